This design comes from an exercise in tuning for small area and a short achievable clock period on the open sky130 flow, not from production work.
At most, simulation tests tie the RTL to the original design; equivalence was not proved.
Order is by start time. A run may have started before the one above it ended, and the first run may already hold edits.
Some runs may be left out. An edit can pass the tests and still lose a function that they never use.
Function not checked in runs 2 to 7, 13, 15, 19 to 25, 32, 35, 36, 38, 39 and 41: the RTL went through the layout flow alone.
Power is estimated from default activity; no workload was simulated.

===== flow/run.sh =====
#!/bin/bash
# synth_recipe.tcl (not shown) runs the flow's synth.tcl, then flattens the netlist and writes it again
# the make line also repeats each setting of config.mk as NAME=value (left out here)
make -C /OpenROAD-flow-scripts/flow DESIGN_CONFIG=/design/flow/config.mk WORK_HOME=/design/flow/orfs CLKGATE_MAP_FILE= SYNTH_SCRIPT=/design/flow/synth_recipe.tcl finish

===== flow/config.mk =====
export PLATFORM = sky130hd
export DESIGN_NAME = Matrix_Multiplication
export DESIGN_NICKNAME = Matrix_Multiplication
export VERILOG_FILES = /design/flow/design.v
export SDC_FILE = /design/flow/constraint.sdc
export NUM_CORES = 4
export LEC_CHECK = 0
export CAP_MARGIN = 20
export CORE_MARGIN = 2
export CORE_UTILIZATION = 40
export SLEW_MARGIN = 20

===== flow/constraint.sdc =====
create_clock -name core_clock -period 6.5 [get_ports {clk}]
set_input_delay 1.3000 -clock core_clock [delete_from_list [all_inputs] [get_ports {clk}]]
set_output_delay 1.3000 -clock core_clock [all_outputs]
set_load 0.01 [all_outputs]

===== flow/design.v =====
module Systolic_array (
    input clk, reset,
    input [7:0] in_a, in_b,
    output reg [7:0] out_a, out_b,
    output reg [16:0] out_c
);
    always @(posedge clk or posedge reset) 
		begin
			if (reset) begin
				out_a <= 8'b0;
				out_b <= 8'b0;
				out_c <= 17'b0;
        end
			else 
				begin
					out_c <= out_c + (in_a * in_b);
					out_a <= in_a;
					out_b <= in_b;
				end
			end
endmodule
module Matrix_Multiplication (
  input clk, reset,
  input [7:0] a1, a2, a3, a4, b1, b2, b3, b4,
  output [16:0] c1, c2, c3, c4, c5, c6, c7, c8, c9, c10, c11, c12, c13, c14, c15, c16
);
  wire [7:0] 
  p12, p15, p23, p26, 
  p34, p37, p48, p56, 
  p59, p610, p67, p78, 
  p711, p812, p913, p910, 
  p1014, p1011, p1115, p1112, 
  p1216, p1314, p1415, p1516;
  Systolic_array B1(
    .clk(clk),
    .reset(reset),
    .in_a(a1),
    .in_b(b1),
    .out_a(p15),
    .out_b(p12),
    .out_c(c1)
  );
  Systolic_array B2(
    .clk(clk),
    .reset(reset),
    .in_a(a2),
    .in_b(p12),
    .out_a(p26),
    .out_b(p23),
    .out_c(c2)
  );
  Systolic_array B3(
    .clk(clk),
    .reset(reset),
    .in_a(a3),
    .in_b(p23),
    .out_a(p37),
    .out_b(p34),
    .out_c(c3)
  );
  Systolic_array B4(
    .clk(clk),
    .reset(reset),
    .in_a(a4),
    .in_b(p34),
    .out_a(p48),
    .out_b(),
    .out_c(c4)
  );
  Systolic_array B5(
    .clk(clk),
    .reset(reset),
    .in_a(p15),
    .in_b(b2),
    .out_a(p59),
    .out_b(p56),
    .out_c(c5)
  );
  Systolic_array B6(
    .clk(clk),
    .reset(reset),
    .in_a(p26),
    .in_b(p56),
    .out_a(p610),
    .out_b(p67),
    .out_c(c6)
  );
  Systolic_array B7(
    .clk(clk),
    .reset(reset),
    .in_a(p37),
    .in_b(p67),
    .out_a(p711),
    .out_b(p78),
    .out_c(c7)
  );
  Systolic_array B8(
    .clk(clk),
    .reset(reset),
    .in_a(p48),
    .in_b(p78),
    .out_a(p812),
    .out_b(),
    .out_c(c8)
  );
  Systolic_array B9(
    .clk(clk),
    .reset(reset),
    .in_a(p59),
    .in_b(b3),
    .out_a(p913),
    .out_b(p910),
    .out_c(c9)
  );
  Systolic_array B10(
    .clk(clk),
    .reset(reset),
    .in_a(p610),
    .in_b(p910),
    .out_a(p1014),
    .out_b(p1011),
    .out_c(c10)
  );
  Systolic_array B11(
    .clk(clk),
    .reset(reset),
    .in_a(p711),
    .in_b(p1011),
    .out_a(p1115),
    .out_b(p1112),
    .out_c(c11)
  );
  Systolic_array B12(
    .clk(clk),
    .reset(reset),
    .in_a(p812),
    .in_b(p1112),
    .out_a(p1216),
    .out_b(),
    .out_c(c12)
  );
  Systolic_array B13(
    .clk(clk),
    .reset(reset),
    .in_a(p913),
    .in_b(b4),
    .out_a(),
    .out_b(p1314),
    .out_c(c13)
  );
  Systolic_array B14(
    .clk(clk),
    .reset(reset),
    .in_a(p1014),
    .in_b(p1314),
    .out_a(),
    .out_b(p1415),
    .out_c(c14)
  );
  Systolic_array B15(
    .clk(clk),
    .reset(reset),
    .in_a(p1115),
    .in_b(p1415),
    .out_a(),
    .out_b(p1516),
    .out_c(c15)
  );
  Systolic_array B16(
    .clk(clk),
    .reset(reset),
    .in_a(p1216),
    .in_b(p1516),
    .out_a(),
    .out_b(),
    .out_c(c16)
  );
endmodule

==> reports/qor.csv, run 1 <==
stage;metric;value;unit
cells_and_area;layout-drive-gt1-share;0.0726;
clock_network;insertion_delay;670;ps
die;die_x;379;um
routing;drtIter0Drc;1840;
run_status;outcome;timing/DRC/antenna clean;
timing;relSlewSlack;0.408;
yosys;synth_top_family_by_area;adder cells;
critical_path;r2r-end;B16.out_c[16];
critical_path;crit_slowest_cell;clkdlybuf4s50_1;
critical_path;r2r-start;B15.out_b[2];
timing;hold_violations;0;
yosys;synth_seq_cells;464;
yosys;yosysTopAreaCellShare;0.211;
yosys;synth_xor_area_frac;0.0616;
die;rows;137;
yosys;yosys.area_share.simple;0.157;
routing;ant_nets;0;
hold_path;holdCritPathClass;flop to flop;
global_routing;grt_pass1_wl;227;mm
placement;dpl_worst_slack;-478;ps
critical_path;worstPathCellList;clkdlybuf4s50_1, and2_1, fa_1, fa_1, inv_1, fa_1, fa_1, inv_1, ha_1, inv_1, o21bai_1, a2111oi_2, buf_4, or2_2, xnor2_1, ha_1, and2_1, a22o_1, a211oi_1, o31ai_1, a21oi_1, xnor2_1;
yosys;netlist_area;56100;um2
clock_network;cts.sinks;464;
timing;post-route-min-period;6260;ps
global_routing;antenna_found_initial;20;
critical_path;cp.arrival;6840;ps
placement;dp_hpwl;113;mm
critical_path;ff2ff_path_depth;22;
routing;drc;0;
global_routing;grt.total_usage;0.196;
critical_path;cpMostUsedCell;fa_1;
global_routing;grt_pass1_vias;44217;
critical_path;worst-path-max-fanout;5;
timing;setup_viol;0;
global_routing;grt_max_degree;135;
clock_network;cts_max_level;3;
clock_network;cts_root_buffer;clkbuf_16;
yosys;synth-edff-count;0;
timing;slew_viol_final;0;
critical_path;cp.depth;22;
die;initial_core_util;0.403;
clock_network;cts_buffer_depth;3;
cells_and_area;area_growth_syn_to_layout;18.3;%
yosys;ys_seq_area_frac;0.207;
placement;io_buffers;337;
routing;wirelength;137;mm
die;die_h;379;um
timing;skew;30.5;ps
cells_and_area;fin_nets;7977;
global_routing;overflow;0;
job;maxCapViolCount;0;
placement;place_congestion;0.895;
yosys;yosysWarnings;1;
routing;vias;41644;
die;io_pins;338;
critical_path;cp_top_family;adder cells;
yosys;ys.flop_type;dfrtp_1;
routing;viasPerCell;4.95;
timing;tightestPinTransition;888;ps
yosys;synthArstFlopShare;1.00;
critical_path;endpoint_kind;flop;
yosys;synth_top_area_cell;fa_1;
timing;setup_ws;239;ps
routing;drt_pass1_iterations;7;
yosys;synthMuxAreaShare;0.00107;
timing;post-route-period-util;0.963;
critical_path;critPathBufInv;5;
critical_path;setup.worst_path.start;b3[3];
critical_path;critical_path_class;primary input to flop;
yosys;synth_area_leaders;fa_1 21%, dfrtp_1 21%, ha_1 19%, and2_1 9.7%, inv_1 6.3%;
clock_network;cts_hold_repair.buffers;0;
yosys;syn_inst;5788;
critical_path;endpoint;B9.out_c[15];
clock_network;cts_tree;built;
yosys;synth_adder_area_share;0.400;
die;fp.coreArea;139000;um2
yosys;ys_types;75;
clock_network;cts_buffers;68;
clock_network;clk_pin_slew_worst_paths;60;ps
timing;fmax;0.160;GHz
yosys;synth.avg_cell_area;9.70;um2
critical_path;cp-start-kind;primary input;
critical_path;critPathRequiredTime;7080;ps
clock_network;cts_setup_buffers;0;
critical_path;r2r_setup_slack;660;ps
critical_path;slowest_delay;560;ps
yosys;synth_compound_area_frac;0.109;
die;die_area;143000;um2
routing;wl_per_cell;16.3;um
[what timing repair did]
action | 4_1_cts | 5_1_grt
hold endpoints to repair | 0 | 0
endpoints found under the setup margin | 0 | 6
resized for setup | 0 | 8
[registers in the layout (all words and copies together), names as in the netlist, 17 cells and up]
| register | flops |
|---|---|
| B3.out_c | 17 |
| B7.out_c | 17 |
| B9.out_c | 17 |
| B10.out_c | 17 |
| B12.out_c | 17 |
| B4.out_c | 17 |
| B15.out_c | 17 |
| B14.out_c | 17 |
| B6.out_c | 17 |
| B8.out_c | 17 |
| B2.out_c | 17 |
| B11.out_c | 17 |
| B5.out_c | 17 |
| B16.out_c | 17 |
| B1.out_c | 17 |
| B13.out_c | 17 |
[per-layer routing]
| metal | part of all wire | track usage |
|---|---|---|
| met1 | 0.43 | 0.242 |
| met2 | 0.48 | 0.338 |
| met3 | 0.051 | 0.0433 |
| met4 | 0.035 | 0.0671 |
| met5 | 0.0013 | 0 |
[stage by stage]
| step | utilization | setup TNS (ps) | area (um2) | hold slack, ps | instances |
|---|---|---|---|---|---|
| global placement | 0.460 | -5320 | 64100 | 459 | 8277 |
| detailed placement | 0.460 | -6480 | 64100 | 456 | 8277 |
| floorplan | - | -501560 | 56100 | 432 | 5788 |
| finish | 0.477 | 0 | 66400 | 467 | 8405 |
| CTS | 0.476 | 0 | 66400 | 467 | 8401 |
| global route | 0.477 | -4.89 | 66400 | 487 | 8403 |
[cell type report]
type                            instances  area [um2]
Clock buffer                           87        1880
Timing Repair Buffer                  636        5670
Clock inverter                         37         452
Antenna cell                            4        10.0
Sequential cell                       464       11600
Inverter                              949        3570
Multi-Input combinational cell       4352       40900
Tap cell                             1876        2350
Fill cell                           13210       72900
[synth_stat cells (11+ instances only)]
library cell	n
a2111o_1	11
a2111oi_0	13
a211oi_1	18
a21o_1	149
a21oi_1	309
a21oi_2	18
a31oi_1	32
and2_1	869
and3_1	19
clkbuf_1	19
dfrtp_1	464
fa_1	592
ha_1	848
inv_1	949
nand2_1	274
nand2b_1	27
nand3_1	35
nand4_1	35
nor2_1	154
nor2b_1	25
nor3_1	51
nor4_1	16
o211ai_1	15
o21a_1	47
o21ai_0	117
o21bai_1	86
o31ai_1	24
or2_2	18
or3_1	19
or4_1	13
xnor2_1	291
xor2_1	104
[worst min-delay path by stage]
stage,cells after the start,from,endpoint
global placement,1,B1.out_c[16],B1.out_c[16]
global route,1,B1.out_c[16],B1.out_c[16]
floorplan,0,B13.out_b[0],B14.out_b[0]
finish,1,B12.out_c[16],B12.out_c[16]
detailed placement,1,B3.out_c[16],B3.out_c[16]
CTS,1,B3.out_c[16],B3.out_c[16]
[kinds of logic after synthesis]
kind of cell / after synthesis
and+or+nand+nor: 1583
adders and majority gates: 1440
buffers and inverters: 972
AOI/OAI and AO/OA: 928
DFF: 464
xor gates and xnor gates: 395
muxes: 6
[cells in the final DEF, fill, tap and decap left out, types with 47 or more instances in the layout]
master	n
buf_4	295
clkdlybuf4s50_1	335
nand2_1	274
a21oi_1	308
nor3_1	51
o21a_1	47
xor2_1	104
o21bai_1	86
ha_1	848
xnor2_1	291
nor2_1	154
fa_1	592
clkbuf_16	70
and2_1	869
dfrtp_1	464
a21o_1	149
inv_1	948
o21ai_0	117
Power of run 1 is not shown: the default activity estimate is doubtful for this run.
==> run 2, diff against run 1 <==
==> flow/design.v (replaced) <==
module Systolic_array (
    input clk, reset,
    input [7:0] in_a, in_b,
    output reg [16:0] out_c
);
  wire pp1;
  assign pp1 = in_a[0] & in_b[0];
  wire pp2;
  assign pp2 = in_a[0] & in_b[1];
  wire pp3;
  assign pp3 = in_a[0] & in_b[2];
  wire pp4;
  assign pp4 = in_a[0] & in_b[3];
  wire pp5;
  assign pp5 = in_a[0] & in_b[4];
  wire pp6;
  assign pp6 = in_a[0] & in_b[5];
  wire pp7;
  assign pp7 = in_a[0] & in_b[6];
  wire pp8;
  assign pp8 = in_a[0] & in_b[7];
  wire pp9;
  assign pp9 = in_a[1] & in_b[0];
  wire pp10;
  assign pp10 = in_a[1] & in_b[1];
  wire pp11;
  assign pp11 = in_a[1] & in_b[2];
  wire pp12;
  assign pp12 = in_a[1] & in_b[3];
  wire pp13;
  assign pp13 = in_a[1] & in_b[4];
  wire pp14;
  assign pp14 = in_a[1] & in_b[5];
  wire pp15;
  assign pp15 = in_a[1] & in_b[6];
  wire pp16;
  assign pp16 = in_a[1] & in_b[7];
  wire pp17;
  assign pp17 = in_a[2] & in_b[0];
  wire pp18;
  assign pp18 = in_a[2] & in_b[1];
  wire pp19;
  assign pp19 = in_a[2] & in_b[2];
  wire pp20;
  assign pp20 = in_a[2] & in_b[3];
  wire pp21;
  assign pp21 = in_a[2] & in_b[4];
  wire pp22;
  assign pp22 = in_a[2] & in_b[5];
  wire pp23;
  assign pp23 = in_a[2] & in_b[6];
  wire pp24;
  assign pp24 = in_a[2] & in_b[7];
  wire pp25;
  assign pp25 = in_a[3] & in_b[0];
  wire pp26;
  assign pp26 = in_a[3] & in_b[1];
  wire pp27;
  assign pp27 = in_a[3] & in_b[2];
  wire pp28;
  assign pp28 = in_a[3] & in_b[3];
  wire pp29;
  assign pp29 = in_a[3] & in_b[4];
  wire pp30;
  assign pp30 = in_a[3] & in_b[5];
  wire pp31;
  assign pp31 = in_a[3] & in_b[6];
  wire pp32;
  assign pp32 = in_a[3] & in_b[7];
  wire pp33;
  assign pp33 = in_a[4] & in_b[0];
  wire pp34;
  assign pp34 = in_a[4] & in_b[1];
  wire pp35;
  assign pp35 = in_a[4] & in_b[2];
  wire pp36;
  assign pp36 = in_a[4] & in_b[3];
  wire pp37;
  assign pp37 = in_a[4] & in_b[4];
  wire pp38;
  assign pp38 = in_a[4] & in_b[5];
  wire pp39;
  assign pp39 = in_a[4] & in_b[6];
  wire pp40;
  assign pp40 = in_a[4] & in_b[7];
  wire pp41;
  assign pp41 = in_a[5] & in_b[0];
  wire pp42;
  assign pp42 = in_a[5] & in_b[1];
  wire pp43;
  assign pp43 = in_a[5] & in_b[2];
  wire pp44;
  assign pp44 = in_a[5] & in_b[3];
  wire pp45;
  assign pp45 = in_a[5] & in_b[4];
  wire pp46;
  assign pp46 = in_a[5] & in_b[5];
  wire pp47;
  assign pp47 = in_a[5] & in_b[6];
  wire pp48;
  assign pp48 = in_a[5] & in_b[7];
  wire pp49;
  assign pp49 = in_a[6] & in_b[0];
  wire pp50;
  assign pp50 = in_a[6] & in_b[1];
  wire pp51;
  assign pp51 = in_a[6] & in_b[2];
  wire pp52;
  assign pp52 = in_a[6] & in_b[3];
  wire pp53;
  assign pp53 = in_a[6] & in_b[4];
  wire pp54;
  assign pp54 = in_a[6] & in_b[5];
  wire pp55;
  assign pp55 = in_a[6] & in_b[6];
  wire pp56;
  assign pp56 = in_a[6] & in_b[7];
  wire pp57;
  assign pp57 = in_a[7] & in_b[0];
  wire pp58;
  assign pp58 = in_a[7] & in_b[1];
  wire pp59;
  assign pp59 = in_a[7] & in_b[2];
  wire pp60;
  assign pp60 = in_a[7] & in_b[3];
  wire pp61;
  assign pp61 = in_a[7] & in_b[4];
  wire pp62;
  assign pp62 = in_a[7] & in_b[5];
  wire pp63;
  assign pp63 = in_a[7] & in_b[6];
  wire pp64;
  assign pp64 = in_a[7] & in_b[7];
  wire s65;
  wire k66;
  mm_ha u66 (.a(out_c[5]), .b(pp6), .s(s65), .co(k66));
  wire s67;
  wire k68;
  mm_fa u68 (.a(out_c[6]), .b(pp7), .c(pp14), .s(s67), .co(k68));
  wire s69;
  wire k70;
  mm_ha u70 (.a(pp21), .b(pp28), .s(s69), .co(k70));
  wire s71;
  wire k72;
  mm_fa u72 (.a(out_c[7]), .b(pp8), .c(pp15), .s(s71), .co(k72));
  wire s73;
  wire k74;
  mm_fa u74 (.a(pp22), .b(pp29), .c(pp36), .s(s73), .co(k74));
  wire s75;
  wire k76;
  mm_ha u76 (.a(pp43), .b(pp50), .s(s75), .co(k76));
  wire s77;
  wire k78;
  mm_fa u78 (.a(out_c[8]), .b(pp16), .c(pp23), .s(s77), .co(k78));
  wire s79;
  wire k80;
  mm_fa u80 (.a(pp30), .b(pp37), .c(pp44), .s(s79), .co(k80));
  wire s81;
  wire k82;
  mm_ha u82 (.a(pp51), .b(pp58), .s(s81), .co(k82));
  wire s83;
  wire k84;
  mm_fa u84 (.a(out_c[9]), .b(pp24), .c(pp31), .s(s83), .co(k84));
  wire s85;
  wire k86;
  mm_fa u86 (.a(pp38), .b(pp45), .c(pp52), .s(s85), .co(k86));
  wire s87;
  wire k88;
  mm_fa u88 (.a(out_c[10]), .b(pp32), .c(pp39), .s(s87), .co(k88));
  wire s89;
  wire k90;
  mm_ha u90 (.a(out_c[3]), .b(pp4), .s(s89), .co(k90));
  wire s91;
  wire k92;
  mm_fa u92 (.a(out_c[4]), .b(pp5), .c(pp12), .s(s91), .co(k92));
  wire s93;
  wire k94;
  mm_ha u94 (.a(pp19), .b(pp26), .s(s93), .co(k94));
  wire s95;
  wire k96;
  mm_fa u96 (.a(pp13), .b(pp20), .c(pp27), .s(s95), .co(k96));
  wire s97;
  wire k98;
  mm_fa u98 (.a(pp34), .b(pp41), .c(s65), .s(s97), .co(k98));
  wire s99;
  wire k100;
  mm_fa u100 (.a(pp35), .b(pp42), .c(pp49), .s(s99), .co(k100));
  wire s101;
  wire k102;
  mm_fa u102 (.a(k66), .b(s69), .c(s67), .s(s101), .co(k102));
  wire s103;
  wire k104;
  mm_fa u104 (.a(pp57), .b(k70), .c(s75), .s(s103), .co(k104));
  wire s105;
  wire k106;
  mm_fa u106 (.a(k68), .b(s71), .c(s73), .s(s105), .co(k106));
  wire s107;
  wire k108;
  mm_fa u108 (.a(k76), .b(s81), .c(k72), .s(s107), .co(k108));
  wire s109;
  wire k110;
  mm_fa u110 (.a(k74), .b(s77), .c(s79), .s(s109), .co(k110));
  wire s111;
  wire k112;
  mm_fa u112 (.a(pp59), .b(k82), .c(k78), .s(s111), .co(k112));
  wire s113;
  wire k114;
  mm_fa u114 (.a(k80), .b(s83), .c(s85), .s(s113), .co(k114));
  wire s115;
  wire k116;
  mm_fa u116 (.a(pp46), .b(pp53), .c(pp60), .s(s115), .co(k116));
  wire s117;
  wire k118;
  mm_fa u118 (.a(k84), .b(k86), .c(s87), .s(s117), .co(k118));
  wire s119;
  wire k120;
  mm_fa u120 (.a(out_c[11]), .b(pp40), .c(pp47), .s(s119), .co(k120));
  wire s121;
  wire k122;
  mm_fa u122 (.a(pp54), .b(pp61), .c(k88), .s(s121), .co(k122));
  wire s123;
  wire k124;
  mm_fa u124 (.a(out_c[12]), .b(pp48), .c(pp55), .s(s123), .co(k124));
  wire s125;
  wire k126;
  mm_ha u126 (.a(out_c[2]), .b(pp3), .s(s125), .co(k126));
  wire s127;
  wire k128;
  mm_fa u128 (.a(pp11), .b(pp18), .c(pp25), .s(s127), .co(k128));
  wire s129;
  wire k130;
  mm_fa u130 (.a(pp33), .b(k90), .c(s93), .s(s129), .co(k130));
  wire s131;
  wire k132;
  mm_fa u132 (.a(k94), .b(k92), .c(s95), .s(s131), .co(k132));
  wire s133;
  wire k134;
  mm_fa u134 (.a(k96), .b(s99), .c(k98), .s(s133), .co(k134));
  wire s135;
  wire k136;
  mm_fa u136 (.a(k100), .b(s103), .c(k102), .s(s135), .co(k136));
  wire s137;
  wire k138;
  mm_fa u138 (.a(k104), .b(k106), .c(s107), .s(s137), .co(k138));
  wire s139;
  wire k140;
  mm_fa u140 (.a(k108), .b(k110), .c(s111), .s(s139), .co(k140));
  wire s141;
  wire k142;
  mm_fa u142 (.a(s115), .b(k112), .c(k114), .s(s141), .co(k142));
  wire s143;
  wire k144;
  mm_fa u144 (.a(k116), .b(s119), .c(k118), .s(s143), .co(k144));
  wire s145;
  wire k146;
  mm_fa u146 (.a(pp62), .b(k120), .c(s123), .s(s145), .co(k146));
  wire s147;
  wire k148;
  mm_fa u148 (.a(out_c[13]), .b(pp56), .c(pp63), .s(s147), .co(k148));
  wire s149;
  wire k150;
  mm_ha u150 (.a(out_c[1]), .b(pp2), .s(s149), .co(k150));
  wire s151;
  wire k152;
  mm_fa u152 (.a(pp10), .b(pp17), .c(s125), .s(s151), .co(k152));
  wire s153;
  wire k154;
  mm_fa u154 (.a(k126), .b(s89), .c(s127), .s(s153), .co(k154));
  wire s155;
  wire k156;
  mm_fa u156 (.a(k128), .b(s91), .c(s129), .s(s155), .co(k156));
  wire s157;
  wire k158;
  mm_fa u158 (.a(k130), .b(s97), .c(s131), .s(s157), .co(k158));
  wire s159;
  wire k160;
  mm_fa u160 (.a(k132), .b(s101), .c(s133), .s(s159), .co(k160));
  wire s161;
  wire k162;
  mm_fa u162 (.a(s105), .b(k134), .c(s135), .s(s161), .co(k162));
  wire s163;
  wire k164;
  mm_fa u164 (.a(s109), .b(k136), .c(s137), .s(s163), .co(k164));
  wire s165;
  wire k166;
  mm_fa u166 (.a(s113), .b(k138), .c(s139), .s(s165), .co(k166));
  wire s167;
  wire k168;
  mm_fa u168 (.a(s117), .b(k140), .c(s141), .s(s167), .co(k168));
  wire s169;
  wire k170;
  mm_fa u170 (.a(s121), .b(k142), .c(s143), .s(s169), .co(k170));
  wire s171;
  wire k172;
  mm_fa u172 (.a(k122), .b(s145), .c(k144), .s(s171), .co(k172));
  wire s173;
  wire k174;
  mm_fa u174 (.a(k124), .b(s147), .c(k146), .s(s173), .co(k174));
  wire s175;
  wire k176;
  mm_fa u176 (.a(out_c[14]), .b(pp64), .c(k148), .s(s175), .co(k176));
  wire [16:0] x = {out_c[16], out_c[15], s175, s173, s171, s169, s167, s165, s163, s161, s159, s157, s155, s153, s151, pp9, out_c[0]};
  wire [16:0] y = {1'b0, k176, k174, k172, k170, k168, k166, k164, k162, k160, k158, k156, k154, k152, k150, s149, pp1};
  wire [16:0] sum = x + y;
  always @(posedge clk or posedge reset) begin
    if (reset) begin
      out_c <= 17'b0;
    end else begin
      out_c <= sum;
    end
  end
endmodule
module mm_fa (input a, b, c, output s, co);
  assign s = a ^ b ^ c;
  assign co = (a & b) | (c & (a ^ b));
endmodule
module mm_ha (input a, b, output s, co);
  assign s = a ^ b;
  assign co = a & b;
endmodule
module Matrix_Multiplication (
  input clk, reset,
  input [7:0] a1, a2, a3, a4, b1, b2, b3, b4,
  output [16:0] c1, c2, c3, c4, c5, c6, c7, c8, c9, c10, c11, c12, c13, c14, c15, c16
);
  reg [7:0] ad1_0, ad1_1, ad1_2, ad1_3, ad2_0, ad2_1, ad2_2, ad2_3, ad3_0, ad3_1, ad3_2, ad3_3;
  reg [7:0] bd1_0, bd1_1, bd1_2, bd1_3, bd2_0, bd2_1, bd2_2, bd2_3, bd3_0, bd3_1, bd3_2, bd3_3;
  wire [7:0] ad0_0 = a1, ad0_1 = a2, ad0_2 = a3, ad0_3 = a4;
  wire [7:0] bd0_0 = b1, bd0_1 = b2, bd0_2 = b3, bd0_3 = b4;
  always @(posedge clk or posedge reset) begin
    if (reset) begin
      ad1_0 <= 8'b0;
      ad1_1 <= 8'b0;
      ad1_2 <= 8'b0;
      ad1_3 <= 8'b0;
      ad2_0 <= 8'b0;
      ad2_1 <= 8'b0;
      ad2_2 <= 8'b0;
      ad2_3 <= 8'b0;
      ad3_0 <= 8'b0;
      ad3_1 <= 8'b0;
      ad3_2 <= 8'b0;
      ad3_3 <= 8'b0;
      bd1_0 <= 8'b0;
      bd1_1 <= 8'b0;
      bd1_2 <= 8'b0;
      bd1_3 <= 8'b0;
      bd2_0 <= 8'b0;
      bd2_1 <= 8'b0;
      bd2_2 <= 8'b0;
      bd2_3 <= 8'b0;
      bd3_0 <= 8'b0;
      bd3_1 <= 8'b0;
      bd3_2 <= 8'b0;
      bd3_3 <= 8'b0;
    end else begin
      ad1_0 <= ad0_0;
      ad1_1 <= ad0_1;
      ad1_2 <= ad0_2;
      ad1_3 <= ad0_3;
      ad2_0 <= ad1_0;
      ad2_1 <= ad1_1;
      ad2_2 <= ad1_2;
      ad2_3 <= ad1_3;
      ad3_0 <= ad2_0;
      ad3_1 <= ad2_1;
      ad3_2 <= ad2_2;
      ad3_3 <= ad2_3;
      bd1_0 <= bd0_0;
      bd1_1 <= bd0_1;
      bd1_2 <= bd0_2;
      bd1_3 <= bd0_3;
      bd2_0 <= bd1_0;
      bd2_1 <= bd1_1;
      bd2_2 <= bd1_2;
      bd2_3 <= bd1_3;
      bd3_0 <= bd2_0;
      bd3_1 <= bd2_1;
      bd3_2 <= bd2_2;
      bd3_3 <= bd2_3;
    end
  end
  Systolic_array B1 (.clk(clk), .reset(reset), .in_a(ad0_0), .in_b(bd0_0), .out_c(c1));
  Systolic_array B2 (.clk(clk), .reset(reset), .in_a(ad0_1), .in_b(bd1_0), .out_c(c2));
  Systolic_array B3 (.clk(clk), .reset(reset), .in_a(ad0_2), .in_b(bd2_0), .out_c(c3));
  Systolic_array B4 (.clk(clk), .reset(reset), .in_a(ad0_3), .in_b(bd3_0), .out_c(c4));
  Systolic_array B5 (.clk(clk), .reset(reset), .in_a(ad1_0), .in_b(bd0_1), .out_c(c5));
  Systolic_array B6 (.clk(clk), .reset(reset), .in_a(ad1_1), .in_b(bd1_1), .out_c(c6));
  Systolic_array B7 (.clk(clk), .reset(reset), .in_a(ad1_2), .in_b(bd2_1), .out_c(c7));
  Systolic_array B8 (.clk(clk), .reset(reset), .in_a(ad1_3), .in_b(bd3_1), .out_c(c8));
  Systolic_array B9 (.clk(clk), .reset(reset), .in_a(ad2_0), .in_b(bd0_2), .out_c(c9));
  Systolic_array B10 (.clk(clk), .reset(reset), .in_a(ad2_1), .in_b(bd1_2), .out_c(c10));
  Systolic_array B11 (.clk(clk), .reset(reset), .in_a(ad2_2), .in_b(bd2_2), .out_c(c11));
  Systolic_array B12 (.clk(clk), .reset(reset), .in_a(ad2_3), .in_b(bd3_2), .out_c(c12));
  Systolic_array B13 (.clk(clk), .reset(reset), .in_a(ad3_0), .in_b(bd0_3), .out_c(c13));
  Systolic_array B14 (.clk(clk), .reset(reset), .in_a(ad3_1), .in_b(bd1_3), .out_c(c14));
  Systolic_array B15 (.clk(clk), .reset(reset), .in_a(ad3_2), .in_b(bd2_3), .out_c(c15));
  Systolic_array B16 (.clk(clk), .reset(reset), .in_a(ad3_3), .in_b(bd3_3), .out_c(c16));
endmodule
--- a/flow/config.mk
+++ b/flow/config.mk
@@ -10,2 +10,4 @@
 export CORE_UTILIZATION = 40
 export SLEW_MARGIN = 20
+export SYNTH_HIERARCHICAL = 1
+export SYNTH_MINIMUM_KEEP_SIZE = 0
==> reports/qor.csv, run 2 <==
stage;metric;value;unit;change
clock_network;cts_tree;built;;
die;die_x;347;um;-8.4%
critical_path;cp-start-kind;primary input;;
die;die_area;120000;um2;-16%
yosys;synth_seq_cells;464;;unchanged
cells_and_area;final_cell_mix;1040 x and2_1, 784 x fa_1, 464 x dfrtp_1;;
critical_path;critPathRequiredTime;7030;ps;-50 ps
yosys;synth-edff-count;0;;unchanged
yosys;synth.avg_cell_area;12.3;um2;+27%
clock_network;cts_setup_buffers;0;;unchanged
global_routing;grt_use_met1;0.274;;+0.0318
placement;io_buffers;337;;unchanged
critical_path;cp.arrival;5400;ps;-1440 ps
critical_path;r2r-end;B6.out_c[14];;
global_routing;grt_use_met3;0.0417;;-0.00158
critical_path;r2r_setup_slack;2410;ps;+1750 ps
clock_network;cts.sinks;464;;unchanged
critical_path;r2r-start;bd1_1[4];;
global_routing;met2_usage;0.345;;+0.00705
yosys;syn_inst;3809;;-34%
timing;setup_viol;0;;unchanged
timing;rsz0062_at_grt;no;;
timing;slew_viol_final;0;;unchanged
routing;drt_pass1_iterations;5;;-2
die;fp.coreArea;116000;um2;-17%
cells_and_area;final_common_cell;and2_1;;
hold_path;hp-start;B14.out_c[16];;
yosys;post-synth-top-count-cell;and2_1;;
clock_network;cts_buffer_depth;3;;unchanged
timing;post-route-period-util;0.749;;-0.214
clock_network;post_cts_resized;0;;unchanged
global_routing;busiest_layer;met2;;
timing;fin_tns_setup;0;ps;unchanged
yosys;synthArstFlopShare;1.00;;unchanged
hold_path;holdCritPathClass;flop to flop;;
routing;drc;0;;unchanged
job;maxCapViolCount;0;;unchanged
global_routing;antenna_found_initial;1;;-95%
critical_path;endpoint_kind;flop;;
yosys;ys.flop_type;dfrtp_1;;
global_routing;overflow;0;;unchanged
yosys;netlist_area;47000;um2;-16%
yosys;ys_types;31;;-59%
global_routing;grt.total_usage;0.207;;+0.0108
routing;wirelength;118;mm;-13%
timing;skew;24.4;ps;-6.07 ps
global_routing;grt_max_degree;110;;-19%
clock_network;insertion_delay;630;ps;-40 ps
cells_and_area;layout-drive-gt1-share;0.0714;;-0.00120
yosys;yosysWarnings;8;;+7
clock_network;clk_pin_slew_worst_paths;50;ps;about the same
die;die_h;347;um;-8.4%
critical_path;worst-path-max-fanout;9;;+4
yosys;yosysTopAreaCellShare;0.334;;+0.123
yosys;ys_seq_area_frac;0.247;;+0.0404
placement;place_congestion;0.877;;-2.0%
yosys;yosys-top-cells-count;1040 x and2_1, 784 x fa_1, 464 x dfrtp_1, 384 x ha_1;;
routing;ant_nets;0;;unchanged
clock_network;cts_hold_repair.buffers;0;;unchanged
timing;hold_violations;0;;unchanged
hold_path;min_path_cells;1;;unchanged
routing;viasPerCell;5.16;;+4.2%
die;initial_core_util;0.404;;+0.000776
yosys;synth_top_area_cell;fa_1;;
clock_network;cts_max_level;3;;unchanged
run_status;outcome;timing/DRC/antenna clean;;
routing;wl_per_cell;20.4;um;+26%
critical_path;ff2ff_path_depth;12;;-45%
clock_network;cts_buffers;66;;-2.9%
cells_and_area;area_growth_syn_to_layout;16.2;%;
timing;fmax;0.205;GHz;+29%
hold_path;hold_end;B14.out_c[16];;
routing;drtIter0Drc;1186;;-36%
routing;vias;29928;;-28%
placement;dp_hpwl;94.9;mm;-16%
yosys;synth_area_leaders;fa_1 33%, dfrtp_1 25%, and2_1 14%, ha_1 10%, xnor2_1 3.3%;;
die;rows;125;;-8.8%
timing;relSlewSlack;0.476;;+0.0686
critical_path;critical_path_class;primary input to flop;;
timing;tightestPinTransition;785;ps;-104 ps
cells_and_area;fin_nets;5453;;-32%
timing;post-route-min-period;4870;ps;-1390 ps
global_routing;grt_pass1_vias;34246;;-23%
die;io_pins;338;;unchanged
global_routing;grt_pass1_wl;195;mm;-14%
clock_network;cts_root_buffer;clkbuf_16;;
[run 2: cell types whose count changed in the layout (fill, tap and decap cells not counted), sizes merged, moves of 115 or more]
cell	previous run	this run
a21oi	327	192
and2	869	1040
buf	299	6
fa	592	784
ha	848	384
inv	957	33
nand2	274	48
xnor2	291	176
[run 2: final cells by class]
type	instances	area (um2)
fillers	10617	61800
multi-input cells	3312	35200
flip-flops and latches	464	11600
repair buffers	342	3430
clock buffers	94	1970
well taps	1524	1910
clock inverters	24	313
inverters	33	128
diodes	2	5.00
[run 2: Yosys stat by module (local to each module, per instance)]
module	cells inside	area [um2]
mm_fa	1	20.0
Systolic_array	170	1570
mm_ha	1	12.5
Matrix_Multiplication	193	4810
[run 2: per-stage QoR]
stage	utilization	setup slack, ps	hold WS [ps]	cells	cell area [um2]
finish	0.469	1630	471	5795	54600
detailed placement	0.449	1030	464	5674	52300
global placement	0.449	1050	462	5674	52300
floorplan	-	1960	431	3809	47000
global route	0.469	1390	490	5794	54600
CTS	0.469	1690	478	5792	54600
[run 2: worst max-delay path by stage]
stage / slack, ps / cells past startpoint / start / end
2_1_floorplan: 1960 / 12 / b1[7] / B1.out_c[14]
3_3_place_gp: 1050 / 12 / a2[1] / B2.out_c[13]
3_5_place_dp: 1030 / 12 / a2[1] / B2.out_c[15]
4_1_cts: 1690 / 12 / a2[1] / B2.out_c[15]
5_1_grt: 1390 / 12 / a2[1] / B2.out_c[15]
6_report: 1630 / 13 / a1[1] / B1.out_c[14]
[run 2: metal layers]
| metal | part of all wire | wire (um) |
|---|---|---|
| met2 | 0.49 | 57500 |
| met3 | 0.048 | 5740 |
| met1 | 0.44 | 51900 |
| met5 | 0 | 0 |
| met4 | 0.027 | 3200 |
[run 2: cells by family after synthesis]
logic type                 count (synthesis)  synth area share
AOI/OAI and AO/OA                        624             0.104
xor gates and xnor gates                 240            0.0448
adders and majority gates               1168             0.436
buffers and inverters                     33           0.00264
DFF                                      464             0.247
and+or+nand+nor                         1280             0.165
[run 2: critical path, cell delays in order]
cell and delay [ps]:
clkdlybuf4s50_1 700, and2_1 230, fa_1 460, fa_1 430, fa_1 550, fa_1 430, ha_1 360, a21oi_1 190
nor2b_1 60, o21ai_1 200, o21ai_4 110, o41ai_2 240, xnor2_1 150
Power of run 2 is not shown: the default activity estimate is doubtful for this run.
==> run 3, diff against run 2 <==
--- a/flow/design.v
+++ b/flow/design.v
@@ -242,8 +242,8 @@
   wire s137;
   wire k138;
-  mm_fa u138 (.a(k104), .b(k106), .c(s107), .s(s137), .co(k138));
+  mm_fa u138 (.a(k104), .b(s107), .c(k106), .s(s137), .co(k138));
   wire s139;
   wire k140;
-  mm_fa u140 (.a(k108), .b(k110), .c(s111), .s(s139), .co(k140));
+  mm_fa u140 (.a(k108), .b(s111), .c(k110), .s(s139), .co(k140));
   wire s141;
   wire k142;
@@ -251,5 +251,5 @@
   wire s143;
   wire k144;
-  mm_fa u144 (.a(k116), .b(s119), .c(k118), .s(s143), .co(k144));
+  mm_fa u144 (.a(k116), .b(s119), .c(s121), .s(s143), .co(k144));
   wire s145;
   wire k146;
@@ -290,5 +290,5 @@
   wire s169;
   wire k170;
-  mm_fa u170 (.a(s121), .b(k142), .c(s143), .s(s169), .co(k170));
+  mm_fa u170 (.a(k118), .b(k142), .c(s143), .s(s169), .co(k170));
   wire s171;
   wire k172;
@@ -300,13 +300,355 @@
   wire k176;
   mm_fa u176 (.a(out_c[14]), .b(pp64), .c(k148), .s(s175), .co(k176));
-  wire [16:0] x = {out_c[16], out_c[15], s175, s173, s171, s169, s167, s165, s163, s161, s159, s157, s155, s153, s151, pp9, out_c[0]};
-  wire [16:0] y = {1'b0, k176, k174, k172, k170, k168, k166, k164, k162, k160, k158, k156, k154, k152, k150, s149, pp1};
-  wire [16:0] sum = x + y;
+  wire s177;
+  wire k178;
+  mm_ha u178 (.a(out_c[0]), .b(pp1), .s(s177), .co(k178));
+  wire s179;
+  wire k180;
+  mm_fa u180 (.a(pp9), .b(k178), .c(s149), .s(s179), .co(k180));
+  wire s181;
+  wire k182;
+  mm_fa u182 (.a(k150), .b(k180), .c(s151), .s(s181), .co(k182));
+  wire [13:0] cx = {out_c[16], out_c[15], s175, s173, s171, s169, s167, s165, s163, s161, s159, s157, s155, s153};
+  wire [13:0] cy = {1'b0, k176, k174, k172, k170, k168, k166, k164, k162, k160, k158, k156, k154, k152};
+  wire [13:0] cs = cx + cy + k182;
+  wire [16:0] sum = {cs[13], cs[12], cs[11], cs[10], cs[9], cs[8], cs[7], cs[6], cs[5], cs[4], cs[3], cs[2], cs[1], cs[0], s181, s179, s177};
   always @(posedge clk or posedge reset) begin
-    if (reset) begin
+    if (reset)
       out_c <= 17'b0;
-    end else begin
+    else
+      out_c <= sum;
+  end
+endmodule
+module Systolic_array_int (
+    input clk, reset,
+    input [7:0] in_a, in_b,
+    output reg [16:0] out_c
+);
+  wire pp1;
+  assign pp1 = in_a[0] & in_b[0];
+  wire pp2;
+  assign pp2 = in_a[0] & in_b[1];
+  wire pp3;
+  assign pp3 = in_a[0] & in_b[2];
+  wire pp4;
+  assign pp4 = in_a[0] & in_b[3];
+  wire pp5;
+  assign pp5 = in_a[0] & in_b[4];
+  wire pp6;
+  assign pp6 = in_a[0] & in_b[5];
+  wire pp7;
+  assign pp7 = in_a[0] & in_b[6];
+  wire pp8;
+  assign pp8 = in_a[0] & in_b[7];
+  wire pp9;
+  assign pp9 = in_a[1] & in_b[0];
+  wire pp10;
+  assign pp10 = in_a[1] & in_b[1];
+  wire pp11;
+  assign pp11 = in_a[1] & in_b[2];
+  wire pp12;
+  assign pp12 = in_a[1] & in_b[3];
+  wire pp13;
+  assign pp13 = in_a[1] & in_b[4];
+  wire pp14;
+  assign pp14 = in_a[1] & in_b[5];
+  wire pp15;
+  assign pp15 = in_a[1] & in_b[6];
+  wire pp16;
+  assign pp16 = in_a[1] & in_b[7];
+  wire pp17;
+  assign pp17 = in_a[2] & in_b[0];
+  wire pp18;
+  assign pp18 = in_a[2] & in_b[1];
+  wire pp19;
+  assign pp19 = in_a[2] & in_b[2];
+  wire pp20;
+  assign pp20 = in_a[2] & in_b[3];
+  wire pp21;
+  assign pp21 = in_a[2] & in_b[4];
+  wire pp22;
+  assign pp22 = in_a[2] & in_b[5];
+  wire pp23;
+  assign pp23 = in_a[2] & in_b[6];
+  wire pp24;
+  assign pp24 = in_a[2] & in_b[7];
+  wire pp25;
+  assign pp25 = in_a[3] & in_b[0];
+  wire pp26;
+  assign pp26 = in_a[3] & in_b[1];
+  wire pp27;
+  assign pp27 = in_a[3] & in_b[2];
+  wire pp28;
+  assign pp28 = in_a[3] & in_b[3];
+  wire pp29;
+  assign pp29 = in_a[3] & in_b[4];
+  wire pp30;
+  assign pp30 = in_a[3] & in_b[5];
+  wire pp31;
+  assign pp31 = in_a[3] & in_b[6];
+  wire pp32;
+  assign pp32 = in_a[3] & in_b[7];
+  wire pp33;
+  assign pp33 = in_a[4] & in_b[0];
+  wire pp34;
+  assign pp34 = in_a[4] & in_b[1];
+  wire pp35;
+  assign pp35 = in_a[4] & in_b[2];
+  wire pp36;
+  assign pp36 = in_a[4] & in_b[3];
+  wire pp37;
+  assign pp37 = in_a[4] & in_b[4];
+  wire pp38;
+  assign pp38 = in_a[4] & in_b[5];
+  wire pp39;
+  assign pp39 = in_a[4] & in_b[6];
+  wire pp40;
+  assign pp40 = in_a[4] & in_b[7];
+  wire pp41;
+  assign pp41 = in_a[5] & in_b[0];
+  wire pp42;
+  assign pp42 = in_a[5] & in_b[1];
+  wire pp43;
+  assign pp43 = in_a[5] & in_b[2];
+  wire pp44;
+  assign pp44 = in_a[5] & in_b[3];
+  wire pp45;
+  assign pp45 = in_a[5] & in_b[4];
+  wire pp46;
+  assign pp46 = in_a[5] & in_b[5];
+  wire pp47;
+  assign pp47 = in_a[5] & in_b[6];
+  wire pp48;
+  assign pp48 = in_a[5] & in_b[7];
+  wire pp49;
+  assign pp49 = in_a[6] & in_b[0];
+  wire pp50;
+  assign pp50 = in_a[6] & in_b[1];
+  wire pp51;
+  assign pp51 = in_a[6] & in_b[2];
+  wire pp52;
+  assign pp52 = in_a[6] & in_b[3];
+  wire pp53;
+  assign pp53 = in_a[6] & in_b[4];
+  wire pp54;
+  assign pp54 = in_a[6] & in_b[5];
+  wire pp55;
+  assign pp55 = in_a[6] & in_b[6];
+  wire pp56;
+  assign pp56 = in_a[6] & in_b[7];
+  wire pp57;
+  assign pp57 = in_a[7] & in_b[0];
+  wire pp58;
+  assign pp58 = in_a[7] & in_b[1];
+  wire pp59;
+  assign pp59 = in_a[7] & in_b[2];
+  wire pp60;
+  assign pp60 = in_a[7] & in_b[3];
+  wire pp61;
+  assign pp61 = in_a[7] & in_b[4];
+  wire pp62;
+  assign pp62 = in_a[7] & in_b[5];
+  wire pp63;
+  assign pp63 = in_a[7] & in_b[6];
+  wire pp64;
+  assign pp64 = in_a[7] & in_b[7];
+  wire s65;
+  wire k66;
+  mm_ha u66 (.a(out_c[5]), .b(pp6), .s(s65), .co(k66));
+  wire s67;
+  wire k68;
+  mm_fa u68 (.a(out_c[6]), .b(pp7), .c(pp14), .s(s67), .co(k68));
+  wire s69;
+  wire k70;
+  mm_ha u70 (.a(pp21), .b(pp28), .s(s69), .co(k70));
+  wire s71;
+  wire k72;
+  mm_fa u72 (.a(out_c[7]), .b(pp8), .c(pp15), .s(s71), .co(k72));
+  wire s73;
+  wire k74;
+  mm_fa u74 (.a(pp22), .b(pp29), .c(pp36), .s(s73), .co(k74));
+  wire s75;
+  wire k76;
+  mm_ha u76 (.a(pp43), .b(pp50), .s(s75), .co(k76));
+  wire s77;
+  wire k78;
+  mm_fa u78 (.a(out_c[8]), .b(pp16), .c(pp23), .s(s77), .co(k78));
+  wire s79;
+  wire k80;
+  mm_fa u80 (.a(pp30), .b(pp37), .c(pp44), .s(s79), .co(k80));
+  wire s81;
+  wire k82;
+  mm_ha u82 (.a(pp51), .b(pp58), .s(s81), .co(k82));
+  wire s83;
+  wire k84;
+  mm_fa u84 (.a(out_c[9]), .b(pp24), .c(pp31), .s(s83), .co(k84));
+  wire s85;
+  wire k86;
+  mm_fa u86 (.a(pp38), .b(pp45), .c(pp52), .s(s85), .co(k86));
+  wire s87;
+  wire k88;
+  mm_fa u88 (.a(out_c[10]), .b(pp32), .c(pp39), .s(s87), .co(k88));
+  wire s89;
+  wire k90;
+  mm_ha u90 (.a(out_c[3]), .b(pp4), .s(s89), .co(k90));
+  wire s91;
+  wire k92;
+  mm_fa u92 (.a(out_c[4]), .b(pp5), .c(pp12), .s(s91), .co(k92));
+  wire s93;
+  wire k94;
+  mm_ha u94 (.a(pp19), .b(pp26), .s(s93), .co(k94));
+  wire s95;
+  wire k96;
+  mm_fa u96 (.a(pp13), .b(pp20), .c(pp27), .s(s95), .co(k96));
+  wire s97;
+  wire k98;
+  mm_fa u98 (.a(pp34), .b(pp41), .c(s65), .s(s97), .co(k98));
+  wire s99;
+  wire k100;
+  mm_fa u100 (.a(pp35), .b(pp42), .c(pp49), .s(s99), .co(k100));
+  wire s101;
+  wire k102;
+  mm_fa u102 (.a(k66), .b(s69), .c(s67), .s(s101), .co(k102));
+  wire s103;
+  wire k104;
+  mm_fa u104 (.a(pp57), .b(k70), .c(s75), .s(s103), .co(k104));
+  wire s105;
+  wire k106;
+  mm_fa u106 (.a(k68), .b(s71), .c(s73), .s(s105), .co(k106));
+  wire s107;
+  wire k108;
+  mm_fa u108 (.a(k76), .b(s81), .c(k72), .s(s107), .co(k108));
+  wire s109;
+  wire k110;
+  mm_fa u110 (.a(k74), .b(s77), .c(s79), .s(s109), .co(k110));
+  wire s111;
+  wire k112;
+  mm_fa u112 (.a(pp59), .b(k82), .c(k78), .s(s111), .co(k112));
+  wire s113;
+  wire k114;
+  mm_fa u114 (.a(k80), .b(s83), .c(s85), .s(s113), .co(k114));
+  wire s115;
+  wire k116;
+  mm_fa u116 (.a(pp46), .b(pp53), .c(pp60), .s(s115), .co(k116));
+  wire s117;
+  wire k118;
+  mm_fa u118 (.a(k84), .b(k86), .c(s87), .s(s117), .co(k118));
+  wire s119;
+  wire k120;
+  mm_fa u120 (.a(out_c[11]), .b(pp40), .c(pp47), .s(s119), .co(k120));
+  wire s121;
+  wire k122;
+  mm_fa u122 (.a(pp54), .b(pp61), .c(k88), .s(s121), .co(k122));
+  wire s123;
+  wire k124;
+  mm_fa u124 (.a(out_c[12]), .b(pp48), .c(pp55), .s(s123), .co(k124));
+  wire s125;
+  wire k126;
+  mm_ha u126 (.a(out_c[2]), .b(pp3), .s(s125), .co(k126));
+  wire s127;
+  wire k128;
+  mm_fa u128 (.a(pp11), .b(pp18), .c(pp25), .s(s127), .co(k128));
+  wire s129;
+  wire k130;
+  mm_fa u130 (.a(pp33), .b(k90), .c(s93), .s(s129), .co(k130));
+  wire s131;
+  wire k132;
+  mm_fa u132 (.a(k94), .b(k92), .c(s95), .s(s131), .co(k132));
+  wire s133;
+  wire k134;
+  mm_fa u134 (.a(k96), .b(s99), .c(k98), .s(s133), .co(k134));
+  wire s135;
+  wire k136;
+  mm_fa u136 (.a(k100), .b(s103), .c(k102), .s(s135), .co(k136));
+  wire s137;
+  wire k138;
+  mm_fa u138 (.a(k104), .b(s107), .c(k106), .s(s137), .co(k138));
+  wire s139;
+  wire k140;
+  mm_fa u140 (.a(k108), .b(s111), .c(k110), .s(s139), .co(k140));
+  wire s141;
+  wire k142;
+  mm_fa u142 (.a(s115), .b(k112), .c(k114), .s(s141), .co(k142));
+  wire s143;
+  wire k144;
+  mm_fa u144 (.a(k116), .b(s119), .c(s121), .s(s143), .co(k144));
+  wire s145;
+  wire k146;
+  mm_fa u146 (.a(pp62), .b(k120), .c(s123), .s(s145), .co(k146));
+  wire s147;
+  wire k148;
+  mm_fa u148 (.a(out_c[13]), .b(pp56), .c(pp63), .s(s147), .co(k148));
+  wire s149;
+  wire k150;
+  mm_ha u150 (.a(out_c[1]), .b(pp2), .s(s149), .co(k150));
+  wire s151;
+  wire k152;
+  mm_fa u152 (.a(pp10), .b(pp17), .c(s125), .s(s151), .co(k152));
+  wire s153;
+  wire k154;
+  mm_fa u154 (.a(k126), .b(s89), .c(s127), .s(s153), .co(k154));
+  wire s155;
+  wire k156;
+  mm_fa u156 (.a(k128), .b(s91), .c(s129), .s(s155), .co(k156));
+  wire s157;
+  wire k158;
+  mm_fa u158 (.a(k130), .b(s97), .c(s131), .s(s157), .co(k158));
+  wire s159;
+  wire k160;
+  mm_fa u160 (.a(k132), .b(s101), .c(s133), .s(s159), .co(k160));
+  wire s161;
+  wire k162;
+  mm_fa u162 (.a(s105), .b(k134), .c(s135), .s(s161), .co(k162));
+  wire s163;
+  wire k164;
+  mm_fa u164 (.a(s109), .b(k136), .c(s137), .s(s163), .co(k164));
+  wire s165;
+  wire k166;
+  mm_fa u166 (.a(s113), .b(k138), .c(s139), .s(s165), .co(k166));
+  wire s167;
+  wire k168;
+  mm_fa u168 (.a(s117), .b(k140), .c(s141), .s(s167), .co(k168));
+  wire s169;
+  wire k170;
+  mm_fa u170 (.a(k118), .b(k142), .c(s143), .s(s169), .co(k170));
+  wire s171;
+  wire k172;
+  mm_fa u172 (.a(k122), .b(s145), .c(k144), .s(s171), .co(k172));
+  wire s173;
+  wire k174;
+  mm_fa u174 (.a(k124), .b(s147), .c(k146), .s(s173), .co(k174));
+  wire s175;
+  wire k176;
+  mm_fa u176 (.a(out_c[14]), .b(pp64), .c(k148), .s(s175), .co(k176));
+  wire s177;
+  wire k178;
+  mm_ha u178 (.a(out_c[0]), .b(pp1), .s(s177), .co(k178));
+  wire s179;
+  wire k180;
+  mm_fa u180 (.a(pp9), .b(k178), .c(s149), .s(s179), .co(k180));
+  wire s181;
+  wire k182;
+  mm_fa u182 (.a(k150), .b(k180), .c(s151), .s(s181), .co(k182));
+  wire s183;
+  wire k184;
+  mm_fa u184 (.a(k152), .b(s153), .c(k182), .s(s183), .co(k184));
+  wire s185;
+  wire k186;
+  mm_fa u186 (.a(k154), .b(s155), .c(k184), .s(s185), .co(k186));
+  wire s187;
+  wire k188;
+  mm_fa u188 (.a(k156), .b(s157), .c(k186), .s(s187), .co(k188));
+  wire s189;
+  wire k190;
+  mm_fa u190 (.a(k158), .b(s159), .c(k188), .s(s189), .co(k190));
+  wire [9:0] cx = {out_c[16], out_c[15], s175, s173, s171, s169, s167, s165, s163, s161};
+  wire [9:0] cy = {1'b0, k176, k174, k172, k170, k168, k166, k164, k162, k160};
+  wire [9:0] cs = cx + cy + k190;
+  wire [16:0] sum = {cs[9], cs[8], cs[7], cs[6], cs[5], cs[4], cs[3], cs[2], cs[1], cs[0], s189, s187, s185, s183, s181, s179, s177};
+  always @(posedge clk or posedge reset) begin
+    if (reset)
+      out_c <= 17'b0;
+    else
       out_c <= sum;
-    end
   end
 endmodule
@@ -386,14 +728,14 @@
   Systolic_array B4 (.clk(clk), .reset(reset), .in_a(ad0_3), .in_b(bd3_0), .out_c(c4));
   Systolic_array B5 (.clk(clk), .reset(reset), .in_a(ad1_0), .in_b(bd0_1), .out_c(c5));
-  Systolic_array B6 (.clk(clk), .reset(reset), .in_a(ad1_1), .in_b(bd1_1), .out_c(c6));
-  Systolic_array B7 (.clk(clk), .reset(reset), .in_a(ad1_2), .in_b(bd2_1), .out_c(c7));
-  Systolic_array B8 (.clk(clk), .reset(reset), .in_a(ad1_3), .in_b(bd3_1), .out_c(c8));
+  Systolic_array_int B6 (.clk(clk), .reset(reset), .in_a(ad1_1), .in_b(bd1_1), .out_c(c6));
+  Systolic_array_int B7 (.clk(clk), .reset(reset), .in_a(ad1_2), .in_b(bd2_1), .out_c(c7));
+  Systolic_array_int B8 (.clk(clk), .reset(reset), .in_a(ad1_3), .in_b(bd3_1), .out_c(c8));
   Systolic_array B9 (.clk(clk), .reset(reset), .in_a(ad2_0), .in_b(bd0_2), .out_c(c9));
-  Systolic_array B10 (.clk(clk), .reset(reset), .in_a(ad2_1), .in_b(bd1_2), .out_c(c10));
-  Systolic_array B11 (.clk(clk), .reset(reset), .in_a(ad2_2), .in_b(bd2_2), .out_c(c11));
-  Systolic_array B12 (.clk(clk), .reset(reset), .in_a(ad2_3), .in_b(bd3_2), .out_c(c12));
+  Systolic_array_int B10 (.clk(clk), .reset(reset), .in_a(ad2_1), .in_b(bd1_2), .out_c(c10));
+  Systolic_array_int B11 (.clk(clk), .reset(reset), .in_a(ad2_2), .in_b(bd2_2), .out_c(c11));
+  Systolic_array_int B12 (.clk(clk), .reset(reset), .in_a(ad2_3), .in_b(bd3_2), .out_c(c12));
   Systolic_array B13 (.clk(clk), .reset(reset), .in_a(ad3_0), .in_b(bd0_3), .out_c(c13));
-  Systolic_array B14 (.clk(clk), .reset(reset), .in_a(ad3_1), .in_b(bd1_3), .out_c(c14));
-  Systolic_array B15 (.clk(clk), .reset(reset), .in_a(ad3_2), .in_b(bd2_3), .out_c(c15));
-  Systolic_array B16 (.clk(clk), .reset(reset), .in_a(ad3_3), .in_b(bd3_3), .out_c(c16));
+  Systolic_array_int B14 (.clk(clk), .reset(reset), .in_a(ad3_1), .in_b(bd1_3), .out_c(c14));
+  Systolic_array_int B15 (.clk(clk), .reset(reset), .in_a(ad3_2), .in_b(bd2_3), .out_c(c15));
+  Systolic_array_int B16 (.clk(clk), .reset(reset), .in_a(ad3_3), .in_b(bd3_3), .out_c(c16));
 endmodule
==> reports/qor.csv, run 3 <==
stage;metric;value;unit;change
run_status;outcome;timing/DRC/antenna clean;;
yosys;yosys-top-cells-count;1024 x and2_1, 868 x fa_1, 464 x dfrtp_1, 300 x ha_1, 112 x xnor2_1;;
yosys;synthArstFlopShare;1.00;;unchanged
yosys;netlist_area;44300;um2;-5.7%
yosys;yosys.area_share.simple;0.180;;+0.0157
clock_network;clk_pin_slew_worst_paths;60;ps;about the same
cells_and_area;final_cell_mix;1024 x and2_1, 868 x fa_1, 464 x dfrtp_1;;
yosys;ys_types;35;;+13%
cells_and_area;final_common_cell;and2_1;;
timing;post-route-min-period;5070;ps;+203 ps
clock_network;cts_tree;built;;
yosys;synthMuxAreaShare;0.00158;;+0.00158
yosys;synth_top_area_cell;fa_1;;
yosys;synth_top_family_by_area;adder cells;;
routing;drtIter0Drc;1345;;+13%
critical_path;critical_path_class;primary input to flop;;
timing;post-route-period-util;0.780;;+0.0313
yosys;yosysTopAreaCellShare;0.393;;+0.0583
cells_and_area;layout-drive-gt1-share;0.0361;;-0.0353
timing;setup_viol;0;;unchanged
die;initial_core_util;0.402;;-0.00195
clock_network;cts_buffers;60;;-9.1%
timing;slew_viol_final;0;;unchanged
critical_path;crit_slowest_cell;clkdlybuf4s50_1;;
yosys;ys_seq_area_frac;0.262;;+0.0151
routing;wl_per_cell;20.6;um;+0.73%
yosys;synth_xor_area_frac;0.0295;;-0.0153
critical_path;endpoint_kind;flop;;
die;rows;122;;-2.4%
job;maxCapViolCount;0;;unchanged
clock_network;cts.sinks;464;;unchanged
timing;fmax;0.197;GHz;-4.0%
critical_path;cp.arrival;5610;ps;+210 ps
global_routing;overflow;0;;unchanged
placement;io_buffers;337;;unchanged
timing;fin_tns_setup;0;ps;unchanged
clock_network;cts_max_level;2;;-1
yosys;synth_compound_area_frac;0.0408;;-0.0636
critical_path;worstPathCellList;clkdlybuf4s50_1, and2_1, fa_1, fa_1, fa_1, fa_1, ha_1, nand2_1, or3b_1, a311oi_2, o221ai_1, xnor2_1;;
die;io_pins;338;;unchanged
clock_network;cts_setup_buffers;0;;unchanged
timing;skew;18.3;ps;-6.08 ps
cells_and_area;fill_cells;10042;;-5.4%
die;die_h;337;um;-2.9%
die;die_x;337;um;-2.9%
clock_network;post_cts_resized;0;;unchanged
clock_network;cts_buffer_depth;3;;unchanged
global_routing;grt_pass1_vias;31248;;-8.8%
yosys;ys.flop_type;dfrtp_1;;
hold_path;holdCritPathClass;flop to flop;;
routing;vias;27438;;-8.3%
cells_and_area;fin_nets;5118;;-6.1%
yosys;synth_seq_cells;464;;unchanged
cells_and_area;area_growth_syn_to_layout;16.4;%;about the same
timing;rsz0062_at_grt;no;;
global_routing;grt_pass1_wl;181;mm;-7.2%
clock_network;cts_hold_repair.buffers;0;;unchanged
yosys;post-synth-top-count-cell;and2_1;;
critical_path;cpMostUsedCell;fa_1;;
clock_network;insertion_delay;660;ps;+30 ps
yosys;syn_inst;3487;;-8.5%
clock_network;cts_root_buffer;clkbuf_16;;
yosys;synth.avg_cell_area;12.7;um2;+3.0%
routing;drc;0;;unchanged
timing;tightestPinTransition;853;ps;+68.4 ps
yosys;synth_area_leaders;fa_1 39%, dfrtp_1 26%, and2_1 14%, ha_1 8.5%, xnor2_1 2.2%;;
die;fp.coreArea;110000;um2;-5.3%
placement;place_congestion;0.863;;-1.6%
global_routing;antenna_found_initial;1;;unchanged
critical_path;worst-path-max-fanout;9;;unchanged
timing;relSlewSlack;0.431;;-0.0450
yosys;yosysWarnings;9;;+1
global_routing;grt_max_degree;145;;+32%
placement;dp_hpwl;88.7;mm;-6.6%
global_routing;grt.total_usage;0.207;;+0.000392
routing;ant_nets;0;;unchanged
routing;wirelength;111;mm;-5.8%
timing;hold_violations;0;;unchanged
cells_and_area;final_util;0.467;;-0.00184
yosys;synth-edff-count;0;;unchanged
routing;viasPerCell;5.06;;-1.9%
yosys;synth_adder_area_share;0.477;;+0.0408
critical_path;slowest_delay;740;ps;+40 ps
die;die_area;113000;um2;-5.7%
critical_path;cp-start-kind;primary input;;
critical_path;critPathRequiredTime;7040;ps;about the same
routing;drt_pass1_iterations;5;;unchanged
[run 3: Yosys stat by module (local to each module, per instance)]
module	flip-flops and latches	times used
Systolic_array_int	17	9
Systolic_array	17	7
mm_ha	0	144
mm_fa	0	836
Matrix_Multiplication	192	1
[run 3: routing by layer]
| layer | global-route usage | vias to the layer above | share of wire |
|---|---|---|---|
| met1 | 0.275 | 14682 | 0.43 |
| met3 | 0.0418 | 123 | 0.050 |
| li1 | - | 12163 | - |
| met5 | 0 | - | 0 |
| met2 | 0.347 | 470 | 0.49 |
| met4 | 0.0551 | 0 | 0.027 |
[run 3: metrics by stage]
step / worst slack [ps] / std cells / hold slack [ps] / instance area, um2
after floorplan: 1770 / 3487 / 431 / 44300
after global placement: 789 / 5310 / 461 / 49500
after detailed placement: 778 / 5310 / 465 / 49500
after CTS: 1480 / 5417 / 474 / 51500
after global routing: 1160 / 5417 / 493 / 51500
final: 1430 / 5418 / 471 / 51500
[run 3: critical path, delay by kind of cell]
| family | cells | cell delay [ps] |
|---|---|---|
| adder cells (fa/ha/maj) | 5 | 2130 |
| buffers and inverters | 1 | 740 |
| AND/OR/NAND/NOR | 3 | 680 |
| AO/OA/AOI/OAI | 2 | 620 |
| XOR/XNOR | 1 | 150 |
[run 3: logic make-up after synthesis]
family	Yosys count
xor gates and xnor gates	149
buffers and inverters	96
and+or+nand+nor	1332
adders and majority gates	1168
AOI/OAI and AO/OA	271
muxes	7
DFF	464
[run 3: layout make-up]
class | instances | area [um2] | area share
Antenna cell | 1 | 2.50 | 0.0000486
Clock buffer | 76 | 1640 | 0.0319
Clock inverter | 31 | 347 | 0.00673
Inverter | 89 | 338 | 0.00656
Multi-Input combinational cell | 2927 | 32300 | 0.627
Sequential cell | 464 | 11600 | 0.225
Tap cell | 1488 | 1860 | 0.0361
Timing Repair Buffer | 342 | 3420 | 0.0664
[run 3: path summary, 6_finish.rpt]
path / startpoint / end / slack, ps / cells after the start
min reg2reg: B9.out_c[16] / B9.out_c[16] / 470 / 1
max reg2reg: bd1_1[2] / B6.out_c[15] / 1690 / 16
max in group asynchronous: reset / ad1_2[2] / 4490 / 4
min in group asynchronous: reset / B12.out_c[8] / 1160 / 3
min: B9.out_c[16] / B9.out_c[16] / 470 / 1
max: b3[5] / B9.out_c[16] / 1430 / 12
Power of run 3 is not shown: the default activity estimate is doubtful for this run.
==> run 4, diff against run 3 <==
--- a/flow/config.mk
+++ b/flow/config.mk
@@ -9,4 +9,5 @@
 export CORE_MARGIN = 2
 export CORE_UTILIZATION = 40
+export SETUP_SLACK_MARGIN = 2.0
 export SLEW_MARGIN = 20
 export SYNTH_HIERARCHICAL = 1
==> reports/qor.csv, run 4 <==
stage;metric;value;unit;change
run_status;outcome;timing/DRC/antenna clean;;
yosys;yosysTopAreaCellShare;0.393;;unchanged
clock_network;cts_root_buffer;clkbuf_16;;
critical_path;worst-path-max-fanout;7;;-2
yosys;syn_inst;3487;;unchanged
critical_path;cpMostUsedCell;fa_2;;
yosys;yosys-top-cells-count;1024 x and2_1, 868 x fa_1, 464 x dfrtp_1, 300 x ha_1, 112 x xnor2_1;;
clock_network;cts_max_level;2;;unchanged
die;die_area;113000;um2;unchanged
global_routing;grt.total_usage;0.210;;+0.00235
yosys;synth-edff-count;0;;unchanged
die;io_pins;338;;unchanged
critical_path;critical_path_class;flop to flop;;
die;die_h;337;um;unchanged
clock_network;cts_buffer_depth;3;;unchanged
critical_path;critPathRequiredTime;7070;ps;+30 ps
routing;vias;27648;;+0.77%
clock_network;clk_pin_slew_worst_paths;60;ps;about the same
global_routing;grt_pass1_vias;31549;;+0.96%
timing;post-route-min-period;4480;ps;-595 ps
yosys;post-synth-top-count-cell;and2_1;;
cells_and_area;layout-drive-gt1-share;0.130;;+0.0937
global_routing;grt_pass1_wl;183;mm;+0.91%
routing;wirelength;114;mm;+1.9%
yosys;ys_types;35;;unchanged
timing;setup_viol;0;;unchanged
timing;skew;32.8;ps;+14.4 ps
timing;fin_tns_setup;0;ps;unchanged
placement;dp.cells;5309;;-0.019%
cells_and_area;final_common_cell;and2_1;;
yosys;synth.avg_cell_area;12.7;um2;unchanged
clock_network;insertion_delay;660;ps;about the same
placement;dp_hpwl;89.6;mm;+0.96%
yosys;yosysWarnings;9;;unchanged
yosys;synth_top_area_cell;fa_1;;
clock_network;cts_tree;built;;
routing;ant_nets;0;;unchanged
cells_and_area;multiInputGateArea;33300;um2;+3.3%
yosys;netlist_area;44300;um2;unchanged
cells_and_area;fin_nets;5166;;+0.94%
die;fp.coreArea;110000;um2;unchanged
global_routing;antenna_found_initial;1;;unchanged
clock_network;cts_hold_repair.buffers;0;;unchanged
yosys;synth_area_leaders;fa_1 39%, dfrtp_1 26%, and2_1 14%, ha_1 8.5%, xnor2_1 2.2%;;
critical_path;cp-start-kind;flop;;
global_routing;overflow;0;;unchanged
placement;io_buffers;337;;unchanged
cells_and_area;fill_cells;9949;;-0.93%
placement;place_congestion;0.837;;-3.1%
yosys;synth_seq_cells;464;;unchanged
timing;hold_violations;0;;unchanged
yosys;ys.flop_type;dfrtp_1;;
timing;rsz0062_at_grt;yes;;
die;die_x;337;um;unchanged
cells_and_area;area.sequential;11700;um2;+0.54%
timing;slew_viol_final;0;;unchanged
critical_path;crit_slowest_cell;fa_1;;
cells_and_area;final_cell_mix;1004 x and2_1, 787 x fa_1, 414 x dfrtp_1;;
die;rows;122;;unchanged
critical_path;endpoint_kind;flop;;
timing;post-route-period-util;0.689;;-0.0916
global_routing;grt_max_degree;144;;-0.69%
critical_path;worstPathCellList;and2_4, ha_4, fa_1, fa_2, fa_2, fa_2, fa_2, fa_2, inv_2, fa_2, nor2b_1, o2111ai_1, nand3_2, o221ai_1, xnor2_1;;
critical_path;cp.arrival;5050;ps;-560 ps
timing;fmax;0.223;GHz;+13%
die;initial_core_util;0.402;;unchanged
cells_and_area;n_antenna_cell;0;;-1
routing;drt_pass1_iterations;5;;unchanged
clock_network;cts_buffers;60;;unchanged
timing;tightestPinTransition;904;ps;+50.8 ps
cells_and_area;area_growth_syn_to_layout;19.5;%;
hold_path;holdCritPathClass;flop to flop;;
job;maxCapViolCount;0;;unchanged
routing;drc;0;;unchanged
routing;viasPerCell;5.06;;-0.17%
routing;wl_per_cell;20.8;um;+0.96%
yosys;ys_seq_area_frac;0.262;;unchanged
clock_network;cts.sinks;464;;unchanged
timing;relSlewSlack;0.397;;-0.0339
routing;drtIter0Drc;1154;;-14%
yosys;synthArstFlopShare;1.00;;unchanged
critical_path;slowest_delay;500;ps;-240 ps
cells_and_area;layoutNonFillerInstCount;5469;;+0.94%
-- run 4: stage by stage --
stage,setup WS (ps),cell area (um2),hold WS (ps),util
2_1_floorplan,1910,44700,431,-
3_3_place_gp,1020,50000,461,0.453
3_5_place_dp,929,50000,462,0.453
4_1_cts,1880,52500,474,0.477
5_1_grt,1870,52900,483,0.480
6_report,2020,52900,467,0.480
-- run 4: final timing paths --
| kind | startpoint | endpoint | slack [ps] | depth (start not counted) |
|---|---|---|---|---|
| worst max-delay path | bd3_3[2] | B16.out_c[16] | 2020 | 15 |
| min in group asynchronous | reset | B11.out_c[2] | 1160 | 3 |
| worst min-delay path | B15.out_c[16] | B15.out_c[16] | 470 | 1 |
| max in group asynchronous | reset | ad1_2[3] | 4410 | 4 |
| worst max register to register | bd3_3[2] | B16.out_c[16] | 2020 | 15 |
| worst min register to register | B15.out_c[16] | B15.out_c[16] | 470 | 1 |
-- run 4: cells by family after synthesis --
kind of cell	share of synthesized area
AND/OR/NAND/NOR	0.180
multiplexers	0.00158
adder cells (fa/ha/maj)	0.477
AO/OA/AOI/OAI	0.0408
flip-flops	0.262
XOR/XNOR	0.0295
buffers and inverters	0.00834
-- run 4: critical path: cells and delay by family, from the launching register on --
kind | cells | cell delay (ps)
DFF | 1 | 450
AOI/OAI and AO/OA | 2 | 470
buffers and inverters | 1 | 60
adders and majority gates | 8 | 2840
xor gates and xnor gates | 1 | 140
and+or+nand+nor | 3 | 420
-- run 4: repair_timing --
item | in CTS | in global routing
endpoints found under the setup margin | 102 | 71
pin swaps | 28 | 103
buffers inserted | 33 | 16
resized for setup | 192 | 205
-- run 4: layout make-up --
cell class              count  area share
clock buffers              75      0.0316
clock inverters            36     0.00899
inverters                  89     0.00639
multi-input cells        2927       0.630
flip-flops and latches    464       0.221
well taps                1488      0.0352
repair buffers            390      0.0668
-- run 4: per-module statistics from Yosys, one instance, submodules excluded --
| module | cells inside | flip-flops and latches |
|---|---|---|
| mm_ha | 1 | 0 |
| Systolic_array | 157 | 17 |
| Matrix_Multiplication | 193 | 192 |
| mm_fa | 1 | 0 |
| Systolic_array_int | 135 | 17 |
-- run 4: routing by layer --
metal | wire, um | GRT usage | up-vias
met2 | 54700 | 0.343 | 520
li1 | - | - | 12250
met1 | 49500 | 0.282 | 14716
met5 | 0 | 0 | -
met3 | 5820 | 0.0427 | 162
met4 | 3500 | 0.0649 | 0
Power of run 4 is not shown: the default activity estimate is doubtful for this run.
==> run 5, diff against run 4 <==
--- a/flow/config.mk
+++ b/flow/config.mk
@@ -9,5 +9,5 @@
 export CORE_MARGIN = 2
 export CORE_UTILIZATION = 40
-export SETUP_SLACK_MARGIN = 2.0
+export SETUP_SLACK_MARGIN = 2.5
 export SLEW_MARGIN = 20
 export SYNTH_HIERARCHICAL = 1
==> reports/qor.csv, run 5 <==
stage;metric;value;unit;change
run_status;outcome;timing/DRC/antenna clean;;
clock_network;cts_max_level;3;;+1
yosys;synth.avg_cell_area;12.7;um2;unchanged
hold_path;hp-start;B16.out_c[16];;
yosys;synth_seq_cells;464;;unchanged
die;io_pins;338;;unchanged
yosys;netlist_area;44300;um2;unchanged
routing;viasPerCell;5.08;;+0.49%
critical_path;r2r_setup_slack;2140;ps;+110 ps
yosys;yosysWarnings;9;;unchanged
yosys;syn_inst;3487;;unchanged
global_routing;grt_max_degree;68;;-53%
critical_path;cp.arrival;4890;ps;-160 ps
timing;fmax;0.229;GHz;+2.6%
hold_path;hold_end;B16.out_c[16];;
routing;wl_per_cell;21.0;um;+1.3%
global_routing;grt_pass1_vias;32818;;+4.0%
clock_network;clk_pin_slew_worst_paths;50;ps;about the same
timing;relSlewSlack;0.374;;-0.0239
clock_network;cts.sinks;464;;unchanged
yosys;ys.flop_type;dfrtp_1;;
cells_and_area;fin_nets;5295;;+2.5%
global_routing;antenna_found_initial;1;;unchanged
critical_path;critPathRequiredTime;7020;ps;-50 ps
global_routing;grt_pass1_wl;189;mm;+3.6%
die;die_x;337;um;unchanged
die;fp.coreArea;110000;um2;unchanged
critical_path;cp-start-kind;flop;;
critical_path;worst-path-max-fanout;4;;-3
cells_and_area;final_common_cell;and2_1;;
timing;tightestPinTransition;940;ps;+35.8 ps
routing;drtIter0Drc;1030;;-11%
critical_path;r2r-start;bd1_2[2];;
timing;hold_violations;0;;unchanged
critical_path;cpMostUsedCell;fa_2;;
critical_path;ff2ff_path_depth;16;;+1
yosys;synth_top_area_cell;fa_1;;
routing;wirelength;118;mm;+3.7%
timing;rsz0062_at_grt;yes;;
clock_network;cts_buffers;67;;+12%
timing;skew;30.2;ps;-2.58 ps
placement;dp.cells;5310;;+0.019%
cells_and_area;n_antenna_cell;0;;unchanged
routing;ant_nets;0;;unchanged
routing;drc;0;;unchanged
cells_and_area;layoutNonFillerInstCount;5600;;+2.4%
timing;post-route-period-util;0.671;;-0.0173
placement;io_buffers;337;;unchanged
yosys;yosysTopAreaCellShare;0.393;;unchanged
cells_and_area;final_cell_mix;944 x and2_1, 738 x fa_1, 401 x dfrtp_1;;
die;die_h;337;um;unchanged
hold_path;min_path_cells;1;;unchanged
critical_path;critical_path_class;flop to flop;;
critical_path;slowest_delay;470;ps;-30 ps
die;initial_core_util;0.402;;unchanged
cells_and_area;area_growth_syn_to_layout;26.9;%;
clock_network;cts_root_buffer;clkbuf_16;;
yosys;ys_seq_area_frac;0.262;;unchanged
placement;place_congestion;0.866;;+3.5%
placement;dp_hpwl;89.9;mm;+0.40%
yosys;synth_area_leaders;fa_1 39%, dfrtp_1 26%, and2_1 14%, ha_1 8.5%, xnor2_1 2.2%;;
yosys;synthArstFlopShare;1.00;;unchanged
hold_path;holdCritPathClass;flop to flop;;
clock_network;cts_buffer_depth;3;;unchanged
timing;setup_viol;0;;unchanged
clock_network;insertion_delay;630;ps;-30 ps
yosys;ys_types;35;;unchanged
yosys;post-synth-top-count-cell;and2_1;;
critical_path;r2r-end;B10.out_c[15];;
die;rows;122;;unchanged
timing;slew_viol_final;0;;unchanged
timing;fin_tns_setup;0;ps;unchanged
yosys;synth-edff-count;0;;unchanged
critical_path;endpoint_kind;flop;;
yosys;yosys-top-cells-count;1024 x and2_1, 868 x fa_1, 464 x dfrtp_1, 300 x ha_1, 112 x xnor2_1;;
critical_path;worstPathCellList;and2_4, ha_4, fa_1, fa_2, fa_2, fa_2, fa_2, fa_2, inv_2, fa_2, fa_2, nand2b_4, a21oi_4, a21o_1, a21oi_2, xnor2_1;;
global_routing;grt.total_usage;0.218;;+0.00775
clock_network;cts_hold_repair.buffers;0;;unchanged
global_routing;overflow;0;;unchanged
critical_path;crit_slowest_cell;dfrtp_2;;
routing;vias;28449;;+2.9%
clock_network;cts_tree;built;;
timing;post-route-min-period;4360;ps;-113 ps
routing;drt_pass1_iterations;4;;-1
job;maxCapViolCount;0;;unchanged
cells_and_area;layout-drive-gt1-share;0.230;;+0.100
die;die_area;113000;um2;unchanged
==> run 5: cell counts after synthesis <==
Identical to the previous run, type by type.
==> run 5: repair_timing <==
action | in CTS | in global routing
resized for setup | 721 | 249
gates cloned | 2 | 1
hold endpoints to repair | 0 | 0
setup endpoints to repair | 143 | 124
pin swaps | 201 | 220
setup buffers | 125 | 42
==> run 5: critical path: cells and delay by family (launching register included) <==
kind            cells  cell delay, ps
simple gates        2             330
xor+xnor            1             130
flops               1             470
compound gates      3             400
fa+ha+maj           9            2880
buf+inv             1              60
==> run 5: per-module statistics from Yosys (local to each module, per instance) <==
module                 flops+latches  cell area (um2)  cells
Systolic_array_int                17             1220    135
mm_fa                              0             20.0      1
Systolic_array                    17             1420    157
Matrix_Multiplication            192             4810    193
mm_ha                              0             12.5      1
==> run 5: routing by layer <==
layer	vias up	track usage	wire [um]
li1	12503	-	-
met1	15227	0.289	50300
met2	544	0.359	58000
met3	175	0.0461	5790
met4	0	0.0650	3690
met5	-	0	0
==> run 5: cell type report <==
| class | count | area [um2] |
|---|---|---|
| Inverter | 89 | 338 |
| Clock buffer | 91 | 1960 |
| Clock inverter | 29 | 380 |
| Multi-Input combinational cell | 2927 | 34900 |
| Sequential cell | 464 | 11700 |
| Tap cell | 1488 | 1860 |
| Fill cell | 9638 | 54000 |
| Timing Repair Buffer | 512 | 5030 |
==> run 5: cell families after synthesis <==
logic type,share of synthesized area
DFF,0.262
xor gates and xnor gates,0.0295
buffers and inverters,0.00834
and+or+nand+nor,0.180
adders and majority gates,0.477
muxes,0.00158
AOI/OAI and AO/OA,0.0408
==> run 5: how the worst max path moves through the flow <==
stage | slack [ps] | cells after the start | end | from
after detailed placement | 930 | 12 | B9.out_c[16] | b3[5]
after CTS | 2090 | 16 | B8.out_c[15] | bd3_1[2]
final | 2140 | 16 | B10.out_c[15] | bd1_2[2]
after floorplan | 1910 | 11 | B1.out_c[16] | b1[6]
after global placement | 950 | 12 | B9.out_c[16] | b3[5]
after global routing | 1980 | 16 | B10.out_c[15] | bd1_2[2]
==> run 5: through the flow <==
stage	utilization	area, um2	hold slack (ps)	worst slack [ps]
after floorplan	-	45000	431	1910
after global placement	0.456	50300	461	955
after detailed placement	0.456	50300	465	930
after CTS	0.498	54900	468	2090
after global routing	0.510	56200	483	1980
final	0.510	56200	467	2140
Power of run 5 is not shown: the default activity estimate is doubtful for this run.
==> run 6, diff against run 5 <==
--- a/flow/config.mk
+++ b/flow/config.mk
@@ -9,5 +9,5 @@
 export CORE_MARGIN = 2
 export CORE_UTILIZATION = 40
-export SETUP_SLACK_MARGIN = 2.5
+export SETUP_SLACK_MARGIN = 3.0
 export SLEW_MARGIN = 20
 export SYNTH_HIERARCHICAL = 1
==> reports/qor.csv, run 6 <==
stage;metric;value;unit;change
timing;slew_viol_final;0;;unchanged
routing;drtIter0Drc;1111;;+7.9%
yosys;yosys-top-cells-count;1024 x and2_1, 868 x fa_1, 464 x dfrtp_1, 300 x ha_1, 112 x xnor2_1;;
routing;vias;28454;;+0.018%
critical_path;endpoint_kind;flop;;
placement;io_buffers;337;;unchanged
yosys;netlist_area;44300;um2;unchanged
critical_path;worst-path-max-fanout;8;;+4
timing;relSlewSlack;0.453;;+0.0795
routing;drc;0;;unchanged
die;io_pins;338;;unchanged
clock_network;cts_root_buffer;clkbuf_16;;
timing;setup_viol;0;;unchanged
critical_path;critical_path_class;flop to flop;;
global_routing;grt_use_met3;0.0423;;-0.00380
yosys;syn_inst;3487;;unchanged
run_status;outcome;timing/DRC/antenna clean;;
global_routing;grt.total_usage;0.216;;-0.00162
routing;ant_nets;0;;unchanged
die;rows;122;;unchanged
critical_path;setup.worst_path.start;bd3_1[1];;
yosys;ys_types;35;;unchanged
placement;place_area;50500;um2;+0.43%
global_routing;overflow;0;;unchanged
timing;post-route-min-period;4350;ps;-11.8 ps
cells_and_area;finalInstanceArea;56500;um2;+0.52%
yosys;synth_seq_cells;464;;unchanged
critical_path;cp.arrival;4890;ps;about the same
cells_and_area;layout-drive-gt1-share;0.243;;+0.0127
critical_path;r2r_setup_slack;2150;ps;about the same
global_routing;grt_pass1_vias;32497;;-0.98%
global_routing;grt_use_met1;0.291;;+0.00203
routing;wl_per_cell;20.9;um;-0.37%
die;die_x;337;um;unchanged
cells_and_area;multiInputGateArea;35200;um2;+0.75%
placement;dp.cells;5310;;unchanged
die;die_area;113000;um2;unchanged
critical_path;endpoint;B8.out_c[15];;
cells_and_area;final_common_cell;and2_1;;
timing;fin_tns_setup;0;ps;unchanged
clock_network;clk_pin_slew_worst_paths;60;ps;about the same
yosys;ys.flop_type;dfrtp_1;;
yosys;yosysTopAreaCellShare;0.393;;unchanged
cells_and_area;fill_cells;9624;;-0.15%
timing;hold_ws;459;ps;-7.73 ps
clock_network;cts_tree;built;;
cells_and_area;layoutNonFillerInstCount;5603;;+0.054%
yosys;synth_area_leaders;fa_1 39%, dfrtp_1 26%, and2_1 14%, ha_1 8.5%, xnor2_1 2.2%;;
cells_and_area;n_antenna_cell;0;;unchanged
timing;post-route-period-util;0.670;;-0.00181
routing;viasPerCell;5.08;;about the same
yosys;yosysWarnings;9;;unchanged
die;fp.coreArea;110000;um2;unchanged
critical_path;r2r-end;B8.out_c[15];;
yosys;synth.avg_cell_area;12.7;um2;unchanged
clock_network;cts_hold_repair.buffers;0;;unchanged
global_routing;busiest_layer;met2;;
job;maxCapViolCount;0;;unchanged
timing;skew;22.9;ps;-7.31 ps
critical_path;ff2ff_path_depth;15;;-1
timing;hold_violations;0;;unchanged
cells_and_area;area.sequential;11700;um2;about the same
die;initial_core_util;0.402;;unchanged
clock_network;insertion_delay;620;ps;about the same
yosys;synth_top_area_cell;fa_1;;
placement;dp_hpwl;89.3;mm;-0.65%
timing;fmax;0.230;GHz;+0.27%
yosys;synth-edff-count;0;;unchanged
critical_path;critPathRequiredTime;7030;ps;about the same
global_routing;met2_usage;0.354;;-0.00574
routing;wirelength;117;mm;-0.32%
timing;rsz0062_at_grt;yes;;
clock_network;cts_buffer_depth;3;;unchanged
routing;drt_pass1_iterations;5;;+1
critical_path;cp-start-kind;flop;;
cells_and_area;area_growth_syn_to_layout;27.5;%;
yosys;synthArstFlopShare;1.00;;unchanged
yosys;post-synth-top-count-cell;and2_1;;
timing;tightestPinTransition;819;ps;-120 ps
cells_and_area;final_cell_mix;946 x and2_1, 733 x fa_1, 397 x dfrtp_1;;
global_routing;grt_pass1_wl;188;mm;-0.80%
global_routing;grt_max_degree;121;;+78%
hold_path;holdCritPathClass;flop to flop;;
critical_path;r2r-start;bd3_1[1];;
global_routing;antenna_found_initial;1;;unchanged
placement;place_congestion;0.846;;-2.3%
clock_network;cts_max_level;3;;unchanged
yosys;ys_seq_area_frac;0.262;;unchanged
cells_and_area;fin_nets;5301;;+0.11%
clock_network;cts.sinks;464;;unchanged
hold_path;hp-start;B16.out_c[16];;
clock_network;cts_buffers;66;;-1.5%
die;die_h;337;um;unchanged
## run 6: critical path, cell delays in order (launching register included)
cell      delay [ps]
dfrtp_2          480
and2_4           190
fa_2             580
fa_1             430
fa_2             390
fa_2             350
fa_2             350
fa_2             350
inv_2             60
fa_2             230
fa_2             230
nand2b_4         130
a21oi_2           70
a21o_1           170
a21oi_2          130
xnor2_1          120
## run 6: area by class of cell
type / count / area share
repair buffers: 519 / 0.0903
flip-flops and latches: 464 / 0.207
well taps: 1488 / 0.0330
clock inverters: 29 / 0.00711
inverters: 89 / 0.00598
multi-input cells: 2927 / 0.623
clock buffers: 87 / 0.0338
## run 6: routing by layer
layer | up-vias | routed length [um]
met5 | - | 0
met4 | 0 | 3420
met3 | 162 | 5990
met2 | 533 | 56900
met1 | 15229 | 51000
li1 | 12530 | -
## run 6: how the worst min path moves through the flow
stage	slack, ps	cells past startpoint	end
3_5_place_dp	460	1	B16.out_c[16]
5_1_grt	480	1	B12.out_c[16]
2_1_floorplan	430	0	bd2_1[0]
3_3_place_gp	450	1	B15.out_c[16]
4_1_cts	470	1	B15.out_c[16]
6_report	460	1	B16.out_c[16]
## run 6: stage by stage
step	setup WS, ps	utilization
after floorplan	1910	-
after global placement	865	0.458
after detailed placement	804	0.458
after CTS	2120	0.500
after global routing	1990	0.512
final	2150	0.512
## run 6: kinds of logic after synthesis
group | synth area share
compound gates | 0.0408
buf+inv | 0.00834
flops | 0.262
simple gates | 0.180
fa+ha+maj | 0.477
mux | 0.00158
xor+xnor | 0.0295
## run 6: timing repair
item / 4_1_cts / 5_1_grt
setup endpoints to repair: 186 / 161
resized for setup: 759 / 224
hold endpoints to repair: 0 / 0
cloned: 1 / 1
buffers inserted: 136 / 39
pin swaps: 192 / 211
## run 6: modules after synthesis (local to each module, per instance)
module                 copies in the design  cells  area, um2
Systolic_array_int                        9    135       1220
Systolic_array                            7    157       1420
mm_fa                                   836      1       20.0
Matrix_Multiplication                     1    193       4810
mm_ha                                   144      1       12.5
Power of run 6 is left out: the tool's default activity adds up to more than one toggle a clock period on the data nets, which glitch-free logic cannot reach.
==> run 7, diff against run 6 <==
--- a/flow/design.v
+++ b/flow/design.v
@@ -311,6 +311,210 @@
   wire [13:0] cx = {out_c[16], out_c[15], s175, s173, s171, s169, s167, s165, s163, s161, s159, s157, s155, s153};
   wire [13:0] cy = {1'b0, k176, k174, k172, k170, k168, k166, k164, k162, k160, k158, k156, k154, k152};
-  wire [13:0] cs = cx + cy + k182;
-  wire [16:0] sum = {cs[13], cs[12], cs[11], cs[10], cs[9], cs[8], cs[7], cs[6], cs[5], cs[4], cs[3], cs[2], cs[1], cs[0], s181, s179, s177};
+  wire s183;
+  wire k184;
+  mm_ha u184 (.a(s153), .b(k152), .s(s183), .co(k184));
+  wire s185;
+  wire k186;
+  mm_ha u186 (.a(s155), .b(k154), .s(s185), .co(k186));
+  wire s187;
+  wire k188;
+  mm_ha u188 (.a(s157), .b(k156), .s(s187), .co(k188));
+  wire s189;
+  wire k190;
+  mm_ha u190 (.a(s159), .b(k158), .s(s189), .co(k190));
+  wire s191;
+  wire k192;
+  mm_ha u192 (.a(s161), .b(k160), .s(s191), .co(k192));
+  wire s193;
+  wire k194;
+  mm_ha u194 (.a(s163), .b(k162), .s(s193), .co(k194));
+  wire s195;
+  wire k196;
+  mm_ha u196 (.a(s165), .b(k164), .s(s195), .co(k196));
+  wire s197;
+  wire k198;
+  mm_ha u198 (.a(s167), .b(k166), .s(s197), .co(k198));
+  wire s199;
+  wire k200;
+  mm_ha u200 (.a(s169), .b(k168), .s(s199), .co(k200));
+  wire s201;
+  wire k202;
+  mm_ha u202 (.a(s171), .b(k170), .s(s201), .co(k202));
+  wire s203;
+  wire k204;
+  mm_ha u204 (.a(s173), .b(k172), .s(s203), .co(k204));
+  wire s205;
+  wire k206;
+  mm_ha u206 (.a(s175), .b(k174), .s(s205), .co(k206));
+  wire s207;
+  wire k208;
+  mm_ha u208 (.a(out_c[15]), .b(k176), .s(s207), .co(k208));
+  wire g209;
+  assign g209 = k184 | (s183 & k182);
+  wire g210;
+  assign g210 = k186 | (s185 & g209);
+  wire p211;
+  assign p211 = s185 & s183;
+  wire g212;
+  assign g212 = k188 | (s187 & k186);
+  wire p213;
+  assign p213 = s187 & s185;
+  wire g214;
+  assign g214 = k190 | (s189 & k188);
+  wire p215;
+  assign p215 = s189 & s187;
+  wire g216;
+  assign g216 = k192 | (s191 & k190);
+  wire p217;
+  assign p217 = s191 & s189;
+  wire g218;
+  assign g218 = k194 | (s193 & k192);
+  wire p219;
+  assign p219 = s193 & s191;
+  wire g220;
+  assign g220 = k196 | (s195 & k194);
+  wire p221;
+  assign p221 = s195 & s193;
+  wire g222;
+  assign g222 = k198 | (s197 & k196);
+  wire p223;
+  assign p223 = s197 & s195;
+  wire g224;
+  assign g224 = k200 | (s199 & k198);
+  wire p225;
+  assign p225 = s199 & s197;
+  wire g226;
+  assign g226 = k202 | (s201 & k200);
+  wire p227;
+  assign p227 = s201 & s199;
+  wire g228;
+  assign g228 = k204 | (s203 & k202);
+  wire p229;
+  assign p229 = s203 & s201;
+  wire g230;
+  assign g230 = k206 | (s205 & k204);
+  wire p231;
+  assign p231 = s205 & s203;
+  wire g232;
+  assign g232 = k208 | (s207 & k206);
+  wire p233;
+  assign p233 = s207 & s205;
+  wire g234;
+  assign g234 = 1'b0 | (out_c[16] & k208);
+  wire p235;
+  assign p235 = out_c[16] & s207;
+  wire g236;
+  assign g236 = g212 | (p213 & g209);
+  wire p237;
+  assign p237 = p213 & s183;
+  wire g238;
+  assign g238 = g214 | (p215 & g210);
+  wire p239;
+  assign p239 = p215 & p211;
+  wire g240;
+  assign g240 = g216 | (p217 & g212);
+  wire p241;
+  assign p241 = p217 & p213;
+  wire g242;
+  assign g242 = g218 | (p219 & g214);
+  wire p243;
+  assign p243 = p219 & p215;
+  wire g244;
+  assign g244 = g220 | (p221 & g216);
+  wire p245;
+  assign p245 = p221 & p217;
+  wire g246;
+  assign g246 = g222 | (p223 & g218);
+  wire p247;
+  assign p247 = p223 & p219;
+  wire g248;
+  assign g248 = g224 | (p225 & g220);
+  wire p249;
+  assign p249 = p225 & p221;
+  wire g250;
+  assign g250 = g226 | (p227 & g222);
+  wire p251;
+  assign p251 = p227 & p223;
+  wire g252;
+  assign g252 = g228 | (p229 & g224);
+  wire p253;
+  assign p253 = p229 & p225;
+  wire g254;
+  assign g254 = g230 | (p231 & g226);
+  wire p255;
+  assign p255 = p231 & p227;
+  wire g256;
+  assign g256 = g232 | (p233 & g228);
+  wire p257;
+  assign p257 = p233 & p229;
+  wire g258;
+  assign g258 = g234 | (p235 & g230);
+  wire p259;
+  assign p259 = p235 & p231;
+  wire g260;
+  assign g260 = g240 | (p241 & g209);
+  wire p261;
+  assign p261 = p241 & s183;
+  wire g262;
+  assign g262 = g242 | (p243 & g210);
+  wire p263;
+  assign p263 = p243 & p211;
+  wire g264;
+  assign g264 = g244 | (p245 & g236);
+  wire p265;
+  assign p265 = p245 & p237;
+  wire g266;
+  assign g266 = g246 | (p247 & g238);
+  wire p267;
+  assign p267 = p247 & p239;
+  wire g268;
+  assign g268 = g248 | (p249 & g240);
+  wire p269;
+  assign p269 = p249 & p241;
+  wire g270;
+  assign g270 = g250 | (p251 & g242);
+  wire p271;
+  assign p271 = p251 & p243;
+  wire g272;
+  assign g272 = g252 | (p253 & g244);
+  wire p273;
+  assign p273 = p253 & p245;
+  wire g274;
+  assign g274 = g254 | (p255 & g246);
+  wire p275;
+  assign p275 = p255 & p247;
+  wire g276;
+  assign g276 = g256 | (p257 & g248);
+  wire p277;
+  assign p277 = p257 & p249;
+  wire g278;
+  assign g278 = g258 | (p259 & g250);
+  wire p279;
+  assign p279 = p259 & p251;
+  wire g280;
+  assign g280 = g268 | (p269 & g209);
+  wire p281;
+  assign p281 = p269 & s183;
+  wire g282;
+  assign g282 = g270 | (p271 & g210);
+  wire p283;
+  assign p283 = p271 & p211;
+  wire g284;
+  assign g284 = g272 | (p273 & g236);
+  wire p285;
+  assign p285 = p273 & p237;
+  wire g286;
+  assign g286 = g274 | (p275 & g238);
+  wire p287;
+  assign p287 = p275 & p239;
+  wire g288;
+  assign g288 = g276 | (p277 & g260);
+  wire p289;
+  assign p289 = p277 & p261;
+  wire g290;
+  assign g290 = g278 | (p279 & g262);
+  wire p291;
+  assign p291 = p279 & p263;
+  wire [16:0] sum = {(out_c[16] ^ g288), (s207 ^ g286), (s205 ^ g284), (s203 ^ g282), (s201 ^ g280), (s199 ^ g266), (s197 ^ g264), (s195 ^ g262), (s193 ^ g260), (s191 ^ g238), (s189 ^ g236), (s187 ^ g210), (s185 ^ g209), (s183 ^ k182), s181, s179, s177};
   always @(posedge clk or posedge reset) begin
     if (reset)
@@ -630,20 +834,148 @@
   wire k182;
   mm_fa u182 (.a(k150), .b(k180), .c(s151), .s(s181), .co(k182));
+  wire [13:0] cx = {out_c[16], out_c[15], s175, s173, s171, s169, s167, s165, s163, s161, s159, s157, s155, s153};
+  wire [13:0] cy = {1'b0, k176, k174, k172, k170, k168, k166, k164, k162, k160, k158, k156, k154, k152};
   wire s183;
   wire k184;
-  mm_fa u184 (.a(k152), .b(s153), .c(k182), .s(s183), .co(k184));
+  mm_ha u184 (.a(s153), .b(k152), .s(s183), .co(k184));
   wire s185;
   wire k186;
-  mm_fa u186 (.a(k154), .b(s155), .c(k184), .s(s185), .co(k186));
+  mm_ha u186 (.a(s155), .b(k154), .s(s185), .co(k186));
   wire s187;
   wire k188;
-  mm_fa u188 (.a(k156), .b(s157), .c(k186), .s(s187), .co(k188));
+  mm_ha u188 (.a(s157), .b(k156), .s(s187), .co(k188));
   wire s189;
   wire k190;
-  mm_fa u190 (.a(k158), .b(s159), .c(k188), .s(s189), .co(k190));
-  wire [9:0] cx = {out_c[16], out_c[15], s175, s173, s171, s169, s167, s165, s163, s161};
-  wire [9:0] cy = {1'b0, k176, k174, k172, k170, k168, k166, k164, k162, k160};
-  wire [9:0] cs = cx + cy + k190;
-  wire [16:0] sum = {cs[9], cs[8], cs[7], cs[6], cs[5], cs[4], cs[3], cs[2], cs[1], cs[0], s189, s187, s185, s183, s181, s179, s177};
+  mm_ha u190 (.a(s159), .b(k158), .s(s189), .co(k190));
+  wire s191;
+  wire k192;
+  mm_ha u192 (.a(s161), .b(k160), .s(s191), .co(k192));
+  wire s193;
+  wire k194;
+  mm_ha u194 (.a(s163), .b(k162), .s(s193), .co(k194));
+  wire s195;
+  wire k196;
+  mm_ha u196 (.a(s165), .b(k164), .s(s195), .co(k196));
+  wire s197;
+  wire k198;
+  mm_ha u198 (.a(s167), .b(k166), .s(s197), .co(k198));
+  wire s199;
+  wire k200;
+  mm_ha u200 (.a(s169), .b(k168), .s(s199), .co(k200));
+  wire s201;
+  wire k202;
+  mm_ha u202 (.a(s171), .b(k170), .s(s201), .co(k202));
+  wire s203;
+  wire k204;
+  mm_ha u204 (.a(s173), .b(k172), .s(s203), .co(k204));
+  wire s205;
+  wire k206;
+  mm_ha u206 (.a(s175), .b(k174), .s(s205), .co(k206));
+  wire s207;
+  wire k208;
+  mm_ha u208 (.a(out_c[15]), .b(k176), .s(s207), .co(k208));
+  wire g209;
+  assign g209 = k184 | (s183 & k182);
+  wire g210;
+  assign g210 = k186 | (s185 & g209);
+  wire p211;
+  assign p211 = s185 & s183;
+  wire g212;
+  assign g212 = k190 | (s189 & k188);
+  wire p213;
+  assign p213 = s189 & s187;
+  wire g214;
+  assign g214 = k194 | (s193 & k192);
+  wire p215;
+  assign p215 = s193 & s191;
+  wire g216;
+  assign g216 = k198 | (s197 & k196);
+  wire p217;
+  assign p217 = s197 & s195;
+  wire g218;
+  assign g218 = k202 | (s201 & k200);
+  wire p219;
+  assign p219 = s201 & s199;
+  wire g220;
+  assign g220 = k206 | (s205 & k204);
+  wire p221;
+  assign p221 = s205 & s203;
+  wire g222;
+  assign g222 = 1'b0 | (out_c[16] & k208);
+  wire p223;
+  assign p223 = out_c[16] & s207;
+  wire g224;
+  assign g224 = k188 | (s187 & g210);
+  wire p225;
+  assign p225 = s187 & p211;
+  wire g226;
+  assign g226 = g212 | (p213 & g210);
+  wire p227;
+  assign p227 = p213 & p211;
+  wire g228;
+  assign g228 = k196 | (s195 & g214);
+  wire p229;
+  assign p229 = s195 & p215;
+  wire g230;
+  assign g230 = g216 | (p217 & g214);
+  wire p231;
+  assign p231 = p217 & p215;
+  wire g232;
+  assign g232 = k204 | (s203 & g218);
+  wire p233;
+  assign p233 = s203 & p219;
+  wire g234;
+  assign g234 = g220 | (p221 & g218);
+  wire p235;
+  assign p235 = p221 & p219;
+  wire g236;
+  assign g236 = k192 | (s191 & g226);
+  wire p237;
+  assign p237 = s191 & p227;
+  wire g238;
+  assign g238 = g214 | (p215 & g226);
+  wire p239;
+  assign p239 = p215 & p227;
+  wire g240;
+  assign g240 = g228 | (p229 & g226);
+  wire p241;
+  assign p241 = p229 & p227;
+  wire g242;
+  assign g242 = g230 | (p231 & g226);
+  wire p243;
+  assign p243 = p231 & p227;
+  wire g244;
+  assign g244 = k208 | (s207 & g234);
+  wire p245;
+  assign p245 = s207 & p235;
+  wire g246;
+  assign g246 = g222 | (p223 & g234);
+  wire p247;
+  assign p247 = p223 & p235;
+  wire g248;
+  assign g248 = k200 | (s199 & g242);
+  wire p249;
+  assign p249 = s199 & p243;
+  wire g250;
+  assign g250 = g218 | (p219 & g242);
+  wire p251;
+  assign p251 = p219 & p243;
+  wire g252;
+  assign g252 = g232 | (p233 & g242);
+  wire p253;
+  assign p253 = p233 & p243;
+  wire g254;
+  assign g254 = g234 | (p235 & g242);
+  wire p255;
+  assign p255 = p235 & p243;
+  wire g256;
+  assign g256 = g244 | (p245 & g242);
+  wire p257;
+  assign p257 = p245 & p243;
+  wire g258;
+  assign g258 = g246 | (p247 & g242);
+  wire p259;
+  assign p259 = p247 & p243;
+  wire [16:0] sum = {(out_c[16] ^ g256), (s207 ^ g254), (s205 ^ g252), (s203 ^ g250), (s201 ^ g248), (s199 ^ g242), (s197 ^ g240), (s195 ^ g238), (s193 ^ g236), (s191 ^ g226), (s189 ^ g224), (s187 ^ g210), (s185 ^ g209), (s183 ^ k182), s181, s179, s177};
   always @(posedge clk or posedge reset) begin
     if (reset)
@@ -672,28 +1004,28 @@
   always @(posedge clk or posedge reset) begin
     if (reset) begin
-      ad1_0 <= 8'b0;
-      ad1_1 <= 8'b0;
-      ad1_2 <= 8'b0;
-      ad1_3 <= 8'b0;
-      ad2_0 <= 8'b0;
-      ad2_1 <= 8'b0;
-      ad2_2 <= 8'b0;
-      ad2_3 <= 8'b0;
-      ad3_0 <= 8'b0;
-      ad3_1 <= 8'b0;
-      ad3_2 <= 8'b0;
-      ad3_3 <= 8'b0;
-      bd1_0 <= 8'b0;
-      bd1_1 <= 8'b0;
-      bd1_2 <= 8'b0;
-      bd1_3 <= 8'b0;
-      bd2_0 <= 8'b0;
-      bd2_1 <= 8'b0;
-      bd2_2 <= 8'b0;
-      bd2_3 <= 8'b0;
-      bd3_0 <= 8'b0;
-      bd3_1 <= 8'b0;
-      bd3_2 <= 8'b0;
-      bd3_3 <= 8'b0;
+      ad1_0 <= 8'b00000000;
+      ad1_1 <= 8'b00000000;
+      ad1_2 <= 8'b00000000;
+      ad1_3 <= 8'b00000000;
+      ad2_0 <= 8'b00000000;
+      ad2_1 <= 8'b00000000;
+      ad2_2 <= 8'b00000000;
+      ad2_3 <= 8'b00000000;
+      ad3_0 <= 8'b00000000;
+      ad3_1 <= 8'b00000000;
+      ad3_2 <= 8'b00000000;
+      ad3_3 <= 8'b00000000;
+      bd1_0 <= 8'b00000000;
+      bd1_1 <= 8'b00000000;
+      bd1_2 <= 8'b00000000;
+      bd1_3 <= 8'b00000000;
+      bd2_0 <= 8'b00000000;
+      bd2_1 <= 8'b00000000;
+      bd2_2 <= 8'b00000000;
+      bd2_3 <= 8'b00000000;
+      bd3_0 <= 8'b00000000;
+      bd3_1 <= 8'b00000000;
+      bd3_2 <= 8'b00000000;
+      bd3_3 <= 8'b00000000;
     end else begin
       ad1_0 <= ad0_0;
==> flow/flow/run.sh (new file) <==
#!/bin/bash
set -uo pipefail
export BUFFER_PORTS_ARGS="-buffer_cell sky130_fd_sc_hd__buf_1"
bash standard.sh > flow_standard.log 2>&1
==> flow/standard.sh (new file) <==
#!/bin/bash
# synth_recipe.tcl (not shown) runs the flow's synth.tcl, then flattens the netlist and writes it again
# the make line also repeats each setting of config.mk as NAME=value (left out here)
make -C /OpenROAD-flow-scripts/flow DESIGN_CONFIG=/design/flow/config.mk WORK_HOME=/design/flow/orfs CLKGATE_MAP_FILE= SYNTH_SCRIPT=/design/flow/synth_recipe.tcl "${@:-finish}"
--- a/flow/config.mk
+++ b/flow/config.mk
@@ -9,5 +9,5 @@
 export CORE_MARGIN = 2
 export CORE_UTILIZATION = 40
-export SETUP_SLACK_MARGIN = 3.0
+export SETUP_SLACK_MARGIN = 2.0
 export SLEW_MARGIN = 20
 export SYNTH_HIERARCHICAL = 1
removed: flow/run.sh
==> reports/qor.csv, run 7 <==
stage;metric;value;unit;change
run_status;outcome;timing/DRC/antenna clean;;
critical_path;endpoint_kind;flop;;
cells_and_area;area_growth_syn_to_layout;12.6;%;
timing;skew;32.5;ps;+9.60 ps
critical_path;critPathBufInv;1;;unchanged
global_routing;grt_pass1_vias;32387;;-0.34%
clock_network;cts_tree;built;;
critical_path;critical_path_class;primary input to flop;;
die;die_h;340;um;+0.98%
clock_network;cts_hold_repair.buffers;0;;unchanged
timing;hold_ws;465;ps;+5.86 ps
clock_network;cts_root_buffer;clkbuf_16;;
yosys;yosysTopAreaCellShare;0.355;;-0.0378
die;initial_core_util;0.402;;+0.000748
yosys;synthArstFlopShare;1.00;;unchanged
global_routing;grt_pass1_wl;190;mm;+0.89%
placement;place_congestion;0.870;;+2.8%
clock_network;cts.sinks;464;;unchanged
die;fp.coreArea;112000;um2;+1.8%
die;die_area;116000;um2;+2.0%
yosys;synth_seq_cells;464;;unchanged
timing;tightestPinTransition;814;ps;-5.77 ps
timing;rsz0062_at_grt;yes;;
critical_path;r2r_setup_slack;2160;ps;about the same
yosys;ys_seq_area_frac;0.257;;-0.00511
yosys;post-synth-top-count-cell;and2_1;;
placement;place_area;48200;um2;-4.4%
clock_network;clk_pin_slew_worst_paths;60;ps;about the same
cells_and_area;multiInputGateArea;33300;um2;-5.4%
yosys;synth-edff-count;0;;unchanged
yosys;ys.flop_type;dfrtp_1;;
routing;drtIter0Drc;1261;;+14%
critical_path;cpMostUsedCell;fa_1;;
critical_path;cp-start-kind;primary input;;
timing;post-route-min-period;4370;ps;+13.0 ps
yosys;ys_types;43;;+23%
die;rows;123;;+0.82%
cells_and_area;fill_cells;10376;;+7.8%
yosys;syn_inst;3641;;+4.4%
clock_network;cts_max_level;3;;unchanged
job;maxCapViolCount;0;;unchanged
yosys;yosysWarnings;9;;unchanged
cells_and_area;final_common_cell;and2_1;;
yosys;synth_top_area_cell;fa_1;;
cells_and_area;final_cell_mix;1024 x and2_1, 800 x fa_1, 432 x dfrtp_1;;
critical_path;slowest_delay;470;ps;-110 ps
routing;drc;0;;unchanged
hold_path;holdCritPathClass;flop to flop;;
yosys;synth_area_leaders;fa_1 35%, dfrtp_1 26%, and2_1 14%, ha_1 11%, xnor2_1 1.8%;;
timing;slew_viol_final;0;;unchanged
global_routing;antenna_found_initial;12;;+11
clock_network;insertion_delay;640;ps;+20 ps
critical_path;cp.arrival;4870;ps;-20 ps
timing;post-route-period-util;0.672;;+0.00200
global_routing;overflow;0;;unchanged
timing;setup_ws;2130;ps;-13.0 ps
global_routing;grt.total_usage;0.212;;-0.00424
routing;ant_nets;0;;unchanged
critical_path;critPathRequiredTime;7000;ps;-30 ps
timing;relSlewSlack;0.457;;+0.00385
die;die_x;340;um;+0.98%
critical_path;worst-path-max-fanout;9;;+1
yosys;yosys-top-cells-count;1024 x and2_1, 800 x fa_1, 464 x dfrtp_1, 411 x ha_1, 92 x a21oi_1;;
placement;dpl_worst_slack;1390;ps;+584 ps
clock_network;cts_buffer_depth;3;;unchanged
critical_path;cp_top_family;adder cells;;
critical_path;worstPathCellList;buf_1, and2_1, fa_1, fa_1, fa_1, fa_1, ha_1, a21oi_1, o21ai_0, a31oi_1, o31ai_1, xor2_1;;
die;io_pins;338;;unchanged
routing;wirelength;117;mm;about the same
timing;setup_viol;0;;unchanged
placement;dp_hpwl;94.5;mm;+5.8%
cells_and_area;layout-drive-gt1-share;0.0736;;-0.169
timing;fin_tns_setup;0;ps;unchanged
routing;vias;28768;;+1.1%
yosys;netlist_area;45200;um2;+2.0%
routing;viasPerCell;5.14;;+1.3%
routing;wl_per_cell;21.0;um;+0.15%
timing;hold_violations;0;;unchanged
clock_network;cts_buffers;66;;unchanged
timing;fmax;0.229;GHz;-0.30%
yosys;synth.avg_cell_area;12.4;um2;-2.3%
cells_and_area;area.sequential;11700;um2;-0.37%
routing;drt_pass1_iterations;5;;unchanged
cells_and_area;fin_nets;5317;;+0.30%
critical_path;crit_slowest_cell;fa_1;;
global_routing;grt_max_degree;98;;-19%
cells_and_area;finalInstanceArea;50800;um2;-9.9%
cells_and_area;n_antenna_cell;0;;unchanged
placement;io_buffers;337;;unchanged
-- run 7: changes by cell type after synthesis, sizes merged, moves of 20 or more --
cell,change
a31oi,+28
fa,-68
xnor2,-21
nand3,-31
inv,-36
nor2b,-23
nor2,+20
or4,+22
o21ai,+36
ha,+111
-- run 7: area by class of cell --
class	instances	share of cell area
clock buffers	91	0.0381
clock inverters	29	0.00930
inverters	53	0.00399
multi-input cells	3103	0.654
flip-flops and latches	464	0.229
well taps	1500	0.0369
repair buffers	352	0.0285
-- run 7: cell families (layout without fill, tap and decap cells) --
group | count (synthesis) | count (layout) | synth area share
DFF | 464 | 464 | 0.257
and+or+nand+nor | 1394 | 1394 | 0.187
buffers and inverters | 74 | 525 | 0.00673
adders and majority gates | 1211 | 1211 | 0.469
xor gates and xnor gates | 140 | 140 | 0.0272
AOI/OAI and AO/OA | 358 | 358 | 0.0535
-- run 7: modules after synthesis (local to each module, per instance) --
module,flops+latches,times used,cells
Matrix_Multiplication,192,1,193
Systolic_array,17,7,148
Systolic_array_int,17,9,140
mm_fa,0,800,1
mm_ha,0,352,1
-- run 7: per-stage QoR --
step	std cells	utilization
after floorplan	3641	-
after global placement	5461	0.430
after detailed placement	5461	0.430
after CTS	5581	0.451
after global routing	5592	0.453
final	5592	0.453
-- run 7: layer usage --
| metal | vias up | GRT usage | part of all wire |
|---|---|---|---|
| met2 | 528 | 0.361 | 0.50 |
| met3 | 162 | 0.0466 | 0.054 |
| met1 | 15128 | 0.276 | 0.42 |
| met5 | - | 0 | 0.0011 |
| li1 | 12930 | - | - |
| met4 | 20 | 0.0475 | 0.022 |
-- run 7: worst paths after layout --
check	start	to	cells after the start
max	a2[0]	B2.out_c[14]	12
max reg2reg	ad2_2[1]	B11.out_c[12]	14
min	B7.out_c[16]	B7.out_c[16]	1
max in group asynchronous	reset	bd2_3[7]	4
min reg2reg	B7.out_c[16]	B7.out_c[16]	1
min in group asynchronous	reset	B12.out_c[2]	3
-- run 7: what timing repair did --
action,4_1_cts,5_1_grt
buffers inserted,0,11
endpoints found under the setup margin,0,51
gates resized for setup,0,82
Power of run 7 is not shown: the default activity estimate is doubtful for this run.
==> run 8, diff against run 7 <==
--- a/flow/design.v
+++ b/flow/design.v
@@ -834,12 +834,12 @@
   wire k182;
   mm_fa u182 (.a(k150), .b(k180), .c(s151), .s(s181), .co(k182));
-  wire [13:0] cx = {out_c[16], out_c[15], s175, s173, s171, s169, s167, s165, s163, s161, s159, s157, s155, s153};
-  wire [13:0] cy = {1'b0, k176, k174, k172, k170, k168, k166, k164, k162, k160, k158, k156, k154, k152};
   wire s183;
   wire k184;
-  mm_ha u184 (.a(s153), .b(k152), .s(s183), .co(k184));
+  mm_fa u184 (.a(k152), .b(s153), .c(k182), .s(s183), .co(k184));
   wire s185;
   wire k186;
-  mm_ha u186 (.a(s155), .b(k154), .s(s185), .co(k186));
+  mm_fa u186 (.a(k154), .b(s155), .c(k184), .s(s185), .co(k186));
+  wire [11:0] cx = {out_c[16], out_c[15], s175, s173, s171, s169, s167, s165, s163, s161, s159, s157};
+  wire [11:0] cy = {1'b0, k176, k174, k172, k170, k168, k166, k164, k162, k160, k158, k156};
   wire s187;
   wire k188;
@@ -876,106 +876,86 @@
   mm_ha u208 (.a(out_c[15]), .b(k176), .s(s207), .co(k208));
   wire g209;
-  assign g209 = k184 | (s183 & k182);
+  assign g209 = k188 | (s187 & k186);
   wire g210;
-  assign g210 = k186 | (s185 & g209);
+  assign g210 = k190 | (s189 & g209);
   wire p211;
-  assign p211 = s185 & s183;
+  assign p211 = s189 & s187;
   wire g212;
-  assign g212 = k190 | (s189 & k188);
+  assign g212 = k194 | (s193 & k192);
   wire p213;
-  assign p213 = s189 & s187;
+  assign p213 = s193 & s191;
   wire g214;
-  assign g214 = k194 | (s193 & k192);
+  assign g214 = k198 | (s197 & k196);
   wire p215;
-  assign p215 = s193 & s191;
+  assign p215 = s197 & s195;
   wire g216;
-  assign g216 = k198 | (s197 & k196);
+  assign g216 = k202 | (s201 & k200);
   wire p217;
-  assign p217 = s197 & s195;
+  assign p217 = s201 & s199;
   wire g218;
-  assign g218 = k202 | (s201 & k200);
+  assign g218 = k206 | (s205 & k204);
   wire p219;
-  assign p219 = s201 & s199;
+  assign p219 = s205 & s203;
   wire g220;
-  assign g220 = k206 | (s205 & k204);
+  assign g220 = 1'b0 | (out_c[16] & k208);
   wire p221;
-  assign p221 = s205 & s203;
+  assign p221 = out_c[16] & s207;
   wire g222;
-  assign g222 = 1'b0 | (out_c[16] & k208);
+  assign g222 = k192 | (s191 & g210);
   wire p223;
-  assign p223 = out_c[16] & s207;
+  assign p223 = s191 & p211;
   wire g224;
-  assign g224 = k188 | (s187 & g210);
+  assign g224 = g212 | (p213 & g210);
   wire p225;
-  assign p225 = s187 & p211;
+  assign p225 = p213 & p211;
   wire g226;
-  assign g226 = g212 | (p213 & g210);
+  assign g226 = k200 | (s199 & g214);
   wire p227;
-  assign p227 = p213 & p211;
+  assign p227 = s199 & p215;
   wire g228;
-  assign g228 = k196 | (s195 & g214);
+  assign g228 = g216 | (p217 & g214);
   wire p229;
-  assign p229 = s195 & p215;
+  assign p229 = p217 & p215;
   wire g230;
-  assign g230 = g216 | (p217 & g214);
+  assign g230 = k208 | (s207 & g218);
   wire p231;
-  assign p231 = p217 & p215;
+  assign p231 = s207 & p219;
   wire g232;
-  assign g232 = k204 | (s203 & g218);
+  assign g232 = g220 | (p221 & g218);
   wire p233;
-  assign p233 = s203 & p219;
+  assign p233 = p221 & p219;
   wire g234;
-  assign g234 = g220 | (p221 & g218);
+  assign g234 = k196 | (s195 & g224);
   wire p235;
-  assign p235 = p221 & p219;
+  assign p235 = s195 & p225;
   wire g236;
-  assign g236 = k192 | (s191 & g226);
+  assign g236 = g214 | (p215 & g224);
   wire p237;
-  assign p237 = s191 & p227;
+  assign p237 = p215 & p225;
   wire g238;
-  assign g238 = g214 | (p215 & g226);
+  assign g238 = g226 | (p227 & g224);
   wire p239;
-  assign p239 = p215 & p227;
+  assign p239 = p227 & p225;
   wire g240;
-  assign g240 = g228 | (p229 & g226);
+  assign g240 = g228 | (p229 & g224);
   wire p241;
-  assign p241 = p229 & p227;
+  assign p241 = p229 & p225;
   wire g242;
-  assign g242 = g230 | (p231 & g226);
+  assign g242 = k204 | (s203 & g240);
   wire p243;
-  assign p243 = p231 & p227;
+  assign p243 = s203 & p241;
   wire g244;
-  assign g244 = k208 | (s207 & g234);
+  assign g244 = g218 | (p219 & g240);
   wire p245;
-  assign p245 = s207 & p235;
+  assign p245 = p219 & p241;
   wire g246;
-  assign g246 = g222 | (p223 & g234);
+  assign g246 = g230 | (p231 & g240);
   wire p247;
-  assign p247 = p223 & p235;
+  assign p247 = p231 & p241;
   wire g248;
-  assign g248 = k200 | (s199 & g242);
+  assign g248 = g232 | (p233 & g240);
   wire p249;
-  assign p249 = s199 & p243;
-  wire g250;
-  assign g250 = g218 | (p219 & g242);
-  wire p251;
-  assign p251 = p219 & p243;
-  wire g252;
-  assign g252 = g232 | (p233 & g242);
-  wire p253;
-  assign p253 = p233 & p243;
-  wire g254;
-  assign g254 = g234 | (p235 & g242);
-  wire p255;
-  assign p255 = p235 & p243;
-  wire g256;
-  assign g256 = g244 | (p245 & g242);
-  wire p257;
-  assign p257 = p245 & p243;
-  wire g258;
-  assign g258 = g246 | (p247 & g242);
-  wire p259;
-  assign p259 = p247 & p243;
-  wire [16:0] sum = {(out_c[16] ^ g256), (s207 ^ g254), (s205 ^ g252), (s203 ^ g250), (s201 ^ g248), (s199 ^ g242), (s197 ^ g240), (s195 ^ g238), (s193 ^ g236), (s191 ^ g226), (s189 ^ g224), (s187 ^ g210), (s185 ^ g209), (s183 ^ k182), s181, s179, s177};
+  assign p249 = p233 & p241;
+  wire [16:0] sum = {(out_c[16] ^ g246), (s207 ^ g244), (s205 ^ g242), (s203 ^ g240), (s201 ^ g238), (s199 ^ g236), (s197 ^ g234), (s195 ^ g224), (s193 ^ g222), (s191 ^ g210), (s189 ^ g209), (s187 ^ k186), s185, s183, s181, s179, s177};
   always @(posedge clk or posedge reset) begin
     if (reset)
--- a/flow/config.mk
+++ b/flow/config.mk
@@ -6,4 +6,5 @@
 export NUM_CORES = 4
 export LEC_CHECK = 0
+export ABC_CLOCK_PERIOD_IN_PS = 3000
 export CAP_MARGIN = 20
 export CORE_MARGIN = 2
==> reports/qor.csv, run 8 <==
stage;metric;value;unit;change
critical_path;cp-start-kind;flop;;
placement;place_congestion;0.858;;-1.4%
cells_and_area;layoutNonFillerInstCount;5348;;-4.4%
critical_path;cp.arrival;4930;ps;+60 ps
global_routing;antenna_found_initial;4;;-8
yosys;ys_types;35;;-19%
timing;slew_viol_final;0;;unchanged
yosys;yosysTopAreaCellShare;0.372;;+0.0171
global_routing;grt.total_usage;0.210;;-0.00127
routing;vias;27489;;-4.4%
timing;rsz0062_at_grt;yes;;
clock_network;cts.sinks;464;;unchanged
job;maxCapViolCount;0;;unchanged
timing;tightestPinTransition;1080;ps;+266 ps
die;fp.coreArea;109000;um2;-2.8%
critical_path;critPathRequiredTime;7070;ps;+70 ps
yosys;synth-edff-count;0;;unchanged
cells_and_area;area_growth_syn_to_layout;13.1;%;
cells_and_area;final_common_cell;and2_1;;
yosys;ys_seq_area_frac;0.264;;+0.00644
routing;wl_per_cell;21.1;um;+0.69%
global_routing;grt_pass1_wl;183;mm;-3.6%
timing;post-route-period-util;0.671;;-0.00102
hold_path;holdCritPathClass;flop to flop;;
timing;relSlewSlack;0.280;;-0.177
clock_network;clk_pin_slew_worst_paths;60;ps;about the same
yosys;ys.flop_type;dfrtp_1;;
routing;drtIter0Drc;1189;;-5.7%
routing;drt_pass1_iterations;5;;unchanged
cells_and_area;n_antenna_cell;0;;unchanged
cells_and_area;final_cell_mix;1020 x and2_1, 793 x fa_1, 408 x dfrtp_1;;
routing;ant_nets;0;;unchanged
global_routing;overflow;0;;unchanged
yosys;synth_top_area_cell;fa_1;;
routing;viasPerCell;5.14;;about the same
global_routing;grt_max_degree;143;;+46%
timing;hold_violations;0;;unchanged
timing;setup_ws;2140;ps;+6.60 ps
clock_network;cts_root_buffer;clkbuf_16;;
yosys;synthArstFlopShare;1.00;;unchanged
die;die_area;113000;um2;-2.4%
routing;wirelength;113;mm;-3.7%
yosys;yosys-top-cells-count;1024 x and2_1, 818 x fa_1, 464 x dfrtp_1, 393 x ha_1, 105 x nand2_1;;
clock_network;insertion_delay;660;ps;+20 ps
placement;dpl_worst_slack;1370;ps;-17.6 ps
timing;skew;14.1;ps;-18.4 ps
routing;drc;0;;unchanged
timing;setup_viol;0;;unchanged
yosys;synth.avg_cell_area;12.8;um2;+2.9%
yosys;synth_seq_cells;464;;unchanged
yosys;synth_area_leaders;fa_1 37%, dfrtp_1 26%, and2_1 15%, ha_1 11%, xnor2_1 1.6%;;
die;initial_core_util;0.404;;+0.00164
placement;dp.cells;5185;;-5.1%
die;io_pins;338;;unchanged
timing;fmax;0.229;GHz;+0.15%
cells_and_area;fin_nets;5163;;-2.9%
yosys;yosysWarnings;9;;unchanged
timing;fin_tns_setup;0;ps;unchanged
yosys;syn_inst;3452;;-5.2%
clock_network;cts_buffer_depth;3;;unchanged
die;die_x;336;um;-1.2%
placement;io_buffers;337;;unchanged
cells_and_area;layout-drive-gt1-share;0.0923;;+0.0187
placement;dp_hpwl;89.7;mm;-5.1%
die;rows;121;;-1.6%
global_routing;grt_pass1_vias;31518;;-2.7%
die;die_h;336;um;-1.2%
yosys;netlist_area;44000;um2;-2.4%
critical_path;endpoint_kind;flop;;
clock_network;cts_buffers;61;;-7.6%
critical_path;worst-path-max-fanout;4;;-5
critical_path;r2r_setup_slack;2140;ps;-20 ps
clock_network;cts_tree;built;;
run_status;outcome;timing/DRC/antenna clean;;
timing;post-route-min-period;4360;ps;-6.60 ps
clock_network;cts_max_level;2;;-1
critical_path;critical_path_class;flop to flop;;
clock_network;cts_hold_repair.buffers;0;;unchanged
yosys;post-synth-top-count-cell;and2_1;;
[run 8: area by class of cell]
type / count / area [um2]
timing repair buffer: 392 / 1760
tap: 1414 / 1770
fill: 10089 / 59200
sequential: 464 / 11700
clock buffer: 90 / 1810
inverter: 17 / 67.6
clock inverter: 21 / 263
multi-input combinational: 2950 / 32500
[run 8: worst paths after layout]
kind | end | from | cells past startpoint
worst min register to register | bd3_3[1] | bd2_3[1] | 0
max in group asynchronous | bd2_2[0] | reset | 4
min in group asynchronous | B1.out_c[11] | reset | 3
worst min-delay path | bd3_3[1] | bd2_3[1] | 0
worst max-delay path | B10.out_c[14] | bd1_2[2] | 17
worst max register to register | B10.out_c[14] | bd1_2[2] | 17
[run 8: critical path, cell delays in order (launching register included)]
cell,delay [ps]
dfrtp_2,460
buf_6,150
and2_4,130
fa_1,470
fa_1,560
fa_1,430
ha_1,290
ha_1,180
or2_2,280
ha_2,180
o211ai_1,170
nand2_1,140
a41o_1,270
nand2_1,70
nand2_1,60
ha_2,190
nor2_2,110
xnor2_1,130
[run 8: timing repair]
item | in CTS | in global routing
resized for setup | 35 | 125
setup buffers | 26 | 26
pin swaps | 11 | 45
setup endpoints to repair | 31 | 62
[run 8: per-stage QoR]
step | util | hold slack [ps] | cell area, um2
detailed placement | 0.431 | 460 | 47000
CTS | 0.453 | 456 | 49300
floorplan | - | 431 | 44100
global route | 0.457 | 453 | 49800
global placement | 0.431 | 456 | 47000
finish | 0.457 | 444 | 49800
[run 8: logic make-up (layout without fill, tap and decap cells)]
kind of cell | after synthesis | after routing | share of synthesized area
AOI/OAI and AO/OA | 286 | 286 | 0.0464
DFF | 464 | 464 | 0.264
and+or+nand+nor | 1322 | 1322 | 0.177
xor gates and xnor gates | 131 | 131 | 0.0260
buffers and inverters | 38 | 520 | 0.00383
adders and majority gates | 1211 | 1211 | 0.483
[run 8: Yosys stat by module (local to each module, per instance)]
module	cells inside	flip-flops and latches	copies in the design	area (um2)
Matrix_Multiplication	193	192	1	4810
Systolic_array_int	119	17	9	1090
mm_fa	1	0	818	20.0
Systolic_array	148	17	7	1270
mm_ha	1	0	334	12.5
[run 8: per-layer routing]
layer,up-vias,GRT usage,routed length (um)
li1,12278,-,-
met1,14528,0.269,46800
met2,515,0.359,56700
met3,168,0.0422,5690
met4,0,0.0671,3790
met5,-,0,0
Power of run 8 is not shown: the default activity estimate is doubtful for this run.
==> run 9, diff against run 8 <==
--- a/flow/config.mk
+++ b/flow/config.mk
@@ -6,9 +6,8 @@
 export NUM_CORES = 4
 export LEC_CHECK = 0
-export ABC_CLOCK_PERIOD_IN_PS = 3000
 export CAP_MARGIN = 20
 export CORE_MARGIN = 2
 export CORE_UTILIZATION = 40
-export SETUP_SLACK_MARGIN = 2.0
+export SETUP_SLACK_MARGIN = 2.4
 export SLEW_MARGIN = 20
 export SYNTH_HIERARCHICAL = 1
==> reports/qor.csv, run 9 <==
stage;metric;value;unit;change
critical_path;critPathRequiredTime;7100;ps;+30 ps
clock_network;cts_max_level;2;;unchanged
die;initial_core_util;0.404;;unchanged
cells_and_area;layout-drive-gt1-share;0.180;;+0.0874
hold_path;holdCritPathClass;flop to flop;;
run_status;outcome;timing/DRC/antenna clean;;
critical_path;setup.worst_path.start;ad1_2[1];;
die;rows;121;;unchanged
critical_path;endpoint_kind;flop;;
cells_and_area;area_growth_syn_to_layout;18.1;%;
placement;dpl_worst_slack;1490;ps;+123 ps
global_routing;grt_pass1_wl;188;mm;+2.8%
clock_network;cts.sinks;464;;unchanged
yosys;synth-edff-count;0;;unchanged
global_routing;grt_pass1_vias;32004;;+1.5%
yosys;synth_top_family_by_area;adder cells;;
critical_path;ff2ff_path_depth;15;;-2
die;die_h;336;um;unchanged
critical_path;cp-start-kind;flop;;
job;maxCapViolCount;0;;unchanged
clock_network;cts_buffers;60;;-1.6%
yosys;yosys.area_share.simple;0.177;;unchanged
yosys;yosysTopAreaCellShare;0.372;;unchanged
critical_path;critical_path_class;flop to flop;;
yosys;yosys-top-cells-count;1024 x and2_1, 818 x fa_1, 464 x dfrtp_1, 393 x ha_1, 105 x nand2_1;;
timing;post-route-min-period;4250;ps;-107 ps
yosys;yosysWarnings;9;;unchanged
placement;io_buffers;337;;unchanged
critical_path;endpoint;B7.out_c[16];;
yosys;synth_seq_cells;464;;unchanged
routing;wirelength;118;mm;+4.1%
clock_network;cts_hold_repair.buffers;0;;unchanged
die;fp.coreArea;109000;um2;unchanged
critical_path;worst-path-max-fanout;6;;+2
yosys;syn_inst;3452;;unchanged
timing;relSlewSlack;0.447;;+0.167
yosys;post-synth-top-count-cell;and2_1;;
global_routing;overflow;0;;unchanged
yosys;synthMuxAreaShare;0;;unchanged
yosys;synth_area_leaders;fa_1 37%, dfrtp_1 26%, and2_1 15%, ha_1 11%, xnor2_1 1.6%;;
routing;drtIter0Drc;1202;;+1.1%
timing;hold_violations;0;;unchanged
timing;slew_viol_final;0;;unchanged
placement;place_congestion;0.869;;+1.3%
clock_network;clk_pin_slew_worst_paths;60;ps;about the same
cells_and_area;final_common_cell;and2_1;;
critical_path;r2r-end;B7.out_c[16];;
critical_path;r2r_setup_slack;2250;ps;+110 ps
global_routing;antenna_found_initial;0;;-4
critical_path;crit_slowest_cell;fa_1;;
routing;drt_pass1_iterations;5;;unchanged
routing;viasPerCell;5.19;;+1.0%
timing;fmax;0.235;GHz;+2.5%
yosys;ys.flop_type;dfrtp_1;;
yosys;synthArstFlopShare;1.00;;unchanged
die;io_pins;338;;unchanged
clock_network;cts_buffer_depth;3;;unchanged
clock_network;cts_root_buffer;clkbuf_16;;
global_routing;grt_max_degree;122;;-15%
timing;setup_viol;0;;unchanged
timing;rsz0062_at_grt;yes;;
die;die_x;336;um;unchanged
timing;tightestPinTransition;828;ps;-252 ps
timing;post-route-period-util;0.654;;-0.0164
cells_and_area;finalInstanceArea;52000;um2;+4.4%
die;die_area;113000;um2;unchanged
cells_and_area;final_util;0.477;;+0.0203
yosys;synth_compound_area_frac;0.0464;;unchanged
routing;wl_per_cell;21.8;um;+3.2%
critical_path;worstPathCellList;buf_6, and2_4, fa_1, fa_1, fa_2, fa_2, ha_4, or2_4, ha_4, o211ai_1, nand2_1, a41o_1, buf_6, a221oi_4, xnor2_1;;
placement;dp_hpwl;91.4;mm;+1.8%
yosys;synth.avg_cell_area;12.8;um2;unchanged
timing;skew;49.4;ps;+35.3 ps
critical_path;r2r-start;ad1_2[1];;
clock_network;insertion_delay;700;ps;+40 ps
critical_path;slowest_delay;530;ps;-30 ps
yosys;ys_types;35;;unchanged
yosys;synth_xor_area_frac;0.0260;;unchanged
yosys;synth_top_area_cell;fa_1;;
routing;drc;0;;unchanged
cells_and_area;fin_nets;5206;;+0.83%
cells_and_area;final_cell_mix;991 x and2_1, 751 x fa_1, 395 x dfrtp_1;;
yosys;ys_seq_area_frac;0.264;;unchanged
routing;ant_nets;0;;unchanged
routing;vias;28009;;+1.9%
critical_path;cp.arrival;4850;ps;-80 ps
clock_network;cts_tree;built;;
timing;fin_tns_setup;0;ps;unchanged
yosys;synth_adder_area_share;0.483;;unchanged
placement;place_area;47700;um2;+1.5%
yosys;netlist_area;44000;um2;unchanged
cells_and_area;fill_cells;9784;;-3.0%
global_routing;grt.total_usage;0.217;;+0.00673
timing;setup_ws;2250;ps;+107 ps
run 9: changes by cell type in the layout (fill, tap and decap cells not counted), moves of 22 or more:
cell | before | now
ha_1 | 382 | 287
buf_2 | 2 | 35
clkbuf_2 | 47 | 25
buf_4 | 49 | 71
and2_1 | 1020 | 991
ha_2 | 6 | 28
a21oi_2 | 0 | 35
a21oi_1 | 83 | 41
and2_4 | 4 | 33
fa_1 | 793 | 751
ha_4 | 5 | 78
fa_2 | 25 | 67
run 9: per-stage QoR:
step | std cells | hold WS [ps]
2_1_floorplan | 3452 | 431
3_3_place_gp | 5186 | 459
4_1_cts | 5364 | 460
5_1_grt | 5393 | 478
6_report | 5395 | 454
3_5_place_dp | 5186 | 463
run 9: critical path, delay by kind of cell (launching register included):
kind,cells,cell delay [ps]
fa+ha+maj,6,2120
compound gates,3,670
flops,1,470
simple gates,3,460
buf+inv,2,300
xor+xnor,1,140
run 9: worst min-delay path by stage:
stage / start / slack, ps / cells past startpoint / to
global placement: B13.out_c[16] / 460 / 1 / B13.out_c[16]
CTS: bd2_3[2] / 460 / 0 / bd3_3[2]
finish: bd2_3[2] / 450 / 0 / bd3_3[2]
global route: ad2_3[0] / 480 / 0 / ad3_3[0]
detailed placement: B13.out_c[16] / 460 / 1 / B13.out_c[16]
floorplan: bd1_0[2] / 430 / 0 / bd2_0[2]
run 9: area by class of cell:
class	instances	area, um2	area share
sequential	464	11700	0.225
timing repair buffer	436	2200	0.0423
clock inverter	37	404	0.00777
tap	1414	1770	0.0340
antenna	2	5.00	0.0000962
multi-input combinational	2950	34300	0.658
clock buffer	75	1640	0.0315
inverter	17	67.6	0.00130
run 9: cell families (layout without fill, tap and decap cells):
logic type | after synthesis | in the layout
AND/OR/NAND/NOR | 1322 | 1322
adder cells (fa/ha/maj) | 1211 | 1211
flip-flops | 464 | 464
AO/OA/AOI/OAI | 286 | 286
XOR/XNOR | 131 | 131
buffers and inverters | 38 | 565
other | 0 | 2
run 9: layer usage:
metal,up-vias,GRT usage,wire [um]
li1,12346,-,-
met1,14927,0.285,49500
met2,566,0.369,58600
met3,170,0.0383,5930
met4,0,0.0626,3590
met5,-,0,0
run 9: modules after synthesis (local to each module, per instance):
module / copies in the design / area (um2) / flip-flops and latches
mm_fa: 818 / 20.0 / 0
mm_ha: 334 / 12.5 / 0
Systolic_array_int: 9 / 1090 / 17
Systolic_array: 7 / 1270 / 17
Matrix_Multiplication: 1 / 4810 / 192
run 9: repair_timing:
item	in CTS	in global routing
setup endpoints to repair	102	108
pin swaps	131	140
gates resized for setup	221	213
hold endpoints to repair	0	0
setup buffers	66	28
Power of run 9 is not shown: the default activity estimate is doubtful for this run.
==> run 10, diff against run 9 <==
--- a/flow/config.mk
+++ b/flow/config.mk
@@ -8,6 +8,6 @@
 export CAP_MARGIN = 20
 export CORE_MARGIN = 2
-export CORE_UTILIZATION = 40
-export SETUP_SLACK_MARGIN = 2.4
+export CORE_UTILIZATION = 60
+export SETUP_SLACK_MARGIN = 2.0
 export SLEW_MARGIN = 20
 export SYNTH_HIERARCHICAL = 1
==> reports/qor.csv, run 10 <==
stage;metric;value;unit;change
run_status;outcome;timing/DRC/antenna clean;;
global_routing;antenna_found_initial;2;;+2
yosys;yosys-top-cells-count;1024 x and2_1, 818 x fa_1, 464 x dfrtp_1, 393 x ha_1, 105 x nand2_1;;
timing;fin_tns_setup;0;ps;unchanged
timing;hold_violations;0;;unchanged
yosys;synth_area_leaders;fa_1 37%, dfrtp_1 26%, and2_1 15%, ha_1 11%, xnor2_1 1.6%;;
global_routing;grt_pass1_wl;180;mm;-4.0%
clock_network;clk_pin_slew_worst_paths;60;ps;about the same
timing;rsz0062_at_grt;no;;
die;die_x;275;um;-18%
clock_network;cts_tree;built;;
die;io_pins;338;;unchanged
routing;wl_per_cell;22.6;um;+3.6%
critical_path;cp-start-kind;flop;;
yosys;synth_top_area_cell;fa_1;;
global_routing;grt_max_degree;193;;+58%
cells_and_area;final_util;0.677;;+0.199
routing;ant_nets;0;;unchanged
yosys;ys.flop_type;dfrtp_1;;
global_routing;grt.total_usage;0.310;;+0.0927
clock_network;cts_max_level;2;;unchanged
global_routing;overflow;0;;unchanged
die;die_area;75600;um2;-33%
yosys;syn_inst;3452;;unchanged
timing;skew;23.0;ps;-26.5 ps
critical_path;cp.arrival;4960;ps;+110 ps
timing;post-route-min-period;4420;ps;+163 ps
cells_and_area;fin_nets;5175;;-0.60%
hold_path;holdCritPathClass;flop to flop;;
routing;drtIter0Drc;1543;;+28%
routing;viasPerCell;5.73;;+10%
cells_and_area;final_cell_mix;1022 x and2_1, 791 x fa_1, 407 x dfrtp_1;;
cells_and_area;final_common_cell;and2_1;;
yosys;yosysTopAreaCellShare;0.372;;unchanged
clock_network;cts_buffers;58;;-3.3%
yosys;netlist_area;44000;um2;unchanged
routing;wirelength;111;mm;-5.9%
timing;slew_viol_final;0;;unchanged
critical_path;worst-path-max-fanout;7;;+1
job;maxCapViolCount;0;;unchanged
routing;vias;28097;;+0.31%
cells_and_area;area_growth_syn_to_layout;11.9;%;
placement;dp_hpwl;87.6;mm;-4.1%
timing;tightestPinTransition;768;ps;-60.3 ps
die;rows;99;;-18%
clock_network;cts_buffer_depth;3;;unchanged
yosys;synthArstFlopShare;1.00;;unchanged
clock_network;cts.sinks;464;;unchanged
yosys;yosysWarnings;9;;unchanged
clock_network;insertion_delay;630;ps;-70 ps
yosys;ys_types;35;;unchanged
critical_path;critical_path_class;flop to flop;;
timing;setup_viol;0;;unchanged
yosys;post-synth-top-count-cell;and2_1;;
placement;place_congestion;0.929;;+6.9%
yosys;ys_seq_area_frac;0.264;;unchanged
cells_and_area;layout-drive-gt1-share;0.0970;;-0.0827
timing;fmax;0.226;GHz;-3.7%
yosys;synth_seq_cells;464;;unchanged
timing;post-route-period-util;0.679;;+0.0250
die;die_h;275;um;-18%
clock_network;cts_root_buffer;clkbuf_16;;
die;initial_core_util;0.605;;+0.201
yosys;synth.avg_cell_area;12.8;um2;unchanged
routing;drc;0;;unchanged
placement;io_buffers;337;;unchanged
yosys;synth-edff-count;0;;unchanged
routing;drt_pass1_iterations;5;;unchanged
global_routing;grt_pass1_vias;32428;;+1.3%
die;fp.coreArea;72800;um2;-33%
critical_path;critPathRequiredTime;7040;ps;-60 ps
critical_path;endpoint_kind;flop;;
timing;relSlewSlack;0.488;;+0.0402
## run 10: kinds of logic (layout without fill, tap and decap cells)
family,Yosys count,after routing,synth area share
buffers and inverters,38,526,0.00383
adder cells (fa/ha/maj),1211,1211,0.483
other,0,2,0
AND/OR/NAND/NOR,1322,1322,0.177
XOR/XNOR,131,131,0.0260
flip-flops,464,464,0.264
AO/OA/AOI/OAI,286,286,0.0464
## run 10: layout make-up
cell class | instances | area, um2
sequential | 464 | 11700
antenna | 2 | 5.00
fill | 5413 | 23500
inverter | 17 | 67.6
clock inverter | 26 | 337
multi-input combinational | 2950 | 32500
timing repair buffer | 407 | 1890
tap | 959 | 1200
clock buffer | 76 | 1640
## run 10: worst paths after layout
check                         start             to  cells after the start  slack (ps)
max                        ad3_2[0]  B15.out_c[14]                     17        2080
min reg2reg                ad2_3[0]       ad3_3[0]                      0         430
min                        ad2_3[0]       ad3_3[0]                      0         430
max in group asynchronous     reset       bd1_1[4]                      5        4250
max reg2reg                ad3_2[0]  B15.out_c[14]                     17        2080
min in group asynchronous     reset    B5.out_c[5]                      3        1130
## run 10: per-layer routing
layer,GRT usage,part of all wire,vias up
li1,-,-,12251
met1,0.394,0.39,14970
met2,0.541,0.52,685
met3,0.0523,0.052,191
met4,0.107,0.040,0
met5,0,0,-
## run 10: through the flow
| step | setup WS (ps) | hold slack [ps] | instance area (um2) | std cells |
|---|---|---|---|---|
| global placement | 1420 | 458 | 46400 | 4729 |
| detailed placement | 1350 | 462 | 46400 | 4729 |
| finish | 2080 | 434 | 49300 | 4901 |
| global route | 1950 | 452 | 49300 | 4901 |
| CTS | 1980 | 434 | 48800 | 4868 |
| floorplan | 2010 | 431 | 44100 | 3452 |
## run 10: timing repair
| action | in CTS | in global routing |
|---|---|---|
| gates resized for setup | 36 | 134 |
| setup endpoints to repair | 29 | 73 |
| setup buffers | 37 | 30 |
| hold buffers | 0 | 0 |
| pin swaps | 15 | 46 |
## run 10: Yosys stat by module (local to each module, per instance)
| module | flops+latches | cells |
|---|---|---|
| Systolic_array_int | 17 | 119 |
| Systolic_array | 17 | 148 |
| mm_fa | 0 | 1 |
| Matrix_Multiplication | 192 | 193 |
| mm_ha | 0 | 1 |
## run 10: worst max-delay path: stages, from the launching register on
cell      delay, ps
dfrtp_2         440
and2_1          160
ha_1            300
fa_1            470
fa_2            380
fa_2            370
fa_1            390
ha_1            220
or2_2           280
ha_1            200
o211ai_1        170
nand2_1         120
a41o_1          230
nand2_1          80
nand2_1          60
ha_1            210
nor2_2          130
xnor2_1         140
Power of run 10 is not shown: the default activity estimate is doubtful for this run.
==> run 11, diff against run 10 <==
--- a/flow/config.mk
+++ b/flow/config.mk
@@ -8,5 +8,5 @@
 export CAP_MARGIN = 20
 export CORE_MARGIN = 2
-export CORE_UTILIZATION = 60
+export CORE_UTILIZATION = 40
 export SETUP_SLACK_MARGIN = 2.0
 export SLEW_MARGIN = 20
==> reports/qor.csv, run 11 <==
stage;metric;value;unit;change
routing;ant_nets;0;;unchanged
hold_path;holdCritPathClass;flop to flop;;
clock_network;cts_buffers;61;;+5.2%
yosys;synth_area_leaders;fa_1 37%, dfrtp_1 26%, and2_1 15%, ha_1 11%, xnor2_1 1.6%;;
yosys;yosysWarnings;9;;unchanged
cells_and_area;final_cell_mix;1020 x and2_1, 793 x fa_1, 408 x dfrtp_1;;
yosys;netlist_area;44000;um2;unchanged
timing;fmax;0.229;GHz;+1.3%
cells_and_area;n_antenna_cell;0;;-2
global_routing;grt_pass1_wl;183;mm;+1.3%
clock_network;clk_pin_slew_worst_paths;60;ps;about the same
timing;post-route-min-period;4360;ps;-56.2 ps
critical_path;endpoint_kind;flop;;
clock_network;cts.sinks;464;;unchanged
routing;drt_pass1_iterations;5;;unchanged
clock_network;cts_max_level;2;;unchanged
yosys;ys_seq_area_frac;0.264;;unchanged
routing;viasPerCell;5.14;;-10%
yosys;syn_inst;3452;;unchanged
global_routing;grt.total_usage;0.210;;-0.0995
yosys;synth_seq_cells;464;;unchanged
timing;rsz0062_at_grt;yes;;
job;maxCapViolCount;0;;unchanged
yosys;synth_top_area_cell;fa_1;;
timing;relSlewSlack;0.280;;-0.207
yosys;yosys-top-cells-count;1024 x and2_1, 818 x fa_1, 464 x dfrtp_1, 393 x ha_1, 105 x nand2_1;;
global_routing;antenna_found_initial;4;;+2
timing;setup_viol;0;;unchanged
yosys;synth-edff-count;0;;unchanged
cells_and_area;multiInputGateArea;32500;um2;about the same
clock_network;cts_buffer_depth;3;;unchanged
cells_and_area;fin_nets;5163;;-0.23%
cells_and_area;fill_cells;10089;;+86%
clock_network;cts_root_buffer;clkbuf_16;;
timing;skew;14.1;ps;-8.86 ps
yosys;synthArstFlopShare;1.00;;unchanged
clock_network;cts_hold_repair.buffers;0;;unchanged
global_routing;grt_pass1_vias;31518;;-2.8%
routing;vias;27489;;-2.2%
global_routing;overflow;0;;unchanged
timing;slew_viol_final;0;;unchanged
routing;drtIter0Drc;1189;;-23%
die;rows;121;;+22%
clock_network;cts_tree;built;;
timing;tightestPinTransition;1080;ps;+312 ps
yosys;yosysTopAreaCellShare;0.372;;unchanged
routing;wl_per_cell;21.1;um;-6.4%
placement;io_buffers;337;;unchanged
critical_path;worst-path-max-fanout;4;;-3
yosys;ys.flop_type;dfrtp_1;;
die;io_pins;338;;unchanged
critical_path;critPathRequiredTime;7070;ps;+30 ps
routing;wirelength;113;mm;+2.1%
die;die_area;113000;um2;+49%
timing;post-route-period-util;0.671;;-0.00864
routing;drc;0;;unchanged
die;fp.coreArea;109000;um2;+50%
die;initial_core_util;0.404;;-0.201
yosys;synth.avg_cell_area;12.8;um2;unchanged
yosys;ys_types;35;;unchanged
cells_and_area;final_common_cell;and2_1;;
global_routing;grt_max_degree;143;;-26%
die;die_x;336;um;+22%
critical_path;cp-start-kind;flop;;
timing;hold_violations;0;;unchanged
critical_path;cp.arrival;4930;ps;-30 ps
cells_and_area;layout-drive-gt1-share;0.0923;;-0.00468
die;die_h;336;um;+22%
clock_network;insertion_delay;660;ps;+30 ps
cells_and_area;area.sequential;11700;um2;about the same
critical_path;critical_path_class;flop to flop;;
run_status;outcome;timing/DRC/antenna clean;;
yosys;post-synth-top-count-cell;and2_1;;
placement;place_congestion;0.858;;-7.7%
timing;fin_tns_setup;0;ps;unchanged
placement;dp_hpwl;89.7;mm;+2.5%
cells_and_area;area_growth_syn_to_layout;13.1;%;
[run 11: cell counts after synthesis]
Identical to the previous run, type by type.
[run 11: Yosys stat by module, one instance, submodules excluded]
module / area (um2) / cells / times used / flip-flops and latches
Systolic_array_int: 1090 / 119 / 9 / 17
Matrix_Multiplication: 4810 / 193 / 1 / 192
Systolic_array: 1270 / 148 / 7 / 17
mm_fa: 20.0 / 1 / 818 / 0
mm_ha: 12.5 / 1 / 334 / 0
[run 11: final cells by class]
class / instances / area share
multi-input cells: 2950 / 0.652
flip-flops and latches: 464 / 0.234
clock buffers: 90 / 0.0363
well taps: 1414 / 0.0355
repair buffers: 392 / 0.0352
clock inverters: 21 / 0.00527
inverters: 17 / 0.00136
[run 11: cell families after synthesis]
logic type	Yosys count	share of synthesized area
flip-flops	464	0.264
AND/OR/NAND/NOR	1322	0.177
buffers and inverters	38	0.00383
adder cells (fa/ha/maj)	1211	0.483
AO/OA/AOI/OAI	286	0.0464
XOR/XNOR	131	0.0260
[run 11: per-stage QoR]
step	cell area (um2)	util	setup WS, ps	std cells	hold WS, ps
after CTS	49300	0.453	1960	5322	456
after global routing	49800	0.457	1920	5348	453
after floorplan	44100	-	2010	3452	431
final	49800	0.457	2140	5348	444
after detailed placement	47000	0.431	1370	5185	460
after global placement	47000	0.431	1410	5185	456
[run 11: critical path: stages (launching register included)]
cell and delay [ps]:
dfrtp_2 460, buf_6 150, and2_4 130, fa_1 470
fa_1 560, fa_1 430, ha_1 290, ha_1 180
or2_2 280, ha_2 180, o211ai_1 170, nand2_1 140
a41o_1 270, nand2_1 70, nand2_1 60, ha_2 190
nor2_2 110, xnor2_1 130
[run 11: timing repair]
action,4_1_cts,5_1_grt
pin swaps,11,45
setup endpoints to repair,31,62
buffers inserted,26,26
gates cloned,0,0
resized for setup,35,125
[run 11: per-layer routing]
layer	part of all wire	wire length (um)	vias to the layer above	track usage
met5	0	0	-	0
met4	0.034	3790	0	0.0671
met3	0.050	5690	168	0.0422
met2	0.50	56700	515	0.359
met1	0.41	46800	14528	0.269
li1	-	-	12278	-
[run 11: worst paths after layout]
path,start,to,slack (ps),cells after the start
setup reg to reg,bd1_2[2],B10.out_c[14],2140,17
min in group asynchronous,reset,B1.out_c[11],1110,3
setup / recovery,bd1_2[2],B10.out_c[14],2140,17
max in group asynchronous,reset,bd2_2[0],4320,4
hold reg to reg,bd2_3[1],bd3_3[1],440,0
hold / removal,bd2_3[1],bd3_3[1],440,0
Power of run 11 is not shown: the default activity estimate is doubtful for this run.
--- run 12: outline of the changes from run 11 ---
flow/design.v: 1053 -> 1053 lines; modules unchanged: 2
  Systolic_array: edited, 525 -> 525 lines, not shown
  Systolic_array_int: edited, 441 -> 441 lines, shown in part
  Matrix_Multiplication: edited, 79 -> 79 lines, not shown
==> module Systolic_array_int, changes in run 12, first 51 of 201 lines <==
@@ -1,135 +1,135 @@
 module Systolic_array_int (
     input clk, reset,
-    input [7:0] in_a, in_b,
+    input [7:0] in_na, in_nb,
     output reg [16:0] out_c
 );
   wire pp1;
-  assign pp1 = in_a[0] & in_b[0];
+  assign pp1 = ~(in_na[0] | in_nb[0]);
   wire pp2;
-  assign pp2 = in_a[0] & in_b[1];
+  assign pp2 = ~(in_na[0] | in_nb[1]);
   wire pp3;
-  assign pp3 = in_a[0] & in_b[2];
+  assign pp3 = ~(in_na[0] | in_nb[2]);
   wire pp4;
-  assign pp4 = in_a[0] & in_b[3];
+  assign pp4 = ~(in_na[0] | in_nb[3]);
   wire pp5;
-  assign pp5 = in_a[0] & in_b[4];
+  assign pp5 = ~(in_na[0] | in_nb[4]);
   wire pp6;
-  assign pp6 = in_a[0] & in_b[5];
+  assign pp6 = ~(in_na[0] | in_nb[5]);
   wire pp7;
-  assign pp7 = in_a[0] & in_b[6];
+  assign pp7 = ~(in_na[0] | in_nb[6]);
   wire pp8;
-  assign pp8 = in_a[0] & in_b[7];
+  assign pp8 = ~(in_na[0] | in_nb[7]);
   wire pp9;
-  assign pp9 = in_a[1] & in_b[0];
+  assign pp9 = ~(in_na[1] | in_nb[0]);
   wire pp10;
-  assign pp10 = in_a[1] & in_b[1];
+  assign pp10 = ~(in_na[1] | in_nb[1]);
   wire pp11;
-  assign pp11 = in_a[1] & in_b[2];
+  assign pp11 = ~(in_na[1] | in_nb[2]);
   wire pp12;
-  assign pp12 = in_a[1] & in_b[3];
+  assign pp12 = ~(in_na[1] | in_nb[3]);
   wire pp13;
-  assign pp13 = in_a[1] & in_b[4];
+  assign pp13 = ~(in_na[1] | in_nb[4]);
   wire pp14;
-  assign pp14 = in_a[1] & in_b[5];
+  assign pp14 = ~(in_na[1] | in_nb[5]);
   wire pp15;
-  assign pp15 = in_a[1] & in_b[6];
==> reports/qor.csv, run 12 <==
stage;metric;value;unit;change
run_status;outcome;timing/DRC/antenna clean;;
global_routing;overflow;0;;unchanged
critical_path;worst-path-max-fanout;4;;unchanged
critical_path;cp.depth;17;;unchanged
yosys;ys.flop_type;dfrtp_1;;
global_routing;grt_pass1_vias;31490;;-0.089%
routing;viasPerCell;5.23;;+1.7%
critical_path;endpoint_kind;flop;;
clock_network;cts_tree;built;;
cells_and_area;n_antenna_cell;0;;unchanged
timing;hold_violations;0;;unchanged
yosys;synth.avg_cell_area;11.4;um2;-11%
clock_network;cts_max_level;2;;unchanged
hold_path;holdCritPathClass;flop to flop;;
timing;setup_viol;0;;unchanged
critical_path;cp.arrival;5020;ps;+90 ps
clock_network;clk_pin_slew_worst_paths;70;ps;about the same
critical_path;endpoint;B11.out_c[14];;
yosys;synth_seq_cells;464;;unchanged
critical_path;r2r-end;B11.out_c[14];;
critical_path;critPathRequiredTime;7080;ps;about the same
yosys;post-synth-top-count-cell;nor2_1;;
job;maxCapViolCount;0;;unchanged
critical_path;r2r-start;bd2_2[2];;
yosys;syn_inst;3772;;+9.3%
routing;drt_pass1_iterations;6;;+1
routing;vias;28608;;+4.1%
timing;fmax;0.225;GHz;-1.9%
placement;dp_hpwl;94.1;mm;+4.9%
die;die_x;332;um;-1.3%
placement;place_congestion;0.888;;+3.4%
critical_path;setup.worst_path.start;bd2_2[2];;
routing;drc;0;;unchanged
yosys;ys_types;36;;+2.9%
critical_path;r2r_setup_slack;2060;ps;-80 ps
routing;wirelength;118;mm;+4.5%
yosys;synth_top_area_cell;fa_1;;
yosys;yosysTopAreaCellShare;0.381;;+0.00971
cells_and_area;layoutNonFillerInstCount;5474;;+2.4%
timing;tightestPinTransition;867;ps;-213 ps
die;die_h;332;um;-1.3%
timing;rsz0062_at_grt;yes;;
critical_path;ff2ff_path_depth;17;;unchanged
cells_and_area;fin_nets;5295;;+2.6%
timing;slew_viol_final;0;;unchanged
critical_path;cp_top_family;adder cells;;
critical_path;slowest_delay;630;ps;+70 ps
yosys;yosys-top-cells-count;1099 x nor2_1, 818 x fa_1, 393 x ha_1, 272 x dfrtp_1, 256 x clkbuf_1;;
timing;post-route-period-util;0.683;;+0.0127
yosys;ys_seq_area_frac;0.276;;+0.0125
yosys;yosysWarnings;9;;unchanged
cells_and_area;area_growth_syn_to_layout;13.3;%;
global_routing;antenna_found_initial;8;;+4
placement;io_buffers;337;;unchanged
yosys;synth-edff-count;0;;unchanged
global_routing;grt_pass1_wl;187;mm;+2.4%
timing;post-route-min-period;4440;ps;+82.6 ps
die;fp.coreArea;107000;um2;-2.1%
critical_path;worstPathCellList;nor2_1, ha_1, fa_1, fa_2, fa_2, fa_2, ha_2, or2_4, ha_4, o211ai_1, nand2_1, a41o_1, nand2_1, nand2_1, ha_2, nor2_2, xnor2_1;;
yosys;synth_area_leaders;fa_1 38%, dfrtp_1 16%, dfstp_2 12%, ha_1 11%, nor2_1 9.6%;;
die;rows;120;;-0.83%
clock_network;cts.sinks;464;;unchanged
yosys;synthArstFlopShare;1.00;;unchanged
cells_and_area;final_common_cell;nor2_1;;
cells_and_area;final_cell_mix;1083 x nor2_1, 782 x fa_1, 367 x ha_1;;
die;io_pins;338;;unchanged
clock_network;insertion_delay;680;ps;+20 ps
global_routing;grt_max_degree;71;;-50%
yosys;netlist_area;42900;um2;-2.5%
timing;fin_tns_setup;0;ps;unchanged
critical_path;crit_slowest_cell;dfstp_2;;
critical_path;cp-start-kind;flop;;
routing;wl_per_cell;21.6;um;+2.1%
routing;drtIter0Drc;1537;;+29%
placement;dp.cells;5239;;+1.0%
die;initial_core_util;0.402;;-0.00198
critical_path;critical_path_class;flop to flop;;
timing;skew;28.0;ps;+13.9 ps
clock_network;cts_buffer_depth;3;;unchanged
timing;relSlewSlack;0.422;;+0.142
die;die_area;110000;um2;-2.5%
routing;ant_nets;0;;unchanged
global_routing;grt.total_usage;0.222;;+0.0120
clock_network;cts_root_buffer;clkbuf_16;;
critical_path;critPathBufInv;0;;-1
cells_and_area;layout-drive-gt1-share;0.142;;+0.0497
clock_network;cts_buffers;61;;unchanged
cells_and_area;final_util;0.456;;-0.00144
==> run 12: changes by cell type after synthesis, sizes merged <==
cell,change
dfstp,+192
inv,+64
dfrtp,-192
and2,-1024
nor2,+1024
clkbuf,+256
==> run 12: cell type report <==
type | instances | area, um2
repair buffers | 460 | 2270
clock buffers | 76 | 1730
clock inverters | 40 | 513
well taps | 1403 | 1760
inverters | 81 | 312
fillers | 9822 | 58100
multi-input cells | 2950 | 30200
flip-flops and latches | 464 | 11900
==> run 12: metrics by stage <==
step	setup WS, ps	hold slack [ps]	area, um2
floorplan	2000	353	43400
finish	2060	400	48600
detailed placement	1420	433	45200
global route	1910	419	48600
CTS	2000	441	47800
global placement	1470	435	45200
==> run 12: cell families after synthesis <==
group,after synthesis,synth area share
AND/OR/NAND/NOR,1322,0.122
adder cells (fa/ha/maj),1211,0.496
flip-flops,464,0.276
buffers and inverters,358,0.0319
AO/OA/AOI/OAI,286,0.0476
XOR/XNOR,131,0.0267
==> run 12: what timing repair did <==
item / 4_1_cts / 5_1_grt
pin swaps: 14 / 60
resized for setup: 7 / 77
setup endpoints to repair: 29 / 44
buffers inserted: 55 / 64
hold buffers: 0 / 0
==> run 12: modules after synthesis (local to each module, per instance) <==
module                 cells  flip-flops and latches  area (um2)
Matrix_Multiplication    257                     192        5290
Systolic_array           164                      17        1170
Systolic_array_int       135                      17         987
mm_fa                      1                       0        20.0
mm_ha                      1                       0        12.5
==> run 12: per-layer routing <==
layer  GRT usage  wire [um]
met1       0.285      48100
met2       0.358      55800
met3      0.0566       8500
met4      0.0956       5590
met5           0         74
==> run 12: worst min-delay path by stage <==
stage	start	to	slack (ps)	depth (start not counted)
3_3_place_gp	ad1_0[6]	ad2_0[6]	430	0
3_5_place_dp	ad1_0[5]	ad2_0[5]	430	0
5_1_grt	ad1_1[1]	ad2_1[1]	420	0
6_report	ad1_1[1]	ad2_1[1]	400	0
4_1_cts	bd1_1[4]	bd2_1[4]	440	0
2_1_floorplan	ad1_0[0]	ad2_0[0]	350	0
==> run 12: worst reg2reg max path, cell delays in order (launching register included) <==
cell and delay (ps):
dfstp_2 630, nor2_1 70, ha_1 310, fa_1 500, fa_2 420, fa_2 390, fa_2 370, ha_2 170
or2_4 230, ha_4 160, o211ai_1 160, nand2_1 140, a41o_1 280, nand2_1 80, nand2_1 60, ha_2 180
nor2_2 90, xnor2_1 130
Power of run 12 is not shown: the default activity estimate is doubtful for this run.
## Run 13: large edit since run 12, in outline
flow/design.v: 1053 -> 1001 lines; modules unchanged: 2
  Systolic_array: edited, 525 -> 473 lines, shown in part
  Systolic_array_int: edited, 441 -> 441 lines, not shown
  Matrix_Multiplication: edited, 79 -> 79 lines, not shown
==> module Systolic_array, changes in run 13, first 51 of 441 lines <==
@@ -1,135 +1,135 @@
 module Systolic_array (
     input clk, reset,
-    input [7:0] in_na, in_nb,
+    input [7:0] in_a, in_b,
     output reg [16:0] out_c
 );
   wire pp1;
-  assign pp1 = ~(in_na[0] | in_nb[0]);
+  assign pp1 = in_a[0] & in_b[0];
   wire pp2;
-  assign pp2 = ~(in_na[0] | in_nb[1]);
+  assign pp2 = in_a[0] & in_b[1];
   wire pp3;
-  assign pp3 = ~(in_na[0] | in_nb[2]);
+  assign pp3 = in_a[0] & in_b[2];
   wire pp4;
-  assign pp4 = ~(in_na[0] | in_nb[3]);
+  assign pp4 = in_a[0] & in_b[3];
   wire pp5;
-  assign pp5 = ~(in_na[0] | in_nb[4]);
+  assign pp5 = in_a[0] & in_b[4];
   wire pp6;
-  assign pp6 = ~(in_na[0] | in_nb[5]);
+  assign pp6 = in_a[0] & in_b[5];
   wire pp7;
-  assign pp7 = ~(in_na[0] | in_nb[6]);
+  assign pp7 = in_a[0] & in_b[6];
   wire pp8;
-  assign pp8 = ~(in_na[0] | in_nb[7]);
+  assign pp8 = in_a[0] & in_b[7];
   wire pp9;
-  assign pp9 = ~(in_na[1] | in_nb[0]);
+  assign pp9 = in_a[1] & in_b[0];
   wire pp10;
-  assign pp10 = ~(in_na[1] | in_nb[1]);
+  assign pp10 = in_a[1] & in_b[1];
   wire pp11;
-  assign pp11 = ~(in_na[1] | in_nb[2]);
+  assign pp11 = in_a[1] & in_b[2];
   wire pp12;
-  assign pp12 = ~(in_na[1] | in_nb[3]);
+  assign pp12 = in_a[1] & in_b[3];
   wire pp13;
-  assign pp13 = ~(in_na[1] | in_nb[4]);
+  assign pp13 = in_a[1] & in_b[4];
   wire pp14;
-  assign pp14 = ~(in_na[1] | in_nb[5]);
+  assign pp14 = in_a[1] & in_b[5];
   wire pp15;
-  assign pp15 = ~(in_na[1] | in_nb[6]);
==> reports/qor.csv, run 13 <==
stage;metric;value;unit;change
run_status;outcome;timing/DRC/antenna clean;;
cells_and_area;final_util;0.463;;+0.00695
critical_path;worst-path-max-fanout;9;;+5
global_routing;grt_max_degree;129;;+82%
critical_path;critical_path_class;primary input to flop;;
placement;dp_hpwl;89.7;mm;-4.7%
timing;skew;23.7;ps;-4.30 ps
routing;viasPerCell;5.11;;-2.2%
yosys;synth_top_area_cell;fa_1;;
timing;tightestPinTransition;839;ps;-28.0 ps
yosys;ys_seq_area_frac;0.265;;-0.0114
yosys;synth-edff-count;0;;unchanged
timing;setup_viol;0;;unchanged
yosys;synth_seq_cells;464;;unchanged
critical_path;critPathRequiredTime;7050;ps;-30 ps
clock_network;cts_hold_repair.buffers;0;;unchanged
cells_and_area;layoutNonFillerInstCount;5347;;-2.3%
cells_and_area;fin_nets;5185;;-2.1%
placement;dp.cells;5180;;-1.1%
clock_network;cts_buffers;60;;-1.6%
timing;hold_ws;471;ps;+71.8 ps
routing;wirelength;113;mm;-4.2%
global_routing;grt_pass1_vias;31685;;+0.62%
yosys;ys_types;33;;-8.3%
timing;fmax;0.228;GHz;+1.4%
global_routing;grt.total_usage;0.212;;-0.0101
die;die_area;112000;um2;+2.2%
cells_and_area;final_common_cell;and2_1;;
routing;ant_nets;0;;unchanged
timing;rsz0062_at_grt;no;;
cells_and_area;area_growth_syn_to_layout;14.8;%;
yosys;syn_inst;3424;;-9.2%
routing;vias;27339;;-4.4%
global_routing;antenna_found_initial;0;;-8
yosys;synth.avg_cell_area;12.8;um2;+13%
hold_path;min_path_cells;1;;+1
critical_path;endpoint_kind;flop;;
timing;fin_tns_setup;0;ps;unchanged
die;fp.coreArea;109000;um2;+2.0%
placement;io_buffers;337;;unchanged
global_routing;grt_pass1_wl;184;mm;-1.9%
yosys;post-synth-top-count-cell;and2_1;;
yosys;netlist_area;43900;um2;+2.2%
clock_network;cts_root_buffer;clkbuf_16;;
die;io_pins;338;;unchanged
cells_and_area;layout-drive-gt1-share;0.122;;-0.0199
timing;slew_viol_final;0;;unchanged
job;maxCapViolCount;0;;unchanged
die;die_h;335;um;+1.1%
clock_network;cts_tree;built;;
timing;post-route-min-period;4380;ps;-59.5 ps
die;initial_core_util;0.403;;+0.000929
routing;wl_per_cell;21.2;um;-1.9%
clock_network;cts_max_level;2;;unchanged
clock_network;cts.sinks;464;;unchanged
cells_and_area;final_cell_mix;1003 x and2_1, 770 x fa_1, 413 x dfrtp_1;;
clock_network;insertion_delay;680;ps;about the same
timing;post-route-period-util;0.674;;-0.00916
critical_path;cp-start-kind;primary input;;
yosys;yosysTopAreaCellShare;0.370;;-0.0114
die;rows;121;;+0.83%
timing;relSlewSlack;0.441;;+0.0187
yosys;yosys-top-cells-count;1024 x and2_1, 811 x fa_1, 464 x dfrtp_1, 421 x ha_1, 110 x nor2_1;;
die;die_x;335;um;+1.1%
yosys;yosysWarnings;9;;unchanged
hold_path;holdCritPathClass;flop to flop;;
critical_path;ff2ff_path_depth;15;;-2
routing;drt_pass1_iterations;5;;-1
routing;drc;0;;unchanged
placement;place_congestion;0.854;;-3.8%
yosys;ys.flop_type;dfrtp_1;;
clock_network;clk_pin_slew_worst_paths;60;ps;about the same
yosys;synth_area_leaders;fa_1 37%, dfrtp_1 26%, and2_1 15%, ha_1 12%, xnor2_1 1.9%;;
routing;drtIter0Drc;1094;;-29%
clock_network;cts_buffer_depth;3;;unchanged
yosys;synthArstFlopShare;1.00;;unchanged
critical_path;cp.arrival;4940;ps;-80 ps
timing;hold_violations;0;;unchanged
global_routing;overflow;0;;unchanged
## run 13: changes by cell type after synthesis, moves of 21 or more
cell and delta:
and2_1 +1024, nor2_1 -989, clkbuf_1 -256, dfrtp_1 +192, dfstp_2 -192, inv_1 -36, xor2_1 -35, ha_1 +28
a21o_1 -21, a21oi_1 -21, nand2_1 -21
## run 13: cell families (layout without fill, tap and decap cells)
group                    Yosys count  count (layout)  synth area share
buffers and inverters             45             553           0.00385
other                              0               1                 0
XOR/XNOR                         110             110            0.0220
AND/OR/NAND/NOR                 1336            1336             0.178
adder cells (fa/ha/maj)         1232            1232             0.490
AO/OA/AOI/OAI                    237             237            0.0410
flip-flops                       464             464             0.265
## run 13: critical path, cell delays in order
cell and delay, ps:
clkbuf_2 200, and2_4 200, fa_1 500, fa_2 380, fa_1 500, fa_1 510
ha_4 320, nand3_2 80, a21oi_2 270, or2_1 190, o21ai_1 80, nand2b_1 80
ha_2 170, nor2_2 40, xnor2_1 110
## run 13: worst paths after layout
kind                       slack (ps)            end           from
setup / recovery                 2120   B5.out_c[11]          b2[3]
hold / removal                    470  B11.out_c[16]  B11.out_c[16]
setup reg to reg                 2150   B6.out_c[16]       bd1_1[2]
hold reg to reg                   470  B11.out_c[16]  B11.out_c[16]
max in group asynchronous        4510       ad1_1[0]          reset
min in group asynchronous        1130    B2.out_c[0]          reset
## run 13: final cells by class
type | instances | area [um2]
clock inverter | 23 | 353
fill | 9824 | 58500
timing repair buffer | 401 | 1830
sequential | 464 | 11700
multi-input combinational | 2915 | 32800
antenna | 1 | 2.50
tap | 1414 | 1770
inverter | 45 | 173
clock buffer | 84 | 1740
## run 13: per-layer routing
metal | vias to the layer above | wire [um] | track usage
li1 | 12156 | - | -
met1 | 14476 | 48400 | 0.279
met2 | 550 | 55900 | 0.360
met3 | 157 | 5590 | 0.0372
met4 | 0 | 3220 | 0.0610
met5 | - | 0 | 0
## run 13: metrics by stage
stage / area [um2] / setup slack [ps]
floorplan: 44300 / 1940
global placement: 47400 / 1260
detailed placement: 47400 / 1210
CTS: 49800 / 1990
global route: 50400 / 1940
finish: 50400 / 2120
## run 13: modules after synthesis (local to each module, per instance)
| module | cells inside | times used | area, um2 | flip-flops and latches |
|---|---|---|---|---|
| Matrix_Multiplication | 193 | 1 | 4810 | 192 |
| Systolic_array | 144 | 7 | 1250 | 17 |
| Systolic_array_int | 119 | 9 | 1090 | 17 |
| mm_fa | 1 | 811 | 20.0 | 0 |
| mm_ha | 1 | 341 | 12.5 | 0 |
## run 13: timing repair
item,4_1_cts,5_1_grt
pin swaps,11,45
resized for setup,33,133
setup buffers,28,31
endpoints found under the setup margin,36,75
Power of run 13 is not shown: the default activity estimate is doubtful for this run.
==> run 14, diff against run 13 <==
==> flow/design.v: back to that of run 8 <==
==> flow/flow/run.sh (replaced) <==
#!/bin/bash
set -uo pipefail
export BUFFER_PORTS_ARGS="-buffer_cell sky130_fd_sc_hd__buf_1"
export CTS_ARGS="-sink_clustering_enable -repair_clock_nets -sink_clustering_size 24 -sink_clustering_max_diameter 150"
bash standard.sh > flow_standard.log 2>&1
==> reports/qor.csv, run 14 <==
stage;metric;value;unit;change
run_status;outcome;timing/DRC/antenna clean;;
timing;hold_violations;0;;unchanged
routing;drc;0;;unchanged
clock_network;cts_buffer_depth;3;;unchanged
timing;tightestPinTransition;1080;ps;+242 ps
routing;viasPerCell;5.14;;+0.52%
yosys;netlist_area;44000;um2;+0.40%
clock_network;insertion_delay;640;ps;-40 ps
clock_network;clk_pin_slew_worst_paths;110;ps;+50 ps
timing;rsz0062_at_grt;yes;;
clock_network;cts_buffers;24;;-60%
yosys;synth_seq_cells;464;;unchanged
die;die_area;113000;um2;+0.39%
die;rows;121;;unchanged
routing;vias;27085;;-0.93%
critical_path;slowest_delay;510;ps;about the same
placement;dpl_worst_slack;1370;ps;+155 ps
routing;wirelength;112;mm;-1.3%
yosys;synth_area_leaders;fa_1 37%, dfrtp_1 26%, and2_1 15%, ha_1 11%, xnor2_1 1.6%;;
clock_network;cts.sinks;464;;unchanged
yosys;synth_top_family_by_area;adder cells;;
routing;wl_per_cell;21.2;um;+0.14%
global_routing;grt_pass1_vias;30999;;-2.2%
timing;relSlewSlack;0.280;;-0.161
critical_path;critPathBufInv;1;;unchanged
cells_and_area;final_cell_mix;1018 x and2_1, 792 x fa_1, 411 x dfrtp_1;;
timing;post-route-period-util;0.673;;-0.00124
timing;skew;38.6;ps;+14.9 ps
placement;place_congestion;0.858;;+0.52%
critical_path;crit_slowest_cell;fa_1;;
global_routing;overflow;0;;unchanged
yosys;ys_seq_area_frac;0.264;;-0.00105
yosys;synth_adder_area_share;0.483;;-0.00672
global_routing;grt.total_usage;0.207;;-0.00517
global_routing;grt_use_met3;0.0352;;-0.00201
yosys;syn_inst;3452;;+0.82%
global_routing;busiest_layer;met2;;
global_routing;grt_pass1_wl;181;mm;-1.5%
cells_and_area;fin_nets;5128;;-1.1%
timing;fin_tns_setup;0;ps;unchanged
routing;drt_pass1_iterations;5;;unchanged
yosys;synth_compound_area_frac;0.0464;;+0.00540
timing;setup_ws;2130;ps;+8.03 ps
yosys;yosysWarnings;9;;unchanged
cells_and_area;final_common_cell;and2_1;;
job;maxCapViolCount;0;;unchanged
die;die_x;336;um;+0.20%
yosys;synthMuxAreaShare;0;;unchanged
timing;fmax;0.229;GHz;+0.18%
die;fp.coreArea;109000;um2;+0.14%
timing;slew_viol_final;0;;unchanged
timing;post-route-min-period;4370;ps;-8.03 ps
yosys;post-synth-top-count-cell;and2_1;;
placement;io_buffers;337;;unchanged
yosys;synth-edff-count;0;;unchanged
global_routing;grt_max_degree;143;;+11%
critical_path;worstPathCellList;buf_4, and2_1, fa_1, fa_1, fa_1, ha_1, ha_1, or2_2, ha_2, o211ai_1, nand2_1, a41o_1, nand2_1, nand2_1, ha_1, nor2_1, xnor2_1;;
cells_and_area;area_growth_syn_to_layout;10.2;%;
yosys;yosysTopAreaCellShare;0.372;;+0.00171
critical_path;endpoint_kind;flop;;
clock_network;cts_max_level;1;;-1
yosys;synthArstFlopShare;1.00;;unchanged
critical_path;critical_path_class;flop to flop;;
global_routing;antenna_found_initial;4;;+4
critical_path;cp.arrival;4940;ps;about the same
placement;dp_hpwl;89.7;mm;about the same
critical_path;cp-start-kind;flop;;
timing;setup_viol;0;;unchanged
routing;drtIter0Drc;1254;;+15%
yosys;synth_xor_area_frac;0.0260;;+0.00409
yosys;ys.flop_type;dfrtp_1;;
yosys;yosys-top-cells-count;1024 x and2_1, 818 x fa_1, 464 x dfrtp_1, 393 x ha_1, 105 x nand2_1;;
hold_path;holdCritPathClass;flop to flop;;
yosys;ys_types;35;;+6.1%
critical_path;worst-path-max-fanout;6;;-3
global_routing;grt_use_met1;0.269;;-0.0108
die;die_h;336;um;+0.20%
clock_network;cts_root_buffer;clkbuf_16;;
die;initial_core_util;0.404;;+0.00105
clock_network;cts_tree;built;;
routing;ant_nets;0;;unchanged
critical_path;critPathRequiredTime;7060;ps;about the same
cells_and_area;layout-drive-gt1-share;0.0791;;-0.0430
yosys;synth.avg_cell_area;12.8;um2;-0.42%
die;io_pins;338;;unchanged
yosys;yosys.area_share.simple;0.177;;-0.00170
global_routing;met2_usage;0.362;;+0.00198
yosys;synth_top_area_cell;fa_1;;
critical_path;cp_top_family;adder cells;;
[run 14: changes by cell type in the layout (fill, tap and decap cells not counted), sizes merged, moves of 26 or more]
cell / delta
clkbuf: -55
nor2: -35
xor2: +35
ha: -28
nand2: +28
inv: -26
[run 14: cell families (layout without fill, tap and decap cells)]
| kind of cell | count (synthesis) | count (layout) |
|---|---|---|
| compound gates | 286 | 286 |
| xor+xnor | 131 | 131 |
| fa+ha+maj | 1211 | 1211 |
| buf+inv | 38 | 441 |
| flops | 464 | 464 |
| other cells | 0 | 1 |
| simple gates | 1322 | 1322 |
[run 14: final timing paths]
path | slack, ps | depth (start not counted) | endpoint | start
setup / recovery | 2130 | 17 | B7.out_c[14] | bd2_1[2]
setup reg to reg | 2130 | 17 | B7.out_c[14] | bd2_1[2]
hold / removal | 460 | 0 | bd3_3[1] | bd2_3[1]
min in group asynchronous | 1120 | 3 | B1.out_c[12] | reset
hold reg to reg | 460 | 0 | bd3_3[1] | bd2_3[1]
max in group asynchronous | 4290 | 4 | bd2_2[0] | reset
[run 14: worst register-to-register path: stages (launching register included)]
cell and delay [ps]:
dfrtp_2 470, buf_4 180, and2_1 140, fa_1 460
fa_1 510, fa_1 430, ha_1 310, ha_1 170
or2_2 270, ha_2 180, o211ai_1 170, nand2_1 150
a41o_1 260, nand2_1 90, nand2_1 50, ha_1 200
nor2_1 120, xnor2_1 140
[run 14: final cells by class]
type / count / area [um2]
clock inverters: 5 / 71.3
multi-input cells: 2950 / 32500
inverters: 17 / 67.6
fillers: 10146 / 60500
flip-flops and latches: 464 / 11700
clock buffers: 25 / 626
diodes: 1 / 2.50
repair buffers: 394 / 1780
well taps: 1414 / 1770
[run 14: through the flow]
step	hold WS (ps)	instance area [um2]	utilization	instances
3_3_place_gp	456	47000	0.431	5185
3_5_place_dp	460	47000	0.431	5185
2_1_floorplan	431	44100	-	3452
5_1_grt	464	48500	0.445	5270
4_1_cts	465	47900	0.440	5239
6_report	458	48500	0.445	5270
[run 14: modules after synthesis, one instance, submodules excluded]
module	area, um2	cells	flops+latches	copies in the design
Systolic_array	1270	148	17	7
mm_ha	12.5	1	0	334
mm_fa	20.0	1	0	818
Matrix_Multiplication	4810	193	192	1
Systolic_array_int	1090	119	17	9
[run 14: what timing repair did]
item	in CTS	in global routing
gates resized for setup	36	133
hold buffers	0	0
setup buffers	24	30
pin swaps	10	52
setup endpoints to repair	31	72
[run 14: per-layer routing]
layer	vias to the layer above	wire length, um
met2	445	57100
li1	12136	-
met5	-	0
met3	111	4950
met1	14393	46700
met4	0	2900
Power of run 14 is not shown: the default activity estimate is doubtful for this run.
==> run 15, diff against run 14 <==
--- a/flow/design.v
+++ b/flow/design.v
@@ -842,120 +842,6 @@
   wire [11:0] cx = {out_c[16], out_c[15], s175, s173, s171, s169, s167, s165, s163, s161, s159, s157};
   wire [11:0] cy = {1'b0, k176, k174, k172, k170, k168, k166, k164, k162, k160, k158, k156};
-  wire s187;
-  wire k188;
-  mm_ha u188 (.a(s157), .b(k156), .s(s187), .co(k188));
-  wire s189;
-  wire k190;
-  mm_ha u190 (.a(s159), .b(k158), .s(s189), .co(k190));
-  wire s191;
-  wire k192;
-  mm_ha u192 (.a(s161), .b(k160), .s(s191), .co(k192));
-  wire s193;
-  wire k194;
-  mm_ha u194 (.a(s163), .b(k162), .s(s193), .co(k194));
-  wire s195;
-  wire k196;
-  mm_ha u196 (.a(s165), .b(k164), .s(s195), .co(k196));
-  wire s197;
-  wire k198;
-  mm_ha u198 (.a(s167), .b(k166), .s(s197), .co(k198));
-  wire s199;
-  wire k200;
-  mm_ha u200 (.a(s169), .b(k168), .s(s199), .co(k200));
-  wire s201;
-  wire k202;
-  mm_ha u202 (.a(s171), .b(k170), .s(s201), .co(k202));
-  wire s203;
-  wire k204;
-  mm_ha u204 (.a(s173), .b(k172), .s(s203), .co(k204));
-  wire s205;
-  wire k206;
-  mm_ha u206 (.a(s175), .b(k174), .s(s205), .co(k206));
-  wire s207;
-  wire k208;
-  mm_ha u208 (.a(out_c[15]), .b(k176), .s(s207), .co(k208));
-  wire g209;
-  assign g209 = k188 | (s187 & k186);
-  wire g210;
-  assign g210 = k190 | (s189 & g209);
-  wire p211;
-  assign p211 = s189 & s187;
-  wire g212;
-  assign g212 = k194 | (s193 & k192);
-  wire p213;
-  assign p213 = s193 & s191;
-  wire g214;
-  assign g214 = k198 | (s197 & k196);
-  wire p215;
-  assign p215 = s197 & s195;
-  wire g216;
-  assign g216 = k202 | (s201 & k200);
-  wire p217;
-  assign p217 = s201 & s199;
-  wire g218;
-  assign g218 = k206 | (s205 & k204);
-  wire p219;
-  assign p219 = s205 & s203;
-  wire g220;
-  assign g220 = 1'b0 | (out_c[16] & k208);
-  wire p221;
-  assign p221 = out_c[16] & s207;
-  wire g222;
-  assign g222 = k192 | (s191 & g210);
-  wire p223;
-  assign p223 = s191 & p211;
-  wire g224;
-  assign g224 = g212 | (p213 & g210);
-  wire p225;
-  assign p225 = p213 & p211;
-  wire g226;
-  assign g226 = k200 | (s199 & g214);
-  wire p227;
-  assign p227 = s199 & p215;
-  wire g228;
-  assign g228 = g216 | (p217 & g214);
-  wire p229;
-  assign p229 = p217 & p215;
-  wire g230;
-  assign g230 = k208 | (s207 & g218);
-  wire p231;
-  assign p231 = s207 & p219;
-  wire g232;
-  assign g232 = g220 | (p221 & g218);
-  wire p233;
-  assign p233 = p221 & p219;
-  wire g234;
-  assign g234 = k196 | (s195 & g224);
-  wire p235;
-  assign p235 = s195 & p225;
-  wire g236;
-  assign g236 = g214 | (p215 & g224);
-  wire p237;
-  assign p237 = p215 & p225;
-  wire g238;
-  assign g238 = g226 | (p227 & g224);
-  wire p239;
-  assign p239 = p227 & p225;
-  wire g240;
-  assign g240 = g228 | (p229 & g224);
-  wire p241;
-  assign p241 = p229 & p225;
-  wire g242;
-  assign g242 = k204 | (s203 & g240);
-  wire p243;
-  assign p243 = s203 & p241;
-  wire g244;
-  assign g244 = g218 | (p219 & g240);
-  wire p245;
-  assign p245 = p219 & p241;
-  wire g246;
-  assign g246 = g230 | (p231 & g240);
-  wire p247;
-  assign p247 = p231 & p241;
-  wire g248;
-  assign g248 = g232 | (p233 & g240);
-  wire p249;
-  assign p249 = p233 & p241;
-  wire [16:0] sum = {(out_c[16] ^ g246), (s207 ^ g244), (s205 ^ g242), (s203 ^ g240), (s201 ^ g238), (s199 ^ g236), (s197 ^ g234), (s195 ^ g224), (s193 ^ g222), (s191 ^ g210), (s189 ^ g209), (s187 ^ k186), s185, s183, s181, s179, s177};
+  wire [11:0] cs = cx + cy + k186;
+  wire [16:0] sum = {cs[11], cs[10], cs[9], cs[8], cs[7], cs[6], cs[5], cs[4], cs[3], cs[2], cs[1], cs[0], s185, s183, s181, s179, s177};
   always @(posedge clk or posedge reset) begin
     if (reset)
==> flow/flow/run.sh (replaced) <==
#!/bin/bash
set -uo pipefail
export BUFFER_PORTS_ARGS="-buffer_cell sky130_fd_sc_hd__buf_1"
bash standard.sh > flow_standard.log 2>&1
==> reports/qor.csv, run 15 <==
stage;metric;value;unit;change
hold_path;hp-start;B3.out_c[16];;
critical_path;r2r-start;bd2_3[2];;
job;maxCapViolCount;0;;unchanged
timing;slew_viol_final;0;;unchanged
yosys;ys_seq_area_frac;0.257;;-0.00657
clock_network;cts_hold_repair.buffers;0;;unchanged
global_routing;busiest_layer;met2;;
clock_network;cts_buffer_depth;3;;unchanged
placement;place_congestion;0.868;;+1.1%
routing;drc;0;;unchanged
critical_path;worstPathCellList;clkbuf_2, and2_1, fa_1, fa_1, fa_1, fa_1, ha_1, a21oi_1, o21ai_0, a31oi_1, o31ai_1, xor2_1;;
timing;fin_tns_setup;0;ps;unchanged
cells_and_area;n_antenna_cell;0;;-1
routing;viasPerCell;5.16;;+0.43%
critical_path;ff2ff_path_depth;14;;-3
yosys;netlist_area;45200;um2;+2.6%
yosys;synth_top_area_cell;fa_1;;
routing;wirelength;115;mm;+2.7%
yosys;ys.flop_type;dfrtp_1;;
timing;fmax;0.227;GHz;-0.69%
timing;skew;23.4;ps;-15.2 ps
timing;rsz0062_at_grt;no;;
routing;drt_pass1_iterations;5;;unchanged
yosys;synth.avg_cell_area;12.7;um2;-0.55%
critical_path;endpoint_kind;flop;;
hold_path;holdCritPathClass;flop to flop;;
critical_path;critical_path_class;primary input to flop;;
critical_path;crit_slowest_cell;fa_1;;
die;rows;123;;+1.7%
cells_and_area;area_growth_syn_to_layout;12.7;%;
timing;post-route-period-util;0.678;;+0.00465
global_routing;met2_usage;0.344;;-0.0184
routing;ant_nets;0;;unchanged
die;initial_core_util;0.403;;-0.00144
cells_and_area;layout-drive-gt1-share;0.0845;;+0.00538
yosys;yosys-top-cells-count;1033 x and2_1, 836 x fa_1, 464 x dfrtp_1, 339 x ha_1, 110 x a21oi_1;;
cells_and_area;final_common_cell;and2_1;;
yosys;synth_area_leaders;fa_1 37%, dfrtp_1 26%, and2_1 14%, ha_1 9.4%, xnor2_1 1.8%;;
critical_path;worst-path-max-fanout;9;;+3
global_routing;overflow;0;;unchanged
timing;setup_viol;0;;unchanged
die;fp.coreArea;112000;um2;+2.9%
yosys;yosysWarnings;9;;unchanged
critical_path;critPathRequiredTime;7000;ps;-60 ps
critical_path;r2r_setup_slack;2140;ps;about the same
global_routing;grt_pass1_vias;32472;;+4.8%
timing;hold_violations;0;;unchanged
hold_path;min_path_cells;1;;+1
critical_path;cp-start-kind;primary input;;
yosys;ys_types;42;;+20%
clock_network;cts_tree;built;;
global_routing;grt_pass1_wl;187;mm;+3.4%
cells_and_area;final_cell_mix;1033 x and2_1, 808 x fa_1, 425 x dfrtp_1;;
cells_and_area;fill_cells;10323;;+1.7%
global_routing;antenna_found_initial;0;;-4
die;die_h;340;um;+1.3%
cells_and_area;fin_nets;5212;;+1.6%
yosys;yosysTopAreaCellShare;0.370;;-0.00129
yosys;synthArstFlopShare;1.00;;unchanged
clock_network;clk_pin_slew_worst_paths;60;ps;-50 ps
critical_path;r2r-end;B15.out_c[13];;
timing;relSlewSlack;0.351;;+0.0717
hold_path;hold_end;B3.out_c[16];;
yosys;synth-edff-count;0;;unchanged
clock_network;insertion_delay;640;ps;about the same
run_status;outcome;timing/DRC/antenna clean;;
clock_network;cts.sinks;464;;unchanged
placement;io_buffers;337;;unchanged
routing;wl_per_cell;20.8;um;-2.0%
placement;dp_hpwl;91.4;mm;+1.8%
clock_network;cts_buffers;66;;+180%
yosys;syn_inst;3560;;+3.1%
critical_path;slowest_delay;510;ps;about the same
clock_network;cts_max_level;3;;+2
global_routing;grt_use_met3;0.0487;;+0.0135
routing;vias;28513;;+5.3%
die;io_pins;338;;unchanged
global_routing;grt_use_met1;0.271;;+0.00234
die;die_area;116000;um2;+2.5%
yosys;post-synth-top-count-cell;and2_1;;
timing;tightestPinTransition;973;ps;-108 ps
yosys;synth_seq_cells;464;;unchanged
die;die_x;340;um;+1.3%
critical_path;cpMostUsedCell;fa_1;;
global_routing;grt.total_usage;0.207;;about the same
global_routing;grt_max_degree;108;;-24%
clock_network;cts_root_buffer;clkbuf_16;;
critical_path;cp.arrival;4910;ps;-30 ps
routing;drtIter0Drc;1287;;+2.6%
timing;post-route-min-period;4400;ps;+30.2 ps
run 15: final cells by class:
type / instances / area, um2 / share of cell area
multi-input cells: 3022 / 33300 / 0.655
flip-flops and latches: 464 / 11700 / 0.229
clock buffers: 87 / 1880 / 0.0370
well taps: 1500 / 1880 / 0.0369
repair buffers: 364 / 1520 / 0.0299
clock inverters: 34 / 442 / 0.00867
inverters: 53 / 203 / 0.00398
run 15: routing by layer:
metal  wire (um)  up-vias  part of all wire
met5           0        -                 0
li1            -    12623                 -
met4        3300        0             0.029
met1       48600    15199              0.42
met2       56000      526              0.49
met3        6750      165             0.059
run 15: cell families after synthesis:
group                      synth area share
DFF                                   0.257
and+or+nand+nor                       0.175
AOI/OAI and AO/OA                    0.0659
xor gates and xnor gates             0.0306
buffers and inverters               0.00673
adders and majority gates             0.464
run 15: metrics by stage:
stage / worst slack (ps) / instance area (um2) / cells / utilization / hold WS, ps
finish: 2100 / 50900 / 5524 / 0.454 / 471
CTS: 1990 / 50600 / 5500 / 0.451 / 471
global route: 2010 / 50900 / 5524 / 0.454 / 475
detailed placement: 1350 / 48300 / 5379 / 0.430 / 457
global placement: 1410 / 48300 / 5379 / 0.430 / 457
floorplan: 2010 / 45200 / 3560 / - / 431
run 15: repair_timing:
action / 4_1_cts / 5_1_grt
pin swaps: 0 / 5
setup endpoints to repair: 11 / 57
resized for setup: 12 / 104
buffers inserted: 0 / 24
run 15: per-module statistics from Yosys (local to each module, per instance):
module / times used / flip-flops and latches / area, um2
Matrix_Multiplication: 1 / 192 / 4810
Systolic_array: 7 / 17 / 1270
Systolic_array_int: 9 / 17 / 1350
mm_fa: 818 / 0 / 20.0
mm_ha: 235 / 0 / 12.5
run 15: how the worst max path moves through the flow:
stage | startpoint | end | cells past startpoint
CTS | bd1_2[1] | B10.out_c[13] | 14
floorplan | a1[1] | B1.out_c[14] | 11
global route | a4[7] | B4.out_c[16] | 12
finish | a1[2] | B1.out_c[14] | 12
detailed placement | b3[6] | B9.out_c[16] | 12
global placement | b3[6] | B9.out_c[16] | 12
run 15: critical path, delay by kind of cell:
| family | cells | cell delay [ps] |
|---|---|---|
| AND/OR/NAND/NOR | 1 | 200 |
| adder cells (fa/ha/maj) | 5 | 2230 |
| XOR/XNOR | 1 | 150 |
| buffers and inverters | 1 | 150 |
| AO/OA/AOI/OAI | 4 | 870 |
Power of run 15 is not shown: the default activity estimate is doubtful for this run.
==> run 16, diff against run 15 <==
==> flow/design.v: back to that of run 8 <==
--- a/flow/config.mk
+++ b/flow/config.mk
@@ -9,4 +9,5 @@
 export CORE_MARGIN = 2
 export CORE_UTILIZATION = 40
+export PLACE_DENSITY = 0.75
 export SETUP_SLACK_MARGIN = 2.0
 export SLEW_MARGIN = 20
==> reports/qor.csv, run 16 <==
stage;metric;value;unit;change
critical_path;ff2ff_path_depth;17;;+3
routing;drc;0;;unchanged
yosys;syn_inst;3452;;-3.0%
die;die_h;336;um;-1.2%
cells_and_area;fin_nets;5159;;-1.0%
placement;dp_hpwl;88.0;mm;-3.7%
yosys;yosysTopAreaCellShare;0.372;;+0.00129
critical_path;r2r-end;B7.out_c[14];;
yosys;synth_compound_area_frac;0.0464;;-0.0195
yosys;netlist_area;44000;um2;-2.5%
job;maxCapViolCount;0;;unchanged
critical_path;worst-path-max-fanout;9;;unchanged
yosys;synth-edff-count;0;;unchanged
hold_path;hp-start;B8.out_c[16];;
critical_path;crit_slowest_cell;fa_1;;
yosys;yosysWarnings;9;;unchanged
clock_network;cts.sinks;464;;unchanged
yosys;synth.avg_cell_area;12.8;um2;+0.56%
critical_path;worstPathCellList;buf_1, and2_1, fa_1, fa_1, fa_1, fa_1, ha_1, a21oi_1, o21ai_0, a31oi_1, o31ai_1, xor2_1;;
timing;post-route-min-period;4430;ps;+23.5 ps
die;rows;121;;-1.6%
clock_network;insertion_delay;680;ps;+40 ps
die;die_x;336;um;-1.2%
global_routing;antenna_found_initial;5;;+5
clock_network;cts_buffers;61;;-7.6%
cells_and_area;layout-drive-gt1-share;0.0859;;+0.00145
critical_path;critPathRequiredTime;7050;ps;+50 ps
critical_path;r2r_setup_slack;2140;ps;about the same
timing;slew_viol_final;0;;unchanged
critical_path;r2r-start;ad1_2[0];;
cells_and_area;area_growth_syn_to_layout;13.0;%;
critical_path;endpoint_kind;flop;;
yosys;ys.flop_type;dfrtp_1;;
die;initial_core_util;0.404;;+0.00144
hold_path;holdCritPathClass;flop to flop;;
critical_path;cp_top_family;adder cells;;
yosys;post-synth-top-count-cell;and2_1;;
timing;skew;43.5;ps;+20.0 ps
cells_and_area;n_antenna_cell;0;;unchanged
critical_path;cp-start-kind;primary input;;
timing;post-route-period-util;0.681;;+0.00362
cells_and_area;final_common_cell;and2_1;;
timing;hold_violations;0;;unchanged
yosys;yosys.area_share.simple;0.177;;+0.00141
routing;drt_pass1_iterations;6;;+1
critical_path;cpMostUsedCell;fa_1;;
critical_path;slowest_delay;510;ps;about the same
yosys;ys_seq_area_frac;0.264;;+0.00657
routing;vias;28030;;-1.7%
clock_network;cts_max_level;2;;-1
critical_path;critPathBufInv;1;;unchanged
clock_network;cts_root_buffer;clkbuf_16;;
placement;io_buffers;337;;unchanged
yosys;synth_xor_area_frac;0.0260;;-0.00459
yosys;synthArstFlopShare;1.00;;unchanged
critical_path;critical_path_class;primary input to flop;;
global_routing;overflow;0;;unchanged
die;io_pins;338;;unchanged
timing;setup_viol;0;;unchanged
clock_network;cts_tree;built;;
die;die_area;113000;um2;-2.5%
timing;fin_tns_setup;0;ps;unchanged
yosys;synth_top_area_cell;fa_1;;
routing;viasPerCell;5.24;;+1.6%
clock_network;cts_buffer_depth;3;;unchanged
routing;wirelength;111;mm;-2.9%
global_routing;grt_pass1_vias;31869;;-1.9%
yosys;synth_area_leaders;fa_1 37%, dfrtp_1 26%, and2_1 15%, ha_1 11%, xnor2_1 1.6%;;
global_routing;grt.total_usage;0.204;;-0.00326
yosys;synth_top_family_by_area;adder cells;;
routing;drtIter0Drc;1439;;+12%
hold_path;hold_end;B8.out_c[16];;
timing;tightestPinTransition;917;ps;-56.2 ps
yosys;synthMuxAreaShare;0;;unchanged
yosys;yosys-top-cells-count;1024 x and2_1, 818 x fa_1, 464 x dfrtp_1, 393 x ha_1, 105 x nand2_1;;
run_status;outcome;timing/DRC/antenna clean;;
global_routing;grt_max_degree;116;;+7.4%
timing;relSlewSlack;0.389;;+0.0374
die;fp.coreArea;109000;um2;-2.8%
global_routing;grt_pass1_wl;180;mm;-4.0%
timing;fmax;0.226;GHz;-0.53%
critical_path;cp.arrival;4980;ps;+70 ps
timing;rsz0062_at_grt;yes;;
routing;wl_per_cell;20.8;um;+0.34%
cells_and_area;final_cell_mix;1024 x and2_1, 793 x fa_1, 415 x dfrtp_1;;
placement;place_congestion;0.918;;+5.8%
clock_network;clk_pin_slew_worst_paths;60;ps;about the same
yosys;synth_adder_area_share;0.483;;+0.0190
hold_path;min_path_cells;1;;unchanged
yosys;synth_seq_cells;464;;unchanged
routing;ant_nets;0;;unchanged
yosys;ys_types;35;;-17%
[run 16: cell types whose count changed in the layout (fill, tap and decap cells not counted), moves of 21 or more]
cell | before | now
ha_1 | 339 | 387
buf_4 | 20 | 42
o21a_1 | 27 | 0
inv_1 | 52 | 16
nand2_1 | 51 | 104
a21oi_1 | 107 | 83
a21oi_2 | 21 | 0
[run 16: layout make-up]
class	instances	area [um2]
clock buffers	76	1680
repair buffers	388	1720
flip-flops and latches	464	11700
multi-input cells	2950	32400
inverters	17	67.6
well taps	1414	1770
clock inverters	38	484
fillers	9767	59200
[run 16: repair_timing]
item,4_1_cts,5_1_grt
gates cloned,0,0
endpoints found under the setup margin,24,64
resized for setup,24,98
setup buffers,20,28
pin swaps,9,33
hold endpoints to repair,0,0
hold buffers,0,0
[run 16: worst max-delay path by stage]
| stage | start | endpoint | depth (start not counted) |
|---|---|---|---|
| 6_report | a3[2] | B3.out_c[14] | 12 |
| 5_1_grt | ad3_1[0] | B14.out_c[14] | 17 |
| 4_1_cts | bd2_1[2] | B7.out_c[14] | 17 |
| 3_5_place_dp | b2[4] | B5.out_c[14] | 12 |
| 3_3_place_gp | b2[7] | B5.out_c[14] | 12 |
| 2_1_floorplan | a1[1] | B1.out_c[14] | 11 |
[run 16: kinds of logic after synthesis]
logic type / count (synthesis)
and+or+nand+nor: 1322
adders and majority gates: 1211
DFF: 464
AOI/OAI and AO/OA: 286
xor gates and xnor gates: 131
buffers and inverters: 38
[run 16: through the flow]
step	instances	utilization	hold WS, ps	setup slack [ps]	cell area (um2)
finish	5347	0.457	469	2070	49800
detailed placement	5185	0.431	459	1350	47000
CTS	5319	0.453	473	1980	49400
global route	5347	0.457	487	1960	49800
floorplan	3452	-	431	2010	44100
global placement	5185	0.431	456	1410	47000
[run 16: per-module statistics from Yosys, one instance, submodules excluded]
module,times used,cells,flip-flops and latches,cell area (um2)
mm_fa,818,1,0,20.0
Matrix_Multiplication,1,193,192,4810
Systolic_array_int,9,119,17,1090
Systolic_array,7,148,17,1270
mm_ha,334,1,0,12.5
[run 16: metal layers]
metal  vias up  routed length [um]  global-route usage
met2       763               55200               0.344
li1      12233                   -                   -
met3       188                8810              0.0588
met5         -                  39                   0
met1     14840               44400               0.256
met4         6                2970              0.0548
Power of run 16 is not shown: the default activity estimate is doubtful for this run.
==> run 17, diff against run 16 <==
--- a/flow/config.mk
+++ b/flow/config.mk
@@ -9,6 +9,5 @@
 export CORE_MARGIN = 2
 export CORE_UTILIZATION = 40
-export PLACE_DENSITY = 0.75
-export SETUP_SLACK_MARGIN = 2.0
+export SETUP_SLACK_MARGIN = 1.8
 export SLEW_MARGIN = 20
 export SYNTH_HIERARCHICAL = 1
==> reports/qor.csv, run 17 <==
stage;metric;value;unit;change
clock_network;cts.sinks;464;;unchanged
job;maxCapViolCount;0;;unchanged
hold_path;hold_end;bd3_3[2];;
clock_network;cts_buffers;61;;unchanged
yosys;synth.avg_cell_area;12.8;um2;unchanged
yosys;yosys.area_share.simple;0.177;;unchanged
global_routing;grt_pass1_wl;182;mm;+1.3%
cells_and_area;area_growth_syn_to_layout;12.2;%;
routing;wl_met2;56.3;mm;+2.0%
hold_path;holdCritPathClass;flop to flop;;
timing;skew;13.6;ps;-29.9 ps
timing;tightestPinTransition;1080;ps;+160 ps
timing;setup_ws;1960;ps;-113 ps
die;die_area;113000;um2;unchanged
timing;hold_violations;0;;unchanged
yosys;yosys-top-cells-count;1024 x and2_1, 818 x fa_1, 464 x dfrtp_1, 393 x ha_1, 105 x nand2_1;;
routing;wirelength;112;mm;+0.89%
cells_and_area;n_antenna_cell;0;;unchanged
cells_and_area;final_cell_mix;1023 x and2_1, 815 x fa_1, 427 x dfrtp_1;;
placement;dpl_worst_slack;1370;ps;+24.8 ps
yosys;ys_seq_area_frac;0.264;;unchanged
hold_path;min_path_cells;0;;-1
yosys;synthMuxAreaShare;0;;unchanged
critical_path;r2r_setup_slack;1960;ps;-180 ps
cells_and_area;final_common_cell;and2_1;;
yosys;yosysTopAreaCellShare;0.372;;unchanged
yosys;synth_seq_cells;464;;unchanged
yosys;ys.flop_type;dfrtp_1;;
run_status;outcome;timing/DRC/antenna clean;;
timing;fin_tns_setup;0;ps;unchanged
yosys;synth_compound_area_frac;0.0464;;unchanged
yosys;synth_area_leaders;fa_1 37%, dfrtp_1 26%, and2_1 15%, ha_1 11%, xnor2_1 1.6%;;
timing;fmax;0.220;GHz;-2.5%
critical_path;cp.arrival;5120;ps;+140 ps
timing;rsz0062_at_grt;no;;
timing;relSlewSlack;0.282;;-0.107
critical_path;r2r-start;bd3_1[1];;
critical_path;ff2ff_path_depth;17;;unchanged
clock_network;cts_max_level;2;;unchanged
routing;drtIter0Drc;1173;;-18%
global_routing;antenna_found_initial;5;;unchanged
routing;ant_nets;0;;unchanged
clock_network;clk_pin_slew_worst_paths;60;ps;about the same
die;fp.coreArea;109000;um2;unchanged
yosys;post-synth-top-count-cell;and2_1;;
routing;highest_layer;met4;;
placement;dp_hpwl;89.7;mm;+2.0%
critical_path;critical_path_class;flop to flop;;
hold_path;hp-start;bd2_3[2];;
yosys;ys_types;35;;unchanged
critical_path;endpoint_kind;flop;;
yosys;synth_top_family_by_area;adder cells;;
yosys;yosysWarnings;9;;unchanged
clock_network;cts_hold_repair.buffers;0;;unchanged
yosys;netlist_area;44000;um2;unchanged
routing;drc;0;;unchanged
clock_network;cts_tree;built;;
critical_path;cp-start-kind;flop;;
cells_and_area;layout-drive-gt1-share;0.0598;;-0.0261
die;die_h;336;um;unchanged
critical_path;worst-path-max-fanout;8;;-1
routing;viasPerCell;5.13;;-2.1%
timing;slew_viol_final;0;;unchanged
critical_path;critPathRequiredTime;7080;ps;+30 ps
clock_network;cts_root_buffer;clkbuf_16;;
placement;io_buffers;337;;unchanged
yosys;syn_inst;3452;;unchanged
routing;dr_wl_met3;5.53;mm;-37%
cells_and_area;fin_nets;5140;;-0.37%
clock_network;cts_buffer_depth;3;;unchanged
yosys;synth_top_area_cell;fa_1;;
routing;wl_per_cell;21.1;um;+1.3%
die;die_x;336;um;unchanged
global_routing;overflow;0;;unchanged
yosys;synth-edff-count;0;;unchanged
die;initial_core_util;0.404;;unchanged
timing;post-route-min-period;4540;ps;+113 ps
routing;drt_pass1_iterations;5;;-1
global_routing;grt_max_degree;143;;+23%
critical_path;r2r-end;B8.out_c[14];;
yosys;synth_xor_area_frac;0.0260;;unchanged
placement;place_congestion;0.858;;-6.5%
die;io_pins;338;;unchanged
timing;post-route-period-util;0.699;;+0.0174
global_routing;grt.total_usage;0.209;;+0.00482
global_routing;grt_pass1_vias;31449;;-1.3%
timing;setup_viol;0;;unchanged
routing;vias;27337;;-2.5%
yosys;synthArstFlopShare;1.00;;unchanged
routing;wl_met1;46.9;mm;+5.6%
yosys;synth_adder_area_share;0.483;;unchanged
clock_network;insertion_delay;660;ps;-20 ps
die;rows;121;;unchanged
==> run 17: worst max-delay path, stage by stage (launching register included) <==
cell and delay (ps):
dfrtp_1 480, and2_1 210, ha_1 290, fa_1 410, fa_1 420, fa_1 390
fa_1 380, ha_1 200, or2_2 280, ha_1 200, o211ai_1 180, nand2_1 140
a41o_1 270, nand2_1 90, nand2_1 50, ha_1 210, nor2_2 130, xnor2_1 130
==> run 17: how the worst max path moves through the flow <==
stage / cells after the start / to / from / slack, ps
after floorplan: 11 / B1.out_c[14] / a1[1] / 2010
after global placement: 12 / B5.out_c[16] / b2[3] / 1410
after detailed placement: 12 / B5.out_c[16] / b2[3] / 1370
after CTS: 16 / B7.out_c[14] / ad1_2[1] / 1790
after global routing: 17 / B8.out_c[14] / ad1_3[0] / 1770
final: 17 / B8.out_c[14] / bd3_1[1] / 1960
==> run 17: cell type report <==
cell class / count / area, um2
flip-flops and latches: 464 / 11700
inverters: 17 / 67.6
multi-input cells: 2950 / 32300
clock buffers: 90 / 1810
repair buffers: 369 / 1510
well taps: 1414 / 1770
clock inverters: 21 / 263
fillers: 10105 / 59600
==> run 17: Yosys stat by module, one instance, submodules excluded <==
module	times used	cell area (um2)
Systolic_array_int	9	1090
mm_ha	334	12.5
Matrix_Multiplication	1	4810
Systolic_array	7	1270
mm_fa	818	20.0
==> run 17: stage by stage <==
step / cells / instance area [um2] / utilization / hold WS [ps]
after floorplan: 3452 / 44100 / - / 431
after global placement: 5185 / 47000 / 0.431 / 456
after detailed placement: 5185 / 47000 / 0.431 / 460
after CTS: 5296 / 49100 / 0.450 / 468
after global routing: 5325 / 49400 / 0.453 / 466
final: 5325 / 49400 / 0.453 / 453
==> run 17: per-layer routing <==
metal  global-route usage  vias to the layer above
met4               0.0648                        0
met5                    0                        -
met2                0.357                      480
li1                     -                    12227
met3               0.0424                      162
met1                0.267                    14468
==> run 17: what timing repair did <==
item / 4_1_cts / 5_1_grt
setup buffers: 0 / 29
hold endpoints to repair: 0 / 0
resized for setup: 13 / 38
setup endpoints to repair: 7 / 19
pin swaps: 0 / 14
==> run 17: cells by family (layout without fill, tap and decap cells) <==
family,count (synthesis),in the layout
DFF,464,464
adders and majority gates,1211,1211
and+or+nand+nor,1322,1322
buffers and inverters,38,497
xor gates and xnor gates,131,131
AOI/OAI and AO/OA,286,286
Power of run 17 is not shown: the default activity estimate is doubtful for this run.
==> run 18, diff against run 17 <==
--- a/flow/config.mk
+++ b/flow/config.mk
@@ -9,5 +9,5 @@
 export CORE_MARGIN = 2
 export CORE_UTILIZATION = 40
-export SETUP_SLACK_MARGIN = 1.8
+export SETUP_SLACK_MARGIN = 2.2
 export SLEW_MARGIN = 20
 export SYNTH_HIERARCHICAL = 1
==> reports/qor.csv, run 18 <==
stage;metric;value;unit;change
critical_path;critPathRequiredTime;7070;ps;about the same
global_routing;grt_pass1_vias;31828;;+1.2%
timing;rsz0062_at_grt;yes;;
yosys;yosysTopAreaCellShare;0.372;;unchanged
timing;slew_viol_final;0;;unchanged
yosys;ys_types;35;;unchanged
routing;vias;27691;;+1.3%
cells_and_area;fin_nets;5192;;+1.0%
placement;place_congestion;0.871;;+1.5%
clock_network;cts_buffer_depth;3;;unchanged
critical_path;endpoint_kind;flop;;
timing;post-route-min-period;4260;ps;-281 ps
clock_network;clk_pin_slew_worst_paths;60;ps;about the same
cells_and_area;layout-drive-gt1-share;0.138;;+0.0784
critical_path;r2r-end;B11.out_c[14];;
hold_path;min_path_cells;1;;+1
critical_path;crit_slowest_cell;dfrtp_2;;
yosys;post-synth-top-count-cell;and2_1;;
clock_network;cts_tree;built;;
routing;drc;0;;unchanged
clock_network;cts.sinks;464;;unchanged
cells_and_area;n_antenna_cell;0;;unchanged
placement;io_buffers;337;;unchanged
yosys;netlist_area;44000;um2;unchanged
placement;dpl_worst_slack;1470;ps;+99.0 ps
cells_and_area;area_growth_syn_to_layout;15.5;%;
hold_path;hp-start;B7.out_c[16];;
timing;post-route-period-util;0.655;;-0.0432
hold_path;holdCritPathClass;flop to flop;;
routing;viasPerCell;5.15;;+0.28%
critical_path;worstPathCellList;and2_4, ha_4, fa_1, fa_2, fa_2, fa_2, ha_2, or2_4, ha_4, o211ai_1, nand2_1, a41o_1, nand2_1, nand2_1, ha_1, nor2_2, xnor2_1;;
die;io_pins;338;;unchanged
global_routing;grt.total_usage;0.212;;+0.00278
yosys;yosysWarnings;9;;unchanged
global_routing;grt_pass1_wl;184;mm;+1.4%
clock_network;cts_root_buffer;clkbuf_16;;
timing;fmax;0.235;GHz;+6.6%
timing;fin_tns_setup;0;ps;unchanged
timing;skew;29.3;ps;+15.7 ps
global_routing;antenna_found_initial;2;;-3
yosys;ys.flop_type;dfrtp_1;;
routing;wl_per_cell;21.2;um;+0.41%
timing;hold_violations;0;;unchanged
timing;setup_ws;2240;ps;+281 ps
timing;relSlewSlack;0.489;;+0.207
die;fp.coreArea;109000;um2;unchanged
yosys;synth-edff-count;0;;unchanged
yosys;synth_top_area_cell;fa_1;;
timing;setup_viol;0;;unchanged
yosys;synth_seq_cells;464;;unchanged
critical_path;slowest_delay;460;ps;-20 ps
critical_path;r2r-start;bd2_2[2];;
die;initial_core_util;0.404;;unchanged
global_routing;overflow;0;;unchanged
routing;ant_nets;0;;unchanged
yosys;syn_inst;3452;;unchanged
die;die_x;336;um;unchanged
critical_path;ff2ff_path_depth;17;;unchanged
yosys;yosys-top-cells-count;1024 x and2_1, 818 x fa_1, 464 x dfrtp_1, 393 x ha_1, 105 x nand2_1;;
critical_path;cp-start-kind;flop;;
routing;wirelength;114;mm;+1.4%
job;maxCapViolCount;0;;unchanged
yosys;synth.avg_cell_area;12.8;um2;unchanged
run_status;outcome;timing/DRC/antenna clean;;
hold_path;hold_end;B7.out_c[16];;
yosys;ys_seq_area_frac;0.264;;unchanged
clock_network;insertion_delay;670;ps;about the same
cells_and_area;final_common_cell;and2_1;;
critical_path;worst-path-max-fanout;3;;-5
global_routing;grt_max_degree;50;;-65%
timing;tightestPinTransition;765;ps;-312 ps
routing;drt_pass1_iterations;5;;unchanged
die;die_area;113000;um2;unchanged
clock_network;cts_max_level;2;;unchanged
cells_and_area;final_util;0.467;;+0.0135
die;rows;121;;unchanged
placement;dp_hpwl;89.9;mm;+0.12%
yosys;synthArstFlopShare;1.00;;unchanged
routing;drtIter0Drc;1253;;+6.8%
critical_path;r2r_setup_slack;2240;ps;+280 ps
cells_and_area;final_cell_mix;1002 x and2_1, 760 x fa_1, 398 x dfrtp_1;;
clock_network;cts_buffers;60;;-1.6%
yosys;synth_area_leaders;fa_1 37%, dfrtp_1 26%, and2_1 15%, ha_1 11%, xnor2_1 1.6%;;
critical_path;critical_path_class;flop to flop;;
die;die_h;336;um;unchanged
critical_path;cp.arrival;4830;ps;-290 ps
[run 18: changes by cell type in the layout (fill, tap and decap cells not counted), moves of 23 or more]
cell,change
a21oi_1,-28
a21oi_2,+28
buf_1,-50
buf_4,+44
clkbuf_2,+48
dfrtp_1,-29
dfrtp_2,+29
fa_1,-55
fa_2,+55
ha_1,-56
ha_2,+23
ha_4,+33
[run 18: layout make-up]
| class | instances | area [um2] |
|---|---|---|
| fill | 9962 | 58100 |
| sequential | 464 | 11700 |
| multi-input combinational | 2950 | 33200 |
| clock buffer | 78 | 1700 |
| tap | 1414 | 1770 |
| timing repair buffer | 422 | 2000 |
| clock inverter | 34 | 394 |
| inverter | 17 | 67.6 |
[run 18: worst max-delay path, delay by kind of cell (launching register included)]
family / cells / cell delay, ps
AO/OA/AOI/OAI: 2 / 410
XOR/XNOR: 1 / 130
adder cells (fa/ha/maj): 8 / 2390
flip-flops: 1 / 460
AND/OR/NAND/NOR: 6 / 780
[run 18: logic make-up (layout without fill, tap and decap cells)]
kind of cell,Yosys count,after routing,synth area share
DFF,464,464,0.264
buffers and inverters,38,551,0.00383
and+or+nand+nor,1322,1322,0.177
xor gates and xnor gates,131,131,0.0260
adders and majority gates,1211,1211,0.483
AOI/OAI and AO/OA,286,286,0.0464
[run 18: repair_timing]
action | in CTS | in global routing
pin swaps | 50 | 110
setup buffers | 56 | 24
setup endpoints to repair | 50 | 88
hold buffers | 0 | 0
gates resized for setup | 101 | 162
[run 18: per-module statistics from Yosys, one instance, submodules excluded]
module | flip-flops and latches | cells
Matrix_Multiplication | 192 | 193
Systolic_array | 17 | 148
Systolic_array_int | 17 | 119
mm_fa | 0 | 1
mm_ha | 0 | 1
[run 18: stage by stage]
| stage | instance area (um2) | hold WS (ps) | instances |
|---|---|---|---|
| final | 50900 | 468 | 5379 |
| after global routing | 50900 | 476 | 5379 |
| after CTS | 50200 | 469 | 5355 |
| after detailed placement | 47400 | 458 | 5187 |
| after global placement | 47400 | 454 | 5187 |
| after floorplan | 44500 | 431 | 3452 |
[run 18: worst max-delay path by stage]
| stage | startpoint | end | slack, ps | cells past startpoint |
|---|---|---|---|---|
| floorplan | a1[4] | B1.out_c[14] | 2140 | 12 |
| global placement | a4[4] | B4.out_c[13] | 1510 | 12 |
| detailed placement | a4[0] | B4.out_c[13] | 1470 | 12 |
| CTS | bd2_2[2] | B11.out_c[14] | 2190 | 17 |
| global route | ad1_2[0] | B7.out_c[14] | 2060 | 17 |
| finish | bd2_2[2] | B11.out_c[14] | 2240 | 17 |
[run 18: layer usage]
metal,vias to the layer above,part of all wire,routed length [um],global-route usage
li1,12313,-,-,-
met1,14730,0.42,48200,0.280
met2,503,0.49,56000,0.351
met3,145,0.056,6360,0.0447
met4,0,0.029,3300,0.0613
met5,-,0,0,0
Power of run 18 is not shown: the default activity estimate is doubtful for this run.
==> run 19: too many edits to list; what changed since run 18 <==
flow/design.v: 1053 -> 1023 lines; modules unchanged: 3
  Systolic_array: edited, 525 -> 496 lines, not shown
  Systolic_array_int: edited, 441 -> 440 lines, not shown
==> flow/flow/run.sh (replaced) <==
#!/bin/bash
set -uo pipefail
export BUFFER_PORTS_ARGS="-buffer_cell sky130_fd_sc_hd__buf_1"
export CTS_ARGS="-sink_clustering_enable -repair_clock_nets -sink_clustering_size 24 -sink_clustering_max_diameter 150"
bash standard.sh > flow_standard.log 2>&1
--- a/flow/config.mk
+++ b/flow/config.mk
@@ -9,5 +9,5 @@
 export CORE_MARGIN = 2
 export CORE_UTILIZATION = 40
-export SETUP_SLACK_MARGIN = 2.2
+export SETUP_SLACK_MARGIN = 2.0
 export SLEW_MARGIN = 20
 export SYNTH_HIERARCHICAL = 1
==> reports/qor.csv, run 19 <==
stage;metric;value;unit;change
die;fp.coreArea;112000;um2;+2.9%
global_routing;grt_pass1_wl;179;mm;-2.7%
yosys;yosysTopAreaCellShare;0.363;;-0.00859
global_routing;grt_pass1_vias;30602;;-3.9%
clock_network;clk_pin_slew_worst_paths;100;ps;+40 ps
placement;dp_hpwl;91.0;mm;+1.3%
cells_and_area;layoutNonFillerInstCount;5366;;-0.24%
critical_path;cp.arrival;4900;ps;+70 ps
cells_and_area;fin_nets;5198;;+0.12%
global_routing;overflow;0;;unchanged
routing;vias;27025;;-2.4%
critical_path;crit_slowest_cell;fa_1;;
routing;drc;0;;unchanged
yosys;yosysWarnings;9;;unchanged
timing;skew;19.0;ps;-10.3 ps
clock_network;cts_hold_repair.buffers;0;;unchanged
cells_and_area;finalInstanceArea;48900;um2;-3.8%
die;io_pins;338;;unchanged
clock_network;cts_max_level;1;;-1
yosys;synth_seq_cells;471;;+1.5%
critical_path;cp_top_family;adder cells;;
yosys;ys_seq_area_frac;0.261;;-0.00221
clock_network;cts_root_buffer;clkbuf_16;;
yosys;synthArstFlopShare;1.00;;unchanged
clock_network;cts_buffer_depth;3;;unchanged
clock_network;insertion_delay;620;ps;-50 ps
placement;dp.cells;5278;;+1.8%
cells_and_area;layout-drive-gt1-share;0.0660;;-0.0722
critical_path;slowest_delay;520;ps;+60 ps
yosys;synth_area_leaders;fa_1 36%, dfrtp_1 26%, and2_1 14%, ha_1 12%, xnor2_1 2.3%;;
run_status;outcome;timing/DRC/antenna clean;;
placement;io_buffers;337;;unchanged
die;initial_core_util;0.402;;-0.00219
global_routing;antenna_found_initial;14;;+12
die;die_h;340;um;+1.2%
die;die_area;115000;um2;+2.3%
placement;place_congestion;0.872;;+0.13%
clock_network;cts_buffers;23;;-62%
cells_and_area;area_growth_syn_to_layout;8.54;%;
critical_path;cpMostUsedCell;fa_1;;
timing;relSlewSlack;0.467;;-0.0223
critical_path;cp-start-kind;flop;;
cells_and_area;final_common_cell;and2_1;;
yosys;ys_types;32;;-8.6%
yosys;post-synth-top-count-cell;and2_1;;
critical_path;worst-path-max-fanout;8;;+5
die;rows;123;;+1.7%
clock_network;cts.sinks;471;;+1.5%
yosys;syn_inst;3522;;+2.0%
yosys;synth-edff-count;0;;unchanged
critical_path;endpoint_kind;flop;;
critical_path;critPathBufInv;0;;unchanged
cells_and_area;final_cell_mix;1026 x and2_1, 794 x fa_1, 441 x ha_1;;
die;die_x;340;um;+1.2%
routing;drtIter0Drc;1024;;-18%
timing;fmax;0.229;GHz;-2.5%
routing;drt_pass1_iterations;5;;unchanged
routing;viasPerCell;5.04;;-2.2%
timing;post-route-min-period;4370;ps;+110 ps
placement;place_area;47600;um2;+0.48%
timing;rsz0062_at_grt;yes;;
global_routing;grt.total_usage;0.200;;-0.0118
yosys;synth.avg_cell_area;12.8;um2;+0.33%
routing;ant_nets;0;;unchanged
yosys;yosys-top-cells-count;1031 x and2_1, 818 x fa_1, 471 x dfrtp_1, 449 x ha_1, 117 x xnor2_1;;
timing;slew_viol_final;0;;unchanged
global_routing;grt_max_degree;128;;+160%
timing;post-route-period-util;0.672;;+0.0169
hold_path;min_path_cells;1;;unchanged
timing;tightestPinTransition;799;ps;+33.4 ps
timing;fin_tns_setup;0;ps;unchanged
critical_path;ff2ff_path_depth;16;;-1
yosys;synth_top_area_cell;fa_1;;
timing;hold_violations;0;;unchanged
timing;setup_viol;0;;unchanged
clock_network;cts_tree;built;;
yosys;netlist_area;45100;um2;+2.4%
hold_path;holdCritPathClass;flop to flop;;
job;maxCapViolCount;0;;unchanged
routing;wirelength;112;mm;-2.0%
critical_path;cp.depth;16;;-1
critical_path;critPathRequiredTime;7030;ps;-40 ps
yosys;ys.flop_type;dfrtp_1;;
critical_path;worstPathCellList;and2_1, fa_1, fa_1, fa_1, fa_1, ha_1, or2_2, ha_1, o211ai_1, nand2_1, a41o_4, nand2_1, nand2_1, ha_1, nor2_1, xnor2_1;;
critical_path;critical_path_class;flop to flop;;
routing;wl_per_cell;20.8;um;-1.7%
-- run 19: cell types whose count changed in the layout (fill, tap and decap cells not counted), sizes merged, moves of 9 or more --
| cell | delta |
|---|---|
| clkbuf | -102 |
| ha | +56 |
| xnor2 | +35 |
| xor2 | -35 |
| buf | +27 |
| nand2 | -21 |
| a31oi | -14 |
| and3 | -14 |
| o31ai | -14 |
| clkinv | -11 |
| clkinvlp | -9 |
-- run 19: cell families (layout without fill, tap and decap cells) --
family / after synthesis / count (layout) / share of synthesized area
buffers and inverters: 108 / 451 / 0.0160
other: 0 / 1 / 0
XOR/XNOR: 131 / 131 / 0.0254
adder cells (fa/ha/maj): 1267 / 1267 / 0.488
AO/OA/AOI/OAI: 244 / 244 / 0.0391
flip-flops: 471 / 471 / 0.261
AND/OR/NAND/NOR: 1294 / 1294 / 0.169
multiplexers: 7 / 7 / 0.00155
-- run 19: layout make-up --
type                    instances  area (um2)
clock inverters                 2        13.8
flip-flops and latches        471       11900
inverters                      24        93.8
multi-input cells            2943       32800
well taps                    1500        1880
repair buffers                402        1770
fillers                     10470       63300
diodes                          1        2.50
clock buffers                  23         576
-- run 19: per-module statistics from Yosys, one instance, submodules excluded --
module / area (um2) / cells
mm_fa: 20.0 / 1
Systolic_array: 1360 / 153
mm_ha: 12.5 / 1
Systolic_array_int: 1090 / 119
Matrix_Multiplication: 4810 / 193
-- run 19: timing repair --
| item | CTS | global route |
|---|---|---|
| setup buffers | 26 | 36 |
| resized for setup | 32 | 74 |
| endpoints found under the setup margin | 21 | 31 |
| pin swaps | 10 | 41 |
-- run 19: layer usage --
layer	up-vias	routed length, um	GRT usage
li1	12109	-	-
met1	14354	47900	0.264
met2	424	54800	0.337
met3	116	6040	0.0431
met4	22	2780	0.0457
met5	-	141	0
-- run 19: per-stage QoR --
step           hold WS (ps)   util  setup slack, ps
5_1_grt                 490  0.436             1950
2_1_floorplan           431      -             2220
3_5_place_dp            462  0.425             1660
4_1_cts                 482  0.432             2010
3_3_place_gp            460  0.425             1680
6_report                476  0.436             2130
-- run 19: path summary, 6_finish.rpt --
check                                end          start  slack, ps
setup / recovery           B15.out_c[14]       ad3_2[2]       2130
hold / removal             B16.out_c[16]  B16.out_c[16]        480
setup reg to reg           B15.out_c[14]       ad3_2[2]       2130
hold reg to reg            B16.out_c[16]  B16.out_c[16]        480
max in group asynchronous       ad2_3[3]          reset       3910
min in group asynchronous   B12.out_c[7]          reset       1200
-- run 19: worst reg2reg max path, delay by kind of cell (launching register included) --
kind	cells	cell delay, ps
xor gates and xnor gates	1	140
adders and majority gates	7	2340
AOI/OAI and AO/OA	2	450
and+or+nand+nor	6	870
DFF	1	490
Power of run 19 is not shown: the default activity estimate is doubtful for this run.
==> run 20: too many edits to list; what changed since run 19 <==
flow/design.v: 1023 -> 1023 lines; modules unchanged: 2
  Systolic_array: edited, 496 -> 496 lines, shown in part
  Systolic_array_int: edited, 440 -> 440 lines, not shown
  Matrix_Multiplication: edited, 79 -> 79 lines, not shown
==> module Systolic_array, changes in run 20, first 52 of 203 lines <==
@@ -1,5 +1,5 @@
 module Systolic_array (
     input clk, reset,
-    input [7:0] in_a, in_b,
+    input [7:0] in_na, in_nb,
     output [16:0] out_c
 );
@@ -8,131 +8,131 @@
   assign out_c = acc + {kc, 12'b0};
   wire pp1;
-  assign pp1 = in_a[0] & in_b[0];
+  assign pp1 = ~(in_na[0] | in_nb[0]);
   wire pp2;
-  assign pp2 = in_a[0] & in_b[1];
+  assign pp2 = ~(in_na[0] | in_nb[1]);
   wire pp3;
-  assign pp3 = in_a[0] & in_b[2];
+  assign pp3 = ~(in_na[0] | in_nb[2]);
   wire pp4;
-  assign pp4 = in_a[0] & in_b[3];
+  assign pp4 = ~(in_na[0] | in_nb[3]);
   wire pp5;
-  assign pp5 = in_a[0] & in_b[4];
+  assign pp5 = ~(in_na[0] | in_nb[4]);
   wire pp6;
-  assign pp6 = in_a[0] & in_b[5];
+  assign pp6 = ~(in_na[0] | in_nb[5]);
   wire pp7;
-  assign pp7 = in_a[0] & in_b[6];
+  assign pp7 = ~(in_na[0] | in_nb[6]);
   wire pp8;
-  assign pp8 = in_a[0] & in_b[7];
+  assign pp8 = ~(in_na[0] | in_nb[7]);
   wire pp9;
-  assign pp9 = in_a[1] & in_b[0];
+  assign pp9 = ~(in_na[1] | in_nb[0]);
   wire pp10;
-  assign pp10 = in_a[1] & in_b[1];
+  assign pp10 = ~(in_na[1] | in_nb[1]);
   wire pp11;
-  assign pp11 = in_a[1] & in_b[2];
+  assign pp11 = ~(in_na[1] | in_nb[2]);
   wire pp12;
-  assign pp12 = in_a[1] & in_b[3];
+  assign pp12 = ~(in_na[1] | in_nb[3]);
   wire pp13;
-  assign pp13 = in_a[1] & in_b[4];
+  assign pp13 = ~(in_na[1] | in_nb[4]);
   wire pp14;
-  assign pp14 = in_a[1] & in_b[5];
+  assign pp14 = ~(in_na[1] | in_nb[5]);
   wire pp15;
==> reports/qor.csv, run 20 <==
stage;metric;value;unit;change
run_status;outcome;timing/DRC/antenna clean;;
cells_and_area;fin_nets;5328;;+2.5%
critical_path;critical_path_class;flop to flop;;
placement;dpl_worst_slack;1630;ps;-24.6 ps
yosys;post-synth-top-count-cell;nor2_1;;
die;io_pins;338;;unchanged
routing;drc;0;;unchanged
global_routing;grt_pass1_wl;183;mm;+2.1%
global_routing;antenna_found_initial;10;;-4
yosys;synth_top_area_cell;fa_1;;
timing;setup_ws;2030;ps;-98.6 ps
clock_network;insertion_delay;630;ps;about the same
timing;setup_viol;0;;unchanged
critical_path;cp.depth;17;;+1
critical_path;slowest_delay;630;ps;+110 ps
cells_and_area;finalInstanceArea;47500;um2;-2.8%
placement;io_buffers;337;;unchanged
timing;relSlewSlack;0.421;;-0.0460
yosys;yosys-top-cells-count;1106 x nor2_1, 818 x fa_1, 449 x ha_1, 279 x dfrtp_1, 256 x clkbuf_1;;
hold_path;holdCritPathClass;flop to flop;;
cells_and_area;layout-drive-gt1-share;0.119;;+0.0527
job;maxCapViolCount;0;;unchanged
global_routing;overflow;0;;unchanged
timing;fmax;0.224;GHz;-2.2%
routing;vias;28155;;+4.2%
routing;drt_pass1_iterations;5;;unchanged
clock_network;cts_tree;built;;
timing;post-route-period-util;0.688;;+0.0152
die;die_x;336;um;-1.2%
yosys;synthArstFlopShare;1.00;;unchanged
critical_path;cp_top_family;adder cells;;
yosys;syn_inst;3842;;+9.1%
clock_network;cts_buffer_depth;3;;unchanged
routing;viasPerCell;5.19;;+3.0%
clock_network;cts_root_buffer;clkbuf_16;;
clock_network;cts_buffers;23;;unchanged
global_routing;grt_max_degree;155;;+21%
critical_path;cp.arrival;5000;ps;+100 ps
yosys;yosysWarnings;9;;unchanged
die;initial_core_util;0.403;;+0.00147
placement;dp_hpwl;92.9;mm;+2.1%
die;die_area;113000;um2;-2.5%
critical_path;endpoint_kind;flop;;
routing;wirelength;115;mm;+3.3%
yosys;yosysTopAreaCellShare;0.372;;+0.00926
cells_and_area;final_common_cell;nor2_1;;
critical_path;ff2ff_path_depth;17;;+1
critical_path;critPathRequiredTime;7030;ps;about the same
routing;ant_nets;0;;unchanged
yosys;synth.avg_cell_area;11.4;um2;-11%
hold_path;min_path_cells;0;;-1
timing;skew;36.1;ps;+17.1 ps
yosys;synth_area_leaders;fa_1 37%, dfrtp_1 16%, ha_1 13%, dfstp_2 11%, nor2_1 9.4%;;
timing;tightestPinTransition;869;ps;+69.9 ps
die;die_h;336;um;-1.2%
timing;fin_tns_setup;0;ps;unchanged
cells_and_area;final_cell_mix;1094 x nor2_1, 794 x fa_1, 428 x ha_1;;
yosys;synth-edff-count;0;;unchanged
die;rows;121;;-1.6%
yosys;ys.flop_type;dfrtp_1;;
yosys;ys_seq_area_frac;0.274;;+0.0121
die;fp.coreArea;109000;um2;-2.8%
critical_path;worst-path-max-fanout;3;;-5
clock_network;cts.sinks;471;;unchanged
timing;slew_viol_final;0;;unchanged
critical_path;worstPathCellList;nor2_1, ha_1, fa_1, fa_2, fa_2, fa_2, ha_2, or2_4, ha_4, o211ai_1, nand2_1, a41o_1, nand2_1, nand2_1, ha_2, nor2_2, xnor2_1;;
yosys;synth_seq_cells;471;;unchanged
critical_path;cp-start-kind;flop;;
critical_path;critPathBufInv;0;;unchanged
global_routing;grt_pass1_vias;30974;;+1.2%
yosys;netlist_area;44000;um2;-2.5%
clock_network;clk_pin_slew_worst_paths;110;ps;about the same
critical_path;crit_slowest_cell;dfstp_2;;
timing;hold_violations;0;;unchanged
timing;post-route-min-period;4470;ps;+98.6 ps
placement;place_area;45400;um2;-4.6%
routing;drtIter0Drc;1417;;+38%
yosys;ys_types;34;;+6.3%
cells_and_area;area_growth_syn_to_layout;8.14;%;
cells_and_area;final_util;0.436;;about the same
clock_network;cts_max_level;1;;unchanged
routing;wl_per_cell;21.3;um;+2.2%
global_routing;grt.total_usage;0.211;;+0.0115
placement;place_congestion;0.868;;-0.47%
timing;rsz0062_at_grt;yes;;
-- run 20: worst register-to-register path: stages, from the launching register on --
cell      delay, ps
dfstp_2         630
nor2_1           80
ha_1            330
fa_1            530
fa_2            420
fa_2            390
fa_2            390
ha_2            170
or2_4           230
ha_4            150
o211ai_1        150
nand2_1         130
a41o_1          260
nand2_1          70
nand2_1          50
ha_2            170
nor2_2           90
xnor2_1         130
-- run 20: final cells by class --
type / count / area [um2]
Fill cell: 10258 / 61500
Inverter: 88 / 334
Timing Repair Buffer: 468 / 2390
Sequential cell: 471 / 12000
Multi-Input combinational cell: 2943 / 30400
Antenna cell: 1 / 2.50
Tap cell: 1414 / 1770
Clock inverter: 2 / 15.0
Clock buffer: 40 / 649
-- run 20: per-stage QoR --
step                hold slack, ps  std cells
detailed placement             426       5255
global placement               425       5255
finish                         412       5427
global route                   420       5426
CTS                            433       5362
floorplan                      353       3842
-- run 20: timing repair --
| item | in CTS | in global routing |
|---|---|---|
| resized for setup | 1 | 99 |
| hold buffers | 0 | 0 |
| buffers inserted | 65 | 63 |
| endpoints found under the setup margin | 27 | 40 |
| pin swaps | 10 | 105 |
-- run 20: cell families after synthesis --
kind of cell               after synthesis  share of synthesized area
muxes                                    7                    0.00159
adders and majority gates             1267                      0.500
DFF                                    471                      0.274
and+or+nand+nor                       1294                      0.115
AOI/OAI and AO/OA                      244                     0.0401
buffers and inverters                  428                     0.0437
xor gates and xnor gates               131                     0.0261
-- run 20: routing by layer --
| layer | track usage | share of wire |
|---|---|---|
| met5 | 0 | 0.00089 |
| met2 | 0.357 | 0.49 |
| met3 | 0.0508 | 0.075 |
| met1 | 0.278 | 0.41 |
| met4 | 0.0427 | 0.023 |
-- run 20: modules after synthesis, one instance, submodules excluded --
module | copies in the design | cells inside | flops+latches
Matrix_Multiplication | 1 | 257 | 192
Systolic_array | 7 | 169 | 18
Systolic_array_int | 9 | 135 | 17
mm_fa | 818 | 1 | 0
mm_ha | 369 | 1 | 0
-- run 20: path summary, 6_finish.rpt --
kind / slack, ps / to / from
min reg2reg: 410 / bd3_3[4] / bd2_3[4]
max in group asynchronous: 4430 / ad3_3[1] / reset
max: 2030 / B8.out_c[14] / ad1_3[0]
min in group asynchronous: 1000 / ad2_3[7] / reset
max reg2reg: 2030 / B8.out_c[14] / ad1_3[0]
min: 410 / bd3_3[4] / bd2_3[4]
Power of run 20 is not shown: the default activity estimate is doubtful for this run.
==> run 21: too many edits to list; what changed since run 20 <==
flow/design.v: 1023 -> 1031 lines; modules unchanged: 2
  Systolic_array: edited, 496 -> 496 lines, not shown
  Systolic_array_int: edited, 440 -> 448 lines, not shown
  Matrix_Multiplication: edited, 79 -> 79 lines, not shown
--- a/flow/config.mk
+++ b/flow/config.mk
@@ -9,5 +9,5 @@
 export CORE_MARGIN = 2
 export CORE_UTILIZATION = 40
-export SETUP_SLACK_MARGIN = 2.0
+export SETUP_SLACK_MARGIN = 2.3
 export SLEW_MARGIN = 20
 export SYNTH_HIERARCHICAL = 1
==> reports/qor.csv, run 21 <==
stage;metric;value;unit;change
yosys;netlist_area;45500;um2;+3.5%
yosys;yosys-top-cells-count;1031 x and2_1, 809 x fa_1, 471 x dfrtp_1, 458 x ha_1, 117 x xnor2_1;;
global_routing;antenna_found_initial;1;;-9
placement;dp_hpwl;89.9;mm;-3.2%
die;io_pins;338;;unchanged
routing;vias;27882;;-0.97%
critical_path;cp.arrival;4770;ps;-230 ps
cells_and_area;layout-drive-gt1-share;0.144;;+0.0250
hold_path;holdCritPathClass;flop to flop;;
die;rows;123;;+1.7%
die;initial_core_util;0.404;;+0.000486
run_status;outcome;timing/DRC/antenna clean;;
routing;wl_per_cell;20.8;um;-2.3%
clock_network;cts_hold_repair.buffers;0;;unchanged
job;maxCapViolCount;0;;unchanged
clock_network;cts_max_level;1;;unchanged
routing;ant_nets;0;;unchanged
timing;tightestPinTransition;867;ps;-1.40 ps
yosys;yosysWarnings;9;;unchanged
yosys;synthArstFlopShare;1.00;;unchanged
clock_network;clk_pin_slew_worst_paths;110;ps;about the same
critical_path;cp_top_family;adder cells;;
timing;post-route-period-util;0.649;;-0.0383
global_routing;grt_max_degree;112;;-28%
routing;drc;0;;unchanged
critical_path;worstPathCellList;clkbuf_4, and2_1, fa_1, fa_1, fa_1, fa_1, ha_4, a21o_1, a31o_4, a21oi_4, o21bai_1, ha_2, nor2_4, xnor2_2;;
critical_path;cpMostUsedCell;fa_1;;
critical_path;ff2ff_path_depth;14;;-3
routing;wirelength;115;mm;about the same
cells_and_area;final_common_cell;and2_1;;
hold_path;min_path_cells;1;;+1
timing;post-route-min-period;4220;ps;-249 ps
yosys;ys.flop_type;dfrtp_1;;
global_routing;overflow;0;;unchanged
global_routing;grt_pass1_vias;31773;;+2.6%
yosys;synth_seq_cells;471;;unchanged
timing;skew;18.1;ps;-18.0 ps
yosys;ys_types;34;;unchanged
routing;drt_pass1_iterations;5;;unchanged
placement;place_congestion;0.864;;-0.40%
placement;dpl_worst_slack;1740;ps;+106 ps
critical_path;cp-start-kind;flop;;
clock_network;cts_tree;built;;
yosys;synth_top_area_cell;fa_1;;
clock_network;cts.sinks;471;;unchanged
die;fp.coreArea;113000;um2;+3.3%
timing;hold_violations;0;;unchanged
timing;slew_viol_final;0;;unchanged
yosys;post-synth-top-count-cell;and2_1;;
timing;fmax;0.237;GHz;+5.9%
yosys;syn_inst;3594;;-6.5%
timing;setup_ws;2280;ps;+249 ps
cells_and_area;final_util;0.457;;+0.0212
routing;viasPerCell;5.02;;-3.2%
cells_and_area;area_growth_syn_to_layout;13.3;%;
clock_network;cts_buffers;24;;+4.3%
die;die_h;341;um;+1.7%
critical_path;critical_path_class;flop to flop;;
die;die_x;341;um;+1.7%
critical_path;critPathBufInv;1;;+1
clock_network;insertion_delay;630;ps;about the same
yosys;ys_seq_area_frac;0.259;;-0.0145
cells_and_area;n_antenna_cell;0;;-1
critical_path;slowest_delay;580;ps;-50 ps
cells_and_area;fin_nets;5379;;+0.96%
critical_path;worst-path-max-fanout;6;;+3
cells_and_area;final_cell_mix;1001 x and2_1, 770 x fa_1, 381 x ha_1;;
critical_path;crit_slowest_cell;fa_1;;
yosys;synth.avg_cell_area;12.7;um2;+11%
clock_network;cts_buffer_depth;3;;unchanged
critical_path;endpoint_kind;flop;;
critical_path;cp.depth;14;;-3
timing;relSlewSlack;0.421;;about the same
timing;setup_viol;0;;unchanged
placement;io_buffers;337;;unchanged
global_routing;grt_pass1_wl;185;mm;+0.91%
global_routing;grt.total_usage;0.204;;-0.00743
yosys;synth_area_leaders;fa_1 36%, dfrtp_1 26%, and2_1 14%, ha_1 13%, xnor2_1 2.3%;;
yosys;yosysTopAreaCellShare;0.356;;-0.0165
critical_path;r2r_setup_slack;2280;ps;+250 ps
timing;fin_tns_setup;0;ps;unchanged
yosys;synth-edff-count;0;;unchanged
timing;rsz0062_at_grt;yes;;
clock_network;cts_root_buffer;clkbuf_16;;
die;die_area;116000;um2;+3.4%
routing;drtIter0Drc;1058;;-25%
critical_path;critPathRequiredTime;7050;ps;+20 ps
==> run 21: cell count changes in the layout (fill, tap and decap cells not counted), sizes merged, moves of 18 or more <==
| cell | delta |
|---|---|
| nor2 | -1033 |
| dfstp | -192 |
| and2 | +1024 |
| nand2 | -36 |
| nor3b | +18 |
| a21oi | +18 |
| inv | -38 |
| dfrtp | +192 |
| xor2 | +18 |
| buf | +20 |
==> run 21: per-layer routing <==
metal | vias to the layer above | routed length (um) | GRT usage
met1 | 14848 | 49800 | 0.275
met2 | 384 | 58200 | 0.350
met4 | 0 | 2220 | 0.0375
met3 | 89 | 5180 | 0.0335
li1 | 12561 | - | -
met5 | - | 0 | 0
==> run 21: cell families (layout without fill, tap and decap cells) <==
logic type | Yosys count | after routing | synth area share
simple gates | 1294 | 1294 | 0.170
buf+inv | 135 | 593 | 0.0181
flops | 471 | 471 | 0.259
mux | 7 | 7 | 0.00154
fa+ha+maj | 1267 | 1267 | 0.482
xor+xnor | 149 | 149 | 0.0287
compound gates | 271 | 271 | 0.0410
==> run 21: final timing paths <==
path	from	endpoint
worst max register to register	bd1_3[3]	B14.out_c[13]
worst min-delay path	B11.out_c[16]	B11.out_c[16]
worst max-delay path	bd1_3[3]	B14.out_c[13]
min in group asynchronous	reset	B10.out_c[4]
worst min register to register	B11.out_c[16]	B11.out_c[16]
max in group asynchronous	reset	bd3_2[6]
==> run 21: cell type report <==
| cell class | instances | area (um2) |
|---|---|---|
| clock buffers | 27 | 643 |
| clock inverters | 5 | 88.8 |
| fillers | 10414 | 61100 |
| inverters | 51 | 195 |
| multi-input cells | 2988 | 34200 |
| flip-flops and latches | 471 | 11900 |
| well taps | 1500 | 1880 |
| repair buffers | 510 | 2660 |
==> run 21: through the flow <==
| step | hold slack, ps | area, um2 | instances |
|---|---|---|---|
| 2_1_floorplan | 431 | 45700 | 3594 |
| 3_3_place_gp | 457 | 48200 | 5351 |
| 3_5_place_dp | 458 | 48200 | 5351 |
| 4_1_cts | 475 | 50200 | 5503 |
| 5_1_grt | 491 | 51500 | 5552 |
| 6_report | 472 | 51500 | 5552 |
==> run 21: what timing repair did <==
action | in CTS | in global routing
hold endpoints to repair | 0 | 0
buffers inserted | 120 | 49
cloned | 0 | 0
pin swaps | 64 | 162
gates resized for setup | 118 | 206
endpoints found under the setup margin | 19 | 48
==> run 21: modules after synthesis, one instance, submodules excluded <==
| module | flops+latches | cell area (um2) |
|---|---|---|
| Matrix_Multiplication | 192 | 4810 |
| Systolic_array_int | 17 | 1140 |
| mm_fa | 0 | 20.0 |
| mm_ha | 0 | 12.5 |
| Systolic_array | 18 | 1360 |
Power of run 21 is not shown: the default activity estimate is doubtful for this run.
==> run 22, diff against run 21 <==
==> flow/design.v: back to that of run 19 <==
==> reports/qor.csv, run 22 <==
stage;metric;value;unit;change
global_routing;busiest_layer;met2;;
timing;setup_viol;0;;unchanged
yosys;synth-edff-count;0;;unchanged
routing;wirelength;112;mm;-3.3%
die;die_h;340;um;-0.44%
routing;viasPerCell;5.07;;+0.88%
clock_network;cts.sinks;471;;unchanged
run_status;outcome;timing/DRC/antenna clean;;
routing;drc;0;;unchanged
die;initial_core_util;0.402;;-0.00195
critical_path;r2r-end;B8.out_c[14];;
critical_path;setup.worst_path.start;bd3_1[2];;
timing;skew;53.5;ps;+35.4 ps
critical_path;critical_path_class;flop to flop;;
yosys;ys_types;32;;-5.9%
yosys;synthArstFlopShare;1.00;;unchanged
timing;tightestPinTransition;1010;ps;+144 ps
yosys;yosysWarnings;9;;unchanged
timing;fin_tns_setup;0;ps;unchanged
global_routing;met2_usage;0.339;;-0.0119
timing;fmax;0.235;GHz;-0.62%
placement;dpl_worst_slack;1720;ps;-21.0 ps
critical_path;endpoint;B8.out_c[14];;
timing;post-route-period-util;0.653;;+0.00408
critical_path;ff2ff_path_depth;18;;+4
die;rows;123;;unchanged
clock_network;cts_hold_repair.buffers;0;;unchanged
global_routing;grt_pass1_vias;31394;;-1.2%
clock_network;cts_tree;built;;
yosys;synth_seq_cells;471;;unchanged
yosys;syn_inst;3522;;-2.0%
die;io_pins;338;;unchanged
placement;place_congestion;0.865;;+0.10%
job;maxCapViolCount;0;;unchanged
critical_path;r2r_setup_slack;2250;ps;-30 ps
placement;place_area;47800;um2;-0.87%
global_routing;grt_max_degree;169;;+51%
clock_network;cts_buffer_depth;3;;unchanged
cells_and_area;final_util;0.448;;-0.00987
yosys;synth_area_leaders;fa_1 36%, dfrtp_1 26%, and2_1 14%, ha_1 12%, xnor2_1 2.3%;;
yosys;ys.flop_type;dfrtp_1;;
die;fp.coreArea;112000;um2;-0.41%
clock_network;clk_pin_slew_worst_paths;120;ps;about the same
yosys;ys_seq_area_frac;0.261;;+0.00233
yosys;yosys-top-cells-count;1031 x and2_1, 818 x fa_1, 471 x dfrtp_1, 449 x ha_1, 117 x xnor2_1;;
clock_network;cts_root_buffer;clkbuf_16;;
cells_and_area;layout-drive-gt1-share;0.110;;-0.0332
critical_path;endpoint_kind;flop;;
clock_network;insertion_delay;650;ps;+20 ps
placement;dp_hpwl;88.2;mm;-1.9%
critical_path;worst-path-max-fanout;5;;-1
critical_path;r2r-start;bd3_1[2];;
yosys;synth_top_area_cell;fa_1;;
routing;ant_nets;0;;unchanged
clock_network;cts_max_level;1;;unchanged
cells_and_area;fin_nets;5223;;-2.9%
die;die_x;340;um;-0.44%
cells_and_area;final_cell_mix;1007 x and2_1, 767 x fa_1, 401 x dfrtp_1;;
yosys;post-synth-top-count-cell;and2_1;;
placement;io_buffers;337;;unchanged
cells_and_area;finalInstanceArea;50200;um2;-2.6%
routing;vias;27328;;-2.0%
critical_path;cp-start-kind;flop;;
global_routing;overflow;0;;unchanged
cells_and_area;area_growth_syn_to_layout;11.4;%;
timing;hold_violations;0;;unchanged
yosys;synth.avg_cell_area;12.8;um2;+1.1%
die;die_area;115000;um2;-0.88%
cells_and_area;n_antenna_cell;0;;unchanged
global_routing;grt_use_met1;0.267;;-0.00727
cells_and_area;final_common_cell;and2_1;;
yosys;netlist_area;45100;um2;-0.89%
timing;slew_viol_final;0;;unchanged
timing;relSlewSlack;0.326;;-0.0950
global_routing;grt_pass1_wl;181;mm;-1.9%
timing;post-route-min-period;4250;ps;+26.5 ps
routing;drt_pass1_iterations;4;;-1
cells_and_area;fill_cells;10299;;-1.1%
global_routing;grt.total_usage;0.201;;-0.00335
routing;wl_per_cell;20.7;um;-0.46%
yosys;yosysTopAreaCellShare;0.363;;+0.00720
global_routing;antenna_found_initial;1;;unchanged
timing;setup_ws;2250;ps;-26.5 ps
critical_path;critPathRequiredTime;7040;ps;about the same
hold_path;holdCritPathClass;flop to flop;;
timing;rsz0062_at_grt;yes;;
global_routing;grt_use_met3;0.0369;;+0.00335
critical_path;cp.arrival;4780;ps;about the same
clock_network;cts_buffers;24;;unchanged
routing;drtIter0Drc;1189;;+12%
-- run 22: area by class of cell --
cell class | count | area (um2) | area share
inverters | 24 | 93.8 | 0.00187
clock buffers | 26 | 629 | 0.0125
clock inverters | 4 | 43.8 | 0.000872
flip-flops and latches | 471 | 11900 | 0.236
multi-input cells | 2943 | 33600 | 0.670
well taps | 1500 | 1880 | 0.0374
repair buffers | 426 | 2060 | 0.0410
-- run 22: routing by layer --
layer  routed length (um)  vias up  part of all wire
li1                     -    12178                 -
met1                48200    14603              0.43
met2                54900      439              0.49
met3                 5410      108             0.049
met4                 3110        0             0.028
met5                    0        -                 0
-- run 22: critical path, cell delays in order, from the launching register on --
cell and delay, ps:
dfrtp_2 440, buf_6 130, and2_4 130, ha_4 230, fa_1 470, fa_2 360, fa_2 370, fa_2 370
ha_4 160, or2_4 250, ha_4 160, o211ai_1 140, nand2_1 120, a41o_1 260, nand2_1 100, nand2_2 70
ha_4 160, nor2_2 90, xnor2_1 120
-- run 22: cells by family after synthesis --
family                     after synthesis  share of synthesized area
and+or+nand+nor                       1294                      0.169
adders and majority gates             1267                      0.488
DFF                                    471                      0.261
AOI/OAI and AO/OA                      244                     0.0391
xor gates and xnor gates               131                     0.0254
buffers and inverters                  108                     0.0160
muxes                                    7                    0.00155
-- run 22: Yosys stat by module (local to each module, per instance) --
module,cells,cell area [um2],times used,flip-flops and latches
Matrix_Multiplication,193,4810,1,192
Systolic_array,153,1360,7,18
Systolic_array_int,119,1090,9,17
mm_fa,1,20.0,818,0
mm_ha,1,12.5,369,0
-- run 22: per-stage QoR --
step	hold WS, ps	instances
floorplan	431	3522
global route	481	5394
detailed placement	462	5277
global placement	462	5277
finish	464	5394
CTS	469	5361
-- run 22: what timing repair did --
action	CTS	global route
setup buffers	54	33
endpoints found under the hold margin	0	0
resized for setup	156	132
endpoints found under the setup margin	62	65
pin swaps	122	124
-- run 22: how the worst min path moves through the flow --
stage	startpoint	end	depth (start not counted)
2_1_floorplan	bd1_0[0]	bd2_0[0]	0
3_3_place_gp	B15.out_c[16]	B15.out_c[16]	1
3_5_place_dp	B7.out_c[16]	B7.out_c[16]	1
4_1_cts	B10.out_c[16]	B10.out_c[16]	1
5_1_grt	ad2_3[0]	ad3_3[0]	0
6_report	ad2_3[0]	ad3_3[0]	0
Power of run 22 is not shown: the default activity estimate is doubtful for this run.
==> run 23, diff against run 22 <==
==> flow/design.v: back to that of run 21 <==
--- a/flow/config.mk
+++ b/flow/config.mk
@@ -9,5 +9,5 @@
 export CORE_MARGIN = 2
 export CORE_UTILIZATION = 40
-export SETUP_SLACK_MARGIN = 2.3
+export SETUP_SLACK_MARGIN = 2.5
 export SLEW_MARGIN = 20
 export SYNTH_HIERARCHICAL = 1
==> reports/qor.csv, run 23 <==
stage;metric;value;unit;change
run_status;outcome;timing/DRC/antenna clean;;
clock_network;clk_pin_slew_worst_paths;110;ps;about the same
yosys;syn_inst;3594;;+2.0%
placement;dp_hpwl;93.4;mm;+5.9%
timing;post-route-min-period;4160;ps;-86.9 ps
routing;drt_pass1_iterations;5;;+1
job;maxCapViolCount;0;;unchanged
die;initial_core_util;0.404;;+0.00195
routing;ant_nets;0;;unchanged
cells_and_area;fill_cells;10141;;-1.5%
cells_and_area;fin_nets;5434;;+4.0%
clock_network;cts.sinks;471;;unchanged
timing;post-route-period-util;0.640;;-0.0134
timing;fmax;0.240;GHz;+2.1%
yosys;synth.avg_cell_area;12.7;um2;-1.1%
placement;dpl_worst_slack;1800;ps;+82.0 ps
global_routing;antenna_found_initial;7;;+6
yosys;synth-edff-count;0;;unchanged
yosys;netlist_area;45500;um2;+0.90%
cells_and_area;area_growth_syn_to_layout;18.2;%;
hold_path;holdCritPathClass;flop to flop;;
die;die_x;341;um;+0.44%
yosys;post-synth-top-count-cell;and2_1;;
yosys;ys_types;34;;+6.3%
routing;vias;28350;;+3.7%
yosys;yosysTopAreaCellShare;0.356;;-0.00720
timing;hold_violations;0;;unchanged
critical_path;endpoint_kind;flop;;
die;die_area;116000;um2;+0.89%
global_routing;grt.total_usage;0.211;;+0.0105
global_routing;grt_pass1_vias;32260;;+2.8%
global_routing;grt_use_met3;0.0320;;-0.00485
routing;drc;0;;unchanged
yosys;ys.flop_type;dfrtp_1;;
critical_path;worst-path-max-fanout;5;;unchanged
critical_path;cp.arrival;4710;ps;-70 ps
timing;fin_tns_setup;0;ps;unchanged
critical_path;crit_slowest_cell;fa_1;;
global_routing;met2_usage;0.365;;+0.0262
yosys;ys_seq_area_frac;0.259;;-0.00233
timing;rsz0062_at_grt;yes;;
routing;drtIter0Drc;1239;;+4.2%
cells_and_area;layout-drive-gt1-share;0.242;;+0.132
yosys;yosys-top-cells-count;1031 x and2_1, 809 x fa_1, 471 x dfrtp_1, 458 x ha_1, 117 x xnor2_1;;
global_routing;grt_max_degree;100;;-41%
clock_network;cts_hold_repair.buffers;0;;unchanged
placement;place_area;48900;um2;+2.3%
clock_network;cts_max_level;1;;unchanged
cells_and_area;final_cell_mix;943 x and2_1, 684 x fa_1, 356 x dfrtp_1;;
placement;place_congestion;0.847;;-2.1%
timing;setup_viol;0;;unchanged
die;io_pins;338;;unchanged
critical_path;cp-start-kind;flop;;
clock_network;cts_root_buffer;clkbuf_16;;
global_routing;grt_pass1_wl;190;mm;+4.8%
timing;relSlewSlack;0.450;;+0.124
clock_network;cts_buffer_depth;3;;unchanged
timing;slew_viol_final;0;;unchanged
critical_path;critPathRequiredTime;7060;ps;+20 ps
critical_path;worstPathCellList;and2_4, ha_4, fa_1, fa_1, ha_1, ha_2, or2_4, ha_4, o211ai_1, nand2_1, a31o_4, a21oi_2, o21bai_1, ha_2, nor2_2, xnor2_1;;
clock_network;insertion_delay;620;ps;-30 ps
clock_network;cts_buffers;24;;unchanged
die;rows;123;;unchanged
die;die_h;341;um;+0.44%
die;fp.coreArea;113000;um2;+0.41%
critical_path;critical_path_class;flop to flop;;
yosys;yosysWarnings;9;;unchanged
placement;io_buffers;337;;unchanged
yosys;synth_top_area_cell;fa_1;;
routing;wirelength;120;mm;+7.4%
global_routing;busiest_layer;met2;;
yosys;synth_area_leaders;fa_1 36%, dfrtp_1 26%, and2_1 14%, ha_1 13%, xnor2_1 2.3%;;
timing;setup_ws;2340;ps;+86.9 ps
clock_network;cts_tree;built;;
routing;viasPerCell;5.05;;-0.31%
global_routing;overflow;0;;unchanged
yosys;synthArstFlopShare;1.00;;unchanged
cells_and_area;finalInstanceArea;53800;um2;+7.1%
yosys;synth_seq_cells;471;;unchanged
critical_path;slowest_delay;500;ps;+30 ps
timing;tightestPinTransition;823;ps;-187 ps
global_routing;grt_use_met1;0.280;;+0.0123
cells_and_area;final_common_cell;and2_1;;
timing;skew;22.2;ps;-31.4 ps
routing;wl_per_cell;21.4;um;+3.3%
## run 23: final cells by class
class / count / area (um2) / area share
diodes: 5 / 12.5 / 0.000233
clock inverters: 5 / 65.1 / 0.00121
multi-input cells: 2988 / 35700 / 0.664
repair buffers: 565 / 3320 / 0.0617
well taps: 1500 / 1880 / 0.0349
flip-flops and latches: 471 / 11900 / 0.222
inverters: 51 / 195 / 0.00363
clock buffers: 28 / 647 / 0.0120
## run 23: worst max-delay path: cells and delay by family (launching register included)
family          cells  cell delay [ps]
flops               1              470
compound gates      4              810
fa+ha+maj           7             1980
simple gates        4              700
xor+xnor            1              110
## run 23: Yosys stat by module (local to each module, per instance)
module / cells / copies in the design / cell area [um2]
mm_fa: 1 / 809 / 20.0
Matrix_Multiplication: 193 / 1 / 4810
mm_ha: 1 / 378 / 12.5
Systolic_array_int: 127 / 9 / 1140
Systolic_array: 153 / 7 / 1360
## run 23: worst paths after layout
check / slack (ps) / endpoint / depth (start not counted) / from
setup / recovery: 2340 / B10.out_c[13] / 16 / ad2_1[2]
hold / removal: 470 / B8.out_c[16] / 1 / B8.out_c[16]
setup reg to reg: 2340 / B10.out_c[13] / 16 / ad2_1[2]
hold reg to reg: 470 / B8.out_c[16] / 1 / B8.out_c[16]
max in group asynchronous: 4230 / bd1_3[7] / 4 / reset
min in group asynchronous: 1120 / bd1_0[6] / 3 / reset
## run 23: metal layers
layer,share of wire,vias up
met5,0.00033,-
met4,0.026,6
met3,0.042,111
met2,0.51,427
met1,0.43,15131
li1,-,12675
## run 23: logic make-up (layout without fill, tap and decap cells)
group,after synthesis,in the layout,synth area share
mux,7,7,0.00154
fa+ha+maj,1267,1267,0.482
simple gates,1294,1294,0.170
buf+inv,135,649,0.0181
compound gates,271,271,0.0410
flops,471,471,0.259
other cells,0,5,0
xor+xnor,149,149,0.0287
## run 23: metrics by stage
step | std cells | util | hold WS (ps)
floorplan | 3594 | - | 431
CTS | 5551 | 0.462 | 476
global placement | 5350 | 0.434 | 454
detailed placement | 5351 | 0.434 | 458
global route | 5611 | 0.477 | 486
finish | 5613 | 0.477 | 466
## run 23: repair_timing
| item | 4_1_cts | 5_1_grt |
|---|---|---|
| setup endpoints to repair | 45 | 94 |
| setup buffers | 167 | 57 |
| pin swaps | 188 | 198 |
| resized for setup | 290 | 306 |
Power of run 23 is not shown: the default activity estimate is doubtful for this run.
## Run 24: large edit since run 23, in outline
flow/design.v: 1031 -> 1051 lines; modules unchanged: 2
  Systolic_array: edited, 496 -> 524 lines, shown in part
  Systolic_array_int: edited, 448 -> 440 lines, not shown
  Matrix_Multiplication: edited, 79 -> 79 lines, not shown
==> module Systolic_array, changes in run 24, first 45 of 635 lines <==
@@ -1,138 +1,136 @@
 module Systolic_array (
     input clk, reset,
-    input [7:0] in_a, in_b,
-    output [16:0] out_c
+    input [7:0] in_na, in_nb,
+    output reg [16:0] out_c
 );
-  reg [16:0] acc;
-  reg kc;
-  assign out_c = acc + {kc, 12'b0};
+  wire [16:0] acc = out_c;
   wire pp1;
-  assign pp1 = in_a[0] & in_b[0];
+  assign pp1 = ~(in_na[0] | in_nb[0]);
   wire pp2;
-  assign pp2 = in_a[0] & in_b[1];
+  assign pp2 = ~(in_na[0] | in_nb[1]);
   wire pp3;
-  assign pp3 = in_a[0] & in_b[2];
+  assign pp3 = ~(in_na[0] | in_nb[2]);
   wire pp4;
-  assign pp4 = in_a[0] & in_b[3];
+  assign pp4 = ~(in_na[0] | in_nb[3]);
   wire pp5;
-  assign pp5 = in_a[0] & in_b[4];
+  assign pp5 = ~(in_na[0] | in_nb[4]);
   wire pp6;
-  assign pp6 = in_a[0] & in_b[5];
+  assign pp6 = ~(in_na[0] | in_nb[5]);
   wire pp7;
-  assign pp7 = in_a[0] & in_b[6];
+  assign pp7 = ~(in_na[0] | in_nb[6]);
   wire pp8;
-  assign pp8 = in_a[0] & in_b[7];
+  assign pp8 = ~(in_na[0] | in_nb[7]);
   wire pp9;
-  assign pp9 = in_a[1] & in_b[0];
+  assign pp9 = ~(in_na[1] | in_nb[0]);
   wire pp10;
-  assign pp10 = in_a[1] & in_b[1];
+  assign pp10 = ~(in_na[1] | in_nb[1]);
   wire pp11;
-  assign pp11 = in_a[1] & in_b[2];
+  assign pp11 = ~(in_na[1] | in_nb[2]);
--- a/flow/config.mk
+++ b/flow/config.mk
@@ -9,5 +9,5 @@
 export CORE_MARGIN = 2
 export CORE_UTILIZATION = 40
-export SETUP_SLACK_MARGIN = 2.5
+export SETUP_SLACK_MARGIN = 2.2
 export SLEW_MARGIN = 20
 export SYNTH_HIERARCHICAL = 1
==> reports/qor.csv, run 24 <==
stage;metric;value;unit;change
run_status;outcome;timing/DRC/antenna clean;;
critical_path;endpoint_kind;flop;;
timing;post-route-period-util;0.662;;+0.0223
die;die_area;110000;um2;-5.6%
cells_and_area;final_util;0.458;;-0.0190
yosys;yosys-top-cells-count;1099 x nor2_1, 818 x fa_1, 393 x ha_1, 272 x dfrtp_1, 256 x clkbuf_1;;
routing;drtIter0Drc;1322;;+6.7%
clock_network;cts_tree;built;;
timing;slew_viol_final;0;;unchanged
clock_network;cts_buffers;24;;unchanged
clock_network;cts_max_level;1;;unchanged
hold_path;holdCritPathClass;flop to flop;;
cells_and_area;layout-drive-gt1-share;0.206;;-0.0364
global_routing;met2_usage;0.362;;-0.00263
die;die_x;332;um;-2.8%
die;io_pins;338;;unchanged
die;fp.coreArea;107000;um2;-5.2%
global_routing;antenna_found_initial;6;;-1
yosys;ys_types;36;;+5.9%
timing;hold_violations;0;;unchanged
routing;vias;28393;;+0.15%
routing;viasPerCell;5.19;;+2.8%
clock_network;cts_root_buffer;clkbuf_16;;
yosys;netlist_area;42900;um2;-5.6%
global_routing;grt_use_met1;0.278;;-0.00196
yosys;synth-edff-count;0;;unchanged
critical_path;cp-start-kind;flop;;
global_routing;grt.total_usage;0.215;;+0.00423
cells_and_area;final_cell_mix;1006 x nor2_1, 732 x fa_1, 334 x ha_1;;
yosys;synthArstFlopShare;1.00;;unchanged
yosys;yosysTopAreaCellShare;0.381;;+0.0255
timing;relSlewSlack;0.411;;-0.0390
routing;wirelength;116;mm;-3.5%
timing;post-route-min-period;4300;ps;+145 ps
die;die_h;332;um;-2.8%
clock_network;cts_buffer_depth;3;;unchanged
critical_path;critPathRequiredTime;7040;ps;-20 ps
yosys;synth_seq_cells;464;;-1.5%
placement;io_buffers;337;;unchanged
timing;tightestPinTransition;883;ps;+59.4 ps
cells_and_area;finalInstanceArea;48900;um2;-9.0%
job;maxCapViolCount;0;;unchanged
critical_path;cp.arrival;4840;ps;+130 ps
global_routing;grt_pass1_wl;184;mm;-3.0%
die;rows;120;;-2.4%
global_routing;grt_use_met3;0.0465;;+0.0145
cells_and_area;n_antenna_cell;0;;-5
yosys;synth_top_area_cell;fa_1;;
routing;drt_pass1_iterations;5;;unchanged
global_routing;busiest_layer;met2;;
routing;drc;0;;unchanged
cells_and_area;fin_nets;5326;;-2.0%
yosys;ys.flop_type;dfrtp_1;;
timing;setup_viol;0;;unchanged
yosys;synth_area_leaders;fa_1 38%, dfrtp_1 16%, dfstp_2 12%, ha_1 11%, nor2_1 9.6%;;
routing;ant_nets;0;;unchanged
yosys;synth.avg_cell_area;11.4;um2;-10%
clock_network;insertion_delay;620;ps;about the same
timing;fmax;0.232;GHz;-3.4%
timing;skew;25.8;ps;+3.66 ps
placement;place_congestion;0.872;;+3.0%
yosys;ys_seq_area_frac;0.276;;+0.0170
global_routing;grt_max_degree;162;;+62%
routing;wl_per_cell;21.2;um;-0.92%
die;initial_core_util;0.402;;-0.00174
clock_network;cts_hold_repair.buffers;0;;unchanged
placement;dp_hpwl;91.7;mm;-1.8%
clock_network;clk_pin_slew_worst_paths;100;ps;about the same
cells_and_area;fill_cells;9766;;-3.7%
yosys;post-synth-top-count-cell;nor2_1;;
global_routing;overflow;0;;unchanged
critical_path;worst-path-max-fanout;3;;-2
yosys;yosysWarnings;9;;unchanged
cells_and_area;area_growth_syn_to_layout;14.0;%;
clock_network;cts.sinks;464;;-1.5%
placement;place_area;45800;um2;-6.3%
critical_path;critical_path_class;flop to flop;;
yosys;syn_inst;3772;;+5.0%
global_routing;grt_pass1_vias;31661;;-1.9%
cells_and_area;final_common_cell;nor2_1;;
timing;rsz0062_at_grt;yes;;
cells_and_area;layoutNonFillerInstCount;5469;;-2.6%
timing;fin_tns_setup;0;ps;unchanged
placement;dp.cells;5238;;-2.1%
## run 24: cell count changes in the layout (fill, tap and decap cells not counted), moves of 56 or more
cell and change:
ha_4 -70, dfrtp_1 -84, and2_4 -88, dfrtp_2 -115, nor2_2 +56, and2_1 -943, nor2_1 +952, dfstp_2 +188
## run 24: area by class of cell
class / count / area [um2] / area share
Sequential cell: 464 / 11900 / 0.243
Timing Repair Buffer: 526 / 2850 / 0.0583
Tap cell: 1403 / 1760 / 0.0359
Inverter: 81 / 502 / 0.0103
Clock inverter: 3 / 41.3 / 0.000844
Multi-Input combinational cell: 2950 / 31200 / 0.638
Timing Repair inverter: 2 / 10.0 / 0.000205
Clock buffer: 40 / 703 / 0.0144
## run 24: logic make-up after synthesis
| group | after synthesis | share of synthesized area |
|---|---|---|
| compound gates | 286 | 0.0476 |
| xor+xnor | 131 | 0.0267 |
| fa+ha+maj | 1211 | 0.496 |
| buf+inv | 358 | 0.0319 |
| flops | 464 | 0.276 |
| simple gates | 1322 | 0.122 |
## run 24: Yosys stat by module (local to each module, per instance)
module,cells,area (um2)
mm_fa,1,20.0
Systolic_array,164,1170
Systolic_array_int,135,987
Matrix_Multiplication,257,5290
mm_ha,1,12.5
## run 24: repair_timing
action / 4_1_cts / 5_1_grt
gates resized for setup: 92 / 153
setup buffers: 107 / 79
cloned: 0 / 2
endpoints found under the setup margin: 53 / 85
pin swaps: 88 / 127
## run 24: worst max-delay path, cell delays in order, from the launching register on
cell and delay, ps:
dfstp_2 580, buf_6 110, buf_6 90, nor2_2 40
fa_1 580, fa_1 450, fa_1 470, ha_1 280
ha_2 160, or2_4 230, ha_4 160, o211ai_1 200
nand2_2 110, a41o_1 240, nand2_1 90, nand2_2 60
ha_4 160, nor2_2 90, xnor2_1 110
## run 24: final timing paths
check / start / end / slack, ps / cells after the start
min in group asynchronous: reset / B16.out_c[6] / 1130 / 3
min: bd2_3[4] / bd3_3[4] / 390 / 0
min reg2reg: bd2_3[4] / bd3_3[4] / 390 / 0
max in group asynchronous: reset / ad1_0[3] / 4150 / 4
max: bd3_2[2] / B12.out_c[14] / 2200 / 18
max reg2reg: bd3_2[2] / B12.out_c[14] / 2200 / 18
## run 24: layer usage
metal  vias to the layer above  share of wire
met5                         -        0.00055
met4                        10          0.038
met3                       158          0.061
met2                       694           0.49
met1                     14996           0.41
li1                      12535              -
## run 24: through the flow
stage          hold WS (ps)  setup slack (ps)
2_1_floorplan           353              2060
3_3_place_gp            425              1460
3_5_place_dp            426              1470
4_1_cts                 397              2090
5_1_grt                 408              2040
6_report                393              2200
Power of run 24 is not shown: the default activity estimate is doubtful for this run.
==> run 25, diff against run 24 <==
==> flow/design.v: back to that of run 20 <==
--- a/flow/config.mk
+++ b/flow/config.mk
@@ -9,5 +9,5 @@
 export CORE_MARGIN = 2
 export CORE_UTILIZATION = 40
-export SETUP_SLACK_MARGIN = 2.2
+export SETUP_SLACK_MARGIN = 2.3
 export SLEW_MARGIN = 20
 export SYNTH_HIERARCHICAL = 1
==> reports/qor.csv, run 25 <==
stage;metric;value;unit;change
critical_path;ff2ff_path_depth;17;;-1
clock_network;cts.sinks;471;;+1.5%
critical_path;cp-start-kind;flop;;
yosys;yosysWarnings;9;;unchanged
cells_and_area;area_growth_syn_to_layout;12.9;%;
timing;rsz0062_at_grt;yes;;
critical_path;cp.arrival;4890;ps;+50 ps
global_routing;grt.total_usage;0.215;;-0.000405
routing;viasPerCell;5.14;;-0.92%
yosys;post-synth-top-count-cell;nor2_1;;
clock_network;cts_hold_repair.buffers;0;;unchanged
yosys;synth-edff-count;0;;unchanged
clock_network;cts_max_level;1;;unchanged
die;initial_core_util;0.403;;+0.00125
cells_and_area;layout-drive-gt1-share;0.205;;-0.000693
yosys;synth_seq_cells;471;;+1.5%
timing;slew_viol_final;0;;unchanged
hold_path;hp-start;bd2_3[1];;
routing;wirelength;116;mm;+0.60%
yosys;synth_area_leaders;fa_1 37%, dfrtp_1 16%, ha_1 13%, dfstp_2 11%, nor2_1 9.4%;;
hold_path;min_path_cells;0;;unchanged
routing;vias;28018;;-1.3%
critical_path;setup.worst_path.start;ad1_2[3];;
critical_path;critPathRequiredTime;7040;ps;about the same
timing;post-route-min-period;4350;ps;+47.0 ps
timing;post-route-period-util;0.669;;+0.00723
critical_path;worst-path-max-fanout;4;;+1
placement;place_congestion;0.861;;-1.2%
timing;skew;21.9;ps;-3.97 ps
global_routing;overflow;0;;unchanged
routing;drc;0;;unchanged
cells_and_area;fin_nets;5346;;+0.38%
clock_network;cts_buffer_depth;3;;unchanged
clock_network;cts_buffers;24;;unchanged
critical_path;r2r-end;B7.out_c[14];;
timing;relSlewSlack;0.456;;+0.0447
timing;hold_violations;0;;unchanged
timing;tightestPinTransition;815;ps;-68.0 ps
routing;ant_nets;0;;unchanged
global_routing;grt_pass1_wl;186;mm;+0.81%
yosys;ys_seq_area_frac;0.274;;-0.00256
yosys;synth.avg_cell_area;11.4;um2;+0.56%
clock_network;clk_pin_slew_worst_paths;110;ps;about the same
die;fp.coreArea;109000;um2;+2.1%
die;die_h;336;um;+1.2%
critical_path;r2r_setup_slack;2150;ps;-50 ps
yosys;synth_top_area_cell;fa_1;;
timing;setup_viol;0;;unchanged
hold_path;hold_end;bd3_3[1];;
routing;drtIter0Drc;1443;;+9.2%
critical_path;r2r-start;ad1_2[3];;
die;die_x;336;um;+1.2%
placement;dp_hpwl;92.7;mm;+1.1%
run_status;outcome;timing/DRC/antenna clean;;
die;io_pins;338;;unchanged
clock_network;cts_tree;built;;
die;die_area;113000;um2;+2.4%
timing;fin_tns_setup;0;ps;unchanged
yosys;yosys-top-cells-count;1106 x nor2_1, 818 x fa_1, 449 x ha_1, 279 x dfrtp_1, 256 x clkbuf_1;;
routing;wl_per_cell;21.4;um;+1.0%
cells_and_area;fill_cells;10060;;+3.0%
timing;fmax;0.230;GHz;-1.1%
critical_path;critical_path_class;flop to flop;;
hold_path;holdCritPathClass;flop to flop;;
placement;io_buffers;337;;unchanged
yosys;syn_inst;3842;;+1.9%
yosys;ys_types;34;;-5.6%
cells_and_area;final_cell_mix;984 x nor2_1, 716 x fa_1, 383 x ha_1;;
job;maxCapViolCount;0;;unchanged
yosys;synthArstFlopShare;1.00;;unchanged
cells_and_area;final_common_cell;nor2_1;;
yosys;yosysTopAreaCellShare;0.372;;-0.00904
critical_path;endpoint_kind;flop;;
routing;drt_pass1_iterations;5;;unchanged
global_routing;grt_max_degree;130;;-20%
clock_network;insertion_delay;620;ps;about the same
yosys;ys.flop_type;dfrtp_1;;
yosys;netlist_area;44000;um2;+2.4%
clock_network;cts_root_buffer;clkbuf_16;;
global_routing;antenna_found_initial;3;;-3
global_routing;grt_pass1_vias;31632;;-0.092%
die;rows;121;;+0.83%
-- run 25: changes by cell type after synthesis, sizes merged, moves of 21 or more --
cell and delta:
buf +70, xor2 -35, ha +56, nand2 -21, xnor2 +35
-- run 25: critical path, cell delays in order (launching register included) --
cell and delay [ps]:
dfstp_4 660, buf_6 130, nor2_4 30, fa_1 570, fa_1 450, fa_1 480
ha_1 290, ha_2 180, or2_4 230, ha_4 160, o211ai_1 180, nand2_1 130
a41o_4 270, nand2_2 80, nand2_2 70, ha_4 170, nor2_4 90, xnor2_2 110
-- run 25: Yosys stat by module (local to each module, per instance) --
module	copies in the design	cells inside	flops+latches
mm_ha	369	1	0
Systolic_array_int	9	135	17
Matrix_Multiplication	1	257	192
mm_fa	818	1	0
Systolic_array	7	169	18
-- run 25: worst max path at each step --
stage	end	depth (start not counted)
floorplan	B1.kc	12
global placement	B9.acc[11]	12
detailed placement	B1.acc[16]	13
CTS	B10.out_c[14]	17
global route	B6.out_c[14]	18
finish	B7.out_c[14]	17
-- run 25: layout make-up --
class | count | area (um2) | area share
Timing Repair Buffer | 485 | 2530 | 0.0510
Antenna cell | 2 | 5.00 | 0.000101
Tap cell | 1414 | 1770 | 0.0356
Sequential cell | 471 | 12100 | 0.243
Inverter | 88 | 529 | 0.0107
Clock inverter | 4 | 42.5 | 0.000857
Multi-Input combinational cell | 2943 | 32000 | 0.645
Clock buffer | 40 | 692 | 0.0139
-- run 25: through the flow --
step	hold slack (ps)	utilization	instance area [um2]	worst slack (ps)	instances
6_report	407	0.456	49700	2150	5447
5_1_grt	409	0.455	49700	2000	5445
3_3_place_gp	434	0.429	46800	1750	5256
3_5_place_dp	436	0.429	46800	1760	5256
2_1_floorplan	353	-	46100	2250	3842
4_1_cts	412	0.448	48800	2100	5402
-- run 25: cells by family after synthesis --
family                   after synthesis  synth area share
AND/OR/NAND/NOR                     1294             0.115
flip-flops                           471             0.274
buffers and inverters                428            0.0437
XOR/XNOR                             131            0.0261
multiplexers                           7           0.00159
adder cells (fa/ha/maj)             1267             0.500
AO/OA/AOI/OAI                        244            0.0401
-- run 25: metal layers --
layer,up-vias,global-route usage,share of wire
li1,12419,-,-
met1,14810,0.277,0.41
met2,659,0.363,0.49
met3,126,0.0480,0.064
met4,4,0.0631,0.031
met5,-,0,0.00023
-- run 25: repair_timing --
item	in CTS	in global routing
gates resized for setup	113	116
pin swaps	140	108
setup buffers	102	43
endpoints found under the setup margin	53	70
Power of run 25 is not shown: the default activity estimate is doubtful for this run.
==> run 26, diff against run 25 <==
==> flow/design.v: back to that of run 12 <==
--- a/flow/config.mk
+++ b/flow/config.mk
@@ -9,5 +9,5 @@
 export CORE_MARGIN = 2
 export CORE_UTILIZATION = 40
-export SETUP_SLACK_MARGIN = 2.3
+export SETUP_SLACK_MARGIN = 2.0
 export SLEW_MARGIN = 20
 export SYNTH_HIERARCHICAL = 1
==> reports/qor.csv, run 26 <==
stage;metric;value;unit;change
run_status;outcome;timing/DRC/antenna clean;;
yosys;post-synth-top-count-cell;nor2_1;;
timing;fmax;0.222;GHz;-3.2%
timing;post-route-period-util;0.692;;+0.0223
yosys;ys_seq_area_frac;0.276;;+0.00256
yosys;synth_top_family_by_area;adder cells;;
yosys;synth_xor_area_frac;0.0267;;+0.000634
global_routing;grt_use_met3;0.0443;;-0.00373
global_routing;overflow;0;;unchanged
cells_and_area;fill_cells;9949;;-1.1%
cells_and_area;fin_nets;5256;;-1.7%
timing;fin_tns_setup;0;ps;unchanged
critical_path;r2r-start;bd2_2[2];;
clock_network;cts_tree;built;;
yosys;synth.avg_cell_area;11.4;um2;-0.56%
placement;io_buffers;337;;unchanged
global_routing;met2_usage;0.362;;-0.000880
placement;place_congestion;0.888;;+3.0%
routing;vias;28352;;+1.2%
yosys;synth_adder_area_share;0.496;;-0.00418
routing;ant_nets;0;;unchanged
clock_network;cts_hold_repair.buffers;0;;unchanged
yosys;synthArstFlopShare;1.00;;unchanged
critical_path;setup.worst_path.start;bd2_2[2];;
timing;skew;22.5;ps;+0.641 ps
critical_path;slowest_delay;660;ps;about the same
routing;drc;0;;unchanged
clock_network;cts_buffer_depth;3;;unchanged
critical_path;crit_slowest_cell;dfstp_2;;
routing;wl_per_cell;21.6;um;+1.2%
die;rows;120;;-0.83%
critical_path;worst-path-max-fanout;4;;unchanged
cells_and_area;final_common_cell;nor2_1;;
critical_path;cp-start-kind;flop;;
die;die_x;332;um;-1.2%
routing;viasPerCell;5.25;;+2.0%
clock_network;cts_root_buffer;clkbuf_16;;
routing;drtIter0Drc;1576;;+9.2%
yosys;synth-edff-count;0;;unchanged
critical_path;critPathBufInv;0;;-1
clock_network;cts_max_level;1;;unchanged
global_routing;grt_pass1_wl;186;mm;about the same
yosys;ys.flop_type;dfrtp_1;;
routing;drt_pass1_iterations;5;;unchanged
yosys;ys_types;36;;+5.9%
critical_path;worstPathCellList;nor2_1, ha_1, fa_1, fa_2, fa_2, fa_2, ha_2, or2_4, ha_4, o211ai_1, nand2_1, a41o_1, nand2_1, nand2_1, ha_2, nor2_2, xnor2_1;;
hold_path;holdCritPathClass;flop to flop;;
yosys;yosys-top-cells-count;1099 x nor2_1, 818 x fa_1, 393 x ha_1, 272 x dfrtp_1, 256 x clkbuf_1;;
cells_and_area;area_growth_syn_to_layout;9.75;%;
hold_path;hp-start;ad1_1[1];;
global_routing;grt_use_met1;0.289;;+0.0121
yosys;yosys.area_share.simple;0.122;;+0.00687
clock_network;cts_buffers;23;;-4.2%
placement;dp_hpwl;94.1;mm;+1.6%
die;io_pins;338;;unchanged
cells_and_area;final_cell_mix;1083 x nor2_1, 782 x fa_1, 364 x ha_1;;
timing;hold_violations;0;;unchanged
yosys;netlist_area;42900;um2;-2.4%
yosys;yosysWarnings;9;;unchanged
timing;tightestPinTransition;868;ps;+53.0 ps
global_routing;grt_pass1_vias;31052;;-1.8%
job;maxCapViolCount;0;;unchanged
critical_path;critPathRequiredTime;7030;ps;about the same
global_routing;grt_max_degree;71;;-45%
critical_path;cp.arrival;5020;ps;+130 ps
timing;setup_viol;0;;unchanged
critical_path;cp_top_family;adder cells;;
timing;slew_viol_final;0;;unchanged
yosys;syn_inst;3772;;-1.8%
timing;rsz0062_at_grt;yes;;
yosys;synth_area_leaders;fa_1 38%, dfrtp_1 16%, dfstp_2 12%, ha_1 11%, nor2_1 9.6%;;
clock_network;insertion_delay;610;ps;about the same
clock_network;cts.sinks;464;;-1.5%
timing;post-route-min-period;4500;ps;+145 ps
global_routing;busiest_layer;met2;;
critical_path;endpoint_kind;flop;;
yosys;synth_compound_area_frac;0.0476;;+0.00750
die;die_area;110000;um2;-2.3%
cells_and_area;layout-drive-gt1-share;0.124;;-0.0808
timing;relSlewSlack;0.421;;-0.0348
die;initial_core_util;0.402;;-0.00125
die;fp.coreArea;107000;um2;-2.1%
yosys;synth_top_area_cell;fa_1;;
global_routing;grt.total_usage;0.219;;+0.00402
yosys;synth_seq_cells;464;;-1.5%
global_routing;antenna_found_initial;10;;+7
clock_network;clk_pin_slew_worst_paths;110;ps;about the same
routing;wirelength;117;mm;+0.39%
yosys;yosysTopAreaCellShare;0.381;;+0.00904
yosys;synthMuxAreaShare;0;;-0.00159
critical_path;critical_path_class;flop to flop;;
die;die_h;332;um;-1.2%
[run 26: cell types whose count changed after synthesis, sizes merged, moves of 21 or more]
cell	delta
buf	-70
xor2	+35
ha	-56
nand2	+21
xnor2	-35
[run 26: Yosys stat by module (local to each module, per instance)]
module | area, um2 | flip-flops and latches | cells inside
Matrix_Multiplication | 5290 | 192 | 257
Systolic_array | 1170 | 17 | 164
Systolic_array_int | 987 | 17 | 135
mm_fa | 20.0 | 0 | 1
mm_ha | 12.5 | 0 | 1
[run 26: kinds of logic (layout without fill, tap and decap cells)]
logic type                 after synthesis  in the layout
AOI/OAI and AO/OA                      286            286
xor gates and xnor gates               131            131
adders and majority gates             1211           1211
buffers and inverters                  358            581
DFF                                    464            464
other                                    0              4
and+or+nand+nor                       1322           1322
[run 26: final cells by class]
cell class / count / area, um2 / share of cell area
multi-input combinational: 2950 / 30200 / 0.641
sequential: 464 / 11900 / 0.252
timing repair buffer: 459 / 2290 / 0.0486
tap: 1403 / 1760 / 0.0373
clock buffer: 39 / 656 / 0.0139
inverter: 81 / 312 / 0.00661
clock inverter: 2 / 15.0 / 0.000319
antenna: 4 / 10.0 / 0.000212
[run 26: timing repair]
item | CTS | global route
endpoints found under the setup margin | 32 | 52
gates resized for setup | 6 | 87
buffers inserted | 56 | 62
pin swaps | 14 | 82
[run 26: path summary, 6_finish.rpt]
check / endpoint / cells after the start / slack, ps
max in group asynchronous: bd2_2[6] / 4 / 4300
worst min-delay path: ad2_1[1] / 0 / 400
worst max-delay path: B11.out_c[14] / 17 / 2000
worst min register to register: ad2_1[1] / 0 / 400
min in group asynchronous: B4.out_c[6] / 3 / 1140
worst max register to register: B11.out_c[14] / 17 / 2000
[run 26: per-layer routing]
metal	wire (um)	up-vias
met5	69	-
met4	4140	10
met3	8100	157
met2	56800	775
met1	47800	15004
li1	-	12406
[run 26: through the flow]
stage / hold WS [ps] / utilization / setup WS, ps / instance area (um2) / std cells
after floorplan: 353 / - / 2000 / 43400 / 3772
after detailed placement: 433 / 0.423 / 1420 / 45200 / 5239
after global routing: 418 / 0.441 / 1870 / 47100 / 5400
final: 400 / 0.441 / 2000 / 47100 / 5402
after CTS: 443 / 0.434 / 2000 / 46300 / 5336
after global placement: 435 / 0.423 / 1470 / 45200 / 5239
Power of run 26 is not shown: the default activity estimate is doubtful for this run.
--- run 27: outline of the changes from run 26 ---
flow/design.v: 1053 -> 1060 lines; modules unchanged: 2
  Systolic_array: edited, 525 -> 513 lines, not shown
  Systolic_array_int: edited, 441 -> 457 lines, not shown
  mm_inv: new, 3 lines
  Matrix_Multiplication: edited, 79 -> 79 lines, not shown
==> module mm_inv as of run 27 <==
module mm_inv (input a, output y);
  assign y = ~a;
endmodule
==> reports/qor.csv, run 27 <==
stage;metric;value;unit;change
routing;drc;0;;unchanged
timing;post-route-min-period;4340;ps;-152 ps
critical_path;r2r_setup_slack;2160;ps;+150 ps
job;maxCapViolCount;0;;unchanged
clock_network;cts_buffers;24;;+4.3%
die;fp.coreArea;111000;um2;+3.5%
critical_path;cp_top_family;adder cells;;
critical_path;ff2ff_path_depth;18;;+1
yosys;syn_inst;4034;;+6.9%
clock_network;cts_tree;built;;
yosys;yosys-top-cells-count;1106 x nor2_1, 818 x fa_1, 471 x dfrtp_1, 449 x ha_1, 280 x inv_1;;
routing;wirelength;115;mm;-1.8%
critical_path;cpMostUsedCell;ha_1;;
timing;setup_ws;2160;ps;+152 ps
timing;rsz0062_at_grt;yes;;
cells_and_area;final_common_cell;nor2_1;;
critical_path;worstPathCellList;inv_4, nor2_1, ha_1, fa_1, fa_2, fa_1, fa_1, ha_1, or2_2, ha_1, o211ai_1, nand2_1, a41o_1, nand2_1, nand2_1, ha_1, nor2_2, xnor2_1;;
die;die_h;337;um;+1.7%
timing;post-route-period-util;0.668;;-0.0233
clock_network;cts.sinks;471;;+1.5%
cells_and_area;area.sequential;11800;um2;-0.41%
global_routing;grt_max_degree;120;;+69%
placement;place_congestion;0.892;;+0.55%
placement;place_area;46000;um2;+1.9%
routing;vias;28342;;-0.035%
global_routing;antenna_found_initial;17;;+7
timing;tightestPinTransition;843;ps;-24.7 ps
timing;setup_viol;0;;unchanged
global_routing;grt.total_usage;0.209;;-0.0104
timing;slew_viol_final;0;;unchanged
die;rows;122;;+1.7%
routing;wl_per_cell;20.4;um;-5.7%
routing;drtIter0Drc;1925;;+22%
yosys;ys_types;33;;-8.3%
yosys;synth_area_leaders;fa_1 37%, dfrtp_1 27%, ha_1 13%, nor2_1 9.3%, inv_1 2.4%;;
yosys;yosysWarnings;9;;unchanged
critical_path;worst-path-max-fanout;6;;+2
critical_path;endpoint;B12.out_c[14];;
yosys;ys_seq_area_frac;0.265;;-0.0109
cells_and_area;fill_cells;10564;;+6.2%
placement;dpl_worst_slack;1480;ps;+58.3 ps
cells_and_area;area_growth_syn_to_layout;7.09;%;
routing;ant_nets;0;;unchanged
critical_path;cp-start-kind;flop;;
global_routing;grt_pass1_wl;181;mm;-2.5%
hold_path;holdCritPathClass;flop to flop;;
yosys;netlist_area;44400;um2;+3.5%
clock_network;cts_hold_repair.buffers;0;;unchanged
die;initial_core_util;0.402;;about the same
yosys;synth.avg_cell_area;11.0;um2;-3.2%
cells_and_area;fin_nets;5460;;+3.9%
clock_network;cts_buffer_depth;3;;unchanged
yosys;synth_seq_cells;471;;+1.5%
die;die_area;114000;um2;+3.5%
critical_path;crit_slowest_cell;fa_1;;
yosys;synth-edff-count;0;;unchanged
yosys;synthArstFlopShare;1.00;;unchanged
critical_path;setup.worst_path.start;ad2_3[0];;
yosys;yosysTopAreaCellShare;0.368;;-0.0131
clock_network;insertion_delay;640;ps;+30 ps
cells_and_area;final_cell_mix;1088 x nor2_1, 797 x fa_1, 452 x dfrtp_1;;
critical_path;critical_path_class;flop to flop;;
yosys;post-synth-top-count-cell;nor2_1;;
yosys;synth_top_area_cell;fa_1;;
timing;fmax;0.230;GHz;+3.5%
timing;skew;44.6;ps;+22.1 ps
cells_and_area;multiInputGateArea;30300;um2;+0.12%
clock_network;cts_root_buffer;clkbuf_16;;
timing;fin_tns_setup;0;ps;unchanged
critical_path;cp.arrival;4920;ps;-100 ps
placement;io_buffers;337;;unchanged
critical_path;r2r-end;B12.out_c[14];;
timing;hold_violations;0;;unchanged
timing;hold_ws;394;ps;-5.40 ps
routing;drt_pass1_iterations;7;;+2
critical_path;cp.depth;18;;+1
cells_and_area;finalInstanceArea;47600;um2;+1.0%
critical_path;endpoint_kind;flop;;
die;io_pins;338;;unchanged
run_status;outcome;timing/DRC/antenna clean;;
critical_path;r2r-start;ad2_3[0];;
routing;viasPerCell;5.04;;-4.0%
die;die_x;337;um;+1.7%
critical_path;critPathBufInv;1;;+1
clock_network;cts_max_level;1;;unchanged
cells_and_area;layout-drive-gt1-share;0.0764;;-0.0480
critical_path;slowest_delay;470;ps;-190 ps
global_routing;grt_pass1_vias;30694;;-1.2%
critical_path;critPathRequiredTime;7070;ps;+40 ps
clock_network;clk_pin_slew_worst_paths;100;ps;about the same
placement;dp_hpwl;96.7;mm;+2.7%
global_routing;overflow;0;;unchanged
timing;relSlewSlack;0.437;;+0.0159
yosys;ys.flop_type;dfrtp_1;;
run 27: cell types whose count changed after synthesis, sizes merged, moves of 21 or more:
cell / change
xnor2: +35
xor2: -35
ha: +56
dfrtp: +199
nand2: -21
inv: +199
buf: +70
dfstp: -192
run 27: kinds of logic after synthesis:
logic type,Yosys count,share of synthesized area
AO/OA/AOI/OAI,244,0.0397
XOR/XNOR,131,0.0258
adder cells (fa/ha/maj),1267,0.495
buffers and inverters,620,0.0595
flip-flops,471,0.265
multiplexers,7,0.00158
AND/OR/NAND/NOR,1294,0.113
run 27: final cells by class:
cell class | instances | share of cell area
multi-input cells | 2943 | 0.636
flip-flops and latches | 471 | 0.248
well taps | 1488 | 0.0391
repair buffers | 407 | 0.0382
inverters | 280 | 0.0244
clock buffers | 28 | 0.0134
clock inverters | 5 | 0.00116
diodes | 2 | 0.000105
run 27: per-module statistics from Yosys (local to each module, per instance):
module | copies in the design | cells
Systolic_array_int | 9 | 135
Systolic_array | 7 | 169
mm_ha | 369 | 1
mm_fa | 818 | 1
Matrix_Multiplication | 1 | 193
mm_inv | 256 | 1
run 27: worst min path at each step:
| stage | slack [ps] | cells after the start | start | end |
|---|---|---|---|---|
| 6_report | 390 | 0 | bd1_0[1] | bd2_0[1] |
| 5_1_grt | 410 | 0 | bd1_0[6] | bd2_0[6] |
| 4_1_cts | 400 | 0 | bd2_1[6] | bd3_1[6] |
| 3_5_place_dp | 370 | 0 | ad2_3[1] | ad3_3[1] |
| 3_3_place_gp | 360 | 0 | ad1_0[3] | ad2_0[3] |
| 2_1_floorplan | 350 | 0 | ad1_0[0] | ad2_0[0] |
run 27: worst register-to-register path, cell delays in order (launching register included):
cell	delay [ps]
dfrtp_1	430
inv_4	110
nor2_1	60
ha_1	290
fa_1	470
fa_2	360
fa_1	390
fa_1	390
ha_1	200
or2_2	270
ha_1	190
o211ai_1	180
nand2_1	140
a41o_1	230
nand2_1	70
nand2_1	70
ha_1	200
nor2_2	120
xnor2_1	120
run 27: through the flow:
stage	utilization	cells
6_report	0.431	5624
5_1_grt	0.431	5622
4_1_cts	0.424	5566
3_5_place_dp	0.416	5522
3_3_place_gp	0.416	5522
2_1_floorplan	-	4034
run 27: what timing repair did:
action / in CTS / in global routing
endpoints found under the hold margin: 0 / 0
buffers inserted: 11 / 56
setup endpoints to repair: 31 / 36
pin swaps: 9 / 46
resized for setup: 65 / 133
run 27: metal layers:
metal | global-route usage | vias up | share of wire | routed length [um]
met2 | 0.336 | 774 | 0.47 | 54300
met5 | 0 | - | 0.0012 | 136
li1 | - | 12626 | - | -
met4 | 0.0567 | 22 | 0.033 | 3830
met1 | 0.280 | 14765 | 0.42 | 47800
met3 | 0.0539 | 155 | 0.077 | 8820
Power of run 27 is not shown: the default activity estimate is doubtful for this run.
==> run 28, diff against run 27 <==
--- a/flow/config.mk
+++ b/flow/config.mk
@@ -9,5 +9,5 @@
 export CORE_MARGIN = 2
 export CORE_UTILIZATION = 40
-export SETUP_SLACK_MARGIN = 2.0
+export SETUP_SLACK_MARGIN = 2.3
 export SLEW_MARGIN = 20
 export SYNTH_HIERARCHICAL = 1
==> reports/qor.csv, run 28 <==
stage;metric;value;unit;change
global_routing;grt.total_usage;0.214;;+0.00582
routing;vias;28594;;+0.89%
critical_path;critPathBufInv;2;;+1
die;io_pins;338;;unchanged
timing;setup_viol;0;;unchanged
global_routing;grt_pass1_wl;186;mm;+2.7%
cells_and_area;finalInstanceArea;50100;um2;+5.2%
clock_network;insertion_delay;640;ps;about the same
routing;ant_nets;0;;unchanged
critical_path;cp_top_family;adder cells;;
routing;drt_pass1_iterations;5;;-2
cells_and_area;final_util;0.453;;+0.0224
global_routing;grt_pass1_vias;31834;;+3.7%
timing;slew_viol_final;0;;unchanged
routing;drtIter0Drc;1251;;-35%
timing;post-route-min-period;4170;ps;-179 ps
critical_path;slowest_delay;520;ps;+50 ps
yosys;synth_area_leaders;fa_1 37%, dfrtp_1 27%, ha_1 13%, nor2_1 9.3%, inv_1 2.4%;;
critical_path;cp.arrival;4730;ps;-190 ps
clock_network;cts_root_buffer;clkbuf_16;;
yosys;post-synth-top-count-cell;nor2_1;;
job;maxCapViolCount;0;;unchanged
global_routing;antenna_found_initial;6;;-11
yosys;ys.flop_type;dfrtp_1;;
hold_path;holdCritPathClass;flop to flop;;
yosys;netlist_area;44400;um2;unchanged
die;fp.coreArea;111000;um2;unchanged
yosys;synth_seq_cells;471;;unchanged
yosys;ys_seq_area_frac;0.265;;unchanged
cells_and_area;final_cell_mix;959 x nor2_1, 712 x fa_1, 446 x dfrtp_1;;
yosys;synth.avg_cell_area;11.0;um2;unchanged
die;initial_core_util;0.402;;unchanged
critical_path;endpoint_kind;flop;;
cells_and_area;fin_nets;5524;;+1.2%
routing;wl_per_cell;20.8;um;+1.9%
timing;fin_tns_setup;0;ps;unchanged
yosys;yosys-top-cells-count;1106 x nor2_1, 818 x fa_1, 471 x dfrtp_1, 449 x ha_1, 280 x inv_1;;
clock_network;cts_max_level;1;;unchanged
die;rows;122;;unchanged
timing;rsz0062_at_grt;yes;;
critical_path;cp-start-kind;flop;;
global_routing;overflow;0;;unchanged
timing;tightestPinTransition;859;ps;+15.8 ps
clock_network;cts_buffers;25;;+4.2%
global_routing;grt_max_degree;121;;+0.83%
yosys;syn_inst;4034;;unchanged
critical_path;crit_slowest_cell;fa_1;;
placement;place_congestion;0.888;;-0.53%
critical_path;critical_path_class;flop to flop;;
routing;drc;0;;unchanged
timing;skew;22.2;ps;-22.4 ps
yosys;synthArstFlopShare;1.00;;unchanged
critical_path;worst-path-max-fanout;7;;+1
die;die_area;114000;um2;unchanged
placement;dp_hpwl;98.2;mm;+1.6%
run_status;outcome;timing/DRC/antenna clean;;
critical_path;worstPathCellList;clkinvlp_4, buf_4, nor2_1, ha_1, fa_1, fa_1, fa_1, ha_1, ha_4, o211ai_1, nand2_2, a41o_1, nand2_1, nand2_1, ha_4, nor2_2, xnor2_1;;
cells_and_area;area_growth_syn_to_layout;12.7;%;
timing;hold_violations;0;;unchanged
yosys;synth-edff-count;0;;unchanged
yosys;ys_types;33;;unchanged
critical_path;critPathRequiredTime;7060;ps;about the same
cells_and_area;final_common_cell;nor2_1;;
clock_network;cts_buffer_depth;3;;unchanged
clock_network;cts.sinks;471;;unchanged
clock_network;clk_pin_slew_worst_paths;100;ps;about the same
yosys;yosysTopAreaCellShare;0.368;;unchanged
routing;wirelength;118;mm;+3.1%
cells_and_area;fill_cells;10385;;-1.7%
die;die_x;337;um;unchanged
critical_path;cpMostUsedCell;fa_1;;
clock_network;cts_tree;built;;
die;die_h;337;um;unchanged
timing;fmax;0.240;GHz;+4.3%
placement;place_area;47200;um2;+2.6%
timing;relSlewSlack;0.427;;-0.00991
yosys;yosysWarnings;9;;unchanged
yosys;synth_top_area_cell;fa_1;;
placement;io_buffers;337;;unchanged
cells_and_area;layout-drive-gt1-share;0.176;;+0.0999
routing;viasPerCell;5.03;;-0.23%
timing;post-route-period-util;0.641;;-0.0275
[run 28: final timing paths]
path                           from  cells past startpoint  slack, ps            to
max in group asynchronous     reset                      4       4190      ad1_1[1]
hold / removal             ad2_1[4]                      0        380      ad3_1[4]
hold reg to reg            ad2_1[4]                      0        380      ad3_1[4]
min in group asynchronous     reset                      3       1070      ad1_3[0]
setup / recovery           bd3_1[5]                     17       2330  B8.out_c[14]
setup reg to reg           bd3_1[5]                     17       2330  B8.out_c[14]
[run 28: worst register-to-register path, stage by stage (launching register included)]
cell	delay (ps)
dfrtp_1	440
clkinvlp_4	230
buf_4	190
nor2_1	80
ha_1	240
fa_1	380
fa_1	520
fa_1	420
ha_1	340
ha_4	170
o211ai_1	190
nand2_2	120
a41o_1	240
nand2_1	80
nand2_1	90
ha_4	170
nor2_2	110
xnor2_1	120
[run 28: logic make-up (layout without fill, tap and decap cells)]
family,count (synthesis),in the layout,synth area share
simple gates,1294,1294,0.113
mux,7,7,0.00158
flops,471,471,0.265
xor+xnor,131,131,0.0258
fa+ha+maj,1267,1267,0.495
buf+inv,620,782,0.0595
compound gates,244,244,0.0397
other cells,0,3,0
[run 28: per-module statistics from Yosys, one instance, submodules excluded]
module	area, um2	cells inside	times used
Matrix_Multiplication	4810	193	1
Systolic_array	1260	169	7
Systolic_array_int	987	135	9
mm_fa	20.0	1	818
mm_ha	12.5	1	369
mm_inv	3.75	1	256
[run 28: repair_timing]
item / CTS / global route
setup endpoints to repair: 68 / 66
gates cloned: 0 / 0
pin swaps: 114 / 124
hold buffers: 0 / 0
resized for setup: 224 / 168
buffers inserted: 86 / 44
[run 28: layout make-up]
type	instances	area (um2)	share of cell area
clock inverter	6	76.3	0.00152
tap	1488	1860	0.0372
sequential	471	11800	0.236
clock buffer	26	639	0.0128
multi-input combinational	2943	32000	0.639
timing repair buffer	470	2380	0.0476
antenna	3	7.51	0.000150
inverter	280	1280	0.0256
[run 28: stage by stage]
| stage | instances | setup slack (ps) | hold slack, ps |
|---|---|---|---|
| 4_1_cts | 5640 | 2190 | 382 |
| 3_3_place_gp | 5522 | 1570 | 360 |
| 5_1_grt | 5686 | 2150 | 392 |
| 3_5_place_dp | 5522 | 1560 | 360 |
| 6_report | 5687 | 2330 | 380 |
| 2_1_floorplan | 4034 | 2260 | 354 |
[run 28: per-layer routing]
layer	vias up	wire length (um)	global-route usage
li1	12789	-	-
met5	-	15	0
met4	2	3850	0.0663
met2	645	59000	0.364
met3	142	7580	0.0466
met1	15016	47900	0.274
Power of run 28 is not shown: the default activity estimate is doubtful for this run.
==> run 29, diff against run 28 <==
==> flow/design.v: back to that of run 12 <==
==> flow/flow/run.sh (replaced) <==
#!/bin/bash
set -uo pipefail
export BUFFER_PORTS_ARGS="-buffer_cell sky130_fd_sc_hd__buf_1"
export CTS_ARGS="-sink_clustering_enable -repair_clock_nets -sink_clustering_size 24 -sink_clustering_max_diameter 150"
export RECOVER_POWER=100
bash standard.sh > flow_standard.log 2>&1
--- a/flow/config.mk
+++ b/flow/config.mk
@@ -9,5 +9,5 @@
 export CORE_MARGIN = 2
 export CORE_UTILIZATION = 40
-export SETUP_SLACK_MARGIN = 2.3
+export SETUP_SLACK_MARGIN = 2.0
 export SLEW_MARGIN = 20
 export SYNTH_HIERARCHICAL = 1
==> reports/qor.csv, run 29 <==
stage;metric;value;unit;change
timing;hold_violations;0;;unchanged
yosys;synth.avg_cell_area;11.4;um2;+3.3%
yosys;ys_seq_area_frac;0.276;;+0.0109
die;die_area;110000;um2;-3.4%
cells_and_area;final_common_cell;nor2_1;;
timing;setup_viol;0;;unchanged
clock_network;clk_pin_slew_worst_paths;110;ps;about the same
critical_path;critical_path_class;flop to flop;;
global_routing;grt_max_degree;71;;-41%
routing;wl_per_cell;21.7;um;+4.1%
cells_and_area;fill_cells;10030;;-3.4%
placement;dpl_worst_slack;1420;ps;-140 ps
die;rows;120;;-1.6%
yosys;yosysTopAreaCellShare;0.381;;+0.0131
routing;vias;28317;;-0.97%
routing;drt_pass1_iterations;5;;unchanged
yosys;syn_inst;3772;;-6.5%
timing;slew_viol_final;199;;+199
yosys;post-synth-top-count-cell;nor2_1;;
yosys;synth_area_leaders;fa_1 38%, dfrtp_1 16%, dfstp_2 12%, ha_1 11%, nor2_1 9.6%;;
routing;ant_nets;0;;unchanged
yosys;ys.flop_type;dfrtp_1;;
timing;fin_tns_setup;0;ps;unchanged
timing;relSlewSlack;-0.713;;-1.14
cells_and_area;layout-drive-gt1-share;0.0706;;-0.106
die;die_h;332;um;-1.7%
job;maxCapViolCount;4;;+4
die;die_x;332;um;-1.7%
timing;fmax;0.203;GHz;-16%
critical_path;cp-start-kind;flop;;
die;io_pins;338;;unchanged
clock_network;cts_root_buffer;clkbuf_16;;
run_status;outcome;complete, but fails checks;;
routing;drc;0;;unchanged
run_status;so.violations;capacitance limit, slew limit;;
timing;tightestPinTransition;2570;ps;+1710 ps
yosys;netlist_area;42900;um2;-3.4%
critical_path;endpoint_kind;flop;;
placement;place_congestion;0.888;;about the same
hold_path;holdCritPathClass;flop to flop;;
critical_path;critPathRequiredTime;6990;ps;-70 ps
yosys;ys_types;36;;+9.1%
global_routing;grt_pass1_vias;31052;;-2.5%
placement;io_buffers;337;;unchanged
die;fp.coreArea;107000;um2;-3.4%
routing;viasPerCell;5.24;;+4.3%
clock_network;cts_buffer_depth;3;;unchanged
cells_and_area;final_cell_mix;1088 x nor2_1, 804 x fa_1, 378 x ha_1;;
clock_network;insertion_delay;610;ps;-30 ps
yosys;synth-edff-count;0;;unchanged
yosys;synth_seq_cells;464;;-1.5%
critical_path;cp.arrival;5420;ps;+690 ps
clock_network;cts.sinks;464;;-1.5%
global_routing;overflow;0;;unchanged
timing;skew;21.2;ps;-0.953 ps
global_routing;grt_pass1_wl;186;mm;-0.18%
global_routing;antenna_found_initial;10;;+4
die;initial_core_util;0.402;;about the same
cells_and_area;area_growth_syn_to_layout;8.54;%;
clock_network;cts_buffers;23;;-8.0%
yosys;yosys-top-cells-count;1099 x nor2_1, 818 x fa_1, 393 x ha_1, 272 x dfrtp_1, 256 x clkbuf_1;;
cells_and_area;fin_nets;5256;;-4.9%
critical_path;worst-path-max-fanout;4;;-3
global_routing;grt.total_usage;0.219;;+0.00457
yosys;synthArstFlopShare;1.00;;unchanged
timing;post-route-period-util;0.759;;+0.118
placement;dp_hpwl;94.1;mm;-4.2%
yosys;synth_top_area_cell;fa_1;;
clock_network;cts_max_level;1;;unchanged
routing;wirelength;117;mm;-1.2%
timing;rsz0062_at_grt;yes;;
timing;setup_ws;1570;ps;-766 ps
routing;drtIter0Drc;1619;;+29%
timing;post-route-min-period;4930;ps;+766 ps
yosys;yosysWarnings;9;;unchanged
clock_network;cts_tree;built;;
## run 29: changes by cell type after synthesis, sizes merged, moves of 14 or more
cell / previous run / this run
a31oi: 14 / 28
and3: 0 / 14
buf: 84 / 14
dfrtp: 471 / 272
dfstp: 0 / 192
ha: 449 / 393
inv: 280 / 81
nand2: 91 / 112
o31ai: 0 / 14
xnor2: 117 / 82
xor2: 14 / 49
## run 29: logic make-up (layout without fill, tap and decap cells)
family                     count (synthesis)  in the layout  synth area share
and+or+nand+nor                         1322           1322             0.122
adders and majority gates               1211           1211             0.496
DFF                                      464            464             0.276
buffers and inverters                    358            581            0.0319
AOI/OAI and AO/OA                        286            286            0.0476
xor gates and xnor gates                 131            131            0.0267
other                                      0              3                 0
## run 29: metal layers
| metal | share of wire | up-vias | track usage |
|---|---|---|---|
| met2 | 0.49 | 741 | 0.362 |
| met4 | 0.036 | 10 | 0.0732 |
| li1 | - | 12396 | - |
| met3 | 0.067 | 164 | 0.0443 |
| met5 | 0.00047 | - | 0 |
| met1 | 0.41 | 15006 | 0.289 |
## run 29: worst max-delay path, stage by stage (launching register included)
cell	delay (ps)
dfstp_1	730
nor2_1	80
ha_1	320
fa_1	510
fa_1	470
fa_1	460
fa_1	420
ha_1	190
or2_2	270
ha_1	200
o211ai_1	170
nand2_1	140
a41o_1	260
clkbuf_1	150
a221oi_1	320
xnor2_1	120
## run 29: path summary, 6_finish.rpt
check	cells after the start	start	slack [ps]	end
min reg2reg	0	ad1_1[1]	450	ad2_1[1]
min	0	ad1_1[1]	450	ad2_1[1]
max reg2reg	15	bd2_2[2]	1570	B11.out_c[16]
max in group asynchronous	4	reset	2010	bd3_2[5]
max	15	bd2_2[2]	1570	B11.out_c[16]
min in group asynchronous	3	reset	2210	B4.out_c[1]
## run 29: what timing repair did
action / CTS / global route
pin swaps: 14 / 82
endpoints found under the setup margin: 32 / 52
hold buffers: 0 / 0
resized for setup: 6 / 87
setup buffers: 56 / 62
cloned: 0 / 0
## run 29: Yosys stat by module (local to each module, per instance)
module	cells	area, um2
Systolic_array_int	135	987
Systolic_array	164	1170
mm_fa	1	20.0
mm_ha	1	12.5
Matrix_Multiplication	257	5290
## run 29: through the flow
step | cell area, um2 | std cells | util | hold WS (ps)
3_3_place_gp | 45200 | 5239 | 0.423 | 435
3_5_place_dp | 45200 | 5239 | 0.423 | 433
4_1_cts | 46300 | 5336 | 0.434 | 443
5_1_grt | 46600 | 5400 | 0.436 | 476
2_1_floorplan | 43400 | 3772 | - | 353
6_report | 46600 | 5401 | 0.436 | 446
## run 29: layout make-up
type,instances,area [um2],share of cell area
Multi-Input combinational cell,2950,29800,0.639
Sequential cell,464,11900,0.254
Timing Repair Buffer,459,2240,0.0480
Tap cell,1403,1760,0.0377
Clock buffer,39,656,0.0141
Inverter,81,307,0.00658
Clock inverter,2,15.0,0.000322
Antenna cell,3,7.51,0.000161
Power of run 29 is not shown: the default activity estimate is doubtful for this run.
==> run 30, diff against run 29 <==
==> flow/design.v: back to that of run 27 <==
==> flow/flow/run.sh (replaced) <==
#!/bin/bash
set -uo pipefail
export BUFFER_PORTS_ARGS="-buffer_cell sky130_fd_sc_hd__buf_1"
export CTS_ARGS="-sink_clustering_enable -repair_clock_nets -sink_clustering_size 24 -sink_clustering_max_diameter 150"
bash standard.sh > flow_standard.log 2>&1
--- a/flow/config.mk
+++ b/flow/config.mk
@@ -9,5 +9,5 @@
 export CORE_MARGIN = 2
 export CORE_UTILIZATION = 40
-export SETUP_SLACK_MARGIN = 2.0
+export SETUP_SLACK_MARGIN = 2.15
 export SLEW_MARGIN = 20
 export SYNTH_HIERARCHICAL = 1
==> reports/qor.csv, run 30 <==
stage;metric;value;unit;change
critical_path;worstPathCellList;inv_4, buf_6, nor2_4, fa_1, fa_1, fa_1, ha_1, ha_1, or2_2, ha_2, o211ai_1, nand2_1, a41o_1, nand2_1, nand2_1, ha_1, nor2_2, xnor2_2;;
critical_path;worst-path-max-fanout;3;;-1
hold_path;hp-start;bd1_2[7];;
yosys;ys_types;33;;-8.3%
yosys;post-synth-top-count-cell;nor2_1;;
timing;post-route-min-period;4280;ps;-651 ps
global_routing;grt_pass1_vias;31082;;+0.097%
placement;io_buffers;337;;unchanged
yosys;yosys.area_share.simple;0.113;;-0.00811
die;initial_core_util;0.402;;about the same
global_routing;antenna_found_initial;7;;-3
clock_network;clk_pin_slew_worst_paths;110;ps;about the same
critical_path;critPathBufInv;2;;+1
yosys;synth-edff-count;0;;unchanged
critical_path;cp.arrival;4810;ps;-610 ps
yosys;synthMuxAreaShare;0.00158;;+0.00158
cells_and_area;final_common_cell;nor2_1;;
die;io_pins;338;;unchanged
clock_network;cts_hold_repair.buffers;0;;unchanged
critical_path;slowest_delay;550;ps;-180 ps
yosys;synth_compound_area_frac;0.0397;;-0.00794
placement;place_congestion;0.897;;+1.0%
global_routing;grt_max_degree;111;;+56%
routing;ant_nets;0;;unchanged
clock_network;cts_root_buffer;clkbuf_16;;
critical_path;endpoint_kind;flop;;
die;fp.coreArea;111000;um2;+3.5%
yosys;synth_top_family_by_area;adder cells;;
timing;relSlewSlack;0.347;;+1.06
placement;place_area;46200;um2;+2.2%
cells_and_area;area_growth_syn_to_layout;8.89;%;
critical_path;crit_slowest_cell;fa_1;;
yosys;synth_area_leaders;fa_1 37%, dfrtp_1 27%, ha_1 13%, nor2_1 9.3%, inv_1 2.4%;;
critical_path;cp-start-kind;flop;;
timing;slew_viol_final;0;;-100%
die;die_x;337;um;+1.7%
yosys;yosys-top-cells-count;1106 x nor2_1, 818 x fa_1, 471 x dfrtp_1, 449 x ha_1, 280 x inv_1;;
critical_path;r2r-start;bd1_1[2];;
yosys;synth_adder_area_share;0.495;;-0.00123
timing;rsz0062_at_grt;yes;;
critical_path;cp_top_family;adder cells;;
placement;dp_hpwl;95.6;mm;+1.6%
cells_and_area;fill_cells;10533;;+5.0%
routing;drt_pass1_iterations;5;;unchanged
cells_and_area;fin_nets;5493;;+4.5%
clock_network;cts_buffers;24;;+4.3%
routing;wirelength;115;mm;-2.1%
job;maxCapViolCount;0;;-4
global_routing;grt_pass1_wl;182;mm;-2.2%
routing;viasPerCell;5.00;;-4.7%
clock_network;cts.sinks;471;;+1.5%
yosys;synth_top_area_cell;fa_1;;
clock_network;insertion_delay;630;ps;+20 ps
yosys;yosysWarnings;9;;unchanged
cells_and_area;final_cell_mix;1077 x nor2_1, 787 x fa_1, 451 x dfrtp_1;;
placement;dp.cells;5522;;+5.4%
cells_and_area;layout-drive-gt1-share;0.0982;;+0.0276
global_routing;overflow;0;;unchanged
critical_path;critical_path_class;flop to flop;;
timing;setup_viol;0;;unchanged
yosys;ys_seq_area_frac;0.265;;-0.0109
routing;vias;28270;;-0.17%
cells_and_area;layoutNonFillerInstCount;5655;;+4.7%
run_status;outcome;timing/DRC/antenna clean;;
yosys;synth_seq_cells;471;;+1.5%
critical_path;critPathRequiredTime;7030;ps;+40 ps
routing;drc;0;;unchanged
critical_path;setup.worst_path.start;bd1_1[2];;
die;rows;122;;+1.7%
die;die_area;114000;um2;+3.5%
routing;wl_per_cell;20.3;um;-6.5%
hold_path;holdCritPathClass;flop to flop;;
timing;hold_violations;0;;unchanged
yosys;synth_xor_area_frac;0.0258;;-0.000916
cells_and_area;finalInstanceArea;48400;um2;+3.9%
yosys;yosysTopAreaCellShare;0.368;;-0.0131
routing;drtIter0Drc;1416;;-13%
die;die_h;337;um;+1.7%
global_routing;grt.total_usage;0.208;;-0.0111
timing;skew;28.7;ps;+7.50 ps
yosys;syn_inst;4034;;+6.9%
yosys;ys.flop_type;dfrtp_1;;
timing;fmax;0.234;GHz;+15%
clock_network;cts_buffer_depth;3;;unchanged
timing;tightestPinTransition;980;ps;-1590 ps
yosys;netlist_area;44400;um2;+3.5%
timing;hold_ws;377;ps;-68.5 ps
clock_network;cts_tree;built;;
yosys;synthArstFlopShare;1.00;;unchanged
timing;post-route-period-util;0.659;;-0.100
clock_network;cts_max_level;1;;unchanged
yosys;synth.avg_cell_area;11.0;um2;-3.2%
timing;fin_tns_setup;0;ps;unchanged
-- run 30: metrics by stage --
step | util | worst slack, ps
after floorplan | - | 2150
after global placement | 0.418 | 1430
after detailed placement | 0.418 | 1420
after CTS | 0.428 | 2130
after global routing | 0.438 | 2030
final | 0.438 | 2220
-- run 30: worst paths after layout --
kind | endpoint | slack (ps) | depth (start not counted)
max | B6.out_c[14] | 2220 | 18
min reg2reg | bd2_2[7] | 380 | 0
min | bd2_2[7] | 380 | 0
max in group asynchronous | bd1_1[3] | 4430 | 3
max reg2reg | B6.out_c[14] | 2220 | 18
min in group asynchronous | bd2_0[0] | 680 | 2
-- run 30: Yosys stat by module (local to each module, per instance) --
module / copies in the design / flip-flops and latches
mm_inv: 256 / 0
Matrix_Multiplication: 1 / 192
mm_fa: 818 / 0
mm_ha: 369 / 0
Systolic_array: 7 / 18
Systolic_array_int: 9 / 17
-- run 30: routing by layer --
metal	global-route usage	share of wire	vias up
li1	-	-	12708
met1	0.279	0.42	14716
met5	0	0.00061	-
met3	0.0449	0.069	155
met4	0.0674	0.036	12
met2	0.337	0.48	679
-- run 30: logic make-up (layout without fill, tap and decap cells) --
kind of cell	Yosys count	after routing
AND/OR/NAND/NOR	1294	1294
adder cells (fa/ha/maj)	1267	1267
buffers and inverters	620	750
flip-flops	471	471
AO/OA/AOI/OAI	244	244
XOR/XNOR	131	131
multiplexers	7	7
other	0	3
-- run 30: worst reg2reg max path, cell delays in order (launching register included) --
cell and delay [ps]:
dfrtp_2 460, inv_4 90, buf_6 120, nor2_4 40, fa_1 490, fa_1 560, fa_1 440, ha_1 290
ha_1 170, or2_2 270, ha_2 180, o211ai_1 160, nand2_1 100, a41o_1 230, nand2_1 80, nand2_1 60
ha_1 200, nor2_2 140, xnor2_2 130
-- run 30: cell type report --
type	count	area, um2	share of cell area
Antenna cell	3	7.51	0.000155
Clock buffer	26	629	0.0130
Clock inverter	4	88.8	0.00184
Inverter	280	1210	0.0250
Multi-Input combinational cell	2943	30700	0.634
Sequential cell	471	11800	0.244
Tap cell	1488	1860	0.0385
Timing Repair Buffer	440	2110	0.0435
-- run 30: timing repair --
| item | 4_1_cts | 5_1_grt |
|---|---|---|
| endpoints found under the setup margin | 46 | 53 |
| setup buffers | 44 | 56 |
| pin swaps | 15 | 108 |
| resized for setup | 117 | 180 |
Power of run 30 is not shown: the default activity estimate is doubtful for this run.
--- run 31: outline of the changes from run 30 ---
flow/design.v: 1060 -> 1088 lines; modules unchanged: 5
  Systolic_array: edited, 513 -> 541 lines, shown in part
==> module Systolic_array, changes in run 31, first 39 of 441 lines <==
@@ -2,9 +2,7 @@
     input clk, reset,
     input [7:0] in_a, in_b,
-    output [16:0] out_c
+    output reg [16:0] out_c
 );
-  reg [16:0] acc;
-  reg [0:0] kc;
-  assign out_c = acc + {kc[0], 12'b0};
+  wire [16:0] acc = out_c;
   wire [7:0] na, nb;   
   mm_inv ua0 (.a(in_a[0]), .y(na[0]));
@@ -241,273 +239,303 @@
   wire s123;
   wire k124;
-  mm_fa u124 (.a(acc[12]), .b(kc[0]), .c(pp48), .s(s123), .co(k124));
+  mm_fa u124 (.a(acc[12]), .b(pp48), .c(pp55), .s(s123), .co(k124));
   wire s125;
   wire k126;
-  mm_ha u126 (.a(pp55), .b(pp62), .s(s125), .co(k126));
+  mm_ha u126 (.a(acc[2]), .b(pp3), .s(s125), .co(k126));
   wire s127;
   wire k128;
-  mm_ha u128 (.a(acc[13]), .b(pp56), .s(s127), .co(k128));
+  mm_fa u128 (.a(pp11), .b(pp18), .c(pp25), .s(s127), .co(k128));
   wire s129;
   wire k130;
-  mm_ha u130 (.a(acc[2]), .b(pp3), .s(s129), .co(k130));
+  mm_fa u130 (.a(pp33), .b(k90), .c(s93), .s(s129), .co(k130));
   wire s131;
   wire k132;
-  mm_fa u132 (.a(pp11), .b(pp18), .c(pp25), .s(s131), .co(k132));
+  mm_fa u132 (.a(k94), .b(k92), .c(s95), .s(s131), .co(k132));
   wire s133;
   wire k134;
-  mm_fa u134 (.a(pp33), .b(k90), .c(s93), .s(s133), .co(k134));
+  mm_fa u134 (.a(k96), .b(s99), .c(k98), .s(s133), .co(k134));
   wire s135;
   wire k136;
--- a/flow/config.mk
+++ b/flow/config.mk
@@ -9,5 +9,5 @@
 export CORE_MARGIN = 2
 export CORE_UTILIZATION = 40
-export SETUP_SLACK_MARGIN = 2.15
+export SETUP_SLACK_MARGIN = 2.0
 export SLEW_MARGIN = 20
 export SYNTH_HIERARCHICAL = 1
==> reports/qor.csv, run 31 <==
stage;metric;value;unit;change
run_status;outcome;timing/DRC/antenna clean;;
routing;ant_nets;0;;unchanged
critical_path;cp_top_family;adder cells;;
hold_path;holdCritPathClass;flop to flop;;
yosys;netlist_area;43400;um2;-2.3%
global_routing;grt_pass1_wl;182;mm;about the same
timing;post-route-min-period;4380;ps;+94.0 ps
placement;place_area;45600;um2;-1.2%
routing;vias;28312;;+0.15%
cells_and_area;area_growth_syn_to_layout;8.42;%;
yosys;synth_top_area_cell;fa_1;;
clock_network;cts_buffers;23;;-4.2%
global_routing;met2_usage;0.339;;+0.00247
yosys;ys.flop_type;dfrtp_1;;
global_routing;grt_use_met1;0.282;;+0.00285
die;die_h;333;um;-1.2%
cells_and_area;final_cell_mix;1080 x nor2_1, 798 x fa_1, 451 x dfrtp_1;;
critical_path;cp-start-kind;primary input;;
global_routing;grt.total_usage;0.212;;+0.00418
global_routing;grt_max_degree;149;;+34%
timing;fmax;0.229;GHz;-2.1%
routing;wl_per_cell;20.6;um;+1.7%
die;io_pins;338;;unchanged
routing;drt_pass1_iterations;5;;unchanged
yosys;synth.avg_cell_area;11.0;um2;-0.62%
critical_path;r2r-end;B14.out_c[14];;
timing;setup_viol;0;;unchanged
yosys;yosysWarnings;9;;unchanged
timing;fin_tns_setup;0;ps;unchanged
routing;drc;0;;unchanged
yosys;post-synth-top-count-cell;nor2_1;;
yosys;synth_seq_cells;464;;-1.5%
die;rows;120;;-1.6%
global_routing;antenna_found_initial;11;;+4
cells_and_area;final_common_cell;nor2_1;;
global_routing;overflow;0;;unchanged
timing;hold_violations;0;;unchanged
cells_and_area;finalInstanceArea;47100;um2;-2.8%
yosys;yosys-top-cells-count;1099 x nor2_1, 818 x fa_1, 464 x dfrtp_1, 393 x ha_1, 273 x inv_1;;
critical_path;r2r_setup_slack;2130;ps;-90 ps
critical_path;worstPathCellList;buf_1, inv_2, nor2_1, fa_1, fa_1, fa_1, fa_1, ha_1, nand3_1, a21oi_1, o21ai_1, and3_1, nor3_1;;
die;die_x;333;um;-1.2%
clock_network;clk_pin_slew_worst_paths;110;ps;about the same
die;die_area;111000;um2;-2.3%
critical_path;ff2ff_path_depth;18;;unchanged
clock_network;cts_tree;built;;
yosys;synth_area_leaders;fa_1 38%, dfrtp_1 27%, ha_1 11%, nor2_1 9.5%, inv_1 2.4%;;
critical_path;slowest_delay;510;ps;-40 ps
routing;drtIter0Drc;1528;;+7.9%
global_routing;grt_use_met3;0.0583;;+0.0133
yosys;synth-edff-count;0;;unchanged
yosys;synthArstFlopShare;1.00;;unchanged
critical_path;crit_slowest_cell;fa_1;;
timing;relSlewSlack;0.338;;-0.00847
critical_path;cpMostUsedCell;fa_1;;
routing;viasPerCell;5.12;;+2.4%
critical_path;critPathRequiredTime;7040;ps;about the same
clock_network;cts_buffer_depth;3;;unchanged
critical_path;critical_path_class;primary input to flop;;
yosys;ys_types;35;;+6.1%
timing;post-route-period-util;0.673;;+0.0145
clock_network;insertion_delay;630;ps;about the same
cells_and_area;fin_nets;5396;;-1.8%
cells_and_area;layout-drive-gt1-share;0.0835;;-0.0147
clock_network;cts.sinks;464;;-1.5%
yosys;yosysTopAreaCellShare;0.377;;+0.00885
cells_and_area;fill_cells;10130;;-3.8%
critical_path;r2r-start;bd1_3[1];;
global_routing;grt_pass1_vias;31131;;+0.16%
global_routing;busiest_layer;met2;;
die;initial_core_util;0.404;;+0.00214
placement;dp_hpwl;94.8;mm;-0.87%
critical_path;critPathBufInv;2;;unchanged
timing;rsz0062_at_grt;yes;;
clock_network;cts_root_buffer;clkbuf_16;;
cells_and_area;final_util;0.438;;+0.000445
job;maxCapViolCount;0;;unchanged
placement;io_buffers;337;;unchanged
placement;place_congestion;0.903;;+0.69%
yosys;syn_inst;3964;;-1.7%
timing;skew;30.4;ps;+1.63 ps
timing;tightestPinTransition;993;ps;+12.7 ps
yosys;ys_seq_area_frac;0.267;;+0.00233
clock_network;cts_max_level;1;;unchanged
timing;slew_viol_final;0;;unchanged
critical_path;cp.arrival;4920;ps;+110 ps
routing;wirelength;114;mm;-0.56%
hold_path;hp-start;ad1_1[6];;
hold_path;hold_end;ad2_1[6];;
hold_path;min_path_cells;0;;unchanged
die;fp.coreArea;107000;um2;-2.9%
critical_path;worst-path-max-fanout;8;;+5
critical_path;endpoint_kind;flop;;
[run 31: changes by cell type in the layout (fill, tap and decap cells not counted), sizes merged, moves of 21 or more]
cell / change
xnor2: -35
nand2: +21
ha: -56
buf: -44
xor2: +35
[run 31: per-module statistics from Yosys, one instance, submodules excluded]
module	cells inside	cell area (um2)	times used	flip-flops and latches
Matrix_Multiplication	193	4810	1	192
Systolic_array	164	1170	7	17
Systolic_array_int	135	987	9	17
mm_fa	1	20.0	818	0
mm_ha	1	12.5	334	0
mm_inv	1	3.75	256	0
[run 31: routing by layer]
metal  vias to the layer above  part of all wire
met5                         -           0.00052
met4                        10             0.035
met3                       148             0.077
met2                       767              0.47
met1                     14726              0.42
li1                      12661                 -
[run 31: repair_timing]
item | CTS | global route
gates cloned | 0 | 0
pin swaps | 8 | 37
setup endpoints to repair | 38 | 55
hold buffers | 0 | 0
gates resized for setup | 79 | 135
buffers inserted | 9 | 58
[run 31: final cells by class]
cell class | count | area (um2) | share of cell area
clock inverters | 3 | 21.3 | 0.000452
flip-flops and latches | 464 | 11600 | 0.247
repair buffers | 407 | 1820 | 0.0387
diodes | 5 | 12.5 | 0.000266
inverters | 273 | 1160 | 0.0246
well taps | 1403 | 1760 | 0.0373
clock buffers | 24 | 579 | 0.0123
multi-input cells | 2950 | 30100 | 0.639
[run 31: logic make-up (layout without fill, tap and decap cells)]
family / after synthesis / after routing / share of synthesized area
and+or+nand+nor: 1322 / 1322 / 0.120
AOI/OAI and AO/OA: 286 / 286 / 0.0471
buffers and inverters: 550 / 707 / 0.0482
xor gates and xnor gates: 131 / 131 / 0.0264
adders and majority gates: 1211 / 1211 / 0.491
other: 0 / 5 / 0
DFF: 464 / 464 / 0.267
[run 31: worst reg2reg max path: cells and delay by family (launching register included)]
| family | cells | cell delay (ps) |
|---|---|---|
| adder cells (fa/ha/maj) | 8 | 2490 |
| AO/OA/AOI/OAI | 2 | 380 |
| buffers and inverters | 1 | 140 |
| AND/OR/NAND/NOR | 6 | 670 |
| XOR/XNOR | 1 | 140 |
| flip-flops | 1 | 470 |
[run 31: worst max path at each step]
stage	depth (start not counted)	slack, ps	to	startpoint
after CTS	18	1950	B10.out_c[14]	ad2_1[0]
after global routing	17	1950	B10.out_c[14]	bd1_2[3]
after floorplan	14	2000	B1.out_c[14]	b1[7]
after global placement	13	1260	B3.out_c[11]	a3[0]
final	13	2120	B13.out_c[13]	b4[7]
after detailed placement	13	1260	B3.out_c[13]	a3[0]
[run 31: stage by stage]
step | setup WS [ps] | hold WS, ps | std cells
finish | 2120 | 384 | 5529
global route | 1950 | 390 | 5528
CTS | 1950 | 385 | 5466
detailed placement | 1260 | 362 | 5430
global placement | 1260 | 360 | 5430
floorplan | 2000 | 354 | 3964
Power of run 31 is not shown: the default activity estimate is doubtful for this run.
--- run 32: outline of the changes from run 31 ---
flow/design.v: 1088 -> 1059 lines; modules unchanged: 5
  Systolic_array: edited, 541 -> 512 lines, shown in part
==> module Systolic_array, changes in run 32, first 47 of 510 lines <==
@@ -2,7 +2,9 @@
     input clk, reset,
     input [7:0] in_a, in_b,
-    output reg [16:0] out_c
+    output [16:0] out_c
 );
-  wire [16:0] acc = out_c;
+  reg [16:0] acc;
+  reg [0:0] kc;
+  assign out_c = acc + {kc[0], 11'b0};
   wire [7:0] na, nb;   
   mm_inv ua0 (.a(in_a[0]), .y(na[0]));
@@ -188,354 +190,323 @@
   wire s89;
   wire k90;
-  mm_ha u90 (.a(acc[3]), .b(pp4), .s(s89), .co(k90));
+  mm_ha u90 (.a(acc[11]), .b(kc[0]), .s(s89), .co(k90));
   wire s91;
   wire k92;
-  mm_fa u92 (.a(acc[4]), .b(pp5), .c(pp12), .s(s91), .co(k92));
+  mm_ha u92 (.a(acc[3]), .b(pp4), .s(s91), .co(k92));
   wire s93;
   wire k94;
-  mm_ha u94 (.a(pp19), .b(pp26), .s(s93), .co(k94));
+  mm_fa u94 (.a(acc[4]), .b(pp5), .c(pp12), .s(s93), .co(k94));
   wire s95;
   wire k96;
-  mm_fa u96 (.a(pp13), .b(pp20), .c(pp27), .s(s95), .co(k96));
+  mm_ha u96 (.a(pp19), .b(pp26), .s(s95), .co(k96));
   wire s97;
   wire k98;
-  mm_fa u98 (.a(pp34), .b(pp41), .c(s65), .s(s97), .co(k98));
+  mm_fa u98 (.a(pp13), .b(pp20), .c(pp27), .s(s97), .co(k98));
   wire s99;
   wire k100;
-  mm_fa u100 (.a(pp35), .b(pp42), .c(pp49), .s(s99), .co(k100));
+  mm_fa u100 (.a(pp34), .b(pp41), .c(s65), .s(s99), .co(k100));
   wire s101;
   wire k102;
-  mm_fa u102 (.a(k66), .b(s69), .c(s67), .s(s101), .co(k102));
+  mm_fa u102 (.a(pp35), .b(pp42), .c(pp49), .s(s101), .co(k102));
   wire s103;
   wire k104;
-  mm_fa u104 (.a(pp57), .b(k70), .c(s75), .s(s103), .co(k104));
+  mm_fa u104 (.a(k66), .b(s69), .c(s67), .s(s103), .co(k104));
   wire s105;
   wire k106;
==> reports/qor.csv, run 32 <==
stage;metric;value;unit;change
die;io_pins;338;;unchanged
timing;hold_violations;0;;unchanged
timing;slew_viol_final;0;;unchanged
critical_path;cp-start-kind;flop;;
placement;io_buffers;337;;unchanged
clock_network;clk_pin_slew_worst_paths;100;ps;about the same
critical_path;ff2ff_path_depth;17;;-1
timing;setup_viol;0;;unchanged
die;die_area;114000;um2;+2.5%
routing;drc;0;;unchanged
critical_path;cpMostUsedCell;ha_1;;
die;initial_core_util;0.403;;-0.00159
timing;tightestPinTransition;911;ps;-82.2 ps
routing;viasPerCell;5.02;;-1.9%
critical_path;worst-path-max-fanout;8;;unchanged
clock_network;cts_max_level;1;;unchanged
routing;vias;28423;;+0.39%
global_routing;grt_use_met1;0.286;;+0.00409
critical_path;r2r-start;bd2_3[3];;
timing;fmax;0.230;GHz;+0.43%
critical_path;endpoint_kind;flop;;
yosys;ys.flop_type;dfrtp_1;;
cells_and_area;final_common_cell;nor2_1;;
placement;place_congestion;0.899;;-0.42%
hold_path;holdCritPathClass;flop to flop;;
yosys;syn_inst;4055;;+2.3%
yosys;synth_area_leaders;fa_1 37%, dfrtp_1 26%, ha_1 13%, nor2_1 9.4%, xnor2_1 2.4%;;
die;die_x;338;um;+1.2%
clock_network;insertion_delay;640;ps;about the same
cells_and_area;fin_nets;5502;;+2.0%
cells_and_area;final_cell_mix;1094 x nor2_1, 794 x fa_1, 447 x dfrtp_1;;
yosys;post-synth-top-count-cell;nor2_1;;
timing;rsz0062_at_grt;yes;;
critical_path;r2r-end;B15.out_c[14];;
yosys;yosysTopAreaCellShare;0.368;;-0.00935
cells_and_area;fill_cells;10628;;+4.9%
critical_path;r2r_setup_slack;2140;ps;about the same
yosys;yosysWarnings;9;;unchanged
cells_and_area;area.sequential;11800;um2;+1.6%
die;rows;122;;+1.7%
run_status;outcome;timing/DRC/antenna clean;;
routing;wl_per_cell;20.3;um;-1.5%
hold_path;min_path_cells;0;;unchanged
yosys;synth_seq_cells;471;;+1.5%
global_routing;antenna_found_initial;9;;-2
critical_path;critical_path_class;flop to flop;;
routing;drtIter0Drc;1514;;-0.92%
hold_path;hp-start;ad1_0[7];;
global_routing;grt_use_met3;0.0482;;-0.0101
job;maxCapViolCount;0;;unchanged
die;fp.coreArea;111000;um2;+2.9%
cells_and_area;layout-drive-gt1-share;0.0785;;-0.00496
global_routing;grt.total_usage;0.208;;-0.00407
hold_path;hold_end;ad2_0[7];;
routing;wirelength;115;mm;+0.79%
yosys;netlist_area;44500;um2;+2.5%
global_routing;grt_pass1_wl;182;mm;unchanged
clock_network;cts_root_buffer;clkbuf_16;;
timing;post-route-min-period;4360;ps;-18.6 ps
cells_and_area;area_growth_syn_to_layout;7.47;%;
clock_network;cts_tree;built;;
yosys;ys_types;31;;-11%
timing;skew;30.7;ps;+0.355 ps
cells_and_area;multiInputGateArea;30400;um2;+1.1%
critical_path;slowest_delay;510;ps;about the same
critical_path;cp.arrival;4910;ps;about the same
yosys;yosys-top-cells-count;1113 x nor2_1, 818 x fa_1, 471 x dfrtp_1, 456 x ha_1, 287 x inv_1;;
routing;ant_nets;0;;unchanged
clock_network;cts.sinks;471;;+1.5%
yosys;synth_top_area_cell;fa_1;;
global_routing;met2_usage;0.334;;-0.00526
timing;post-route-period-util;0.670;;-0.00286
placement;dp_hpwl;96.1;mm;+1.4%
global_routing;overflow;0;;unchanged
critical_path;critPathRequiredTime;7060;ps;+20 ps
global_routing;busiest_layer;met2;;
die;die_h;338;um;+1.2%
timing;relSlewSlack;0.393;;+0.0548
critical_path;worstPathCellList;inv_1, nor2_1, fa_1, fa_1, fa_1, ha_1, ha_1, or2_2, ha_1, o211ai_1, nand2_1, a41o_4, nand2_1, nand2_1, ha_1, nor2_1, xnor2_1;;
yosys;synthArstFlopShare;1.00;;unchanged
yosys;ys_seq_area_frac;0.265;;-0.00270
yosys;synth-edff-count;0;;unchanged
clock_network;cts_buffers;24;;+4.3%
yosys;synth.avg_cell_area;11.0;um2;+0.24%
global_routing;grt_max_degree;113;;-24%
clock_network;cts_buffer_depth;3;;unchanged
global_routing;grt_pass1_vias;31174;;+0.14%
critical_path;crit_slowest_cell;fa_1;;
routing;drt_pass1_iterations;5;;unchanged
timing;fin_tns_setup;0;ps;unchanged
==> run 32: metrics by stage <==
stage	area, um2	util	hold WS [ps]	std cells	setup slack [ps]
floorplan	44500	-	354	4055	2090
global placement	46100	0.417	358	5550	1370
detailed placement	46100	0.417	361	5550	1350
CTS	47000	0.425	371	5594	1940
global route	47800	0.433	382	5653	1970
finish	47800	0.433	365	5657	2140
==> run 32: how the worst max path moves through the flow <==
stage                     to  slack (ps)     start
4_1_cts         B7.out_c[14]        1940  bd2_1[2]
6_report       B15.out_c[14]        2140  bd2_3[3]
2_1_floorplan          B1.kc        2090     b1[7]
3_3_place_gp           B9.kc        1370     b3[2]
3_5_place_dp           B9.kc        1350     b3[2]
5_1_grt         B8.out_c[14]        1970  bd3_1[3]
==> run 32: worst max-delay path: cells and delay by family (launching register included) <==
family,cells,cell delay (ps)
AO/OA/AOI/OAI,2,430
XOR/XNOR,1,120
adder cells (fa/ha/maj),7,2250
buffers and inverters,1,250
flip-flops,1,450
AND/OR/NAND/NOR,6,780
==> run 32: area by class of cell <==
type,instances,share of cell area
multi-input cells,2964,0.636
clock buffers,25,0.0131
repair buffers,414,0.0389
inverters,287,0.0251
well taps,1488,0.0389
diodes,4,0.000209
clock inverters,4,0.000968
flip-flops and latches,471,0.247
==> run 32: Yosys stat by module, one instance, submodules excluded <==
module,cells inside,flip-flops and latches,area [um2],times used
Systolic_array,171,18,1250,7
mm_ha,1,0,12.5,376
mm_fa,1,0,20.0,818
mm_inv,1,0,3.75,256
Matrix_Multiplication,193,192,4810,1
Systolic_array_int,135,17,987,9
==> run 32: cell families (layout without fill, tap and decap cells) <==
logic type | after synthesis | in the layout | synth area share
compound gates | 223 | 223 | 0.0359
xor+xnor | 138 | 138 | 0.0272
fa+ha+maj | 1274 | 1274 | 0.496
buf+inv | 620 | 730 | 0.0588
flops | 471 | 471 | 0.265
mux | 7 | 7 | 0.00157
other cells | 0 | 4 | 0
simple gates | 1322 | 1322 | 0.116
==> run 32: routing by layer <==
metal / share of wire / up-vias
li1: - / 12700
met1: 0.43 / 14846
met2: 0.47 / 733
met3: 0.073 / 132
met4: 0.028 / 12
met5: 0.00066 / -
==> run 32: timing repair <==
item,4_1_cts,5_1_grt
resized for setup,77,140
hold buffers,0,0
setup endpoints to repair,37,38
pin swaps,9,65
setup buffers,15,59
Power of run 32 is not shown: the default activity estimate is doubtful for this run.
==> run 33, diff against run 32 <==
==> flow/design.v: back to that of run 31 <==
==> flow/flow/run.sh (replaced) <==
#!/bin/bash
set -uo pipefail
export BUFFER_PORTS_ARGS="-buffer_cell sky130_fd_sc_hd__buf_1"
export CTS_ARGS="-sink_clustering_enable -repair_clock_nets -sink_clustering_size 24 -sink_clustering_max_diameter 150"
export REMOVE_ABC_BUFFERS=1
bash standard.sh > flow_standard.log 2>&1
==> reports/qor.csv, run 33 <==
stage;metric;value;unit;change
timing;post-route-min-period;4410;ps;+49.8 ps
critical_path;ff2ff_path_depth;17;;unchanged
die;initial_core_util;0.404;;+0.00159
die;die_h;333;um;-1.2%
yosys;ys_seq_area_frac;0.267;;+0.00270
clock_network;cts_buffer_depth;3;;unchanged
timing;hold_violations;0;;unchanged
timing;setup_ws;2090;ps;-49.9 ps
cells_and_area;n_antenna_cell;0;;-4
critical_path;critPathRequiredTime;7010;ps;-50 ps
hold_path;min_path_cells;0;;unchanged
yosys;ys.flop_type;dfrtp_1;;
hold_path;hold_end;ad3_1[6];;
yosys;synth_top_area_cell;fa_1;;
placement;io_buffers;337;;unchanged
critical_path;cp.arrival;4910;ps;about the same
timing;skew;20.4;ps;-10.3 ps
clock_network;clk_pin_slew_worst_paths;110;ps;about the same
run_status;outcome;timing/DRC/antenna clean;;
timing;fmax;0.227;GHz;-1.1%
cells_and_area;layout-drive-gt1-share;0.0870;;+0.00845
critical_path;r2r-end;B7.out_c[14];;
cells_and_area;final_cell_mix;1079 x nor2_1, 797 x fa_1, 443 x dfrtp_1;;
clock_network;cts_hold_repair.buffers;0;;unchanged
timing;fin_tns_setup;0;ps;unchanged
hold_path;holdCritPathClass;flop to flop;;
routing;ant_nets;0;;unchanged
critical_path;critical_path_class;primary input to flop;;
job;maxCapViolCount;0;;unchanged
routing;vias;28596;;+0.61%
critical_path;endpoint_kind;flop;;
global_routing;grt_pass1_vias;31144;;-0.096%
hold_path;hp-start;ad2_1[6];;
placement;place_congestion;0.918;;+2.1%
critical_path;cp-start-kind;primary input;;
timing;setup_viol;0;;unchanged
global_routing;grt_max_degree;109;;-3.5%
clock_network;cts_root_buffer;clkbuf_16;;
yosys;synth.avg_cell_area;11.0;um2;-0.24%
cells_and_area;final_util;0.439;;+0.00637
routing;wirelength;115;mm;about the same
yosys;ys_types;35;;+13%
global_routing;grt_pass1_wl;184;mm;+1.1%
die;io_pins;338;;unchanged
yosys;post-synth-top-count-cell;nor2_1;;
cells_and_area;area_growth_syn_to_layout;8.62;%;
die;fp.coreArea;107000;um2;-2.9%
timing;rsz0062_at_grt;no;;
yosys;yosys-top-cells-count;1099 x nor2_1, 818 x fa_1, 464 x dfrtp_1, 393 x ha_1, 273 x inv_1;;
clock_network;cts.sinks;464;;-1.5%
yosys;netlist_area;43400;um2;-2.5%
clock_network;cts_buffers;24;;unchanged
yosys;syn_inst;3964;;-2.2%
global_routing;grt.total_usage;0.213;;+0.00451
critical_path;r2r_setup_slack;2130;ps;about the same
routing;viasPerCell;5.16;;+2.7%
yosys;synth_seq_cells;464;;-1.5%
die;rows;120;;-1.6%
placement;dpl_worst_slack;1290;ps;-55.8 ps
routing;wl_per_cell;20.7;um;+2.0%
yosys;yosysTopAreaCellShare;0.377;;+0.00935
cells_and_area;final_common_cell;nor2_1;;
routing;drt_pass1_iterations;5;;unchanged
cells_and_area;area.sequential;11600;um2;-1.5%
yosys;synth-edff-count;0;;unchanged
global_routing;antenna_found_initial;1;;-8
critical_path;r2r-start;ad1_2[0];;
timing;tightestPinTransition;848;ps;-62.8 ps
timing;relSlewSlack;0.435;;+0.0419
placement;dp_hpwl;95.2;mm;-0.89%
timing;post-route-period-util;0.678;;+0.00767
yosys;synthArstFlopShare;1.00;;unchanged
global_routing;overflow;0;;unchanged
die;die_area;111000;um2;-2.4%
clock_network;cts_tree;built;;
yosys;yosysWarnings;9;;unchanged
cells_and_area;fin_nets;5410;;-1.7%
cells_and_area;fill_cells;10125;;-4.7%
routing;drtIter0Drc;1955;;+29%
yosys;synth_area_leaders;fa_1 38%, dfrtp_1 27%, ha_1 11%, nor2_1 9.5%, inv_1 2.4%;;
die;die_x;333;um;-1.2%
clock_network;insertion_delay;630;ps;about the same
cells_and_area;multiInputGateArea;30000;um2;-1.4%
critical_path;worst-path-max-fanout;8;;unchanged
routing;drc;0;;unchanged
clock_network;cts_max_level;1;;unchanged
timing;slew_viol_final;0;;unchanged
run 33: changes by cell type after synthesis, sizes merged, moves of 14 or more:
cell   change
o31ai     +14
buf       -63
nor2      -14
a21o      +21
ha        -63
xnor2     -42
a31oi     +21
xor2      +35
inv       -14
run 33: stage by stage:
stage | cells | hold slack [ps] | cell area [um2]
global route | 5543 | 391 | 47100
global placement | 5430 | 358 | 45400
detailed placement | 5430 | 359 | 45400
finish | 5543 | 375 | 47100
CTS | 5499 | 379 | 46500
floorplan | 3687 | 354 | 42300
run 33: worst max-delay path: stages:
cell,delay [ps]
buf_1,200
inv_1,220
nor2_1,170
ha_1,260
fa_1,430
fa_1,580
fa_1,420
ha_1,390
a21oi_1,260
o21ai_0,200
a31oi_1,220
o31ai_1,120
xor2_1,150
run 33: cell families after synthesis:
family          after synthesis  synth area share
simple gates               1322             0.120
compound gates              286            0.0471
buf+inv                     550            0.0482
xor+xnor                    131            0.0264
fa+ha+maj                  1211             0.491
flops                       464             0.267
run 33: cell type report:
cell class                 instances  area share
inverter                         273      0.0245
clock inverter                     6     0.00154
clock buffer                      27      0.0134
sequential                       464       0.247
timing repair buffer             420      0.0405
multi-input combinational       2950       0.636
tap                             1403      0.0372
run 33: per-layer routing:
layer  routed length, um  track usage  up-vias
li1                    -            -    12670
met1               50500        0.296    14998
met2               54500        0.345      789
met3                7070       0.0415      137
met4                2640       0.0463        2
met5                  11            0        -
run 33: worst max path at each step:
stage               endpoint  slack (ps)     start
2_1_floorplan       ad1_0[0]         -30     reset
3_3_place_gp   B13.out_c[14]        1370     b4[1]
3_5_place_dp   B13.out_c[16]        1290     b4[1]
4_1_cts         B6.out_c[14]        1970  ad1_1[0]
5_1_grt        B14.out_c[16]        1970  ad3_1[0]
6_report        B9.out_c[16]        2090     b3[1]
run 33: Yosys stat by module, one instance, submodules excluded:
module                 cell area [um2]  cells inside  times used
Matrix_Multiplication             4810           193           1
mm_ha                             12.5             1         334
Systolic_array                    1170           164           7
Systolic_array_int                 987           135           9
mm_inv                            3.75             1         256
mm_fa                             20.0             1         818
run 33: what timing repair did:
item                                   in CTS  in global routing
gates cloned                                0                  0
pin swaps                                  12                 51
setup buffers                              36                 44
setup endpoints to repair                  33                 80
endpoints found under the hold margin       0                  0
gates resized for setup                    73                160
Power of run 33 is not shown: the default activity estimate is doubtful for this run.
==> run 34, diff against run 33 <==
==> flow/flow/run.sh (replaced) <==
#!/bin/bash
set -uo pipefail
export BUFFER_PORTS_ARGS="-buffer_cell sky130_fd_sc_hd__buf_1"
export CTS_ARGS="-sink_clustering_enable -repair_clock_nets -sink_clustering_size 24 -sink_clustering_max_diameter 150"
bash standard.sh > flow_standard.log 2>&1
--- a/flow/config.mk
+++ b/flow/config.mk
@@ -9,4 +9,5 @@
 export CORE_MARGIN = 2
 export CORE_UTILIZATION = 40
+export GPL_ROUTABILITY_DRIVEN = 0
 export SETUP_SLACK_MARGIN = 2.0
 export SLEW_MARGIN = 20
==> reports/qor.csv, run 34 <==
stage;metric;value;unit;change
routing;viasPerCell;5.12;;-0.70%
routing;drtIter0Drc;1529;;-22%
die;io_pins;338;;unchanged
die;die_area;111000;um2;unchanged
placement;io_buffers;337;;unchanged
yosys;ys.flop_type;dfrtp_1;;
routing;drt_pass1_iterations;5;;unchanged
placement;dp_hpwl;95.7;mm;+0.47%
critical_path;endpoint;B2.out_c[16];;
yosys;syn_inst;3964;;unchanged
yosys;synthArstFlopShare;1.00;;unchanged
die;die_h;333;um;unchanged
clock_network;cts_buffer_depth;3;;unchanged
yosys;synth_seq_cells;464;;unchanged
global_routing;antenna_found_initial;9;;+8
critical_path;endpoint_kind;flop;;
clock_network;clk_pin_slew_worst_paths;100;ps;about the same
timing;relSlewSlack;0.395;;-0.0400
critical_path;cp-start-kind;primary input;;
yosys;synth.avg_cell_area;11.0;um2;unchanged
die;initial_core_util;0.404;;unchanged
clock_network;cts_tree;built;;
yosys;ys_seq_area_frac;0.267;;unchanged
timing;fin_tns_setup;0;ps;unchanged
routing;drc;0;;unchanged
global_routing;overflow;0;;unchanged
critical_path;setup.worst_path.start;a2[3];;
yosys;yosysTopAreaCellShare;0.377;;unchanged
routing;wirelength;115;mm;about the same
routing;wl_per_cell;20.8;um;+0.24%
routing;ant_nets;0;;unchanged
yosys;yosys-top-cells-count;1099 x nor2_1, 818 x fa_1, 464 x dfrtp_1, 393 x ha_1, 273 x inv_1;;
clock_network;cts_max_level;1;;unchanged
timing;post-route-period-util;0.671;;-0.00688
timing;setup_viol;0;;unchanged
critical_path;cp_top_family;adder cells;;
global_routing;grt_pass1_wl;183;mm;-0.31%
global_routing;grt_max_degree;151;;+39%
die;rows;120;;unchanged
timing;post-route-min-period;4360;ps;-44.7 ps
critical_path;critPathBufInv;2;;unchanged
critical_path;ff2ff_path_depth;18;;+1
critical_path;critical_path_class;primary input to flop;;
yosys;synth_area_leaders;fa_1 38%, dfrtp_1 27%, ha_1 11%, nor2_1 9.5%, inv_1 2.4%;;
critical_path;slowest_delay;540;ps;-40 ps
critical_path;worstPathCellList;clkbuf_2, inv_1, nor2_1, fa_1, fa_1, fa_1, fa_1, ha_1, a21oi_1, o21ai_1, a31oi_1, o31ai_1, xor2_1;;
job;maxCapViolCount;0;;unchanged
critical_path;r2r-start;bd3_3[2];;
cells_and_area;area_growth_syn_to_layout;8.58;%;about the same
critical_path;cp.arrival;4860;ps;-50 ps
critical_path;cp.depth;13;;unchanged
clock_network;cts_root_buffer;clkbuf_16;;
cells_and_area;final_common_cell;nor2_1;;
critical_path;r2r_setup_slack;2140;ps;about the same
yosys;netlist_area;43400;um2;unchanged
yosys;synth-edff-count;0;;unchanged
yosys;post-synth-top-count-cell;nor2_1;;
cells_and_area;final_cell_mix;1074 x nor2_1, 798 x fa_1, 451 x dfrtp_1;;
timing;slew_viol_final;0;;unchanged
yosys;synth_top_area_cell;fa_1;;
hold_path;holdCritPathClass;flop to flop;;
timing;rsz0062_at_grt;yes;;
critical_path;r2r-end;B16.out_c[14];;
timing;skew;22.2;ps;+1.82 ps
timing;fmax;0.229;GHz;+1.0%
critical_path;cpMostUsedCell;fa_1;;
clock_network;cts_buffers;23;;-4.2%
critical_path;critPathRequiredTime;7000;ps;about the same
die;die_x;333;um;unchanged
yosys;ys_types;35;;unchanged
timing;hold_violations;0;;unchanged
run_status;outcome;timing/DRC/antenna clean;;
critical_path;crit_slowest_cell;fa_1;;
global_routing;grt_pass1_vias;31090;;-0.17%
global_routing;grt.total_usage;0.214;;+0.00136
timing;tightestPinTransition;908;ps;+60.0 ps
clock_network;cts.sinks;464;;unchanged
routing;vias;28329;;-0.93%
critical_path;worst-path-max-fanout;9;;+1
cells_and_area;fin_nets;5397;;-0.24%
clock_network;insertion_delay;640;ps;about the same
yosys;yosysWarnings;9;;unchanged
die;fp.coreArea;107000;um2;unchanged
cells_and_area;layout-drive-gt1-share;0.0849;;-0.00207
-- run 34: cell counts after synthesis --
Identical to the previous run, type by type.
-- run 34: cell type report --
class | count | area (um2)
Antenna cell | 4 | 10.0
Clock inverter | 3 | 25.0
Timing Repair Buffer | 408 | 1830
Tap cell | 1403 | 1760
Clock buffer | 25 | 603
Sequential cell | 464 | 11600
Multi-Input combinational cell | 2950 | 30100
Fill cell | 10137 | 60200
Inverter | 273 | 1180
-- run 34: how the worst min path moves through the flow --
stage | startpoint | end | slack (ps) | cells past startpoint
finish | bd1_2[7] | bd2_2[7] | 380 | 0
global route | ad2_2[6] | ad3_2[6] | 390 | 0
CTS | bd1_2[7] | bd2_2[7] | 380 | 0
detailed placement | bd1_2[7] | bd2_2[7] | 360 | 0
global placement | bd2_3[1] | bd3_3[1] | 360 | 0
floorplan | ad1_0[0] | ad2_0[0] | 350 | 0
-- run 34: per-layer routing --
metal  GRT usage  wire (um)  vias to the layer above
met1       0.285      47800                    14776
met5           0         65                        -
met3      0.0518       8440                      137
met4      0.0654       3710                       10
met2       0.346      54800                      727
li1            -          -                    12679
-- run 34: cell families after synthesis --
kind of cell / after synthesis / share of synthesized area
DFF: 464 / 0.267
AOI/OAI and AO/OA: 286 / 0.0471
buffers and inverters: 550 / 0.0482
xor gates and xnor gates: 131 / 0.0264
and+or+nand+nor: 1322 / 0.120
adders and majority gates: 1211 / 0.491
-- run 34: Yosys stat by module, one instance, submodules excluded --
module	flip-flops and latches	copies in the design	cell area [um2]
Matrix_Multiplication	192	1	4810
Systolic_array	17	7	1170
mm_ha	0	334	12.5
Systolic_array_int	17	9	987
mm_fa	0	818	20.0
mm_inv	0	256	3.75
-- run 34: what timing repair did --
| action | in CTS | in global routing |
|---|---|---|
| buffers inserted | 14 | 54 |
| gates resized for setup | 75 | 150 |
| setup endpoints to repair | 36 | 55 |
| hold endpoints to repair | 0 | 0 |
| pin swaps | 7 | 40 |
| hold buffers | 0 | 0 |
| cloned | 0 | 0 |
-- run 34: metrics by stage --
step	instances	instance area, um2	hold WS (ps)	utilization	setup slack (ps)
2_1_floorplan	3964	43800	354	-	2000
3_5_place_dp	5430	45600	360	0.425	1240
5_1_grt	5528	47100	394	0.439	1950
4_1_cts	5472	46400	383	0.432	1970
6_report	5530	47100	382	0.439	2140
3_3_place_gp	5430	45600	360	0.425	1270
Power of run 34 is not shown: the default activity estimate is doubtful for this run.
==> run 35, diff against run 34 <==
--- a/flow/design.v
+++ b/flow/design.v
@@ -5,149 +5,132 @@
 );
   wire [16:0] acc = out_c;
-  wire [7:0] na, nb;   
-  mm_inv ua0 (.a(in_a[0]), .y(na[0]));
-  mm_inv ub0 (.a(in_b[0]), .y(nb[0]));
-  mm_inv ua1 (.a(in_a[1]), .y(na[1]));
-  mm_inv ub1 (.a(in_b[1]), .y(nb[1]));
-  mm_inv ua2 (.a(in_a[2]), .y(na[2]));
-  mm_inv ub2 (.a(in_b[2]), .y(nb[2]));
-  mm_inv ua3 (.a(in_a[3]), .y(na[3]));
-  mm_inv ub3 (.a(in_b[3]), .y(nb[3]));
-  mm_inv ua4 (.a(in_a[4]), .y(na[4]));
-  mm_inv ub4 (.a(in_b[4]), .y(nb[4]));
-  mm_inv ua5 (.a(in_a[5]), .y(na[5]));
-  mm_inv ub5 (.a(in_b[5]), .y(nb[5]));
-  mm_inv ua6 (.a(in_a[6]), .y(na[6]));
-  mm_inv ub6 (.a(in_b[6]), .y(nb[6]));
-  mm_inv ua7 (.a(in_a[7]), .y(na[7]));
-  mm_inv ub7 (.a(in_b[7]), .y(nb[7]));
   wire pp1;
-  assign pp1 = ~(na[0] | nb[0]);
+  assign pp1 = in_a[0] & in_b[0];
   wire pp2;
-  assign pp2 = ~(na[0] | nb[1]);
+  assign pp2 = in_a[0] & in_b[1];
   wire pp3;
-  assign pp3 = ~(na[0] | nb[2]);
+  assign pp3 = in_a[0] & in_b[2];
   wire pp4;
-  assign pp4 = ~(na[0] | nb[3]);
+  assign pp4 = in_a[0] & in_b[3];
   wire pp5;
-  assign pp5 = ~(na[0] | nb[4]);
+  assign pp5 = in_a[0] & in_b[4];
   wire pp6;
-  assign pp6 = ~(na[0] | nb[5]);
+  assign pp6 = in_a[0] & in_b[5];
   wire pp7;
-  assign pp7 = ~(na[0] | nb[6]);
+  assign pp7 = in_a[0] & in_b[6];
   wire pp8;
-  assign pp8 = ~(na[0] | nb[7]);
+  assign pp8 = in_a[0] & in_b[7];
   wire pp9;
-  assign pp9 = ~(na[1] | nb[0]);
+  assign pp9 = in_a[1] & in_b[0];
   wire pp10;
-  assign pp10 = ~(na[1] | nb[1]);
+  assign pp10 = in_a[1] & in_b[1];
   wire pp11;
-  assign pp11 = ~(na[1] | nb[2]);
+  assign pp11 = in_a[1] & in_b[2];
   wire pp12;
-  assign pp12 = ~(na[1] | nb[3]);
+  assign pp12 = in_a[1] & in_b[3];
   wire pp13;
-  assign pp13 = ~(na[1] | nb[4]);
+  assign pp13 = in_a[1] & in_b[4];
   wire pp14;
-  assign pp14 = ~(na[1] | nb[5]);
+  assign pp14 = in_a[1] & in_b[5];
   wire pp15;
-  assign pp15 = ~(na[1] | nb[6]);
+  assign pp15 = in_a[1] & in_b[6];
   wire pp16;
-  assign pp16 = ~(na[1] | nb[7]);
+  assign pp16 = in_a[1] & in_b[7];
   wire pp17;
-  assign pp17 = ~(na[2] | nb[0]);
+  assign pp17 = in_a[2] & in_b[0];
   wire pp18;
-  assign pp18 = ~(na[2] | nb[1]);
+  assign pp18 = in_a[2] & in_b[1];
   wire pp19;
-  assign pp19 = ~(na[2] | nb[2]);
+  assign pp19 = in_a[2] & in_b[2];
   wire pp20;
-  assign pp20 = ~(na[2] | nb[3]);
+  assign pp20 = in_a[2] & in_b[3];
   wire pp21;
-  assign pp21 = ~(na[2] | nb[4]);
+  assign pp21 = in_a[2] & in_b[4];
   wire pp22;
-  assign pp22 = ~(na[2] | nb[5]);
+  assign pp22 = in_a[2] & in_b[5];
   wire pp23;
-  assign pp23 = ~(na[2] | nb[6]);
+  assign pp23 = in_a[2] & in_b[6];
   wire pp24;
-  assign pp24 = ~(na[2] | nb[7]);
+  assign pp24 = in_a[2] & in_b[7];
   wire pp25;
-  assign pp25 = ~(na[3] | nb[0]);
+  assign pp25 = in_a[3] & in_b[0];
   wire pp26;
-  assign pp26 = ~(na[3] | nb[1]);
+  assign pp26 = in_a[3] & in_b[1];
   wire pp27;
-  assign pp27 = ~(na[3] | nb[2]);
+  assign pp27 = in_a[3] & in_b[2];
   wire pp28;
-  assign pp28 = ~(na[3] | nb[3]);
+  assign pp28 = in_a[3] & in_b[3];
   wire pp29;
-  assign pp29 = ~(na[3] | nb[4]);
+  assign pp29 = in_a[3] & in_b[4];
   wire pp30;
-  assign pp30 = ~(na[3] | nb[5]);
+  assign pp30 = in_a[3] & in_b[5];
   wire pp31;
-  assign pp31 = ~(na[3] | nb[6]);
+  assign pp31 = in_a[3] & in_b[6];
   wire pp32;
-  assign pp32 = ~(na[3] | nb[7]);
+  assign pp32 = in_a[3] & in_b[7];
   wire pp33;
-  assign pp33 = ~(na[4] | nb[0]);
+  assign pp33 = in_a[4] & in_b[0];
   wire pp34;
-  assign pp34 = ~(na[4] | nb[1]);
+  assign pp34 = in_a[4] & in_b[1];
   wire pp35;
-  assign pp35 = ~(na[4] | nb[2]);
+  assign pp35 = in_a[4] & in_b[2];
   wire pp36;
-  assign pp36 = ~(na[4] | nb[3]);
+  assign pp36 = in_a[4] & in_b[3];
   wire pp37;
-  assign pp37 = ~(na[4] | nb[4]);
+  assign pp37 = in_a[4] & in_b[4];
   wire pp38;
-  assign pp38 = ~(na[4] | nb[5]);
+  assign pp38 = in_a[4] & in_b[5];
   wire pp39;
-  assign pp39 = ~(na[4] | nb[6]);
+  assign pp39 = in_a[4] & in_b[6];
   wire pp40;
-  assign pp40 = ~(na[4] | nb[7]);
+  assign pp40 = in_a[4] & in_b[7];
   wire pp41;
-  assign pp41 = ~(na[5] | nb[0]);
+  assign pp41 = in_a[5] & in_b[0];
   wire pp42;
-  assign pp42 = ~(na[5] | nb[1]);
+  assign pp42 = in_a[5] & in_b[1];
   wire pp43;
-  assign pp43 = ~(na[5] | nb[2]);
+  assign pp43 = in_a[5] & in_b[2];
   wire pp44;
-  assign pp44 = ~(na[5] | nb[3]);
+  assign pp44 = in_a[5] & in_b[3];
   wire pp45;
-  assign pp45 = ~(na[5] | nb[4]);
+  assign pp45 = in_a[5] & in_b[4];
   wire pp46;
-  assign pp46 = ~(na[5] | nb[5]);
+  assign pp46 = in_a[5] & in_b[5];
   wire pp47;
-  assign pp47 = ~(na[5] | nb[6]);
+  assign pp47 = in_a[5] & in_b[6];
   wire pp48;
-  assign pp48 = ~(na[5] | nb[7]);
+  assign pp48 = in_a[5] & in_b[7];
   wire pp49;
-  assign pp49 = ~(na[6] | nb[0]);
+  assign pp49 = in_a[6] & in_b[0];
   wire pp50;
-  assign pp50 = ~(na[6] | nb[1]);
+  assign pp50 = in_a[6] & in_b[1];
   wire pp51;
-  assign pp51 = ~(na[6] | nb[2]);
+  assign pp51 = in_a[6] & in_b[2];
   wire pp52;
-  assign pp52 = ~(na[6] | nb[3]);
+  assign pp52 = in_a[6] & in_b[3];
   wire pp53;
-  assign pp53 = ~(na[6] | nb[4]);
+  assign pp53 = in_a[6] & in_b[4];
   wire pp54;
-  assign pp54 = ~(na[6] | nb[5]);
+  assign pp54 = in_a[6] & in_b[5];
   wire pp55;
-  assign pp55 = ~(na[6] | nb[6]);
+  assign pp55 = in_a[6] & in_b[6];
   wire pp56;
-  assign pp56 = ~(na[6] | nb[7]);
+  assign pp56 = in_a[6] & in_b[7];
   wire pp57;
-  assign pp57 = ~(na[7] | nb[0]);
+  assign pp57 = in_a[7] & in_b[0];
   wire pp58;
-  assign pp58 = ~(na[7] | nb[1]);
+  assign pp58 = in_a[7] & in_b[1];
   wire pp59;
-  assign pp59 = ~(na[7] | nb[2]);
+  assign pp59 = in_a[7] & in_b[2];
   wire pp60;
-  assign pp60 = ~(na[7] | nb[3]);
+  assign pp60 = in_a[7] & in_b[3];
   wire pp61;
-  assign pp61 = ~(na[7] | nb[4]);
+  assign pp61 = in_a[7] & in_b[4];
   wire pp62;
-  assign pp62 = ~(na[7] | nb[5]);
+  assign pp62 = in_a[7] & in_b[5];
   wire pp63;
-  assign pp63 = ~(na[7] | nb[6]);
+  assign pp63 = in_a[7] & in_b[6];
   wire pp64;
-  assign pp64 = ~(na[7] | nb[7]);
+  assign pp64 = in_a[7] & in_b[7];
   wire s65;
   wire k66;
--- a/flow/config.mk
+++ b/flow/config.mk
@@ -9,5 +9,4 @@
 export CORE_MARGIN = 2
 export CORE_UTILIZATION = 40
-export GPL_ROUTABILITY_DRIVEN = 0
 export SETUP_SLACK_MARGIN = 2.0
 export SLEW_MARGIN = 20
==> reports/qor.csv, run 35 <==
stage;metric;value;unit;change
cells_and_area;fin_nets;5285;;-2.1%
clock_network;cts_root_buffer;clkbuf_16;;
critical_path;cp.arrival;4950;ps;+90 ps
routing;vias;27895;;-1.5%
global_routing;antenna_found_initial;4;;-5
timing;relSlewSlack;0.431;;+0.0366
routing;drtIter0Drc;1553;;+1.6%
routing;viasPerCell;5.14;;+0.26%
routing;wl_per_cell;20.4;um;-1.7%
critical_path;worstPathCellList;inv_2, nor2_1, fa_1, fa_1, fa_2, fa_1, ha_1, or2_2, ha_1, o211ai_1, nand2_1, a41o_4, nand2_1, nand2_1, ha_1, nor2_2, xnor2_1;;
critical_path;ff2ff_path_depth;17;;-1
cells_and_area;area.sequential;11600;um2;about the same
yosys;yosysWarnings;9;;unchanged
clock_network;clk_pin_slew_worst_paths;120;ps;+20 ps
placement;dp_hpwl;91.6;mm;-4.3%
clock_network;cts_buffer_depth;3;;unchanged
timing;hold_ws;370;ps;-11.4 ps
timing;skew;32.1;ps;+9.91 ps
clock_network;insertion_delay;610;ps;-30 ps
routing;wirelength;111;mm;-3.5%
yosys;synth.avg_cell_area;11.7;um2;+6.7%
critical_path;worst-path-max-fanout;8;;-1
timing;post-route-min-period;4410;ps;+48.9 ps
clock_network;cts_max_level;1;;unchanged
placement;place_congestion;0.875;;
die;rows;121;;+0.83%
critical_path;critical_path_class;flop to flop;;
die;die_x;334;um;+0.32%
placement;place_area;46100;um2;+1.1%
cells_and_area;final_cell_mix;799 x fa_1, 628 x nor2_1, 448 x and2_1;;
yosys;ys_seq_area_frac;0.266;;-0.00172
yosys;ys.flop_type;dfrtp_1;;
yosys;ys_types;36;;+2.9%
yosys;yosysTopAreaCellShare;0.375;;-0.00242
placement;io_buffers;337;;unchanged
critical_path;endpoint;B10.out_c[14];;
die;initial_core_util;0.402;;-0.00188
routing;drt_pass1_iterations;5;;unchanged
cells_and_area;multiInputGateArea;31100;um2;+3.3%
critical_path;slowest_delay;560;ps;+20 ps
yosys;synthArstFlopShare;1.00;;unchanged
clock_network;cts_buffers;23;;unchanged
critical_path;r2r_setup_slack;2090;ps;-50 ps
timing;rsz0062_at_grt;yes;;
hold_path;holdCritPathClass;flop to flop;;
critical_path;r2r-start;ad2_1[1];;
run_status;outcome;timing/DRC/antenna clean;;
die;io_pins;338;;unchanged
global_routing;grt.total_usage;0.203;;-0.0106
clock_network;cts.sinks;464;;unchanged
critical_path;setup.worst_path.start;ad2_1[1];;
timing;slew_viol_final;0;;unchanged
global_routing;grt_max_degree;121;;-20%
clock_network;cts_hold_repair.buffers;0;;unchanged
yosys;yosys-top-cells-count;818 x fa_1, 651 x nor2_1, 464 x dfrtp_1, 448 x and2_1, 393 x ha_1;;
critical_path;cp_top_family;adder cells;;
clock_network;cts_tree;built;;
die;fp.coreArea;109000;um2;+1.1%
yosys;synth_area_leaders;fa_1 37%, dfrtp_1 27%, ha_1 11%, and2_1 6.4%, nor2_1 5.6%;;
critical_path;cp.depth;17;;+4
timing;fmax;0.227;GHz;-1.1%
timing;setup_viol;0;;unchanged
cells_and_area;fill_cells;10147;;+0.099%
global_routing;grt_pass1_vias;30630;;-1.5%
timing;hold_violations;0;;unchanged
cells_and_area;layoutNonFillerInstCount;5431;;-1.8%
routing;drc;0;;unchanged
critical_path;endpoint_kind;flop;;
critical_path;critPathRequiredTime;7040;ps;+40 ps
die;die_area;112000;um2;+0.64%
yosys;synth_seq_cells;464;;unchanged
placement;dp.cells;5329;;-1.9%
critical_path;cp-start-kind;flop;;
yosys;syn_inst;3740;;-5.7%
die;die_h;334;um;+0.32%
critical_path;critPathBufInv;1;;-1
critical_path;r2r-end;B10.out_c[14];;
cells_and_area;layout-drive-gt1-share;0.0883;;+0.00337
critical_path;crit_slowest_cell;fa_1;;
global_routing;overflow;0;;unchanged
cells_and_area;final_common_cell;fa_1;;
cells_and_area;area_growth_syn_to_layout;9.30;%;
job;maxCapViolCount;0;;unchanged
cells_and_area;finalInstanceArea;47700;um2;+1.3%
timing;fin_tns_setup;0;ps;unchanged
routing;ant_nets;0;;unchanged
yosys;synth-edff-count;0;;unchanged
yosys;synth_top_area_cell;fa_1;;
global_routing;grt_pass1_wl;177;mm;-3.4%
yosys;post-synth-top-count-cell;fa_1;;
timing;tightestPinTransition;851;ps;-56.8 ps
yosys;netlist_area;43700;um2;+0.65%
timing;post-route-period-util;0.679;;+0.00753
## run 35: cell types whose count changed after synthesis
cell / before / now
and2_1: 0 / 448
clkbuf_1: 256 / 144
nor2_1: 1099 / 651
inv_1: 273 / 161
## run 35: metal layers
metal	up-vias	track usage	wire length [um]	part of all wire
met5	-	0	16	0.00014
met4	2	0.0517	2860	0.026
met3	102	0.0281	5570	0.050
met2	638	0.339	54000	0.49
met1	14710	0.280	48300	0.44
li1	12443	-	-	-
## run 35: how the worst min path moves through the flow
stage | start | endpoint | slack [ps] | depth (start not counted)
finish | ad2_3[5] | ad3_3[5] | 370 | 0
global route | ad2_3[3] | ad3_3[3] | 390 | 0
CTS | ad2_3[5] | ad3_3[5] | 370 | 0
detailed placement | ad1_1[1] | ad2_1[1] | 360 | 0
global placement | ad2_3[0] | ad3_3[0] | 360 | 0
floorplan | ad1_1[0] | ad2_1[0] | 350 | 0
## run 35: what timing repair did
action,4_1_cts,5_1_grt
gates resized for setup,66,182
setup endpoints to repair,33,75
setup buffers,18,50
pin swaps,8,39
gates cloned,0,0
## run 35: modules after synthesis (local to each module, per instance)
module                 cells inside  copies in the design  area [um2]  flip-flops and latches
Matrix_Multiplication           193                     1        4810                     192
Systolic_array                  148                     7        1270                      17
Systolic_array_int              135                     9         987                      17
mm_fa                             1                   818        20.0                       0
mm_ha                             1                   334        12.5                       0
mm_inv                            1                   144        3.75                       0
## run 35: final cells by class
type / count / share of cell area
Antenna cell: 6 / 0.000314
Clock buffer: 26 / 0.0125
Clock inverter: 2 / 0.000812
Inverter: 161 / 0.0154
Multi-Input combinational cell: 2950 / 0.651
Sequential cell: 464 / 0.244
Tap cell: 1414 / 0.0371
Timing Repair Buffer: 408 / 0.0394
## run 35: worst reg2reg max path, delay by kind of cell, from the launching register on
family / cells / cell delay (ps)
compound gates: 2 / 470
fa+ha+maj: 7 / 2350
simple gates: 6 / 760
buf+inv: 1 / 170
flops: 1 / 490
xor+xnor: 1 / 130
## run 35: cells by family (layout without fill, tap and decap cells)
group | Yosys count | count (layout) | synth area share
compound gates | 286 | 286 | 0.0468
other cells | 0 | 6 | 0
xor+xnor | 131 | 131 | 0.0263
flops | 464 | 464 | 0.266
simple gates | 1322 | 1322 | 0.145
fa+ha+maj | 1211 | 1211 | 0.487
buf+inv | 326 | 597 | 0.0286
## run 35: through the flow
stage / setup slack, ps / util
3_3_place_gp: 1240 / 0.425
4_1_cts: 1890 / 0.433
6_report: 2090 / 0.440
2_1_floorplan: 2010 / -
5_1_grt: 1910 / 0.440
3_5_place_dp: 1180 / 0.425
Power of run 35 is not shown: the default activity estimate is doubtful for this run.
## Run 36: large edit since run 35, in outline
flow/design.v: 1071 -> 1043 lines; modules unchanged: 5
  Systolic_array: edited, 524 -> 496 lines, shown in part
==> module Systolic_array, changes in run 36, first 40 of 441 lines <==
@@ -2,7 +2,9 @@
     input clk, reset,
     input [7:0] in_a, in_b,
-    output reg [16:0] out_c
+    output [16:0] out_c
 );
-  wire [16:0] acc = out_c;
+  reg [16:0] acc;
+  reg [0:0] kc;
+  assign out_c = acc + {kc[0], 12'b0};
   wire pp1;
   assign pp1 = in_a[0] & in_b[0];
@@ -222,303 +224,273 @@
   wire s123;
   wire k124;
-  mm_fa u124 (.a(acc[12]), .b(pp48), .c(pp55), .s(s123), .co(k124));
+  mm_fa u124 (.a(acc[12]), .b(kc[0]), .c(pp48), .s(s123), .co(k124));
   wire s125;
   wire k126;
-  mm_ha u126 (.a(acc[2]), .b(pp3), .s(s125), .co(k126));
+  mm_ha u126 (.a(pp55), .b(pp62), .s(s125), .co(k126));
   wire s127;
   wire k128;
-  mm_fa u128 (.a(pp11), .b(pp18), .c(pp25), .s(s127), .co(k128));
+  mm_ha u128 (.a(acc[13]), .b(pp56), .s(s127), .co(k128));
   wire s129;
   wire k130;
-  mm_fa u130 (.a(pp33), .b(k90), .c(s93), .s(s129), .co(k130));
+  mm_ha u130 (.a(acc[2]), .b(pp3), .s(s129), .co(k130));
   wire s131;
   wire k132;
-  mm_fa u132 (.a(k94), .b(k92), .c(s95), .s(s131), .co(k132));
+  mm_fa u132 (.a(pp11), .b(pp18), .c(pp25), .s(s131), .co(k132));
   wire s133;
   wire k134;
-  mm_fa u134 (.a(k96), .b(s99), .c(k98), .s(s133), .co(k134));
+  mm_fa u134 (.a(pp33), .b(k90), .c(s93), .s(s133), .co(k134));
   wire s135;
   wire k136;
-  mm_fa u136 (.a(k100), .b(s103), .c(k102), .s(s135), .co(k136));
--- a/flow/config.mk
+++ b/flow/config.mk
@@ -9,5 +9,5 @@
 export CORE_MARGIN = 2
 export CORE_UTILIZATION = 40
-export SETUP_SLACK_MARGIN = 2.0
+export SETUP_SLACK_MARGIN = 2.2
 export SLEW_MARGIN = 20
 export SYNTH_HIERARCHICAL = 1
==> reports/qor.csv, run 36 <==
stage;metric;value;unit;change
hold_path;hp-start;ad1_3[5];;
yosys;ys_seq_area_frac;0.264;;-0.00228
critical_path;critical_path_class;flop to flop;;
critical_path;worst-path-max-fanout;5;;-3
clock_network;cts_max_level;1;;unchanged
die;die_x;338;um;+1.2%
timing;hold_violations;0;;unchanged
critical_path;cp_top_family;adder cells;;
routing;vias;27998;;+0.37%
global_routing;grt_max_degree;85;;-30%
hold_path;hold_end;ad2_3[5];;
timing;skew;44.3;ps;+12.2 ps
clock_network;cts_tree;built;;
critical_path;ff2ff_path_depth;18;;+1
critical_path;r2r_setup_slack;2220;ps;+130 ps
cells_and_area;fill_cells;10400;;+2.5%
placement;dp_hpwl;93.3;mm;+1.9%
critical_path;endpoint_kind;flop;;
routing;drc;0;;unchanged
cells_and_area;finalInstanceArea;49200;um2;+3.1%
yosys;ys_types;33;;-8.3%
critical_path;cp-start-kind;flop;;
yosys;yosysTopAreaCellShare;0.366;;-0.00873
placement;io_buffers;337;;unchanged
clock_network;cts.sinks;471;;+1.5%
cells_and_area;area_growth_syn_to_layout;10.0;%;
cells_and_area;final_cell_mix;786 x fa_1, 623 x nor2_1, 455 x and2_1;;
yosys;synth.avg_cell_area;11.7;um2;+0.50%
cells_and_area;final_common_cell;fa_1;;
clock_network;cts_buffer_depth;3;;unchanged
run_status;outcome;timing/DRC/antenna clean;;
global_routing;grt_pass1_vias;31223;;+1.9%
routing;drtIter0Drc;1431;;-7.9%
clock_network;cts_buffers;24;;+4.3%
global_routing;grt_pass1_wl;183;mm;+3.2%
timing;post-route-period-util;0.658;;-0.0206
cells_and_area;n_antenna_cell;0;;-6
routing;ant_nets;0;;unchanged
yosys;ys.flop_type;dfrtp_1;;
die;initial_core_util;0.404;;+0.00116
yosys;post-synth-top-count-cell;fa_1;;
global_routing;antenna_found_initial;6;;+2
yosys;yosysWarnings;9;;unchanged
clock_network;insertion_delay;630;ps;+20 ps
clock_network;cts_root_buffer;clkbuf_16;;
timing;fin_tns_setup;0;ps;unchanged
timing;rsz0062_at_grt;yes;;
timing;tightestPinTransition;787;ps;-64.4 ps
clock_network;clk_pin_slew_worst_paths;110;ps;about the same
timing;post-route-min-period;4280;ps;-134 ps
timing;relSlewSlack;0.475;;+0.0436
die;die_h;338;um;+1.2%
routing;wl_per_cell;20.5;um;+0.68%
die;die_area;115000;um2;+2.4%
cells_and_area;layout-drive-gt1-share;0.114;;+0.0254
yosys;netlist_area;44700;um2;+2.4%
global_routing;overflow;0;;unchanged
yosys;yosys-top-cells-count;818 x fa_1, 658 x nor2_1, 471 x dfrtp_1, 455 x and2_1, 449 x ha_1;;
timing;setup_ws;2220;ps;+134 ps
critical_path;r2r-end;B8.out_c[14];;
critical_path;critPathBufInv;2;;+1
placement;place_congestion;0.863;;-1.3%
die;io_pins;338;;unchanged
yosys;synth_top_area_cell;fa_1;;
cells_and_area;fin_nets;5396;;+2.1%
global_routing;grt.total_usage;0.205;;+0.00190
critical_path;slowest_delay;490;ps;-70 ps
yosys;synth-edff-count;0;;unchanged
yosys;synth_area_leaders;fa_1 37%, dfrtp_1 26%, ha_1 13%, and2_1 6.4%, nor2_1 5.5%;;
placement;dpl_worst_slack;1530;ps;+351 ps
critical_path;cp.arrival;4830;ps;-120 ps
yosys;syn_inst;3810;;+1.9%
critical_path;r2r-start;ad1_3[3];;
routing;viasPerCell;5.04;;-1.8%
clock_network;cts_hold_repair.buffers;0;;unchanged
die;fp.coreArea;111000;um2;+2.1%
hold_path;holdCritPathClass;flop to flop;;
yosys;synth_seq_cells;471;;+1.5%
critical_path;crit_slowest_cell;fa_1;;
routing;drt_pass1_iterations;5;;unchanged
critical_path;worstPathCellList;clkinvlp_4, buf_6, nor2_4, fa_1, fa_1, fa_2, fa_2, ha_4, or2_4, ha_4, o211ai_1, nand2_1, a41o_4, nand2_2, nand2_1, ha_2, nor2_2, xnor2_1;;
timing;fmax;0.234;GHz;+3.1%
placement;place_area;46700;um2;+1.4%
hold_path;min_path_cells;0;;unchanged
critical_path;critPathRequiredTime;7050;ps;about the same
timing;setup_viol;0;;unchanged
die;rows;122;;+0.83%
routing;wirelength;114;mm;+2.9%
timing;slew_viol_final;0;;unchanged
yosys;synthArstFlopShare;1.00;;unchanged
job;maxCapViolCount;0;;unchanged
==> run 36: layout make-up <==
type / instances / area, um2 / share of cell area
clock buffer: 25 / 626 / 0.0127
clock inverter: 3 / 38.8 / 0.000788
inverter: 168 / 785 / 0.0159
multi-input combinational: 2943 / 31800 / 0.647
sequential: 471 / 11800 / 0.240
tap: 1488 / 1860 / 0.0378
timing repair buffer: 455 / 2250 / 0.0457
==> run 36: how the worst max path moves through the flow <==
stage              from            end  slack [ps]  cells past startpoint
2_1_floorplan  bd3_2[2]  B12.out_c[14]        2200                     19
3_5_place_dp      a3[0]          B3.kc        1530                     10
5_1_grt        bd1_3[2]  B14.out_c[14]        2040                     19
6_report       ad1_3[3]   B8.out_c[14]        2220                     18
3_3_place_gp      b2[3]          B5.kc        1520                     11
4_1_cts        bd1_2[2]  B10.out_c[14]        2170                     18
==> run 36: cell families (layout without fill, tap and decap cells) <==
| logic type | Yosys count | in the layout | synth area share |
|---|---|---|---|
| flip-flops | 471 | 471 | 0.264 |
| multiplexers | 7 | 7 | 0.00157 |
| AO/OA/AOI/OAI | 244 | 244 | 0.0394 |
| buffers and inverters | 396 | 651 | 0.0403 |
| AND/OR/NAND/NOR | 1294 | 1294 | 0.138 |
| adder cells (fa/ha/maj) | 1267 | 1267 | 0.492 |
| XOR/XNOR | 131 | 131 | 0.0257 |
==> run 36: repair_timing <==
action,in CTS,in global routing
setup buffers,69,44
pin swaps,41,127
resized for setup,162,185
setup endpoints to repair,53,70
==> run 36: stage by stage <==
stage / hold slack (ps) / util / std cells
2_1_floorplan: 354 / - / 3810
3_5_place_dp: 362 / 0.422 / 5412
4_1_cts: 389 / 0.435 / 5509
6_report: 383 / 0.444 / 5553
5_1_grt: 397 / 0.444 / 5553
3_3_place_gp: 362 / 0.422 / 5412
==> run 36: per-layer routing <==
metal	wire, um	global-route usage	vias to the layer above
met5	39	0	-
met4	3230	0.0506	6
met3	6460	0.0434	134
met2	55700	0.340	607
met1	48600	0.275	14752
li1	-	-	12499
==> run 36: modules after synthesis, one instance, submodules excluded <==
module | cell area (um2) | flops+latches
mm_fa | 20.0 | 0
Systolic_array | 1360 | 18
Matrix_Multiplication | 4810 | 192
mm_ha | 12.5 | 0
Systolic_array_int | 987 | 17
mm_inv | 3.75 | 0
Power of run 36 is not shown: the default activity estimate is doubtful for this run.
==> run 37, diff against run 36 <==
==> flow/design.v: back to that of run 31 <==
--- a/flow/config.mk
+++ b/flow/config.mk
@@ -9,5 +9,5 @@
 export CORE_MARGIN = 2
 export CORE_UTILIZATION = 40
-export SETUP_SLACK_MARGIN = 2.2
+export SETUP_SLACK_MARGIN = 1.9
 export SLEW_MARGIN = 20
 export SYNTH_HIERARCHICAL = 1
==> reports/qor.csv, run 37 <==
stage;metric;value;unit;change
yosys;yosys-top-cells-count;1099 x nor2_1, 818 x fa_1, 464 x dfrtp_1, 393 x ha_1, 273 x inv_1;;
yosys;synthArstFlopShare;1.00;;unchanged
cells_and_area;final_cell_mix;1090 x nor2_1, 807 x fa_1, 451 x dfrtp_1;;
routing;wl_per_cell;21.3;um;+3.9%
yosys;netlist_area;43400;um2;-3.0%
yosys;synth_area_leaders;fa_1 38%, dfrtp_1 27%, ha_1 11%, nor2_1 9.5%, inv_1 2.4%;;
clock_network;cts_buffer_depth;3;;unchanged
placement;dp_hpwl;98.4;mm;+5.5%
timing;relSlewSlack;0.413;;-0.0619
routing;viasPerCell;5.15;;+2.2%
critical_path;endpoint_kind;flop;;
yosys;synth.avg_cell_area;11.0;um2;-6.7%
yosys;synth_top_area_cell;fa_1;;
clock_network;cts_buffers;24;;unchanged
clock_network;clk_pin_slew_worst_paths;110;ps;about the same
routing;wirelength;118;mm;+3.2%
die;die_x;333;um;-1.5%
global_routing;grt_pass1_wl;187;mm;+2.4%
yosys;ys.flop_type;dfrtp_1;;
critical_path;cpMostUsedCell;fa_1;;
cells_and_area;final_common_cell;nor2_1;;
placement;place_congestion;0.896;;+3.8%
timing;rsz0062_at_grt;yes;;
yosys;yosysTopAreaCellShare;0.377;;+0.0112
die;io_pins;338;;unchanged
timing;slew_viol_final;0;;unchanged
routing;drt_pass1_iterations;5;;unchanged
clock_network;insertion_delay;650;ps;+20 ps
yosys;synth_seq_cells;464;;-1.5%
cells_and_area;area_growth_syn_to_layout;8.01;%;
critical_path;cp_top_family;adder cells;;
routing;drc;0;;unchanged
clock_network;cts_max_level;1;;unchanged
placement;place_area;45500;um2;-2.7%
cells_and_area;layout-drive-gt1-share;0.0674;;-0.0462
die;rows;120;;-1.6%
cells_and_area;finalInstanceArea;46900;um2;-4.7%
routing;vias;28422;;+1.5%
routing;ant_nets;0;;unchanged
run_status;outcome;timing/DRC/antenna clean;;
timing;post-route-min-period;4450;ps;+176 ps
critical_path;critPathBufInv;2;;unchanged
timing;post-route-period-util;0.685;;+0.0270
global_routing;overflow;0;;unchanged
cells_and_area;fin_nets;5381;;-0.28%
timing;hold_violations;0;;unchanged
hold_path;holdCritPathClass;flop to flop;;
critical_path;crit_slowest_cell;fa_1;;
routing;drtIter0Drc;1743;;+22%
yosys;post-synth-top-count-cell;nor2_1;;
yosys;syn_inst;3964;;+4.0%
critical_path;worst-path-max-fanout;8;;+3
clock_network;cts_tree;built;;
global_routing;grt.total_usage;0.219;;+0.0136
timing;tightestPinTransition;879;ps;+92.7 ps
timing;skew;25.4;ps;-18.9 ps
die;initial_core_util;0.404;;+0.000721
die;die_area;111000;um2;-2.9%
timing;fmax;0.225;GHz;-3.9%
global_routing;grt_max_degree;110;;+29%
clock_network;cts.sinks;464;;-1.5%
yosys;ys_seq_area_frac;0.267;;+0.00399
global_routing;grt_pass1_vias;31235;;+0.038%
die;fp.coreArea;107000;um2;-3.1%
yosys;yosysWarnings;9;;unchanged
global_routing;antenna_found_initial;6;;unchanged
critical_path;cp-start-kind;primary input;;
timing;fin_tns_setup;0;ps;unchanged
critical_path;slowest_delay;530;ps;+40 ps
critical_path;critical_path_class;primary input to flop;;
die;die_h;333;um;-1.5%
critical_path;critPathRequiredTime;7040;ps;about the same
cells_and_area;final_util;0.437;;-0.00726
yosys;synth-edff-count;0;;unchanged
clock_network;cts_root_buffer;clkbuf_16;;
job;maxCapViolCount;0;;unchanged
yosys;ys_types;35;;+6.1%
placement;io_buffers;337;;unchanged
timing;setup_viol;0;;unchanged
critical_path;cp.arrival;5000;ps;+170 ps
critical_path;worstPathCellList;buf_1, inv_2, nor2_1, fa_1, fa_1, fa_1, fa_1, ha_1, nand3_1, a21oi_1, o21ai_1, and3_1, nor3_1;;
[run 37: worst paths after layout]
path                       depth (start not counted)     start  slack, ps             to
min in group asynchronous                          3     reset       1020       bd3_0[0]
max in group asynchronous                          4     reset       4520       bd2_2[1]
setup / recovery                                  13     a2[1]       2050   B2.out_c[13]
hold / removal                                     0  bd1_2[4]        380       bd2_2[4]
hold reg to reg                                    0  bd1_2[4]        380       bd2_2[4]
setup reg to reg                                  18  ad3_2[0]       2060  B15.out_c[14]
[run 37: final cells by class]
| type | instances | area, um2 |
|---|---|---|
| diodes | 6 | 15.0 |
| fillers | 10180 | 60500 |
| clock inverters | 6 | 65.1 |
| inverters | 273 | 1140 |
| clock buffers | 25 | 614 |
| flip-flops and latches | 464 | 11600 |
| repair buffers | 391 | 1730 |
| well taps | 1403 | 1760 |
| multi-input cells | 2950 | 29900 |
[run 37: timing repair]
action	CTS	global route
resized for setup	38	120
endpoints found under the hold margin	0	0
buffers inserted	1	49
pin swaps	1	22
endpoints found under the setup margin	12	53
hold buffers	0	0
[run 37: per-stage QoR]
| stage | setup slack (ps) | instances | hold WS (ps) |
|---|---|---|---|
| after global placement | 1250 | 5430 | 359 |
| final | 2050 | 5518 | 380 |
| after floorplan | 1920 | 3964 | 354 |
| after global routing | 1820 | 5512 | 392 |
| after detailed placement | 1260 | 5430 | 359 |
| after CTS | 1890 | 5462 | 378 |
[run 37: modules after synthesis, one instance, submodules excluded]
| module | cells | copies in the design | area [um2] | flip-flops and latches |
|---|---|---|---|---|
| Matrix_Multiplication | 193 | 1 | 4810 | 192 |
| mm_inv | 1 | 256 | 3.75 | 0 |
| Systolic_array_int | 135 | 9 | 987 | 17 |
| Systolic_array | 164 | 7 | 1170 | 17 |
| mm_fa | 1 | 818 | 20.0 | 0 |
| mm_ha | 1 | 334 | 12.5 | 0 |
[run 37: routing by layer]
metal,up-vias,GRT usage,part of all wire
li1,12650,-,-
met2,865,0.349,0.47
met5,-,0,0.00021
met4,4,0.0530,0.026
met3,133,0.0597,0.085
met1,14770,0.297,0.42
[run 37: cell families (layout without fill, tap and decap cells)]
kind of cell             Yosys count  in the layout  share of synthesized area
other                              0              6                          0
XOR/XNOR                         131            131                     0.0264
flip-flops                       464            464                      0.267
buffers and inverters            550            695                     0.0482
adder cells (fa/ha/maj)         1211           1211                      0.491
AO/OA/AOI/OAI                    286            286                     0.0471
AND/OR/NAND/NOR                 1322           1322                      0.120
[run 37: worst register-to-register path, cell delays in order, from the launching register on]
cell,delay [ps]
dfrtp_1,410
inv_4,110
nor2_1,60
ha_1,280
fa_1,460
fa_2,360
fa_1,380
fa_1,380
ha_1,200
or2_2,280
ha_1,200
o211ai_1,210
nand2_1,160
a41o_4,340
nand2_1,70
nand2_1,60
ha_1,190
nor2_2,110
xnor2_1,110
Power of run 37 is not shown: the default activity estimate is doubtful for this run.
==> run 38: too many edits to list; what changed since run 37 <==
flow/design.v: 1088 -> 2645 lines; modules unchanged: 3
  Systolic_array_00: new, 541 lines, not shown
  Systolic_array_ma: new, 549 lines, shown in part
  Systolic_array_mb: new, 549 lines, not shown
  Systolic_array_int_ma: new, 465 lines, not shown
  Systolic_array_int_mb: new, 465 lines, not shown
  mm_nand: new, 3 lines
  Matrix_Multiplication: edited, 79 -> 62 lines, not shown
  removed: Systolic_array, Systolic_array_int
==> module Systolic_array_ma as of run 38, first 30 of 549 lines <==
module Systolic_array_ma (
    input clk, reset,
    input [7:0] in_a, in_b,
    input valid_in,   
    output reg [16:0] out_c
);
  wire [16:0] acc = out_c;
  reg valid;
  always @(posedge clk or posedge reset) begin
    if (reset)
      valid <= 1'b0;
    else
      valid <= valid_in;
  end
  wire [7:0] na, nb;   
  mm_nand ua0 (.a(in_a[0]), .b(valid), .y(na[0]));
  mm_inv ub0 (.a(in_b[0]), .y(nb[0]));
  mm_nand ua1 (.a(in_a[1]), .b(valid), .y(na[1]));
  mm_inv ub1 (.a(in_b[1]), .y(nb[1]));
  mm_nand ua2 (.a(in_a[2]), .b(valid), .y(na[2]));
  mm_inv ub2 (.a(in_b[2]), .y(nb[2]));
  mm_nand ua3 (.a(in_a[3]), .b(valid), .y(na[3]));
  mm_inv ub3 (.a(in_b[3]), .y(nb[3]));
  mm_nand ua4 (.a(in_a[4]), .b(valid), .y(na[4]));
  mm_inv ub4 (.a(in_b[4]), .y(nb[4]));
  mm_nand ua5 (.a(in_a[5]), .b(valid), .y(na[5]));
  mm_inv ub5 (.a(in_b[5]), .y(nb[5]));
  mm_nand ua6 (.a(in_a[6]), .b(valid), .y(na[6]));
  mm_inv ub6 (.a(in_b[6]), .y(nb[6]));
  mm_nand ua7 (.a(in_a[7]), .b(valid), .y(na[7]));
==> module mm_nand as of run 38 <==
module mm_nand (input a, b, output y);
  assign y = ~(a & b);
endmodule
--- a/flow/config.mk
+++ b/flow/config.mk
@@ -9,5 +9,5 @@
 export CORE_MARGIN = 2
 export CORE_UTILIZATION = 40
-export SETUP_SLACK_MARGIN = 1.9
+export SETUP_SLACK_MARGIN = 2.0
 export SLEW_MARGIN = 20
 export SYNTH_HIERARCHICAL = 1
==> reports/qor.csv, run 38 <==
stage;metric;value;unit;change
clock_network;cts_max_level;1;;unchanged
global_routing;grt_max_degree;26;;-76%
yosys;synth_adder_area_share;0.497;;+0.00608
global_routing;grt_pass1_wl;185;mm;-1.1%
clock_network;cts_buffer_depth;3;;unchanged
cells_and_area;fill_cells;10080;;-0.98%
routing;viasPerCell;5.17;;+0.29%
critical_path;setup.worst_path.start;B6.valid;;
yosys;synth_xor_area_frac;0.0268;;+0.000328
timing;relSlewSlack;0.308;;-0.105
yosys;synth_top_family_by_area;adder cells;;
critical_path;slowest_delay;500;ps;-30 ps
timing;slew_viol_final;0;;unchanged
timing;setup_viol;0;;unchanged
job;maxCapViolCount;0;;unchanged
cells_and_area;final_cell_mix;1054 x nor2_1, 784 x fa_1, 363 x ha_1;;
yosys;synth_top_area_cell;fa_1;;
cells_and_area;final_common_cell;nor2_1;;
timing;skew;35.1;ps;+9.61 ps
critical_path;critPathRequiredTime;7030;ps;about the same
clock_network;cts_root_buffer;clkbuf_16;;
clock_network;cts_hold_repair.buffers;0;;unchanged
yosys;synth_area_leaders;fa_1 38%, dfrtp_1 17%, ha_1 11%, nor2_1 9.6%, dfxtp_1 9.0%;;
yosys;ys_types;37;;+5.7%
routing;drt_pass1_iterations;8;;+3
clock_network;cts_tree;built;;
timing;tightestPinTransition;1040;ps;+158 ps
cells_and_area;fin_nets;5428;;+0.87%
die;die_area;110000;um2;-1.2%
yosys;synth_compound_area_frac;0.0477;;+0.000584
global_routing;grt.total_usage;0.218;;-0.00113
power_and_ir_drop;p_per_area;488;nW/um2;
critical_path;crit_slowest_cell;dfrtp_2;;
routing;vias;28800;;+1.3%
yosys;yosys.area_share.simple;0.132;;+0.0120
timing;post-route-period-util;0.671;;-0.0139
die;die_x;331;um;-0.61%
yosys;netlist_area;42900;um2;-1.2%
timing;rsz0062_at_grt;yes;;
clock_network;insertion_delay;630;ps;-20 ps
placement;dp_hpwl;98.2;mm;-0.20%
yosys;yosys-top-cells-count;1099 x nor2_1, 818 x fa_1, 393 x ha_1, 289 x dfrtp_1, 256 x clkbuf_1;;
global_routing;grt_pass1_vias;31434;;+0.64%
critical_path;ff2ff_path_depth;18;;unchanged
critical_path;worstPathCellList;nand2_4, nor2_2, ha_1, fa_1, fa_2, fa_2, fa_2, ha_1, or2_2, ha_1, o211ai_1, nand2_1, a41o_4, nand2_1, nand2_1, ha_1, nor2_2, xnor2_1;;
yosys;ys.flop_type;dfrtp_1;;
yosys;synthArstFlopShare;0.601;;-0.399
run_status;outcome;timing/DRC/antenna clean;;
routing;wl_per_cell;20.9;um;-1.8%
routing;wirelength;117;mm;-0.82%
cells_and_area;layoutNonFillerInstCount;5575;;+1.0%
yosys;synth_seq_cells;481;;+3.7%
cells_and_area;layout-drive-gt1-share;0.0971;;+0.0297
critical_path;cp-start-kind;flop;;
yosys;synth-edff-count;0;;unchanged
clock_network;cts.sinks;481;;+3.7%
timing;fin_tns_setup;0;ps;unchanged
placement;dp.cells;5448;;+0.33%
timing;post-route-min-period;4360;ps;-90.4 ps
critical_path;cpMostUsedCell;ha_1;;
yosys;yosysTopAreaCellShare;0.382;;+0.00468
critical_path;worst-path-max-fanout;5;;-3
clock_network;cts_buffers;24;;unchanged
cells_and_area;area_growth_syn_to_layout;10.3;%;
die;initial_core_util;0.402;;-0.00271
global_routing;overflow;0;;unchanged
power_and_ir_drop;leakage;22.7;nW;
global_routing;antenna_found_initial;23;;+17
die;fp.coreArea;107000;um2;-0.56%
yosys;synthMuxAreaShare;0;;unchanged
yosys;post-synth-top-count-cell;nor2_1;;
yosys;yosysWarnings;12;;+3
critical_path;r2r-start;B6.valid;;
yosys;synth.avg_cell_area;10.8;um2;-1.7%
die;rows;120;;unchanged
timing;hold_violations;0;;unchanged
routing;drc;0;;unchanged
yosys;ys_seq_area_frac;0.258;;-0.00917
timing;fmax;0.229;GHz;+2.1%
die;io_pins;338;;unchanged
routing;ant_nets;0;;unchanged
routing;drtIter0Drc;1641;;-5.9%
critical_path;endpoint;B6.out_c[14];;
critical_path;endpoint_kind;flop;;
critical_path;r2r_setup_slack;2140;ps;+80 ps
critical_path;critical_path_class;flop to flop;;
power_and_ir_drop;worst_ir_drop_vdd;0.000524;V;
placement;place_congestion;0.882;;-1.6%
die;die_h;331;um;-0.61%
critical_path;r2r-end;B6.out_c[14];;
clock_network;clk_pin_slew_worst_paths;110;ps;about the same
placement;io_buffers;337;;unchanged
yosys;syn_inst;3982;;+0.45%
hold_path;holdCritPathClass;flop to flop;;
critical_path;cp.arrival;4890;ps;-110 ps
-- run 38: changes by cell type in the layout (fill, tap and decap cells not counted), moves of 35 or more --
cell | before | now
nand2_1 | 101 | 168
inv_1 | 196 | 121
dfxtp_1 | 0 | 173
nor2_1 | 1090 | 1054
dfrtp_1 | 451 | 280
nand2_4 | 0 | 35
-- run 38: cell families after synthesis --
group	after synthesis
simple gates	1442
compound gates	286
xor+xnor	131
other cells	1
buf+inv	430
fa+ha+maj	1211
flops	481
-- run 38: final cells by class --
class | count | area, um2 | area share
multi-input cells | 3074 | 31100 | 0.658
flip-flops and latches | 481 | 11100 | 0.235
repair buffers | 417 | 1930 | 0.0408
well taps | 1403 | 1760 | 0.0371
clock buffers | 41 | 686 | 0.0145
inverters | 153 | 616 | 0.0130
clock inverters | 3 | 31.3 | 0.000661
diodes | 3 | 7.51 | 0.000159
-- run 38: per-layer routing --
layer / wire length, um / vias up / global-route usage
li1: - / 12886 / -
met1: 49400 / 14932 / 0.293
met2: 55300 / 809 / 0.356
met3: 7910 / 151 / 0.0448
met4: 4040 / 22 / 0.0655
met5: 121 / - / 0
-- run 38: how the worst min path moves through the flow --
stage	cells after the start	from	slack, ps	end
6_report	0	bd2_2[6]	340	bd3_2[6]
5_1_grt	0	bd2_2[6]	350	bd3_2[6]
4_1_cts	0	bd1_1[1]	340	bd2_1[1]
3_5_place_dp	0	bd2_3[7]	340	bd3_3[7]
3_3_place_gp	0	bd2_2[1]	340	bd3_2[1]
2_1_floorplan	0	ad1_2[0]	330	ad2_2[0]
-- run 38: timing repair --
action	CTS	global route
setup buffers	24	56
pin swaps	14	84
hold endpoints to repair	0	0
cloned	0	0
setup endpoints to repair	42	52
gates resized for setup	92	196
-- run 38: modules after synthesis, one instance, submodules excluded --
module / copies in the design / cell area (um2)
Systolic_array_00: 1 / 1170
Systolic_array_int_mb: 3 / 1010
mm_ha: 334 / 12.5
mm_nand: 120 / 3.75
mm_inv: 136 / 3.75
Systolic_array_int_ma: 6 / 1010
mm_fa: 818 / 20.0
Systolic_array_mb: 3 / 1200
Matrix_Multiplication: 1 / 3900
Systolic_array_ma: 3 / 1200
-- run 38: worst max-delay path: cells and delay by family (launching register included) --
kind                     cells  cell delay, ps
adder cells (fa/ha/maj)      8            2380
AND/OR/NAND/NOR              7             810
flip-flops                   1             500
AO/OA/AOI/OAI                2             460
XOR/XNOR                     1             130
-- run 38: power by group --
part           leakage (nW)  internal (mW)  switching, mW
clock                 0.343          0.737           1.10
sequential             4.99           4.21           1.07
combinational          17.4           7.13           8.85
total                  22.7           12.1           11.0
-- run 38: stage by stage --
| stage | hold WS, ps | area, um2 | util | setup slack, ps | power, mW |
|---|---|---|---|---|---|
| 2_1_floorplan | 331 | 43200 | - | 2000 | 16.8 |
| 3_3_place_gp | 336 | 45100 | 0.422 | 1490 | 20.5 |
| 4_1_cts | 340 | 46200 | 0.433 | 1960 | 22.9 |
| 5_1_grt | 352 | 47300 | 0.443 | 1950 | 25.7 |
| 3_5_place_dp | 339 | 45100 | 0.422 | 1450 | 20.8 |
| 6_report | 342 | 47300 | 0.443 | 2140 | 23.1 |
==> run 39, diff against run 38 <==
--- a/flow/design.v
+++ b/flow/design.v
@@ -543,15 +543,8 @@
     input clk, reset,
     input [7:0] in_a, in_b,
-    input valid_in,   
+    input valid,   
     output reg [16:0] out_c
 );
   wire [16:0] acc = out_c;
-  reg valid;
-  always @(posedge clk or posedge reset) begin
-    if (reset)
-      valid <= 1'b0;
-    else
-      valid <= valid_in;
-  end
   wire [7:0] na, nb;   
   mm_nand ua0 (.a(in_a[0]), .b(valid), .y(na[0]));
@@ -1092,15 +1085,8 @@
     input clk, reset,
     input [7:0] in_a, in_b,
-    input valid_in,   
+    input valid,   
     output reg [16:0] out_c
 );
   wire [16:0] acc = out_c;
-  reg valid;
-  always @(posedge clk or posedge reset) begin
-    if (reset)
-      valid <= 1'b0;
-    else
-      valid <= valid_in;
-  end
   wire [7:0] na, nb;   
   mm_inv ua0 (.a(in_a[0]), .y(na[0]));
@@ -1641,15 +1627,8 @@
     input clk, reset,
     input [7:0] in_a, in_b,
-    input valid_in,   
+    input valid,   
     output reg [16:0] out_c
 );
   wire [16:0] acc = out_c;
-  reg valid;
-  always @(posedge clk or posedge reset) begin
-    if (reset)
-      valid <= 1'b0;
-    else
-      valid <= valid_in;
-  end
   wire [7:0] na, nb;   
   mm_nand ua0 (.a(in_a[0]), .b(valid), .y(na[0]));
@@ -2106,15 +2085,8 @@
     input clk, reset,
     input [7:0] in_a, in_b,
-    input valid_in,   
+    input valid,   
     output reg [16:0] out_c
 );
   wire [16:0] acc = out_c;
-  reg valid;
-  always @(posedge clk or posedge reset) begin
-    if (reset)
-      valid <= 1'b0;
-    else
-      valid <= valid_in;
-  end
   wire [7:0] na, nb;   
   mm_inv ua0 (.a(in_a[0]), .y(na[0]));
@@ -2592,11 +2564,30 @@
   wire [7:0] bd0_0 = b1, bd0_1 = b2, bd0_2 = b3, bd0_3 = b4;
   reg v1, v2;
+  reg v1_0, v1_1, v2_0, v2_1, v2_2, v3_0, v3_1, v3_2, v3_3;
   always @(posedge clk or posedge reset) begin
     if (reset) begin
       v1 <= 1'b0;
       v2 <= 1'b0;
+      v1_0 <= 1'b0;
+      v1_1 <= 1'b0;
+      v2_0 <= 1'b0;
+      v2_1 <= 1'b0;
+      v2_2 <= 1'b0;
+      v3_0 <= 1'b0;
+      v3_1 <= 1'b0;
+      v3_2 <= 1'b0;
+      v3_3 <= 1'b0;
     end else begin
       v1 <= 1'b1;
       v2 <= v1;
+      v1_0 <= 1'b1;
+      v1_1 <= 1'b1;
+      v2_0 <= v1;
+      v2_1 <= v1;
+      v2_2 <= v1;
+      v3_0 <= v2;
+      v3_1 <= v2;
+      v3_2 <= v2;
+      v3_3 <= v2;
     end
   end
@@ -2628,18 +2619,18 @@
   end
   Systolic_array_00 B1 (.clk(clk), .reset(reset), .in_a(ad0_0), .in_b(bd0_0), .out_c(c1));
-  Systolic_array_mb B2 (.clk(clk), .reset(reset), .valid_in(1'b1), .in_a(ad0_1), .in_b(bd1_0), .out_c(c2));
-  Systolic_array_mb B3 (.clk(clk), .reset(reset), .valid_in(v1), .in_a(ad0_2), .in_b(bd2_0), .out_c(c3));
-  Systolic_array_mb B4 (.clk(clk), .reset(reset), .valid_in(v2), .in_a(ad0_3), .in_b(bd3_0), .out_c(c4));
-  Systolic_array_ma B5 (.clk(clk), .reset(reset), .valid_in(1'b1), .in_a(ad1_0), .in_b(bd0_1), .out_c(c5));
-  Systolic_array_int_ma B6 (.clk(clk), .reset(reset), .valid_in(1'b1), .in_a(ad1_1), .in_b(bd1_1), .out_c(c6));
-  Systolic_array_int_mb B7 (.clk(clk), .reset(reset), .valid_in(v1), .in_a(ad1_2), .in_b(bd2_1), .out_c(c7));
-  Systolic_array_int_mb B8 (.clk(clk), .reset(reset), .valid_in(v2), .in_a(ad1_3), .in_b(bd3_1), .out_c(c8));
-  Systolic_array_ma B9 (.clk(clk), .reset(reset), .valid_in(v1), .in_a(ad2_0), .in_b(bd0_2), .out_c(c9));
-  Systolic_array_int_ma B10 (.clk(clk), .reset(reset), .valid_in(v1), .in_a(ad2_1), .in_b(bd1_2), .out_c(c10));
-  Systolic_array_int_ma B11 (.clk(clk), .reset(reset), .valid_in(v1), .in_a(ad2_2), .in_b(bd2_2), .out_c(c11));
-  Systolic_array_int_mb B12 (.clk(clk), .reset(reset), .valid_in(v2), .in_a(ad2_3), .in_b(bd3_2), .out_c(c12));
-  Systolic_array_ma B13 (.clk(clk), .reset(reset), .valid_in(v2), .in_a(ad3_0), .in_b(bd0_3), .out_c(c13));
-  Systolic_array_int_ma B14 (.clk(clk), .reset(reset), .valid_in(v2), .in_a(ad3_1), .in_b(bd1_3), .out_c(c14));
-  Systolic_array_int_ma B15 (.clk(clk), .reset(reset), .valid_in(v2), .in_a(ad3_2), .in_b(bd2_3), .out_c(c15));
-  Systolic_array_int_ma B16 (.clk(clk), .reset(reset), .valid_in(v2), .in_a(ad3_3), .in_b(bd3_3), .out_c(c16));
+  Systolic_array_mb B2 (.clk(clk), .reset(reset), .valid(v1_0), .in_a(ad0_1), .in_b(bd1_0), .out_c(c2));
+  Systolic_array_mb B3 (.clk(clk), .reset(reset), .valid(v2_0), .in_a(ad0_2), .in_b(bd2_0), .out_c(c3));
+  Systolic_array_mb B4 (.clk(clk), .reset(reset), .valid(v3_0), .in_a(ad0_3), .in_b(bd3_0), .out_c(c4));
+  Systolic_array_ma B5 (.clk(clk), .reset(reset), .valid(v1_0), .in_a(ad1_0), .in_b(bd0_1), .out_c(c5));
+  Systolic_array_int_ma B6 (.clk(clk), .reset(reset), .valid(v1_1), .in_a(ad1_1), .in_b(bd1_1), .out_c(c6));
+  Systolic_array_int_mb B7 (.clk(clk), .reset(reset), .valid(v2_0), .in_a(ad1_2), .in_b(bd2_1), .out_c(c7));
+  Systolic_array_int_mb B8 (.clk(clk), .reset(reset), .valid(v3_0), .in_a(ad1_3), .in_b(bd3_1), .out_c(c8));
+  Systolic_array_ma B9 (.clk(clk), .reset(reset), .valid(v2_1), .in_a(ad2_0), .in_b(bd0_2), .out_c(c9));
+  Systolic_array_int_ma B10 (.clk(clk), .reset(reset), .valid(v2_1), .in_a(ad2_1), .in_b(bd1_2), .out_c(c10));
+  Systolic_array_int_ma B11 (.clk(clk), .reset(reset), .valid(v2_2), .in_a(ad2_2), .in_b(bd2_2), .out_c(c11));
+  Systolic_array_int_mb B12 (.clk(clk), .reset(reset), .valid(v3_1), .in_a(ad2_3), .in_b(bd3_2), .out_c(c12));
+  Systolic_array_ma B13 (.clk(clk), .reset(reset), .valid(v3_1), .in_a(ad3_0), .in_b(bd0_3), .out_c(c13));
+  Systolic_array_int_ma B14 (.clk(clk), .reset(reset), .valid(v3_2), .in_a(ad3_1), .in_b(bd1_3), .out_c(c14));
+  Systolic_array_int_ma B15 (.clk(clk), .reset(reset), .valid(v3_2), .in_a(ad3_2), .in_b(bd2_3), .out_c(c15));
+  Systolic_array_int_ma B16 (.clk(clk), .reset(reset), .valid(v3_3), .in_a(ad3_3), .in_b(bd3_3), .out_c(c16));
 endmodule
==> reports/qor.csv, run 39 <==
stage;metric;value;unit;change
run_status;outcome;timing/DRC/antenna clean;;
clock_network;cts_root_buffer;clkbuf_16;;
die;initial_core_util;0.403;;+0.00177
timing;rsz0062_at_grt;yes;;
yosys;synth_seq_cells;467;;-2.9%
global_routing;grt_pass1_wl;189;mm;+2.3%
clock_network;cts_hold_repair.buffers;0;;unchanged
yosys;post-synth-top-count-cell;nor2_1;;
die;io_pins;338;;unchanged
global_routing;grt_max_degree;26;;unchanged
timing;skew;21.4;ps;-13.7 ps
routing;viasPerCell;5.21;;+0.81%
cells_and_area;area_growth_syn_to_layout;16.4;%;
job;maxCapViolCount;0;;unchanged
yosys;synth-edff-count;0;;unchanged
yosys;syn_inst;3968;;-0.35%
yosys;yosysTopAreaCellShare;0.385;;+0.00315
power_and_ir_drop;leakage;23.2;nW;+2.2%
global_routing;overflow;0;;unchanged
routing;drt_pass1_iterations;26;;+18
die;die_area;109000;um2;-0.81%
yosys;ys_types;37;;unchanged
timing;slew_viol_final;0;;unchanged
critical_path;endpoint_kind;flop;;
clock_network;clk_pin_slew_worst_paths;110;ps;about the same
clock_network;cts_tree;built;;
yosys;netlist_area;42500;um2;-0.82%
placement;place_congestion;0.903;;+2.4%
cells_and_area;fin_nets;5461;;+0.61%
clock_network;insertion_delay;630;ps;about the same
die;die_h;330;um;-0.40%
placement;io_buffers;337;;unchanged
routing;drc;0;;unchanged
yosys;yosysWarnings;12;;unchanged
placement;dp_hpwl;97.6;mm;-0.60%
critical_path;cp.arrival;5120;ps;+230 ps
clock_network;cts_max_level;1;;unchanged
routing;wirelength;122;mm;+4.6%
timing;tightestPinTransition;769;ps;-268 ps
yosys;ys.flop_type;dfrtp_1;;
power_and_ir_drop;p_per_area;501;nW/um2;+2.6%
yosys;synth.avg_cell_area;10.7;um2;-0.47%
power_and_ir_drop;worst_ir_drop_vdd;0.000442;V;-16%
critical_path;cp-start-kind;flop;;
clock_network;cts_buffers;24;;unchanged
yosys;ys_seq_area_frac;0.252;;-0.00611
timing;relSlewSlack;0.487;;+0.178
routing;wl_per_cell;21.8;um;+4.2%
routing;drtIter0Drc;1794;;+9.3%
die;rows;119;;-0.83%
timing;fmax;0.219;GHz;-4.4%
die;die_x;330;um;-0.40%
global_routing;grt.total_usage;0.228;;+0.0101
yosys;synth_area_leaders;fa_1 39%, dfrtp_1 16%, ha_1 12%, nor2_1 9.7%, dfxtp_1 9.0%;;
power_and_ir_drop;p_total;24.8;mW;+7.4%
yosys;yosys-top-cells-count;1099 x nor2_1, 818 x fa_1, 393 x ha_1, 275 x dfrtp_1, 256 x clkbuf_1;;
yosys;synthArstFlopShare;0.589;;-0.0120
routing;ant_nets;0;;unchanged
global_routing;antenna_found_initial;17;;-26%
critical_path;critical_path_class;flop to flop;;
timing;post-route-period-util;0.702;;+0.0309
cells_and_area;final_cell_mix;1010 x nor2_1, 771 x fa_1, 330 x buf_1;;
clock_network;cts.sinks;467;;-2.9%
timing;hold_violations;0;;unchanged
die;fp.coreArea;105000;um2;-1.3%
global_routing;grt_pass1_vias;31525;;+0.29%
timing;post-route-min-period;4560;ps;+201 ps
cells_and_area;layout-drive-gt1-share;0.145;;+0.0483
clock_network;cts_buffer_depth;3;;unchanged
critical_path;critPathRequiredTime;7060;ps;+30 ps
routing;vias;29132;;+1.2%
timing;fin_tns_setup;0;ps;unchanged
cells_and_area;final_common_cell;nor2_1;;
yosys;synth_top_area_cell;fa_1;;
hold_path;holdCritPathClass;flop to flop;;
critical_path;worst-path-max-fanout;6;;+1
timing;setup_viol;0;;unchanged
[run 39: changes by cell type after synthesis]
cell,before,now
dfrtp_1,289,275
[run 39: cell families (layout without fill, tap and decap cells)]
family / after synthesis / after routing / share of synthesized area
flops: 467 / 467 / 0.252
compound gates: 286 / 286 / 0.0481
buf+inv: 430 / 664 / 0.0386
fa+ha+maj: 1211 / 1211 / 0.501
simple gates: 1442 / 1442 / 0.133
other cells: 1 / 2 / 0.0000882
xor+xnor: 131 / 131 / 0.0270
[run 39: worst max-delay path, cell delays in order, from the launching register on]
cell	delay [ps]
dfrtp_4	520
buf_12	140
buf_16	160
buf_8	140
nand2_8	60
buf_4	150
nor2_1	50
ha_1	300
fa_1	500
fa_1	450
fa_2	380
ha_4	160
or2_4	250
ha_4	160
o211ai_1	170
nand2_1	110
a41o_1	240
nand2_1	90
nand2_2	70
ha_4	160
nor2_2	80
xnor2_1	120
[run 39: cell type report]
| type | count | area [um2] |
|---|---|---|
| Clock buffer | 41 | 727 |
| Tap cell | 1391 | 1740 |
| Inverter | 153 | 574 |
| Timing Repair Buffer | 467 | 2760 |
| Antenna cell | 1 | 2.50 |
| Clock inverter | 3 | 35.0 |
| Sequential cell | 467 | 10700 |
| Fill cell | 9705 | 55900 |
| Multi-Input combinational cell | 3071 | 32900 |
[run 39: timing repair]
item | 4_1_cts | 5_1_grt
pin swaps | 121 | 140
gates cloned | 5 | 2
endpoints found under the hold margin | 0 | 0
setup buffers | 68 | 52
gates resized for setup | 312 | 298
setup endpoints to repair | 109 | 103
[run 39: final timing paths]
path | start | endpoint | slack, ps | depth (start not counted)
max in group asynchronous | reset | B8.out_c[12] | 4710 | 3
hold reg to reg | bd1_1[5] | bd2_1[5] | 340 | 0
min in group asynchronous | reset | v2_0 | 1010 | 3
setup reg to reg | v2_0 | B7.out_c[14] | 1940 | 21
setup / recovery | v2_0 | B7.out_c[14] | 1940 | 21
hold / removal | bd1_1[5] | bd2_1[5] | 340 | 0
[run 39: per-stage QoR]
step	util	instance area (um2)	worst slack [ps]	hold slack (ps)	instances
2_1_floorplan	-	42900	1960	331	3968
4_1_cts	0.451	47600	1930	338	5539
3_5_place_dp	0.424	44700	1270	337	5422
3_3_place_gp	0.424	44700	1270	337	5422
5_1_grt	0.469	49500	1790	345	5594
6_report	0.469	49500	1940	338	5594
[run 39: metal layers]
| metal | up-vias | part of all wire | GRT usage |
|---|---|---|---|
| met3 | 160 | 0.064 | 0.0459 |
| met4 | 20 | 0.032 | 0.0616 |
| met2 | 810 | 0.49 | 0.381 |
| met5 | - | 0.00099 | 0 |
| li1 | 12958 | - | - |
| met1 | 15184 | 0.41 | 0.302 |
[run 39: modules after synthesis (local to each module, per instance)]
module	copies in the design	area [um2]
mm_ha	334	12.5
Systolic_array_int_ma	6	987
Matrix_Multiplication	1	3930
Systolic_array_ma	3	1170
mm_nand	120	3.75
Systolic_array_00	1	1170
mm_inv	136	3.75
Systolic_array_mb	3	1170
Systolic_array_int_mb	3	987
mm_fa	818	20.0
[run 39: report_power, final]
group / internal, mW / switching (mW)
clock: 0.783 / 1.12
combinational: 8.17 / 9.50
sequential: 4.12 / 1.10
total: 13.1 / 11.7
==> run 40, diff against run 39 <==
==> flow/design.v: back to that of run 31 <==
--- a/flow/config.mk
+++ b/flow/config.mk
@@ -9,5 +9,5 @@
 export CORE_MARGIN = 2
 export CORE_UTILIZATION = 40
-export SETUP_SLACK_MARGIN = 2.0
+export SETUP_SLACK_MARGIN = 2.1
 export SLEW_MARGIN = 20
 export SYNTH_HIERARCHICAL = 1
==> reports/qor.csv, run 40 <==
stage;metric;value;unit;change
critical_path;cp-start-kind;primary input;;
timing;setup_viol;0;;unchanged
timing;rsz0062_at_grt;yes;;
hold_path;holdCritPathClass;flop to flop;;
die;die_area;111000;um2;+2.0%
routing;viasPerCell;5.14;;-1.3%
clock_network;clk_pin_slew_worst_paths;100;ps;about the same
critical_path;critical_path_class;primary input to flop;;
placement;place_area;46200;um2;+3.4%
timing;fin_tns_setup;0;ps;unchanged
yosys;yosysTopAreaCellShare;0.377;;-0.00783
critical_path;r2r-start;bd1_3[2];;
clock_network;cts_tree;built;;
run_status;outcome;timing/DRC/antenna clean;;
routing;vias;28559;;-2.0%
routing;drtIter0Drc;1594;;-11%
yosys;ys_types;35;;-5.4%
critical_path;ff2ff_path_depth;18;;-14%
cells_and_area;fill_cells;10028;;+3.3%
job;maxCapViolCount;0;;unchanged
global_routing;grt_max_degree;109;;+320%
routing;drt_pass1_iterations;7;;-73%
yosys;syn_inst;3964;;-0.10%
critical_path;cp.depth;13;;-38%
critical_path;endpoint;B3.out_c[11];;
global_routing;grt_pass1_wl;188;mm;-0.78%
routing;ant_nets;0;;unchanged
critical_path;endpoint_kind;flop;;
die;die_x;333;um;+1.0%
critical_path;worst-path-max-fanout;8;;+2
die;fp.coreArea;107000;um2;+1.8%
placement;dp_hpwl;98.4;mm;+0.79%
cells_and_area;final_common_cell;nor2_1;;
cells_and_area;fin_nets;5420;;-0.75%
yosys;synth_top_area_cell;fa_1;;
yosys;ys_seq_area_frac;0.267;;+0.0153
cells_and_area;multiInputGateArea;30900;um2;-6.1%
timing;slew_viol_final;0;;unchanged
clock_network;cts_max_level;1;;unchanged
timing;relSlewSlack;0.467;;-0.0194
die;die_h;333;um;+1.0%
yosys;post-synth-top-count-cell;nor2_1;;
cells_and_area;finalInstanceArea;48300;um2;-2.4%
yosys;synth_area_leaders;fa_1 38%, dfrtp_1 27%, ha_1 11%, nor2_1 9.5%, inv_1 2.4%;;
critical_path;cpMostUsedCell;fa_1;;
clock_network;cts.sinks;464;;-0.64%
routing;drc;0;;unchanged
die;io_pins;338;;unchanged
timing;hold_violations;0;;unchanged
critical_path;setup.worst_path.start;a3[0];;
cells_and_area;area.sequential;11600;um2;+8.4%
hold_path;min_path_cells;0;;unchanged
cells_and_area;final_cell_mix;1008 x nor2_1, 743 x fa_1, 438 x dfrtp_1;;
critical_path;cp.arrival;4810;ps;-310 ps
critical_path;r2r_setup_slack;2230;ps;+290 ps
cells_and_area;layout-drive-gt1-share;0.136;;-0.00974
critical_path;crit_slowest_cell;fa_1;;
yosys;synth-edff-count;0;;unchanged
clock_network;cts_buffer_depth;3;;unchanged
global_routing;grt.total_usage;0.220;;-0.00817
critical_path;critPathBufInv;2;;-2
cells_and_area;area_growth_syn_to_layout;11.2;%;
global_routing;overflow;0;;unchanged
die;initial_core_util;0.404;;+0.000939
timing;tightestPinTransition;798;ps;+29.1 ps
yosys;netlist_area;43400;um2;+2.1%
global_routing;grt_pass1_vias;31378;;-0.47%
die;rows;120;;+0.84%
clock_network;cts_buffers;24;;unchanged
critical_path;slowest_delay;510;ps;about the same
timing;hold_ws;378;ps;+39.3 ps
clock_network;insertion_delay;640;ps;about the same
routing;wl_per_cell;21.3;um;-2.6%
yosys;synth.avg_cell_area;11.0;um2;+2.2%
clock_network;cts_hold_repair.buffers;0;;unchanged
yosys;yosys-top-cells-count;1099 x nor2_1, 818 x fa_1, 464 x dfrtp_1, 393 x ha_1, 273 x inv_1;;
placement;place_congestion;0.886;;-1.9%
critical_path;critPathRequiredTime;7040;ps;-20 ps
timing;post-route-period-util;0.657;;-0.0450
critical_path;cp_top_family;adder cells;;
timing;fmax;0.234;GHz;+6.9%
placement;io_buffers;337;;unchanged
yosys;yosysWarnings;9;;-3
critical_path;r2r-end;B14.out_c[14];;
timing;post-route-min-period;4270;ps;-293 ps
clock_network;cts_root_buffer;clkbuf_16;;
critical_path;worstPathCellList;buf_1, inv_1, nor2_1, ha_1, fa_1, fa_1, fa_1, ha_1, a21oi_1, a21oi_2, o21ai_1, nor2b_1, xnor2_1;;
yosys;synth_seq_cells;464;;-0.64%
yosys;ys.flop_type;dfrtp_1;;
routing;wirelength;118;mm;-3.3%
yosys;synthArstFlopShare;1.00;;+0.411
timing;skew;39.6;ps;+18.2 ps
global_routing;antenna_found_initial;11;;-6
## run 40: cell count changes after synthesis, sizes merged
cell | previous run | this run
nand2 | 232 | 112
inv | 153 | 273
conb | 1 | 0
dfxtp | 192 | 0
dfrtp | 275 | 464
## run 40: what timing repair did
action | CTS | global route
setup endpoints to repair | 40 | 68
resized for setup | 105 | 166
pin swaps | 16 | 75
setup buffers | 38 | 51
## run 40: area by class of cell
cell class | instances | share of cell area
Clock inverter | 6 | 0.00181
Timing Repair Buffer | 430 | 0.0417
Sequential cell | 464 | 0.241
Inverter | 273 | 0.0256
Multi-Input combinational cell | 2950 | 0.640
Clock buffer | 27 | 0.0131
Antenna cell | 1 | 0.0000518
Tap cell | 1403 | 0.0364
## run 40: metal layers
layer	track usage	share of wire	up-vias
met5	0	0.00040	-
met3	0.0487	0.067	149
met2	0.363	0.48	725
met4	0.0575	0.028	10
li1	-	-	12717
met1	0.293	0.42	14958
## run 40: cell families (layout without fill, tap and decap cells)
family          after synthesis  after routing  share of synthesized area
compound gates              286            286                     0.0471
xor+xnor                    131            131                     0.0264
fa+ha+maj                  1211           1211                      0.491
buf+inv                     550            736                     0.0482
flops                       464            464                      0.267
other cells                   0              1                          0
simple gates               1322           1322                      0.120
## run 40: worst min path at each step
stage / from / to / slack, ps
after global routing: ad2_3[6] / ad3_3[6] / 390
after detailed placement: ad2_3[6] / ad3_3[6] / 360
after CTS: ad2_3[6] / ad3_3[6] / 380
after floorplan: ad1_0[0] / ad2_0[0] / 350
after global placement: ad2_3[6] / ad3_3[6] / 360
final: ad2_3[6] / ad3_3[6] / 380
## run 40: stage by stage
| step | std cells | util | worst slack [ps] |
|---|---|---|---|
| 2_1_floorplan | 3964 | - | 2060 |
| 3_3_place_gp | 5430 | 0.431 | 1490 |
| 3_5_place_dp | 5430 | 0.431 | 1490 |
| 4_1_cts | 5501 | 0.441 | 2100 |
| 5_1_grt | 5553 | 0.450 | 2050 |
| 6_report | 5554 | 0.450 | 2230 |
## run 40: Yosys stat by module (local to each module, per instance)
module / cells inside / flip-flops and latches
mm_inv: 1 / 0
mm_fa: 1 / 0
Systolic_array: 164 / 17
Systolic_array_int: 135 / 17
mm_ha: 1 / 0
Matrix_Multiplication: 193 / 192
Power of run 40 is not shown: the default activity estimate is doubtful for this run.
==> run 41, diff against run 40 <==
==> flow/design.v: back to that of run 36 <==
--- a/flow/config.mk
+++ b/flow/config.mk
@@ -9,5 +9,5 @@
 export CORE_MARGIN = 2
 export CORE_UTILIZATION = 40
-export SETUP_SLACK_MARGIN = 2.1
+export SETUP_SLACK_MARGIN = 2.0
 export SLEW_MARGIN = 20
 export SYNTH_HIERARCHICAL = 1
==> reports/qor.csv, run 41 <==
stage;metric;value;unit;change
global_routing;grt_pass1_vias;30697;;-2.2%
global_routing;antenna_found_initial;8;;-3
cells_and_area;fin_nets;5355;;-1.2%
critical_path;critical_path_class;flop to flop;;
yosys;yosysWarnings;9;;unchanged
critical_path;endpoint_kind;flop;;
critical_path;worst-path-max-fanout;8;;unchanged
global_routing;grt_max_degree;118;;+8.3%
yosys;ys.flop_type;dfrtp_1;;
timing;rsz0062_at_grt;yes;;
cells_and_area;layout-drive-gt1-share;0.0797;;-0.0560
global_routing;grt.total_usage;0.202;;-0.0180
run_status;outcome;timing/DRC/antenna clean;;
job;maxCapViolCount;0;;unchanged
routing;drc;0;;unchanged
routing;viasPerCell;5.03;;-2.2%
yosys;yosys-top-cells-count;818 x fa_1, 658 x nor2_1, 471 x dfrtp_1, 455 x and2_1, 449 x ha_1;;
clock_network;cts_buffers;24;;unchanged
placement;dp_hpwl;93.1;mm;-5.4%
routing;drtIter0Drc;1223;;-23%
clock_network;cts_hold_repair.buffers;0;;unchanged
timing;skew;43.1;ps;+3.47 ps
routing;wl_per_cell;20.3;um;-4.3%
yosys;syn_inst;3810;;-3.9%
die;initial_core_util;0.404;;-0.000721
die;io_pins;338;;unchanged
timing;relSlewSlack;0.382;;-0.0856
yosys;synth-edff-count;0;;unchanged
clock_network;cts.sinks;471;;+1.5%
yosys;synthArstFlopShare;1.00;;unchanged
critical_path;critPathRequiredTime;7070;ps;+30 ps
timing;slew_viol_final;0;;unchanged
timing;post-route-period-util;0.672;;+0.0147
routing;ant_nets;0;;unchanged
timing;setup_ws;2130;ps;-95.3 ps
routing;vias;27741;;-2.9%
global_routing;grt_pass1_wl;180;mm;-4.4%
timing;setup_viol;0;;unchanged
clock_network;cts_buffer_depth;3;;unchanged
yosys;ys_types;33;;-5.7%
die;rows;122;;+1.7%
placement;io_buffers;337;;unchanged
yosys;ys_seq_area_frac;0.264;;-0.00399
timing;hold_violations;0;;unchanged
timing;post-route-min-period;4370;ps;+95.3 ps
yosys;yosysTopAreaCellShare;0.366;;-0.0112
yosys;synth_top_area_cell;fa_1;;
yosys;synth_seq_cells;471;;+1.5%
placement;place_congestion;0.874;;-1.4%
cells_and_area;area_growth_syn_to_layout;8.08;%;
critical_path;cp-start-kind;flop;;
placement;dpl_worst_slack;1550;ps;+60.2 ps
timing;fmax;0.229;GHz;-2.2%
clock_network;cts_root_buffer;clkbuf_16;;
timing;fin_tns_setup;0;ps;unchanged
critical_path;cp.arrival;4940;ps;+130 ps
clock_network;cts_tree;built;;
die;die_h;338;um;+1.5%
routing;wirelength;112;mm;-4.9%
yosys;netlist_area;44700;um2;+3.0%
clock_network;clk_pin_slew_worst_paths;100;ps;about the same
die;die_area;115000;um2;+3.0%
yosys;synth.avg_cell_area;11.7;um2;+7.2%
clock_network;insertion_delay;640;ps;about the same
global_routing;overflow;0;;unchanged
hold_path;holdCritPathClass;flop to flop;;
cells_and_area;final_common_cell;fa_1;;
yosys;post-synth-top-count-cell;fa_1;;
cells_and_area;final_cell_mix;798 x fa_1, 640 x nor2_1, 455 x and2_1;;
cells_and_area;finalInstanceArea;48300;um2;+0.15%
routing;drt_pass1_iterations;5;;-2
clock_network;cts_max_level;1;;unchanged
timing;tightestPinTransition;928;ps;+129 ps
yosys;synth_area_leaders;fa_1 37%, dfrtp_1 26%, ha_1 13%, and2_1 6.4%, nor2_1 5.5%;;
die;die_x;338;um;+1.5%
die;fp.coreArea;111000;um2;+3.2%
placement;place_area;46700;um2;+1.1%
## run 41: path summary, 6_finish.rpt
check | startpoint | to | slack, ps | cells after the start
min in group asynchronous | reset | ad3_3[0] | 680 | 2
setup / recovery | ad2_2[0] | B11.out_c[14] | 2130 | 18
setup reg to reg | ad2_2[0] | B11.out_c[14] | 2130 | 18
hold reg to reg | bd2_2[5] | bd3_2[5] | 370 | 0
max in group asynchronous | reset | bd1_1[4] | 4470 | 3
hold / removal | bd2_2[5] | bd3_2[5] | 370 | 0
## run 41: critical path, stage by stage, from the launching register on
cell	delay, ps
dfrtp_2	460
inv_4	120
nor2_1	60
ha_1	280
fa_1	460
fa_2	370
fa_2	350
fa_1	380
ha_1	200
or2_2	270
ha_1	210
o211ai_1	180
nand2_1	120
a41o_1	270
nand2_1	90
nand2_1	60
ha_1	180
nor2_1	120
xnor2_1	130
## run 41: what timing repair did
action / 4_1_cts / 5_1_grt
setup buffers: 15 / 58
pin swaps: 9 / 37
gates resized for setup: 73 / 121
setup endpoints to repair: 30 / 31
## run 41: cells by family after synthesis
kind of cell	Yosys count	synth area share
buf+inv	396	0.0403
compound gates	244	0.0394
simple gates	1294	0.138
mux	7	0.00157
flops	471	0.264
xor+xnor	131	0.0257
fa+ha+maj	1267	0.492
## run 41: cell type report
cell class / instances / area [um2]
Antenna cell: 2 / 5.00
Clock buffer: 25 / 604
Clock inverter: 6 / 86.3
Fill cell: 10510 / 62500
Inverter: 168 / 763
Multi-Input combinational cell: 2943 / 31400
Sequential cell: 471 / 11800
Tap cell: 1488 / 1860
Timing Repair Buffer: 414 / 1860
## run 41: metrics by stage
step | hold WS [ps] | utilization | cells
after floorplan | 354 | - | 3810
after global placement | 360 | 0.422 | 5411
after detailed placement | 358 | 0.422 | 5411
after CTS | 371 | 0.430 | 5457
after global routing | 394 | 0.436 | 5515
final | 373 | 0.436 | 5517
## run 41: per-module statistics from Yosys, one instance, submodules excluded
| module | area (um2) | times used | cells |
|---|---|---|---|
| Systolic_array | 1360 | 7 | 153 |
| mm_inv | 3.75 | 144 | 1 |
| mm_fa | 20.0 | 818 | 1 |
| Matrix_Multiplication | 4810 | 1 | 193 |
| Systolic_array_int | 987 | 9 | 135 |
| mm_ha | 12.5 | 369 | 1 |
## run 41: layer usage
metal	vias to the layer above	GRT usage	wire (um)
met1	14589	0.272	48300
met4	10	0.0494	3140
li1	12438	-	-
met3	136	0.0387	5940
met5	-	0	57
met2	568	0.335	54800
Power of run 41 is not shown: the default activity estimate is doubtful for this run.
==> run 42, diff against run 41 <==
==> flow/design.v: back to that of run 27 <==
--- a/flow/config.mk
+++ b/flow/config.mk
@@ -9,5 +9,5 @@
 export CORE_MARGIN = 2
 export CORE_UTILIZATION = 40
-export SETUP_SLACK_MARGIN = 2.0
+export SETUP_SLACK_MARGIN = 2.1
 export SLEW_MARGIN = 20
 export SYNTH_HIERARCHICAL = 1
==> reports/qor.csv, run 42 <==
stage;metric;value;unit;change
routing;viasPerCell;5.03;;about the same
timing;tightestPinTransition;822;ps;-106 ps
die;initial_core_util;0.402;;-0.00142
cells_and_area;area_growth_syn_to_layout;8.10;%;about the same
clock_network;cts_tree;built;;
yosys;yosys.area_share.simple;0.113;;-0.0244
die;die_area;114000;um2;-0.62%
yosys;synth_area_leaders;fa_1 37%, dfrtp_1 27%, ha_1 13%, nor2_1 9.3%, inv_1 2.4%;;
global_routing;antenna_found_initial;8;;unchanged
cells_and_area;layout-drive-gt1-share;0.0911;;+0.0114
clock_network;clk_pin_slew_worst_paths;100;ps;about the same
critical_path;ff2ff_path_depth;17;;-1
timing;fin_tns_setup;0;ps;unchanged
placement;io_buffers;337;;unchanged
cells_and_area;final_cell_mix;1079 x nor2_1, 789 x fa_1, 451 x dfrtp_1;;
routing;drc;0;;unchanged
yosys;ys.flop_type;dfrtp_1;;
hold_path;min_path_cells;0;;unchanged
critical_path;r2r_setup_slack;2220;ps;+90 ps
cells_and_area;final_common_cell;nor2_1;;
critical_path;slowest_delay;510;ps;+50 ps
global_routing;grt_pass1_vias;31192;;+1.6%
critical_path;crit_slowest_cell;fa_1;;
placement;place_area;46100;um2;-1.4%
yosys;yosysWarnings;9;;unchanged
critical_path;worst-path-max-fanout;7;;-1
routing;vias;28418;;+2.4%
cells_and_area;fill_cells;10612;;+0.97%
yosys;synth.avg_cell_area;11.0;um2;-6.1%
clock_network;cts_hold_repair.buffers;0;;unchanged
clock_network;cts_buffers;24;;unchanged
critical_path;worstPathCellList;clkinvlp_4, nor2_4, fa_1, fa_1, fa_1, ha_1, ha_2, or2_2, ha_2, o211ai_1, nand2_1, a41o_1, nand2_1, nand2_1, ha_1, nor2_1, xnor2_1;;
yosys;synth_compound_area_frac;0.0397;;+0.000249
routing;wirelength;116;mm;+3.4%
yosys;synth_top_family_by_area;adder cells;;
cells_and_area;final_util;0.435;;-0.00147
die;fp.coreArea;111000;um2;-0.28%
critical_path;cp.arrival;4820;ps;-120 ps
timing;post-route-period-util;0.658;;-0.0138
timing;hold_violations;0;;unchanged
timing;relSlewSlack;0.452;;+0.0705
yosys;ys_types;33;;unchanged
cells_and_area;finalInstanceArea;48000;um2;-0.61%
yosys;synth-edff-count;0;;unchanged
yosys;yosysTopAreaCellShare;0.368;;+0.00231
yosys;synthMuxAreaShare;0.00158;;+0.00000988
yosys;post-synth-top-count-cell;nor2_1;;
clock_network;insertion_delay;640;ps;about the same
yosys;netlist_area;44400;um2;-0.63%
yosys;synth_adder_area_share;0.495;;+0.00310
critical_path;critical_path_class;flop to flop;;
timing;rsz0062_at_grt;yes;;
global_routing;grt_max_degree;143;;+21%
critical_path;r2r-end;B12.out_c[14];;
yosys;synth_xor_area_frac;0.0258;;+0.000162
placement;place_congestion;0.876;;+0.30%
timing;skew;31.0;ps;-12.1 ps
timing;setup_viol;0;;unchanged
yosys;synth_seq_cells;471;;unchanged
critical_path;cp-start-kind;flop;;
hold_path;hp-start;ad1_0[4];;
yosys;ys_seq_area_frac;0.265;;+0.00166
job;maxCapViolCount;0;;unchanged
critical_path;r2r-start;bd3_2[3];;
routing;ant_nets;0;;unchanged
clock_network;cts_buffer_depth;3;;unchanged
yosys;synthArstFlopShare;1.00;;unchanged
yosys;yosys-top-cells-count;1106 x nor2_1, 818 x fa_1, 471 x dfrtp_1, 449 x ha_1, 280 x inv_1;;
die;die_h;337;um;-0.31%
hold_path;holdCritPathClass;flop to flop;;
yosys;syn_inst;4034;;+5.9%
global_routing;grt_pass1_wl;183;mm;+1.9%
die;io_pins;338;;unchanged
timing;fmax;0.234;GHz;+2.1%
timing;post-route-min-period;4280;ps;-89.4 ps
routing;drtIter0Drc;1501;;+23%
critical_path;critPathRequiredTime;7050;ps;-20 ps
critical_path;endpoint_kind;flop;;
timing;slew_viol_final;0;;unchanged
run_status;outcome;timing/DRC/antenna clean;;
yosys;synth_top_area_cell;fa_1;;
clock_network;cts_root_buffer;clkbuf_16;;
routing;drt_pass1_iterations;5;;unchanged
die;die_x;337;um;-0.31%
hold_path;hold_end;ad2_0[4];;
global_routing;overflow;0;;unchanged
critical_path;setup.worst_path.start;bd3_2[3];;
cells_and_area;fin_nets;5485;;+2.4%
placement;dp_hpwl;96.8;mm;+4.0%
die;rows;122;;unchanged
routing;wl_per_cell;20.6;um;+1.1%
global_routing;grt.total_usage;0.210;;+0.00864
clock_network;cts_max_level;1;;unchanged
clock_network;cts.sinks;471;;unchanged
[run 42: changes by cell type in the layout (fill, tap and decap cells not counted), moves of 6 or more]
cell | before | now
buf_4 | 76 | 87
ha_2 | 3 | 11
ha_4 | 2 | 12
inv_1 | 89 | 198
fa_1 | 798 | 789
ha_1 | 444 | 426
and2_1 | 455 | 7
fa_2 | 20 | 29
buf_6 | 0 | 7
nor2_2 | 16 | 22
nor2_1 | 640 | 1079
[run 42: logic make-up after synthesis]
group | Yosys count
AND/OR/NAND/NOR | 1294
adder cells (fa/ha/maj) | 1267
buffers and inverters | 620
flip-flops | 471
AO/OA/AOI/OAI | 244
XOR/XNOR | 131
multiplexers | 7
[run 42: how the worst max path moves through the flow]
stage | depth (start not counted) | end | slack [ps]
2_1_floorplan | 12 | B2.kc | 2110
3_3_place_gp | 12 | B3.kc | 1400
3_5_place_dp | 12 | B3.kc | 1420
4_1_cts | 18 | B11.out_c[14] | 2080
5_1_grt | 17 | B12.out_c[14] | 2030
6_report | 17 | B12.out_c[14] | 2220
[run 42: Yosys stat by module, one instance, submodules excluded]
module | cells inside | flip-flops and latches
Matrix_Multiplication | 193 | 192
mm_ha | 1 | 0
mm_fa | 1 | 0
Systolic_array | 169 | 18
Systolic_array_int | 135 | 17
mm_inv | 1 | 0
[run 42: worst max-delay path, delay by kind of cell (launching register included)]
family	cells	cell delay [ps]
compound gates	2	440
xor+xnor	1	130
fa+ha+maj	7	2200
buf+inv	1	220
flops	1	380
simple gates	6	830
[run 42: routing by layer]
| layer | up-vias | wire length (um) | GRT usage |
|---|---|---|---|
| met5 | - | 57 | 0 |
| met1 | 14963 | 48900 | 0.281 |
| met2 | 632 | 57400 | 0.355 |
| met4 | 10 | 3280 | 0.0532 |
| li1 | 12675 | - | - |
| met3 | 138 | 6420 | 0.0371 |
[run 42: stage by stage]
step	setup slack [ps]	hold slack [ps]	instances
2_1_floorplan	2110	354	4034
6_report	2220	383	5647
3_3_place_gp	1400	361	5522
5_1_grt	2030	391	5646
3_5_place_dp	1420	361	5522
4_1_cts	2080	380	5587
[run 42: cell type report]
cell class / count / area, um2 / area share
clock inverters: 6 / 66.3 / 0.00138
clock buffers: 26 / 629 / 0.0131
repair buffers: 432 / 2020 / 0.0421
diodes: 1 / 2.50 / 0.0000521
multi-input cells: 2943 / 30500 / 0.634
inverters: 280 / 1190 / 0.0248
flip-flops and latches: 471 / 11800 / 0.246
well taps: 1488 / 1860 / 0.0387
[run 42: repair_timing]
item                                    in CTS  in global routing
gates resized for setup                     92                164
pin swaps                                   21                 88
endpoints found under the setup margin      39                 54
endpoints found under the hold margin        0                  0
setup buffers                               33                 59
Power of run 42 is not shown: the default activity estimate is doubtful for this run.
==> run 43, diff against run 42 <==
==> flow/design.v: back to that of run 31 <==
--- a/flow/config.mk
+++ b/flow/config.mk
@@ -6,8 +6,9 @@
 export NUM_CORES = 4
 export LEC_CHECK = 0
+export ABC_AREA = 1
 export CAP_MARGIN = 20
 export CORE_MARGIN = 2
 export CORE_UTILIZATION = 40
-export SETUP_SLACK_MARGIN = 2.1
+export SETUP_SLACK_MARGIN = 2.0
 export SLEW_MARGIN = 20
 export SYNTH_HIERARCHICAL = 1
==> reports/qor.csv, run 43 <==
stage;metric;value;unit;change
clock_network;cts_root_buffer;clkbuf_16;;
global_routing;grt_max_degree;115;;-20%
yosys;ys_types;22;;-33%
placement;io_buffers;337;;unchanged
timing;skew;43.4;ps;+12.3 ps
timing;slew_viol_final;0;;unchanged
critical_path;critPathRequiredTime;7050;ps;about the same
placement;dp.cells;6305;;+14%
yosys;ys.flop_type;dfrtp_1;;
yosys;yosysTopAreaCellShare;0.359;;-0.00895
yosys;post-synth-top-count-cell;nor2_1;;
clock_network;cts_tree;built;;
critical_path;worst-path-max-fanout;8;;+1
yosys;synth-edff-count;0;;unchanged
routing;viasPerCell;4.87;;-3.3%
timing;fmax;0.231;GHz;-1.4%
die;rows;123;;+0.82%
global_routing;grt.total_usage;0.216;;+0.00569
placement;place_congestion;0.881;;+0.55%
critical_path;critical_path_class;flop to flop;;
cells_and_area;final_cell_mix;1169 x nor2_1, 818 x fa_1, 607 x nand2_1;;
routing;ant_nets;0;;unchanged
cells_and_area;fill_cells;11048;;+4.1%
timing;rsz0062_at_grt;yes;;
yosys;synth_seq_cells;464;;-1.5%
routing;drc;0;;unchanged
yosys;yosysWarnings;9;;unchanged
routing;vias;30868;;+8.6%
timing;post-route-min-period;4340;ps;+62.2 ps
cells_and_area;layout-drive-gt1-share;0.0409;;-0.0502
yosys;netlist_area;45600;um2;+2.5%
die;initial_core_util;0.404;;+0.00220
global_routing;grt_pass1_vias;33459;;+7.3%
cells_and_area;layoutNonFillerInstCount;6342;;+12%
global_routing;antenna_found_initial;10;;+2
cells_and_area;multiInputGateArea;30700;um2;+0.63%
yosys;synth_top_area_cell;fa_1;;
clock_network;cts_hold_repair.buffers;0;;unchanged
cells_and_area;area_growth_syn_to_layout;6.46;%;
yosys;ys_seq_area_frac;0.255;;-0.0103
placement;dp_hpwl;104;mm;+7.0%
clock_network;cts_max_level;1;;unchanged
clock_network;clk_pin_slew_worst_paths;110;ps;about the same
routing;wirelength;121;mm;+4.4%
yosys;yosys-top-cells-count;1169 x nor2_1, 818 x fa_1, 621 x inv_1, 607 x nand2_1, 464 x dfrtp_1;;
routing;wl_per_cell;19.1;um;-7.0%
critical_path;cp.arrival;4890;ps;+70 ps
cells_and_area;area.sequential;11600;um2;-1.7%
timing;hold_ws;378;ps;-4.31 ps
die;fp.coreArea;113000;um2;+1.9%
clock_network;cts_buffers;24;;unchanged
yosys;syn_inst;4721;;+17%
hold_path;holdCritPathClass;flop to flop;;
run_status;outcome;timing/DRC/antenna clean;;
timing;relSlewSlack;0.453;;+0.000927
global_routing;overflow;0;;unchanged
timing;hold_violations;0;;unchanged
yosys;synth.avg_cell_area;9.65;um2;-12%
yosys;synth_area_leaders;fa_1 36%, dfrtp_1 25%, ha_1 11%, nor2_1 9.6%, inv_1 5.1%;;
die;io_pins;338;;unchanged
clock_network;cts_buffer_depth;3;;unchanged
die;die_x;341;um;+1.2%
critical_path;endpoint_kind;flop;;
clock_network;insertion_delay;640;ps;about the same
die;die_h;341;um;+1.2%
yosys;synthArstFlopShare;1.00;;unchanged
global_routing;grt_pass1_wl;195;mm;+6.5%
critical_path;cp-start-kind;flop;;
routing;drtIter0Drc;1697;;+13%
clock_network;cts.sinks;464;;-1.5%
cells_and_area;final_common_cell;nor2_1;;
timing;post-route-period-util;0.667;;+0.00956
routing;drt_pass1_iterations;5;;unchanged
timing;fin_tns_setup;0;ps;unchanged
cells_and_area;fin_nets;6109;;+11%
timing;tightestPinTransition;820;ps;-2.29 ps
timing;setup_viol;0;;unchanged
job;maxCapViolCount;0;;unchanged
die;die_area;117000;um2;+2.5%
run 43: cell types whose count changed after synthesis, sizes merged, moves of 23 or more:
cell	delta
a21o	-28
buf	-84
ha	-56
inv	+341
nand2	+589
nand3	+37
nor2	+77
o211ai	-23
xnor2	-76
xor2	+30
run 43: layout make-up:
| class | instances | area share |
|---|---|---|
| flip-flops and latches | 464 | 0.239 |
| repair buffers | 341 | 0.0270 |
| well taps | 1500 | 0.0387 |
| clock buffers | 28 | 0.0135 |
| diodes | 3 | 0.000155 |
| inverters | 621 | 0.0482 |
| multi-input cells | 3380 | 0.632 |
| clock inverters | 5 | 0.000877 |
run 43: per-layer routing:
layer | wire, um | GRT usage | up-vias
li1 | - | - | 14200
met1 | 52100 | 0.294 | 15813
met2 | 59600 | 0.366 | 754
met3 | 7310 | 0.0363 | 95
met4 | 2190 | 0.0404 | 6
met5 | 31 | 0 | -
run 43: stage by stage:
step	utilization	cell area (um2)	setup WS (ps)
global route	0.430	48500	1930
CTS	0.430	48500	2090
finish	0.431	48500	2160
detailed placement	0.424	47800	1390
floorplan	-	45600	2040
global placement	0.424	47800	1440
run 43: cells by family after synthesis:
| kind of cell | synth area share |
|---|---|
| and+or+nand+nor | 0.177 |
| adders and majority gates | 0.467 |
| DFF | 0.255 |
| buffers and inverters | 0.0723 |
| AOI/OAI and AO/OA | 0.0124 |
| xor gates and xnor gates | 0.0163 |
run 43: worst paths after layout:
check                           slack (ps)  cells past startpoint     start       endpoint
worst min register to register         380                      0  ad2_3[4]       ad3_3[4]
worst min-delay path                   380                      0  ad2_3[4]       ad3_3[4]
worst max-delay path                  2160                     19  bd1_3[1]  B14.out_c[14]
worst max register to register        2160                     19  bd1_3[1]  B14.out_c[14]
min in group asynchronous             1130                      3     reset       ad1_0[6]
max in group asynchronous             4260                      4     reset       ad3_3[5]
run 43: modules after synthesis (local to each module, per instance):
| module | times used | area [um2] | cells inside | flops+latches |
|---|---|---|---|---|
| Matrix_Multiplication | 1 | 4810 | 193 | 192 |
| Systolic_array | 7 | 1390 | 240 | 17 |
| Systolic_array_int | 9 | 1050 | 160 | 17 |
| mm_fa | 818 | 20.0 | 1 | 0 |
| mm_ha | 334 | 12.5 | 1 | 0 |
| mm_inv | 256 | 3.75 | 1 | 0 |
run 43: timing repair:
action | CTS | global route
setup endpoints to repair | 0 | 14
setup buffers | 0 | 1
resized for setup | 0 | 22
run 43: critical path: stages, from the launching register on:
cell and delay, ps:
dfrtp_1 440, inv_1 290, nor2_1 80, ha_1 290
fa_1 400, fa_1 450, fa_1 420, fa_1 400
ha_1 200, or2_2 270, ha_1 180, inv_1 50
nand2_1 70, nand2_1 80, nand2_2 80, nand2_2 70
nand2_2 70, ha_1 180, nor2_1 120, xnor2_1 130
Power of run 43 is not shown: the default activity estimate is doubtful for this run.
==> run 44, diff against run 43 <==
==> flow/design.v: back to that of run 27 <==
--- a/flow/config.mk
+++ b/flow/config.mk
@@ -6,9 +6,8 @@
 export NUM_CORES = 4
 export LEC_CHECK = 0
-export ABC_AREA = 1
 export CAP_MARGIN = 20
 export CORE_MARGIN = 2
-export CORE_UTILIZATION = 40
-export SETUP_SLACK_MARGIN = 2.0
+export CORE_UTILIZATION = 50
+export SETUP_SLACK_MARGIN = 2.1
 export SLEW_MARGIN = 20
 export SYNTH_HIERARCHICAL = 1
==> reports/qor.csv, run 44 <==
stage;metric;value;unit;change
run_status;outcome;timing/DRC/antenna clean;;
cells_and_area;fill_cells;7880;;-29%
global_routing;grt_pass1_wl;177;mm;-9.2%
clock_network;cts_tree;built;;
critical_path;r2r-end;B10.out_c[16];;
yosys;yosysWarnings;9;;unchanged
clock_network;insertion_delay;610;ps;-30 ps
critical_path;cp_top_family;adder cells;;
die;die_area;91300;um2;-22%
routing;wl_per_cell;20.7;um;+8.2%
hold_path;hold_end;bd2_2[4];;
timing;post-route-period-util;0.683;;+0.0153
die;initial_core_util;0.504;;+0.0993
die;io_pins;338;;unchanged
critical_path;worstPathCellList;clkinvlp_4, buf_6, nor2_4, ha_4, fa_2, fa_2, fa_2, fa_2, ha_4, or2_4, ha_4, o211ai_1, nand2_1, a41o_1, buf_4, a221oi_2, xnor2_1;;
cells_and_area;fin_nets;5477;;-10%
global_routing;grt.total_usage;0.253;;+0.0367
placement;dp.cells;5200;;-18%
critical_path;critPathBufInv;3;;+1
timing;slew_viol_final;0;;unchanged
die;die_x;302;um;-12%
yosys;ys.flop_type;dfrtp_1;;
die;die_h;302;um;-12%
critical_path;r2r-start;ad2_1[0];;
placement;dp_hpwl;91.1;mm;-12%
die;rows;109;;-11%
die;fp.coreArea;88200;um2;-22%
timing;post-route-min-period;4440;ps;+99.7 ps
routing;ant_nets;0;;unchanged
yosys;post-synth-top-count-cell;nor2_1;;
yosys;syn_inst;4034;;-15%
critical_path;critPathRequiredTime;7040;ps;about the same
critical_path;r2r_setup_slack;2060;ps;-100 ps
timing;setup_viol;0;;unchanged
routing;drc;0;;unchanged
global_routing;grt_pass1_vias;31360;;-6.3%
clock_network;cts_buffer_depth;3;;unchanged
clock_network;cts.sinks;471;;+1.5%
critical_path;critical_path_class;flop to flop;;
critical_path;endpoint_kind;flop;;
critical_path;worst-path-max-fanout;5;;-3
job;maxCapViolCount;0;;unchanged
yosys;synth_top_area_cell;fa_1;;
global_routing;grt_max_degree;74;;-36%
clock_network;cts_buffers;23;;-4.2%
cells_and_area;final_cell_mix;1079 x nor2_1, 792 x fa_1, 449 x dfrtp_1;;
yosys;synth-edff-count;0;;unchanged
yosys;yosysTopAreaCellShare;0.368;;+0.00895
global_routing;overflow;0;;unchanged
yosys;netlist_area;44400;um2;-2.4%
routing;drtIter0Drc;1599;;-5.8%
yosys;synth_seq_cells;471;;+1.5%
yosys;ys_seq_area_frac;0.265;;+0.0103
placement;dpl_worst_slack;1540;ps;+156 ps
yosys;synthArstFlopShare;1.00;;unchanged
critical_path;slowest_delay;430;ps;-20 ps
critical_path;ff2ff_path_depth;17;;-2
critical_path;crit_slowest_cell;dfrtp_1;;
clock_network;cts_root_buffer;clkbuf_16;;
clock_network;cts_max_level;1;;unchanged
cells_and_area;area_growth_syn_to_layout;6.91;%;
hold_path;hp-start;bd1_2[4];;
hold_path;min_path_cells;0;;unchanged
cells_and_area;final_common_cell;nor2_1;;
critical_path;cpMostUsedCell;fa_2;;
timing;skew;18.9;ps;-24.5 ps
timing;rsz0062_at_grt;yes;;
routing;viasPerCell;5.33;;+9.5%
cells_and_area;layout-drive-gt1-share;0.0869;;+0.0459
critical_path;cp.arrival;4980;ps;+90 ps
yosys;synth.avg_cell_area;11.0;um2;+14%
placement;io_buffers;337;;unchanged
yosys;ys_types;33;;+50%
yosys;synth_area_leaders;fa_1 37%, dfrtp_1 27%, ha_1 13%, nor2_1 9.3%, inv_1 2.4%;;
timing;tightestPinTransition;964;ps;+144 ps
hold_path;holdCritPathClass;flop to flop;;
timing;fin_tns_setup;0;ps;unchanged
routing;drt_pass1_iterations;8;;+3
timing;fmax;0.225;GHz;-2.2%
yosys;yosys-top-cells-count;1106 x nor2_1, 818 x fa_1, 471 x dfrtp_1, 449 x ha_1, 280 x inv_1;;
critical_path;cp-start-kind;flop;;
placement;place_congestion;0.861;;-2.3%
routing;wirelength;110;mm;-9.4%
clock_network;clk_pin_slew_worst_paths;100;ps;about the same
timing;relSlewSlack;0.357;;-0.0957
timing;hold_violations;0;;unchanged
routing;vias;28308;;-8.3%
timing;setup_ws;2060;ps;-99.7 ps
global_routing;antenna_found_initial;7;;-3
cells_and_area;layoutNonFillerInstCount;5311;;-16%
## run 44: cell types whose count changed in the layout (fill, tap and decap cells not counted), moves of 28 or more
cell,before,now
buf_4,3,82
nand2_2,73,1
nand2_1,607,90
xnor2_1,41,117
xor2_1,44,14
nor2_1,1169,1079
inv_4,0,28
ha_1,393,429
a21o_1,9,37
inv_1,601,202
## run 44: worst max path at each step
stage | from | slack [ps] | cells after the start | endpoint
2_1_floorplan | a2[1] | 2110 | 12 | B2.kc
3_3_place_gp | a3[2] | 1530 | 12 | B3.kc
3_5_place_dp | a2[4] | 1540 | 12 | B2.kc
4_1_cts | ad2_1[0] | 2070 | 18 | B10.out_c[14]
5_1_grt | ad2_1[0] | 1910 | 18 | B10.out_c[14]
6_report | ad2_1[0] | 2060 | 17 | B10.out_c[16]
## run 44: layout make-up
type / count / area (um2) / share of cell area
sequential: 471 / 11800 / 0.249
timing repair buffer: 425 / 1970 / 0.0415
antenna: 1 / 2.50 / 0.0000527
multi-input combinational: 2943 / 30500 / 0.641
clock buffer: 24 / 579 / 0.0122
clock inverter: 2 / 17.5 / 0.000369
tap: 1165 / 1460 / 0.0307
inverter: 280 / 1210 / 0.0254
## run 44: worst register-to-register path, delay by kind of cell (launching register included)
kind	cells	cell delay, ps
AND/OR/NAND/NOR	3	480
flip-flops	1	430
buffers and inverters	3	550
AO/OA/AOI/OAI	3	730
adder cells (fa/ha/maj)	7	2060
XOR/XNOR	1	140
## run 44: cells by family after synthesis
kind of cell,Yosys count,share of synthesized area
mux,7,0.00158
flops,471,0.265
simple gates,1294,0.113
buf+inv,620,0.0595
xor+xnor,131,0.0258
fa+ha+maj,1267,0.495
compound gates,244,0.0397
## run 44: timing repair
action                                 in CTS  in global routing
setup endpoints to repair                  41                 57
endpoints found under the hold margin       0                  0
buffers inserted                           27                 57
pin swaps                                  16                 92
hold buffers                                0                  0
resized for setup                          80                174
## run 44: stage by stage
step	instance area (um2)	utilization	hold WS, ps
2_1_floorplan	44600	-	354
3_3_place_gp	45700	0.518	358
3_5_place_dp	45700	0.518	360
4_1_cts	46500	0.527	379
5_1_grt	47500	0.539	391
6_report	47500	0.539	373
## run 44: Yosys stat by module (local to each module, per instance)
| module | cell area (um2) | cells inside | flops+latches |
|---|---|---|---|
| Systolic_array | 1260 | 169 | 18 |
| mm_ha | 12.5 | 1 | 0 |
| Matrix_Multiplication | 4810 | 193 | 192 |
| mm_fa | 20.0 | 1 | 0 |
| Systolic_array_int | 987 | 135 | 17 |
| mm_inv | 3.75 | 1 | 0 |
## run 44: routing by layer
| metal | vias up | part of all wire | GRT usage |
|---|---|---|---|
| met3 | 150 | 0.059 | 0.0452 |
| li1 | 12661 | - | - |
| met1 | 14823 | 0.41 | 0.339 |
| met5 | - | 0.00066 | 0 |
| met2 | 662 | 0.50 | 0.424 |
| met4 | 12 | 0.034 | 0.0718 |
Power of run 44 is not shown: the default activity estimate is doubtful for this run.
==> run 45, diff against run 44 <==
==> flow/flow/run.sh (replaced) <==
#!/bin/bash
set -uo pipefail
export BUFFER_PORTS_ARGS="-buffer_cell sky130_fd_sc_hd__buf_1"
export CTS_ARGS="-sink_clustering_enable -repair_clock_nets -sink_clustering_size 20 -sink_clustering_max_diameter 130"
bash standard.sh > flow_standard.log 2>&1
--- a/flow/config.mk
+++ b/flow/config.mk
@@ -8,5 +8,5 @@
 export CAP_MARGIN = 20
 export CORE_MARGIN = 2
-export CORE_UTILIZATION = 50
+export CORE_UTILIZATION = 40
 export SETUP_SLACK_MARGIN = 2.1
 export SLEW_MARGIN = 20
==> reports/qor.csv, run 45 <==
stage;metric;value;unit;change
run_status;outcome;timing/DRC/antenna clean;;
yosys;synth.avg_cell_area;11.0;um2;unchanged
routing;drc;0;;unchanged
critical_path;cp-start-kind;flop;;
routing;drtIter0Drc;1429;;-11%
critical_path;r2r-end;B8.out_c[16];;
job;maxCapViolCount;0;;unchanged
timing;post-route-period-util;0.664;;-0.0187
clock_network;cts_tree;built;;
global_routing;grt_pass1_vias;31220;;-0.45%
global_routing;grt.total_usage;0.210;;-0.0422
timing;setup_ws;2180;ps;+122 ps
die;io_pins;338;;unchanged
cells_and_area;fin_nets;5478;;+0.018%
timing;rsz0062_at_grt;yes;;
clock_network;cts_hold_repair.buffers;0;;unchanged
critical_path;crit_slowest_cell;fa_1;;
yosys;synth_compound_area_frac;0.0397;;unchanged
critical_path;worstPathCellList;clkinv_4, nor2_4, ha_4, fa_1, fa_2, fa_2, fa_2, ha_4, or2_4, ha_4, o211ai_1, nand2_1, a41o_1, buf_4, a221oi_4, xnor2_1;;
yosys;ys_seq_area_frac;0.265;;unchanged
critical_path;critical_path_class;flop to flop;;
yosys;syn_inst;4034;;unchanged
clock_network;cts_buffer_depth;3;;unchanged
yosys;synth-edff-count;0;;unchanged
yosys;synth_xor_area_frac;0.0258;;unchanged
yosys;synth_adder_area_share;0.495;;unchanged
critical_path;worst-path-max-fanout;7;;+2
placement;io_buffers;337;;unchanged
yosys;synth_top_area_cell;fa_1;;
timing;slew_viol_final;0;;unchanged
critical_path;endpoint_kind;flop;;
critical_path;ff2ff_path_depth;16;;-1
routing;ant_nets;0;;unchanged
critical_path;cp.arrival;4870;ps;-110 ps
timing;relSlewSlack;0.450;;+0.0929
yosys;ys.flop_type;dfrtp_1;;
clock_network;clk_pin_slew_worst_paths;90;ps;about the same
yosys;netlist_area;44400;um2;unchanged
cells_and_area;area_growth_syn_to_layout;8.26;%;
routing;wirelength;116;mm;+5.6%
placement;place_congestion;0.876;;+1.8%
placement;dp_hpwl;96.8;mm;+6.2%
timing;hold_violations;0;;unchanged
timing;skew;31.7;ps;+12.8 ps
die;die_area;114000;um2;+25%
placement;dpl_worst_slack;1420;ps;-125 ps
clock_network;cts_root_buffer;clkbuf_16;;
yosys;yosysTopAreaCellShare;0.368;;unchanged
yosys;ys_types;33;;unchanged
critical_path;setup.worst_path.start;bd3_1[2];;
cells_and_area;fill_cells;10614;;+35%
yosys;synthMuxAreaShare;0.00158;;unchanged
yosys;yosysWarnings;9;;unchanged
cells_and_area;final_common_cell;nor2_1;;
yosys;synth_top_family_by_area;adder cells;;
clock_network;cts.sinks;471;;unchanged
die;die_x;337;um;+12%
clock_network;cts_max_level;1;;unchanged
global_routing;overflow;0;;unchanged
timing;post-route-min-period;4320;ps;-122 ps
die;die_h;337;um;+12%
routing;viasPerCell;5.02;;-5.8%
timing;fin_tns_setup;0;ps;unchanged
timing;tightestPinTransition;825;ps;-139 ps
yosys;yosys.area_share.simple;0.113;;unchanged
critical_path;r2r_setup_slack;2180;ps;+120 ps
yosys;yosys-top-cells-count;1106 x nor2_1, 818 x fa_1, 471 x dfrtp_1, 449 x ha_1, 280 x inv_1;;
critical_path;slowest_delay;500;ps;+70 ps
timing;fmax;0.232;GHz;+2.8%
critical_path;critPathRequiredTime;7050;ps;about the same
critical_path;r2r-start;bd3_1[2];;
yosys;synth_seq_cells;471;;unchanged
die;rows;122;;+12%
global_routing;antenna_found_initial;9;;+2
yosys;synthArstFlopShare;1.00;;unchanged
clock_network;insertion_delay;660;ps;+50 ps
global_routing;grt_max_degree;143;;+93%
cells_and_area;layout-drive-gt1-share;0.0893;;+0.00246
routing;drt_pass1_iterations;5;;-3
global_routing;grt_pass1_wl;183;mm;+3.5%
die;initial_core_util;0.402;;-0.102
yosys;post-synth-top-count-cell;nor2_1;;
clock_network;cts_buffers;29;;+26%
cells_and_area;final_cell_mix;1079 x nor2_1, 790 x fa_1, 452 x dfrtp_1;;
routing;wl_per_cell;20.6;um;-0.61%
yosys;synth_area_leaders;fa_1 37%, dfrtp_1 27%, ha_1 13%, nor2_1 9.3%, inv_1 2.4%;;
routing;vias;28326;;+0.064%
hold_path;holdCritPathClass;flop to flop;;
timing;setup_viol;0;;unchanged
critical_path;endpoint;B8.out_c[16];;
die;fp.coreArea;111000;um2;+25%
-- run 45: kinds of logic after synthesis --
group / after synthesis
and+or+nand+nor: 1294
DFF: 471
muxes: 7
AOI/OAI and AO/OA: 244
buffers and inverters: 620
adders and majority gates: 1267
xor gates and xnor gates: 131
-- run 45: how the worst min path moves through the flow --
stage                  start       end  slack [ps]  cells past startpoint
floorplan           ad1_0[0]  ad2_0[0]         350                      0
global placement    ad1_1[1]  ad2_1[1]         360                      0
detailed placement  ad1_1[6]  ad2_1[6]         360                      0
CTS                 ad1_1[6]  ad2_1[6]         380                      0
global route        ad2_1[4]  ad3_1[4]         390                      0
finish              ad1_0[6]  ad2_0[6]         380                      0
-- run 45: cell type report --
class / instances / area, um2 / share of cell area
diodes: 2 / 5.00 / 0.000104
repair buffers: 420 / 1920 / 0.0400
well taps: 1488 / 1860 / 0.0387
clock buffers: 30 / 739 / 0.0154
clock inverters: 10 / 141 / 0.00294
inverters: 280 / 1190 / 0.0247
flip-flops and latches: 471 / 11800 / 0.245
multi-input cells: 2943 / 30400 / 0.633
-- run 45: timing repair --
action,CTS,global route
setup buffers,30,50
endpoints found under the setup margin,39,55
pin swaps,12,86
gates resized for setup,87,166
-- run 45: metal layers --
layer / vias up / track usage / wire length, um
met5: - / 0 / 56
li1: 12669 / - / -
met3: 138 / 0.0396 / 6630
met4: 10 / 0.0553 / 3520
met1: 14869 / 0.280 / 48600
met2: 640 / 0.354 / 57200
-- run 45: Yosys stat by module (local to each module, per instance) --
module,flip-flops and latches,cells,area (um2),times used
Systolic_array,18,169,1260,7
mm_inv,0,1,3.75,256
Matrix_Multiplication,192,193,4810,1
mm_ha,0,1,12.5,369
Systolic_array_int,17,135,987,9
mm_fa,0,1,20.0,818
-- run 45: critical path, delay by kind of cell (launching register included) --
family                   cells  cell delay (ps)
flip-flops                   1              420
adder cells (fa/ha/maj)      7             2250
buffers and inverters        2              270
XOR/XNOR                     1              160
AND/OR/NAND/NOR              3              480
AO/OA/AOI/OAI                3              650
-- run 45: metrics by stage --
stage               utilization  std cells  cell area (um2)  hold WS (ps)
floorplan                     -       4034            44600           354
global placement          0.417       5522            46100           361
detailed placement        0.417       5522            46100           361
CTS                       0.428       5592            47300           379
global route              0.435       5642            48100           392
finish                    0.435       5644            48100           379
Power of run 45 is not shown: the default activity estimate is doubtful for this run.

[port drivers added, routing unchanged]
How much do the figures lean on ideal ports? The routed layouts below were timed once more, with nothing changed but the port constraints.
Step 1 sets driving cells, clkbuf_16 on the clock port and buf_2 on the other inputs (assumed; they add their load-dependent delay and slew).
Step 2 times the ports against the registers' clock, not the clock port: input delays grow and output delays shrink by t, the midpoint of the rising clock arrivals with the driver on.
Three values: no drivers, after step 1, after step 2; two values: the first two.
| run | shift t [ns] | setup slack, ns | worst hold slack (ns) | worst setup path at the end | pins driven straight from the clock port |
|---|---|---|---|---|---|
| run 1 | 0.728 | 0.239 / 0.262 / -0.466 | 0.467 / 0.467 / 0.467 | input to register | 1 |
| run 2 | 0.686 | 1.631 / 1.679 / 0.993 | 0.471 / 0.471 / 0.471 | input to register | 1 |
| run 3 | 0.718 | 1.427 / 1.472 / 0.753 | 0.471 / 0.471 / 0.471 | input to register | 1 |
| run 4 | 0.707 | 2.023 / 2.023 / 1.389 | 0.467 / 0.467 / 0.467 | input to register | 1 |
| run 5 | 0.686 | 2.135 / 2.135 / 1.565 | 0.467 / 0.467 / 0.467 | input to register | 1 |
| run 6 | 0.678 | 2.147 / 2.147 / 1.525 | 0.459 / 0.459 / 0.459 | input to register | 1 |
| run 7 | 0.700 | 2.134 / 2.156 / 1.471 | 0.465 / 0.465 / 0.465 | input to register | 1 |
| run 8 | 0.726 | 2.141 / 2.141 / 1.506 | 0.444 / 0.444 / 0.444 | input to register | 1 |
| run 9 | 0.744 | 2.247 / 2.247 / 1.745 | 0.454 / 0.454 / 0.454 | input to register | 1 |
| run 10 | 0.694 | 2.085 / 2.085 / 1.505 | 0.434 / 0.434 / 0.434 | input to register | 1 |
| run 11 | 0.726 | 2.141 / 2.141 / 1.506 | 0.444 / 0.444 / 0.444 | input to register | 1 |
| run 12 | 0.743 | 2.058 / 2.058 / 1.452 | 0.400 / 0.400 / 0.400 | input to register | 1 |
| run 13 | 0.734 | 2.118 / 2.145 / 1.432 | 0.471 / 0.471 / 0.471 | input to register | 1 |
| run 14 | 0.695 | 2.126 / 2.126 / 1.513 | 0.458 / 0.458 / 0.458 | input to register | 1 |
| run 15 | 0.704 | 2.095 / 2.144 / 1.439 | 0.471 / 0.471 / 0.471 | input to register | 1 |
| run 16 | 0.718 | 2.072 / 2.110 / 1.392 | 0.469 / 0.469 / 0.469 | input to register | 1 |
| run 17 | 0.726 | 1.959 / 1.959 / 1.371 | 0.453 / 0.453 / 0.453 | input to register | 1 |
| run 18 | 0.734 | 2.239 / 2.239 / 1.570 | 0.468 / 0.468 / 0.468 | input to register | 1 |
| run 19 | 0.683 | 2.130 / 2.130 / 1.635 | 0.476 / 0.476 / 0.476 | input to register | 1 |
| run 20 | 0.690 | 2.031 / 2.031 / 1.593 | 0.412 / 0.412 / 0.412 | input to register | 1 |
| run 21 | 0.697 | 2.280 / 2.280 / 1.715 | 0.472 / 0.472 / 0.472 | input to register | 1 |
| run 22 | 0.695 | 2.253 / 2.253 / 1.781 | 0.464 / 0.464 / 0.464 | input to register | 1 |
| run 23 | 0.686 | 2.340 / 2.340 / 1.971 | 0.466 / 0.466 / 0.466 | input to register | 1 |
| run 24 | 0.683 | 2.195 / 2.195 / 1.596 | 0.393 / 0.393 / 0.393 | input to register | 1 |
| run 25 | 0.682 | 2.148 / 2.148 / 1.770 | 0.407 / 0.407 / 0.407 | input to register | 1 |
| run 26 | 0.671 | 2.004 / 2.004 / 1.488 | 0.400 / 0.400 / 0.400 | input to register | 1 |
| run 27 | 0.692 | 2.155 / 2.155 / 1.593 | 0.394 / 0.394 / 0.394 | input to register | 1 |
| run 28 | 0.695 | 2.334 / 2.334 / 1.727 | 0.380 / 0.380 / 0.380 | input to register | 1 |
| run 29 | 0.673 | 1.568 / 1.568 / 1.124 | 0.446 / 0.446 / 0.446 | input to register | 1 |
| run 30 | 0.694 | 2.219 / 2.219 / 1.612 | 0.377 / 0.377 / 0.377 | input to register | 1 |
| run 31 | 0.689 | 2.125 / 2.133 / 1.480 | 0.384 / 0.384 / 0.384 | input to register | 1 |
| run 32 | 0.682 | 2.143 / 2.143 / 1.609 | 0.365 / 0.365 / 0.365 | input to register | 1 |
| run 33 | 0.689 | 2.094 / 2.130 / 1.456 | 0.375 / 0.375 / 0.375 | input to register | 1 |
| run 34 | 0.697 | 2.138 / 2.143 / 1.494 | 0.382 / 0.382 / 0.382 | input to register | 1 |
| run 35 | 0.665 | 2.089 / 2.089 / 1.514 | 0.370 / 0.370 / 0.370 | input to register | 1 |
| run 36 | 0.685 | 2.223 / 2.223 / 1.635 | 0.383 / 0.383 / 0.383 | input to register | 1 |
| run 37 | 0.702 | 2.048 / 2.056 / 1.389 | 0.380 / 0.380 / 0.380 | input to register | 1 |
| run 38 | 0.677 | 2.138 / 2.138 / 1.527 | 0.342 / 0.342 / 0.342 | input to register | 1 |
| run 39 | 0.689 | 1.937 / 1.937 / 1.404 | 0.338 / 0.338 / 0.338 | input to register | 1 |
| run 40 | 0.687 | 2.230 / 2.232 / 1.545 | 0.378 / 0.378 / 0.378 | input to register | 1 |
| run 41 | 0.695 | 2.135 / 2.135 / 1.601 | 0.373 / 0.373 / 0.373 | input to register | 1 |
| run 42 | 0.690 | 2.224 / 2.223 / 1.533 | 0.383 / 0.383 / 0.383 | input to register | 1 |
| run 43 | 0.685 | 2.162 / 2.162 / 1.522 | 0.378 / 0.378 / 0.378 | input to register | 1 |
| run 44 | 0.666 | 2.062 / 2.062 / 1.572 | 0.373 / 0.373 / 0.373 | input to register | 1 |
| run 45 | 0.713 | 2.184 / 2.184 / 1.505 | 0.379 / 0.379 / 0.379 | input to register | 1 |
Met with ideal ports but missed after step 2: setup timing in run 1. The setup slack of run 1, which loses most, moves by +0.023 ns with the drivers and by -0.705 ns with both steps.
